Background: an optimization exercise with open tools, aiming at small area and a short achievable clock period. Do not read the settings as production practice. Where RTL was checked, it was by simulation tests only, not by an equivalence proof against the original. Order is by start time. A run may have started before the one above it ended, and the first run may already hold edits. The series may have gaps, and a smaller design here may also do less where the tests do not look. Function not checked in runs 2 to 10, 12, 15 to 18, 27 to 31, 34, 36, 40, 42, 49, 50, 52, 54, 61 and 69: the RTL went through the layout flow alone. In runs 62 to 71 the design's own scripts or RTL, not TritonCTS, make the clock network. The flow treats the clock pin as an ideal source. Dropping or thinning the clock tree relies on that and would not hold on a real chip. No activity file was given, so power comes from the tool's default toggle rates.

### design/flow/design.v
`timescale 1ns / 1ps
module black_cell(
    input  wire g_left, p_left,
    input  wire g_right, p_right,
    output wire g_out, p_out
);
    assign g_out = g_left | (p_left & g_right);
    assign p_out = p_left & p_right;
endmodule
module gray_cell(
    input  wire g_left, p_left,
    input  wire g_right,
    output wire g_out
);
    assign g_out = g_left | (p_left & g_right);
endmodule
module han_carlson_32(
    input  wire [31:0] a,
    input  wire [31:0] b,
    output wire [31:0] s,
    output wire        ca
);
    wire [31:0] g0, p0;
    assign g0 = a & b;
    assign p0 = a ^ b;
    wire [31:0] gg1, pp1;
    wire [31:0] gg2, pp2;
    wire [31:0] gg3, pp3;
    wire [31:0] gg4, pp4;
    wire [31:0] gg5, pp5;
    genvar i;
    generate
        for (i = 0; i < 32; i = i + 1) begin : STAGE1
            if (i >= 1) begin
                assign gg1[i] = g0[i] | (p0[i] & g0[i-1]);
                assign pp1[i] = p0[i] & p0[i-1];
            end else begin
                assign gg1[i] = g0[i];
                assign pp1[i] = p0[i];
            end
        end
    endgenerate
    generate
        for (i = 0; i < 32; i = i + 1) begin : STAGE2
            if (i >= 2) begin
                assign gg2[i] = gg1[i] | (pp1[i] & gg1[i-2]);
                assign pp2[i] = pp1[i] & pp1[i-2];
            end else begin
                assign gg2[i] = gg1[i];
                assign pp2[i] = pp1[i];
            end
        end
    endgenerate
    generate
        for (i = 0; i < 32; i = i + 1) begin : STAGE3
            if (i >= 4) begin
                assign gg3[i] = gg2[i] | (pp2[i] & gg2[i-4]);
                assign pp3[i] = pp2[i] & pp2[i-4];
            end else begin
                assign gg3[i] = gg2[i];
                assign pp3[i] = pp2[i];
            end
        end
    endgenerate
    generate
        for (i = 0; i < 32; i = i + 1) begin : STAGE4
            if (i >= 8) begin
                assign gg4[i] = gg3[i] | (pp3[i] & gg3[i-8]);
                assign pp4[i] = pp3[i] & pp3[i-8];
            end else begin
                assign gg4[i] = gg3[i];
                assign pp4[i] = pp3[i];
            end
        end
    endgenerate
    generate
        for (i = 0; i < 32; i = i + 1) begin : STAGE5
            if (i >= 16) begin
                assign gg5[i] = gg4[i] | (pp4[i] & gg4[i-16]);
                assign pp5[i] = pp4[i] & pp4[i-16];
            end else begin
                assign gg5[i] = gg4[i];
                assign pp5[i] = pp4[i];
            end
        end
    endgenerate
    wire [31:0] c;
    assign c[0] = 1'b0;
    generate
        for (i = 1; i < 32; i = i + 1) begin : CARRY_ASSIGN
            assign c[i] = gg5[i-1];
        end
    endgenerate
    assign ca = gg5[31];
    assign s = p0 ^ c;
endmodule
module full_adder(
    input a, b, c,
    output s, ca
);
    assign s  = a ^ b ^ c;
    assign ca = (a & b) | (b & c) | (c & a);
endmodule
module compressor_7to3(
    input  [31:0] a1, a2, a3, a4, a5, a6, a7,
    output [31:0] s,
    output [31:0] c1,   
    output [31:0] c2    
);
    genvar j;
    generate
        for (j = 0; j < 32; j = j + 1) begin
            wire s1, s2, s3, s4, d1, d2, d3, d4;
            full_adder f1 (.a(a1[j]), .b(a2[j]), .c(a3[j]), .s(s1), .ca(d1));
            full_adder f2 (.a(a4[j]), .b(a5[j]), .c(a6[j]), .s(s2), .ca(d2));
            full_adder f3 (.a(s1),   .b(s2),   .c(a7[j]),  .s(s3), .ca(d3));
            full_adder f4 (.a(d1),   .b(d2),   .c(d3),    .s(s4), .ca(d4));
            assign s[j]  = s3;
            assign c1[j] = s4;  
            assign c2[j] = d4;  
        end
    endgenerate
endmodule
module csa(
    input  [31:0] a, b, c,
    output [31:0] s,
    output [31:0] ca 
);
    assign s  = a ^ b ^ c;
    assign ca = ((a & b) | (b & c) | (c & a)) << 1;
endmodule
module Optimized_Wallace(
    input clk, rst,
    input [15:0] A, B,
    output reg [31:0] PRODUCT
);
    genvar i, j;
    wire [31:0] pp [0:15];
    generate
        for (i = 0; i < 16; i = i + 1) begin
            for (j = 0; j < 32; j = j + 1) begin
                if ((j >= i) && (j < i + 16))
                    assign pp[i][j] = A[j - i] & B[i];
                else
                    assign pp[i][j] = 1'b0;
            end
        end
    endgenerate
    wire [31:0] s0, s1_1, c0, c1, c0_2, c1_2, b0, b1, b0_2, b1_2;
     compressor_7to3 u1 (.a1(pp[0]), .a2(pp[1]), .a3(pp[2]), .a4(pp[3]), .a5(pp[4]), .a6(pp[5]), .a7(pp[6]), .s(s0), .c1(b0), .c2(b0_2));
     compressor_7to3 u2 (.a1(pp[7]), .a2(pp[8]), .a3(pp[9]), .a4(pp[10]), .a5(pp[11]), .a6(pp[12]), .a7(pp[13]), .s(s1_1), .c1(b1), .c2(b1_2));
   assign c0   = b0<<1;      
   assign c1   = b1<<1;      
   assign c0_2 = b0_2<<2;    
   assign c1_2 = b1_2<<2;   
    reg [31:0] r_s0, r_s1, r_c0, r_c1, r_c02, r_c12, r_pp14, r_pp15;
    always @(posedge clk or posedge rst) begin
        if (rst) begin
            r_s0 <= 0; r_s1 <= 0;
            r_c0 <= 0; r_c1 <= 0;
            r_c02 <= 0; r_c12 <= 0;
            r_pp14 <= 0; r_pp15 <= 0;
        end 
        else begin
            r_s0 <= s0; r_s1 <= s1_1;
            r_c0 <= c0; r_c1 <= c1;
            r_c02 <= c0_2; r_c12 <= c1_2;
            r_pp14 <= pp[14]; r_pp15 <= pp[15];
        end
    end
    wire [31:0] sum2, c1_s2, c2_s2, ca1, ca2;
    compressor_7to3 p1 (.a1(r_s0), .a2(r_s1), .a3(r_c0), .a4(r_c1), .a5(r_c02), .a6(r_c12), .a7(r_pp14), .s(sum2), .c1(c1_s2), .c2(c2_s2));
    assign ca1 = c1_s2<<1;     
    assign ca2 = c2_s2<<2;     
    reg [31:0] rsum2, rca1, rca2, rlt;
    always @(posedge clk or posedge rst) begin
        if (rst) begin
            rsum2 <= 0;
            rca1 <= 0;
            rca2 <= 0;
            rlt <= 0;
        end
        else begin
            rsum2 <= sum2;
            rca1 <= ca1;
            rca2 <= ca2;
            rlt <= r_pp15;
        end
    end
    wire [31:0] ps1, pca1, s, ca;
    csa q1 (.a(rsum2), .b(rca1), .c(rca2), .s(ps1), .ca(pca1));
    csa q2 (.a(rlt), .b(ps1), .c(pca1), .s(s), .ca(ca));
    reg [31:0] rsum, rcarry;
    always @(posedge clk or posedge rst) begin
        if (rst) begin
            rsum <= 0;
            rcarry <= 0;
        end 
        else begin
            rsum <= s;
            rcarry <= ca;
        end
    end
    wire [31:0] sum;
    wire carry;
    han_carlson_32 p2 (.a(rsum), .b(rcarry), .s(sum), .ca(carry));
    always @(posedge clk or posedge rst) begin
        if (rst)
            PRODUCT <= 0;
        else
            PRODUCT <= sum;
    end
endmodule
### design/flow/config.mk
export PLATFORM = sky130hd
export DESIGN_NAME = Optimized_Wallace
export DESIGN_NICKNAME = Optimized_Wallace
export VERILOG_FILES = /design/flow/design.v
export SDC_FILE = /design/flow/constraint.sdc
export NUM_CORES = 4
export LEC_CHECK = 0
export CAP_MARGIN = 20
export CORE_MARGIN = 2
export CORE_UTILIZATION = 40
export SLEW_MARGIN = 20
### design/flow/constraint.sdc
create_clock -name core_clock -period 3.0 [get_ports {clk}]
set_input_delay 0.6000 -clock core_clock [delete_from_list [all_inputs] [get_ports {clk}]]
set_output_delay 0.6000 -clock core_clock [all_outputs]
set_load 0.01 [all_outputs]
### design/flow/run.sh
#!/bin/bash
# synth_recipe.tcl (not shown) runs the flow's synth.tcl, then flattens the netlist and writes it again
# the make line also repeats each setting of config.mk as NAME=value (left out here)
make -C /OpenROAD-flow-scripts/flow DESIGN_CONFIG=/design/flow/config.mk WORK_HOME=/design/flow/orfs CLKGATE_MAP_FILE= SYNTH_SCRIPT=/design/flow/synth_recipe.tcl finish
==> results of run 1 <==
## sequential cells by signal, indices dropped and copies added (netlist names)
name     cells
p1.a4       20
rsum        31
p1.a2       22
q1.c        24
r_s0        22
p1.a3       20
PRODUCT     32
p1.a5       17
q1.b        27
rcarry      27
rsum2       30
p1.a6       17
r_pp15      16
q2.a        16
p1.a7       16
## worst register-to-register path, cell delays in order, from the launching register on
cell and delay [ns]:
dfrtp_1 0.34, ha_1 0.18, inv_1 0.06, fa_1 0.45
nand2b_1 0.18, a21oi_1 0.21, a211oi_1 0.08, buf_4 0.16
o31ai_2 0.45, a2111oi_0 0.25, o21bai_1 0.21, xor2_1 0.15
## cell type report
| class | instances | area [sq um] |
|---|---|---|
| well taps | 539 | 674 |
| inverters | 205 | 773 |
| clock inverters | 15 | 191 |
| repair buffers | 118 | 1390 |
| flip-flops and latches | 337 | 8430 |
| clock buffers | 50 | 1050 |
| multi-input cells | 722 | 7850 |
| fillers | 3703 | 21900 |
## routing by layer
layer	track usage	up-vias
li1	-	4168
met1	0.238	4712
met2	0.249	182
met3	0.0242	53
met4	0.0505	0
met5	0	-
## how the worst max path moves through the flow
stage,endpoint,slack [ns],start,cells past startpoint
floorplan,PRODUCT[0]$_DFF_PP0_,-2.10,rst,1
global placement,p1.a3[7]$_DFF_PP0_,-0.03,A[2],7
finish,PRODUCT[31]$_DFF_PP0_,0.21,rcarry[5]$_DFF_PP0_,11
detailed placement,p1.a3[7]$_DFF_PP0_,-0.06,A[2],7
CTS,PRODUCT[31]$_DFF_PP0_,0.25,rcarry[5]$_DFF_PP0_,11
global route,PRODUCT[31]$_DFF_PP0_,0.08,rcarry[5]$_DFF_PP0_,11
## cell families after synthesis
logic type,share of synthesized area
adders and majority gates,0.312
and+or+nand+nor,0.103
AOI/OAI and AO/OA,0.0290
xor gates and xnor gates,0.0107
muxes,0.00124
buffers and inverters,0.0534
DFF,0.490
## cells in the mapped netlist (all sizes together), types with 3 or more instances
master,n,area [sq um]
dfrtp,337,8430
and2,210,1310
inv,205,769
fa,203,4060
ha,104,1300
nand2,68,255
clkbuf,34,131
a21oi,28,155
nor2,21,78.8
xnor2,14,123
a21o,10,76.3
o21ai,8,40.0
xor2,7,61.3
o211ai,6,45.0
nand3,5,25.0
o21a,5,38.8
a311oi,3,32.5
nand4,3,18.8
## per-stage QoR
step | setup TNS [ns] | worst slack, ns | area (sq um) | util | hold slack (ns)
floorplan | -709.24 | -2.10 | 17200 | - | 0.331
global placement | -0.0473 | -0.0349 | 19100 | 0.453 | 0.332
detailed placement | -0.391 | -0.0625 | 19100 | 0.453 | 0.335
CTS | 0 | 0.249 | 20400 | 0.482 | 0.344
global route | 0 | 0.0831 | 20400 | 0.482 | 0.353
finish | 0 | 0.210 | 20400 | 0.482 | 0.343
## where the power goes
group | internal [mW] | switching, mW | total, mW | leakage (nW)
Combinational | 2.53 | 3.03 | 5.56 | 5.43
Clock | 2.82 | 1.79 | 4.61 | 0.613
Sequential | 5.82 | 0.497 | 6.31 | 4.23
==> impl_metrics.yaml, run 1 <==
clock_tree:
  path_clk_slew_ns: 0.06
  cts.sinks: 337
  cts-root-buf: "clkbuf_16"
  postCtsResizedCells: 0
  cts_tree: "done"
  cts_max_path_buffers: 3
  cts_max_level: 2
  cts-hold-fix-buffers: 0
  post_cts_buffers: 0
  numCtsBuffers: 37
  worstSkewPairLatency_ns: 0.53
finish:
  final_layout_size_suffix_gt1_frac: 0.0857
  instances_no_fill: 1986
  syn_to_final_growth_pct: 18.4
  most-common-layout-cells: "dfrtp_1, and2_1, inv_1"
  antenna_cells: 0
  layout.nets: 1762
  final_common_cell: "dfrtp_1"
setup_path:
  cp_top_family: "compound AO/OA/AOI/OAI gates"
  critPathMaxFanout: 3
  r2r_cells: 11
  cp.arrival_ns: 3.24
  max_stage_delay_ns: 0.45
  r2r-end: "PRODUCT[31]$_DFF_PP0_"
  worst_setup_path_end_kind: "register"
  rr_startpoint: "rcarry[5]$_DFF_PP0_"
  r2r_setup_slack_ns: 0.21
  worst-path-buf-inv: 2
  worstSetupPathType: "reg -> reg"
  critPathLaunchType: "register"
  cp.required_ns: 3.45
  path_cells: "ha_1, inv_1, fa_1, nand2b_1, a21oi_1, a211oi_1, buf_4, o31ai_2, a2111oi_0, o21bai_1, xor2_1"
  cp_slowest_cell: "fa_1"
route:
  top_layer_used: "met4"
  m1WireLength_um: 16300
  route.met2.wl_um: 14900
  dr.pass1.iters: 5
  viasPerCell: 4.59
  drc: 0
  drtAntennaViolNets: 0
  dr.first_iter.drc_count: 442
  routed_wl_um: 33500
  route.met3.wl_um: 1460
  vias: 9115
  wl_per_cell_um: 16.8
power_and_ir_drop:
  p_leak_nw: 10.3
  ir_drop_mv: 0.385
  p_per_area_nw_per_um2: 809
  total_power_mw: 16.5
timing:
  fmax_mhz: 358
  rsz0062_at_grt: "no"
  drv_slew: 0
  period_needed_ns: 2.79
  fin_worst_skew_ns: 0.0144
  finalSetupViolCount: 0
  worst_slew_pin_slew_ns: 0.712
  maxSlewHeadroom: 0.524
  hold_viol: 0
  min_period_over_period: 0.930
hold_path:
  hp-class: "reg -> reg"
  timing.hold.worst_endpoint: "q2.a[18]$_DFF_PP0_"
  hold_path_depth: 0
  min_from: "r_pp15[18]$_DFF_PP0_"
grt:
  grt-ovfl-total: 0
  grt_pass1_wl_um: 55600
  grt_antenna_before_repair: 0
  grt_pass1_vias: 10100
  grt_max_degree: 79
  grt_use_total: 0.162
die:
  rows: 75
  core_sq_um: 42200
  die-area_sq_um: 44700
  start_util: 0.407
  fp.dieW_um: 211
  die_h_um: 211
  io_pins: 66
synth:
  yosysSeqAreaShare: 0.490
  syn_area_sq_um: 17200
  async_flop_share: 1.00
  yosys_warnings: 1
  syn_inst: 1300
  ys_ff_latch: 337
  postSynthAreaPerCell_sq_um: 13.2
  syn-num-nets: 1641
  ys_dominant_reg_cell: "dfrtp_1"
  ys_types: 49
  synth_edf_count: 0
status:
  outcome: "finished clean"
placed_design:
  io_buffers: 65
  globalplace.congestion: 0.839
  place_inst: 1921
  post-dp-hpwl_um: 24600
job:
  drv_cap: 0
==> run 2: too many edits to list; what changed since run 1 <==
design/flow/design.v: 213 -> 950 lines; modules unchanged: 0
  Optimized_Wallace: edited, 82 -> 949 lines, shown in part
  removed: black_cell, gray_cell, han_carlson_32, full_adder, compressor_7to3, csa
==> module Optimized_Wallace, changes in run 2, first 18 of 1018 lines <==
@@ -4,79 +4,946 @@
     output reg [31:0] PRODUCT
 );
-    genvar i, j;
-    wire [31:0] pp [0:15];
-    generate
-        for (i = 0; i < 16; i = i + 1) begin
-            for (j = 0; j < 32; j = j + 1) begin
-                if ((j >= i) && (j < i + 16))
-                    assign pp[i][j] = A[j - i] & B[i];
-                else
-                    assign pp[i][j] = 1'b0;
-            end
-        end
-    endgenerate
-    wire [31:0] s0, s1_1, c0, c1, c0_2, c1_2, b0, b1, b0_2, b1_2;
-     compressor_7to3 u1 (.a1(pp[0]), .a2(pp[1]), .a3(pp[2]), .a4(pp[3]), .a5(pp[4]), .a6(pp[5]), .a7(pp[6]), .s(s0), .c1(b0), .c2(b0_2));
-     compressor_7to3 u2 (.a1(pp[7]), .a2(pp[8]), .a3(pp[9]), .a4(pp[10]), .a5(pp[11]), .a6(pp[12]), .a7(pp[13]), .s(s1_1), .c1(b1), .c2(b1_2));
==> impl_metrics.yaml, run 2 <==
route:
  dr.pass1.iters: 5
  m1WireLength_um: 12900
  route.met2.wl_um: 12300
  top_layer_used: "met4"
  vias: 8033
  viasPerCell: 4.71
  drc: 0
  routed_wl_um: 27800
clock_tree:
  postCtsResizedCells: 20
  cts-hold-fix-buffers: 0
  cts_tree: "done"
  cts-root-buf: "clkbuf_16"
  cts_max_path_buffers: 3
  worstSkewPairLatency_ns: 0.55
synth:
  syn-num-nets: 1358
  syn_area_sq_um: 13100
  ys_dominant_reg_cell: "dfxtp_1"
  yosysTopAreaCell: "dfxtp_1"
  synth_edf_count: 0
  ys_ff_latch: 280
  synth_common_cells: "dfxtp_1, inv_1, xnor2_1, fa_1, a22oi_1"
  async_flop_share: 0.125
  postSynthAreaPerCell_sq_um: 11.2
power_and_ir_drop:
  p_leak_nw: 6.74
  switching_power_mw: 7.62
  pg_clk_mw: 3.92
  swShare: 0.365
  pg_comb_mw: 11.4
  power_leader: "combinational cells"
  total_power_mw: 20.9
  p_seq_frac: 0.268
grt:
  top_usage_layer: "met2"
  grt_pass1_vias: 8483
  grt_use_total: 0.169
  grt_max_degree: 36
  grt_antenna_before_repair: 0
  globalRouteMet3Util: 0.0338
die:
  core_sq_um: 32400
  fp.dieW_um: 185
  start_util: 0.404
  die-area_sq_um: 34200
setup_path:
  worst-path-buf-inv: 5
  critPathMaxFanout: 4
  r2r_setup_slack_ns: -2.28
  cp_slowest_cell: "fa_1"
  worst_setup_path_end_kind: "register"
  cp_top_family: "adder cells"
  r2r_cells: 21
  max_stage_delay_ns: 0.41
  worstSetupPathType: "reg -> reg"
  rr_startpoint: "r3[7]$_DFF_P_"
  cp.arrival_ns: 5.72
finish:
  antenna_cells: 0
  largest_reg_flops: 128
  largestRegisters: "r2: 128 flops, r3: 76 flops, PRODUCT: 32 flops"
  regMostFlops: "r2"
timing:
  rsz0062_at_grt: "yes"
  finalSetupViolCount: 21
  fin_worst_skew_ns: 0.0115
  tns_ns: -40.67
  maxSlewHeadroom: 0.388
  final.setup.worst_slack_ns: -2.28
  hold_viol: 0
  fmax_mhz: 189
hold_path:
  min_from: "r2[123]$_DFF_P_"
  timing.hold.worst_endpoint: "r3[72]$_DFF_P_"
  hp-class: "reg -> reg"
status:
  outcome: "failed layout checks"
  so.violations: "negative setup slack"
placed_design:
  placed_cell_area_sq_um: 14400
  pre_cts_slack_ns: -2.37
-- run 2: cells by family (layout without fill, tap and decap cells) --
group	Yosys count	count (layout)	synth area share
muxes	6	6	0.00468
and+or+nand+nor	143	143	0.0642
xor gates and xnor gates	151	151	0.101
AOI/OAI and AO/OA	162	162	0.0918
buffers and inverters	279	369	0.0808
other	1	1	0.000287
adders and majority gates	151	151	0.215
DFF	280	280	0.442
-- run 2: worst max path at each step --
stage	endpoint	depth (start not counted)	slack (ns)
2_1_floorplan	PRODUCT[24]$_DFF_PP0_	20	-2.11
3_3_place_gp	PRODUCT[26]$_DFF_PP0_	21	-2.32
3_5_place_dp	PRODUCT[26]$_DFF_PP0_	21	-2.37
4_1_cts	PRODUCT[26]$_DFF_PP0_	21	-2.31
5_1_grt	PRODUCT[26]$_DFF_PP0_	21	-2.46
6_report	PRODUCT[26]$_DFF_PP0_	21	-2.28
-- run 2: final cells by class --
cell class,instances,area [sq um],share of cell area
sequential,280,5780,0.371
multi-input combinational,614,6350,0.407
clock inverter,15,194,0.0124
tap,442,553,0.0355
timing repair buffer,119,1090,0.0699
inverter,195,732,0.0469
clock buffer,40,891,0.0571
-- run 2: worst reg2reg max path, delay by kind of cell (launching register included) --
kind	cells	cell delay, ns
buffers and inverters	5	0.35
adder cells (fa/ha/maj)	11	3.62
AO/OA/AOI/OAI	2	0.29
XOR/XNOR	1	0.14
AND/OR/NAND/NOR	2	0.45
flip-flops	1	0.34
--- run 3: outline of the changes from run 2 ---
design/flow/design.v: 950 -> 1394 lines; modules unchanged: 0
  Optimized_Wallace: edited, 949 -> 1393 lines, shown in part
==> module Optimized_Wallace, changes in run 3, first 50 of 1696 lines <==
@@ -5,31 +5,7 @@
 );
     reg [15:0] ra;
-    reg rb15;
-    reg one0;
-    reg two0;
-    reg neg0;
-    reg one1;
-    reg two1;
-    reg neg1;
-    reg one2;
-    reg two2;
-    reg neg2;
-    reg one3;
-    reg two3;
-    reg neg3;
-    reg one4;
-    reg two4;
-    reg neg4;
-    reg one5;
-    reg two5;
-    reg neg5;
-    reg one6;
-    reg two6;
-    reg neg6;
-    reg one7;
-    reg two7;
-    reg neg7;
-    reg [127:0] r2;
-    reg [75:0] r3;
+    reg [15:0] rb;
+    reg [180:0] r2;
+    reg [98:0] r3;
     reg v1, v2, v3;
     wire pp1;
@@ -50,5 +26,5 @@
     wire pp16;
     wire pp17;
-    wire ns18;
+    wire pp18;
     wire pp19;
     wire pp20;
@@ -68,5 +44,5 @@
     wire pp34;
     wire pp35;
-    wire ns36;
+    wire pp36;
     wire pp37;
     wire pp38;
@@ -86,5 +62,5 @@
==> impl_metrics.yaml, run 3 <==
status:
  outcome: "failed layout checks"
  so.violations: "negative setup slack"
die:
  core_sq_um: 37600
  die-area_sq_um: 39600
  start_util: 0.405
  rows: 71
  die_h_um: 199
  io_pins: 66
timing:
  rsz0062_at_grt: "yes"
  maxSlewHeadroom: 0.263
  period_needed_ns: 5.26
  drv_slew: 0
  worst_slew_pin_slew_ns: 1.10
  holdWs_ns: 0.324
  finalSetupViolCount: 21
  min_period_over_period: 1.75
  final.setup.worst_slack_ns: -2.26
clock_tree:
  cts-hold-fix-buffers: 0
  cts.sinks: 347
  cts_max_path_buffers: 3
  cts_tree: "done"
  numCtsBuffers: 38
  cts-root-buf: "clkbuf_16"
route:
  drc: 0
  dr.pass1.iters: 6
  top_layer_used: "met4"
  drtAntennaViolNets: 0
  wl_per_cell_um: 15.6
  route.met2.wl_um: 15000
synth:
  yosysSeqAreaShare: 0.468
  yosys_warnings: 1
  synth_top_family_by_area: "adder cells"
  synth_edf_count: 0
  yosysTopAreaCell: "dfxtp_1"
  ys_types: 46
  synth.most_common_cell: "inv_1"
  muxShareOfSynthArea: 0.00197
  syn-num-nets: 1678
  postSynthAreaPerCell_sq_um: 10.8
  synthXorXnorAreaFrac: 0.0104
  yosys.area_share.simple: 0.101
grt:
  grt_pass1_vias: 9793
  use_met2: 0.289
  globalRouteMet3Util: 0.0326
  grt_max_degree: 37
  top_usage_layer: "met2"
  grt_pass1_wl_um: 52600
finish:
  design_area_sq_um: 18300
  most-common-layout-cells: "inv_1, dfxtp_1, nand2_1"
  final_common_cell: "inv_1"
  antenna_cells: 0
  layout.nets: 1792
  largest_reg_flops: 181
  regMostFlops: "r2"
power_and_ir_drop:
  p_clk_frac: 0.218
  pg_clk_mw: 4.98
  ir_drop_mv: 1.10
  combPwrFrac: 0.520
  p_per_area_nw_per_um2: 1250
  pg_comb_mw: 11.9
  p_int_mw: 14.7
setup_path:
  r2r_setup_slack_ns: -2.26
  r2r-end: "PRODUCT[26]$_DFF_PP0_"
  cp.arrival_ns: 5.68
  setup.worst_path.end: "PRODUCT[26]$_DFF_PP0_"
  critPathMaxFanout: 3
  worst_setup_path_end_kind: "register"
  critPathLaunchType: "register"
placed_design:
  globalplace.congestion: 0.805
hold_path:
  timing.hold.worst_endpoint: "r3[0]$_DFF_P_"
  hp-class: "reg -> reg"
-- run 3: changes by cell type in the layout (fill, tap and decap cells not counted), moves of 23 or more --
cell     change
dfxtp_1     +67
inv_1      +191
a22oi_1    -120
fa_1        +86
and2_1      +23
nand2_1    +206
xnor2_1    -136
-- run 3: stage by stage --
stage                     total power [mW]  utilization  cells  setup slack [ns]  setup TNS [ns]
final                                 22.8        0.486   2069             -2.26          -38.38
after global routing                  24.7        0.486   2069             -2.51          -42.99
after CTS                             22.9        0.485   2068             -2.28          -39.23
after detailed placement              17.6        0.447   1996             -2.32          -38.91
after global placement                17.4        0.447   1996             -2.29          -38.24
after floorplan                       13.2            -   1415             -2.03          -33.23
-- run 3: final cells by class --
type / instances / area share
Inverter: 385 / 0.0791
Tap cell: 511 / 0.0350
Timing Repair Buffer: 120 / 0.0586
Clock buffer: 56 / 0.0625
Clock inverter: 13 / 0.0125
Sequential cell: 347 / 0.390
Multi-Input combinational cell: 637 / 0.362
-- run 3: critical path: stages (launching register included) --
cell	delay (ns)
dfxtp_2	0.32
fa_2	0.37
inv_2	0.06
fa_2	0.19
fa_1	0.16
inv_1	0.05
fa_2	0.33
inv_2	0.06
fa_2	0.19
fa_2	0.21
fa_1	0.18
inv_2	0.04
fa_2	0.33
fa_2	0.35
fa_2	0.35
fa_2	0.35
fa_2	0.37
ha_4	0.29
nand2_4	0.08
nor3_4	0.17
nand4_1	0.22
a21oi_2	0.21
o21ai_1	0.08
and3b_1	0.16
-- run 3: what timing repair did --
action,CTS,global route
pin swaps,16,9
endpoints found under the setup margin,21,22
setup buffers,3,1
gates resized for setup,7,10
==> run 4: too many edits to list; what changed since run 3 <==
design/flow/design.v: 1394 -> 732 lines; modules unchanged: 0
  fa: new, 4 lines
  ha: new, 4 lines
  Optimized_Wallace: edited, 1393 -> 723 lines, not shown
==> module fa as of run 4 <==
module fa(input a, b, c, output s, co);
    assign s = a ^ b ^ c;
    assign co = (a & b) | (a & c) | (b & c);
endmodule
==> module ha as of run 4 <==
module ha(input a, b, output s, co);
    assign s = a ^ b;
    assign co = a & b;
endmodule
--- a/design/flow/config.mk
+++ b/design/flow/config.mk
@@ -9,3 +9,6 @@
 export CORE_MARGIN = 2
 export CORE_UTILIZATION = 40
+export SETUP_SLACK_MARGIN = 1.4
 export SLEW_MARGIN = 20
+export SYNTH_HIERARCHICAL = 1
+export SYNTH_MINIMUM_KEEP_SIZE = 0
==> impl_metrics.yaml, run 4 <==
power_and_ir_drop:
  swShare: 0.361
  p_seq_mw: 5.71
  p_per_area_nw_per_um2: 1310
  p_clk_frac: 0.173
  pg_clk_mw: 3.38
  p_leak_nw: 5.94
  total_power_mw: 19.5
  p_seq_frac: 0.293
  switching_power_mw: 7.03
timing:
  tns_ns: -49.47
  maxSlewHeadroom: 0.575
  finalSetupViolCount: 22
  final.setup.worst_slack_ns: -2.81
  rsz0062_at_grt: "yes"
  holdWs_ns: 0.326
  fmax_mhz: 172
finish:
  final_layout_size_suffix_gt1_frac: 0.213
  design_area_sq_um: 14800
  layout.nets: 1238
  final_common_cell: "dfxtp_1"
  num-fill-cells: 2651
  largest_reg_flops: 128
  antenna_cells: 0
  multi_input_area_sq_um: 6300
synth:
  ys_types: 46
  yosysSeqAreaShare: 0.471
  syn_inst: 971
  synth.most_common_cell: "dfxtp_1"
  synth.top_cells.by_area: "dfxtp_1, fa_1, xnor2_1, a22oi_1, dfrtp_1"
  syn-num-nets: 1163
  ys_ff_latch: 280
  yosysTopAreaCell: "dfxtp_1"
  yosys_warnings: 7
  syn_area_sq_um: 12300
grt:
  grt_max_degree: 36
  grt_pass1_vias: 7488
  grt_pass1_wl_um: 42000
die:
  die_h_um: 179
  io_pins: 66
  fp.dieW_um: 179
route:
  viasPerCell: 4.91
  drtAntennaViolNets: 0
  vias: 7183
  drc: 0
  routed_wl_um: 26000
setup_path:
  cp_slowest_cell: "or4_4"
  worstSetupPathType: "reg -> reg"
  max_stage_delay_ns: 0.60
  worst_setup_path_end_kind: "register"
  cp.arrival_ns: 6.20
  r2r_cells: 16
  r2r_setup_slack_ns: -2.81
  cp_top_family: "adder cells"
  path_cells: "fa_2, fa_2, fa_2, fa_2, fa_2, fa_2, fa_2, fa_2, fa_2, fa_2, fa_2, nand4_4, or4_4, a2111oi_4, o211a_1, nor3_1"
  crit_start: "r3[6]$_DFF_P_"
  r2r-end: "PRODUCT[27]$_DFF_PP0_"
clock_tree:
  numCtsBuffers: 29
  cts-hold-fix-buffers: 0
  path_clk_slew_ns: 0.06
  cts_max_path_buffers: 3
  cts_tree: "done"
  cts-root-buf: "clkbuf_16"
  worstSkewPairLatency_ns: 0.54
  postCtsResizedCells: 213
placed_design:
  globalplace.congestion: 0.819
  io_buffers: 65
  post-dp-hpwl_um: 18300
job:
  drv_cap: 0
status:
  outcome: "failed layout checks"
  so.violations: "negative setup slack"
hold_path:
  timing.hold.worst_endpoint: "r3[1]$_DFF_P_"
## run 4: changes by cell type in the layout (fill, tap and decap cells not counted), moves of 9 or more
cell and delta:
inv_1 -354, nand2_1 -208, xnor2_1 +130, a22oi_1 +120, dfxtp_1 -98, fa_1 -85
and2_1 -37, clkdlybuf4s50_1 -32, dfxtp_4 +31, buf_6 +24, buf_2 +21, clkbuf_16 -11
a21oi_1 -9, ha_1 +9
## run 4: kinds of logic after synthesis
logic type               count (synthesis)  synth area share
flip-flops                             280             0.471
adder cells (fa/ha/maj)                158             0.238
XOR/XNOR                               148             0.106
AO/OA/AOI/OAI                          147            0.0931
AND/OR/NAND/NOR                        119            0.0522
buffers and inverters                  114            0.0357
multiplexers                             4           0.00327
other                                    1          0.000306
## run 4: worst max-delay path by stage
stage,end,slack [ns],cells after the start
after detailed placement,PRODUCT[27]$_DFF_PP0_,-2.94,17
after floorplan,PRODUCT[27]$_DFF_PP0_,-2.77,17
after CTS,PRODUCT[23]$_DFF_PP0_,-2.81,17
final,PRODUCT[27]$_DFF_PP0_,-2.81,16
after global placement,PRODUCT[27]$_DFF_PP0_,-2.92,17
after global routing,PRODUCT[25]$_DFF_PP0_,-3.00,16
## run 4: area by class of cell
cell class                 count  area share
multi-input combinational    577       0.425
tap                          396      0.0334
sequential                   280       0.398
clock inverter                12     0.00540
timing repair buffer         128      0.0743
clock buffer                  40      0.0565
inverter                      30     0.00776
## run 4: per-layer routing
layer,GRT usage,wire length [um]
met2,0.256,11400
met3,0.0354,2110
met4,0.0386,348
met5,0,0
met1,0.248,12100
==> inputs of run 5 (changes only) <==
--- a/design/flow/config.mk
+++ b/design/flow/config.mk
@@ -9,5 +9,4 @@
 export CORE_MARGIN = 2
 export CORE_UTILIZATION = 40
-export SETUP_SLACK_MARGIN = 1.4
 export SLEW_MARGIN = 20
 export SYNTH_HIERARCHICAL = 1
==> impl_metrics.yaml, run 5 <==
clock_tree:
  cts.sinks: 280
  cts_tree: "done"
  numCtsBuffers: 29
  worstSkewPairLatency_ns: 0.53
  cts_max_path_buffers: 3
setup_path:
  cp_common_cell: "fa_2"
  rr_startpoint: "r3[6]$_DFF_P_"
  critPathLaunchType: "register"
  cp_slowest_cell: "or4_4"
  critPathMaxFanout: 4
  cp.arrival_ns: 6.22
  worst_setup_path_end_kind: "register"
  cp.required_ns: 3.40
  cp_top_family: "adder cells"
  max_stage_delay_ns: 0.59
  crit_start: "r3[6]$_DFF_P_"
power_and_ir_drop:
  p_per_area_nw_per_um2: 1320
  pg_comb_mw: 10.1
  swShare: 0.353
  p_leak_nw: 5.85
  switching_power_mw: 6.85
  p_seq_mw: 5.70
  p_int_mw: 12.5
  combPwrFrac: 0.520
  pg_clk_mw: 3.61
grt:
  use_met1: 0.244
  grt_antenna_before_repair: 2
  grt_pass1_wl_um: 41700
  grt_max_degree: 36
  top_usage_layer: "met2"
  globalRouteMet3Util: 0.0327
  grt_use_total: 0.168
  use_met2: 0.260
synth:
  synthXorXnorAreaFrac: 0.106
  synth_compound_area_frac: 0.0931
  yosys_warnings: 7
  muxShareOfSynthArea: 0.00326
  syn_inst: 971
  async_flop_share: 0.125
  yosysSeqAreaShare: 0.471
  synth_edf_count: 0
  yosysTopAreaCell: "dfxtp_1"
  synth_common_cells: "dfxtp_1, xnor2_1, fa_1, a22oi_1, clkbuf_1"
  synth.most_common_cell: "dfxtp_1"
finish:
  final_layout_size_suffix_gt1_frac: 0.136
  antenna_cells: 0
  final_common_cell: "dfxtp_1"
  fin_util: 0.485
  regMostFlops: "r2"
  design_area_sq_um: 14700
route:
  dr.pass1.iters: 5
  vias: 7108
  dr.first_iter.drc_count: 440
  wl_per_cell_um: 17.8
status:
  outcome: "failed layout checks"
  so.violations: "negative setup slack"
timing:
  final.setup.worst_slack_ns: -2.82
  holdWs_ns: 0.327
  finalSetupViolCount: 22
  period_needed_ns: 5.82
  min_period_over_period: 1.94
  hold_viol: 0
  maxSlewHeadroom: 0.377
placed_design:
  post-dp-hpwl_um: 18000
  place_inst: 1400
  globalplace.congestion: 0.808
die:
  rows: 64
  core_sq_um: 30300
  io_pins: 66
hold_path:
  hp-class: "reg -> reg"
  timing.hold.worst_endpoint: "r3[1]$_DFF_P_"
run 5: cell count changes in the layout (fill, tap and decap cells not counted), moves of 3 or more:
cell,delta
clkinv_2,-3
dfxtp_1,+33
clkdlybuf4s50_1,+32
buf_6,-13
buf_4,-3
and2_1,+3
buf_2,-21
ha_1,+3
dfxtp_4,-31
and2_4,-3
bufinv_16,+3
ha_4,-3
run 5: timing repair:
action | 4_1_cts | 5_1_grt
hold buffers | 0 | 0
endpoints found under the setup margin | 22 | 22
endpoints found under the hold margin | 0 | 0
pin swaps | 9 | 4
buffers inserted | 3 | 3
gates resized for setup | 27 | 3
run 5: layout make-up:
class | instances | share of cell area
Sequential cell | 280 | 0.393
Clock inverter | 13 | 0.0116
Clock buffer | 40 | 0.0555
Tap cell | 396 | 0.0337
Multi-Input combinational cell | 577 | 0.422
Timing Repair Buffer | 122 | 0.0766
Inverter | 30 | 0.00782
run 5: Yosys stat by module, one instance, submodules excluded:
module,cell area [sq um],cells
fa,20.0,1
ha,12.5,1
Optimized_Wallace,9690,841
run 5: layer usage:
| layer | part of all wire | vias up |
|---|---|---|
| met4 | 0.016 | 0 |
| met5 | 0 | - |
| met2 | 0.44 | 237 |
| met1 | 0.48 | 3498 |
| met3 | 0.070 | 36 |
| li1 | - | 3337 |
run 5: cells by family after synthesis:
group	count (synthesis)
flops	280
fa+ha+maj	158
simple gates	119
other cells	1
xor+xnor	148
mux	4
compound gates	147
buf+inv	114
==> run 6: too many edits to list; what changed since run 5 <==
design/flow/design.v: 732 -> 769 lines; modules unchanged: 2
  fx: new, 5 lines
  Optimized_Wallace: edited, 723 -> 755 lines, shown in part
==> module fx as of run 6 <==
module fx(input a, b, c, output s, co);
    wire t = a ^ b;
    assign s = t ^ c;
    assign co = t ? c : a;
endmodule
==> module Optimized_Wallace, changes in run 6, first 19 of 912 lines <==
@@ -30,6 +30,6 @@
     reg two7;
     reg neg7;
-    reg [127:0] r2;
-    reg [75:0] r3;
+    reg [126:0] r2;
+    reg [72:0] r3;
     reg v1, v2, v3;
     wire pp1 = ((one0 & ra[0])) ^ neg0;
@@ -194,492 +194,524 @@
     wire pp160 = rb15 & ra[15];
     wire s161, c162;
-    ha u_s161 (.a(neg0), .b(pp1), .s(s161), .co(c162));
+    fa u_s161 (.a(pp3), .b(pp19), .c(neg1), .s(s161), .co(c162));
     wire s163, c164;
-    ha u_s163 (.a(pp2), .b(c162), .s(s163), .co(c164));
+    fa u_s163 (.a(pp5), .b(pp21), .c(pp37), .s(s163), .co(c164));
     wire s165, c166;
-    fa u_s165 (.a(neg1), .b(pp3), .c(pp19), .s(s165), .co(c166));
==> impl_metrics.yaml, run 6 <==
setup_path:
  worst-path-buf-inv: 0
  max_stage_delay_ns: 0.42
  cp.required_ns: 3.41
  path_cells: "fa_1, ha_1, nand2_1, o31a_1, o21ai_1, a41o_1, a21o_1, a21o_1, fa_1, xnor2_1, nor2_1"
  cp.arrival_ns: 3.28
  r2r_cells: 11
  setup.worst_path.end: "PRODUCT[17]$_DFF_PP0_"
  critPathLaunchType: "register"
  worst_setup_path_end_kind: "register"
power_and_ir_drop:
  swShare: 0.354
  ir_drop_mv: 0.429
  pg_comb_mw: 7.21
  switching_power_mw: 5.84
  p_per_area_nw_per_um2: 1130
  power_leader: "combinational cells"
  p_clk_frac: 0.223
  p_seq_mw: 5.60
  pg_clk_mw: 3.67
finish:
  regArea_sq_um: 5700
  inv_count: 28
  area_dominant_class: "multi-input gates"
  largest_reg_flops: 127
  nFlopsAndLatches: 276
  most-common-layout-cells: "dfxtp_1, xnor2_1, a22oi_1"
  clockBufferCount: 38
  area_share_clock_buf_inv: 0.0678
  nMultiInputCombCells: 647
  final_layout_size_suffix_gt1_frac: 0.0690
  n_all_buffers: 84
  multi_input_area_share: 0.444
  antenna_cells: 0
  num-fill-cells: 2752
  final_common_cell: "dfxtp_1"
grt:
  grt_antenna_before_repair: 0
  grt_max_degree: 36
clock_tree:
  numCtsBuffers: 28
  cts.sinks: 276
  cts_max_level: 1
  postCtsResizedCells: 0
  cts_tree: "done"
  post_cts_buffers: 0
  worstSkewPairLatency_ns: 0.54
timing:
  finalSetupViolCount: 0
  rsz0062_at_grt: "no"
  drv_slew: 0
  hold_viol: 0
  fmax_mhz: 348
  holdWs_ns: 0.325
  maxSlewHeadroom: 0.388
  period_needed_ns: 2.87
die:
  die_h_um: 181
  start_util: 0.409
  io_pins: 66
  die-area_sq_um: 32900
  core_sq_um: 30800
  fp.dieW_um: 181
  rows: 64
synth:
  postSynthAreaPerCell_sq_um: 12.1
  yosysSeqAreaShare: 0.453
  syn-num-nets: 1242
  synth_common_cells: "dfxtp_1, xnor2_1, a22oi_1, fa_1, clkbuf_1"
  syn_inst: 1039
  syn_area_sq_um: 12600
hold_path:
  timing.hold.worst_endpoint: "r3[8]$_DFF_P_"
  min_from: "r2[10]$_DFF_P_"
placed_design:
  post-dp-hpwl_um: 18500
  io_buffers: 65
  place_inst: 1431
status:
  outcome: "finished clean"
route:
  wl_per_cell_um: 17.6
job:
  drv_cap: 0
[run 6: stage by stage]
step / setup WS (ns) / utilization / instance area, sq um / total power [mW]
floorplan: 0.113 / - / 12600 / 10.7
global placement: 0.153 / 0.439 / 13500 / 12.8
detailed placement: 0.147 / 0.439 / 13500 / 12.9
CTS: 0.114 / 0.471 / 14500 / 16.6
global route: 0.00559 / 0.471 / 14500 / 17.8
finish: 0.129 / 0.471 / 14500 / 16.5
[run 6: logic make-up (layout without fill, tap and decap cells)]
kind of cell / after synthesis / in the layout / synth area share
adder cells (fa/ha/maj): 169 / 169 / 0.235
AND/OR/NAND/NOR: 136 / 136 / 0.0583
other: 1 / 1 / 0.000298
XOR/XNOR: 148 / 148 / 0.103
buffers and inverters: 116 / 164 / 0.0358
AO/OA/AOI/OAI: 185 / 185 / 0.108
multiplexers: 8 / 8 / 0.00675
flip-flops: 276 / 276 / 0.453
[run 6: metal layers]
| metal | global-route usage | wire (um) | up-vias |
|---|---|---|---|
| met5 | 0 | 0 | - |
| met4 | 0.0348 | 298 | 0 |
| met3 | 0.0275 | 1640 | 27 |
| met2 | 0.245 | 11100 | 233 |
| met1 | 0.241 | 13200 | 3633 |
| li1 | - | - | 3539 |
[run 6: worst register-to-register path: stages, from the launching register on]
cell and delay [ns]:
dfxtp_1 0.32, fa_1 0.42, ha_1 0.35, nand2_1 0.09, o31a_1 0.19, o21ai_1 0.12, a41o_1 0.27, a21o_1 0.20
a21o_1 0.20, fa_1 0.38, xnor2_1 0.16, nor2_1 0.06
==> inputs of run 7 (changes only) <==
--- a/design/flow/design.v
+++ b/design/flow/design.v
@@ -45,5 +45,5 @@
     reg neg7;
     reg [126:0] r2;
-    reg [72:0] r3;
+    reg [57:0] r3;
     reg v1, v2, v3;
     wire pp1 = ((one0 & ra[0])) ^ neg0;
@@ -422,53 +422,53 @@
     fa u_s373 (.a(c332), .b(r2[120]), .c(r2[121]), .s(s373), .co(c374));
     wire s375, c376;
-    fa u_s375 (.a(r3[6]), .b(r3[7]), .c(r3[8]), .s(s375), .co(c376));
+    fa u_s375 (.a(c336), .b(r2[9]), .c(r2[10]), .s(s375), .co(c376));
     wire s377, c378;
-    ha u_s377 (.a(r3[9]), .b(r3[10]), .s(s377), .co(c378));
+    ha u_s377 (.a(s265), .b(r2[14]), .s(s377), .co(c378));
     wire s379, c380;
-    ha u_s379 (.a(r3[11]), .b(r3[12]), .s(s379), .co(c380));
+    ha u_s379 (.a(c266), .b(s267), .s(s379), .co(c380));
     wire s381, c382;
-    ha u_s381 (.a(r3[13]), .b(r3[14]), .s(s381), .co(c382));
+    ha u_s381 (.a(c268), .b(s269), .s(s381), .co(c382));
     wire s383, c384;
-    ha u_s383 (.a(r3[15]), .b(r3[16]), .s(s383), .co(c384));
+    ha u_s383 (.a(s337), .b(r2[25]), .s(s383), .co(c384));
     wire s385, c386;
-    ha u_s385 (.a(r3[17]), .b(r3[18]), .s(s385), .co(c386));
+    ha u_s385 (.a(c338), .b(s339), .s(s385), .co(c386));
     wire s387, c388;
-    ha u_s387 (.a(r3[19]), .b(r3[20]), .s(s387), .co(c388));
+    ha u_s387 (.a(c340), .b(s341), .s(s387), .co(c388));
     wire s389, c390;
-    ha u_s389 (.a(r3[21]), .b(r3[22]), .s(s389), .co(c390));
+    ha u_s389 (.a(c342), .b(s343), .s(s389), .co(c390));
     wire s391, c392;
-    fa u_s391 (.a(r3[23]), .b(r3[24]), .c(r3[25]), .s(s391), .co(c392));
+    fa u_s391 (.a(c344), .b(s345), .c(s283), .s(s391), .co(c392));
     wire s393, c394;
-    fa u_s393 (.a(r3[26]), .b(r3[27]), .c(r3[28]), .s(s393), .co(c394));
+    fa u_s393 (.a(c346), .b(s347), .c(s287), .s(s393), .co(c394));
     wire s395, c396;
-    fa u_s395 (.a(r3[29]), .b(r3[30]), .c(r3[31]), .s(s395), .co(c396));
+    fa u_s395 (.a(c348), .b(s349), .c(s291), .s(s395), .co(c396));
     wire s397, c398;
-    fa u_s397 (.a(r3[32]), .b(r3[33]), .c(r3[34]), .s(s397), .co(c398));
+    fa u_s397 (.a(c350), .b(s351), .c(s295), .s(s397), .co(c398));
     wire s399, c400;
-    fa u_s399 (.a(r3[35]), .b(r3[36]), .c(r3[37]), .s(s399), .co(c400));
+    fa u_s399 (.a(c352), .b(s353), .c(s299), .s(s399), .co(c400));
     wire s401, c402;
-    fa u_s401 (.a(r3[38]), .b(r3[39]), .c(r3[40]), .s(s401), .co(c402));
+    fa u_s401 (.a(c354), .b(s355), .c(s303), .s(s401), .co(c402));
     wire s403, c404;
-    fa u_s403 (.a(r3[41]), .b(r3[42]), .c(r3[43]), .s(s403), .co(c404));
+    fa u_s403 (.a(c356), .b(s357), .c(s307), .s(s403), .co(c404));
     wire s405, c406;
-    fa u_s405 (.a(r3[44]), .b(r3[45]), .c(r3[46]), .s(s405), .co(c406));
+    fa u_s405 (.a(c358), .b(s359), .c(s311), .s(s405), .co(c406));
     wire s407, c408;
-    fa u_s407 (.a(r3[47]), .b(r3[48]), .c(r3[49]), .s(s407), .co(c408));
+    fa u_s407 (.a(c360), .b(s361), .c(s315), .s(s407), .co(c408));
     wire s409, c410;
-    fa u_s409 (.a(r3[50]), .b(r3[51]), .c(r3[52]), .s(s409), .co(c410));
+    fa u_s409 (.a(c362), .b(s363), .c(s319), .s(s409), .co(c410));
     wire s411, c412;
-    fa u_s411 (.a(r3[53]), .b(r3[54]), .c(r3[55]), .s(s411), .co(c412));
+    fa u_s411 (.a(c364), .b(s365), .c(r2[100]), .s(s411), .co(c412));
     wire s413, c414;
-    ha u_s413 (.a(r3[56]), .b(r3[57]), .s(s413), .co(c414));
+    ha u_s413 (.a(c366), .b(s367), .s(s413), .co(c414));
     wire s415, c416;
-    fa u_s415 (.a(r3[58]), .b(r3[59]), .c(r3[60]), .s(s415), .co(c416));
+    fa u_s415 (.a(c368), .b(s369), .c(r2[109]), .s(s415), .co(c416));
     wire s417, c418;
-    ha u_s417 (.a(r3[61]), .b(r3[62]), .s(s417), .co(c418));
+    ha u_s417 (.a(c370), .b(s371), .s(s417), .co(c418));
     wire s419, c420;
-    fa u_s419 (.a(r3[63]), .b(r3[64]), .c(r3[65]), .s(s419), .co(c420));
+    fa u_s419 (.a(c372), .b(c328), .c(s329), .s(s419), .co(c420));
     wire s421, c422;
-    ha u_s421 (.a(r3[66]), .b(r3[67]), .s(s421), .co(c422));
+    ha u_s421 (.a(c330), .b(s331), .s(s421), .co(c422));
     wire s423, c424;
-    fa u_s423 (.a(r3[69]), .b(r3[70]), .c(r3[71]), .s(s423), .co(c424));
+    fa u_s423 (.a(c374), .b(r2[122]), .c(r2[123]), .s(s423), .co(c424));
     wire g425 = r3[0] & r3[1];
     wire p426 = r3[0] ^ r3[1];
@@ -481,58 +481,58 @@
     wire g433 = r3[5] & 1'b0;
     wire p434 = r3[5] ^ 1'b0;
-    wire g435 = s375 & 1'b0;
-    wire p436 = s375 ^ 1'b0;
-    wire g437 = c376 & s377;
-    wire p438 = c376 ^ s377;
-    wire g439 = c378 & s379;
-    wire p440 = c378 ^ s379;
-    wire g441 = c380 & s381;
-    wire p442 = c380 ^ s381;
-    wire g443 = c382 & s383;
-    wire p444 = c382 ^ s383;
-    wire g445 = c384 & s385;
-    wire p446 = c384 ^ s385;
-    wire g447 = c386 & s387;
-    wire p448 = c386 ^ s387;
-    wire g449 = c388 & s389;
-    wire p450 = c388 ^ s389;
-    wire g451 = c390 & s391;
-    wire p452 = c390 ^ s391;
-    wire g453 = c392 & s393;
-    wire p454 = c392 ^ s393;
-    wire g455 = c394 & s395;
-    wire p456 = c394 ^ s395;
-    wire g457 = c396 & s397;
-    wire p458 = c396 ^ s397;
-    wire g459 = c398 & s399;
-    wire p460 = c398 ^ s399;
-    wire g461 = c400 & s401;
-    wire p462 = c400 ^ s401;
-    wire g463 = c402 & s403;
-    wire p464 = c402 ^ s403;
-    wire g465 = c404 & s405;
-    wire p466 = c404 ^ s405;
-    wire g467 = c406 & s407;
-    wire p468 = c406 ^ s407;
-    wire g469 = c408 & s409;
-    wire p470 = c408 ^ s409;
-    wire g471 = c410 & s411;
-    wire p472 = c410 ^ s411;
-    wire g473 = c412 & s413;
-    wire p474 = c412 ^ s413;
-    wire g475 = c414 & s415;
-    wire p476 = c414 ^ s415;
-    wire g477 = c416 & s417;
-    wire p478 = c416 ^ s417;
-    wire g479 = c418 & s419;
-    wire p480 = c418 ^ s419;
-    wire g481 = c420 & s421;
-    wire p482 = c420 ^ s421;
-    wire g483 = c422 & r3[68];
-    wire p484 = c422 ^ r3[68];
-    wire g485 = s423 & 1'b0;
-    wire p486 = s423 ^ 1'b0;
-    wire g487 = c424 & r3[72];
-    wire p488 = c424 ^ r3[72];
+    wire g435 = r3[6] & 1'b0;
+    wire p436 = r3[6] ^ 1'b0;
+    wire g437 = r3[7] & r3[8];
+    wire p438 = r3[7] ^ r3[8];
+    wire g439 = r3[9] & r3[10];
+    wire p440 = r3[9] ^ r3[10];
+    wire g441 = r3[11] & r3[12];
+    wire p442 = r3[11] ^ r3[12];
+    wire g443 = r3[13] & r3[14];
+    wire p444 = r3[13] ^ r3[14];
+    wire g445 = r3[15] & r3[16];
+    wire p446 = r3[15] ^ r3[16];
+    wire g447 = r3[17] & r3[18];
+    wire p448 = r3[17] ^ r3[18];
+    wire g449 = r3[19] & r3[20];
+    wire p450 = r3[19] ^ r3[20];
+    wire g451 = r3[21] & r3[22];
+    wire p452 = r3[21] ^ r3[22];
+    wire g453 = r3[23] & r3[24];
+    wire p454 = r3[23] ^ r3[24];
+    wire g455 = r3[25] & r3[26];
+    wire p456 = r3[25] ^ r3[26];
+    wire g457 = r3[27] & r3[28];
+    wire p458 = r3[27] ^ r3[28];
+    wire g459 = r3[29] & r3[30];
+    wire p460 = r3[29] ^ r3[30];
+    wire g461 = r3[31] & r3[32];
+    wire p462 = r3[31] ^ r3[32];
+    wire g463 = r3[33] & r3[34];
+    wire p464 = r3[33] ^ r3[34];
+    wire g465 = r3[35] & r3[36];
+    wire p466 = r3[35] ^ r3[36];
+    wire g467 = r3[37] & r3[38];
+    wire p468 = r3[37] ^ r3[38];
+    wire g469 = r3[39] & r3[40];
+    wire p470 = r3[39] ^ r3[40];
+    wire g471 = r3[41] & r3[42];
+    wire p472 = r3[41] ^ r3[42];
+    wire g473 = r3[43] & r3[44];
+    wire p474 = r3[43] ^ r3[44];
+    wire g475 = r3[45] & r3[46];
+    wire p476 = r3[45] ^ r3[46];
+    wire g477 = r3[47] & r3[48];
+    wire p478 = r3[47] ^ r3[48];
+    wire g479 = r3[49] & r3[50];
+    wire p480 = r3[49] ^ r3[50];
+    wire g481 = r3[51] & r3[52];
+    wire p482 = r3[51] ^ r3[52];
+    wire g483 = r3[53] & r3[54];
+    wire p484 = r3[53] ^ r3[54];
+    wire g485 = r3[55] & 1'b0;
+    wire p486 = r3[55] ^ 1'b0;
+    wire g487 = r3[56] & r3[57];
+    wire p488 = r3[56] ^ r3[57];
     wire G489 = g427 | (p428 & g425);
     wire P490 = p428 & p426;
@@ -765,5 +765,5 @@
         neg7 <= B[15] & ~(B[14] & B[13]);
         r2 <= {pp160, ns144, c262, s261, c260, s259, c258, pp157, s257, c256, pp156, s255, c254, pp155, pp139, s253, c252, pp154, pp138, s251, c250, c248, s249, s247, c246, c244, s245, s243, c242, c240, pp151, s241, s239, c238, c236, pp150, s237, s235, c234, c232, c230, s233, s231, s229, c228, c226, c224, s227, s225, s223, c222, c220, c218, s221, s219, s217, c216, c214, c212, s215, s213, s211, c210, c208, c206, s209, s207, s205, c204, c202, c200, s203, s201, s199, c198, c196, c194, s197, s195, s193, c192, c190, pp110, s191, s189, c188, c186, neg6, pp109, s187, s185, c184, c182, s183, s181, c180, c178, neg5, s179, s177, c176, pp74, pp58, s175, c174, c172, s173, s171, c170, pp56, s169, c168, neg3, pp55, s167, c166, s165, c164, neg2, s163, pp20, pp4, c162, s161, pp2, neg0, pp1};
-        r3 <= {s333, r2[123], r2[122], c374, s373, s331, c330, s329, c328, c372, s371, c370, r2[109], s369, c368, s367, c366, r2[100], s365, c364, s319, s363, c362, s315, s361, c360, s311, s359, c358, s307, s357, c356, s303, s355, c354, s299, s353, c352, s295, s351, c350, s291, s349, c348, s287, s347, c346, s283, s345, c344, s343, c342, s341, c340, s339, c338, r2[25], s337, s269, c268, s267, c266, r2[14], s265, r2[10], r2[9], c336, s335, s263, r2[3], r2[2], r2[1], r2[0]};
+        r3 <= {s333, c424, s423, s373, c422, s421, c420, s419, c418, s417, c416, s415, c414, s413, c412, s411, c410, s409, c408, s407, c406, s405, c404, s403, c402, s401, c400, s399, c398, s397, c396, s395, c394, s393, c392, s391, c390, s389, c388, s387, c386, s385, c384, s383, c382, s381, c380, s379, c378, s377, c376, s375, s335, s263, r2[3], r2[2], r2[1], r2[0]};
     end
 endmodule
==> impl_metrics.yaml, run 7 <==
setup_path:
  r2r_setup_slack_ns: 0.33
  r2r-end: "PRODUCT[17]$_DFF_PP0_"
  worst-path-buf-inv: 0
  rr_startpoint: "r3[0]$_DFF_P_"
  r2r_cells: 11
  path_cells: "ha_1, ha_1, and3_1, a221oi_2, o21ai_1, a41o_1, a21o_1, a21o_1, fa_1, xnor2_1, nor2_1"
  worst_setup_path_end_kind: "register"
  critPathLaunchType: "register"
  critPathMaxFanout: 3
clock_tree:
  numCtsBuffers: 28
  path_clk_slew_ns: 0.06
  cts.sinks: 261
  cts_tree: "done"
  cts_max_path_buffers: 3
  cts-root-buf: "clkbuf_16"
  post_cts_buffers: 0
placed_design:
  placed_cell_area_sq_um: 13300
  pre_cts_slack_ns: 0.317
  io_buffers: 65
  globalplace.congestion: 0.817
  place_inst: 1414
timing:
  hold_viol: 0
  worst_slew_pin_slew_ns: 1.01
  finalSetupViolCount: 0
  drv_slew: 0
  maxSlewHeadroom: 0.329
  min_period_over_period: 0.889
  period_needed_ns: 2.67
  fmax_mhz: 375
  holdWs_ns: 0.326
finish:
  instances_no_fill: 1466
  n_all_buffers: 82
  multi_input_area_sq_um: 6490
  nFlopsAndLatches: 261
  regMostFlops: "r2"
  buf_share: 0.0542
  final_layout_size_suffix_gt1_frac: 0.0748
  num-fill-cells: 2722
  inv_count: 27
  final_common_cell: "dfxtp_1"
  clockBufferCount: 35
synth:
  synth_common_cells: "dfxtp_1, xnor2_1, a22oi_1, fa_1, clkbuf_1"
  ys_dominant_reg_cell: "dfxtp_1"
  syn_area_sq_um: 12300
  synth.top_cells.by_area: "dfxtp_1, fa_1, xnor2_1, a22oi_1, dfrtp_1"
  synth_edf_count: 0
  yosysTopAreaCellShare: 0.367
  synth.most_common_cell: "dfxtp_1"
  syn_inst: 1024
  ys_ff_latch: 261
  ys_types: 57
die:
  fp.dieW_um: 180
  tap_cells: 396
power_and_ir_drop:
  p_seq_frac: 0.354
  p_per_area_nw_per_um2: 1040
  total_power_mw: 14.9
  switching_power_mw: 4.94
  ir_drop_mv: 0.453
grt:
  grt-ovfl-total: 0
  grt_max_degree: 36
  grt_pass1_vias: 7829
  use_met2: 0.244
  top_usage_layer: "met2"
route:
  m1WireLength_um: 12400
  top_layer_used: "met4"
  drc: 0
  route.met3.wl_um: 1700
  dr.first_iter.drc_count: 420
  wl_per_cell_um: 17.6
  routed_wl_um: 25900
status:
  outcome: "finished clean"
run 7: cell count changes in the layout (fill, tap and decap cells not counted), sizes merged, moves of 3 or more:
cell,delta
dfxtp,-15
clkbuf,-3
inv,-3
clkinv,+4
bufinv,+3
run 7: cell families (layout without fill, tap and decap cells):
family | after synthesis | count (layout) | share of synthesized area
mux | 9 | 9 | 0.00771
simple gates | 137 | 137 | 0.0606
buf+inv | 115 | 161 | 0.0356
fa+ha+maj | 169 | 169 | 0.240
flops | 261 | 261 | 0.438
compound gates | 184 | 184 | 0.113
other cells | 1 | 1 | 0.000304
xor+xnor | 148 | 148 | 0.105
run 7: power groups by stage:
stage / Sequential (mW) / Clock (mW) / Combinational, mW
floorplan: 5.14 / 0 / 4.05
global placement: 5.34 / 0 / 5.60
detailed placement: 5.37 / 0 / 5.69
CTS: 5.30 / 4.05 / 5.74
global route: 5.41 / 4.21 / 6.57
finish: 5.29 / 3.95 / 5.68
run 7: worst max-delay path by stage:
stage                  startpoint               endpoint  slack (ns)  cells after the start
floorplan           r3[0]$_DFF_P_  PRODUCT[17]$_DFF_PP0_        0.34                     11
global placement    r3[0]$_DFF_P_  PRODUCT[17]$_DFF_PP0_        0.29                     11
detailed placement  r3[0]$_DFF_P_  PRODUCT[17]$_DFF_PP0_        0.32                     11
CTS                 r3[0]$_DFF_P_  PRODUCT[17]$_DFF_PP0_        0.31                     11
global route        r3[0]$_DFF_P_  PRODUCT[17]$_DFF_PP0_        0.16                     11
finish              r3[0]$_DFF_P_  PRODUCT[17]$_DFF_PP0_        0.33                     11
==> inputs of run 8 (changes only) <==
==> design/flow/design.v: back to that of run 6 <==
--- a/design/flow/config.mk
+++ b/design/flow/config.mk
@@ -9,4 +9,5 @@
 export CORE_MARGIN = 2
 export CORE_UTILIZATION = 40
+export SETUP_SLACK_MARGIN = 1.4
 export SLEW_MARGIN = 20
 export SYNTH_HIERARCHICAL = 1
==> impl_metrics.yaml, run 8 <==
power_and_ir_drop:
  p_clk_frac: 0.191
  p_seq_mw: 5.62
  p_per_area_nw_per_um2: 1230
  pg_comb_mw: 9.52
  ir_drop_mv: 0.554
  p_leak_nw: 6.12
  pg_clk_mw: 3.59
  switching_power_mw: 6.77
  total_power_mw: 18.7
  power_leader: "combinational cells"
placed_design:
  globalplace.congestion: 0.809
  place_inst: 1432
  post-dp-hpwl_um: 18700
timing:
  holdWs_ns: 0.322
  finalSetupViolCount: 0
  fin_worst_skew_ns: 0.0227
  fmax_mhz: 364
  rsz0062_at_grt: "yes"
synth:
  yosys_warnings: 7
  synth_common_cells: "dfxtp_1, xnor2_1, a22oi_1, fa_1, clkbuf_1"
  syn_area_sq_um: 12600
  syn-num-nets: 1242
  ys_dominant_reg_cell: "dfxtp_1"
  synth_edf_count: 0
  syn_inst: 1039
grt:
  grt_use_total: 0.168
  grt-ovfl-total: 0
  use_met2: 0.260
  grt_pass1_vias: 8092
  globalRouteMet3Util: 0.0333
  use_met1: 0.240
finish:
  num-fill-cells: 2721
  multi_input_area_sq_um: 6790
  regArea_sq_um: 5840
  layout.nets: 1302
  design_area_sq_um: 15200
  largest_reg_flops: 127
  antenna_cells: 0
  final_common_cell: "dfxtp_1"
  instances_no_fill: 1518
  largestRegisters: "r2: 127 flops, r3: 73 flops, PRODUCT: 32 flops"
route:
  route.met2.wl_um: 12200
  m1WireLength_um: 12800
  top_layer_used: "met4"
  drtAntennaViolNets: 0
  routed_wl_um: 27400
  vias: 7710
  drc: 0
  dr.first_iter.drc_count: 568
hold_path:
  hp-class: "reg -> reg"
setup_path:
  worstSetupPathType: "reg -> reg"
  cp.arrival_ns: 3.18
  worst-path-buf-inv: 0
  cp_top_family: "compound AO/OA/AOI/OAI gates"
  critPathMaxFanout: 3
  max_stage_delay_ns: 0.57
  cp_slowest_cell: "fa_1"
  critPathLaunchType: "register"
clock_tree:
  cts.sinks: 276
  postCtsResizedCells: 223
  cts_tree: "done"
  numCtsBuffers: 29
  worstSkewPairLatency_ns: 0.55
  cts-root-buf: "clkbuf_16"
  post_cts_buffers: 19
  cts_max_level: 1
  cts-hold-fix-buffers: 0
die:
  start_util: 0.409
  fp.dieW_um: 181
job:
  drv_cap: 0
status:
  outcome: "finished clean"
-- run 8: worst paths after layout --
path	to	start	cells past startpoint	slack, ns
min in group asynchronous	PRODUCT[26]$_DFF_PP0_	rst	3	0.44
max in group asynchronous	PRODUCT[8]$_DFF_PP0_	rst	3	2.22
setup / recovery	PRODUCT[31]$_DFF_PP0_	r3[41]$_DFF_P_	8	0.25
hold reg to reg	r3[8]$_DFF_P_	r2[10]$_DFF_P_	0	0.32
hold / removal	r3[8]$_DFF_P_	r2[10]$_DFF_P_	0	0.32
setup reg to reg	PRODUCT[31]$_DFF_PP0_	r3[41]$_DFF_P_	8	0.25
-- run 8: logic make-up (layout without fill, tap and decap cells) --
kind of cell / after synthesis / after routing / share of synthesized area
AO/OA/AOI/OAI: 185 / 185 / 0.108
XOR/XNOR: 148 / 148 / 0.103
adder cells (fa/ha/maj): 169 / 169 / 0.235
buffers and inverters: 116 / 199 / 0.0358
flip-flops: 276 / 276 / 0.453
multiplexers: 8 / 8 / 0.00675
other: 1 / 1 / 0.000298
AND/OR/NAND/NOR: 136 / 136 / 0.0583
-- run 8: final cells by class --
| class | count | area share |
|---|---|---|
| tap | 396 | 0.0326 |
| sequential | 276 | 0.384 |
| multi-input combinational | 647 | 0.446 |
| inverter | 28 | 0.00691 |
| clock buffer | 40 | 0.0545 |
| clock inverter | 14 | 0.00930 |
| timing repair buffer | 117 | 0.0665 |
-- run 8: through the flow --
step                      worst slack [ns]  utilization
final                                0.251        0.493
after global routing                 0.151        0.493
after CTS                            0.243        0.483
after detailed placement            0.0864        0.442
after global placement               0.142        0.442
after floorplan                      0.189            -
==> inputs of run 9 (changes only) <==
==> design/flow/design.v: back to that of run 7 <==
==> impl_metrics.yaml, run 9 <==
route:
  drtAntennaViolNets: 0
  dr.first_iter.drc_count: 511
  routed_wl_um: 26200
  viasPerCell: 5.00
placed_design:
  place_inst: 1413
  post-dp-hpwl_um: 18100
  placed_cell_area_sq_um: 13400
  globalplace.congestion: 0.807
  io_buffers: 65
synth:
  async_flop_share: 0.134
  postSynthAreaPerCell_sq_um: 12.0
  yosysSeqAreaShare: 0.438
  synth_edf_count: 0
  yosys_warnings: 7
  synth_common_cells: "dfxtp_1, xnor2_1, a22oi_1, fa_1, clkbuf_1"
  ys_dominant_reg_cell: "dfxtp_1"
  syn_area_sq_um: 12300
  yosysTopAreaCell: "dfxtp_1"
  ys_ff_latch: 261
power_and_ir_drop:
  p_per_area_nw_per_um2: 1040
  combPwrFrac: 0.432
  p_int_mw: 10.2
  ir_drop_mv: 0.527
  p_seq_frac: 0.346
  total_power_mw: 15.6
  swShare: 0.344
  p_clk_frac: 0.222
clock_tree:
  cts-root-buf: "clkbuf_16"
  cts.sinks: 261
  worstSkewPairLatency_ns: 0.53
  cts_max_path_buffers: 3
  cts_tree: "done"
timing:
  hold_viol: 0
  worst_slew_pin_slew_ns: 0.535
  drv_slew: 0
  fin_worst_skew_ns: 0.0122
  rsz0062_at_grt: "yes"
  maxSlewHeadroom: 0.643
  fmax_mhz: 412
  finalSetupViolCount: 0
  min_period_over_period: 0.808
die:
  die-area_sq_um: 32300
  die_h_um: 180
  io_pins: 66
  rows: 64
  fp.dieW_um: 180
  start_util: 0.404
  core_sq_um: 30500
grt:
  grt_pass1_wl_um: 42800
  grt-ovfl-total: 0
  grt_use_total: 0.162
  grt_pass1_vias: 7714
  grt_max_degree: 36
  grt_antenna_before_repair: 0
setup_path:
  rr_startpoint: "r3[0]$_DFF_P_"
  worst_setup_path_end_kind: "register"
  cp.required_ns: 3.47
  crit_start: "r3[0]$_DFF_P_"
  max_stage_delay_ns: 0.51
finish:
  antenna_cells: 0
  final_common_cell: "dfxtp_1"
  syn_to_final_growth_pct: 21.0
  final_layout_size_suffix_gt1_frac: 0.258
  instances_no_fill: 1485
  fin_util: 0.489
  design_area_sq_um: 14900
  most-common-layout-cells: "dfxtp_1, xnor2_1, a22oi_1"
hold_path:
  timing.hold.worst_endpoint: "r3[0]$_DFF_P_"
  min_from: "r2[0]$_DFF_P_"
  hold_path_depth: 0
status:
  outcome: "finished clean"
run 9: cell count changes in the layout (fill, tap and decap cells not counted), sizes merged, moves of 2 or more:
cell / delta
dfxtp: -15
buf: -14
inv: -4
a21oi: -2
and3: -2
nand3: +2
run 9: critical path: cells and delay by family (launching register included):
family,cells,cell delay (ns)
compound gates,5,0.95
flops,1,0.30
fa+ha+maj,3,0.86
simple gates,2,0.27
run 9: repair_timing:
action | CTS | global route
setup buffers | 9 | 12
pin swaps | 37 | 21
cloned | 0 | 0
endpoints found under the setup margin | 195 | 123
resized for setup | 251 | 58
hold buffers | 0 | 0
run 9: per-layer routing:
metal  routed length [um]  global-route usage  up-vias
li1                     -                   -     3525
met2                11600               0.249      240
met5                   45              0.0104        -
met3                 1430              0.0280       38
met1                12700               0.237     3625
met4                  460              0.0390        2
run 9: cell families (layout without fill, tap and decap cells):
logic type | count (synthesis) | in the layout | share of synthesized area
other cells | 1 | 1 | 0.000304
buf+inv | 115 | 180 | 0.0356
fa+ha+maj | 169 | 169 | 0.240
flops | 261 | 261 | 0.438
simple gates | 137 | 137 | 0.0606
compound gates | 184 | 184 | 0.113
mux | 9 | 9 | 0.00771
xor+xnor | 148 | 148 | 0.105
run 9: layout make-up:
| cell class | instances | area (sq um) |
|---|---|---|
| Sequential cell | 261 | 5570 |
| Clock buffer | 40 | 828 |
| Clock inverter | 11 | 119 |
| Tap cell | 396 | 495 |
| Inverter | 27 | 101 |
| Timing Repair Buffer | 102 | 856 |
| Fill cell | 2713 | 15600 |
| Multi-Input combinational cell | 648 | 6950 |
--- run 10: outline of the changes from run 9 ---
design/flow/design.v: 769 -> 855 lines; modules unchanged: 3
  Optimized_Wallace: edited, 755 -> 841 lines, shown in part
==> module Optimized_Wallace, changes in run 10, first 20 of 856 lines <==
@@ -30,5 +30,5 @@
     reg two7;
     reg neg7;
-    reg [126:0] r2;
+    reg [92:0] r2;
     reg [57:0] r3;
     reg v1, v2, v3;
@@ -296,125 +296,125 @@
     wire c262 = pp143 | pp159;
     wire s263, c264;
-    fa u_s263 (.a(r2[4]), .b(r2[5]), .c(r2[6]), .s(s263), .co(c264));
+    fa u_s263 (.a(c162), .b(pp4), .c(pp20), .s(s263), .co(c264));
     wire s265, c266;
-    fa u_s265 (.a(r2[11]), .b(r2[12]), .c(r2[13]), .s(s265), .co(c266));
+    fa u_s265 (.a(c166), .b(s167), .c(pp55), .s(s265), .co(c266));
     wire s267, c268;
-    fa u_s267 (.a(r2[15]), .b(r2[16]), .c(r2[17]), .s(s267), .co(c268));
+    fa u_s267 (.a(c168), .b(s169), .c(pp56), .s(s267), .co(c268));
     wire s269, c270;
-    fa u_s269 (.a(r2[18]), .b(r2[19]), .c(r2[20]), .s(s269), .co(c270));
==> impl_metrics.yaml, run 10 <==
timing:
  finalSetupViolCount: 0
  holdWs_ns: 0.326
  period_needed_ns: 2.01
  rsz0062_at_grt: "yes"
  fin_worst_skew_ns: 0.0101
  fmax_mhz: 497
  final.setup.worst_slack_ns: 0.988
setup_path:
  worstSetupPathType: "reg -> reg"
  rr_startpoint: "one1$_DFF_P_"
  worst_setup_path_end_kind: "register"
  cp.required_ns: 3.39
  critPathMaxFanout: 8
  r2r_setup_slack_ns: 0.99
  critPathLaunchType: "register"
  r2r_cells: 5
synth:
  ys_ff_latch: 226
  synth_edf_count: 0
  yosysSeqAreaShare: 0.396
  synthXorXnorAreaFrac: 0.113
  yosys.area_share.simple: 0.0728
  ys_dominant_reg_cell: "dfxtp_1"
  yosysTopAreaCellShare: 0.322
  yosysTopAreaCell: "dfxtp_1"
  synth_compound_area_frac: 0.131
  yosys_warnings: 7
  synth_top_family_by_area: "adder cells"
  async_flop_share: 0.155
  synth.most_common_cell: "dfxtp_1"
  synth-adder-area-share: 0.245
  synth.top_cells.by_area: "dfxtp_1, fa_1, xnor2_1, a22oi_1, dfrtp_1"
die:
  die-area_sq_um: 31100
  io_pins: 66
  die_h_um: 176
  rows: 63
  core_sq_um: 29400
  fp.dieW_um: 176
finish:
  regMostFlops: "r2"
  final_layout_size_suffix_gt1_frac: 0.507
  design_area_sq_um: 16800
  syn_to_final_growth_pct: 41.9
  most-common-layout-cells: "dfxtp_1, a22oi_2, xnor2_1, fa_2, buf_4"
  final_common_cell: "dfxtp_1"
  antenna_cells: 0
  num-fill-cells: 2322
power_and_ir_drop:
  swShare: 0.363
  p_clk_frac: 0.206
  p_int_mw: 9.58
  p_seq_frac: 0.349
  p_leak_nw: 6.60
  combPwrFrac: 0.445
hold_path:
  min_from: "r2[3]$_DFF_P_"
  timing.hold.worst_endpoint: "r3[3]$_DFF_P_"
clock_tree:
  cts_tree: "done"
  cts-root-buf: "clkbuf_16"
  numCtsBuffers: 25
  path_clk_slew_ns: 0.06
  cts.sinks: 226
  cts-hold-fix-buffers: 0
grt:
  grt_max_degree: 36
  grt_use_total: 0.188
placed_design:
  post-dp-hpwl_um: 19400
  globalplace.congestion: 0.835
  placed_cell_area_sq_um: 13400
  io_buffers: 65
route:
  wl_per_cell_um: 18.2
  drc: 0
  dr.pass1.iters: 5
  vias: 8151
  drtAntennaViolNets: 0
  dr.first_iter.drc_count: 477
status:
  outcome: "finished clean"
-- run 10: modules after synthesis, one instance, submodules excluded --
| module | flops+latches | cells inside |
|---|---|---|
| fa | 0 | 1 |
| Optimized_Wallace | 226 | 901 |
| ha | 0 | 1 |
-- run 10: power groups by stage --
stage	Combinational, mW	Clock (mW)	Sequential [mW]
finish	6.69	3.10	5.25
global route	7.64	3.33	5.40
CTS	5.97	3.21	5.14
detailed placement	5.24	0	5.10
global placement	5.15	0	5.09
floorplan	3.76	0	4.87
-- run 10: cell type report --
class                   count  area [sq um]  share of cell area
clock inverters            12           129             0.00765
multi-input cells         712          8450               0.502
flip-flops and latches    226          4880               0.290
well taps                 390           488              0.0290
repair buffers            196          2070               0.123
inverters                  26           101             0.00602
clock buffers              32           723              0.0429
-- run 10: worst max-delay path, stage by stage, from the launching register on --
cell     delay, ns
dfxtp_4       0.37
buf_12        0.15
a22oi_2       0.20
xnor2_2       0.11
fa_2          0.62
fa_2          0.44
-- run 10: logic make-up after synthesis --
kind of cell | after synthesis
other | 1
adder cells (fa/ha/maj) | 166
AO/OA/AOI/OAI | 222
XOR/XNOR | 153
buffers and inverters | 115
AND/OR/NAND/NOR | 165
multiplexers | 5
flip-flops | 226
-- run 10: metal layers --
metal  vias to the layer above  track usage  routed length, um
met5                         -            0                  0
met4                         0       0.0561                780
met3                        62       0.0308               1610
met2                       224        0.301              13300
met1                      4019        0.262              13300
li1                       3846            -                  -
--- run 11: outline of the changes from run 10 ---
design/flow/design.v: 855 -> 855 lines; modules unchanged: 3
  Optimized_Wallace: edited, 841 -> 841 lines, shown in part
==> module Optimized_Wallace, changes in run 11, first 20 of 263 lines <==
@@ -30,5 +30,5 @@
     reg two7;
     reg neg7;
-    reg [92:0] r2;
+    reg [126:0] r2;
     reg [57:0] r3;
     reg v1, v2, v3;
@@ -296,125 +296,125 @@
     wire c262 = pp143 | pp159;
     wire s263, c264;
-    fa u_s263 (.a(c162), .b(pp4), .c(pp20), .s(s263), .co(c264));
+    fa u_s263 (.a(r2[4]), .b(r2[5]), .c(r2[6]), .s(s263), .co(c264));
     wire s265, c266;
-    fa u_s265 (.a(c166), .b(s167), .c(pp55), .s(s265), .co(c266));
+    fa u_s265 (.a(r2[11]), .b(r2[12]), .c(r2[13]), .s(s265), .co(c266));
     wire s267, c268;
-    fa u_s267 (.a(c168), .b(s169), .c(pp56), .s(s267), .co(c268));
+    fa u_s267 (.a(r2[15]), .b(r2[16]), .c(r2[17]), .s(s267), .co(c268));
     wire s269, c270;
-    fa u_s269 (.a(c170), .b(s171), .c(s173), .s(s269), .co(c270));
==> impl_metrics.yaml, run 11 <==
finish:
  clockBufferCount: 37
  most-common-layout-cells: "xnor2_1, dfxtp_1, a22oi_1"
  buf_share: 0.0588
  inv_count: 26
  regMostFlops: "r2"
  n_all_buffers: 107
  largest_reg_flops: 127
  final_common_cell: "xnor2_1"
  final_layout_size_suffix_gt1_frac: 0.276
  nFlopsAndLatches: 260
  largestRegisters: "r2: 127 flops, r3: 57 flops, PRODUCT: 32 flops"
  multi_input_area_sq_um: 7320
  syn_to_final_growth_pct: 21.6
timing:
  drv_slew: 0
  final.setup.worst_slack_ns: 0.812
  maxSlewHeadroom: 0.579
  tns_ns: 0
  fin_worst_skew_ns: 0.0103
  hold_viol: 0
  finalSetupViolCount: 0
power_and_ir_drop:
  combPwrFrac: 0.438
  p_per_area_nw_per_um2: 1040
  pg_comb_mw: 6.97
  ir_drop_mv: 0.503
  switching_power_mw: 5.86
  swShare: 0.368
synth:
  yosysTopAreaCellShare: 0.359
  synth.most_common_cell: "dfxtp_1"
  async_flop_share: 0.135
  ys_ff_latch: 260
  ys_types: 57
  yosys_warnings: 7
  synth_top_family_by_area: "adder cells"
  postSynthAreaPerCell_sq_um: 11.5
  syn-num-nets: 1287
  muxShareOfSynthArea: 0.00399
  synth_common_cells: "dfxtp_1, xnor2_1, a22oi_1, fa_1, clkbuf_1"
  ys_dominant_reg_cell: "dfxtp_1"
  syn_inst: 1087
  synth-adder-area-share: 0.232
hold_path:
  hold_path_depth: 0
setup_path:
  critPathLaunchType: "register"
  worstSetupPathType: "reg -> reg"
  r2r_cells: 4
  cp_common_cell: "fa_1"
  worst-path-buf-inv: 0
  cp_top_family: "adder cells"
  cp_num_cells: 4
placed_design:
  pre_cts_slack_ns: 0.810
  io_buffers: 65
  globalplace.congestion: 0.832
route:
  dr.first_iter.drc_count: 483
  dr.pass1.iters: 5
  viasPerCell: 5.18
clock_tree:
  postCtsResizedCells: 286
  cts-root-buf: "clkbuf_16"
  numCtsBuffers: 28
  cts_tree: "done"
  cts_max_path_buffers: 3
  path_clk_slew_ns: 0.06
  post_cts_buffers: 12
die:
  io_pins: 66
  start_util: 0.408
  core_sq_um: 30700
  fp.dieW_um: 181
  tap_cells: 396
grt:
  grt-ovfl-total: 0
  grt_pass1_vias: 8465
  grt_max_degree: 36
  grt_pass1_wl_um: 47200
status:
  outcome: "finished clean"
==> run 11: cell types whose count changed in the layout (fill, tap and decap cells not counted), moves of 7 or more <==
cell / change
a22oi_1: +97
fa_2: -46
xnor2_1: +68
fa_1: +46
dfxtp_2: +13
a22oi_2: -97
buf_6: -19
ha_4: +8
buf_4: -41
dfxtp_1: +17
buf_12: -19
xnor2_2: -68
buf_8: -9
ha_1: -7
==> run 11: worst paths after layout <==
kind,startpoint,to,slack [ns]
max,r2[92]$_DFF_P_,r3[39]$_DFF_P_,0.81
min,r2[2]$_DFF_P_,r3[2]$_DFF_P_,0.33
max reg2reg,r2[92]$_DFF_P_,r3[39]$_DFF_P_,0.81
min reg2reg,r2[2]$_DFF_P_,r3[2]$_DFF_P_,0.33
max in group asynchronous,rst,PRODUCT[22]$_DFF_PP0_,2.25
min in group asynchronous,rst,PRODUCT[0]$_DFF_PP0_,0.43
==> run 11: routing by layer <==
metal	global-route usage	vias to the layer above	routed length [um]
met2	0.283	251	12900
met5	0	-	0
met1	0.249	3961	13400
met3	0.0399	52	1910
met4	0.0517	0	680
li1	-	3772	-
==> run 11: metrics by stage <==
| stage | util | area, sq um | hold WS, ns | instances | total power, mW |
|---|---|---|---|---|---|
| floorplan | - | 12600 | 0.310 | 1087 | 9.32 |
| global placement | 0.439 | 13500 | 0.315 | 1471 | 11.2 |
| detailed placement | 0.439 | 13500 | 0.314 | 1471 | 11.4 |
| CTS | 0.480 | 14800 | 0.327 | 1534 | 15.4 |
| global route | 0.496 | 15300 | 0.338 | 1552 | 17.4 |
| finish | 0.496 | 15300 | 0.325 | 1552 | 15.9 |
==> run 12: too many edits to list; what changed since run 11 <==
design/flow/design.v: 855 -> 771 lines; modules unchanged: 2
  Optimized_Wallace: edited, 841 -> 762 lines, shown in part
  removed: fx
==> module Optimized_Wallace, changes in run 12, first 39 of 1163 lines <==
@@ -4,193 +4,192 @@
     output reg [31:0] PRODUCT
 );
-    reg [15:0] ra;
-    reg rb15;
-    reg one0;
-    reg two0;
-    reg neg0;
-    reg one1;
-    reg two1;
-    reg neg1;
-    reg one2;
-    reg two2;
-    reg neg2;
-    reg one3;
-    reg two3;
-    reg neg3;
-    reg one4;
-    reg two4;
-    reg neg4;
-    reg one5;
-    reg two5;
-    reg neg5;
-    reg one6;
-    reg two6;
-    reg neg6;
-    reg one7;
-    reg two7;
-    reg neg7;
-    reg [126:0] r2;
-    reg [57:0] r3;
+    reg [126:0] r1;
+    reg [72:0] r2;
+    reg [52:0] r3;
     reg v1, v2, v3;
-    wire pp1 = ((one0 & ra[0])) ^ neg0;
-    wire pp2 = ((one0 & ra[1]) | (two0 & ra[0])) ^ neg0;
-    wire pp3 = ((one0 & ra[2]) | (two0 & ra[1])) ^ neg0;
-    wire pp4 = ((one0 & ra[3]) | (two0 & ra[2])) ^ neg0;
==> impl_metrics.yaml, run 12 <==
status:
  outcome: "finished clean"
placed_design:
  io_buffers: 65
  globalplace.congestion: 0.834
  pre_cts_slack_ns: 0.0301
  post-dp-hpwl_um: 21000
timing:
  fin_worst_skew_ns: 0.0337
  hold_viol: 0
  maxSlewHeadroom: 0.604
  final.setup.worst_slack_ns: 0.974
  fmax_mhz: 494
power_and_ir_drop:
  ir_drop_mv: 0.478
  combPwrFrac: 0.368
  switching_power_mw: 5.33
  p_clk_frac: 0.233
  power_leader: "registers"
  swShare: 0.340
  total_power_mw: 15.7
  pg_clk_mw: 3.66
  p_seq_mw: 6.24
  p_int_mw: 10.3
  p_per_area_nw_per_um2: 861
finish:
  syn_to_final_growth_pct: 39.5
  design_area_sq_um: 18200
  largestRegisters: "r1: 127 flops, r2: 73 flops, r3: 51 flops"
  most-common-layout-cells: "dfxtp_1, fa_1, a22oi_2"
  final_common_cell: "dfxtp_1"
  regArea_sq_um: 5900
  final_layout_size_suffix_gt1_frac: 0.381
  layout.nets: 1444
  largest_reg_flops: 127
synth:
  synth_common_cells: "dfxtp_1, xnor2_1, fa_1, a22oi_1, ha_1"
  yosysTopAreaCell: "dfxtp_1"
  yosysTopAreaCellShare: 0.385
  syn_area_sq_um: 13000
  syn_inst: 1091
  yosys_warnings: 7
  synth_edf_count: 0
  yosysSeqAreaShare: 0.453
  ys_types: 58
  postSynthAreaPerCell_sq_um: 11.9
clock_tree:
  cts_tree: "done"
  path_clk_slew_ns: 0.06
  cts-hold-fix-buffers: 0
  cts_max_path_buffers: 3
  cts-root-buf: "clkbuf_16"
  cts.sinks: 286
setup_path:
  max_stage_delay_ns: 0.33
  worst-path-buf-inv: 0
  cp.required_ns: 3.48
  cp_top_family: "compound AO/OA/AOI/OAI gates"
  cp_slowest_cell: "dfxtp_2"
  path_cells: "ha_4, or2_4, ha_4, o211a_4, o211a_4, o31a_1, o21a_1, nor3_2"
route:
  dr.first_iter.drc_count: 572
  drc: 0
  viasPerCell: 5.16
  top_layer_used: "met4"
  route.met3.wl_um: 2300
  m1WireLength_um: 15800
  drtAntennaViolNets: 0
grt:
  use_met2: 0.339
  grt_use_total: 0.210
  grt_pass1_wl_um: 54400
  grt-ovfl-total: 0
  globalRouteMet3Util: 0.0371
  grt_antenna_before_repair: 1
  grt_pass1_vias: 9246
  use_met1: 0.286
hold_path:
  hp-class: "reg -> reg"
die:
  fp.dieW_um: 185
  die_h_um: 185
  die-area_sq_um: 34100
[run 12: cell types whose count changed after synthesis, moves of 13 or more]
cell and change:
and2_1 +13, buf_2 +14, dfxtp_1 +26, clkbuf_1 -29
a22oi_1 -18, nor2_1 -18, a21oi_1 -16, xnor2_1 -23
a22o_1 +14
[run 12: worst paths after layout]
kind / start / end / slack (ns) / cells past startpoint
min: r1[10]$_DFF_P_ / r2[8]$_DFF_P_ / 0.32 / 0
max: r3[12]$_DFF_P_ / PRODUCT[22]$_DFF_PP0_ / 0.97 / 8
min reg2reg: r1[10]$_DFF_P_ / r2[8]$_DFF_P_ / 0.32 / 0
max reg2reg: r3[12]$_DFF_P_ / PRODUCT[22]$_DFF_PP0_ / 0.97 / 8
min in group asynchronous: rst / PRODUCT[16]$_DFF_PP0_ / 0.46 / 3
max in group asynchronous: rst / v3$_DFF_PP0_ / 2.18 / 3
[run 12: cell families (layout without fill, tap and decap cells)]
kind of cell	after synthesis	after routing	share of synthesized area
adders and majority gates	168	168	0.225
other	1	1	0.000288
xor gates and xnor gates	134	134	0.0900
muxes	17	17	0.0131
and+or+nand+nor	159	160	0.0652
AOI/OAI and AO/OA	213	213	0.119
buffers and inverters	113	284	0.0348
DFF	286	286	0.453
[run 12: cell type report]
class                      instances  area share
inverter                          29     0.00922
clock inverter                    13     0.00764
tap                              442      0.0304
timing repair buffer             202       0.137
sequential                       286       0.325
clock buffer                      39      0.0465
timing repair inverter             1    0.000344
multi-input combinational        693       0.444
==> inputs of run 13 (changes only) <==
==> design/flow/design.v: back to that of run 11 <==
--- a/design/flow/config.mk
+++ b/design/flow/config.mk
@@ -13,2 +13,3 @@
 export SYNTH_HIERARCHICAL = 1
 export SYNTH_MINIMUM_KEEP_SIZE = 0
+export TNS_END_PERCENT = 0
==> impl_metrics.yaml, run 13 <==
synth:
  synth.most_common_cell: "dfxtp_1"
  synth_edf_count: 0
  syn_inst: 1087
  syn-num-nets: 1287
  synthXorXnorAreaFrac: 0.107
  ys_ff_latch: 260
  yosys_warnings: 7
  yosys.area_share.simple: 0.0689
  ys_types: 57
  synth_top_family_by_area: "adder cells"
  async_flop_share: 0.135
power_and_ir_drop:
  swShare: 0.351
  p_per_area_nw_per_um2: 1030
  p_leak_nw: 5.72
  power_leader: "combinational cells"
  total_power_mw: 15.0
  pg_comb_mw: 5.63
  pg_clk_mw: 3.77
  combPwrFrac: 0.376
grt:
  grt_max_degree: 36
  grt_use_total: 0.175
  grt_antenna_before_repair: 0
  use_met2: 0.273
  grt_pass1_wl_um: 46200
  use_met1: 0.252
setup_path:
  worstSetupPathType: "reg -> reg"
  path_cells: "fa_1, fa_1, fa_1, ha_1"
  worst_setup_path_end_kind: "register"
  max_stage_delay_ns: 0.58
  worst-path-buf-inv: 0
  critPathLaunchType: "register"
  crit_start: "r2[88]$_DFF_P_"
finish:
  final_layout_size_suffix_gt1_frac: 0.0750
  regArea_sq_um: 5380
  area_share_clock_buf_inv: 0.0734
  nMultiInputCombCells: 712
  inv_count: 26
  most-common-layout-cells: "dfxtp_1, xnor2_1, a22oi_1"
  instances_no_fill: 1529
  largestRegisters: "r2: 127 flops, r3: 57 flops, PRODUCT: 32 flops"
  largest_reg_flops: 127
  multi_input_area_share: 0.463
  clockBufferCount: 44
  antenna_cells: 0
hold_path:
  min_from: "r2[3]$_DFF_P_"
clock_tree:
  cts-hold-fix-buffers: 0
  cts.sinks: 260
  path_clk_slew_ns: 0.06
  numCtsBuffers: 30
  cts-root-buf: "clkbuf_16"
timing:
  maxSlewHeadroom: 0.422
  period_needed_ns: 2.17
  finalSetupViolCount: 0
  tns_ns: 0
die:
  start_util: 0.408
  core_sq_um: 30700
  io_pins: 66
  tap_cells: 396
  rows: 64
route:
  m1WireLength_um: 13500
  dr.pass1.iters: 5
  route.met3.wl_um: 1820
  top_layer_used: "met4"
  dr.first_iter.drc_count: 593
  vias: 7899
  viasPerCell: 5.17
  drtAntennaViolNets: 0
placed_design:
  placed_cell_area_sq_um: 13500
  io_buffers: 65
  post-dp-hpwl_um: 20000
status:
  outcome: "finished clean"
[run 13: changes by cell type after synthesis, moves of 16 or more]
cell      before  now
a21oi_1       21   37
a22oi_1      105  123
clkbuf_1      49   78
dfxtp_1      251  225
nor2_1        15   33
xnor2_1      120  143
[run 13: per-module statistics from Yosys (local to each module, per instance)]
module,flops+latches,times used,cells,cell area [sq um]
ha,0,41,1,12.5
Optimized_Wallace,260,1,935,9810
fa,0,111,1,20.0
[run 13: worst paths after layout]
path	endpoint	slack, ns	depth (start not counted)
worst max register to register	r3[37]$_DFF_P_	0.83	4
min in group asynchronous	PRODUCT[0]$_DFF_PP0_	0.45	3
worst min register to register	r3[3]$_DFF_P_	0.34	0
max in group asynchronous	PRODUCT[29]$_DFF_PP0_	2.24	3
worst max-delay path	r3[37]$_DFF_P_	0.83	4
worst min-delay path	r3[3]$_DFF_P_	0.34	0
[run 13: timing repair]
action / 4_1_cts / 5_1_grt
pin swaps: 2 / 3
hold endpoints to repair: 0 / 0
endpoints found under the setup margin: 190 / 199
buffers inserted: 0 / 0
resized for setup: 1 / 1
[run 13: per-stage QoR]
step           hold slack, ns  utilization  worst slack, ns
2_1_floorplan           0.310            -            0.899
3_3_place_gp            0.315        0.438            0.853
3_5_place_dp            0.327        0.438            0.820
4_1_cts                 0.338        0.472            0.823
5_1_grt                 0.354        0.472            0.769
6_report                0.336        0.472            0.827
[run 13: worst reg2reg max path, cell delays in order (launching register included)]
cell and delay, ns:
dfxtp_2 0.33, fa_1 0.58, fa_1 0.44, fa_1 0.44, ha_1 0.27
==> inputs of run 14 (changes only) <==
--- a/design/flow/config.mk
+++ b/design/flow/config.mk
@@ -8,5 +8,5 @@
 export CAP_MARGIN = 20
 export CORE_MARGIN = 2
-export CORE_UTILIZATION = 40
+export CORE_UTILIZATION = 65
 export SETUP_SLACK_MARGIN = 1.4
 export SLEW_MARGIN = 20
==> impl_metrics.yaml, run 14 <==
synth:
  yosys.area_share.simple: 0.0689
  muxShareOfSynthArea: 0.00399
  syn-num-nets: 1287
  synth_compound_area_frac: 0.124
  synth.most_common_cell: "dfxtp_1"
  synth-adder-area-share: 0.232
  synth_edf_count: 0
  synth_common_cells: "dfxtp_1, xnor2_1, a22oi_1, fa_1, clkbuf_1"
  yosysTopAreaCellShare: 0.359
  ys_types: 57
  syn_inst: 1087
  synth.top_cells.by_area: "dfxtp_1, fa_1, xnor2_1, a22oi_1, dfrtp_1"
  synthXorXnorAreaFrac: 0.107
  synth_top_family_by_area: "adder cells"
die:
  start_util: 0.666
  io_pins: 66
  fp.dieW_um: 143
  die_h_um: 143
finish:
  largest_reg_flops: 127
  antenna_cells: 0
  fin_util: 0.755
  final_common_cell: "dfxtp_1"
  instances_no_fill: 1388
  most-common-layout-cells: "dfxtp_1, xnor2_1, a22oi_1"
  num-fill-cells: 1299
  regMostFlops: "r2"
setup_path:
  path_cells: "fa_1, fa_1, fa_1, ha_1"
  worst_setup_path_end_kind: "register"
  cp_slowest_cell: "fa_1"
  cp.required_ns: 3.42
  critPathLaunchType: "register"
grt:
  grt-ovfl-total: 0
  grt_antenna_before_repair: 0
  grt_pass1_vias: 8378
  grt_use_total: 0.280
  globalRouteMet3Util: 0.0567
  grt_max_degree: 36
  use_met2: 0.438
placed_design:
  place_inst: 1336
  globalplace.congestion: 0.850
  placed_cell_area_sq_um: 13300
  io_buffers: 65
  pre_cts_slack_ns: 0.808
route:
  top_layer_used: "met4"
  drc: 0
  dr.first_iter.drc_count: 689
  vias: 8149
  route.met3.wl_um: 2260
  m1WireLength_um: 11900
  routed_wl_um: 27100
clock_tree:
  cts_max_path_buffers: 3
  cts-root-buf: "clkbuf_16"
  post_cts_buffers: 0
  postCtsResizedCells: 1
  cts-hold-fix-buffers: 0
  cts_max_level: 1
  worstSkewPairLatency_ns: 0.54
  numCtsBuffers: 28
timing:
  min_period_over_period: 0.731
  maxSlewHeadroom: 0.384
  finalSetupViolCount: 0
  rsz0062_at_grt: "yes"
  hold_viol: 0
  worst_slew_pin_slew_ns: 0.922
  drv_slew: 0
  tns_ns: 0
power_and_ir_drop:
  ir_drop_mv: 0.557
  p_leak_nw: 5.66
job:
  drv_cap: 0
hold_path:
  hp-class: "reg -> reg"
status:
  outcome: "finished clean"
run 14: cell counts after synthesis:
Identical to the previous run, type by type.
run 14: path summary, 6_finish.rpt:
check	start	endpoint	slack [ns]	cells past startpoint
min in group asynchronous	rst	PRODUCT[29]$_DFF_PP0_	0.47	3
max reg2reg	r2[50]$_DFF_P_	r3[25]$_DFF_P_	0.81	4
min reg2reg	r2[2]$_DFF_P_	r3[2]$_DFF_P_	0.33	0
min	r2[2]$_DFF_P_	r3[2]$_DFF_P_	0.33	0
max in group asynchronous	rst	PRODUCT[25]$_DFF_PP0_	2.24	3
max	r2[50]$_DFF_P_	r3[25]$_DFF_P_	0.81	4
run 14: logic make-up (layout without fill, tap and decap cells):
group / count (synthesis) / in the layout
flip-flops: 260 / 260
AO/OA/AOI/OAI: 222 / 222
other: 1 / 1
XOR/XNOR: 153 / 153
multiplexers: 5 / 5
buffers and inverters: 115 / 156
adder cells (fa/ha/maj): 166 / 166
AND/OR/NAND/NOR: 165 / 165
run 14: cell type report:
class                           instances  area (sq um)  area share
Multi-Input combinational cell        712          6730       0.473
Clock buffer                           39           835      0.0587
Clock inverter                         13           109     0.00765
Timing Repair Buffer                   78           748      0.0526
Tap cell                              260           325      0.0229
Sequential cell                       260          5380       0.378
Inverter                               26          97.6     0.00686
run 14: power by group:
part	switching, mW	total (mW)	internal [mW]
Combinational	2.93	5.75	2.82
Sequential	0.958	5.59	4.63
Clock	1.38	3.42	2.04
run 14: worst max-delay path: cells and delay by family (launching register included):
kind / cells / cell delay (ns)
adders and majority gates: 4 / 1.78
DFF: 1 / 0.31
--- run 15: outline of the changes from run 14 ---
design/flow/design.v: 855 -> 798 lines; modules unchanged: 2
  Optimized_Wallace: edited, 841 -> 789 lines, shown in part
  removed: fx
==> module Optimized_Wallace, changes in run 15, first 35 of 1190 lines <==
@@ -4,193 +4,192 @@
     output reg [31:0] PRODUCT
 );
-    reg [15:0] ra;
-    reg rb15;
-    reg one0;
-    reg two0;
-    reg neg0;
-    reg one1;
-    reg two1;
-    reg neg1;
-    reg one2;
-    reg two2;
-    reg neg2;
-    reg one3;
-    reg two3;
-    reg neg3;
-    reg one4;
-    reg two4;
-    reg neg4;
-    reg one5;
-    reg two5;
-    reg neg5;
-    reg one6;
-    reg two6;
-    reg neg6;
-    reg one7;
-    reg two7;
-    reg neg7;
-    reg [126:0] r2;
-    reg [57:0] r3;
+    reg [126:0] r1;
+    reg [72:0] r2;
+    reg [52:0] r3;
     reg v1, v2, v3;
--- a/design/flow/config.mk
+++ b/design/flow/config.mk
@@ -8,5 +8,5 @@
 export CAP_MARGIN = 20
 export CORE_MARGIN = 2
-export CORE_UTILIZATION = 65
+export CORE_UTILIZATION = 40
 export SETUP_SLACK_MARGIN = 1.4
 export SLEW_MARGIN = 20
==> impl_metrics.yaml, run 15 <==
status:
  outcome: "finished clean"
setup_path:
  cp.arrival_ns: 2.31
  critPathMaxFanout: 8
  rr_startpoint: "r2[8]$_DFF_P_"
  crit_start: "B[11]"
  critPathLaunchType: "input port"
  cp_num_cells: 7
  worst_setup_path_end_kind: "register"
  r2r_cells: 7
  path_cells: "dlygate4sd2_1, buf_4, ha_4, buf_12, a22oi_1, xnor2_1, fa_1"
grt:
  grt_pass1_vias: 8098
  grt_max_degree: 36
  grt_antenna_before_repair: 0
timing:
  drv_slew: 0
  min_period_over_period: 0.638
  holdWs_ns: 0.323
  finalSetupViolCount: 0
  fmax_mhz: 522
  maxSlewHeadroom: 0.550
die:
  io_pins: 66
  tap_cells: 402
  die_h_um: 182
  core_sq_um: 31400
  fp.dieW_um: 182
power_and_ir_drop:
  ir_drop_mv: 0.464
  total_power_mw: 14.7
finish:
  regMostFlops: "r1"
  largest_reg_flops: 127
  inv_count: 25
  n_all_buffers: 141
  regArea_sq_um: 5900
  instances_no_fill: 1563
  nMultiInputCombCells: 657
  multi_input_area_sq_um: 7080
  area_share_clock_buf_inv: 0.0628
  final_common_cell: "dfxtp_1"
  nFlopsAndLatches: 286
  largestRegisters: "r1: 127 flops, r2: 73 flops, r3: 51 flops"
  num-fill-cells: 2760
  fin_util: 0.513
  area_dominant_class: "multi-input gates"
  antenna_cells: 0
  most-common-layout-cells: "dfxtp_1, xnor2_1, fa_1"
synth:
  async_flop_share: 0.122
  yosys_warnings: 7
  synth_compound_area_frac: 0.106
  syn-num-nets: 1243
  yosysSeqAreaShare: 0.465
  yosysTopAreaCell: "dfxtp_1"
  postSynthAreaPerCell_sq_um: 12.2
  ys_dominant_reg_cell: "dfxtp_1"
  muxShareOfSynthArea: 0.0134
  synth_top_family_by_area: "adder cells"
  synth-adder-area-share: 0.230
  synth.most_common_cell: "dfxtp_1"
  synth_edf_count: 0
  ys_types: 48
  ys_ff_latch: 286
hold_path:
  hold_path_depth: 0
  hp-class: "reg -> reg"
clock_tree:
  cts-root-buf: "clkbuf_16"
  numCtsBuffers: 29
  cts.sinks: 286
  worstSkewPairLatency_ns: 0.53
  path_clk_slew_ns: 0.06
route:
  drc: 0
  wl_per_cell_um: 18.7
  viasPerCell: 4.97
  routed_wl_um: 29300
  drtAntennaViolNets: 0
placed_design:
  post-dp-hpwl_um: 19900
run 15: changes by cell type after synthesis, sizes merged, moves of 7 or more:
cell	delta
dfxtp	+26
clkbuf	-22
a21oi	-21
xnor2	-20
a22oi	-18
a22o	+14
mux2i	+12
o21ai	-12
and2	+11
nand2	-11
buf	+9
nand4	-9
nor2b	-7
run 15: what timing repair did:
| item | 4_1_cts | 5_1_grt |
|---|---|---|
| hold buffers | 0 | 0 |
| cloned | 4 | 0 |
| pin swaps | 26 | 9 |
| setup buffers | 31 | 3 |
| setup endpoints to repair | 160 | 154 |
| gates resized for setup | 101 | 15 |
| endpoints found under the hold margin | 0 | 0 |
run 15: worst min-delay path by stage:
stage                           endpoint  slack [ns]       startpoint
after floorplan            r2[0]$_DFF_P_        0.31    r1[0]$_DFF_P_
after global placement    r2[10]$_DFF_P_        0.31   r1[14]$_DFF_P_
after detailed placement  r2[16]$_DFF_P_        0.31   r1[25]$_DFF_P_
after CTS                 r2[71]$_DFF_P_        0.32  r1[123]$_DFF_P_
after global routing       r2[0]$_DFF_P_        0.33    r1[0]$_DFF_P_
final                      r2[0]$_DFF_P_        0.32    r1[0]$_DFF_P_
run 15: metal layers:
layer  part of all wire  routed length, um  vias up  GRT usage
met3              0.045               1310       48     0.0220
li1                   -                  -     3708          -
met2               0.44              12900      210      0.279
met1               0.49              14500     3799      0.268
met4              0.020                588        0     0.0471
met5                  0                  0        -          0
run 15: power breakdown:
part	internal [mW]	leakage, nW	switching, mW
clock	2.28	0.499	1.45
combinational	2.41	3.56	2.45
sequential	5.30	2.56	0.825
total	10.0	6.62	4.72
--- run 16: outline of the changes from run 15 ---
design/flow/design.v: 798 -> 790 lines; modules unchanged: 2
  Optimized_Wallace: edited, 789 -> 781 lines, shown in part
==> module Optimized_Wallace, changes in run 16, first 26 of 527 lines <==
@@ -6,5 +6,5 @@
     reg [126:0] r1;
     reg [72:0] r2;
-    reg [52:0] r3;
+    reg [48:0] r3;
     reg v1, v2, v3;
     wire one0 = B[0] ^ 1'b0;
@@ -515,262 +515,254 @@
     wire t482 = p436 | g435;
     wire t483 = p438 | g437;
-    wire G484 = 1'b0 | (r2[2] & g425);
-    wire P485 = r2[2] & t477;
-    wire G486 = 1'b0 | (r2[3] & 1'b0);
-    wire P487 = r2[3] & r2[2];
-    wire G488 = 1'b0 | (r2[4] & 1'b0);
-    wire P489 = r2[4] & r2[3];
-    wire G490 = 1'b0 | (r2[5] & 1'b0);
-    wire P491 = r2[5] & r2[4];
-    wire G492 = 1'b0 | (s375 & 1'b0);
-    wire P493 = s375 & r2[5];
-    wire G494 = g427 | (t478 & 1'b0);
-    wire P495 = t478 & s375;
-    wire G496 = g429 | (t479 & g427);
-    wire P497 = t479 & t478;
-    wire G498 = g431 | (t480 & g429);
-    wire P499 = t480 & t479;
==> impl_metrics.yaml, run 16 <==
status:
  outcome: "finished clean"
power_and_ir_drop:
  p_seq_frac: 0.386
  pg_clk_mw: 3.70
  p_leak_nw: 6.51
  switching_power_mw: 5.22
  combPwrFrac: 0.377
  ir_drop_mv: 0.483
  total_power_mw: 15.6
clock_tree:
  cts_tree: "done"
  path_clk_slew_ns: 0.07
  numCtsBuffers: 29
  cts-hold-fix-buffers: 0
  post_cts_buffers: 19
  cts.sinks: 282
  cts-root-buf: "clkbuf_16"
grt:
  grt_pass1_wl_um: 47200
  grt_max_degree: 36
  top_usage_layer: "met2"
  use_met1: 0.263
  grt_antenna_before_repair: 0
  grt_use_total: 0.181
synth:
  yosysSeqAreaShare: 0.456
  yosysTopAreaCellShare: 0.387
  ys_dominant_reg_cell: "dfxtp_1"
  ys_ff_latch: 282
  synth_common_cells: "dfxtp_1, xnor2_1, fa_1, a22oi_1, ha_1"
  synth.most_common_cell: "dfxtp_1"
  syn-num-nets: 1251
route:
  top_layer_used: "met4"
  vias: 8008
  route.met2.wl_um: 12700
  drtAntennaViolNets: 0
  viasPerCell: 5.11
  wl_per_cell_um: 18.9
  dr.first_iter.drc_count: 399
  routed_wl_um: 29600
placed_design:
  globalplace.congestion: 0.803
  post-dp-hpwl_um: 20100
  io_buffers: 65
  place_inst: 1483
setup_path:
  path_cells: "clkdlybuf4s50_1, buf_4, nand3b_1, o21ai_4, buf_12, a22oi_2, xnor2_2, fa_1"
  cp.required_ns: 3.42
  max_stage_delay_ns: 0.43
  setup.worst_path.end: "r1[54]$_DFF_P_"
  r2r-end: "r3[12]$_DFF_P_"
  critPathLaunchType: "input port"
  r2r_setup_slack_ns: 1.02
  cp.arrival_ns: 2.44
  cp_slowest_cell: "fa_1"
die:
  core_sq_um: 31500
  die-area_sq_um: 33400
  start_util: 0.406
  tap_cells: 402
timing:
  rsz0062_at_grt: "yes"
  fin_worst_skew_ns: 0.0215
  min_period_over_period: 0.673
finish:
  area_dominant_class: "multi-input gates"
  num-fill-cells: 2696
  layout.nets: 1346
  area_share_clock_buf_inv: 0.0626
  regArea_sq_um: 5820
  seq_area_frac: 0.364
  largestRegisters: "r1: 127 flops, r2: 73 flops, r3: 47 flops"
  multi_input_area_share: 0.445
  n_all_buffers: 138
  design_area_sq_um: 16000
  inv_count: 28
  most-common-layout-cells: "dfxtp_1, xnor2_1, fa_1"
hold_path:
  hp-class: "reg -> reg"
  timing.hold.worst_endpoint: "r2[60]$_DFF_P_"
job:
  drv_cap: 0
run 16: changes by cell type after synthesis, moves of 4 or more:
| cell | before | now |
|---|---|---|
| a21o_1 | 4 | 8 |
| buf_2 | 8 | 16 |
| clkbuf_1 | 56 | 50 |
| dfxtp_1 | 251 | 247 |
| inv_1 | 16 | 20 |
| nor2_1 | 29 | 18 |
| nor3b_1 | 0 | 4 |
| o21ai_0 | 5 | 10 |
| o22ai_1 | 7 | 3 |
| xor2_1 | 15 | 11 |
run 16: kinds of logic (layout without fill, tap and decap cells):
logic type / after synthesis / count (layout) / share of synthesized area
muxes: 16 / 16 / 0.0125
adders and majority gates: 167 / 167 / 0.229
and+or+nand+nor: 144 / 144 / 0.0603
DFF: 282 / 282 / 0.456
other: 1 / 1 / 0.000294
AOI/OAI and AO/OA: 200 / 201 / 0.116
xor gates and xnor gates: 137 / 137 / 0.0940
buffers and inverters: 103 / 217 / 0.0319
run 16: worst max-delay path, delay by kind of cell:
kind                     cells  cell delay (ns)
AO/OA/AOI/OAI                2             0.35
buffers and inverters        3             0.72
adder cells (fa/ha/maj)      1             0.43
AND/OR/NAND/NOR              1             0.20
XOR/XNOR                     1             0.14
run 16: modules after synthesis, one instance, submodules excluded:
module,cells,flops+latches
fa,1,0
Optimized_Wallace,898,282
ha,1,0
run 16: metrics by stage:
stage	worst slack (ns)	utilization	hold slack, ns
floorplan	1.01	-	0.310
global placement	0.135	0.458	0.313
detailed placement	0.0987	0.458	0.312
CTS	0.939	0.500	0.326
global route	0.927	0.507	0.342
finish	0.981	0.507	0.326
==> inputs of run 17 (changes only) <==
==> design/flow/design.v: back to that of run 15 <==
--- a/design/flow/config.mk
+++ b/design/flow/config.mk
@@ -9,4 +9,5 @@
 export CORE_MARGIN = 2
 export CORE_UTILIZATION = 40
+export CTS_BUF_LIST = sky130_fd_sc_hd__clkbuf_4 sky130_fd_sc_hd__clkbuf_8
 export SETUP_SLACK_MARGIN = 1.4
 export SLEW_MARGIN = 20
==> impl_metrics.yaml, run 17 <==
status:
  outcome: "finished clean"
clock_tree:
  worstSkewPairLatency_ns: 0.57
  cts_max_path_buffers: 3
  numCtsBuffers: 47
  path_clk_slew_ns: 0.06
  cts-root-buf: "clkbuf_8"
die:
  rows: 65
  die_h_um: 182
  tap_cells: 402
  io_pins: 66
finish:
  clockBufferCount: 75
  syn_to_final_growth_pct: 26.8
  regArea_sq_um: 5910
  largestRegisters: "r1: 127 flops, r2: 73 flops, r3: 51 flops"
  antenna_cells: 0
  seq_area_frac: 0.367
  area_share_clock_buf_inv: 0.0660
  largest_reg_flops: 127
  nFlopsAndLatches: 286
  layout.nets: 1356
  buf_share: 0.0886
setup_path:
  max_stage_delay_ns: 0.48
  critPathMaxFanout: 12
  worst_setup_path_end_kind: "register"
  cp_top_family: "adder cells"
  r2r_cells: 7
  worstSetupPathType: "in -> reg"
  path_cells: "clkdlybuf4s15_1, ha_4, buf_4, a22oi_2, xnor2_1, fa_1"
  cp_num_cells: 6
  critPathLaunchType: "input port"
  worst-path-buf-inv: 2
synth:
  synth_edf_count: 0
  synth.most_common_cell: "dfxtp_1"
  yosys.area_share.simple: 0.0586
  synth.top_cells.by_area: "dfxtp_1, fa_1, xnor2_1, dfrtp_1, a22oi_1"
  syn-num-nets: 1243
  synth-adder-area-share: 0.230
  ys_types: 48
  synth_top_family_by_area: "adder cells"
  ys_ff_latch: 286
  syn_inst: 1042
  yosysTopAreaCell: "dfxtp_1"
  yosysTopAreaCellShare: 0.396
  yosys_warnings: 7
  synthXorXnorAreaFrac: 0.0953
  muxShareOfSynthArea: 0.0134
power_and_ir_drop:
  p_seq_mw: 6.12
  p_seq_frac: 0.419
  swShare: 0.325
  power_leader: "registers"
  pg_comb_mw: 4.81
route:
  vias: 7828
  drc: 0
  dr.first_iter.drc_count: 353
  route.met3.wl_um: 1470
  top_layer_used: "met4"
  m1WireLength_um: 13900
  drtAntennaViolNets: 0
  dr.pass1.iters: 5
  route.met2.wl_um: 12700
  viasPerCell: 4.91
placed_design:
  post-dp-hpwl_um: 19900
  placed_cell_area_sq_um: 14400
  globalplace.congestion: 0.802
timing:
  fin_worst_skew_ns: 0.0308
  maxSlewHeadroom: 0.564
  drv_slew: 0
  rsz0062_at_grt: "yes"
  worst_slew_pin_slew_ns: 0.654
job:
  drv_cap: 0
grt:
  grt_pass1_vias: 8275
[run 17: changes by cell type after synthesis, moves of 4 or more]
cell      change
xor2_1        +4
clkbuf_1      +6
buf_2         -8
nor2_1       +11
dfxtp_1       +4
o22ai_1       +4
inv_1         -4
o21ai_0       -5
a21o_1        -4
nor3b_1       -4
[run 17: stage by stage]
stage	instances	util
floorplan	1042	-
global placement	1473	0.458
detailed placement	1473	0.458
CTS	1594	0.512
global route	1595	0.512
finish	1595	0.512
[run 17: final timing paths]
path,to,slack (ns),start
min in group asynchronous,PRODUCT[17]$_DFF_PP0_,0.46,rst
setup reg to reg,r3[11]$_DFF_P_,1.11,r2[6]$_DFF_P_
hold reg to reg,r2[71]$_DFF_P_,0.30,r1[123]$_DFF_P_
setup / recovery,r1[32]$_DFF_P_,1.09,B[3]
max in group asynchronous,v1$_DFF_PP0_,2.22,rst
hold / removal,r2[71]$_DFF_P_,0.30,r1[123]$_DFF_P_
[run 17: cell families after synthesis]
logic type | count (synthesis)
other cells | 1
flops | 286
xor+xnor | 138
mux | 17
fa+ha+maj | 167
simple gates | 147
compound gates | 187
buf+inv | 99
[run 17: routing by layer]
layer | GRT usage | up-vias
met2 | 0.277 | 244
met1 | 0.261 | 3798
met5 | 0 | -
li1 | - | 3740
met4 | 0.0494 | 0
met3 | 0.0273 | 46
[run 17: timing repair]
| item | CTS | global route |
|---|---|---|
| gates cloned | 2 | 0 |
| hold endpoints to repair | 0 | 0 |
| pin swaps | 27 | 9 |
| gates resized for setup | 92 | 12 |
| setup buffers | 32 | 1 |
| hold buffers | 0 | 0 |
| endpoints found under the setup margin | 157 | 154 |
==> inputs of run 18 (changes only) <==
--- a/design/flow/config.mk
+++ b/design/flow/config.mk
@@ -9,5 +9,6 @@
 export CORE_MARGIN = 2
 export CORE_UTILIZATION = 40
-export CTS_BUF_LIST = sky130_fd_sc_hd__clkbuf_4 sky130_fd_sc_hd__clkbuf_8
+export CTS_BUF_LIST = sky130_fd_sc_hd__clkbuf_8
+export CTS_CLUSTER_SIZE = 20
 export SETUP_SLACK_MARGIN = 1.4
 export SLEW_MARGIN = 20
==> impl_metrics.yaml, run 18 <==
route:
  drc: 0
  dr.first_iter.drc_count: 445
  vias: 7886
  viasPerCell: 4.93
power_and_ir_drop:
  p_int_mw: 9.75
  p_clk_frac: 0.246
  p_seq_frac: 0.422
  pg_clk_mw: 3.57
  power_leader: "registers"
  switching_power_mw: 4.75
  ir_drop_mv: 0.388
  swShare: 0.328
  p_per_area_nw_per_um2: 902
setup_path:
  r2r_setup_slack_ns: 1.10
  rr_startpoint: "r2[6]$_DFF_P_"
  r2r-end: "r3[11]$_DFF_P_"
  critPathMaxFanout: 11
  crit_start: "B[3]"
  r2r_cells: 7
  setup.worst_path.end: "r1[47]$_DFF_P_"
  cp.required_ns: 3.44
synth:
  postSynthAreaPerCell_sq_um: 12.2
  yosysTopAreaCell: "dfxtp_1"
  ys_dominant_reg_cell: "dfxtp_1"
  synth_edf_count: 0
  yosysTopAreaCellShare: 0.396
  ys_types: 48
  syn-num-nets: 1243
  yosysSeqAreaShare: 0.465
  synth.most_common_cell: "dfxtp_1"
  ys_ff_latch: 286
  yosys_warnings: 7
  async_flop_share: 0.122
job:
  drv_cap: 0
clock_tree:
  cts_max_level: 2
  cts-hold-fix-buffers: 0
  cts.sinks: 286
  worstSkewPairLatency_ns: 0.57
  cts_tree: "done"
finish:
  final_layout_size_suffix_gt1_frac: 0.220
  inv_count: 24
  seq_area_frac: 0.367
  num-fill-cells: 2754
  n_all_buffers: 144
  largestRegisters: "r1: 127 flops, r2: 73 flops, r3: 51 flops"
  layout.nets: 1361
  regArea_sq_um: 5910
  nFlopsAndLatches: 286
  area_share_clock_buf_inv: 0.0637
  multi_input_area_sq_um: 7060
  nMultiInputCombCells: 657
die:
  rows: 65
  core_sq_um: 31400
  io_pins: 66
  fp.dieW_um: 182
  tap_cells: 402
hold_path:
  timing.hold.worst_endpoint: "r2[71]$_DFF_P_"
  min_from: "r1[123]$_DFF_P_"
  hp-class: "reg -> reg"
timing:
  finalSetupViolCount: 0
  drv_slew: 0
  tns_ns: 0
  rsz0062_at_grt: "yes"
  min_period_over_period: 0.643
  fmax_mhz: 518
  final.setup.worst_slack_ns: 1.07
placed_design:
  globalplace.congestion: 0.802
  post-dp-hpwl_um: 19900
status:
  outcome: "finished clean"
grt:
  grt_pass1_wl_um: 46500
  grt-ovfl-total: 0
==> run 18: cell counts after synthesis <==
No cell type changed its count.
==> run 18: cells by family after synthesis <==
kind of cell / Yosys count / synth area share
xor+xnor: 138 / 0.0953
simple gates: 147 / 0.0586
buf+inv: 99 / 0.0307
fa+ha+maj: 167 / 0.230
flops: 286 / 0.465
other cells: 1 / 0.000296
mux: 17 / 0.0134
compound gates: 187 / 0.106
==> run 18: worst max-delay path, cell delays in order <==
cell,delay [ns]
clkdlybuf4s15_1,0.37
ha_4,0.40
buf_4,0.16
a22oi_1,0.23
xnor2_1,0.16
fa_1,0.44
==> run 18: per-stage QoR <==
stage               hold WS, ns  instances  power (mW)  utilization
floorplan                 0.310       1042        9.17            -
global placement          0.312       1473        10.7        0.458
detailed placement        0.312       1473        10.8        0.458
CTS                       0.287       1597        14.6        0.511
global route              0.311       1600        15.7        0.512
finish                    0.303       1600        14.5        0.512
==> run 18: timing repair <==
| action | in CTS | in global routing |
|---|---|---|
| setup endpoints to repair | 157 | 150 |
| pin swaps | 27 | 8 |
| resized for setup | 97 | 8 |
| hold endpoints to repair | 0 | 0 |
| buffers inserted | 35 | 3 |
| cloned | 2 | 0 |
==> run 18: layer usage <==
| layer | routed length, um | up-vias | GRT usage |
|---|---|---|---|
| li1 | - | 3753 | - |
| met3 | 1580 | 42 | 0.0273 |
| met5 | 0 | - | 0 |
| met1 | 14000 | 3842 | 0.263 |
| met4 | 482 | 0 | 0.0471 |
| met2 | 12900 | 249 | 0.279 |
==> run 18: per-module statistics from Yosys (local to each module, per instance) <==
module	cells	flops+latches
ha	1	0
Optimized_Wallace	890	286
fa	1	0
## Run 19: large edit since run 18, in outline
design/flow/design.v: 798 -> 828 lines; modules unchanged: 2
  Optimized_Wallace: edited, 789 -> 819 lines, shown in part
==> module Optimized_Wallace, changes in run 19, first 33 of 1195 lines <==
@@ -4,192 +4,193 @@
     output reg [31:0] PRODUCT
 );
-    reg [126:0] r1;
-    reg [72:0] r2;
-    reg [52:0] r3;
+    reg [15:0] ra;
+    reg rb15;
+    reg one0;
+    reg two0;
+    reg neg0;
+    reg one1;
+    reg two1;
+    reg neg1;
+    reg one2;
+    reg two2;
+    reg neg2;
+    reg one3;
+    reg two3;
+    reg neg3;
+    reg one4;
+    reg two4;
+    reg neg4;
+    reg one5;
+    reg two5;
+    reg neg5;
+    reg one6;
+    reg two6;
+    reg neg6;
+    reg one7;
+    reg two7;
+    reg neg7;
+    reg [92:0] r2;
--- a/design/flow/config.mk
+++ b/design/flow/config.mk
@@ -9,6 +9,4 @@
 export CORE_MARGIN = 2
 export CORE_UTILIZATION = 40
-export CTS_BUF_LIST = sky130_fd_sc_hd__clkbuf_8
-export CTS_CLUSTER_SIZE = 20
 export SETUP_SLACK_MARGIN = 1.4
 export SLEW_MARGIN = 20
==> impl_metrics.yaml, run 19 <==
synth:
  async_flop_share: 0.158
  synth_common_cells: "dfxtp_1, xnor2_1, a22oi_1, fa_1, clkbuf_1"
  syn-num-nets: 1190
  ys_types: 45
  syn_inst: 989
  yosys_warnings: 7
  synth.top_cells.by_area: "dfxtp_1, fa_1, xnor2_1, a22oi_1, dfrtp_1"
  synth_edf_count: 0
  yosysTopAreaCellShare: 0.327
  postSynthAreaPerCell_sq_um: 11.6
  yosysSeqAreaShare: 0.403
  yosysTopAreaCell: "dfxtp_1"
clock_tree:
  cts_max_path_buffers: 3
  cts_max_level: 1
  cts-root-buf: "clkbuf_16"
  cts_tree: "done"
  path_clk_slew_ns: 0.06
  worstSkewPairLatency_ns: 0.52
  numCtsBuffers: 25
grt:
  use_met2: 0.270
  grt-ovfl-total: 0
  grt_pass1_wl_um: 42400
  grt_max_degree: 36
finish:
  design_area_sq_um: 14000
  largest_reg_flops: 93
  area_share_clock_buf_inv: 0.0630
  area_dominant_class: "multi-input gates"
  multi_input_area_share: 0.486
  regArea_sq_um: 4640
  nFlopsAndLatches: 222
  most-common-layout-cells: "dfxtp_1, xnor2_1, fa_1"
  nMultiInputCombCells: 659
  largestRegisters: "r2: 93 flops, r3: 53 flops, PRODUCT: 32 flops"
  n_all_buffers: 112
  inv_count: 23
timing:
  finalSetupViolCount: 0
  maxSlewHeadroom: 0.662
  tns_ns: 0
  drv_slew: 0
  fmax_mhz: 489
  rsz0062_at_grt: "yes"
setup_path:
  cp.arrival_ns: 2.43
  worstSetupPathType: "reg -> reg"
  worst_setup_path_end_kind: "register"
  cp_top_family: "adder cells"
  path_cells: "buf_6, a22oi_2, xnor2_1, fa_1, fa_1"
  max_stage_delay_ns: 0.49
  cp_slowest_cell: "fa_1"
  critPathLaunchType: "register"
route:
  route.met3.wl_um: 1620
  drc: 0
  m1WireLength_um: 12500
  drtAntennaViolNets: 0
  dr.first_iter.drc_count: 447
  routed_wl_um: 25600
  top_layer_used: "met4"
placed_design:
  globalplace.congestion: 0.828
  post-dp-hpwl_um: 17800
  place_inst: 1391
  placed_cell_area_sq_um: 12900
die:
  start_util: 0.409
  core_sq_um: 28000
power_and_ir_drop:
  p_per_area_nw_per_um2: 949
  p_clk_frac: 0.246
  switching_power_mw: 4.48
  p_leak_nw: 5.53
  swShare: 0.337
  pg_comb_mw: 5.22
  pg_clk_mw: 3.27
hold_path:
  hp-class: "reg -> reg"
status:
  outcome: "finished clean"
run 19: cell types whose count changed after synthesis, moves of 9 or more:
cell      previous run  this run
a22o_1              14         0
a22oi_1            105       120
clkbuf_1            56        82
dfxtp_1            251       187
mux2i_1             17         8
o21ai_0              5        17
o21ai_1             10         0
xnor2_1            123       147
xor2_1              15         5
run 19: final timing paths:
path / start / slack, ns / to / cells after the start
max reg2reg: two5$_DFF_P_ / 0.95 / r2[28]$_DFF_P_ / 5
min: v1$_DFF_PP0_ / 0.36 / v2$_DFF_PP0_ / 0
max: two5$_DFF_P_ / 0.95 / r2[28]$_DFF_P_ / 5
min reg2reg: v1$_DFF_PP0_ / 0.36 / v2$_DFF_PP0_ / 0
min in group asynchronous: rst / 0.48 / PRODUCT[1]$_DFF_PP0_ / 3
max in group asynchronous: rst / 2.20 / PRODUCT[25]$_DFF_PP0_ / 3
run 19: worst register-to-register path, stage by stage (launching register included):
cell	delay [ns]
dfxtp_2	0.44
buf_6	0.20
a22oi_2	0.07
xnor2_1	0.26
fa_1	0.49
fa_1	0.45
run 19: logic make-up (layout without fill, tap and decap cells):
group                      after synthesis  in the layout  synth area share
and+or+nand+nor                        141            141            0.0642
adders and majority gates              167            167             0.255
AOI/OAI and AO/OA                      190            190             0.118
buffers and inverters                  108            179            0.0354
DFF                                    222            222             0.403
muxes                                    8              8           0.00699
other                                    1              1          0.000327
xor gates and xnor gates               152            152             0.116
run 19: what timing repair did:
action / in CTS / in global routing
gates resized for setup: 23 / 29
endpoints found under the hold margin: 0 / 0
pin swaps: 9 / 7
hold buffers: 0 / 0
setup endpoints to repair: 156 / 163
setup buffers: 1 / 2
==> inputs of run 20 (changes only) <==
--- a/design/flow/config.mk
+++ b/design/flow/config.mk
@@ -9,4 +9,7 @@
 export CORE_MARGIN = 2
 export CORE_UTILIZATION = 40
+export CTS_BUF_LIST = sky130_fd_sc_hd__clkbuf_16
+export CTS_CLUSTER_DIAMETER = 80
+export CTS_CLUSTER_SIZE = 30
 export SETUP_SLACK_MARGIN = 1.4
 export SLEW_MARGIN = 20
==> impl_metrics.yaml, run 20 <==
status:
  outcome: "finished clean"
grt:
  use_met2: 0.265
  grt_max_degree: 36
  use_met1: 0.252
synth:
  synth_top_family_by_area: "adder cells"
  yosysSeqAreaShare: 0.403
  async_flop_share: 0.158
  synth.top_cells.by_area: "dfxtp_1, fa_1, xnor2_1, a22oi_1, dfrtp_1"
  muxShareOfSynthArea: 0.00699
  yosysTopAreaCell: "dfxtp_1"
  ys_dominant_reg_cell: "dfxtp_1"
  synth_common_cells: "dfxtp_1, xnor2_1, a22oi_1, fa_1, clkbuf_1"
  yosysTopAreaCellShare: 0.327
  yosys_warnings: 7
  syn_area_sq_um: 11500
  synth_compound_area_frac: 0.118
  ys_ff_latch: 222
  synth-adder-area-share: 0.255
  yosys.area_share.simple: 0.0642
route:
  route.met3.wl_um: 1720
  drc: 0
  dr.pass1.iters: 5
  dr.first_iter.drc_count: 526
  top_layer_used: "met4"
  viasPerCell: 5.01
  vias: 7096
  m1WireLength_um: 12200
clock_tree:
  cts_max_path_buffers: 3
  cts-root-buf: "clkbuf_16"
  cts_tree: "done"
  numCtsBuffers: 14
  cts_max_level: 1
  path_clk_slew_ns: 0.11
hold_path:
  hp-class: "reg -> reg"
finish:
  layout.nets: 1232
  final_common_cell: "dfxtp_1"
  syn_to_final_growth_pct: 18.8
  antenna_cells: 0
  design_area_sq_um: 13600
  instances_no_fill: 1417
  largest_reg_flops: 93
power_and_ir_drop:
  p_clk_frac: 0.178
  swShare: 0.364
  power_leader: "combinational cells"
  ir_drop_mv: 0.347
  combPwrFrac: 0.428
  pg_comb_mw: 5.21
  switching_power_mw: 4.43
placed_design:
  io_buffers: 65
  globalplace.congestion: 0.828
  placed_cell_area_sq_um: 12900
  place_inst: 1391
timing:
  final.setup.worst_slack_ns: 0.942
  fin_worst_skew_ns: 0.0225
  rsz0062_at_grt: "yes"
  maxSlewHeadroom: 0.671
  tns_ns: 0
setup_path:
  worst-path-buf-inv: 1
  critPathMaxFanout: 9
  cp_top_family: "adder cells"
  cp.required_ns: 3.38
  worstSetupPathType: "reg -> reg"
  path_cells: "buf_6, a22oi_2, xnor2_1, fa_1, fa_1"
  worst_setup_path_end_kind: "register"
  cp.arrival_ns: 2.43
  cp_slowest_cell: "fa_1"
job:
  drv_cap: 0
die:
  rows: 61
  die_h_um: 173
  core_sq_um: 28000
  io_pins: 66
==> run 20: changes by cell type in the layout (fill, tap and decap cells not counted), sizes merged <==
cell / change
bufinv: -6
clkbuf: -12
clkinv: -4
buf: -1
inv: +2
==> run 20: path summary, 6_finish.rpt <==
check	start	end	slack (ns)
setup reg to reg	two5$_DFF_P_	r2[28]$_DFF_P_	0.94
max in group asynchronous	rst	PRODUCT[31]$_DFF_PP0_	2.20
min in group asynchronous	rst	PRODUCT[1]$_DFF_PP0_	0.49
hold reg to reg	v1$_DFF_PP0_	v2$_DFF_PP0_	0.37
setup / recovery	two5$_DFF_P_	r2[28]$_DFF_P_	0.94
hold / removal	v1$_DFF_PP0_	v2$_DFF_PP0_	0.37
==> run 20: per-stage QoR <==
step,util,hold slack (ns)
5_1_grt,0.486,0.390
6_report,0.486,0.367
2_1_floorplan,-,0.330
4_1_cts,0.481,0.371
3_5_place_dp,0.461,0.336
3_3_place_gp,0.461,0.336
==> run 20: modules after synthesis, one instance, submodules excluded <==
| module | cells | area [sq um] | flops+latches |
|---|---|---|---|
| fa | 1 | 20.0 | 0 |
| ha | 1 | 12.5 | 0 |
| Optimized_Wallace | 837 | 8720 | 222 |
==> run 20: repair_timing <==
item | CTS | global route
setup buffers | 1 | 1
pin swaps | 9 | 7
setup endpoints to repair | 157 | 162
gates resized for setup | 18 | 27
==> run 20: area by class of cell <==
type / instances / area (sq um)
Timing Repair Buffer: 111 / 1080
Clock buffer: 15 / 375
Multi-Input combinational cell: 659 / 6810
Fill cell: 2538 / 14400
Tap cell: 378 / 473
Inverter: 23 / 86.3
Clock inverter: 9 / 141
Sequential cell: 222 / 4640
==> inputs of run 21 (changes only) <==
--- a/design/flow/config.mk
+++ b/design/flow/config.mk
@@ -10,6 +10,6 @@
 export CORE_UTILIZATION = 40
 export CTS_BUF_LIST = sky130_fd_sc_hd__clkbuf_16
-export CTS_CLUSTER_DIAMETER = 80
-export CTS_CLUSTER_SIZE = 30
+export CTS_CLUSTER_DIAMETER = 100
+export CTS_CLUSTER_SIZE = 25
 export SETUP_SLACK_MARGIN = 1.4
 export SLEW_MARGIN = 20
==> impl_metrics.yaml, run 21 <==
timing:
  maxSlewHeadroom: 0.664
  period_needed_ns: 2.04
  hold_viol: 0
  holdWs_ns: 0.365
  final.setup.worst_slack_ns: 0.961
  fmax_mhz: 490
  min_period_over_period: 0.680
  finalSetupViolCount: 0
  tns_ns: 0
job:
  drv_cap: 0
clock_tree:
  cts-hold-fix-buffers: 0
  path_clk_slew_ns: 0.11
  cts.sinks: 222
  worstSkewPairLatency_ns: 0.51
  cts_max_path_buffers: 3
  cts-root-buf: "clkbuf_16"
  numCtsBuffers: 13
  cts_tree: "done"
finish:
  most-common-layout-cells: "dfxtp_1, xnor2_1, fa_1"
  antenna_cells: 0
  regArea_sq_um: 4650
  multi_input_area_sq_um: 6830
  largestRegisters: "r2: 93 flops, r3: 53 flops, PRODUCT: 32 flops"
  final_common_cell: "dfxtp_1"
  layout.nets: 1233
  largest_reg_flops: 93
  design_area_sq_um: 13600
  regMostFlops: "r2"
route:
  viasPerCell: 5.03
  dr.pass1.iters: 5
  drtAntennaViolNets: 0
  vias: 7113
  routed_wl_um: 25200
hold_path:
  hp-class: "reg -> reg"
  min_from: "v1$_DFF_PP0_"
grt:
  grt_use_total: 0.172
  grt_pass1_vias: 7464
  grt_pass1_wl_um: 41800
  grt-ovfl-total: 0
  grt_max_degree: 36
synth:
  synth_edf_count: 0
  synth_common_cells: "dfxtp_1, xnor2_1, a22oi_1, fa_1, clkbuf_1"
  yosysSeqAreaShare: 0.403
  yosys_warnings: 7
  syn_area_sq_um: 11500
  yosysTopAreaCell: "dfxtp_1"
  synth.top_cells.by_area: "dfxtp_1, fa_1, xnor2_1, a22oi_1, dfrtp_1"
  yosysTopAreaCellShare: 0.327
  synth.most_common_cell: "dfxtp_1"
  syn-num-nets: 1190
  ys_dominant_reg_cell: "dfxtp_1"
  postSynthAreaPerCell_sq_um: 11.6
placed_design:
  post-dp-hpwl_um: 17800
  place_inst: 1391
  placed_cell_area_sq_um: 12900
  io_buffers: 65
setup_path:
  path_cells: "buf_8, a22oi_1, xnor2_1, fa_1, fa_1"
  cp.required_ns: 3.36
  cp_slowest_cell: "fa_1"
  worst-path-buf-inv: 1
  cp_common_cell: "fa_1"
  cp.arrival_ns: 2.40
  rr_startpoint: "ra[10]$_DFF_P_"
  critPathLaunchType: "register"
die:
  core_sq_um: 28000
  die-area_sq_um: 30000
  fp.dieW_um: 173
  die_h_um: 173
status:
  outcome: "finished clean"
power_and_ir_drop:
  p_leak_nw: 5.30
  ir_drop_mv: 0.350
-- run 21: logic make-up (layout without fill, tap and decap cells) --
kind of cell	after synthesis	after routing	share of synthesized area
DFF	222	222	0.403
AOI/OAI and AO/OA	190	190	0.118
adders and majority gates	167	167	0.255
xor gates and xnor gates	152	152	0.116
and+or+nand+nor	141	141	0.0642
buffers and inverters	108	156	0.0354
muxes	8	8	0.00699
other	1	1	0.000327
-- run 21: final cells by class --
class,count,share of cell area
Clock buffer,13,0.0240
Sequential cell,222,0.343
Multi-Input combinational cell,659,0.504
Timing Repair Buffer,113,0.0833
Clock inverter,7,0.00443
Inverter,23,0.00637
Tap cell,378,0.0349
-- run 21: repair_timing --
item | CTS | global route
pin swaps | 10 | 11
setup buffers | 1 | 3
resized for setup | 29 | 35
setup endpoints to repair | 161 | 165
-- run 21: routing by layer --
metal	track usage	vias to the layer above	part of all wire
met3	0.0330	22	0.062
met4	0.0353	0	0.014
met5	0	-	0
met2	0.267	213	0.44
li1	-	3400	-
met1	0.252	3478	0.49
-- run 21: where the power goes --
group          internal [mW]  switching, mW
logic                   2.66           2.61
registers               4.12          0.683
clock network          0.826           1.03
total                   7.60           4.32
-- run 21: path summary, 6_finish.rpt --
check                      cells after the start                    end  slack (ns)
min                                            0           v2$_DFF_PP0_        0.37
min reg2reg                                    0           v2$_DFF_PP0_        0.37
max                                            5         r2[60]$_DFF_P_        0.96
max in group asynchronous                      3  PRODUCT[31]$_DFF_PP0_        2.17
min in group asynchronous                      3   PRODUCT[1]$_DFF_PP0_        0.48
max reg2reg                                    5         r2[60]$_DFF_P_        0.96
==> inputs of run 22 (changes only) <==
--- a/design/flow/config.mk
+++ b/design/flow/config.mk
@@ -12,5 +12,5 @@
 export CTS_CLUSTER_DIAMETER = 100
 export CTS_CLUSTER_SIZE = 25
-export SETUP_SLACK_MARGIN = 1.4
+export SETUP_SLACK_MARGIN = 1.1
 export SLEW_MARGIN = 20
 export SYNTH_HIERARCHICAL = 1
==> impl_metrics.yaml, run 22 <==
status:
  outcome: "finished clean"
finish:
  most-common-layout-cells: "dfxtp_1, xnor2_1, fa_1"
  final_common_cell: "dfxtp_1"
  design_area_sq_um: 13600
  regArea_sq_um: 4650
  layout.nets: 1233
  syn_to_final_growth_pct: 18.3
  largest_reg_flops: 93
  regMostFlops: "r2"
  fin_util: 0.484
  largestRegisters: "r2: 93 flops, r3: 53 flops, PRODUCT: 32 flops"
synth:
  ys_dominant_reg_cell: "dfxtp_1"
  synth_compound_area_frac: 0.118
  yosysSeqAreaShare: 0.403
  muxShareOfSynthArea: 0.00699
  ys_ff_latch: 222
  synth-adder-area-share: 0.255
  synth.top_cells.by_area: "dfxtp_1, fa_1, xnor2_1, a22oi_1, dfrtp_1"
  syn-num-nets: 1190
  async_flop_share: 0.158
  synthXorXnorAreaFrac: 0.116
  synth_top_family_by_area: "adder cells"
setup_path:
  crit_start: "ra[10]$_DFF_P_"
  cp_slowest_cell: "fa_1"
  critPathLaunchType: "register"
  worstSetupPathType: "reg -> reg"
  max_stage_delay_ns: 0.48
  worst_setup_path_end_kind: "register"
  setup.worst_path.end: "r2[60]$_DFF_P_"
  cp.arrival_ns: 2.40
  cp_num_cells: 5
  cp.required_ns: 3.36
  cp_top_family: "adder cells"
  cp_common_cell: "fa_1"
  r2r_setup_slack_ns: 0.96
  rr_startpoint: "ra[10]$_DFF_P_"
placed_design:
  placed_cell_area_sq_um: 12900
  io_buffers: 65
  post-dp-hpwl_um: 17800
route:
  viasPerCell: 5.03
  routed_wl_um: 25200
  drtAntennaViolNets: 0
  dr.pass1.iters: 5
  vias: 7113
  wl_per_cell_um: 17.8
timing:
  rsz0062_at_grt: "yes"
  drv_slew: 0
  hold_viol: 0
  holdWs_ns: 0.365
  tns_ns: 0
  worst_slew_pin_slew_ns: 0.492
die:
  start_util: 0.409
  core_sq_um: 28000
  die_h_um: 173
  fp.dieW_um: 173
power_and_ir_drop:
  swShare: 0.362
  p_int_mw: 7.60
  ir_drop_mv: 0.350
  combPwrFrac: 0.442
  switching_power_mw: 4.32
  p_seq_frac: 0.402
  p_leak_nw: 5.30
clock_tree:
  path_clk_slew_ns: 0.11
  worstSkewPairLatency_ns: 0.51
  cts_max_path_buffers: 3
hold_path:
  min_from: "v1$_DFF_PP0_"
  hp-class: "reg -> reg"
grt:
  grt_use_total: 0.172
  grt_antenna_before_repair: 0
  grt_max_degree: 36
job:
  drv_cap: 0
## run 22: routing by layer
layer / global-route usage / part of all wire / wire, um / up-vias
met3: 0.0330 / 0.062 / 1560 / 22
met5: 0 / 0 / 0 / -
met1: 0.252 / 0.49 / 12300 / 3478
met4: 0.0353 / 0.014 / 344 / 0
met2: 0.267 / 0.44 / 11000 / 213
li1: - / - / - / 3400
## run 22: power groups by stage
stage	Sequential, mW	Combinational [mW]	Clock [mW]
after global placement	4.84	5.03	0
after CTS	4.78	5.26	1.94
after global routing	4.93	6.16	2.03
after floorplan	4.73	3.65	0
after detailed placement	4.85	5.16	0
final	4.80	5.27	1.86
## run 22: final cells by class
cell class              instances  area share
clock buffers                  13      0.0240
clock inverters                 7     0.00443
inverters                      23     0.00637
multi-input cells             659       0.504
flip-flops and latches        222       0.343
well taps                     378      0.0349
repair buffers                113      0.0833
## run 22: cell families (layout without fill, tap and decap cells)
logic type	Yosys count	in the layout
flops	222	222
mux	8	8
xor+xnor	152	152
simple gates	141	141
other cells	1	1
buf+inv	108	156
fa+ha+maj	167	167
compound gates	190	190
## run 22: worst reg2reg max path: cells and delay by family, from the launching register on
| family | cells | cell delay, ns |
|---|---|---|
| AO/OA/AOI/OAI | 1 | 0.14 |
| XOR/XNOR | 1 | 0.23 |
| adder cells (fa/ha/maj) | 2 | 0.96 |
| buffers and inverters | 1 | 0.20 |
| flip-flops | 1 | 0.37 |
## run 22: what timing repair did
item                       in CTS  in global routing
resized for setup              29                 35
hold endpoints to repair        0                  0
buffers inserted                1                  3
hold buffers                    0                  0
gates cloned                    0                  0
pin swaps                      10                 11
setup endpoints to repair     116                114
==> inputs of run 23 (changes only) <==
==> design/flow/flow/run.sh (new file) <==
#!/bin/bash
# The standard layout (standard.sh: ORFS synthesis through finish),
# with the port buffers made of sky130_fd_sc_hd__buf_1 instead of the
# resizer's default pick.  Every tool's output goes to a log in this folder
# (make's own output to flow_make.log, ORFS's per-step logs under orfs/logs).
set -euo pipefail
export BUFFER_PORTS_ARGS="-buffer_cell sky130_fd_sc_hd__buf_1"
bash standard.sh finish > flow_make.log 2>&1
==> design/flow/standard.sh (new file) <==
#!/bin/bash
# synth_recipe.tcl (not shown) runs the flow's synth.tcl, then flattens the netlist and writes it again
# the make line also repeats each setting of config.mk as NAME=value (left out here)
make -C /OpenROAD-flow-scripts/flow DESIGN_CONFIG=/design/flow/config.mk WORK_HOME=/design/flow/orfs CLKGATE_MAP_FILE= SYNTH_SCRIPT=/design/flow/synth_recipe.tcl "${@:-finish}"
--- a/design/flow/config.mk
+++ b/design/flow/config.mk
@@ -12,5 +12,5 @@
 export CTS_CLUSTER_DIAMETER = 100
 export CTS_CLUSTER_SIZE = 25
-export SETUP_SLACK_MARGIN = 1.1
+export SETUP_SLACK_MARGIN = 1.4
 export SLEW_MARGIN = 20
 export SYNTH_HIERARCHICAL = 1
removed: design/flow/run.sh
==> impl_metrics.yaml, run 23 <==
job:
  drv_cap: 0
finish:
  largestRegisters: "r2: 93 flops, r3: 53 flops, PRODUCT: 32 flops"
  final_layout_size_suffix_gt1_frac: 0.160
  design_area_sq_um: 13200
  multi_input_area_sq_um: 6850
  antenna_cells: 0
  regMostFlops: "r2"
  regArea_sq_um: 4650
  final_common_cell: "dfxtp_1"
  layout.nets: 1237
placed_design:
  pre_cts_slack_ns: 0.724
  post-dp-hpwl_um: 17800
  placed_cell_area_sq_um: 12500
synth:
  yosysSeqAreaShare: 0.403
  synth.most_common_cell: "dfxtp_1"
  yosys_warnings: 7
  synth_common_cells: "dfxtp_1, xnor2_1, a22oi_1, fa_1, clkbuf_1"
  ys_types: 45
  synth.top_cells.by_area: "dfxtp_1, fa_1, xnor2_1, a22oi_1, dfrtp_1"
  postSynthAreaPerCell_sq_um: 11.6
  async_flop_share: 0.158
  yosysTopAreaCellShare: 0.327
  ys_ff_latch: 222
  synth_edf_count: 0
  syn-num-nets: 1190
power_and_ir_drop:
  p_per_area_nw_per_um2: 882
  p_clk_frac: 0.154
  switching_power_mw: 4.27
  p_seq_frac: 0.414
  p_int_mw: 7.36
  combPwrFrac: 0.432
timing:
  maxSlewHeadroom: 0.629
  fin_worst_skew_ns: 0.0163
  rsz0062_at_grt: "yes"
  final.setup.worst_slack_ns: 0.940
  finalSetupViolCount: 0
  hold_viol: 0
  worst_slew_pin_slew_ns: 0.556
  drv_slew: 0
  min_period_over_period: 0.687
route:
  vias: 7028
  wl_per_cell_um: 17.7
  m1WireLength_um: 12300
  top_layer_used: "met4"
  dr.pass1.iters: 4
  route.met2.wl_um: 10800
  dr.first_iter.drc_count: 404
  routed_wl_um: 25100
  drc: 0
setup_path:
  cp.arrival_ns: 2.39
  cp_slowest_cell: "fa_1"
  cp_num_cells: 5
  crit_start: "ra[6]$_DFF_P_"
  cp.required_ns: 3.33
  critPathMaxFanout: 17
  path_cells: "buf_6, a22oi_1, xnor2_1, fa_1, fa_1"
clock_tree:
  cts-hold-fix-buffers: 0
  cts-root-buf: "clkbuf_16"
  worstSkewPairLatency_ns: 0.47
  path_clk_slew_ns: 0.10
  cts_max_path_buffers: 3
die:
  die-area_sq_um: 30000
  fp.dieW_um: 173
  io_pins: 66
grt:
  grt_pass1_vias: 7336
  top_usage_layer: "met2"
  use_met1: 0.247
  grt_max_degree: 36
  grt_use_total: 0.171
hold_path:
  hp-class: "in -> async"
status:
  outcome: "finished clean"
## run 23: cell type report
| class | count | share of cell area |
|---|---|---|
| tap | 378 | 0.0359 |
| multi-input combinational | 659 | 0.519 |
| sequential | 222 | 0.353 |
| timing repair buffer | 117 | 0.0575 |
| clock buffer | 13 | 0.0247 |
| inverter | 23 | 0.00654 |
| clock inverter | 6 | 0.00360 |
## run 23: metrics by stage
stage                     hold slack (ns)  std cells   util
after global placement              0.335       1393  0.447
final                               0.173       1418  0.471
after CTS                           0.183       1417  0.466
after floorplan                     0.330        989      -
after global routing                0.188       1418  0.471
after detailed placement            0.341       1393  0.447
## run 23: logic make-up (layout without fill, tap and decap cells)
family / Yosys count / count (layout) / synth area share
flip-flops: 222 / 222 / 0.403
AO/OA/AOI/OAI: 190 / 190 / 0.118
adder cells (fa/ha/maj): 167 / 167 / 0.255
XOR/XNOR: 152 / 152 / 0.116
AND/OR/NAND/NOR: 141 / 141 / 0.0642
buffers and inverters: 108 / 159 / 0.0354
multiplexers: 8 / 8 / 0.00699
other: 1 / 1 / 0.000327
## run 23: power by group through the flow
stage	registers, mW	clock network, mW	logic [mW]
after detailed placement	4.86	0	4.95
after global routing	4.95	1.99	5.92
after floorplan	4.73	0	3.65
final	4.81	1.79	5.03
after global placement	4.84	0	4.81
after CTS	4.79	1.88	5.07
## run 23: modules after synthesis, one instance, submodules excluded
module,cells,times used,flops+latches
fa,1,111,0
ha,1,41,0
Optimized_Wallace,837,1,222
## run 23: repair_timing
action | CTS | global route
resized for setup | 45 | 25
pin swaps | 15 | 8
gates cloned | 0 | 0
endpoints found under the setup margin | 135 | 157
setup buffers | 5 | 1
==> inputs of run 24 (changes only) <==
==> design/flow/run.sh (new file) <==
#!/bin/bash
# synth_recipe.tcl (not shown) runs the flow's synth.tcl, then flattens the netlist and writes it again
# the make line also repeats each setting of config.mk as NAME=value (left out here)
make -C /OpenROAD-flow-scripts/flow DESIGN_CONFIG=/design/flow/config.mk WORK_HOME=/design/flow/orfs CLKGATE_MAP_FILE= SYNTH_SCRIPT=/design/flow/synth_recipe.tcl finish
--- a/design/flow/config.mk
+++ b/design/flow/config.mk
@@ -12,5 +12,4 @@
 export CTS_CLUSTER_DIAMETER = 100
 export CTS_CLUSTER_SIZE = 25
-export SETUP_SLACK_MARGIN = 1.4
 export SLEW_MARGIN = 20
 export SYNTH_HIERARCHICAL = 1
removed: design/flow/flow/run.sh
removed: design/flow/standard.sh
==> impl_metrics.yaml, run 24 <==
placed_design:
  io_buffers: 65
  post-dp-hpwl_um: 17200
timing:
  fmax_mhz: 409
  min_period_over_period: 0.814
  maxSlewHeadroom: 0.461
  worst_slew_pin_slew_ns: 0.808
  fin_worst_skew_ns: 0.0200
  drv_slew: 0
  rsz0062_at_grt: "no"
  hold_viol: 0
  tns_ns: 0
route:
  routed_wl_um: 23900
  dr.first_iter.drc_count: 563
  vias: 6958
  top_layer_used: "met4"
  wl_per_cell_um: 17.1
  viasPerCell: 4.99
  drc: 0
clock_tree:
  cts-hold-fix-buffers: 0
  postCtsResizedCells: 0
  worstSkewPairLatency_ns: 0.47
  cts_max_path_buffers: 3
  post_cts_buffers: 0
  path_clk_slew_ns: 0.10
  numCtsBuffers: 13
  cts_max_level: 1
die:
  die-area_sq_um: 30000
  rows: 61
  die_h_um: 173
  fp.dieW_um: 173
synth:
  async_flop_share: 0.158
  synth_compound_area_frac: 0.118
  yosysTopAreaCellShare: 0.327
  synthXorXnorAreaFrac: 0.116
  ys_dominant_reg_cell: "dfxtp_1"
  ys_types: 45
  synth_top_family_by_area: "adder cells"
  synth.top_cells.by_area: "dfxtp_1, fa_1, xnor2_1, a22oi_1, dfrtp_1"
  syn_inst: 989
  yosysTopAreaCell: "dfxtp_1"
  yosys.area_share.simple: 0.0642
  syn_area_sq_um: 11500
  syn-num-nets: 1190
setup_path:
  critPathMaxFanout: 16
  critPathLaunchType: "register"
  r2r_setup_slack_ns: 0.56
  rr_startpoint: "one4$_DFF_P_"
  cp.arrival_ns: 2.79
  cp_common_cell: "fa_1"
  cp_top_family: "adder cells"
hold_path:
  hp-class: "reg -> reg"
  min_from: "v2$_DFF_PP0_"
grt:
  grt_use_total: 0.162
  grt_max_degree: 36
  grt_pass1_vias: 7103
  top_usage_layer: "met1"
  grt-ovfl-total: 0
  globalRouteMet3Util: 0.0200
  grt_pass1_wl_um: 39900
job:
  drv_cap: 0
finish:
  layout.nets: 1212
  antenna_cells: 0
  largest_reg_flops: 93
  final_common_cell: "dfxtp_1"
  regMostFlops: "r2"
  regArea_sq_um: 4620
  multi_input_area_sq_um: 6430
  most-common-layout-cells: "dfxtp_1, xnor2_1, a22oi_1"
power_and_ir_drop:
  p_per_area_nw_per_um2: 905
  p_leak_nw: 5.11
status:
  outcome: "finished clean"
## run 24: cell type report
cell class | count | area share
Clock buffer | 13 | 0.0253
Clock inverter | 7 | 0.00574
Inverter | 23 | 0.00671
Multi-Input combinational cell | 659 | 0.500
Sequential cell | 222 | 0.359
Tap cell | 378 | 0.0368
Timing Repair Buffer | 92 | 0.0664
## run 24: modules after synthesis, one instance, submodules excluded
module,cells inside,copies in the design,flops+latches,cell area (sq um)
Optimized_Wallace,837,1,222,8720
fa,1,111,0,20.0
ha,1,41,0,12.5
## run 24: path summary, 6_finish.rpt
check,endpoint,cells past startpoint
min reg2reg,v3$_DFF_PP0_,0
min in group asynchronous,PRODUCT[1]$_DFF_PP0_,3
max,r2[56]$_DFF_P_,4
min,v3$_DFF_PP0_,0
max reg2reg,r2[56]$_DFF_P_,4
max in group asynchronous,PRODUCT[28]$_DFF_PP0_,3
## run 24: through the flow
| stage | total power [mW] | cells | hold WS, ns | setup WS, ns | area [sq um] |
|---|---|---|---|---|---|
| after CTS | 11.8 | 1394 | 0.360 | 0.592 | 12900 |
| after floorplan | 8.18 | 989 | 0.329 | 0.462 | 11500 |
| after detailed placement | 9.89 | 1374 | 0.336 | 0.603 | 12500 |
| after global routing | 12.9 | 1394 | 0.362 | 0.458 | 12900 |
| after global placement | 9.76 | 1374 | 0.335 | 0.611 | 12500 |
| final | 11.6 | 1394 | 0.353 | 0.557 | 12900 |
## run 24: report_power, final
group	total [mW]	internal, mW	switching, mW
clock	1.87	0.900	0.969
sequential	4.86	4.11	0.750
combinational	4.91	2.49	2.42
==> inputs of run 25 (changes only) <==
==> design/flow/flow/run.sh (new file) <==
#!/bin/bash
# The standard layout (standard.sh: ORFS synthesis through finish),
# with the port buffers made of sky130_fd_sc_hd__buf_1 instead of the
# resizer's default pick.  Every tool's output goes to a log in this folder
# (make's own output to flow_make.log, ORFS's per-step logs under orfs/logs).
set -euo pipefail
export BUFFER_PORTS_ARGS="-buffer_cell sky130_fd_sc_hd__buf_1"
bash standard.sh finish > flow_make.log 2>&1
==> design/flow/standard.sh (new file) <==
#!/bin/bash
# synth_recipe.tcl (not shown) runs the flow's synth.tcl, then flattens the netlist and writes it again
# the make line also repeats each setting of config.mk as NAME=value (left out here)
make -C /OpenROAD-flow-scripts/flow DESIGN_CONFIG=/design/flow/config.mk WORK_HOME=/design/flow/orfs CLKGATE_MAP_FILE= SYNTH_SCRIPT=/design/flow/synth_recipe.tcl "${@:-finish}"
--- a/design/flow/config.mk
+++ b/design/flow/config.mk
@@ -8,8 +8,9 @@
 export CAP_MARGIN = 20
 export CORE_MARGIN = 2
-export CORE_UTILIZATION = 40
+export CORE_UTILIZATION = 60
 export CTS_BUF_LIST = sky130_fd_sc_hd__clkbuf_16
 export CTS_CLUSTER_DIAMETER = 100
 export CTS_CLUSTER_SIZE = 25
+export SETUP_SLACK_MARGIN = 1.4
 export SLEW_MARGIN = 20
 export SYNTH_HIERARCHICAL = 1
removed: design/flow/run.sh
==> impl_metrics.yaml, run 25 <==
status:
  outcome: "finished clean"
finish:
  antenna_cells: 0
  most-common-layout-cells: "dfxtp_1, xnor2_1, fa_1"
  regMostFlops: "r2"
  largest_reg_flops: 93
  final_layout_size_suffix_gt1_frac: 0.141
  num-fill-cells: 1401
  final_common_cell: "dfxtp_1"
  syn_to_final_growth_pct: 11.5
  design_area_sq_um: 12800
  fin_util: 0.682
  largestRegisters: "r2: 93 flops, r3: 53 flops, PRODUCT: 32 flops"
clock_tree:
  cts_tree: "done"
  worstSkewPairLatency_ns: 0.47
  numCtsBuffers: 12
  cts.sinks: 222
  cts-root-buf: "clkbuf_16"
  path_clk_slew_ns: 0.10
setup_path:
  worst-path-buf-inv: 1
  rr_startpoint: "two2$_DFF_P_"
  critPathMaxFanout: 16
  worstSetupPathType: "reg -> reg"
  r2r_setup_slack_ns: 0.91
  cp_slowest_cell: "fa_1"
  cp.arrival_ns: 2.43
  max_stage_delay_ns: 0.50
  cp_common_cell: "fa_1"
  r2r-end: "r2[40]$_DFF_P_"
  critPathLaunchType: "register"
route:
  drtAntennaViolNets: 0
  drc: 0
  viasPerCell: 5.81
synth:
  yosys_warnings: 7
  synth.top_cells.by_area: "dfxtp_1, fa_1, xnor2_1, a22oi_1, dfrtp_1"
  syn_inst: 989
  syn_area_sq_um: 11500
  yosysSeqAreaShare: 0.403
  synth_edf_count: 0
  synth_common_cells: "dfxtp_1, xnor2_1, a22oi_1, fa_1, clkbuf_1"
  ys_dominant_reg_cell: "dfxtp_1"
die:
  die_h_um: 142
  rows: 50
  start_util: 0.612
timing:
  fin_worst_skew_ns: 0.0149
  rsz0062_at_grt: "yes"
  tns_ns: 0
  finalSetupViolCount: 0
  period_needed_ns: 2.09
  final.setup.worst_slack_ns: 0.914
  worst_slew_pin_slew_ns: 0.686
  drv_slew: 0
  maxSlewHeadroom: 0.542
power_and_ir_drop:
  combPwrFrac: 0.434
  p_clk_frac: 0.145
  p_leak_nw: 5.04
  p_per_area_nw_per_um2: 904
  p_seq_frac: 0.421
  swShare: 0.367
  total_power_mw: 11.5
  switching_power_mw: 4.24
  p_int_mw: 7.31
job:
  drv_cap: 0
placed_design:
  globalplace.congestion: 0.912
  io_buffers: 65
  pre_cts_slack_ns: 0.526
  place_inst: 1241
grt:
  grt_antenna_before_repair: 0
  grt_pass1_wl_um: 39500
  grt_use_total: 0.249
  grt_max_degree: 36
hold_path:
  hp-class: "in -> async"
==> run 25: cell counts after synthesis <==
Identical to the previous run, type by type.
==> run 25: power groups by stage <==
stage | combinational [mW] | sequential [mW] | clock (mW)
CTS | 5.06 | 4.85 | 1.72
finish | 5.01 | 4.86 | 1.67
floorplan | 3.65 | 4.73 | 0
global route | 5.82 | 4.98 | 1.82
detailed placement | 4.96 | 4.92 | 0
global placement | 4.75 | 4.88 | 0
==> run 25: area by class of cell <==
class                           count  area [sq um]  share of cell area
Inverter                           23          86.3             0.00676
Clock inverter                      6          22.5             0.00176
Sequential cell                   222          4680               0.367
Timing Repair Buffer              103           567              0.0444
Clock buffer                       13           325              0.0255
Multi-Input combinational cell    659          6790               0.532
Tap cell                          234           293              0.0229
==> run 25: what timing repair did <==
action	in CTS	in global routing
gates resized for setup	51	4
gates cloned	0	0
pin swaps	2	2
endpoints found under the setup margin	125	133
hold buffers	0	0
hold endpoints to repair	0	0
==> run 25: layer usage <==
layer  global-route usage  part of all wire  routed length [um]
met5                    0                 0                   0
met4               0.0695             0.019                 467
met3               0.0424             0.077                1880
met2                0.402              0.46               11200
met1                0.349              0.45               11000
==> run 25: kinds of logic (layout without fill, tap and decap cells) <==
logic type                 Yosys count  in the layout  synth area share
adders and majority gates          167            167             0.255
xor gates and xnor gates           152            152             0.116
buffers and inverters              108            145            0.0354
and+or+nand+nor                    141            141            0.0642
other                                1              1          0.000327
AOI/OAI and AO/OA                  190            190             0.118
DFF                                222            222             0.403
muxes                                8              8           0.00699
==> inputs of run 26 (changes only) <==
--- a/design/flow/config.mk
+++ b/design/flow/config.mk
@@ -8,8 +8,9 @@
 export CAP_MARGIN = 20
 export CORE_MARGIN = 2
-export CORE_UTILIZATION = 60
+export CORE_UTILIZATION = 40
 export CTS_BUF_LIST = sky130_fd_sc_hd__clkbuf_16
 export CTS_CLUSTER_DIAMETER = 100
 export CTS_CLUSTER_SIZE = 25
+export PLACE_DENSITY = 0.75
 export SETUP_SLACK_MARGIN = 1.4
 export SLEW_MARGIN = 20
==> impl_metrics.yaml, run 26 <==
status:
  outcome: "finished clean"
synth:
  postSynthAreaPerCell_sq_um: 11.6
  syn-num-nets: 1190
  yosys_warnings: 7
  yosysTopAreaCell: "dfxtp_1"
  synth.top_cells.by_area: "dfxtp_1, fa_1, xnor2_1, a22oi_1, dfrtp_1"
  ys_types: 45
  synth_edf_count: 0
  syn_area_sq_um: 11500
  ys_ff_latch: 222
finish:
  nMultiInputCombCells: 659
  syn_to_final_growth_pct: 15.1
  largestRegisters: "r2: 93 flops, r3: 53 flops, PRODUCT: 32 flops"
  nFlopsAndLatches: 222
  layout.nets: 1234
  final_common_cell: "dfxtp_1"
  multi_input_area_sq_um: 6860
  antenna_cells: 0
  regArea_sq_um: 4660
  area_share_clock_buf_inv: 0.0262
power_and_ir_drop:
  p_leak_nw: 5.15
  p_seq_mw: 4.82
  total_power_mw: 11.6
  p_seq_frac: 0.415
  switching_power_mw: 4.25
  p_clk_frac: 0.146
  p_per_area_nw_per_um2: 882
  p_int_mw: 7.37
  combPwrFrac: 0.439
route:
  wl_per_cell_um: 17.6
  drtAntennaViolNets: 0
  m1WireLength_um: 10800
  top_layer_used: "met4"
  routed_wl_um: 24900
  vias: 7376
  dr.pass1.iters: 5
  drc: 0
  viasPerCell: 5.21
setup_path:
  path_cells: "buf_4, xnor2_1, fa_1, fa_1"
  worstSetupPathType: "reg -> reg"
  cp_common_cell: "fa_1"
  worst-path-buf-inv: 1
  r2r_cells: 4
  max_stage_delay_ns: 0.57
  cp.required_ns: 3.34
  worst_setup_path_end_kind: "register"
  cp_slowest_cell: "dfxtp_2"
  cp.arrival_ns: 2.39
  critPathLaunchType: "register"
grt:
  grt_use_total: 0.167
  grt_max_degree: 31
  use_met1: 0.219
  grt_pass1_vias: 7891
  grt_antenna_before_repair: 0
  top_usage_layer: "met2"
clock_tree:
  cts-hold-fix-buffers: 0
  cts_max_path_buffers: 3
  cts_max_level: 1
  worstSkewPairLatency_ns: 0.48
  numCtsBuffers: 12
  path_clk_slew_ns: 0.09
  post_cts_buffers: 1
  cts_tree: "done"
  postCtsResizedCells: 47
die:
  rows: 61
  die_h_um: 173
  start_util: 0.409
timing:
  period_needed_ns: 2.05
  hold_viol: 0
  rsz0062_at_grt: "yes"
  min_period_over_period: 0.684
-- run 26: per-module statistics from Yosys, one instance, submodules excluded --
module	cell area (sq um)	cells inside	flops+latches	copies in the design
fa	20.0	1	0	111
ha	12.5	1	0	41
Optimized_Wallace	8720	837	222	1
-- run 26: cells by family (layout without fill, tap and decap cells) --
kind of cell	Yosys count	after routing	synth area share
xor+xnor	152	152	0.116
simple gates	141	141	0.0642
compound gates	190	190	0.118
flops	222	222	0.403
mux	8	8	0.00699
buf+inv	108	156	0.0354
other cells	1	1	0.000327
fa+ha+maj	167	167	0.255
-- run 26: final timing paths --
path                         startpoint              endpoint  slack (ns)
max                        neg6$_DFF_P_        r2[64]$_DFF_P_        0.95
min                                 rst          v3$_DFF_PP0_       0.005
max reg2reg                neg6$_DFF_P_        r2[64]$_DFF_P_        0.95
min reg2reg                v1$_DFF_PP0_          v2$_DFF_PP0_        0.35
max in group asynchronous           rst  PRODUCT[7]$_DFF_PP0_        2.61
min in group core_clock            A[1]         ra[1]$_DFF_P_        0.20
-- run 26: metrics by stage --
| step | utilization | cells | setup slack (ns) | area (sq um) |
|---|---|---|---|---|
| 2_1_floorplan | - | 989 | 1.04 | 12300 |
| 3_3_place_gp | 0.446 | 1393 | 0.675 | 12500 |
| 3_5_place_dp | 0.446 | 1393 | 0.642 | 12500 |
| 4_1_cts | 0.464 | 1412 | 0.946 | 13000 |
| 5_1_grt | 0.470 | 1415 | 0.902 | 13200 |
| 6_report | 0.470 | 1415 | 0.949 | 13200 |
--- run 27: outline of the changes from run 26 ---
design/flow/design.v: 828 -> 740 lines; modules unchanged: 2
  Optimized_Wallace: edited, 819 -> 731 lines, not shown
--- a/design/flow/config.mk
+++ b/design/flow/config.mk
@@ -8,9 +8,8 @@
 export CAP_MARGIN = 20
 export CORE_MARGIN = 2
-export CORE_UTILIZATION = 40
+export CORE_UTILIZATION = 60
 export CTS_BUF_LIST = sky130_fd_sc_hd__clkbuf_16
 export CTS_CLUSTER_DIAMETER = 100
 export CTS_CLUSTER_SIZE = 25
-export PLACE_DENSITY = 0.75
 export SETUP_SLACK_MARGIN = 1.4
 export SLEW_MARGIN = 20
==> impl_metrics.yaml, run 27 <==
synth:
  ys_ff_latch: 222
  syn_area_sq_um: 11400
  syn-num-nets: 1168
  async_flop_share: 0.158
  yosys_warnings: 7
  synth_edf_count: 0
  synth.most_common_cell: "dfxtp_1"
  yosysSeqAreaShare: 0.405
  synth_common_cells: "dfxtp_1, xnor2_1, a22oi_1, fa_1, clkbuf_1"
  ys_types: 49
  ys_dominant_reg_cell: "dfxtp_1"
finish:
  final_layout_size_suffix_gt1_frac: 0.127
  seq_area_frac: 0.376
  layout.nets: 1196
  inv_count: 26
  nFlopsAndLatches: 222
  largest_reg_flops: 93
  instances_no_fill: 1233
  buf_share: 0.0403
  multi_input_area_share: 0.523
  area_dominant_class: "multi-input gates"
  syn_to_final_growth_pct: 10.4
  design_area_sq_um: 12600
  nMultiInputCombCells: 632
  num-fill-cells: 1420
  clockBufferCount: 13
  n_all_buffers: 98
  multi_input_area_sq_um: 6570
  final_common_cell: "dfxtp_1"
  most-common-layout-cells: "dfxtp_1, xnor2_1, fa_1"
  area_share_clock_buf_inv: 0.0301
  regArea_sq_um: 4730
  fin_util: 0.675
setup_path:
  worst_setup_path_end_kind: "register"
  crit_start: "two7$_DFF_P_"
  r2r_cells: 4
  path_cells: "a22oi_1, xnor2_1, fa_1, fa_1"
  r2r_setup_slack_ns: 0.89
  cp_common_cell: "fa_1"
  cp_slowest_cell: "dfxtp_2"
  cp.required_ns: 3.33
  setup.worst_path.end: "r2[58]$_DFF_P_"
  r2r-end: "r2[58]$_DFF_P_"
route:
  m1WireLength_um: 10900
  drc: 0
  drtAntennaViolNets: 0
  viasPerCell: 5.80
  dr.first_iter.drc_count: 568
  dr.pass1.iters: 5
  top_layer_used: "met5"
  route.met2.wl_um: 11200
  wl_per_cell_um: 20.1
  route.met3.wl_um: 2160
  routed_wl_um: 24800
clock_tree:
  cts_tree: "done"
  cts-root-buf: "clkbuf_16"
  worstSkewPairLatency_ns: 0.47
  numCtsBuffers: 13
  cts_max_path_buffers: 3
  cts-hold-fix-buffers: 0
  cts_max_level: 1
  cts.sinks: 222
power_and_ir_drop:
  total_power_mw: 11.7
  pg_clk_mw: 1.78
  p_int_mw: 7.39
  combPwrFrac: 0.428
  switching_power_mw: 4.30
  p_per_area_nw_per_um2: 930
  p_seq_frac: 0.419
  p_clk_frac: 0.153
  swShare: 0.368
  p_leak_nw: 5.00
timing:
  rsz0062_at_grt: "yes"
  fmax_mhz: 473
  min_period_over_period: 0.704
  final.setup.worst_slack_ns: 0.888
  period_needed_ns: 2.11
  worst_slew_pin_slew_ns: 0.814
  tns_ns: 0
  drv_slew: 0
  finalSetupViolCount: 0
  fin_worst_skew_ns: 0.0102
  hold_viol: 0
grt:
  grt_pass1_vias: 7451
  grt_use_total: 0.257
  grt_antenna_before_repair: 1
  grt_pass1_wl_um: 40400
  grt-ovfl-total: 0
  use_met2: 0.396
  top_usage_layer: "met2"
  globalRouteMet3Util: 0.0499
die:
  die-area_sq_um: 20100
  io_pins: 66
  die_h_um: 142
placed_design:
  post-dp-hpwl_um: 17200
  place_inst: 1206
  io_buffers: 65
  globalplace.congestion: 0.884
  placed_cell_area_sq_um: 12000
  pre_cts_slack_ns: 0.512
job:
  drv_cap: 0
status:
  outcome: "finished clean"
-- run 27: cell count changes after synthesis, sizes merged, moves of 3 or more --
cell	delta
a21oi	-9
o21ai	-6
o21a	+4
xnor2	-4
inv	+3
or3	+3
nand3	-4
a21o	-3
nand2	-5
nor2	-7
o211ai	-3
-- run 27: critical path, delay by kind of cell, from the launching register on --
kind | cells | cell delay [ns]
adders and majority gates | 2 | 0.96
AOI/OAI and AO/OA | 1 | 0.14
DFF | 1 | 0.58
xor gates and xnor gates | 1 | 0.29
-- run 27: worst min path at each step --
stage / startpoint / endpoint / slack (ns) / cells after the start
after floorplan: neg3$_DFF_P_ / r2[11]$_DFF_P_ / 0.33 / 0
after global placement: v1$_DFF_PP0_ / v2$_DFF_PP0_ / 0.34 / 0
after detailed placement: v2$_DFF_PP0_ / v3$_DFF_PP0_ / 0.34 / 0
after CTS: rst / PRODUCT[11]$_DFF_PP0_ / 0.18 / 3
after global routing: rst / PRODUCT[9]$_DFF_PP0_ / 0.20 / 3
final: rst / PRODUCT[0]$_DFF_PP0_ / 0.17 / 3
-- run 27: timing repair --
action                     CTS  global route
resized for setup           44            30
gates cloned                 0             0
buffers inserted             0             6
pin swaps                    3             6
setup endpoints to repair  124           150
-- run 27: kinds of logic after synthesis --
| group | share of synthesized area |
|---|---|
| simple gates | 0.0615 |
| flops | 0.405 |
| other cells | 0.000329 |
| xor+xnor | 0.115 |
| compound gates | 0.116 |
| fa+ha+maj | 0.259 |
| buf+inv | 0.0366 |
| mux | 0.00703 |
==> inputs of run 28 (changes only) <==
--- a/design/flow/design.v
+++ b/design/flow/design.v
@@ -533,170 +533,150 @@
     wire G490 = g433 | (t481 & g431);
     wire P491 = t481 & t480;
-    wire G492 = 1'b0 | (r2[3] & G482);
-    wire P493 = r2[3] & P483;
-    wire G494 = G484 | (P485 & G482);
-    wire P495 = P485 & P483;
-    wire G496 = g427 | (t478 & G486);
-    wire P497 = t478 & P487;
-    wire G498 = G488 | (P489 & G486);
-    wire P499 = P489 & P487;
-    wire G500 = 1'b0 | (s335 & G494);
-    wire P501 = s335 & P495;
-    wire G502 = G486 | (P487 & G494);
-    wire P503 = P487 & P495;
-    wire G504 = G496 | (P497 & G494);
-    wire P505 = P497 & P495;
-    wire G506 = G498 | (P499 & G494);
-    wire P507 = P499 & P495;
-    wire G508 = g431 | (t480 & G506);
-    wire P509 = t480 & P507;
-    wire G510 = G490 | (P491 & G506);
-    wire P511 = P491 & P507;
-    wire sum512 = p426;
-    wire sum513 = r2[2] ^ g425;
-    wire sum514 = r2[3] ^ G482;
-    wire sum515 = r2[4] ^ G492;
-    wire sum516 = s335 ^ G494;
-    wire sum517 = s375 ^ G500;
-    wire sum518 = p428 ^ G502;
-    wire sum519 = p430 ^ G504;
-    wire sum520 = p432 ^ G506;
-    wire sum521 = p434 ^ G508;
-    wire t522 = r3[11] | r3[12];
-    wire t523 = r3[13] | r3[14];
-    wire t524 = r3[15] | r3[16];
-    wire t525 = r3[17] | r3[18];
-    wire t526 = r3[19] | r3[20];
-    wire t527 = r3[21] | r3[22];
-    wire t528 = r3[23] | r3[24];
-    wire t529 = r3[25] | r3[26];
-    wire t530 = r3[27] | r3[28];
-    wire t531 = r3[29] | r3[30];
-    wire t532 = r3[31] | r3[32];
-    wire t533 = r3[33] | r3[34];
-    wire t534 = r3[35] | r3[36];
-    wire t535 = r3[37] | r3[38];
-    wire t536 = r3[39] | r3[40];
-    wire t537 = r3[41] | r3[42];
-    wire t538 = r3[43] | r3[44];
-    wire t539 = r3[45] | r3[46];
-    wire t540 = r3[47] | r3[48];
-    wire t541 = r3[49] | r3[50];
-    wire t542 = r3[51] | r3[52];
-    wire t543 = r3[53] | r3[54];
-    wire g544 = r3[12] | (r3[11] & r3[10]);
-    wire G545 = r3[14] | (t523 & g544);
+    wire G492 = G484 | (P485 & G482);
+    wire P493 = P485 & P483;
+    wire G494 = G488 | (P489 & G486);
+    wire P495 = P489 & P487;
+    wire G496 = G494 | (P495 & G492);
+    wire P497 = P495 & P493;
+    wire G498 = G486 | (P487 & G492);
+    wire P499 = P487 & P493;
+    wire G500 = G490 | (P491 & G496);
+    wire P501 = P491 & P497;
+    wire G502 = 1'b0 | (r2[3] & G482);
+    wire P503 = r2[3] & P483;
+    wire G504 = 1'b0 | (s335 & G492);
+    wire P505 = s335 & P493;
+    wire G506 = g427 | (t478 & G498);
+    wire P507 = t478 & P499;
+    wire G508 = g431 | (t480 & G496);
+    wire P509 = t480 & P497;
+    wire sum510 = p426;
+    wire sum511 = r2[2] ^ g425;
+    wire sum512 = r2[3] ^ G482;
+    wire sum513 = r2[4] ^ G502;
+    wire sum514 = s335 ^ G492;
+    wire sum515 = s375 ^ G504;
+    wire sum516 = p428 ^ G498;
+    wire sum517 = p430 ^ G506;
+    wire sum518 = p432 ^ G496;
+    wire sum519 = p434 ^ G508;
+    wire t520 = r3[11] | r3[12];
+    wire t521 = r3[13] | r3[14];
+    wire t522 = r3[15] | r3[16];
+    wire t523 = r3[17] | r3[18];
+    wire t524 = r3[19] | r3[20];
+    wire t525 = r3[21] | r3[22];
+    wire t526 = r3[23] | r3[24];
+    wire t527 = r3[25] | r3[26];
+    wire t528 = r3[27] | r3[28];
+    wire t529 = r3[29] | r3[30];
+    wire t530 = r3[31] | r3[32];
+    wire t531 = r3[33] | r3[34];
+    wire t532 = r3[35] | r3[36];
+    wire t533 = r3[37] | r3[38];
+    wire t534 = r3[39] | r3[40];
+    wire t535 = r3[41] | r3[42];
+    wire t536 = r3[43] | r3[44];
+    wire t537 = r3[45] | r3[46];
+    wire t538 = r3[47] | r3[48];
+    wire t539 = r3[49] | r3[50];
+    wire t540 = r3[51] | r3[52];
+    wire t541 = r3[53] | r3[54];
+    wire g542 = r3[12] | (r3[11] & r3[10]);
+    wire G543 = r3[14] | (t521 & g542);
+    wire P544 = t521 & t520;
+    wire G545 = r3[18] | (t523 & r3[16]);
     wire P546 = t523 & t522;
-    wire G547 = r3[18] | (t525 & r3[16]);
+    wire G547 = r3[22] | (t525 & r3[20]);
     wire P548 = t525 & t524;
-    wire G549 = r3[22] | (t527 & r3[20]);
+    wire G549 = r3[26] | (t527 & r3[24]);
     wire P550 = t527 & t526;
-    wire G551 = r3[26] | (t529 & r3[24]);
+    wire G551 = r3[30] | (t529 & r3[28]);
     wire P552 = t529 & t528;
-    wire G553 = r3[30] | (t531 & r3[28]);
+    wire G553 = r3[34] | (t531 & r3[32]);
     wire P554 = t531 & t530;
-    wire G555 = r3[34] | (t533 & r3[32]);
+    wire G555 = r3[38] | (t533 & r3[36]);
     wire P556 = t533 & t532;
-    wire G557 = r3[38] | (t535 & r3[36]);
+    wire G557 = r3[42] | (t535 & r3[40]);
     wire P558 = t535 & t534;
-    wire G559 = r3[42] | (t537 & r3[40]);
+    wire G559 = r3[46] | (t537 & r3[44]);
     wire P560 = t537 & t536;
-    wire G561 = r3[46] | (t539 & r3[44]);
+    wire G561 = r3[50] | (t539 & r3[48]);
     wire P562 = t539 & t538;
-    wire G563 = r3[50] | (t541 & r3[48]);
+    wire G563 = r3[54] | (t541 & r3[52]);
     wire P564 = t541 & t540;
-    wire G565 = r3[54] | (t543 & r3[52]);
-    wire P566 = t543 & t542;
-    wire G567 = r3[16] | (t524 & G545);
-    wire P568 = t524 & P546;
-    wire G569 = G547 | (P548 & G545);
-    wire P570 = P548 & P546;
-    wire G571 = r3[24] | (t528 & G549);
-    wire P572 = t528 & P550;
-    wire G573 = G551 | (P552 & G549);
-    wire P574 = P552 & P550;
-    wire G575 = r3[32] | (t532 & G553);
-    wire P576 = t532 & P554;
-    wire G577 = G555 | (P556 & G553);
-    wire P578 = P556 & P554;
-    wire G579 = r3[40] | (t536 & G557);
-    wire P580 = t536 & P558;
-    wire G581 = G559 | (P560 & G557);
-    wire P582 = P560 & P558;
-    wire G583 = r3[48] | (t540 & G561);
-    wire P584 = t540 & P562;
-    wire G585 = G563 | (P564 & G561);
-    wire P586 = P564 & P562;
-    wire G587 = r3[20] | (t526 & G569);
-    wire P588 = t526 & P570;
-    wire G589 = G549 | (P550 & G569);
-    wire P590 = P550 & P570;
-    wire G591 = G571 | (P572 & G569);
-    wire P592 = P572 & P570;
-    wire G593 = G573 | (P574 & G569);
-    wire P594 = P574 & P570;
-    wire G595 = r3[36] | (t534 & G577);
-    wire P596 = t534 & P578;
-    wire G597 = G557 | (P558 & G577);
-    wire P598 = P558 & P578;
-    wire G599 = G579 | (P580 & G577);
-    wire P600 = P580 & P578;
-    wire G601 = G581 | (P582 & G577);
-    wire P602 = P582 & P578;
-    wire G603 = r3[52] | (t542 & G585);
-    wire P604 = t542 & P586;
-    wire G605 = G565 | (P566 & G585);
-    wire P606 = P566 & P586;
-    wire G607 = r3[28] | (t530 & G593);
-    wire P608 = t530 & P594;
-    wire G609 = G553 | (P554 & G593);
-    wire P610 = P554 & P594;
-    wire G611 = G575 | (P576 & G593);
-    wire P612 = P576 & P594;
-    wire G613 = G577 | (P578 & G593);
-    wire P614 = P578 & P594;
-    wire G615 = G595 | (P596 & G593);
-    wire P616 = P596 & P594;
-    wire G617 = G597 | (P598 & G593);
-    wire P618 = P598 & P594;
-    wire G619 = G599 | (P600 & G593);
-    wire P620 = P600 & P594;
-    wire G621 = G601 | (P602 & G593);
-    wire P622 = P602 & P594;
-    wire G623 = r3[44] | (t538 & G621);
-    wire P624 = t538 & P622;
-    wire G625 = G561 | (P562 & G621);
-    wire P626 = P562 & P622;
-    wire G627 = G583 | (P584 & G621);
-    wire P628 = P584 & P622;
-    wire G629 = G585 | (P586 & G621);
-    wire P630 = P586 & P622;
-    wire G631 = G603 | (P604 & G621);
-    wire P632 = P604 & P622;
-    wire G633 = G605 | (P606 & G621);
-    wire P634 = P606 & P622;
-    wire sum635 = r3[11] ^ r3[10];
-    wire sum636 = r3[13] ^ g544;
-    wire sum637 = r3[15] ^ G545;
-    wire sum638 = r3[17] ^ G567;
-    wire sum639 = r3[19] ^ G569;
-    wire sum640 = r3[21] ^ G587;
-    wire sum641 = r3[23] ^ G589;
-    wire sum642 = r3[25] ^ G591;
-    wire sum643 = r3[27] ^ G593;
-    wire sum644 = r3[29] ^ G607;
-    wire sum645 = r3[31] ^ G609;
-    wire sum646 = r3[33] ^ G611;
-    wire sum647 = r3[35] ^ G613;
-    wire sum648 = r3[37] ^ G615;
-    wire sum649 = r3[39] ^ G617;
-    wire sum650 = r3[41] ^ G619;
-    wire sum651 = r3[43] ^ G621;
-    wire sum652 = r3[45] ^ G623;
-    wire sum653 = r3[47] ^ G625;
-    wire sum654 = r3[49] ^ G627;
-    wire sum655 = r3[51] ^ G629;
-    wire sum656 = r3[53] ^ G631;
-    wire [31:0] sum = {sum656, sum655, sum654, sum653, sum652, sum651, sum650, sum649, sum648, sum647, sum646, sum645, sum644, sum643, sum642, sum641, sum640, sum639, sum638, sum637, sum636, sum635, r3[9], r3[8], r3[7], r3[6], r3[5], r3[4], r3[3], r3[2], r3[1], r3[0]};
+    wire G565 = G545 | (P546 & G543);
+    wire P566 = P546 & P544;
+    wire G567 = G549 | (P550 & G547);
+    wire P568 = P550 & P548;
+    wire G569 = G553 | (P554 & G551);
+    wire P570 = P554 & P552;
+    wire G571 = G557 | (P558 & G555);
+    wire P572 = P558 & P556;
+    wire G573 = G561 | (P562 & G559);
+    wire P574 = P562 & P560;
+    wire G575 = G567 | (P568 & G565);
+    wire P576 = P568 & P566;
+    wire G577 = G571 | (P572 & G569);
+    wire P578 = P572 & P570;
+    wire G579 = G577 | (P578 & G575);
+    wire P580 = P578 & P576;
+    wire G581 = G569 | (P570 & G575);
+    wire P582 = P570 & P576;
+    wire G583 = G573 | (P574 & G579);
+    wire P584 = P574 & P580;
+    wire G585 = G547 | (P548 & G565);
+    wire P586 = P548 & P566;
+    wire G587 = G551 | (P552 & G575);
+    wire P588 = P552 & P576;
+    wire G589 = G555 | (P556 & G581);
+    wire P590 = P556 & P582;
+    wire G591 = G559 | (P560 & G579);
+    wire P592 = P560 & P580;
+    wire G593 = G563 | (P564 & G583);
+    wire P594 = P564 & P584;
+    wire G595 = r3[16] | (t522 & G543);
+    wire P596 = t522 & P544;
+    wire G597 = r3[20] | (t524 & G565);
+    wire P598 = t524 & P566;
+    wire G599 = r3[24] | (t526 & G585);
+    wire P600 = t526 & P586;
+    wire G601 = r3[28] | (t528 & G575);
+    wire P602 = t528 & P576;
+    wire G603 = r3[32] | (t530 & G587);
+    wire P604 = t530 & P588;
+    wire G605 = r3[36] | (t532 & G581);
+    wire P606 = t532 & P582;
+    wire G607 = r3[40] | (t534 & G589);
+    wire P608 = t534 & P590;
+    wire G609 = r3[44] | (t536 & G579);
+    wire P610 = t536 & P580;
+    wire G611 = r3[48] | (t538 & G591);
+    wire P612 = t538 & P592;
+    wire G613 = r3[52] | (t540 & G583);
+    wire P614 = t540 & P584;
+    wire sum615 = r3[11] ^ r3[10];
+    wire sum616 = r3[13] ^ g542;
+    wire sum617 = r3[15] ^ G543;
+    wire sum618 = r3[17] ^ G595;
+    wire sum619 = r3[19] ^ G565;
+    wire sum620 = r3[21] ^ G597;
+    wire sum621 = r3[23] ^ G585;
+    wire sum622 = r3[25] ^ G599;
+    wire sum623 = r3[27] ^ G575;
+    wire sum624 = r3[29] ^ G601;
+    wire sum625 = r3[31] ^ G587;
+    wire sum626 = r3[33] ^ G603;
+    wire sum627 = r3[35] ^ G581;
+    wire sum628 = r3[37] ^ G605;
+    wire sum629 = r3[39] ^ G589;
+    wire sum630 = r3[41] ^ G607;
+    wire sum631 = r3[43] ^ G579;
+    wire sum632 = r3[45] ^ G609;
+    wire sum633 = r3[47] ^ G591;
+    wire sum634 = r3[49] ^ G611;
+    wire sum635 = r3[51] ^ G583;
+    wire sum636 = r3[53] ^ G613;
+    wire [31:0] sum = {sum636, sum635, sum634, sum633, sum632, sum631, sum630, sum629, sum628, sum627, sum626, sum625, sum624, sum623, sum622, sum621, sum620, sum619, sum618, sum617, sum616, sum615, r3[9], r3[8], r3[7], r3[6], r3[5], r3[4], r3[3], r3[2], r3[1], r3[0]};
     always @(posedge clk or posedge rst) begin
         if (rst) begin
@@ -736,5 +716,5 @@
         neg7 <= B[15] & ~(B[14] & B[13]);
         r2 <= {s333, s261, c260, s259, c258, c332, s331, c330, s329, c328, pp155, s327, c326, pp154, pp138, s325, c324, s249, s323, c322, s245, s321, c320, c318, s319, s317, c316, c314, s315, s313, c312, c310, s311, s309, c308, c306, s307, s305, c304, c302, s303, s301, c300, c298, s299, s297, c296, c294, s295, s293, c292, c290, s291, s289, c288, c286, s287, s285, c284, c282, s283, s281, c280, c278, s279, s277, c276, s183, s275, c274, neg5, s273, c272, pp74, pp58, s271, c270, s269, c268, s267, c266, neg3, s265, s165, c164, neg2, s163, c264, s263, s161, pp2, neg0, pp1};
-        r3 <= {g475, p476, 1'b0, s423, g473, p474, g471, p472, g469, p470, g467, p468, g465, p466, g463, p464, g461, p462, g459, p460, g457, p458, g455, p456, g453, p454, g451, p452, g449, p450, g447, p448, g445, p446, g443, p444, g441, p442, g439, p440, g437, p438, g435, p436, G510, sum521, sum520, sum519, sum518, sum517, sum516, sum515, sum514, sum513, sum512};
+        r3 <= {g475, p476, 1'b0, s423, g473, p474, g471, p472, g469, p470, g467, p468, g465, p466, g463, p464, g461, p462, g459, p460, g457, p458, g455, p456, g453, p454, g451, p452, g449, p450, g447, p448, g445, p446, g443, p444, g441, p442, g439, p440, g437, p438, g435, p436, G500, sum519, sum518, sum517, sum516, sum515, sum514, sum513, sum512, sum511, sum510};
     end
 endmodule
==> impl_metrics.yaml, run 28 <==
power_and_ir_drop:
  switching_power_mw: 4.08
  pg_comb_mw: 4.79
  p_seq_frac: 0.428
  p_seq_mw: 4.86
  combPwrFrac: 0.422
  p_per_area_nw_per_um2: 937
  p_clk_frac: 0.149
  swShare: 0.360
  total_power_mw: 11.3
  p_leak_nw: 4.81
  power_leader: "registers"
timing:
  worst_slew_pin_slew_ns: 0.704
  holdWs_ns: 0.175
  fmax_mhz: 465
  min_period_over_period: 0.716
  hold_viol: 0
  period_needed_ns: 2.15
  maxSlewHeadroom: 0.531
  rsz0062_at_grt: "yes"
route:
  route.met3.wl_um: 1610
  drtAntennaViolNets: 0
  dr.first_iter.drc_count: 513
  viasPerCell: 5.77
  m1WireLength_um: 10900
  dr.pass1.iters: 5
  drc: 0
  routed_wl_um: 23100
  route.met2.wl_um: 10100
setup_path:
  crit_start: "ra[4]$_DFF_P_"
  critPathLaunchType: "register"
  r2r_cells: 4
  worst_setup_path_end_kind: "register"
  rr_startpoint: "ra[4]$_DFF_P_"
  critPathMaxFanout: 17
  worstSetupPathType: "reg -> reg"
placed_design:
  io_buffers: 65
  place_inst: 1176
  globalplace.congestion: 0.877
  post-dp-hpwl_um: 16800
finish:
  syn_to_final_growth_pct: 7.53
  most-common-layout-cells: "dfxtp_1, xnor2_1, a22oi_1"
  instances_no_fill: 1200
  fin_util: 0.651
  largestRegisters: "r2: 93 flops, r3: 53 flops, PRODUCT: 32 flops"
  multi_input_area_sq_um: 6290
  antenna_cells: 0
synth:
  synth_edf_count: 0
  postSynthAreaPerCell_sq_um: 11.9
  yosys_warnings: 7
  ys_types: 46
  yosysTopAreaCell: "dfxtp_1"
  yosysSeqAreaShare: 0.410
  async_flop_share: 0.158
  ys_dominant_reg_cell: "dfxtp_1"
  synth.top_cells.by_area: "dfxtp_1, fa_1, xnor2_1, a22oi_1, dfrtp_1"
  syn_inst: 948
  ys_ff_latch: 222
die:
  die_h_um: 141
  io_pins: 66
status:
  outcome: "finished clean"
clock_tree:
  cts_max_path_buffers: 3
  path_clk_slew_ns: 0.10
  cts.sinks: 222
  cts-root-buf: "clkbuf_16"
  numCtsBuffers: 12
  postCtsResizedCells: 46
job:
  drv_cap: 0
grt:
  grt_max_degree: 36
  grt_antenna_before_repair: 0
  grt-ovfl-total: 0
  grt_use_total: 0.241
run 28: cell count changes after synthesis, moves of 3 or more:
cell      previous run  this run
o21bai_1             0         4
mux2i_1              8         4
o22ai_1              5         1
xnor2_1            143       148
nor4_1               3         0
nor2_1              17        13
o21ai_0             11        20
a21o_1               5         2
nand2b_1            15        12
run 28: layout make-up:
cell class	count	share of cell area
clock buffers	13	0.0269
clock inverters	5	0.00165
inverters	28	0.00869
multi-input cells	614	0.520
flip-flops and latches	222	0.387
well taps	234	0.0242
repair buffers	84	0.0320
run 28: worst max-delay path by stage:
stage / to / slack (ns)
5_1_grt: r3[9]$_DFF_P_ / 0.76
6_report: r2[10]$_DFF_P_ / 0.85
2_1_floorplan: PRODUCT[30]$_DFF_PP0_ / 1.0
3_3_place_gp: r2[15]$_DFF_P_ / 0.51
3_5_place_dp: r2[10]$_DFF_P_ / 0.50
4_1_cts: r3[10]$_DFF_P_ / 0.89
run 28: kinds of logic after synthesis:
kind of cell	synth area share
AO/OA/AOI/OAI	0.114
XOR/XNOR	0.118
adder cells (fa/ha/maj)	0.263
buffers and inverters	0.0374
flip-flops	0.410
multiplexers	0.00356
other	0.000333
AND/OR/NAND/NOR	0.0534
run 28: through the flow:
step / area, sq um / setup WS [ns]
5_1_grt: 12100 / 0.763
4_1_cts: 12100 / 0.892
6_report: 12100 / 0.851
3_5_place_dp: 11600 / 0.501
3_3_place_gp: 11600 / 0.512
2_1_floorplan: 11500 / 0.996
run 28: critical path, stage by stage, from the launching register on:
cell,delay [ns]
dfxtp_2,0.60
a22oi_1,0.18
xnor2_1,0.28
fa_1,0.49
fa_1,0.47
## Run 29: large edit since run 28, in outline
design/flow/design.v: 720 -> 726 lines; modules unchanged: 2
  Optimized_Wallace: edited, 711 -> 717 lines, shown in part
==> module Optimized_Wallace, changes in run 29, first 26 of 337 lines <==
@@ -31,5 +31,5 @@
     reg neg7;
     reg [92:0] r2;
-    reg [54:0] r3;
+    reg [52:0] r3;
     reg v1, v2, v3;
     wire pp1 = ((one0 & ra[0])) ^ neg0;
@@ -514,160 +514,166 @@
     wire t480 = p432 | g431;
     wire t481 = p434 | g433;
-    wire G482 = 1'b0 | (r2[2] & g425);
-    wire P483 = r2[2] & t477;
-    wire G484 = 1'b0 | (r2[4] & 1'b0);
-    wire P485 = r2[4] & r2[3];
-    wire G486 = 1'b0 | (s375 & 1'b0);
-    wire P487 = s375 & s335;
-    wire G488 = g429 | (t479 & g427);
-    wire P489 = t479 & t478;
-    wire G490 = g433 | (t481 & g431);
-    wire P491 = t481 & t480;
-    wire G492 = G484 | (P485 & G482);
-    wire P493 = P485 & P483;
-    wire G494 = G488 | (P489 & G486);
-    wire P495 = P489 & P487;
-    wire G496 = G494 | (P495 & G492);
-    wire P497 = P495 & P493;
==> impl_metrics.yaml, run 29 <==
synth:
  yosysTopAreaCellShare: 0.331
  ys_ff_latch: 220
  synth.most_common_cell: "dfxtp_1"
  synthXorXnorAreaFrac: 0.120
  postSynthAreaPerCell_sq_um: 11.9
  synth_edf_count: 0
  synth.top_cells.by_area: "dfxtp_1, fa_1, xnor2_1, a22oi_1, dfrtp_1"
  yosys_warnings: 7
  synth_compound_area_frac: 0.116
  yosysTopAreaCell: "dfxtp_1"
  async_flop_share: 0.159
  syn-num-nets: 1141
hold_path:
  hp-class: "in -> async"
status:
  outcome: "finished clean"
finish:
  multi_input_area_sq_um: 6260
  final_common_cell: "dfxtp_1"
  final_layout_size_suffix_gt1_frac: 0.0677
  fin_util: 0.657
  design_area_sq_um: 11900
  syn_to_final_growth_pct: 6.51
  antenna_cells: 0
  most-common-layout-cells: "dfxtp_1, xnor2_1, a22oi_1"
  largestRegisters: "r2: 93 flops, r3: 51 flops, PRODUCT: 32 flops"
  regArea_sq_um: 4610
  regMostFlops: "r2"
  largest_reg_flops: 93
route:
  route.met3.wl_um: 1740
  drtAntennaViolNets: 0
  viasPerCell: 5.78
  drc: 0
  top_layer_used: "met4"
  wl_per_cell_um: 19.1
placed_design:
  placed_cell_area_sq_um: 11500
  pre_cts_slack_ns: 0.613
  io_buffers: 65
job:
  drv_cap: 0
clock_tree:
  cts-hold-fix-buffers: 0
  cts_tree: "done"
  numCtsBuffers: 12
  cts_max_level: 1
  postCtsResizedCells: 13
  post_cts_buffers: 0
timing:
  hold_viol: 0
  maxSlewHeadroom: 0.422
  fin_worst_skew_ns: 0.0148
  final.setup.worst_slack_ns: 0.627
  period_needed_ns: 2.37
  rsz0062_at_grt: "yes"
  fmax_mhz: 421
grt:
  grt_max_degree: 36
  grt_use_total: 0.233
  grt_pass1_wl_um: 36800
  grt_pass1_vias: 6901
power_and_ir_drop:
  p_clk_frac: 0.147
  pg_clk_mw: 1.67
  power_leader: "combinational cells"
  total_power_mw: 11.4
  combPwrFrac: 0.429
  pg_comb_mw: 4.87
  p_int_mw: 7.25
  p_seq_frac: 0.423
  ir_drop_mv: 0.478
setup_path:
  worstSetupPathType: "reg -> reg"
  critPathMaxFanout: 16
  cp_slowest_cell: "dfxtp_1"
die:
  io_pins: 66
  die-area_sq_um: 19800
  rows: 49
  start_util: 0.617
  fp.dieW_um: 141
  die_h_um: 141
[run 29: cell count changes after synthesis, moves of 3 or more]
| cell | previous run | this run |
|---|---|---|
| nor2_1 | 13 | 16 |
| o21ai_0 | 20 | 11 |
| nand2_1 | 26 | 22 |
| a21o_1 | 2 | 8 |
| clkbuf_1 | 81 | 78 |
| o21a_1 | 4 | 1 |
| xor2_1 | 4 | 7 |
| buf_1 | 3 | 6 |
[run 29: metal layers]
layer,track usage,vias up
met4,0.0558,0
met5,0,-
met2,0.361,336
met1,0.352,3296
li1,-,3119
met3,0.0340,46
[run 29: area by class of cell]
type / count / area share
sequential: 220 / 0.387
inverter: 27 / 0.00850
multi-input combinational: 606 / 0.525
tap: 229 / 0.0240
clock buffer: 13 / 0.0273
timing repair buffer: 75 / 0.0268
clock inverter: 5 / 0.00189
[run 29: per-module statistics from Yosys, one instance, submodules excluded]
| module | area [sq um] | times used |
|---|---|---|
| Optimized_Wallace | 8460 | 1 |
| fa | 20.0 | 111 |
| ha | 12.5 | 41 |
[run 29: final timing paths]
check	startpoint	endpoint	slack, ns	depth (start not counted)
max reg2reg	two0$_DFF_P_	r2[27]$_DFF_P_	0.63	4
min in group core_clock	A[2]	ra[2]$_DFF_P_	0.21	1
max	two0$_DFF_P_	r2[27]$_DFF_P_	0.63	4
min	rst	PRODUCT[10]$_DFF_PP0_	0.18	3
min reg2reg	v1$_DFF_PP0_	v2$_DFF_PP0_	0.36	0
max in group asynchronous	rst	PRODUCT[31]$_DFF_PP0_	2.52	3
[run 29: tightest hold or removal path, stage by stage]
cell and delay, ns:
buf_1 0.07, inv_1 0.04, buf_4 0.37
## Run 30: large edit since run 29, in outline
design/flow/design.v: 726 -> 726 lines; modules unchanged: 2
  Optimized_Wallace: edited, 717 -> 717 lines, shown in part
==> module Optimized_Wallace, changes in run 30, first 26 of 347 lines <==
@@ -31,5 +31,5 @@
     reg neg7;
     reg [92:0] r2;
-    reg [52:0] r3;
+    reg [56:0] r3;
     reg v1, v2, v3;
     wire pp1 = ((one0 & ra[0])) ^ neg0;
@@ -512,168 +512,168 @@
     wire t478 = p428 | g427;
     wire t479 = p430 | g429;
-    wire t480 = p432 | g431;
-    wire t481 = p434 | g433;
-    wire t482 = p436 | g435;
-    wire t483 = p438 | g437;
-    wire G484 = 1'b0 | (r2[2] & g425);
-    wire P485 = r2[2] & t477;
-    wire G486 = 1'b0 | (r2[4] & 1'b0);
-    wire P487 = r2[4] & r2[3];
-    wire G488 = 1'b0 | (s375 & 1'b0);
-    wire P489 = s375 & s335;
-    wire G490 = g429 | (t479 & g427);
-    wire P491 = t479 & t478;
-    wire G492 = g433 | (t481 & g431);
-    wire P493 = t481 & t480;
-    wire G494 = g437 | (t483 & g435);
-    wire P495 = t483 & t482;
==> impl_metrics.yaml, run 30 <==
setup_path:
  cp.arrival_ns: 2.66
  worst-path-buf-inv: 0
  critPathMaxFanout: 16
  path_cells: "a22oi_1, xnor2_1, fa_1, fa_1"
  worstSetupPathType: "reg -> reg"
  critPathLaunchType: "register"
  max_stage_delay_ns: 0.74
  cp_common_cell: "fa_1"
  worst_setup_path_end_kind: "register"
  cp.required_ns: 3.37
  cp_slowest_cell: "dfxtp_1"
placed_design:
  globalplace.congestion: 0.884
  post-dp-hpwl_um: 16800
  pre_cts_slack_ns: 0.560
  placed_cell_area_sq_um: 11700
  place_inst: 1187
  io_buffers: 65
power_and_ir_drop:
  swShare: 0.361
  p_per_area_nw_per_um2: 933
  total_power_mw: 11.4
  p_int_mw: 7.27
  p_clk_frac: 0.147
  p_leak_nw: 4.86
  switching_power_mw: 4.10
finish:
  regArea_sq_um: 4700
  num-fill-cells: 1450
  multi_input_area_sq_um: 6370
  fin_util: 0.651
  nMultiInputCombCells: 623
  antenna_cells: 0
  nFlopsAndLatches: 224
  n_all_buffers: 83
  syn_to_final_growth_pct: 6.73
  final_layout_size_suffix_gt1_frac: 0.0790
  area_dominant_class: "multi-input gates"
  layout.nets: 1176
  design_area_sq_um: 12200
  seq_area_frac: 0.386
  multi_input_area_share: 0.522
  most-common-layout-cells: "dfxtp_1, xnor2_1, a22oi_1"
  final_common_cell: "dfxtp_1"
timing:
  min_period_over_period: 0.765
  fin_worst_skew_ns: 0.0276
  holdWs_ns: 0.178
  hold_viol: 0
  rsz0062_at_grt: "yes"
  fmax_mhz: 436
  worst_slew_pin_slew_ns: 0.677
  period_needed_ns: 2.29
  maxSlewHeadroom: 0.548
  final.setup.worst_slack_ns: 0.706
  finalSetupViolCount: 0
synth:
  syn_inst: 960
  ys_ff_latch: 224
  yosysSeqAreaShare: 0.408
  syn-num-nets: 1164
  synth.top_cells.by_area: "dfxtp_1, fa_1, xnor2_1, a22oi_1, dfrtp_1"
  synth.most_common_cell: "dfxtp_1"
  postSynthAreaPerCell_sq_um: 11.9
  synth_edf_count: 0
  syn_area_sq_um: 11400
  async_flop_share: 0.156
  yosysTopAreaCellShare: 0.331
  synth_common_cells: "dfxtp_1, xnor2_1, a22oi_1, fa_1, clkbuf_1"
  ys_types: 51
route:
  drtAntennaViolNets: 0
  dr.pass1.iters: 5
  top_layer_used: "met4"
  wl_per_cell_um: 19.2
  route.met3.wl_um: 1540
  drc: 0
  viasPerCell: 5.77
  routed_wl_um: 23200
  vias: 6977
  route.met2.wl_um: 10400
clock_tree:
  postCtsResizedCells: 34
  numCtsBuffers: 12
  cts-root-buf: "clkbuf_16"
  cts_max_path_buffers: 3
  worstSkewPairLatency_ns: 0.48
  cts_tree: "done"
  cts_max_level: 1
  post_cts_buffers: 3
  cts.sinks: 224
grt:
  grt_use_total: 0.240
  use_met2: 0.382
  top_usage_layer: "met2"
  globalRouteMet3Util: 0.0410
  grt_pass1_wl_um: 38100
  grt_max_degree: 36
  grt_pass1_vias: 7398
  grt_antenna_before_repair: 0
die:
  start_util: 0.610
  fp.dieW_um: 142
  tap_cells: 234
  io_pins: 66
  core_sq_um: 18700
  die-area_sq_um: 20100
  rows: 50
  die_h_um: 142
status:
  outcome: "finished clean"
hold_path:
  hp-class: "in -> async"
## run 30: logic make-up (layout without fill, tap and decap cells)
kind of cell             count (synthesis)  count (layout)  share of synthesized area
other                                    1               1                   0.000328
AO/OA/AOI/OAI                          182             182                      0.119
adder cells (fa/ha/maj)                170             170                      0.259
XOR/XNOR                               149             149                      0.114
buffers and inverters                  113             128                     0.0372
AND/OR/NAND/NOR                        114             114                     0.0552
multiplexers                             7               7                    0.00614
flip-flops                             224             224                      0.408
## run 30: per-module statistics from Yosys, one instance, submodules excluded
module	cell area, sq um	flip-flops and latches
Optimized_Wallace	8680	224
fa	20.0	0
ha	12.5	0
## run 30: final timing paths
path | start | endpoint | slack (ns) | cells past startpoint
max | two0$_DFF_P_ | r2[40]$_DFF_P_ | 0.71 | 4
min | rst | v2$_DFF_PP0_ | 0.18 | 3
max reg2reg | two0$_DFF_P_ | r2[40]$_DFF_P_ | 0.71 | 4
min reg2reg | v2$_DFF_PP0_ | v3$_DFF_PP0_ | 0.36 | 0
max in group asynchronous | rst | PRODUCT[6]$_DFF_PP0_ | 2.54 | 3
min in group core_clock | A[12] | ra[12]$_DFF_P_ | 0.20 | 1
## run 30: power by group through the flow
stage | clock (mW) | combinational (mW) | sequential, mW
3_3_place_gp | 0 | 4.48 | 4.94
6_report | 1.68 | 4.77 | 4.93
4_1_cts | 1.73 | 4.83 | 4.91
3_5_place_dp | 0 | 4.68 | 4.98
2_1_floorplan | 0 | 3.32 | 4.74
5_1_grt | 1.83 | 5.55 | 5.05
==> run 31: too many edits to list; what changed since run 30 <==
design/flow/design.v: 726 -> 720 lines; modules unchanged: 2
  Optimized_Wallace: edited, 717 -> 711 lines, shown in part
==> module Optimized_Wallace, changes in run 31, first 26 of 341 lines <==
@@ -31,5 +31,5 @@
     reg neg7;
     reg [92:0] r2;
-    reg [56:0] r3;
+    reg [55:0] r3;
     reg v1, v2, v3;
     wire pp1 = ((one0 & ra[0])) ^ neg0;
@@ -512,168 +512,162 @@
     wire t478 = p428 | g427;
     wire t479 = p430 | g429;
-    wire G480 = 1'b0 | (r2[2] & g425);
-    wire P481 = r2[2] & t477;
-    wire G482 = 1'b0 | (r2[4] & 1'b0);
-    wire P483 = r2[4] & r2[3];
-    wire G484 = 1'b0 | (s375 & 1'b0);
-    wire P485 = s375 & s335;
-    wire G486 = g429 | (t479 & g427);
-    wire P487 = t479 & t478;
-    wire G488 = 1'b0 | (r2[3] & G480);
-    wire P489 = r2[3] & P481;
-    wire G490 = G482 | (P483 & G480);
-    wire P491 = P483 & P481;
-    wire G492 = g427 | (t478 & G484);
-    wire P493 = t478 & P485;
-    wire G494 = G486 | (P487 & G484);
-    wire P495 = P487 & P485;
==> impl_metrics.yaml, run 31 <==
placed_design:
  post-dp-hpwl_um: 17600
  placed_cell_area_sq_um: 12200
  globalplace.congestion: 0.925
hold_path:
  hp-class: "in -> async"
timing:
  tns_ns: 0
  drv_slew: 0
  fin_worst_skew_ns: 0.0177
  finalSetupViolCount: 0
  worst_slew_pin_slew_ns: 0.521
  fmax_mhz: 477
  rsz0062_at_grt: "yes"
  min_period_over_period: 0.699
  period_needed_ns: 2.10
  hold_viol: 0
finish:
  clockBufferCount: 13
  syn_to_final_growth_pct: 13.1
  num-fill-cells: 1352
  buf_share: 0.0554
  most-common-layout-cells: "dfxtp_1, xnor2_1, fa_1"
  nMultiInputCombCells: 623
  final_common_cell: "dfxtp_1"
  multi_input_area_share: 0.518
  instances_no_fill: 1243
  largest_reg_flops: 93
  layout.nets: 1206
  regMostFlops: "r2"
  n_all_buffers: 115
  final_layout_size_suffix_gt1_frac: 0.159
  multi_input_area_sq_um: 6630
  design_area_sq_um: 12800
  regArea_sq_um: 4680
  inv_count: 27
route:
  m1WireLength_um: 11100
  drtAntennaViolNets: 0
  wl_per_cell_um: 19.7
  top_layer_used: "met4"
  drc: 0
  vias: 7153
  viasPerCell: 5.75
  routed_wl_um: 24500
  dr.pass1.iters: 5
setup_path:
  worstSetupPathType: "reg -> reg"
  cp_slowest_cell: "dfxtp_2"
  path_cells: "a22oi_2, xnor2_1, fa_1, fa_1"
  cp_top_family: "adder cells"
  worst-path-buf-inv: 0
  worst_setup_path_end_kind: "register"
  critPathLaunchType: "register"
  critPathMaxFanout: 15
  cp.required_ns: 3.34
  cp_common_cell: "fa_1"
power_and_ir_drop:
  ir_drop_mv: 0.527
  swShare: 0.367
  p_leak_nw: 5.06
  p_int_mw: 7.30
  switching_power_mw: 4.23
  p_per_area_nw_per_um2: 901
  combPwrFrac: 0.426
  p_seq_frac: 0.418
grt:
  use_met1: 0.359
  grt_pass1_wl_um: 39600
  top_usage_layer: "met2"
  grt_pass1_vias: 7425
  grt-ovfl-total: 0
  grt_use_total: 0.252
  use_met2: 0.396
  grt_max_degree: 36
  grt_antenna_before_repair: 0
  globalRouteMet3Util: 0.0530
clock_tree:
  cts_tree: "done"
  numCtsBuffers: 13
  cts.sinks: 223
  cts-hold-fix-buffers: 0
  post_cts_buffers: 7
  path_clk_slew_ns: 0.09
  cts_max_path_buffers: 3
synth:
  syn_area_sq_um: 11300
  synth_edf_count: 0
  ys_ff_latch: 223
  synth_top_family_by_area: "adder cells"
  async_flop_share: 0.157
  synth-adder-area-share: 0.260
  syn-num-nets: 1160
  synth_compound_area_frac: 0.113
  yosys.area_share.simple: 0.0584
  yosys_warnings: 7
  muxShareOfSynthArea: 0.00177
  yosysSeqAreaShare: 0.410
  synth_common_cells: "dfxtp_1, xnor2_1, a22oi_1, fa_1, clkbuf_1"
  yosysTopAreaCell: "dfxtp_1"
  ys_dominant_reg_cell: "dfxtp_1"
  ys_types: 49
  postSynthAreaPerCell_sq_um: 11.8
die:
  rows: 50
  start_util: 0.609
  core_sq_um: 18600
  tap_cells: 234
  die_h_um: 141
  die-area_sq_um: 20000
  fp.dieW_um: 141
job:
  drv_cap: 0
status:
  outcome: "finished clean"
## run 31: cell count changes in the layout (fill, tap and decap cells not counted), sizes merged, moves of 3 or more
cell   change
buf       +32
nand2      +3
nand3      +5
a21oi      -5
o21a       -4
nor2      +13
xor2       +4
mux2i      -5
## run 31: worst paths after layout
kind | from | to | slack (ns) | depth (start not counted)
worst max register to register | two4$_DFF_P_ | r2[44]$_DFF_P_ | 0.90 | 4
min in group core_clock | A[12] | ra[12]$_DFF_P_ | 0.21 | 1
worst min-delay path | rst | PRODUCT[6]$_DFF_PP0_ | 0.17 | 3
max in group asynchronous | rst | PRODUCT[29]$_DFF_PP0_ | 2.54 | 3
worst max-delay path | two4$_DFF_P_ | r2[44]$_DFF_P_ | 0.90 | 4
worst min register to register | v2$_DFF_PP0_ | v3$_DFF_PP0_ | 0.37 | 0
## run 31: power by group through the flow
stage                     registers [mW]  clock network (mW)  logic [mW]
after detailed placement            4.88                   0        4.84
after global routing                4.94                1.95        5.69
after CTS                           4.82                1.84        4.98
after global placement              4.85                   0        4.61
final                               4.82                1.79        4.92
after floorplan                     4.72                   0        3.47
## run 31: worst min-delay path, delay by kind of cell
family	cells	cell delay [ns]
buffers and inverters	3	0.46
## run 31: Yosys stat by module, one instance, submodules excluded
module             cell area, sq um  flops+latches  copies in the design
ha                             12.5              0                    41
Optimized_Wallace              8580            223                     1
fa                             20.0              0                   111
## run 31: metrics by stage
step / setup slack [ns] / power [mW]
after floorplan: 1.04 / 8.19
after global placement: 0.654 / 9.46
after detailed placement: 0.601 / 9.72
after CTS: 0.942 / 11.6
after global routing: 0.846 / 12.6
final: 0.902 / 11.5
--- run 32: outline of the changes from run 31 ---
design/flow/design.v: 720 -> 722 lines; modules unchanged: 2
  Optimized_Wallace: edited, 711 -> 713 lines, shown in part
==> module Optimized_Wallace, changes in run 32, first 20 of 335 lines <==
@@ -31,5 +31,5 @@
     reg neg7;
     reg [92:0] r2;
-    reg [55:0] r3;
+    reg [54:0] r3;
     reg v1, v2, v3;
     wire pp1 = ((one0 & ra[0])) ^ neg0;
@@ -513,161 +513,163 @@
     wire t479 = p430 | g429;
     wire t480 = p432 | g431;
-    wire G481 = 1'b0 | (r2[2] & g425);
-    wire P482 = r2[2] & t477;
-    wire G483 = 1'b0 | (r2[4] & 1'b0);
-    wire P484 = r2[4] & r2[3];
-    wire G485 = 1'b0 | (s375 & 1'b0);
-    wire P486 = s375 & s335;
-    wire G487 = g429 | (t479 & g427);
-    wire P488 = t479 & t478;
-    wire G489 = 1'b0 | (r2[3] & G481);
-    wire P490 = r2[3] & P482;
--- a/design/flow/config.mk
+++ b/design/flow/config.mk
@@ -16,3 +16,3 @@
 export SYNTH_HIERARCHICAL = 1
 export SYNTH_MINIMUM_KEEP_SIZE = 0
-export TNS_END_PERCENT = 0
+export TNS_END_PERCENT = 10
==> impl_metrics.yaml, run 32 <==
route:
  wl_per_cell_um: 21.3
  routed_wl_um: 27600
  dr.first_iter.drc_count: 802
  m1WireLength_um: 11100
  top_layer_used: "met4"
  drc: 0
  route.met2.wl_um: 12700
  route.met3.wl_um: 2750
grt:
  grt_pass1_vias: 7825
  grt_pass1_wl_um: 42200
  grt-ovfl-total: 0
  use_met2: 0.428
  grt_max_degree: 27
  grt_use_total: 0.274
  grt_antenna_before_repair: 0
  use_met1: 0.374
status:
  outcome: "finished clean"
timing:
  min_period_over_period: 0.709
  maxSlewHeadroom: 0.427
  rsz0062_at_grt: "yes"
  finalSetupViolCount: 0
  hold_viol: 0
  holdWs_ns: 0.192
  period_needed_ns: 2.13
  drv_slew: 0
  final.setup.worst_slack_ns: 0.874
synth:
  synth-adder-area-share: 0.263
  ys_types: 46
  synth_top_family_by_area: "adder cells"
  synth.most_common_cell: "dfxtp_1"
  yosysTopAreaCellShare: 0.333
  ys_ff_latch: 222
  yosys_warnings: 7
  synth_common_cells: "dfxtp_1, xnor2_1, a22oi_1, fa_1, clkbuf_1"
  synthXorXnorAreaFrac: 0.118
  yosysSeqAreaShare: 0.410
  syn-num-nets: 1152
  async_flop_share: 0.158
  synth.top_cells.by_area: "dfxtp_1, fa_1, xnor2_1, a22oi_1, dfrtp_1"
  yosysTopAreaCell: "dfxtp_1"
  synth_compound_area_frac: 0.114
  syn_area_sq_um: 11300
  ys_dominant_reg_cell: "dfxtp_1"
finish:
  antenna_cells: 0
  instances_no_fill: 1293
  most-common-layout-cells: "dfxtp_1, xnor2_1, fa_1"
  largest_reg_flops: 93
  syn_to_final_growth_pct: 21.6
  regMostFlops: "r2"
  final_layout_size_suffix_gt1_frac: 0.266
placed_design:
  placed_cell_area_sq_um: 11800
  io_buffers: 65
  place_inst: 1182
  post-dp-hpwl_um: 16600
  pre_cts_slack_ns: 0.507
setup_path:
  worstSetupPathType: "reg -> reg"
  cp_common_cell: "fa_2"
  critPathMaxFanout: 8
  cp_slowest_cell: "fa_2"
clock_tree:
  cts-hold-fix-buffers: 0
  worstSkewPairLatency_ns: 0.49
  numCtsBuffers: 12
  cts-root-buf: "clkbuf_16"
power_and_ir_drop:
  total_power_mw: 12.0
  p_leak_nw: 5.49
  ir_drop_mv: 0.671
die:
  fp.dieW_um: 141
  io_pins: 66
  start_util: 0.606
  die-area_sq_um: 19900
job:
  drv_cap: 0
## run 32: cell types whose count changed in the layout (fill, tap and decap cells not counted), moves of 6 or more
cell,previous run,this run
xnor2_1,138,129
xor2_1,10,4
buf_12,3,18
fa_2,0,21
dfxtp_4,8,33
buf_4,33,71
xnor2_2,6,19
dfxtp_1,171,143
nor2_1,24,11
fa_1,111,90
## run 32: power breakdown
part	internal (mW)	total (mW)	switching, mW
logic	2.76	5.50	2.74
registers	4.12	4.82	0.704
clock network	0.786	1.70	0.911
## run 32: final timing paths
path	from	end	slack [ns]	depth (start not counted)
worst max-delay path	ra[9]$_DFF_P_	r2[56]$_DFF_P_	0.87	5
worst min-delay path	A[10]	ra[10]$_DFF_P_	0.19	1
worst max register to register	ra[9]$_DFF_P_	r2[56]$_DFF_P_	0.87	5
worst min register to register	v1$_DFF_PP0_	v2$_DFF_PP0_	0.36	0
max in group asynchronous	rst	PRODUCT[27]$_DFF_PP0_	2.06	3
min in group asynchronous	rst	PRODUCT[15]$_DFF_PP0_	0.26	2
## run 32: repair_timing
item | in CTS | in global routing
pin swaps | 64 | 44
setup buffers | 63 | 30
gates resized for setup | 121 | 62
setup endpoints to repair | 125 | 143
## run 32: cell type report
| class | count | area (sq um) | area share |
|---|---|---|---|
| clock inverter | 5 | 20.0 | 0.00146 |
| clock buffer | 13 | 325 | 0.0238 |
| inverter | 28 | 105 | 0.00768 |
| multi-input combinational | 614 | 6780 | 0.495 |
| tap | 234 | 293 | 0.0214 |
| timing repair buffer | 177 | 1410 | 0.103 |
| sequential | 222 | 4760 | 0.348 |
==> inputs of run 33 (changes only) <==
--- a/design/flow/config.mk
+++ b/design/flow/config.mk
@@ -12,7 +12,7 @@
 export CTS_CLUSTER_DIAMETER = 100
 export CTS_CLUSTER_SIZE = 25
-export SETUP_SLACK_MARGIN = 1.4
+export SETUP_SLACK_MARGIN = 1.8
 export SLEW_MARGIN = 20
 export SYNTH_HIERARCHICAL = 1
 export SYNTH_MINIMUM_KEEP_SIZE = 0
-export TNS_END_PERCENT = 10
+export TNS_END_PERCENT = 0
==> impl_metrics.yaml, run 33 <==
setup_path:
  crit_start: "two0$_DFF_P_"
  r2r_cells: 4
  cp.required_ns: 3.35
  worstSetupPathType: "reg -> reg"
  critPathLaunchType: "register"
  cp.arrival_ns: 2.47
  setup.worst_path.end: "r2[40]$_DFF_P_"
  rr_startpoint: "two0$_DFF_P_"
  worst_setup_path_end_kind: "register"
timing:
  drv_slew: 0
  fin_worst_skew_ns: 0.0136
  worst_slew_pin_slew_ns: 0.681
  hold_viol: 0
  period_needed_ns: 2.12
  tns_ns: 0
  min_period_over_period: 0.708
die:
  die-area_sq_um: 19900
  io_pins: 66
  core_sq_um: 18600
  die_h_um: 141
grt:
  grt_use_total: 0.248
  grt-ovfl-total: 0
  grt_pass1_wl_um: 38500
  grt_pass1_vias: 7218
  grt_max_degree: 36
finish:
  layout.nets: 1163
  final_common_cell: "dfxtp_1"
  syn_to_final_growth_pct: 7.67
  buf_share: 0.0304
  largestRegisters: "r2: 93 flops, r3: 53 flops, PRODUCT: 32 flops"
  regArea_sq_um: 4720
  antenna_cells: 0
  multi_input_area_share: 0.519
  fin_util: 0.652
  area_share_clock_buf_inv: 0.0285
  nFlopsAndLatches: 222
  multi_input_area_sq_um: 6280
  final_layout_size_suffix_gt1_frac: 0.0841
synth:
  synth_edf_count: 0
  synth-adder-area-share: 0.263
  ys_dominant_reg_cell: "dfxtp_1"
  synthXorXnorAreaFrac: 0.118
  yosysTopAreaCellShare: 0.333
  syn_area_sq_um: 11300
  synth.top_cells.by_area: "dfxtp_1, fa_1, xnor2_1, a22oi_1, dfrtp_1"
  syn_inst: 948
  yosysSeqAreaShare: 0.410
  yosys_warnings: 7
  synth_compound_area_frac: 0.114
  yosys.area_share.simple: 0.0534
  synth_common_cells: "dfxtp_1, xnor2_1, a22oi_1, fa_1, clkbuf_1"
  ys_types: 46
route:
  routed_wl_um: 23700
  wl_per_cell_um: 19.8
  dr.pass1.iters: 6
  vias: 6928
  drtAntennaViolNets: 0
clock_tree:
  numCtsBuffers: 12
  cts_tree: "done"
  cts.sinks: 222
  cts-root-buf: "clkbuf_16"
  cts_max_level: 1
  worstSkewPairLatency_ns: 0.48
placed_design:
  io_buffers: 65
  globalplace.congestion: 0.927
power_and_ir_drop:
  p_per_area_nw_per_um2: 936
  swShare: 0.361
  ir_drop_mv: 0.441
  switching_power_mw: 4.10
status:
  outcome: "finished clean"
job:
  drv_cap: 0
==> run 33: cell counts after synthesis <==
No cell type changed its count.
==> run 33: metrics by stage <==
stage          hold slack [ns]  instance area (sq um)  power [mW]  setup WS [ns]  cells
6_report                 0.171                  12100        11.3          0.877   1197
5_1_grt                  0.187                  12100        12.4          0.791   1197
4_1_cts                  0.175                  12100        11.5          0.901   1197
3_5_place_dp             0.346                  11600        9.63          0.511   1176
3_3_place_gp             0.339                  11600        9.39          0.528   1176
2_1_floorplan            0.330                  11500        8.09          0.996    948
==> run 33: worst max-delay path, cell delays in order, from the launching register on <==
cell     delay [ns]
dfxtp_2        0.59
a22oi_1        0.14
xnor2_1        0.18
fa_1           0.57
fa_1           0.51
==> run 33: power groups by stage <==
| stage | combinational, mW | sequential (mW) | clock, mW |
|---|---|---|---|
| floorplan | 3.42 | 4.68 | 0 |
| global route | 5.63 | 4.97 | 1.85 |
| finish | 4.80 | 4.85 | 1.69 |
| CTS | 4.86 | 4.85 | 1.75 |
| global placement | 4.53 | 4.86 | 0 |
| detailed placement | 4.72 | 4.91 | 0 |
==> run 33: layer usage <==
layer  GRT usage  routed length, um  vias up
met1       0.360              10700     3394
met5           0                  0        -
met2       0.377              10600      318
met4      0.0784                427        0
li1            -                  -     3171
met3      0.0499               1980       45
==> run 33: timing repair <==
action / CTS / global route
setup buffers: 3 / 0
hold endpoints to repair: 0 / 0
hold buffers: 0 / 0
pin swaps: 5 / 0
gates resized for setup: 53 / 9
setup endpoints to repair: 188 / 183
## Run 34: large edit since run 33, in outline
design/flow/design.v: 722 -> 722 lines; modules unchanged: 2
  Optimized_Wallace: edited, 713 -> 713 lines, shown in part
==> module Optimized_Wallace, changes in run 34, first 11 of 316 lines <==
@@ -194,23 +194,23 @@
     wire pp160 = rb15 & ra[15];
     wire s161, c162;
-    fa u_s161 (.a(pp3), .b(pp19), .c(neg1), .s(s161), .co(c162));
+    fa u_s161 (.a(neg1), .b(pp3), .c(pp19), .s(s161), .co(c162));
     wire s163, c164;
-    fa u_s163 (.a(pp5), .b(pp21), .c(pp37), .s(s163), .co(c164));
+    fa u_s163 (.a(neg2), .b(pp5), .c(pp21), .s(s163), .co(c164));
     wire s165, c166;
     fa u_s165 (.a(pp6), .b(pp22), .c(pp38), .s(s165), .co(c166));
     wire s167, c168;
--- a/design/flow/config.mk
+++ b/design/flow/config.mk
@@ -12,5 +12,5 @@
 export CTS_CLUSTER_DIAMETER = 100
 export CTS_CLUSTER_SIZE = 25
-export SETUP_SLACK_MARGIN = 1.8
+export SETUP_SLACK_MARGIN = 1.4
 export SLEW_MARGIN = 20
 export SYNTH_HIERARCHICAL = 1
==> impl_metrics.yaml, run 34 <==
timing:
  fmax_mhz: 473
  worst_slew_pin_slew_ns: 0.646
  hold_viol: 0
  finalSetupViolCount: 0
  fin_worst_skew_ns: 0.0294
  rsz0062_at_grt: "yes"
  maxSlewHeadroom: 0.569
  min_period_over_period: 0.705
route:
  dr.first_iter.drc_count: 561
  m1WireLength_um: 11300
  route.met3.wl_um: 1980
  drc: 0
  wl_per_cell_um: 20.0
  top_layer_used: "met4"
  dr.pass1.iters: 6
  drtAntennaViolNets: 0
setup_path:
  worst_setup_path_end_kind: "register"
  path_cells: "a22oi_1, xnor2_1, fa_1, fa_1"
  cp_common_cell: "fa_1"
  worstSetupPathType: "reg -> reg"
  critPathMaxFanout: 15
  r2r-end: "r2[21]$_DFF_P_"
  r2r_cells: 4
  critPathLaunchType: "register"
  cp_slowest_cell: "dfxtp_2"
clock_tree:
  worstSkewPairLatency_ns: 0.49
  postCtsResizedCells: 40
  cts_max_level: 1
  path_clk_slew_ns: 0.11
  cts.sinks: 222
  numCtsBuffers: 12
grt:
  use_met1: 0.375
  grt_pass1_vias: 7252
  top_usage_layer: "met2"
  use_met2: 0.399
synth:
  ys_dominant_reg_cell: "dfxtp_1"
  ys_types: 46
  postSynthAreaPerCell_sq_um: 11.9
  synthXorXnorAreaFrac: 0.118
  synth-adder-area-share: 0.263
  synth_top_family_by_area: "adder cells"
  yosys.area_share.simple: 0.0523
  yosysTopAreaCellShare: 0.333
  yosysSeqAreaShare: 0.411
  synth.most_common_cell: "dfxtp_1"
placed_design:
  post-dp-hpwl_um: 17100
  pre_cts_slack_ns: 0.619
  globalplace.congestion: 0.888
power_and_ir_drop:
  pg_comb_mw: 4.74
  p_seq_frac: 0.430
  combPwrFrac: 0.418
  p_clk_frac: 0.152
  p_per_area_nw_per_um2: 930
  p_int_mw: 7.23
  switching_power_mw: 4.11
  power_leader: "registers"
  p_seq_mw: 4.88
  swShare: 0.363
  pg_clk_mw: 1.72
die:
  io_pins: 66
  fp.dieW_um: 141
finish:
  final_common_cell: "dfxtp_1"
  num-fill-cells: 1424
  layout.nets: 1182
  syn_to_final_growth_pct: 8.46
  largestRegisters: "r2: 93 flops, r3: 53 flops, PRODUCT: 32 flops"
  regMostFlops: "r2"
  regArea_sq_um: 4670
  instances_no_fill: 1217
job:
  drv_cap: 0
status:
  outcome: "finished clean"
[run 34: cell types whose count changed in the layout (fill, tap and decap cells not counted), sizes merged]
cell,delta
and2,-5
buf,+19
diode,+1
nand2,+5
[run 34: critical path, delay by kind of cell (launching register included)]
family / cells / cell delay (ns)
compound gates: 1 / 0.17
xor+xnor: 1 / 0.25
fa+ha+maj: 2 / 0.98
flops: 1 / 0.57
[run 34: layout make-up]
class                           instances  share of cell area
Multi-Input combinational cell        614               0.514
Timing Repair Buffer                  100              0.0416
Tap cell                              234              0.0240
Inverter                               28             0.00862
Clock buffer                           13              0.0267
Sequential cell                       222               0.383
Clock inverter                          5             0.00164
Antenna cell                            1            0.000205
[run 34: worst min path at each step]
stage	start	endpoint
5_1_grt	A[9]	ra[9]$_DFF_P_
6_report	rst	PRODUCT[30]$_DFF_PP0_
3_3_place_gp	v1$_DFF_PP0_	v2$_DFF_PP0_
3_5_place_dp	v2$_DFF_PP0_	v3$_DFF_PP0_
4_1_cts	rst	PRODUCT[10]$_DFF_PP0_
2_1_floorplan	v1$_DFF_PP0_	v2$_DFF_PP0_
[run 34: kinds of logic after synthesis]
family,count (synthesis)
AOI/OAI and AO/OA,177
xor gates and xnor gates,152
adders and majority gates,170
buffers and inverters,112
DFF,222
muxes,4
other,1
and+or+nand+nor,110
[run 34: through the flow]
stage                     utilization  power (mW)  hold WS, ns  cell area [sq um]
after floorplan                     -        8.04        0.331              11400
after global routing            0.658        12.3        0.170              12200
after CTS                       0.658        11.4        0.176              12200
after detailed placement        0.635        9.56        0.342              11800
final                           0.658        11.3        0.177              12200
after global placement          0.635        9.31        0.339              11800
==> inputs of run 35 (changes only) <==
==> design/flow/design.v: back to that of run 32 <==
==> impl_metrics.yaml, run 35 <==
setup_path:
  rr_startpoint: "two0$_DFF_P_"
  cp_top_family: "adder cells"
  worst-path-buf-inv: 0
  worst_setup_path_end_kind: "register"
  r2r_cells: 4
  cp_common_cell: "fa_1"
  cp_slowest_cell: "dfxtp_2"
  path_cells: "a22oi_1, xnor2_1, fa_1, fa_1"
  r2r_setup_slack_ns: 0.88
clock_tree:
  cts-hold-fix-buffers: 0
  postCtsResizedCells: 53
  post_cts_buffers: 3
  cts_tree: "done"
  path_clk_slew_ns: 0.10
  cts-root-buf: "clkbuf_16"
  numCtsBuffers: 12
  worstSkewPairLatency_ns: 0.48
finish:
  most-common-layout-cells: "dfxtp_1, xnor2_1, a22oi_1"
  fin_util: 0.652
  syn_to_final_growth_pct: 7.67
  final_common_cell: "dfxtp_1"
  largestRegisters: "r2: 93 flops, r3: 53 flops, PRODUCT: 32 flops"
  layout.nets: 1163
  regMostFlops: "r2"
synth:
  synth.top_cells.by_area: "dfxtp_1, fa_1, xnor2_1, a22oi_1, dfrtp_1"
  ys_types: 46
  synth-adder-area-share: 0.263
  synth_compound_area_frac: 0.114
  yosysTopAreaCellShare: 0.333
  ys_dominant_reg_cell: "dfxtp_1"
  synth_top_family_by_area: "adder cells"
  ys_ff_latch: 222
  syn_area_sq_um: 11300
  synthXorXnorAreaFrac: 0.118
  synth.most_common_cell: "dfxtp_1"
  syn_inst: 948
  yosysSeqAreaShare: 0.410
  synth_common_cells: "dfxtp_1, xnor2_1, a22oi_1, fa_1, clkbuf_1"
job:
  drv_cap: 0
die:
  start_util: 0.606
  core_sq_um: 18600
  fp.dieW_um: 141
  io_pins: 66
status:
  outcome: "finished clean"
grt:
  grt_use_total: 0.248
  top_usage_layer: "met2"
  use_met2: 0.377
  grt_antenna_before_repair: 0
  grt-ovfl-total: 0
  use_met1: 0.360
timing:
  period_needed_ns: 2.12
  maxSlewHeadroom: 0.546
  holdWs_ns: 0.171
  fin_worst_skew_ns: 0.0136
  finalSetupViolCount: 0
route:
  vias: 6928
  routed_wl_um: 23700
  viasPerCell: 5.79
power_and_ir_drop:
  power_leader: "registers"
  p_int_mw: 7.25
  p_leak_nw: 4.80
  p_clk_frac: 0.149
  p_seq_mw: 4.85
  switching_power_mw: 4.10
  swShare: 0.361
  p_per_area_nw_per_um2: 936
  ir_drop_mv: 0.441
placed_design:
  globalplace.congestion: 0.927
  pre_cts_slack_ns: 0.511
  post-dp-hpwl_um: 16700
  place_inst: 1176
-- run 35: worst max path at each step --
| stage | cells after the start | to | startpoint |
|---|---|---|---|
| after floorplan | 8 | PRODUCT[30]$_DFF_PP0_ | r3[37]$_DFF_P_ |
| after global placement | 4 | r2[10]$_DFF_P_ | ra[6]$_DFF_P_ |
| after detailed placement | 4 | r2[10]$_DFF_P_ | ra[4]$_DFF_P_ |
| after CTS | 9 | PRODUCT[31]$_DFF_PP0_ | r3[37]$_DFF_P_ |
| after global routing | 9 | PRODUCT[31]$_DFF_PP0_ | r3[41]$_DFF_P_ |
| final | 4 | r2[40]$_DFF_P_ | two0$_DFF_P_ |
-- run 35: per-module statistics from Yosys, one instance, submodules excluded --
module             flops+latches  times used  cell area, sq um  cells
Optimized_Wallace            222           1              8520    796
fa                             0         111              20.0      1
ha                             0          41              12.5      1
-- run 35: area by class of cell --
type / instances / area [sq um] / share of cell area
clock buffers: 13 / 325 / 0.0268
clock inverters: 5 / 20.0 / 0.00165
inverters: 28 / 105 / 0.00867
multi-input cells: 614 / 6280 / 0.519
flip-flops and latches: 222 / 4720 / 0.390
well taps: 234 / 293 / 0.0242
repair buffers: 81 / 368 / 0.0304
-- run 35: cells by family after synthesis --
logic type / count (synthesis)
compound gates: 177
xor+xnor: 152
fa+ha+maj: 170
buf+inv: 112
flops: 222
mux: 4
other cells: 1
simple gates: 110
-- run 35: metal layers --
| layer | part of all wire | wire length (um) |
|---|---|---|
| met1 | 0.45 | 10700 |
| met2 | 0.45 | 10600 |
| met3 | 0.084 | 1980 |
| met4 | 0.018 | 427 |
| met5 | 0 | 0 |
==> inputs of run 36 (changes only) <==
--- a/design/flow/design.v
+++ b/design/flow/design.v
@@ -588,97 +588,183 @@
     wire G545 = r3[14] | (t523 & g544);
     wire P546 = t523 & t522;
-    wire G547 = r3[18] | (t525 & r3[16]);
-    wire P548 = t525 & t524;
-    wire G549 = r3[22] | (t527 & r3[20]);
-    wire P550 = t527 & t526;
-    wire G551 = r3[26] | (t529 & r3[24]);
-    wire P552 = t529 & t528;
-    wire G553 = r3[30] | (t531 & r3[28]);
-    wire P554 = t531 & t530;
-    wire G555 = r3[34] | (t533 & r3[32]);
-    wire P556 = t533 & t532;
-    wire G557 = r3[38] | (t535 & r3[36]);
-    wire P558 = t535 & t534;
-    wire G559 = r3[42] | (t537 & r3[40]);
-    wire P560 = t537 & t536;
-    wire G561 = r3[46] | (t539 & r3[44]);
-    wire P562 = t539 & t538;
-    wire G563 = r3[50] | (t541 & r3[48]);
-    wire P564 = t541 & t540;
-    wire G565 = r3[54] | (t543 & r3[52]);
-    wire P566 = t543 & t542;
-    wire G567 = G547 | (P548 & G545);
-    wire P568 = P548 & P546;
-    wire G569 = G551 | (P552 & G549);
-    wire P570 = P552 & P550;
-    wire G571 = G555 | (P556 & G553);
-    wire P572 = P556 & P554;
-    wire G573 = G559 | (P560 & G557);
-    wire P574 = P560 & P558;
-    wire G575 = G563 | (P564 & G561);
-    wire P576 = P564 & P562;
-    wire G577 = G569 | (P570 & G567);
-    wire P578 = P570 & P568;
-    wire G579 = G573 | (P574 & G571);
-    wire P580 = P574 & P572;
-    wire G581 = G579 | (P580 & G577);
-    wire P582 = P580 & P578;
-    wire G583 = G571 | (P572 & G577);
-    wire P584 = P572 & P578;
-    wire G585 = G575 | (P576 & G581);
-    wire P586 = P576 & P582;
-    wire G587 = G549 | (P550 & G567);
-    wire P588 = P550 & P568;
-    wire G589 = G553 | (P554 & G577);
-    wire P590 = P554 & P578;
-    wire G591 = G557 | (P558 & G583);
-    wire P592 = P558 & P584;
-    wire G593 = G561 | (P562 & G581);
-    wire P594 = P562 & P582;
-    wire G595 = G565 | (P566 & G585);
-    wire P596 = P566 & P586;
-    wire G597 = r3[16] | (t524 & G545);
-    wire P598 = t524 & P546;
-    wire G599 = r3[20] | (t526 & G567);
-    wire P600 = t526 & P568;
-    wire G601 = r3[24] | (t528 & G587);
-    wire P602 = t528 & P588;
-    wire G603 = r3[28] | (t530 & G577);
-    wire P604 = t530 & P578;
-    wire G605 = r3[32] | (t532 & G589);
-    wire P606 = t532 & P590;
-    wire G607 = r3[36] | (t534 & G583);
-    wire P608 = t534 & P584;
-    wire G609 = r3[40] | (t536 & G591);
-    wire P610 = t536 & P592;
-    wire G611 = r3[44] | (t538 & G581);
-    wire P612 = t538 & P582;
-    wire G613 = r3[48] | (t540 & G593);
-    wire P614 = t540 & P594;
-    wire G615 = r3[52] | (t542 & G585);
-    wire P616 = t542 & P586;
-    wire sum617 = r3[11] ^ r3[10];
-    wire sum618 = r3[13] ^ g544;
-    wire sum619 = r3[15] ^ G545;
-    wire sum620 = r3[17] ^ G597;
-    wire sum621 = r3[19] ^ G567;
-    wire sum622 = r3[21] ^ G599;
-    wire sum623 = r3[23] ^ G587;
-    wire sum624 = r3[25] ^ G601;
-    wire sum625 = r3[27] ^ G577;
-    wire sum626 = r3[29] ^ G603;
-    wire sum627 = r3[31] ^ G589;
-    wire sum628 = r3[33] ^ G605;
-    wire sum629 = r3[35] ^ G583;
-    wire sum630 = r3[37] ^ G607;
-    wire sum631 = r3[39] ^ G591;
-    wire sum632 = r3[41] ^ G609;
-    wire sum633 = r3[43] ^ G581;
-    wire sum634 = r3[45] ^ G611;
-    wire sum635 = r3[47] ^ G593;
-    wire sum636 = r3[49] ^ G613;
-    wire sum637 = r3[51] ^ G585;
-    wire sum638 = r3[53] ^ G615;
-    wire [31:0] sum = {sum638, sum637, sum636, sum635, sum634, sum633, sum632, sum631, sum630, sum629, sum628, sum627, sum626, sum625, sum624, sum623, sum622, sum621, sum620, sum619, sum618, sum617, r3[9], r3[8], r3[7], r3[6], r3[5], r3[4], r3[3], r3[2], r3[1], r3[0]};
+    wire G547 = r3[16] | (t524 & r3[14]);
+    wire P548 = t524 & t523;
+    wire G549 = r3[18] | (t525 & r3[16]);
+    wire P550 = t525 & t524;
+    wire G551 = r3[20] | (t526 & r3[18]);
+    wire P552 = t526 & t525;
+    wire G553 = r3[22] | (t527 & r3[20]);
+    wire P554 = t527 & t526;
+    wire G555 = r3[24] | (t528 & r3[22]);
+    wire P556 = t528 & t527;
+    wire G557 = r3[26] | (t529 & r3[24]);
+    wire P558 = t529 & t528;
+    wire G559 = r3[28] | (t530 & r3[26]);
+    wire P560 = t530 & t529;
+    wire G561 = r3[30] | (t531 & r3[28]);
+    wire P562 = t531 & t530;
+    wire G563 = r3[32] | (t532 & r3[30]);
+    wire P564 = t532 & t531;
+    wire G565 = r3[34] | (t533 & r3[32]);
+    wire P566 = t533 & t532;
+    wire G567 = r3[36] | (t534 & r3[34]);
+    wire P568 = t534 & t533;
+    wire G569 = r3[38] | (t535 & r3[36]);
+    wire P570 = t535 & t534;
+    wire G571 = r3[40] | (t536 & r3[38]);
+    wire P572 = t536 & t535;
+    wire G573 = r3[42] | (t537 & r3[40]);
+    wire P574 = t537 & t536;
+    wire G575 = r3[44] | (t538 & r3[42]);
+    wire P576 = t538 & t537;
+    wire G577 = r3[46] | (t539 & r3[44]);
+    wire P578 = t539 & t538;
+    wire G579 = r3[48] | (t540 & r3[46]);
+    wire P580 = t540 & t539;
+    wire G581 = r3[50] | (t541 & r3[48]);
+    wire P582 = t541 & t540;
+    wire G583 = r3[52] | (t542 & r3[50]);
+    wire P584 = t542 & t541;
+    wire G585 = r3[54] | (t543 & r3[52]);
+    wire P586 = t543 & t542;
+    wire G587 = G547 | (P548 & g544);
+    wire P588 = P548 & t522;
+    wire G589 = G549 | (P550 & G545);
+    wire P590 = P550 & P546;
+    wire G591 = G551 | (P552 & G547);
+    wire P592 = P552 & P548;
+    wire G593 = G553 | (P554 & G549);
+    wire P594 = P554 & P550;
+    wire G595 = G555 | (P556 & G551);
+    wire P596 = P556 & P552;
+    wire G597 = G557 | (P558 & G553);
+    wire P598 = P558 & P554;
+    wire G599 = G559 | (P560 & G555);
+    wire P600 = P560 & P556;
+    wire G601 = G561 | (P562 & G557);
+    wire P602 = P562 & P558;
+    wire G603 = G563 | (P564 & G559);
+    wire P604 = P564 & P560;
+    wire G605 = G565 | (P566 & G561);
+    wire P606 = P566 & P562;
+    wire G607 = G567 | (P568 & G563);
+    wire P608 = P568 & P564;
+    wire G609 = G569 | (P570 & G565);
+    wire P610 = P570 & P566;
+    wire G611 = G571 | (P572 & G567);
+    wire P612 = P572 & P568;
+    wire G613 = G573 | (P574 & G569);
+    wire P614 = P574 & P570;
+    wire G615 = G575 | (P576 & G571);
+    wire P616 = P576 & P572;
+    wire G617 = G577 | (P578 & G573);
+    wire P618 = P578 & P574;
+    wire G619 = G579 | (P580 & G575);
+    wire P620 = P580 & P576;
+    wire G621 = G581 | (P582 & G577);
+    wire P622 = P582 & P578;
+    wire G623 = G583 | (P584 & G579);
+    wire P624 = P584 & P580;
+    wire G625 = G585 | (P586 & G581);
+    wire P626 = P586 & P582;
+    wire G627 = G591 | (P592 & g544);
+    wire P628 = P592 & t522;
+    wire G629 = G593 | (P594 & G545);
+    wire P630 = P594 & P546;
+    wire G631 = G595 | (P596 & G587);
+    wire P632 = P596 & P588;
+    wire G633 = G597 | (P598 & G589);
+    wire P634 = P598 & P590;
+    wire G635 = G599 | (P600 & G591);
+    wire P636 = P600 & P592;
+    wire G637 = G601 | (P602 & G593);
+    wire P638 = P602 & P594;
+    wire G639 = G603 | (P604 & G595);
+    wire P640 = P604 & P596;
+    wire G641 = G605 | (P606 & G597);
+    wire P642 = P606 & P598;
+    wire G643 = G607 | (P608 & G599);
+    wire P644 = P608 & P600;
+    wire G645 = G609 | (P610 & G601);
+    wire P646 = P610 & P602;
+    wire G647 = G611 | (P612 & G603);
+    wire P648 = P612 & P604;
+    wire G649 = G613 | (P614 & G605);
+    wire P650 = P614 & P606;
+    wire G651 = G615 | (P616 & G607);
+    wire P652 = P616 & P608;
+    wire G653 = G617 | (P618 & G609);
+    wire P654 = P618 & P610;
+    wire G655 = G619 | (P620 & G611);
+    wire P656 = P620 & P612;
+    wire G657 = G621 | (P622 & G613);
+    wire P658 = P622 & P614;
+    wire G659 = G623 | (P624 & G615);
+    wire P660 = P624 & P616;
+    wire G661 = G625 | (P626 & G617);
+    wire P662 = P626 & P618;
+    wire G663 = G635 | (P636 & g544);
+    wire P664 = P636 & t522;
+    wire G665 = G637 | (P638 & G545);
+    wire P666 = P638 & P546;
+    wire G667 = G639 | (P640 & G587);
+    wire P668 = P640 & P588;
+    wire G669 = G641 | (P642 & G589);
+    wire P670 = P642 & P590;
+    wire G671 = G643 | (P644 & G627);
+    wire P672 = P644 & P628;
+    wire G673 = G645 | (P646 & G629);
+    wire P674 = P646 & P630;
+    wire G675 = G647 | (P648 & G631);
+    wire P676 = P648 & P632;
+    wire G677 = G649 | (P650 & G633);
+    wire P678 = P650 & P634;
+    wire G679 = G651 | (P652 & G635);
+    wire P680 = P652 & P636;
+    wire G681 = G653 | (P654 & G637);
+    wire P682 = P654 & P638;
+    wire G683 = G655 | (P656 & G639);
+    wire P684 = P656 & P640;
+    wire G685 = G657 | (P658 & G641);
+    wire P686 = P658 & P642;
+    wire G687 = G659 | (P660 & G643);
+    wire P688 = P660 & P644;
+    wire G689 = G661 | (P662 & G645);
+    wire P690 = P662 & P646;
+    wire G691 = G679 | (P680 & g544);
+    wire P692 = P680 & t522;
+    wire G693 = G681 | (P682 & G545);
+    wire P694 = P682 & P546;
+    wire G695 = G683 | (P684 & G587);
+    wire P696 = P684 & P588;
+    wire G697 = G685 | (P686 & G589);
+    wire P698 = P686 & P590;
+    wire G699 = G687 | (P688 & G627);
+    wire P700 = P688 & P628;
+    wire G701 = G689 | (P690 & G629);
+    wire P702 = P690 & P630;
+    wire sum703 = r3[11] ^ r3[10];
+    wire sum704 = r3[13] ^ g544;
+    wire sum705 = r3[15] ^ G545;
+    wire sum706 = r3[17] ^ G587;
+    wire sum707 = r3[19] ^ G589;
+    wire sum708 = r3[21] ^ G627;
+    wire sum709 = r3[23] ^ G629;
+    wire sum710 = r3[25] ^ G631;
+    wire sum711 = r3[27] ^ G633;
+    wire sum712 = r3[29] ^ G663;
+    wire sum713 = r3[31] ^ G665;
+    wire sum714 = r3[33] ^ G667;
+    wire sum715 = r3[35] ^ G669;
+    wire sum716 = r3[37] ^ G671;
+    wire sum717 = r3[39] ^ G673;
+    wire sum718 = r3[41] ^ G675;
+    wire sum719 = r3[43] ^ G677;
+    wire sum720 = r3[45] ^ G691;
+    wire sum721 = r3[47] ^ G693;
+    wire sum722 = r3[49] ^ G695;
+    wire sum723 = r3[51] ^ G697;
+    wire sum724 = r3[53] ^ G699;
+    wire [31:0] sum = {sum724, sum723, sum722, sum721, sum720, sum719, sum718, sum717, sum716, sum715, sum714, sum713, sum712, sum711, sum710, sum709, sum708, sum707, sum706, sum705, sum704, sum703, r3[9], r3[8], r3[7], r3[6], r3[5], r3[4], r3[3], r3[2], r3[1], r3[0]};
     always @(posedge clk or posedge rst) begin
         if (rst) begin
==> impl_metrics.yaml, run 36 <==
status:
  outcome: "finished clean"
timing:
  fin_worst_skew_ns: 0.0260
  rsz0062_at_grt: "yes"
  maxSlewHeadroom: 0.592
  fmax_mhz: 479
  period_needed_ns: 2.09
  finalSetupViolCount: 0
  hold_viol: 0
  worst_slew_pin_slew_ns: 0.611
  drv_slew: 0
clock_tree:
  cts_max_path_buffers: 3
  cts-root-buf: "clkbuf_16"
  path_clk_slew_ns: 0.11
  worstSkewPairLatency_ns: 0.48
  cts_tree: "done"
  cts.sinks: 222
route:
  dr.pass1.iters: 5
  drc: 0
  wl_per_cell_um: 19.8
  dr.first_iter.drc_count: 528
  routed_wl_um: 24700
  viasPerCell: 5.78
finish:
  fin_util: 0.670
  final_layout_size_suffix_gt1_frac: 0.110
  final_common_cell: "dfxtp_1"
  design_area_sq_um: 12500
  largestRegisters: "r2: 93 flops, r3: 53 flops, PRODUCT: 32 flops"
  syn_to_final_growth_pct: 9.58
  largest_reg_flops: 93
synth:
  yosysSeqAreaShare: 0.404
  syn-num-nets: 1186
  yosysTopAreaCellShare: 0.327
  synthXorXnorAreaFrac: 0.115
  synth_common_cells: "dfxtp_1, xnor2_1, a22oi_1, fa_1, clkbuf_1"
  syn_area_sq_um: 11400
  synth.most_common_cell: "dfxtp_1"
  syn_inst: 983
  ys_types: 45
  ys_dominant_reg_cell: "dfxtp_1"
  yosys.area_share.simple: 0.0636
  muxShareOfSynthArea: 0.00700
  yosys_warnings: 7
power_and_ir_drop:
  total_power_mw: 11.4
  switching_power_mw: 4.15
  p_leak_nw: 4.98
  ir_drop_mv: 0.386
  p_int_mw: 7.23
  p_seq_mw: 4.90
  power_leader: "registers"
  combPwrFrac: 0.421
  p_seq_frac: 0.431
setup_path:
  rr_startpoint: "neg4$_DFF_P_"
  r2r_cells: 4
  worst_setup_path_end_kind: "register"
  cp.required_ns: 3.42
  worstSetupPathType: "reg -> reg"
  critPathLaunchType: "register"
  critPathMaxFanout: 11
hold_path:
  hp-class: "in -> async"
die:
  io_pins: 66
  die-area_sq_um: 20200
  rows: 50
grt:
  use_met2: 0.406
  grt_pass1_wl_um: 40000
  use_met1: 0.356
  grt_antenna_before_repair: 0
  grt_use_total: 0.252
  grt-ovfl-total: 0
placed_design:
  placed_cell_area_sq_um: 12000
  place_inst: 1225
  post-dp-hpwl_um: 17100
-- run 36: changes by cell type in the layout (fill, tap and decap cells not counted), sizes merged, moves of 4 or more --
| cell | previous run | this run |
|---|---|---|
| a21o | 2 | 7 |
| o21ai | 20 | 16 |
| o22ai | 1 | 7 |
| nand2 | 26 | 31 |
| buf | 81 | 95 |
| inv | 32 | 27 |
| nand2b | 12 | 18 |
| mux2i | 4 | 8 |
| nor2 | 13 | 26 |
-- run 36: metal layers --
| layer | share of wire | wire length (um) |
|---|---|---|
| met4 | 0.018 | 438 |
| met1 | 0.46 | 11400 |
| met5 | 0 | 0 |
| met2 | 0.45 | 11200 |
| met3 | 0.066 | 1630 |
-- run 36: final cells by class --
| cell class | count | area [sq um] |
|---|---|---|
| Inverter | 23 | 86.3 |
| Clock buffer | 13 | 325 |
| Multi-Input combinational cell | 653 | 6600 |
| Sequential cell | 222 | 4700 |
| Timing Repair Buffer | 95 | 503 |
| Fill cell | 1413 | 6180 |
| Clock inverter | 5 | 20.0 |
| Tap cell | 234 | 293 |
-- run 36: repair_timing --
item                       CTS  global route
gates resized for setup     50            14
pin swaps                    2             0
setup endpoints to repair  130           136
gates cloned                 0             0
hold buffers                 0             0
buffers inserted             0             2
-- run 36: Yosys stat by module, one instance, submodules excluded --
| module | copies in the design | flops+latches |
|---|---|---|
| ha | 41 | 0 |
| Optimized_Wallace | 1 | 222 |
| fa | 111 | 0 |
-- run 36: critical path: stages (launching register included) --
cell	delay, ns
dfxtp_2	0.48
buf_4	0.31
xnor2_1	0.17
fa_1	0.51
fa_1	0.55
==> inputs of run 37 (changes only) <==
==> design/flow/design.v: back to that of run 32 <==
--- a/design/flow/config.mk
+++ b/design/flow/config.mk
@@ -11,5 +11,5 @@
 export CTS_BUF_LIST = sky130_fd_sc_hd__clkbuf_16
 export CTS_CLUSTER_DIAMETER = 100
-export CTS_CLUSTER_SIZE = 25
+export CTS_CLUSTER_SIZE = 30
 export SETUP_SLACK_MARGIN = 1.4
 export SLEW_MARGIN = 20
==> impl_metrics.yaml, run 37 <==
finish:
  n_all_buffers: 80
  instances_no_fill: 1194
  largestRegisters: "r2: 93 flops, r3: 53 flops, PRODUCT: 32 flops"
  num-fill-cells: 1459
  regMostFlops: "r2"
  multi_input_area_share: 0.521
  nFlopsAndLatches: 222
  area_share_clock_buf_inv: 0.0254
  multi_input_area_sq_um: 6280
  most-common-layout-cells: "dfxtp_1, xnor2_1, a22oi_1"
  buf_share: 0.0299
  area_dominant_class: "multi-input gates"
synth:
  yosysTopAreaCell: "dfxtp_1"
  syn-num-nets: 1152
  syn_area_sq_um: 11300
  postSynthAreaPerCell_sq_um: 11.9
  yosysSeqAreaShare: 0.410
  synth.most_common_cell: "dfxtp_1"
  synth_compound_area_frac: 0.114
  muxShareOfSynthArea: 0.00356
  yosys.area_share.simple: 0.0534
  yosys_warnings: 7
  syn_inst: 948
  synthXorXnorAreaFrac: 0.118
  synth_top_family_by_area: "adder cells"
  synth.top_cells.by_area: "dfxtp_1, fa_1, xnor2_1, a22oi_1, dfrtp_1"
placed_design:
  place_inst: 1176
  globalplace.congestion: 0.927
  post-dp-hpwl_um: 16700
setup_path:
  r2r_cells: 4
  path_cells: "a22oi_1, xnor2_1, fa_1, fa_1"
  cp_top_family: "adder cells"
  worst-path-buf-inv: 0
  r2r-end: "r2[10]$_DFF_P_"
  worst_setup_path_end_kind: "register"
  max_stage_delay_ns: 0.60
  cp_slowest_cell: "dfxtp_2"
  cp.required_ns: 3.35
  critPathMaxFanout: 16
die:
  die_h_um: 141
  die-area_sq_um: 19900
  rows: 50
  fp.dieW_um: 141
  io_pins: 66
power_and_ir_drop:
  switching_power_mw: 4.10
  swShare: 0.365
  p_seq_mw: 4.85
  pg_comb_mw: 4.78
  p_per_area_nw_per_um2: 930
  p_leak_nw: 4.77
  pg_clk_mw: 1.60
  p_clk_frac: 0.142
  p_seq_frac: 0.432
grt:
  use_met1: 0.363
  grt_use_total: 0.247
  grt_max_degree: 36
  grt_pass1_vias: 7174
  globalRouteMet3Util: 0.0493
  top_usage_layer: "met2"
route:
  top_layer_used: "met4"
  routed_wl_um: 23800
  dr.pass1.iters: 7
timing:
  fin_worst_skew_ns: 0.0290
  worst_slew_pin_slew_ns: 0.690
  tns_ns: 0
clock_tree:
  cts_max_level: 1
  cts-root-buf: "clkbuf_16"
  path_clk_slew_ns: 0.11
status:
  outcome: "finished clean"
hold_path:
  hp-class: "in -> async"
job:
  drv_cap: 0
run 37: through the flow:
stage          hold slack (ns)  cell area, sq um  setup WS, ns  total power, mW
2_1_floorplan            0.330             11500         0.996             8.09
3_3_place_gp             0.339             11600         0.528             9.39
3_5_place_dp             0.346             11600         0.511             9.63
4_1_cts                  0.177             12000         0.886             11.3
5_1_grt                  0.182             12100         0.772             12.3
6_report                 0.177             12100         0.868             11.2
run 37: worst max path at each step:
stage	startpoint	to	slack, ns	cells after the start
2_1_floorplan	r3[37]$_DFF_P_	PRODUCT[30]$_DFF_PP0_	1.0	8
3_5_place_dp	ra[4]$_DFF_P_	r2[10]$_DFF_P_	0.51	4
5_1_grt	r3[37]$_DFF_P_	PRODUCT[31]$_DFF_PP0_	0.77	9
3_3_place_gp	ra[6]$_DFF_P_	r2[10]$_DFF_P_	0.53	4
4_1_cts	r3[37]$_DFF_P_	PRODUCT[31]$_DFF_PP0_	0.89	9
6_report	one2$_DFF_P_	r2[10]$_DFF_P_	0.87	4
run 37: per-module statistics from Yosys, one instance, submodules excluded:
| module | flops+latches | cells inside | cell area, sq um | copies in the design |
|---|---|---|---|---|
| ha | 0 | 1 | 12.5 | 41 |
| Optimized_Wallace | 222 | 796 | 8520 | 1 |
| fa | 0 | 1 | 20.0 | 111 |
run 37: what timing repair did:
action,CTS,global route
setup buffers,2,0
gates resized for setup,49,11
pin swaps,4,0
setup endpoints to repair,127,140
run 37: worst register-to-register path, cell delays in order (launching register included):
cell,delay (ns)
dfxtp_2,0.60
a22oi_1,0.15
xnor2_1,0.25
fa_1,0.50
fa_1,0.50
==> inputs of run 38 (changes only) <==
--- a/design/flow/config.mk
+++ b/design/flow/config.mk
@@ -8,8 +8,9 @@
 export CAP_MARGIN = 20
 export CORE_MARGIN = 2
-export CORE_UTILIZATION = 60
+export CORE_UTILIZATION = 70
 export CTS_BUF_LIST = sky130_fd_sc_hd__clkbuf_16
 export CTS_CLUSTER_DIAMETER = 100
-export CTS_CLUSTER_SIZE = 30
+export CTS_CLUSTER_SIZE = 25
+export PLACE_DENSITY = 0.75
 export SETUP_SLACK_MARGIN = 1.4
 export SLEW_MARGIN = 20
==> impl_metrics.yaml, run 38 <==
clock_tree:
  worstSkewPairLatency_ns: 0.49
  post_cts_buffers: 6
  cts.sinks: 222
  cts_max_path_buffers: 3
  cts-root-buf: "clkbuf_16"
  cts-hold-fix-buffers: 0
  cts_tree: "done"
  postCtsResizedCells: 37
  numCtsBuffers: 12
synth:
  syn_area_sq_um: 11300
  ys_dominant_reg_cell: "dfxtp_1"
  yosysTopAreaCellShare: 0.333
  synth-adder-area-share: 0.263
  ys_types: 46
  synth_compound_area_frac: 0.114
  syn_inst: 948
  yosysSeqAreaShare: 0.410
  synth.top_cells.by_area: "dfxtp_1, fa_1, xnor2_1, a22oi_1, dfrtp_1"
  synth_top_family_by_area: "adder cells"
  yosysTopAreaCell: "dfxtp_1"
  yosys_warnings: 7
  synth_common_cells: "dfxtp_1, xnor2_1, a22oi_1, fa_1, clkbuf_1"
  ys_ff_latch: 222
  async_flop_share: 0.158
  muxShareOfSynthArea: 0.00356
  postSynthAreaPerCell_sq_um: 11.9
finish:
  layout.nets: 1178
  regMostFlops: "r2"
  nMultiInputCombCells: 614
  num-fill-cells: 998
  n_all_buffers: 96
  fin_util: 0.771
  clockBufferCount: 13
  inv_count: 28
  instances_no_fill: 1194
  seq_area_frac: 0.384
  multi_input_area_sq_um: 6290
  multi_input_area_share: 0.518
  final_common_cell: "dfxtp_1"
  most-common-layout-cells: "dfxtp_1, xnor2_1, a22oi_1"
  antenna_cells: 0
  regArea_sq_um: 4660
  syn_to_final_growth_pct: 7.99
setup_path:
  max_stage_delay_ns: 0.35
  worstSetupPathType: "reg -> reg"
  cp.required_ns: 3.38
  r2r_setup_slack_ns: 0.83
  critPathLaunchType: "register"
  worst-path-buf-inv: 0
  worst_setup_path_end_kind: "register"
  rr_startpoint: "r3[37]$_DFF_P_"
  critPathMaxFanout: 4
  cp_top_family: "compound AO/OA/AOI/OAI gates"
  path_cells: "a21o_1, a31o_1, o31a_1, and3_4, a221oi_4, o21bai_1, ha_2, and2_1"
grt:
  globalRouteMet3Util: 0.0647
  grt_max_degree: 36
  use_met2: 0.500
  use_met1: 0.417
  grt-ovfl-total: 0
  grt_antenna_before_repair: 0
  grt_pass1_wl_um: 39700
  grt_pass1_vias: 7492
route:
  viasPerCell: 6.00
  drtAntennaViolNets: 0
  routed_wl_um: 24900
  vias: 7165
  wl_per_cell_um: 20.8
  route.met3.wl_um: 2250
  top_layer_used: "met4"
  dr.first_iter.drc_count: 625
  route.met2.wl_um: 11800
  m1WireLength_um: 10300
placed_design:
  globalplace.congestion: 0.879
  place_inst: 1168
  io_buffers: 65
timing:
  fin_worst_skew_ns: 0.0362
  worst_slew_pin_slew_ns: 0.688
  maxSlewHeadroom: 0.541
  drv_slew: 0
  tns_ns: 0
  fmax_mhz: 461
  period_needed_ns: 2.17
  rsz0062_at_grt: "yes"
die:
  tap_cells: 216
  die_h_um: 131
  die-area_sq_um: 17100
  start_util: 0.714
  rows: 46
job:
  drv_cap: 0
power_and_ir_drop:
  p_int_mw: 7.40
  total_power_mw: 11.8
  pg_clk_mw: 1.70
  power_leader: "combinational cells"
  p_seq_frac: 0.414
  combPwrFrac: 0.441
  pg_comb_mw: 5.19
  swShare: 0.371
  ir_drop_mv: 0.572
  p_per_area_nw_per_um2: 968
  p_seq_mw: 4.88
hold_path:
  hp-class: "in -> async"
status:
  outcome: "finished clean"
-- run 38: logic make-up (layout without fill, tap and decap cells) --
group                    after synthesis  in the layout
buffers and inverters                112            142
flip-flops                           222            222
AND/OR/NAND/NOR                      110            110
multiplexers                           4              4
adder cells (fa/ha/maj)              170            170
AO/OA/AOI/OAI                        177            177
other                                  1              1
XOR/XNOR                             152            152
-- run 38: Yosys stat by module, one instance, submodules excluded --
module             cells  area (sq um)  flops+latches
Optimized_Wallace    796          8520            222
fa                     1          20.0              0
ha                     1          12.5              0
-- run 38: through the flow --
step	setup slack, ns	hold WS [ns]	area, sq um
5_1_grt	0.728	0.187	12200
3_3_place_gp	0.622	0.344	11700
4_1_cts	0.857	0.182	12100
3_5_place_dp	0.620	0.354	11700
6_report	0.829	0.161	12200
2_1_floorplan	0.996	0.330	11500
-- run 38: worst max-delay path by stage --
stage / cells after the start / slack, ns / startpoint / end
final: 8 / 0.83 / r3[37]$_DFF_P_ / PRODUCT[30]$_DFF_PP0_
after CTS: 9 / 0.86 / r3[41]$_DFF_P_ / PRODUCT[31]$_DFF_PP0_
after global placement: 4 / 0.62 / ra[9]$_DFF_P_ / r2[40]$_DFF_P_
after global routing: 9 / 0.73 / r3[37]$_DFF_P_ / PRODUCT[31]$_DFF_PP0_
after floorplan: 8 / 1.0 / r3[37]$_DFF_P_ / PRODUCT[30]$_DFF_PP0_
after detailed placement: 4 / 0.62 / ra[7]$_DFF_P_ / r2[13]$_DFF_P_
==> inputs of run 39 (changes only) <==
==> design/flow/run.sh (new file) <==
#!/bin/bash
# synth_recipe.tcl (not shown) runs the flow's synth.tcl, then flattens the netlist and writes it again
# the make line also repeats each setting of config.mk as NAME=value (left out here)
make -C /OpenROAD-flow-scripts/flow DESIGN_CONFIG=/design/flow/config.mk WORK_HOME=/design/flow/orfs CLKGATE_MAP_FILE= SYNTH_SCRIPT=/design/flow/synth_recipe.tcl finish
--- a/design/flow/config.mk
+++ b/design/flow/config.mk
@@ -8,9 +8,8 @@
 export CAP_MARGIN = 20
 export CORE_MARGIN = 2
-export CORE_UTILIZATION = 70
+export CORE_UTILIZATION = 60
 export CTS_BUF_LIST = sky130_fd_sc_hd__clkbuf_16
 export CTS_CLUSTER_DIAMETER = 100
 export CTS_CLUSTER_SIZE = 25
-export PLACE_DENSITY = 0.75
 export SETUP_SLACK_MARGIN = 1.4
 export SLEW_MARGIN = 20
removed: design/flow/flow/run.sh
removed: design/flow/standard.sh
==> impl_metrics.yaml, run 39 <==
setup_path:
  r2r_cells: 4
  path_cells: "a22oi_1, xnor2_1, fa_1, fa_1"
  worstSetupPathType: "reg -> reg"
  cp.arrival_ns: 2.50
  cp_common_cell: "fa_1"
  r2r-end: "r2[56]$_DFF_P_"
  critPathMaxFanout: 16
  max_stage_delay_ns: 0.60
  setup.worst_path.end: "r2[56]$_DFF_P_"
route:
  m1WireLength_um: 11000
  wl_per_cell_um: 20.2
  route.met3.wl_um: 1880
  dr.pass1.iters: 5
  vias: 7048
  drc: 0
  top_layer_used: "met4"
  viasPerCell: 5.84
placed_design:
  placed_cell_area_sq_um: 12000
  post-dp-hpwl_um: 17500
  pre_cts_slack_ns: 0.503
  place_inst: 1176
  io_buffers: 65
  globalplace.congestion: 0.910
grt:
  top_usage_layer: "met2"
  grt_pass1_vias: 7221
  grt_use_total: 0.253
  use_met1: 0.373
  grt_antenna_before_repair: 0
  use_met2: 0.401
  grt-ovfl-total: 0
  globalRouteMet3Util: 0.0397
power_and_ir_drop:
  total_power_mw: 11.8
  ir_drop_mv: 0.438
synth:
  synth_edf_count: 0
  syn_area_sq_um: 11300
  synth.most_common_cell: "dfxtp_1"
  ys_types: 46
  yosysSeqAreaShare: 0.410
  yosysTopAreaCell: "dfxtp_1"
  postSynthAreaPerCell_sq_um: 11.9
  synth_common_cells: "dfxtp_1, xnor2_1, a22oi_1, fa_1, clkbuf_1"
  async_flop_share: 0.158
finish:
  largestRegisters: "r2: 93 flops, r3: 53 flops, PRODUCT: 32 flops"
  design_area_sq_um: 12600
  final_common_cell: "dfxtp_1"
  regMostFlops: "r2"
  most-common-layout-cells: "dfxtp_1, xnor2_1, a22oi_1"
  instances_no_fill: 1206
  final_layout_size_suffix_gt1_frac: 0.0936
  layout.nets: 1170
timing:
  finalSetupViolCount: 0
  final.setup.worst_slack_ns: 0.847
  maxSlewHeadroom: 0.541
  tns_ns: 0
  hold_viol: 0
  min_period_over_period: 0.718
  rsz0062_at_grt: "yes"
hold_path:
  hp-class: "reg -> reg"
  min_from: "v2$_DFF_PP0_"
  timing.hold.worst_endpoint: "v3$_DFF_PP0_"
die:
  die_h_um: 141
  start_util: 0.606
  core_sq_um: 18600
  io_pins: 66
  rows: 50
job:
  drv_cap: 0
clock_tree:
  worstSkewPairLatency_ns: 0.47
  cts-hold-fix-buffers: 0
  cts_tree: "done"
  numCtsBuffers: 13
status:
  outcome: "finished clean"
run 39: cell counts after synthesis:
No cell type changed its count.
run 39: worst max-delay path: cells and delay by family, from the launching register on:
family / cells / cell delay (ns)
XOR/XNOR: 1 / 0.28
adder cells (fa/ha/maj): 2 / 0.97
AO/OA/AOI/OAI: 1 / 0.17
flip-flops: 1 / 0.60
run 39: cells by family after synthesis:
kind of cell / after synthesis / share of synthesized area
AO/OA/AOI/OAI: 177 / 0.114
buffers and inverters: 112 / 0.0374
AND/OR/NAND/NOR: 110 / 0.0534
XOR/XNOR: 152 / 0.118
flip-flops: 222 / 0.410
other: 1 / 0.000333
adder cells (fa/ha/maj): 170 / 0.263
multiplexers: 4 / 0.00356
run 39: where the power goes:
part,internal [mW],switching (mW),leakage [nW]
registers,4.12,0.754,2.02
clock network,0.814,0.968,0.199
logic,2.65,2.53,2.79
run 39: repair_timing:
action | CTS | global route
pin swaps | 8 | 7
setup buffers | 6 | 3
gates resized for setup | 40 | 11
endpoints found under the setup margin | 156 | 164
run 39: layout make-up:
class | count | area (sq um)
inverters | 28 | 105
fillers | 1357 | 6000
flip-flops and latches | 222 | 4680
clock inverters | 8 | 50.0
clock buffers | 13 | 325
multi-input cells | 614 | 6300
repair buffers | 87 | 816
well taps | 234 | 293
run 39: Yosys stat by module (local to each module, per instance):
module             times used  flip-flops and latches  cells  cell area [sq um]
fa                        111                       0      1               20.0
Optimized_Wallace           1                     222    796               8520
ha                         41                       0      1               12.5
==> run 40: too many edits to list; what changed since run 39 <==
design/flow/design.v: 722 -> 796 lines; modules unchanged: 2
  Optimized_Wallace: edited, 713 -> 787 lines, not shown
removed: design/flow/run.sh
==> design/flow/flow/run.sh (new file) <==
#!/bin/bash
# The standard layout (standard.sh: ORFS synthesis through finish),
# with the port buffers made of sky130_fd_sc_hd__buf_1 instead of the
# resizer's default pick.  Every tool's output goes to a log in this folder
# (make's own output to flow_make.log, ORFS's per-step logs under orfs/logs).
set -euo pipefail
export BUFFER_PORTS_ARGS="-buffer_cell sky130_fd_sc_hd__buf_1"
bash standard.sh finish > flow_make.log 2>&1
==> design/flow/standard.sh (new file) <==
#!/bin/bash
# synth_recipe.tcl (not shown) runs the flow's synth.tcl, then flattens the netlist and writes it again
# the make line also repeats each setting of config.mk as NAME=value (left out here)
make -C /OpenROAD-flow-scripts/flow DESIGN_CONFIG=/design/flow/config.mk WORK_HOME=/design/flow/orfs CLKGATE_MAP_FILE= SYNTH_SCRIPT=/design/flow/synth_recipe.tcl "${@:-finish}"
==> impl_metrics.yaml, run 40 <==
clock_tree:
  cts-root-buf: "clkbuf_16"
  cts-hold-fix-buffers: 0
  cts_max_path_buffers: 3
  worstSkewPairLatency_ns: 0.50
  cts_tree: "done"
  numCtsBuffers: 15
status:
  outcome: "finished clean"
power_and_ir_drop:
  p_seq_frac: 0.485
  total_power_mw: 12.8
  p_leak_nw: 5.82
  pg_clk_mw: 2.11
  p_int_mw: 8.46
  p_per_area_nw_per_um2: 896
  switching_power_mw: 4.38
  swShare: 0.341
  p_seq_mw: 6.23
timing:
  min_period_over_period: 0.697
  finalSetupViolCount: 0
  rsz0062_at_grt: "yes"
  fmax_mhz: 478
  tns_ns: 0
  maxSlewHeadroom: 0.469
  worst_slew_pin_slew_ns: 0.797
setup_path:
  worst_setup_path_end_kind: "register"
  cp.arrival_ns: 2.47
  worstSetupPathType: "reg -> reg"
  critPathLaunchType: "register"
  critPathMaxFanout: 5
  cp.required_ns: 3.37
synth:
  muxShareOfSynthArea: 0.0141
  ys_dominant_reg_cell: "dfxtp_1"
  ys_types: 52
  postSynthAreaPerCell_sq_um: 12.4
  yosysSeqAreaShare: 0.467
  syn_inst: 1037
  yosys.area_share.simple: 0.0560
  ys_ff_latch: 290
  yosys_warnings: 7
  synth.most_common_cell: "dfxtp_1"
  async_flop_share: 0.121
  syn_area_sq_um: 12800
  yosysTopAreaCellShare: 0.398
  synth_edf_count: 0
  synth_common_cells: "dfxtp_1, xnor2_1, fa_1, a22oi_1, clkbuf_1"
route:
  wl_per_cell_um: 19.2
  dr.first_iter.drc_count: 339
  routed_wl_um: 26000
  dr.pass1.iters: 5
  viasPerCell: 5.53
finish:
  largest_reg_flops: 127
  fin_util: 0.681
  regArea_sq_um: 5990
  final_common_cell: "dfxtp_1"
  layout.nets: 1277
  regMostFlops: "r1"
  design_area_sq_um: 14300
  final_layout_size_suffix_gt1_frac: 0.139
  most-common-layout-cells: "dfxtp_1, xnor2_1, fa_1"
grt:
  grt_pass1_wl_um: 41400
  grt_antenna_before_repair: 0
  grt_max_degree: 27
die:
  core_sq_um: 21000
  start_util: 0.610
  io_pins: 66
  die-area_sq_um: 22500
placed_design:
  io_buffers: 65
  pre_cts_slack_ns: 0.439
  post-dp-hpwl_um: 18600
  globalplace.congestion: 0.858
  place_inst: 1329
  placed_cell_area_sq_um: 13800
==> run 40: worst paths after layout <==
check	start	to	slack (ns)
setup reg to reg	r3[9]$_DFF_P_	PRODUCT[25]$_DFF_PP0_	0.91
hold / removal	rst	PRODUCT[26]$_DFF_PP0_	0.08
min in group core_clock	r1[10]$_DFF_P_	r2[8]$_DFF_P_	0.33
setup / recovery	r3[9]$_DFF_P_	PRODUCT[25]$_DFF_PP0_	0.91
hold reg to reg	r1[10]$_DFF_P_	r2[8]$_DFF_P_	0.33
max in group asynchronous	rst	v3$_DFF_PP0_	2.27
==> run 40: layer usage <==
metal	vias to the layer above	global-route usage	part of all wire
li1	3545	-	-
met1	3646	0.365	0.48
met2	253	0.361	0.43
met3	41	0.0364	0.067
met4	0	0.0693	0.024
met5	-	0	0
==> run 40: area by class of cell <==
type	count	share of cell area
multi-input cells	642	0.487
flip-flops and latches	290	0.418
repair buffers	97	0.0338
clock buffers	15	0.0262
well taps	275	0.0240
inverters	28	0.00856
clock inverters	6	0.00245
==> run 40: repair_timing <==
| action | in CTS | in global routing |
|---|---|---|
| pin swaps | 0 | 7 |
| buffers inserted | 0 | 3 |
| endpoints found under the setup margin | 135 | 155 |
| gates resized for setup | 3 | 20 |
==> run 40: modules after synthesis (local to each module, per instance) <==
module             area [sq um]  flip-flops and latches
Optimized_Wallace         10100                     290
fa                         20.0                       0
ha                         12.5                       0
==> run 40: critical path: stages, from the launching register on <==
cell and delay, ns:
dfxtp_2 0.35, ha_4 0.13, o21a_4 0.14, o22ai_4 0.08, or3_4 0.44, a31oi_4 0.29
a211oi_2 0.11, o31a_1 0.31, mux2i_1 0.13
==> inputs of run 41 (changes only) <==
==> design/flow/design.v: back to that of run 32 <==
--- a/design/flow/config.mk
+++ b/design/flow/config.mk
@@ -6,4 +6,5 @@
 export NUM_CORES = 4
 export LEC_CHECK = 0
+export ABC_AREA = 1
 export CAP_MARGIN = 20
 export CORE_MARGIN = 2
==> impl_metrics.yaml, run 41 <==
clock_tree:
  post_cts_buffers: 57
  cts_tree: "done"
  cts-hold-fix-buffers: 0
  numCtsBuffers: 12
  cts_max_level: 1
  cts_max_path_buffers: 3
route:
  drtAntennaViolNets: 0
  top_layer_used: "met4"
  viasPerCell: 5.46
  dr.first_iter.drc_count: 584
  route.met3.wl_um: 1830
  m1WireLength_um: 11100
  wl_per_cell_um: 18.0
  routed_wl_um: 24700
synth:
  syn_area_sq_um: 11200
  syn-num-nets: 1239
  ys_dominant_reg_cell: "dfxtp_1"
  syn_inst: 1035
  yosysTopAreaCell: "dfxtp_1"
  synth.most_common_cell: "dfxtp_1"
  synth_common_cells: "dfxtp_1, xor2_1, inv_1, o22ai_1, fa_1"
  yosysSeqAreaShare: 0.413
  postSynthAreaPerCell_sq_um: 10.8
power_and_ir_drop:
  p_clk_frac: 0.154
  p_int_mw: 7.09
  power_leader: "combinational cells"
  pg_comb_mw: 4.77
  pg_clk_mw: 1.72
  total_power_mw: 11.2
  p_seq_mw: 4.68
  swShare: 0.366
  p_seq_frac: 0.419
  switching_power_mw: 4.09
  combPwrFrac: 0.427
  p_per_area_nw_per_um2: 853
placed_design:
  placed_cell_area_sq_um: 11700
  place_inst: 1288
  pre_cts_slack_ns: 0.666
  io_buffers: 65
timing:
  holdWs_ns: 0.0776
  tns_ns: 0
  drv_slew: 0
  min_period_over_period: 0.731
  maxSlewHeadroom: 0.584
  final.setup.worst_slack_ns: 0.806
  period_needed_ns: 2.19
die:
  fp.dieW_um: 141
  io_pins: 66
  rows: 49
  core_sq_um: 18100
  die_h_um: 141
setup_path:
  cp.arrival_ns: 2.56
  worst_setup_path_end_kind: "register"
  r2r-end: "r2[56]$_DFF_P_"
  critPathMaxFanout: 16
  worstSetupPathType: "reg -> reg"
  path_cells: "clkinvlp_4, buf_12, o22ai_1, xor2_1, fa_1, fa_1"
status:
  outcome: "finished clean"
hold_path:
  hp-class: "in -> async"
finish:
  final_common_cell: "dfxtp_1"
  layout.nets: 1341
  most-common-layout-cells: "dfxtp_1, xor2_1, fa_1"
  instances_no_fill: 1371
  design_area_sq_um: 13100
  syn_to_final_growth_pct: 17.0
  antenna_cells: 0
grt:
  grt_use_total: 0.255
  grt_pass1_wl_um: 39500
  use_met1: 0.380
  grt_antenna_before_repair: 0
job:
  drv_cap: 0
run 41: cell count changes after synthesis, sizes merged, moves of 28 or more:
cell | before | now
dfxtp | 255 | 187
a22oi | 105 | 0
o22ai | 5 | 122
nand2 | 29 | 96
inv | 28 | 127
and2 | 37 | 0
nor2 | 11 | 39
xor2 | 15 | 141
clkbuf | 62 | 29
xnor2 | 123 | 3
run 41: cell families after synthesis:
| family | Yosys count | synth area share |
|---|---|---|
| adder cells (fa/ha/maj) | 170 | 0.265 |
| other | 1 | 0.000335 |
| buffers and inverters | 179 | 0.0610 |
| AND/OR/NAND/NOR | 160 | 0.0612 |
| XOR/XNOR | 144 | 0.113 |
| flip-flops | 222 | 0.413 |
| AO/OA/AOI/OAI | 159 | 0.0875 |
run 41: layout make-up:
class	instances	area, sq um
Fill cell	1333	5050
Multi-Input combinational cell	634	6140
Clock buffer	13	325
Sequential cell	222	4660
Tap cell	229	287
Timing Repair inverter	2	15.0
Timing Repair Buffer	138	1060
Clock inverter	6	23.8
Inverter	127	586
run 41: how the worst max path moves through the flow:
stage                                 to  slack [ns]  cells after the start
after global placement    r2[64]$_DFF_P_        0.67                      5
after CTS                 r2[28]$_DFF_P_        0.88                      6
final                     r2[56]$_DFF_P_        0.81                      6
after floorplan            r3[9]$_DFF_P_        1.03                      8
after detailed placement  r2[52]$_DFF_P_        0.67                      5
after global routing      r2[56]$_DFF_P_        0.73                      6
run 41: modules after synthesis, one instance, submodules excluded:
| module | flops+latches | cells | times used |
|---|---|---|---|
| fa | 0 | 1 | 111 |
| Optimized_Wallace | 222 | 883 | 1 |
| ha | 0 | 1 | 41 |
==> inputs of run 42 (changes only) <==
==> design/flow/design.v: back to that of run 36 <==
==> impl_metrics.yaml, run 42 <==
finish:
  largestRegisters: "r2: 93 flops, r3: 53 flops, PRODUCT: 32 flops"
  syn_to_final_growth_pct: 12.0
  buf_share: 0.0466
  fin_util: 0.686
  clockBufferCount: 13
  n_all_buffers: 102
  multi_input_area_share: 0.503
  area_dominant_class: "multi-input gates"
  seq_area_frac: 0.347
  regArea_sq_um: 4640
setup_path:
  cp.required_ns: 3.36
  worstSetupPathType: "reg -> reg"
  cp.arrival_ns: 2.56
  critPathLaunchType: "register"
  worst_setup_path_end_kind: "register"
  r2r_setup_slack_ns: 0.80
  critPathMaxFanout: 7
  r2r_cells: 6
die:
  die_h_um: 145
  fp.dieW_um: 145
  rows: 51
  core_sq_um: 19500
  io_pins: 66
  die-area_sq_um: 21100
timing:
  hold_viol: 0
  fmax_mhz: 455
  min_period_over_period: 0.733
  finalSetupViolCount: 0
  holdWs_ns: 0.174
  maxSlewHeadroom: 0.605
  rsz0062_at_grt: "yes"
power_and_ir_drop:
  p_clk_frac: 0.146
  p_leak_nw: 6.32
  total_power_mw: 12.2
  switching_power_mw: 4.92
  pg_clk_mw: 1.79
  p_seq_mw: 4.76
  pg_comb_mw: 5.66
  p_int_mw: 7.28
  power_leader: "combinational cells"
  p_seq_frac: 0.390
route:
  drc: 0
  drtAntennaViolNets: 0
  route.met3.wl_um: 2060
  routed_wl_um: 27000
  m1WireLength_um: 11800
  dr.first_iter.drc_count: 549
  top_layer_used: "met4"
synth:
  synth-adder-area-share: 0.246
  synth_top_family_by_area: "adder cells"
  postSynthAreaPerCell_sq_um: 9.80
  syn_area_sq_um: 12000
  synth.most_common_cell: "dfxtp_1"
  muxShareOfSynthArea: 0
  synth_common_cells: "dfxtp_1, nand2_1, inv_1, xor2_1, o22ai_1"
  yosys.area_share.simple: 0.105
  synth_edf_count: 0
  yosysTopAreaCellShare: 0.313
grt:
  use_met1: 0.354
  globalRouteMet3Util: 0.0472
  use_met2: 0.433
  grt_pass1_vias: 8357
  grt_use_total: 0.260
clock_tree:
  path_clk_slew_ns: 0.09
  cts.sinks: 222
  numCtsBuffers: 13
hold_path:
  hp-class: "in -> async"
placed_design:
  post-dp-hpwl_um: 20000
  globalplace.congestion: 0.925
  io_buffers: 65
status:
  outcome: "finished clean"
==> run 42: cell count changes in the layout (fill, tap and decap cells not counted), sizes merged, moves of 3 or more <==
cell	change
clkinvlp	-21
xnor2	-3
nor2	+45
nand2	+82
nor3	-12
nand4	+5
a21oi	+21
buf	-36
nand3	+18
inv	+55
==> run 42: how the worst max path moves through the flow <==
stage | end | slack (ns) | cells past startpoint
final | r2[48]$_DFF_P_ | 0.80 | 6
after global routing | r2[84]$_DFF_P_ | 0.79 | 6
after CTS | r2[24]$_DFF_P_ | 0.89 | 6
after detailed placement | r2[48]$_DFF_P_ | 0.62 | 5
after global placement | r2[48]$_DFF_P_ | 0.59 | 5
after floorplan | r3[9]$_DFF_P_ | 1.07 | 9
==> run 42: kinds of logic (layout without fill, tap and decap cells) <==
kind of cell | after synthesis | in the layout
buffers and inverters | 214 | 282
xor gates and xnor gates | 141 | 141
adders and majority gates | 169 | 169
DFF | 222 | 222
and+or+nand+nor | 297 | 297
other | 1 | 1
AOI/OAI and AO/OA | 177 | 177
==> run 42: per-module statistics from Yosys, one instance, submodules excluded <==
| module | cells inside | times used |
|---|---|---|
| Optimized_Wallace | 1069 | 1 |
| ha | 1 | 41 |
| fa | 1 | 111 |
==> run 42: critical path: cells and delay by family (launching register included) <==
kind            cells  cell delay (ns)
fa+ha+maj           2             0.89
flops               1             0.41
buf+inv             2             0.34
xor+xnor            1             0.25
compound gates      1             0.19
==> run 42: what timing repair did <==
action,4_1_cts,5_1_grt
resized for setup,33,25
pin swaps,12,16
buffers inserted,17,7
endpoints found under the setup margin,112,137
endpoints found under the hold margin,0,0
==> inputs of run 43 (changes only) <==
==> design/flow/design.v: back to that of run 32 <==
--- a/design/flow/config.mk
+++ b/design/flow/config.mk
@@ -6,5 +6,5 @@
 export NUM_CORES = 4
 export LEC_CHECK = 0
-export ABC_AREA = 1
+export ABC_CLOCK_PERIOD_IN_PS = 1500
 export CAP_MARGIN = 20
 export CORE_MARGIN = 2
==> impl_metrics.yaml, run 43 <==
placed_design:
  post-dp-hpwl_um: 16700
  placed_cell_area_sq_um: 11600
  place_inst: 1176
  globalplace.congestion: 0.927
  pre_cts_slack_ns: 0.511
power_and_ir_drop:
  total_power_mw: 11.3
  ir_drop_mv: 0.441
  p_leak_nw: 4.80
hold_path:
  hp-class: "in -> async"
setup_path:
  cp_common_cell: "fa_1"
  worst_setup_path_end_kind: "register"
  setup.worst_path.end: "r2[40]$_DFF_P_"
  path_cells: "a22oi_1, xnor2_1, fa_1, fa_1"
  rr_startpoint: "two0$_DFF_P_"
  cp.required_ns: 3.35
  critPathLaunchType: "register"
  cp_slowest_cell: "dfxtp_2"
  r2r_cells: 4
  cp.arrival_ns: 2.47
  critPathMaxFanout: 16
timing:
  drv_slew: 0
  tns_ns: 0
  worst_slew_pin_slew_ns: 0.681
  hold_viol: 0
  holdWs_ns: 0.171
  min_period_over_period: 0.708
  final.setup.worst_slack_ns: 0.877
  finalSetupViolCount: 0
  maxSlewHeadroom: 0.546
  rsz0062_at_grt: "yes"
finish:
  final_common_cell: "dfxtp_1"
  largestRegisters: "r2: 93 flops, r3: 53 flops, PRODUCT: 32 flops"
  syn_to_final_growth_pct: 7.67
  final_layout_size_suffix_gt1_frac: 0.0841
  most-common-layout-cells: "dfxtp_1, xnor2_1, a22oi_1"
  antenna_cells: 0
  regMostFlops: "r2"
  instances_no_fill: 1197
  design_area_sq_um: 12100
grt:
  grt_pass1_wl_um: 38500
  grt-ovfl-total: 0
  grt_max_degree: 36
  grt_antenna_before_repair: 0
  grt_pass1_vias: 7218
die:
  die-area_sq_um: 19900
  start_util: 0.606
  io_pins: 66
  fp.dieW_um: 141
  core_sq_um: 18600
  die_h_um: 141
route:
  drc: 0
  wl_per_cell_um: 19.8
  routed_wl_um: 23700
  dr.first_iter.drc_count: 726
  drtAntennaViolNets: 0
  vias: 6928
clock_tree:
  cts.sinks: 222
  path_clk_slew_ns: 0.10
  worstSkewPairLatency_ns: 0.48
  cts_max_level: 1
  cts-root-buf: "clkbuf_16"
  cts_tree: "done"
synth:
  yosysTopAreaCellShare: 0.333
  yosysTopAreaCell: "dfxtp_1"
  synth_edf_count: 0
  postSynthAreaPerCell_sq_um: 11.9
  synth_common_cells: "dfxtp_1, xnor2_1, a22oi_1, fa_1, clkbuf_1"
  ys_types: 46
  yosysSeqAreaShare: 0.410
status:
  outcome: "finished clean"
job:
  drv_cap: 0
[run 43: area by class of cell]
class | instances | area [sq um]
flip-flops and latches | 222 | 4720
clock buffers | 13 | 325
fillers | 1457 | 6460
inverters | 28 | 105
multi-input cells | 614 | 6280
well taps | 234 | 293
repair buffers | 81 | 368
clock inverters | 5 | 20.0
[run 43: critical path: cells and delay by family (launching register included)]
| kind | cells | cell delay [ns] |
|---|---|---|
| xor gates and xnor gates | 1 | 0.18 |
| AOI/OAI and AO/OA | 1 | 0.14 |
| adders and majority gates | 2 | 1.08 |
| DFF | 1 | 0.59 |
[run 43: kinds of logic (layout without fill, tap and decap cells)]
logic type	after synthesis	in the layout	synth area share
fa+ha+maj	170	170	0.263
other cells	1	1	0.000333
compound gates	177	177	0.114
mux	4	4	0.00356
flops	222	222	0.410
simple gates	110	110	0.0534
xor+xnor	152	152	0.118
buf+inv	112	127	0.0374
[run 43: per-layer routing]
metal	GRT usage	share of wire	vias up
li1	-	-	3171
met1	0.360	0.45	3394
met2	0.377	0.45	318
met3	0.0499	0.084	45
met4	0.0784	0.018	0
met5	0	0	-
[run 43: repair_timing]
action                                  in CTS  in global routing
endpoints found under the setup margin     124                144
endpoints found under the hold margin        0                  0
setup buffers                                3                  0
resized for setup                           53                  9
pin swaps                                    5                  0
hold buffers                                 0                  0
[run 43: per-module statistics from Yosys (local to each module, per instance)]
module / flip-flops and latches / copies in the design
Optimized_Wallace: 222 / 1
fa: 0 / 111
ha: 0 / 41
[run 43: power breakdown]
group | switching [mW] | internal [mW]
registers | 0.739 | 4.11
clock network | 0.907 | 0.786
logic | 2.45 | 2.35
==> inputs of run 44 (changes only) <==
--- a/design/flow/config.mk
+++ b/design/flow/config.mk
@@ -6,5 +6,5 @@
 export NUM_CORES = 4
 export LEC_CHECK = 0
-export ABC_CLOCK_PERIOD_IN_PS = 1500
+export ABC_CLOCK_PERIOD_IN_PS = 800
 export CAP_MARGIN = 20
 export CORE_MARGIN = 2
==> impl_metrics.yaml, run 44 <==
status:
  outcome: "finished clean"
timing:
  fmax_mhz: 471
  worst_slew_pin_slew_ns: 0.681
  min_period_over_period: 0.708
  maxSlewHeadroom: 0.546
  drv_slew: 0
  rsz0062_at_grt: "yes"
  period_needed_ns: 2.12
  holdWs_ns: 0.171
setup_path:
  cp_slowest_cell: "dfxtp_2"
  cp.required_ns: 3.35
  cp_common_cell: "fa_1"
  worst_setup_path_end_kind: "register"
  critPathMaxFanout: 16
  cp_top_family: "adder cells"
  critPathLaunchType: "register"
  worst-path-buf-inv: 0
grt:
  grt_max_degree: 36
  grt_antenna_before_repair: 0
  top_usage_layer: "met2"
  globalRouteMet3Util: 0.0499
  use_met1: 0.360
finish:
  regArea_sq_um: 4720
  instances_no_fill: 1197
  final_layout_size_suffix_gt1_frac: 0.0841
  fin_util: 0.652
  num-fill-cells: 1457
  antenna_cells: 0
  multi_input_area_sq_um: 6280
  final_common_cell: "dfxtp_1"
  syn_to_final_growth_pct: 7.67
  largest_reg_flops: 93
die:
  core_sq_um: 18600
  rows: 50
  io_pins: 66
  die-area_sq_um: 19900
  fp.dieW_um: 141
  die_h_um: 141
synth:
  yosysSeqAreaShare: 0.410
  syn_inst: 948
  synth_compound_area_frac: 0.114
  synth.most_common_cell: "dfxtp_1"
  synth_top_family_by_area: "adder cells"
  yosysTopAreaCell: "dfxtp_1"
  syn-num-nets: 1152
  ys_dominant_reg_cell: "dfxtp_1"
  synth_edf_count: 0
  syn_area_sq_um: 11300
  muxShareOfSynthArea: 0.00356
  ys_ff_latch: 222
  postSynthAreaPerCell_sq_um: 11.9
  synth-adder-area-share: 0.263
  ys_types: 46
route:
  top_layer_used: "met4"
  drtAntennaViolNets: 0
  drc: 0
  routed_wl_um: 23700
  route.met3.wl_um: 1980
power_and_ir_drop:
  p_seq_frac: 0.427
  p_clk_frac: 0.149
  combPwrFrac: 0.423
  ir_drop_mv: 0.441
  switching_power_mw: 4.10
  p_int_mw: 7.25
clock_tree:
  worstSkewPairLatency_ns: 0.48
  path_clk_slew_ns: 0.10
  numCtsBuffers: 12
  post_cts_buffers: 3
placed_design:
  globalplace.congestion: 0.927
  place_inst: 1176
hold_path:
  hp-class: "in -> async"
[run 44: cell counts after synthesis]
No cell type changed its count.
[run 44: path summary, 6_finish.rpt]
kind | start | endpoint | slack, ns | cells after the start
worst min-delay path | rst | PRODUCT[24]$_DFF_PP0_ | 0.17 | 3
worst min register to register | v1$_DFF_PP0_ | v2$_DFF_PP0_ | 0.36 | 0
min in group core_clock | A[7] | ra[7]$_DFF_P_ | 0.20 | 1
max in group asynchronous | rst | PRODUCT[17]$_DFF_PP0_ | 2.54 | 3
worst max-delay path | two0$_DFF_P_ | r2[40]$_DFF_P_ | 0.88 | 4
worst max register to register | two0$_DFF_P_ | r2[40]$_DFF_P_ | 0.88 | 4
[run 44: power by group through the flow]
stage	registers (mW)	logic (mW)	clock network, mW
floorplan	4.68	3.42	0
global placement	4.86	4.53	0
detailed placement	4.91	4.72	0
CTS	4.85	4.86	1.75
global route	4.97	5.63	1.85
finish	4.85	4.80	1.69
[run 44: final cells by class]
| cell class | instances | share of cell area |
|---|---|---|
| Multi-Input combinational cell | 614 | 0.519 |
| Sequential cell | 222 | 0.390 |
| Timing Repair Buffer | 81 | 0.0304 |
| Clock buffer | 13 | 0.0268 |
| Tap cell | 234 | 0.0242 |
| Inverter | 28 | 0.00867 |
| Clock inverter | 5 | 0.00165 |
[run 44: tightest hold or removal path, delay by kind of cell]
family | cells | cell delay [ns]
buffers and inverters | 3 | 0.47
[run 44: stage by stage]
stage / area, sq um / worst slack [ns]
floorplan: 11500 / 0.996
global placement: 11600 / 0.528
detailed placement: 11600 / 0.511
CTS: 12100 / 0.901
global route: 12100 / 0.791
finish: 12100 / 0.877
==> inputs of run 45 (changes only) <==
==> design/flow/flow/run.sh (replaced) <==
#!/bin/bash
set -euo pipefail
export BUFFER_PORTS_ARGS="-buffer_cell sky130_fd_sc_hd__buf_1"
bash standard.sh cts > flow_cts.log 2>&1
export RES=$PWD/orfs/results/sky130hd/Optimized_Wallace/base
export PLATFORM_DIR=$FLOW_HOME/platforms/sky130hd
export SKEW_PLAN=$PWD/flow/plan.tcl
openroad -no_splash -exit flow/skew.tcl > skew_eco.log 2>&1
bash standard.sh finish > flow_make.log 2>&1
==> design/flow/flow/plan.tcl (new file) <==
branch r1 {ra* rb15* one* two* neg*} {clkbuf_16} 2
branch r3 {r3*} {clkbuf_4 clkbuf_4 clkbuf_16} 2
branch prod {PRODUCT*} {clkbuf_4 clkbuf_4 clkbuf_4 clkbuf_16} 1
==> design/flow/flow/skew.tcl (new file) <==
set res $::env(RES)
read_lef $::env(PLATFORM_DIR)/lef/sky130_fd_sc_hd.tlef
read_lef $::env(PLATFORM_DIR)/lef/sky130_fd_sc_hd_merged.lef
read_liberty $::env(PLATFORM_DIR)/lib/sky130_fd_sc_hd__tt_025C_1v80.lib
read_db $res/4_cts.odb
read_sdc $res/4_cts.sdc
source $::env(PLATFORM_DIR)/setRC.tcl
set db [ord::get_db]
set block [ord::get_db_block]
set root [$block findNet clknet_0_clk]

proc master {n} { return [[ord::get_db] findMaster sky130_fd_sc_hd__$n] }
set uid 0
proc newbuf {type innet x y} {
  global block uid
  incr uid
  set inst [odb::dbInst_create $block [master $type] "cksk_buf_$uid"]
  set net [odb::dbNet_create $block "cksk_net_$uid"]
  $net setSigType CLOCK
  [$inst findITerm A] connect $innet
  [$inst findITerm X] connect $net
  $inst setLocation [expr int($x)] [expr int($y)]
  $inst setPlacementStatus PLACED
  return $net
}
proc flops {pats} {
  global block
  set out {}
  foreach inst [$block getInsts] {
    set n [$inst getName]
    foreach p $pats { if {[string match $p $n]} { lappend out $inst; break } }
  }
  return $out
}
proc centroid {insts} {
  set sx 0; set sy 0
  foreach i $insts { set b [$i getBBox]; set sx [expr $sx + [$b xMin]]; set sy [expr $sy + [$b yMin]] }
  set n [llength $insts]
  return [list [expr $sx / $n] [expr $sy / $n]]
}
# chain: list of buffer types from the root; the last one is repeated per leaf cluster
proc branch {name pats chain nleaf} {
  global root
  set fl [flops $pats]
  set fl [lsort -command {apply {{a b} {expr {[[$a getBBox] xMin] - [[$b getBBox] xMin]}}}} $fl]
  set c [centroid $fl]
  set net $root
  foreach t [lrange $chain 0 end-1] { set net [newbuf $t $net [lindex $c 0] [lindex $c 1]] }
  set per [expr {([llength $fl] + $nleaf - 1) / $nleaf}]
  for {set k 0} {$k < $nleaf} {incr k} {
    set grp [lrange $fl [expr $k*$per] [expr ($k+1)*$per - 1]]
    if {![llength $grp]} continue
    set cc [centroid $grp]
    set leaf [newbuf [lindex $chain end] $net [lindex $cc 0] [lindex $cc 1]]
    foreach f $grp {
      set it [$f findITerm CLK]
      $it disconnect
      $it connect $leaf
    }
  }
  puts "branch $name: [llength $fl] flops, chain $chain x $nleaf"
}
source $::env(SKEW_PLAN)
# remove clock buffers left without sinks
set changed 1
while {$changed} {
  set changed 0
  foreach inst [$block getInsts] {
    set m [[$inst getMaster] getName]
    if {![string match "*clkbuf*" $m] && ![string match "*clkinv*" $m]} continue
    set x [$inst findITerm X]
    if {$x eq "NULL"} { set x [$inst findITerm Y] }
    if {$x eq "NULL"} continue
    set n [$x getNet]
    if {$n eq "NULL"} continue
    if {[llength [$n getITerms]] <= 1 && [llength [$n getBTerms]] == 0} {
      puts "removing [$inst getName]"
      odb::dbInst_destroy $inst
      odb::dbNet_destroy $n
      set changed 1
    }
  }
}
detailed_placement
check_placement
estimate_parasitics -placement
set_propagated_clock [all_clocks]
catch { report_checks -path_delay max -group_path_count 3 -format end }
catch { report_clock_skew }
foreach p {ra[0]* one0* r2[0]* r3[0]* PRODUCT[0]* v1*} {
  catch { foreach pin [get_pins -quiet $p/CLK] { puts "latency [get_full_name $pin] [get_property $pin arrival_max_rise]" } }
}
write_db $res/4_cts.odb
--- a/design/flow/config.mk
+++ b/design/flow/config.mk
@@ -6,5 +6,4 @@
 export NUM_CORES = 4
 export LEC_CHECK = 0
-export ABC_CLOCK_PERIOD_IN_PS = 800
 export CAP_MARGIN = 20
 export CORE_MARGIN = 2
==> impl_metrics.yaml, run 45 <==
clock_tree:
  path_clk_slew_ns: 0.11
  cts_tree: "done"
  worstSkewPairLatency_ns: 0.69
  numCtsBuffers: 12
grt:
  grt-ovfl-total: 0
  use_met1: 0.357
  globalRouteMet3Util: 0.0676
  use_met2: 0.390
  grt_max_degree: 36
synth:
  ys_dominant_reg_cell: "dfxtp_1"
  yosysSeqAreaShare: 0.410
  synth_edf_count: 0
  yosysTopAreaCellShare: 0.333
  yosys_warnings: 7
  ys_ff_latch: 222
  synth_top_family_by_area: "adder cells"
  yosysTopAreaCell: "dfxtp_1"
  synth.most_common_cell: "dfxtp_1"
  ys_types: 46
  synthXorXnorAreaFrac: 0.118
  synth.top_cells.by_area: "dfxtp_1, fa_1, xnor2_1, a22oi_1, dfrtp_1"
  muxShareOfSynthArea: 0.00356
  syn_area_sq_um: 11300
power_and_ir_drop:
  p_per_area_nw_per_um2: 965
  pg_comb_mw: 4.82
  swShare: 0.357
  p_int_mw: 7.61
  p_seq_frac: 0.410
  combPwrFrac: 0.407
  p_leak_nw: 4.89
  ir_drop_mv: 0.546
  p_seq_mw: 4.85
route:
  route.met2.wl_um: 10900
  vias: 6974
  route.met3.wl_um: 2090
  wl_per_cell_um: 20.0
  viasPerCell: 5.77
  top_layer_used: "met4"
  dr.pass1.iters: 5
  m1WireLength_um: 10700
  drtAntennaViolNets: 0
  dr.first_iter.drc_count: 687
die:
  die-area_sq_um: 19900
  fp.dieW_um: 141
  rows: 50
  io_pins: 66
hold_path:
  hp-class: "reg -> reg"
setup_path:
  cp.arrival_ns: 2.61
  cp_top_family: "compound AO/OA/AOI/OAI gates"
  worst_setup_path_end_kind: "register"
  worst-path-buf-inv: 0
  critPathLaunchType: "register"
  worstSetupPathType: "reg -> reg"
  cp.required_ns: 3.57
  max_stage_delay_ns: 0.34
  critPathMaxFanout: 4
finish:
  regMostFlops: "r2"
  final_common_cell: "dfxtp_1"
  largestRegisters: "r2: 93 flops, r3: 53 flops, PRODUCT: 32 flops"
  instances_no_fill: 1208
  design_area_sq_um: 12300
job:
  drv_cap: 0
timing:
  fmax_mhz: 491
  drv_slew: 0
  hold_viol: 0
  tns_ns: 0
  rsz0062_at_grt: "yes"
  fin_worst_skew_ns: 0.224
placed_design:
  place_inst: 1176
  pre_cts_slack_ns: 0.511
status:
  outcome: "finished clean"
run 45: what timing repair did:
item | in CTS | in global routing
hold buffers | 0 | 1
gates cloned | 0 | 0
gates resized for setup | 53 | 1
endpoints found under the hold margin | 0 | 32
buffers inserted | 3 | 0
endpoints found under the setup margin | 124 | 132
pin swaps | 5 | 0
run 45: per-module statistics from Yosys (local to each module, per instance):
module             cells  flip-flops and latches  times used
ha                     1                       0          41
Optimized_Wallace    796                     222           1
fa                     1                       0         111
run 45: kinds of logic after synthesis:
logic type | count (synthesis)
AOI/OAI and AO/OA | 177
buffers and inverters | 112
other | 1
muxes | 4
adders and majority gates | 170
and+or+nand+nor | 110
xor gates and xnor gates | 152
DFF | 222
run 45: final timing paths:
check                                             end  cells past startpoint           start  slack [ns]
worst min-delay path                     v2$_DFF_PP0_                      0    v1$_DFF_PP0_        0.35
worst max register to register  PRODUCT[31]$_DFF_PP0_                      9  r3[37]$_DFF_P_        0.96
worst max-delay path            PRODUCT[31]$_DFF_PP0_                      9  r3[37]$_DFF_P_        0.96
max in group asynchronous                v2$_DFF_PP0_                      4             rst        1.97
min in group asynchronous       PRODUCT[24]$_DFF_PP0_                      4             rst        0.50
worst min register to register           v2$_DFF_PP0_                      0    v1$_DFF_PP0_        0.35
run 45: final cells by class:
type / count / area [sq um]
fill: 1441 / 6310
timing repair buffer: 82 / 374
buffer: 10 / 163
inverter: 28 / 105
sequential: 222 / 4700
tap: 234 / 293
clock buffer: 13 / 325
clock inverter: 5 / 20.0
multi-input combinational: 614 / 6280
==> inputs of run 46 (changes only) <==
==> design/flow/flow/plan.tcl (replaced) <==
branch r1 {ra* rb15* one* two* neg*} {clkbuf_16} 2
branch r2 {r2*} {clkbuf_4 clkbuf_4 clkbuf_16} 4
branch r3 {r3*} {clkbuf_4 clkbuf_4 clkbuf_4 clkbuf_4 clkbuf_16} 2
branch prod {PRODUCT*} {clkbuf_4 clkbuf_4 clkbuf_4 clkbuf_4 clkbuf_4 clkbuf_4 clkbuf_16} 1
--- a/design/flow/flow/skew.tcl
+++ b/design/flow/flow/skew.tcl
@@ -46,4 +46,9 @@
   set c [centroid $fl]
   set net $root
+  if {![llength $chain]} {
+    foreach f $fl { set it [$f findITerm CLK]; $it disconnect; $it connect $root }
+    puts "branch $name: [llength $fl] flops on the root net"
+    return
+  }
   foreach t [lrange $chain 0 end-1] { set net [newbuf $t $net [lindex $c 0] [lindex $c 1]] }
   set per [expr {([llength $fl] + $nleaf - 1) / $nleaf}]
==> impl_metrics.yaml, run 46 <==
status:
  outcome: "finished clean"
grt:
  grt_use_total: 0.258
  grt_pass1_vias: 7372
  use_met2: 0.399
  top_usage_layer: "met2"
  grt_pass1_wl_um: 39400
  grt_antenna_before_repair: 1
  grt-ovfl-total: 0
  use_met1: 0.360
  grt_max_degree: 36
  globalRouteMet3Util: 0.0608
setup_path:
  cp.required_ns: 2.40
  worstSetupPathType: "reg -> out"
  worst-path-buf-inv: 1
  cp_slowest_cell: "dfrtp_1"
  critPathMaxFanout: 1
  worst_setup_path_end_kind: "primary output"
  cp.arrival_ns: 1.54
  critPathLaunchType: "register"
finish:
  largestRegisters: "r2: 93 flops, r3: 53 flops, PRODUCT: 32 flops"
  most-common-layout-cells: "dfxtp_1, xnor2_1, a22oi_1"
  syn_to_final_growth_pct: 9.47
  instances_no_fill: 1216
  inv_count: 28
  regArea_sq_um: 4700
  num-fill-cells: 1432
  multi_input_area_sq_um: 6280
  largest_reg_flops: 93
  antenna_cells: 1
  seq_area_frac: 0.382
  layout.nets: 1181
  multi_input_area_share: 0.510
  buf_share: 0.0561
  area_share_clock_buf_inv: 0.0199
  final_layout_size_suffix_gt1_frac: 0.0999
  n_all_buffers: 103
  final_common_cell: "dfxtp_1"
clock_tree:
  worstSkewPairLatency_ns: 1.03
  cts.sinks: 222
  cts_max_level: 1
  numCtsBuffers: 12
  postCtsResizedCells: 53
  cts_tree: "done"
  cts_max_path_buffers: 3
  path_clk_slew_ns: 0.11
  cts-hold-fix-buffers: 0
  post_cts_buffers: 3
placed_design:
  post-dp-hpwl_um: 16700
  place_inst: 1176
  globalplace.congestion: 0.927
  io_buffers: 65
synth:
  yosysSeqAreaShare: 0.410
  muxShareOfSynthArea: 0.00356
  async_flop_share: 0.158
  synth.top_cells.by_area: "dfxtp_1, fa_1, xnor2_1, a22oi_1, dfrtp_1"
  synth.most_common_cell: "dfxtp_1"
  syn-num-nets: 1152
  synth_compound_area_frac: 0.114
  ys_ff_latch: 222
  synth_top_family_by_area: "adder cells"
  synth_edf_count: 0
  yosys_warnings: 7
  ys_dominant_reg_cell: "dfxtp_1"
  yosysTopAreaCellShare: 0.333
  synthXorXnorAreaFrac: 0.118
  postSynthAreaPerCell_sq_um: 11.9
  syn_inst: 948
  yosysTopAreaCell: "dfxtp_1"
die:
  fp.dieW_um: 141
  tap_cells: 234
  start_util: 0.606
  die-area_sq_um: 19900
  rows: 50
  core_sq_um: 18600
route:
  vias: 7023
  dr.first_iter.drc_count: 689
  wl_per_cell_um: 20.1
  routed_wl_um: 24500
  viasPerCell: 5.78
  drc: 0
power_and_ir_drop:
  switching_power_mw: 4.29
  p_clk_frac: 0.192
  power_leader: "registers"
  pg_comb_mw: 4.83
  p_seq_frac: 0.405
  pg_clk_mw: 2.31
  p_seq_mw: 4.86
  p_int_mw: 7.71
  p_leak_nw: 4.92
  total_power_mw: 12.0
  swShare: 0.357
timing:
  drv_slew: 0
  finalSetupViolCount: 0
  rsz0062_at_grt: "yes"
  fmax_mhz: 467
  maxSlewHeadroom: 0.541
  hold_viol: 0
  worst_slew_pin_slew_ns: 0.689
  period_needed_ns: 2.14
  min_period_over_period: 0.714
job:
  drv_cap: 0
hold_path:
  hp-class: "in -> async"
-- run 46: cell counts after synthesis --
Identical to the previous run, type by type.
-- run 46: per-stage QoR --
step           utilization  setup WS, ns  cell area, sq um  hold WS [ns]
6_report             0.663         0.859             12300         0.158
2_1_floorplan            -         0.996             11500         0.330
3_3_place_gp         0.625         0.528             11600         0.339
3_5_place_dp         0.625         0.511             11600         0.346
4_1_cts              0.651         0.901             12100         0.175
5_1_grt              0.663         0.777             12300         0.181
-- run 46: worst paths after layout --
kind	from	endpoint	slack, ns	cells after the start
worst max register to register	r3[37]$_DFF_P_	PRODUCT[31]$_DFF_PP0_	1.07	9
max in group asynchronous	rst	v2$_DFF_PP0_	1.97	4
worst max-delay path	PRODUCT[29]$_DFF_PP0_	PRODUCT[29]	0.86	1
worst min register to register	neg3$_DFF_P_	r2[11]$_DFF_P_	0.26	1
min in group core_clock	neg3$_DFF_P_	r2[11]$_DFF_P_	0.26	1
worst min-delay path	rst	PRODUCT[24]$_DFF_PP0_	0.16	4
-- run 46: kinds of logic after synthesis --
kind of cell | Yosys count
flops | 222
compound gates | 177
fa+ha+maj | 170
xor+xnor | 152
buf+inv | 112
simple gates | 110
mux | 4
other cells | 1
-- run 46: modules after synthesis (local to each module, per instance) --
module             cells  area [sq um]
ha                     1          12.5
Optimized_Wallace    796          8520
fa                     1          20.0
-- run 46: layer usage --
layer	up-vias	share of wire
li1	3207	-
met1	3412	0.44
met2	342	0.45
met3	62	0.081
met4	0	0.023
met5	-	0
==> inputs of run 47 (changes only) <==
==> design/flow/flow/plan.tcl (replaced) <==
branch r1 {ra* rb15* one* two* neg*} {clkbuf_16} 2
tune r2 {r2*} 0.55 4
tune r3 {r3*} 0.695 3
tune prod {PRODUCT*} 0.875 2
--- a/design/flow/flow/skew.tcl
+++ b/design/flow/flow/skew.tcl
@@ -66,4 +66,66 @@
   puts "branch $name: [llength $fl] flops, chain $chain x $nleaf"
 }
+
+# Build a branch, measure the mean clock latency of its flops, and undo it.
+set created {}
+proc newbuf2 {type innet x y} {
+  global created
+  set net [newbuf $type $innet $x $y]
+  lappend created $net
+  return $net
+}
+proc build {fl chain nleaf} {
+  global root created
+  set created {}
+  set c [centroid $fl]
+  set net $root
+  foreach t [lrange $chain 0 end-1] { set net [newbuf2 $t $net [lindex $c 0] [lindex $c 1]] }
+  set per [expr {([llength $fl] + $nleaf - 1) / $nleaf}]
+  for {set k 0} {$k < $nleaf} {incr k} {
+    set grp [lrange $fl [expr $k*$per] [expr ($k+1)*$per - 1]]
+    if {![llength $grp]} continue
+    set cc [centroid $grp]
+    set leaf [newbuf2 [lindex $chain end] $net [lindex $cc 0] [lindex $cc 1]]
+    foreach f $grp { set it [$f findITerm CLK]; $it disconnect; $it connect $leaf }
+  }
+}
+proc undo {fl orig} {
+  global created
+  foreach f $fl o $orig { set it [$f findITerm CLK]; $it disconnect; $it connect $o }
+  foreach net [lreverse $created] {
+    foreach it [$net getITerms] { if {[$it isOutputSignal]} { set inst [$it getInst] } }
+    odb::dbInst_destroy $inst
+    odb::dbNet_destroy $net
+  }
+  set created {}
+}
+proc meanlat {fl} {
+  estimate_parasitics -placement
+  set s 0.0
+  foreach f $fl { set s [expr {$s + [get_property [get_pins "[$f getName]/CLK"] arrival_max_rise]}] }
+  return [expr {$s / [llength $fl]}]
+}
+proc tune {name pats target nleaf} {
+  set fl [flops $pats]
+  set fl [lsort -command {apply {{a b} {expr {[[$a getBBox] xMin] - [[$b getBBox] xMin]}}}} $fl]
+  set orig {}
+  foreach f $fl { lappend orig [[$f findITerm CLK] getNet] }
+  set best {}
+  set besterr 1e9
+  foreach first {{} clkbuf_1 clkbuf_2 clkbuf_8} {
+    for {set n 0} {$n <= 6} {incr n} {
+      set chain [concat $first [lrepeat $n clkbuf_4] clkbuf_16]
+      build $fl $chain $nleaf
+      set lat [meanlat $fl]
+      undo $fl $orig
+      set err [expr {abs($lat - $target)}]
+      puts "tune $name: $chain x $nleaf -> [format %.3f $lat] (target $target)"
+      if {$err < $besterr} { set besterr $err; set best $chain }
+    }
+  }
+  build $fl $best $nleaf
+  puts "tune $name: chose $best x $nleaf, latency [format %.3f [meanlat $fl]]"
+}
+
 source $::env(SKEW_PLAN)
 # remove clock buffers left without sinks
==> impl_metrics.yaml, run 47 <==
synth:
  postSynthAreaPerCell_sq_um: 11.9
  ys_dominant_reg_cell: "dfxtp_1"
  synth.top_cells.by_area: "dfxtp_1, fa_1, xnor2_1, a22oi_1, dfrtp_1"
  synth_common_cells: "dfxtp_1, xnor2_1, a22oi_1, fa_1, clkbuf_1"
  ys_types: 46
  synth_edf_count: 0
  synth.most_common_cell: "dfxtp_1"
  syn_area_sq_um: 11300
  async_flop_share: 0.158
  yosysTopAreaCellShare: 0.333
  yosysTopAreaCell: "dfxtp_1"
grt:
  grt-ovfl-total: 0
  grt_pass1_vias: 7477
  grt_use_total: 0.260
status:
  outcome: "finished clean"
die:
  core_sq_um: 18600
  rows: 50
  die_h_um: 141
  start_util: 0.606
  fp.dieW_um: 141
power_and_ir_drop:
  p_per_area_nw_per_um2: 979
  total_power_mw: 12.1
timing:
  drv_slew: 0
  fmax_mhz: 496
  min_period_over_period: 0.672
  worst_slew_pin_slew_ns: 0.689
  period_needed_ns: 2.02
  holdWs_ns: 0.240
  final.setup.worst_slack_ns: 0.983
  hold_viol: 0
  fin_worst_skew_ns: 0.462
finish:
  syn_to_final_growth_pct: 9.68
  nMultiInputCombCells: 614
  fin_util: 0.664
  largestRegisters: "r2: 93 flops, r3: 53 flops, PRODUCT: 32 flops"
  area_dominant_class: "multi-input gates"
  instances_no_fill: 1214
  final_common_cell: "dfxtp_1"
  design_area_sq_um: 12300
  antenna_cells: 0
  layout.nets: 1180
  regArea_sq_um: 4700
  num-fill-cells: 1432
  most-common-layout-cells: "dfxtp_1, xnor2_1, a22oi_1"
  multi_input_area_share: 0.509
  seq_area_frac: 0.381
  area_share_clock_buf_inv: 0.0199
  buf_share: 0.0581
clock_tree:
  postCtsResizedCells: 53
  worstSkewPairLatency_ns: 0.92
  path_clk_slew_ns: 0.08
  post_cts_buffers: 3
  numCtsBuffers: 12
  cts.sinks: 222
  cts_tree: "done"
route:
  viasPerCell: 5.83
  dr.pass1.iters: 6
  routed_wl_um: 24700
  wl_per_cell_um: 20.3
  vias: 7079
  drc: 0
placed_design:
  placed_cell_area_sq_um: 11600
  io_buffers: 65
setup_path:
  worst_setup_path_end_kind: "primary output"
  cp.arrival_ns: 1.42
  cp_top_family: "flip-flops"
  worst-path-buf-inv: 1
  max_stage_delay_ns: 0.37
  path_cells: "clkbuf_2"
job:
  drv_cap: 0
hold_path:
  hp-class: "reg -> reg"
-- run 47: cell counts after synthesis --
Identical to the previous run, type by type.
-- run 47: final timing paths --
check,from,end,slack [ns],depth (start not counted)
min reg2reg,r3[1]$_DFF_P_,PRODUCT[1]$_DFF_PP0_,0.24,1
min in group asynchronous,rst,PRODUCT[24]$_DFF_PP0_,0.28,4
max in group asynchronous,rst,v2$_DFF_PP0_,1.97,4
min,r3[1]$_DFF_P_,PRODUCT[1]$_DFF_PP0_,0.24,1
max reg2reg,ra[12]$_DFF_P_,r2[40]$_DFF_P_,1.06,4
max,PRODUCT[29]$_DFF_PP0_,PRODUCT[29],0.98,1
-- run 47: power by group --
| part | switching [mW] | internal (mW) | total [mW] |
|---|---|---|---|
| Clock | 1.10 | 1.31 | 2.41 |
| Sequential | 0.748 | 4.12 | 4.86 |
| Combinational | 2.46 | 2.35 | 4.81 |
| Total | 4.31 | 7.77 | 12.1 |
-- run 47: layer usage --
layer  wire length (um)  up-vias  track usage
li1                   -     3207            -
met1              10700     3476        0.353
met2              11300      338        0.407
met3               2130       58       0.0652
met4                599        0       0.0953
met5                  0        -            0
-- run 47: kinds of logic after synthesis --
kind of cell             Yosys count  synth area share
other                              1          0.000333
adder cells (fa/ha/maj)          170             0.263
AO/OA/AOI/OAI                    177             0.114
buffers and inverters            112            0.0374
XOR/XNOR                         152             0.118
AND/OR/NAND/NOR                  110            0.0534
multiplexers                       4           0.00356
flip-flops                       222             0.410
-- run 47: worst reg2reg max path, cell delays in order, from the launching register on --
cell	delay [ns]
dfxtp_2	0.59
a22oi_1	0.16
xnor2_1	0.22
fa_1	0.52
fa_1	0.51
==> inputs of run 48 (changes only) <==
==> design/flow/flow/plan.tcl (replaced) <==
branch r1 {ra* rb15* one* two* neg*} {clkbuf_16} 2
branch r2 {r2*} {clkbuf_4 clkbuf_16} 4
branch r3 {r3*} {clkbuf_4 clkbuf_4 clkbuf_4 clkbuf_16} 2
branch prod {PRODUCT*} {clkbuf_4 clkbuf_4 clkbuf_4 clkbuf_4 clkbuf_4 clkbuf_16} 1
--- a/design/flow/flow/skew.tcl
+++ b/design/flow/flow/skew.tcl
@@ -66,66 +66,4 @@
   puts "branch $name: [llength $fl] flops, chain $chain x $nleaf"
 }
-
-# Build a branch, measure the mean clock latency of its flops, and undo it.
-set created {}
-proc newbuf2 {type innet x y} {
-  global created
-  set net [newbuf $type $innet $x $y]
-  lappend created $net
-  return $net
-}
-proc build {fl chain nleaf} {
-  global root created
-  set created {}
-  set c [centroid $fl]
-  set net $root
-  foreach t [lrange $chain 0 end-1] { set net [newbuf2 $t $net [lindex $c 0] [lindex $c 1]] }
-  set per [expr {([llength $fl] + $nleaf - 1) / $nleaf}]
-  for {set k 0} {$k < $nleaf} {incr k} {
-    set grp [lrange $fl [expr $k*$per] [expr ($k+1)*$per - 1]]
-    if {![llength $grp]} continue
-    set cc [centroid $grp]
-    set leaf [newbuf2 [lindex $chain end] $net [lindex $cc 0] [lindex $cc 1]]
-    foreach f $grp { set it [$f findITerm CLK]; $it disconnect; $it connect $leaf }
-  }
-}
-proc undo {fl orig} {
-  global created
-  foreach f $fl o $orig { set it [$f findITerm CLK]; $it disconnect; $it connect $o }
-  foreach net [lreverse $created] {
-    foreach it [$net getITerms] { if {[$it isOutputSignal]} { set inst [$it getInst] } }
-    odb::dbInst_destroy $inst
-    odb::dbNet_destroy $net
-  }
-  set created {}
-}
-proc meanlat {fl} {
-  estimate_parasitics -placement
-  set s 0.0
-  foreach f $fl { set s [expr {$s + [get_property [get_pins "[$f getName]/CLK"] arrival_max_rise]}] }
-  return [expr {$s / [llength $fl]}]
-}
-proc tune {name pats target nleaf} {
-  set fl [flops $pats]
-  set fl [lsort -command {apply {{a b} {expr {[[$a getBBox] xMin] - [[$b getBBox] xMin]}}}} $fl]
-  set orig {}
-  foreach f $fl { lappend orig [[$f findITerm CLK] getNet] }
-  set best {}
-  set besterr 1e9
-  foreach first {{} clkbuf_1 clkbuf_2 clkbuf_8} {
-    for {set n 0} {$n <= 6} {incr n} {
-      set chain [concat $first [lrepeat $n clkbuf_4] clkbuf_16]
-      build $fl $chain $nleaf
-      set lat [meanlat $fl]
-      undo $fl $orig
-      set err [expr {abs($lat - $target)}]
-      puts "tune $name: $chain x $nleaf -> [format %.3f $lat] (target $target)"
-      if {$err < $besterr} { set besterr $err; set best $chain }
-    }
-  }
-  build $fl $best $nleaf
-  puts "tune $name: chose $best x $nleaf, latency [format %.3f [meanlat $fl]]"
-}
-
 source $::env(SKEW_PLAN)
 # remove clock buffers left without sinks
==> impl_metrics.yaml, run 48 <==
status:
  outcome: "finished clean"
synth:
  yosysTopAreaCell: "dfxtp_1"
  syn_inst: 948
  ys_types: 46
  yosysTopAreaCellShare: 0.333
  synth.top_cells.by_area: "dfxtp_1, fa_1, xnor2_1, a22oi_1, dfrtp_1"
  async_flop_share: 0.158
  yosysSeqAreaShare: 0.410
  synth_common_cells: "dfxtp_1, xnor2_1, a22oi_1, fa_1, clkbuf_1"
  postSynthAreaPerCell_sq_um: 11.9
  yosys_warnings: 7
route:
  wl_per_cell_um: 20.1
  route.met3.wl_um: 2100
  drc: 0
  drtAntennaViolNets: 0
  routed_wl_um: 24300
  dr.first_iter.drc_count: 594
  route.met2.wl_um: 11000
timing:
  maxSlewHeadroom: 0.543
  worst_slew_pin_slew_ns: 0.686
  hold_viol: 0
  fmax_mhz: 494
  drv_slew: 0
  holdWs_ns: 0.260
  rsz0062_at_grt: "yes"
  period_needed_ns: 2.02
  fin_worst_skew_ns: 0.457
die:
  die-area_sq_um: 19900
  rows: 50
  start_util: 0.606
  fp.dieW_um: 141
placed_design:
  place_inst: 1176
  pre_cts_slack_ns: 0.511
  post-dp-hpwl_um: 16700
power_and_ir_drop:
  ir_drop_mv: 0.550
  switching_power_mw: 4.25
  pg_comb_mw: 4.82
  swShare: 0.357
  total_power_mw: 11.9
  pg_clk_mw: 2.24
finish:
  final_common_cell: "dfxtp_1"
  layout.nets: 1178
  num-fill-cells: 1435
  most-common-layout-cells: "dfxtp_1, xnor2_1, a22oi_1"
  antenna_cells: 0
  design_area_sq_um: 12300
  fin_util: 0.662
  regMostFlops: "r2"
  final_layout_size_suffix_gt1_frac: 0.0971
  instances_no_fill: 1212
clock_tree:
  postCtsResizedCells: 53
  worstSkewPairLatency_ns: 0.92
  post_cts_buffers: 3
  cts.sinks: 222
  cts_tree: "done"
  path_clk_slew_ns: 0.11
  cts-hold-fix-buffers: 0
  cts-root-buf: "clkbuf_16"
  numCtsBuffers: 12
setup_path:
  rr_startpoint: "r2[5]$_DFF_P_"
  crit_start: "PRODUCT[29]$_DFF_PP0_"
  cp.arrival_ns: 1.42
  cp.required_ns: 2.40
  cp_top_family: "flip-flops"
grt:
  use_met1: 0.354
  use_met2: 0.398
  grt_antenna_before_repair: 0
  grt_pass1_wl_um: 39300
  grt_max_degree: 36
job:
  drv_cap: 0
hold_path:
  min_from: "r3[0]$_DFF_P_"
## run 48: changes by cell type in the layout (fill, tap and decap cells not counted)
cell / previous run / this run
clkbuf_8: 1 / 0
clkbuf_4: 6 / 9
clkbuf_16: 20 / 18
clkbuf_1: 2 / 0
## run 48: layout make-up
cell class / count / area (sq um) / share of cell area
repair buffers: 82 / 375 / 0.0305
well taps: 234 / 293 / 0.0238
clock buffers: 9 / 225 / 0.0183
flip-flops and latches: 222 / 4700 / 0.383
plain buffers: 18 / 293 / 0.0238
inverters: 28 / 105 / 0.00855
clock inverters: 5 / 20.0 / 0.00163
multi-input cells: 614 / 6280 / 0.511
## run 48: logic make-up after synthesis
kind of cell               share of synthesized area
AOI/OAI and AO/OA                              0.114
and+or+nand+nor                               0.0534
buffers and inverters                         0.0374
xor gates and xnor gates                       0.118
adders and majority gates                      0.263
other                                       0.000333
DFF                                            0.410
muxes                                        0.00356
## run 48: Yosys stat by module (local to each module, per instance)
module	times used	flops+latches	cells	cell area, sq um
Optimized_Wallace	1	222	796	8520
ha	41	0	1	12.5
fa	111	0	1	20.0
## run 48: path summary, 6_finish.rpt
kind / endpoint / slack [ns] / depth (start not counted)
worst min register to register: PRODUCT[0]$_DFF_PP0_ / 0.26 / 1
worst max register to register: r3[10]$_DFF_P_ / 1.07 / 8
worst min-delay path: PRODUCT[0]$_DFF_PP0_ / 0.26 / 1
max in group asynchronous: v2$_DFF_PP0_ / 1.96 / 4
worst max-delay path: PRODUCT[29] / 0.98 / 1
min in group asynchronous: PRODUCT[24]$_DFF_PP0_ / 0.28 / 4
==> inputs of run 49 (changes only) <==
--- a/design/flow/design.v
+++ b/design/flow/design.v
@@ -39,5 +39,5 @@
     reg two7;
     reg neg7;
-    reg [92:0] r2;
+    reg [72:0] r2;
     reg [54:0] r3;
     reg v1, v2, v3;
@@ -377,93 +377,93 @@
     fa u_s333 (.a(c262), .b(ns144), .c(pp160), .s(s333), .co(c334));
     wire s335, c336;
-    fa u_s335 (.a(r2[5]), .b(r2[6]), .c(r2[7]), .s(s335), .co(c336));
+    fa u_s335 (.a(c264), .b(s163), .c(neg2), .s(s335), .co(c336));
     wire s337, c338;
-    fa u_s337 (.a(r2[16]), .b(r2[17]), .c(r2[18]), .s(s337), .co(c338));
+    fa u_s337 (.a(c270), .b(s271), .c(pp58), .s(s337), .co(c338));
     wire s339, c340;
-    fa u_s339 (.a(r2[20]), .b(r2[21]), .c(r2[22]), .s(s339), .co(c340));
+    fa u_s339 (.a(c272), .b(s273), .c(neg5), .s(s339), .co(c340));
     wire s341, c342;
-    fa u_s341 (.a(r2[23]), .b(r2[24]), .c(r2[25]), .s(s341), .co(c342));
+    fa u_s341 (.a(c274), .b(s275), .c(s183), .s(s341), .co(c342));
     wire s343, c344;
-    fa u_s343 (.a(r2[26]), .b(r2[27]), .c(r2[28]), .s(s343), .co(c344));
+    fa u_s343 (.a(c276), .b(s277), .c(s279), .s(s343), .co(c344));
     wire s345, c346;
-    fa u_s345 (.a(r2[29]), .b(r2[30]), .c(r2[31]), .s(s345), .co(c346));
+    fa u_s345 (.a(c278), .b(c280), .c(s281), .s(s345), .co(c346));
     wire s347, c348;
-    fa u_s347 (.a(r2[33]), .b(r2[34]), .c(r2[35]), .s(s347), .co(c348));
+    fa u_s347 (.a(c282), .b(c284), .c(s285), .s(s347), .co(c348));
     wire s349, c350;
-    fa u_s349 (.a(r2[37]), .b(r2[38]), .c(r2[39]), .s(s349), .co(c350));
+    fa u_s349 (.a(c286), .b(c288), .c(s289), .s(s349), .co(c350));
     wire s351, c352;
-    fa u_s351 (.a(r2[41]), .b(r2[42]), .c(r2[43]), .s(s351), .co(c352));
+    fa u_s351 (.a(c290), .b(c292), .c(s293), .s(s351), .co(c352));
     wire s353, c354;
-    fa u_s353 (.a(r2[45]), .b(r2[46]), .c(r2[47]), .s(s353), .co(c354));
+    fa u_s353 (.a(c294), .b(c296), .c(s297), .s(s353), .co(c354));
     wire s355, c356;
-    fa u_s355 (.a(r2[49]), .b(r2[50]), .c(r2[51]), .s(s355), .co(c356));
+    fa u_s355 (.a(c298), .b(c300), .c(s301), .s(s355), .co(c356));
     wire s357, c358;
-    fa u_s357 (.a(r2[53]), .b(r2[54]), .c(r2[55]), .s(s357), .co(c358));
+    fa u_s357 (.a(c302), .b(c304), .c(s305), .s(s357), .co(c358));
     wire s359, c360;
-    fa u_s359 (.a(r2[57]), .b(r2[58]), .c(r2[59]), .s(s359), .co(c360));
+    fa u_s359 (.a(c306), .b(c308), .c(s309), .s(s359), .co(c360));
     wire s361, c362;
-    fa u_s361 (.a(r2[61]), .b(r2[62]), .c(r2[63]), .s(s361), .co(c362));
+    fa u_s361 (.a(c310), .b(c312), .c(s313), .s(s361), .co(c362));
     wire s363, c364;
-    fa u_s363 (.a(r2[65]), .b(r2[66]), .c(r2[67]), .s(s363), .co(c364));
+    fa u_s363 (.a(c314), .b(c316), .c(s317), .s(s363), .co(c364));
     wire s365, c366;
-    fa u_s365 (.a(r2[69]), .b(r2[70]), .c(r2[71]), .s(s365), .co(c366));
+    fa u_s365 (.a(c318), .b(c320), .c(s321), .s(s365), .co(c366));
     wire s367, c368;
-    fa u_s367 (.a(r2[73]), .b(r2[74]), .c(r2[75]), .s(s367), .co(c368));
+    fa u_s367 (.a(c322), .b(s323), .c(s249), .s(s367), .co(c368));
     wire s369, c370;
-    fa u_s369 (.a(r2[76]), .b(r2[77]), .c(r2[78]), .s(s369), .co(c370));
+    fa u_s369 (.a(c324), .b(s325), .c(pp138), .s(s369), .co(c370));
     wire s371, c372;
-    fa u_s371 (.a(r2[80]), .b(r2[81]), .c(r2[82]), .s(s371), .co(c372));
+    fa u_s371 (.a(c326), .b(s327), .c(pp155), .s(s371), .co(c372));
     wire s373, c374;
-    fa u_s373 (.a(r2[87]), .b(r2[88]), .c(r2[89]), .s(s373), .co(c374));
+    fa u_s373 (.a(c332), .b(c258), .c(s259), .s(s373), .co(c374));
     wire s375, c376;
-    fa u_s375 (.a(c336), .b(r2[8]), .c(r2[9]), .s(s375), .co(c376));
+    fa u_s375 (.a(r2[6]), .b(r2[7]), .c(r2[8]), .s(s375), .co(c376));
     wire s377, c378;
-    ha u_s377 (.a(r2[10]), .b(r2[11]), .s(s377), .co(c378));
+    ha u_s377 (.a(r2[9]), .b(r2[10]), .s(s377), .co(c378));
     wire s379, c380;
-    ha u_s379 (.a(r2[12]), .b(r2[13]), .s(s379), .co(c380));
+    ha u_s379 (.a(r2[11]), .b(r2[12]), .s(s379), .co(c380));
     wire s381, c382;
-    ha u_s381 (.a(r2[14]), .b(r2[15]), .s(s381), .co(c382));
+    ha u_s381 (.a(r2[13]), .b(r2[14]), .s(s381), .co(c382));
     wire s383, c384;
-    ha u_s383 (.a(s337), .b(r2[19]), .s(s383), .co(c384));
+    ha u_s383 (.a(r2[15]), .b(r2[16]), .s(s383), .co(c384));
     wire s385, c386;
-    ha u_s385 (.a(c338), .b(s339), .s(s385), .co(c386));
+    ha u_s385 (.a(r2[17]), .b(r2[18]), .s(s385), .co(c386));
     wire s387, c388;
-    ha u_s387 (.a(c340), .b(s341), .s(s387), .co(c388));
+    ha u_s387 (.a(r2[19]), .b(r2[20]), .s(s387), .co(c388));
     wire s389, c390;
-    ha u_s389 (.a(c342), .b(s343), .s(s389), .co(c390));
+    ha u_s389 (.a(r2[21]), .b(r2[22]), .s(s389), .co(c390));
     wire s391, c392;
-    fa u_s391 (.a(c344), .b(s345), .c(r2[32]), .s(s391), .co(c392));
+    fa u_s391 (.a(r2[23]), .b(r2[24]), .c(r2[25]), .s(s391), .co(c392));
     wire s393, c394;
-    fa u_s393 (.a(c346), .b(s347), .c(r2[36]), .s(s393), .co(c394));
+    fa u_s393 (.a(r2[26]), .b(r2[27]), .c(r2[28]), .s(s393), .co(c394));
     wire s395, c396;
-    fa u_s395 (.a(c348), .b(s349), .c(r2[40]), .s(s395), .co(c396));
+    fa u_s395 (.a(r2[29]), .b(r2[30]), .c(r2[31]), .s(s395), .co(c396));
     wire s397, c398;
-    fa u_s397 (.a(c350), .b(s351), .c(r2[44]), .s(s397), .co(c398));
+    fa u_s397 (.a(r2[32]), .b(r2[33]), .c(r2[34]), .s(s397), .co(c398));
     wire s399, c400;
-    fa u_s399 (.a(c352), .b(s353), .c(r2[48]), .s(s399), .co(c400));
+    fa u_s399 (.a(r2[35]), .b(r2[36]), .c(r2[37]), .s(s399), .co(c400));
     wire s401, c402;
-    fa u_s401 (.a(c354), .b(s355), .c(r2[52]), .s(s401), .co(c402));
+    fa u_s401 (.a(r2[38]), .b(r2[39]), .c(r2[40]), .s(s401), .co(c402));
     wire s403, c404;
-    fa u_s403 (.a(c356), .b(s357), .c(r2[56]), .s(s403), .co(c404));
+    fa u_s403 (.a(r2[41]), .b(r2[42]), .c(r2[43]), .s(s403), .co(c404));
     wire s405, c406;
-    fa u_s405 (.a(c358), .b(s359), .c(r2[60]), .s(s405), .co(c406));
+    fa u_s405 (.a(r2[44]), .b(r2[45]), .c(r2[46]), .s(s405), .co(c406));
     wire s407, c408;
-    fa u_s407 (.a(c360), .b(s361), .c(r2[64]), .s(s407), .co(c408));
+    fa u_s407 (.a(r2[47]), .b(r2[48]), .c(r2[49]), .s(s407), .co(c408));
     wire s409, c410;
-    fa u_s409 (.a(c362), .b(s363), .c(r2[68]), .s(s409), .co(c410));
+    fa u_s409 (.a(r2[50]), .b(r2[51]), .c(r2[52]), .s(s409), .co(c410));
     wire s411, c412;
-    fa u_s411 (.a(c364), .b(s365), .c(r2[72]), .s(s411), .co(c412));
+    fa u_s411 (.a(r2[53]), .b(r2[54]), .c(r2[55]), .s(s411), .co(c412));
     wire s413, c414;
-    ha u_s413 (.a(c366), .b(s367), .s(s413), .co(c414));
+    ha u_s413 (.a(r2[56]), .b(r2[57]), .s(s413), .co(c414));
     wire s415, c416;
-    fa u_s415 (.a(c368), .b(s369), .c(r2[79]), .s(s415), .co(c416));
+    fa u_s415 (.a(r2[58]), .b(r2[59]), .c(r2[60]), .s(s415), .co(c416));
     wire s417, c418;
-    ha u_s417 (.a(c370), .b(s371), .s(s417), .co(c418));
+    ha u_s417 (.a(r2[61]), .b(r2[62]), .s(s417), .co(c418));
     wire s419, c420;
-    fa u_s419 (.a(c372), .b(r2[83]), .c(r2[84]), .s(s419), .co(c420));
+    fa u_s419 (.a(r2[63]), .b(r2[64]), .c(r2[65]), .s(s419), .co(c420));
     wire s421, c422;
-    ha u_s421 (.a(r2[85]), .b(r2[86]), .s(s421), .co(c422));
+    ha u_s421 (.a(r2[66]), .b(r2[67]), .s(s421), .co(c422));
     wire s423, c424;
-    fa u_s423 (.a(c374), .b(r2[90]), .c(r2[91]), .s(s423), .co(c424));
+    fa u_s423 (.a(r2[69]), .b(r2[70]), .c(r2[71]), .s(s423), .co(c424));
     wire g425, p426;
     ha u_p426 (.a(r2[0]), .b(r2[1]), .s(p426), .co(g425));
@@ -515,7 +515,7 @@
     ha u_p472 (.a(c420), .b(s421), .s(p472), .co(g471));
     wire g473, p474;
-    ha u_p474 (.a(c422), .b(s373), .s(p474), .co(g473));
+    ha u_p474 (.a(c422), .b(r2[68]), .s(p474), .co(g473));
     wire g475, p476;
-    ha u_p476 (.a(c424), .b(r2[92]), .s(p476), .co(g475));
+    ha u_p476 (.a(c424), .b(r2[72]), .s(p476), .co(g475));
     wire t477 = p426 | g425;
     wire t478 = p428 | g427;
@@ -528,5 +528,5 @@
     wire P485 = r2[4] & r2[3];
     wire G486 = 1'b0 | (s375 & 1'b0);
-    wire P487 = s375 & s335;
+    wire P487 = s375 & r2[5];
     wire G488 = g429 | (t479 & g427);
     wire P489 = t479 & t478;
@@ -541,6 +541,6 @@
     wire G498 = G488 | (P489 & G486);
     wire P499 = P489 & P487;
-    wire G500 = 1'b0 | (s335 & G494);
-    wire P501 = s335 & P495;
+    wire G500 = 1'b0 | (r2[5] & G494);
+    wire P501 = r2[5] & P495;
     wire G502 = G486 | (P487 & G494);
     wire P503 = P487 & P495;
@@ -557,5 +557,5 @@
     wire sum514 = r2[3] ^ G482;
     wire sum515 = r2[4] ^ G492;
-    wire sum516 = s335 ^ G494;
+    wire sum516 = r2[5] ^ G494;
     wire sum517 = s375 ^ G500;
     wire sum518 = p428 ^ G502;
@@ -717,5 +717,5 @@
         two7 <= (B[15] & ~B[14] & ~B[13]) | (~B[15] & B[14] & B[13]);
         neg7 <= B[15] & ~(B[14] & B[13]);
-        r2 <= {s333, s261, c260, s259, c258, c332, s331, c330, s329, c328, pp155, s327, c326, pp154, pp138, s325, c324, s249, s323, c322, s245, s321, c320, c318, s319, s317, c316, c314, s315, s313, c312, c310, s311, s309, c308, c306, s307, s305, c304, c302, s303, s301, c300, c298, s299, s297, c296, c294, s295, s293, c292, c290, s291, s289, c288, c286, s287, s285, c284, c282, s283, s281, c280, c278, s279, s277, c276, s183, s275, c274, neg5, s273, c272, pp74, pp58, s271, c270, s269, c268, s267, c266, neg3, s265, s165, c164, neg2, s163, c264, s263, s161, pp2, neg0, pp1};
+        r2 <= {s333, s261, c260, c374, s373, s331, c330, s329, c328, c372, s371, c370, pp154, s369, c368, s367, c366, s245, s365, c364, s319, s363, c362, s315, s361, c360, s311, s359, c358, s307, s357, c356, s303, s355, c354, s299, s353, c352, s295, s351, c350, s291, s349, c348, s287, s347, c346, s283, s345, c344, s343, c342, s341, c340, s339, c338, pp74, s337, s269, c268, s267, c266, neg3, s265, s165, c164, c336, s335, s263, s161, pp2, neg0, pp1};
         r3 <= {g475, p476, 1'b0, s423, g473, p474, g471, p472, g469, p470, g467, p468, g465, p466, g463, p464, g461, p462, g459, p460, g457, p458, g455, p456, g453, p454, g451, p452, g449, p450, g447, p448, g445, p446, g443, p444, g441, p442, g439, p440, g437, p438, g435, p436, G510, sum521, sum520, sum519, sum518, sum517, sum516, sum515, sum514, sum513, sum512};
     end
==> design/flow/flow/run.sh (replaced) <==
#!/bin/bash
# The standard layout (standard.sh: ORFS synthesis through finish),
# with the port buffers made of sky130_fd_sc_hd__buf_1 instead of the
# resizer's default pick.  Every tool's output goes to a log in this folder
# (make's own output to flow_make.log, ORFS's per-step logs under orfs/logs).
set -euo pipefail
export BUFFER_PORTS_ARGS="-buffer_cell sky130_fd_sc_hd__buf_1"
bash standard.sh finish > flow_make.log 2>&1
removed: design/flow/flow/plan.tcl
removed: design/flow/flow/skew.tcl
==> impl_metrics.yaml, run 49 <==
setup_path:
  crit_start: "one1$_DFF_P_"
  worst-path-buf-inv: 1
  worstSetupPathType: "reg -> reg"
  rr_startpoint: "one1$_DFF_P_"
  cp_common_cell: "fa_1"
  max_stage_delay_ns: 0.54
  worst_setup_path_end_kind: "register"
  path_cells: "buf_8, a22oi_2, xnor2_2, fa_1, fa_1, fa_1"
  r2r_cells: 6
  r2r_setup_slack_ns: 0.48
  cp_num_cells: 6
  critPathMaxFanout: 8
  cp.required_ns: 3.33
  cp_top_family: "adder cells"
  setup.worst_path.end: "r2[18]$_DFF_P_"
  critPathLaunchType: "register"
finish:
  layout.nets: 1179
  seq_area_frac: 0.344
  area_dominant_class: "multi-input gates"
  regMostFlops: "r2"
  num-fill-cells: 1314
  syn_to_final_growth_pct: 14.1
  antenna_cells: 0
  regArea_sq_um: 4260
  final_layout_size_suffix_gt1_frac: 0.145
  area_share_clock_buf_inv: 0.0302
  multi_input_area_share: 0.524
  n_all_buffers: 117
  nFlopsAndLatches: 202
  largestRegisters: "r2: 73 flops, r3: 53 flops, PRODUCT: 32 flops"
  clockBufferCount: 13
  most-common-layout-cells: "dfxtp_1, xnor2_1, fa_1"
  fin_util: 0.694
  multi_input_area_sq_um: 6480
  inv_count: 28
power_and_ir_drop:
  pg_clk_mw: 1.66
  combPwrFrac: 0.436
  total_power_mw: 10.6
  swShare: 0.360
  ir_drop_mv: 0.647
  p_seq_mw: 4.33
  pg_comb_mw: 4.63
  switching_power_mw: 3.82
  power_leader: "combinational cells"
synth:
  yosysTopAreaCellShare: 0.308
  ys_dominant_reg_cell: "dfxtp_1"
  postSynthAreaPerCell_sq_um: 11.7
  syn_inst: 928
  syn_area_sq_um: 10900
  yosys_warnings: 7
  syn-num-nets: 1132
  synth_common_cells: "dfxtp_1, xnor2_1, a22oi_1, fa_1, clkbuf_1"
  synth.top_cells.by_area: "dfxtp_1, fa_1, xnor2_1, a22oi_1, dfrtp_1"
  ys_types: 46
  yosysTopAreaCell: "dfxtp_1"
  yosysSeqAreaShare: 0.389
timing:
  fin_worst_skew_ns: 0.0197
  period_needed_ns: 2.52
  fmax_mhz: 397
  min_period_over_period: 0.839
  tns_ns: 0
  maxSlewHeadroom: 0.620
  drv_slew: 0
  holdWs_ns: 0.00753
  worst_slew_pin_slew_ns: 0.569
  final.setup.worst_slack_ns: 0.484
  finalSetupViolCount: 0
grt:
  grt_antenna_before_repair: 0
  grt_use_total: 0.247
  grt-ovfl-total: 0
  grt_pass1_wl_um: 38400
  grt_max_degree: 30
  globalRouteMet3Util: 0.0412
  use_met2: 0.382
  use_met1: 0.363
route:
  dr.first_iter.drc_count: 668
  drc: 0
  wl_per_cell_um: 19.5
  routed_wl_um: 23600
  m1WireLength_um: 10600
  route.met3.wl_um: 1920
  vias: 6989
  route.met2.wl_um: 10500
  dr.pass1.iters: 6
  top_layer_used: "met4"
placed_design:
  pre_cts_slack_ns: 0.0809
  globalplace.congestion: 0.939
  placed_cell_area_sq_um: 11500
  place_inst: 1180
clock_tree:
  cts.sinks: 202
  cts-hold-fix-buffers: 0
  worstSkewPairLatency_ns: 0.47
  cts-root-buf: "clkbuf_16"
  cts_tree: "done"
die:
  fp.dieW_um: 138
  rows: 49
  die_h_um: 138
  tap_cells: 229
  core_sq_um: 17800
  die-area_sq_um: 19200
status:
  outcome: "finished clean"
job:
  drv_cap: 0
==> run 49: cell types whose count changed in the layout (fill, tap and decap cells not counted), moves of 8 or more <==
cell / before / now
a22oi_1: 119 / 87
a22oi_2: 2 / 34
buf_12: 0 / 10
buf_6: 0 / 10
clkbuf_4: 9 / 1
dfxtp_2: 19 / 8
xnor2_1: 147 / 137
xnor2_2: 1 / 11
==> run 49: repair_timing <==
action / CTS / global route
cloned: 0 / 1
buffers inserted: 2 / 7
gates resized for setup: 44 / 63
endpoints found under the setup margin: 86 / 91
pin swaps: 9 / 25
==> run 49: kinds of logic after synthesis <==
kind of cell,Yosys count,share of synthesized area
buffers and inverters,112,0.0387
AND/OR/NAND/NOR,110,0.0553
AO/OA/AOI/OAI,177,0.118
flip-flops,202,0.389
XOR/XNOR,152,0.123
other,1,0.000346
adder cells (fa/ha/maj),170,0.273
multiplexers,4,0.00369
==> run 49: modules after synthesis, one instance, submodules excluded <==
module / flops+latches / times used / cells
ha: 0 / 41 / 1
Optimized_Wallace: 202 / 1 / 776
fa: 0 / 111 / 1
==> run 49: how the worst min path moves through the flow <==
stage          slack [ns]                    end
2_1_floorplan        0.33         r2[10]$_DFF_P_
3_3_place_gp         0.34           v2$_DFF_PP0_
3_5_place_dp         0.34           v2$_DFF_PP0_
4_1_cts             0.006           v3$_DFF_PP0_
5_1_grt              0.03  PRODUCT[28]$_DFF_PP0_
6_report            0.008           v2$_DFF_PP0_
==> run 50: too many edits to list; what changed since run 49 <==
design/flow/design.v: 722 -> 736 lines; modules unchanged: 2
  Optimized_Wallace: edited, 713 -> 727 lines, shown in part
==> module Optimized_Wallace, changes in run 50, first 26 of 349 lines <==
@@ -31,5 +31,5 @@
     reg neg7;
     reg [72:0] r2;
-    reg [54:0] r3;
+    reg [48:0] r3;
     reg v1, v2, v3;
     wire pp1 = ((one0 & ra[0])) ^ neg0;
@@ -514,162 +514,176 @@
     wire t480 = p432 | g431;
     wire t481 = p434 | g433;
-    wire G482 = 1'b0 | (r2[2] & g425);
-    wire P483 = r2[2] & t477;
-    wire G484 = 1'b0 | (r2[4] & 1'b0);
-    wire P485 = r2[4] & r2[3];
-    wire G486 = 1'b0 | (s375 & 1'b0);
-    wire P487 = s375 & r2[5];
-    wire G488 = g429 | (t479 & g427);
-    wire P489 = t479 & t478;
-    wire G490 = g433 | (t481 & g431);
-    wire P491 = t481 & t480;
-    wire G492 = 1'b0 | (r2[3] & G482);
-    wire P493 = r2[3] & P483;
-    wire G494 = G484 | (P485 & G482);
-    wire P495 = P485 & P483;
-    wire G496 = g427 | (t478 & G486);
-    wire P497 = t478 & P487;
==> impl_metrics.yaml, run 50 <==
power_and_ir_drop:
  p_leak_nw: 5.05
  ir_drop_mv: 0.499
  p_per_area_nw_per_um2: 930
  total_power_mw: 11.7
synth:
  syn-num-nets: 1129
  ys_ff_latch: 196
  yosys_warnings: 7
  yosysSeqAreaShare: 0.379
  muxShareOfSynthArea: 0.00474
  yosysTopAreaCell: "dfxtp_1"
  syn_area_sq_um: 10800
  syn_inst: 925
  async_flop_share: 0.179
  synth-adder-area-share: 0.274
  ys_dominant_reg_cell: "dfxtp_1"
  synth.top_cells.by_area: "dfxtp_1, fa_1, xnor2_1, a22oi_1, dfrtp_1"
  synth_edf_count: 0
  synth_common_cells: "dfxtp_1, xnor2_1, a22oi_1, fa_1, clkbuf_1"
  yosys.area_share.simple: 0.0618
  synth_compound_area_frac: 0.117
  postSynthAreaPerCell_sq_um: 11.7
  synth_top_family_by_area: "adder cells"
  ys_types: 45
  synth.most_common_cell: "dfxtp_1"
setup_path:
  rr_startpoint: "ra[6]$_DFF_P_"
  worst-path-buf-inv: 1
  r2r-end: "r2[15]$_DFF_P_"
  crit_start: "ra[6]$_DFF_P_"
  critPathLaunchType: "register"
  cp.required_ns: 3.31
  cp_num_cells: 6
  cp_top_family: "adder cells"
  critPathMaxFanout: 11
  cp_slowest_cell: "fa_1"
  setup.worst_path.end: "r2[15]$_DFF_P_"
  r2r_cells: 6
  cp_common_cell: "fa_1"
  r2r_setup_slack_ns: 0.50
  worst_setup_path_end_kind: "register"
  max_stage_delay_ns: 0.48
timing:
  drv_slew: 0
  tns_ns: 0
  maxSlewHeadroom: 0.404
  fmax_mhz: 400
  fin_worst_skew_ns: 0.0145
  hold_viol: 0
  period_needed_ns: 2.50
  rsz0062_at_grt: "yes"
  min_period_over_period: 0.832
  worst_slew_pin_slew_ns: 0.895
  holdWs_ns: 0.210
  finalSetupViolCount: 0
route:
  drtAntennaViolNets: 0
  dr.pass1.iters: 6
  dr.first_iter.drc_count: 663
  wl_per_cell_um: 20.1
  drc: 0
  routed_wl_um: 24500
  viasPerCell: 5.74
  vias: 6999
grt:
  grt_pass1_wl_um: 40100
  grt_antenna_before_repair: 0
  grt-ovfl-total: 0
  use_met2: 0.423
  grt_max_degree: 40
  top_usage_layer: "met2"
  grt_pass1_vias: 7532
  grt_use_total: 0.266
  globalRouteMet3Util: 0.0464
  use_met1: 0.373
finish:
  fin_util: 0.705
  syn_to_final_growth_pct: 16.2
  most-common-layout-cells: "dfxtp_1, xnor2_1, fa_1"
  regMostFlops: "r2"
  final_layout_size_suffix_gt1_frac: 0.158
  design_area_sq_um: 12600
  instances_no_fill: 1219
  layout.nets: 1181
  antenna_cells: 0
  largest_reg_flops: 73
  final_common_cell: "dfxtp_1"
clock_tree:
  cts_max_level: 4
  cts-hold-fix-buffers: 0
  numCtsBuffers: 17
  cts_tree: "done"
  cts-root-buf: "clkbuf_16"
placed_design:
  place_inst: 1177
  globalplace.congestion: 0.882
  placed_cell_area_sq_um: 11500
  io_buffers: 65
  pre_cts_slack_ns: 0.0803
  post-dp-hpwl_um: 16900
status:
  outcome: "finished clean"
die:
  io_pins: 66
  rows: 49
  die_h_um: 138
  fp.dieW_um: 138
  die-area_sq_um: 19100
  start_util: 0.606
  core_sq_um: 17800
job:
  drv_cap: 0
hold_path:
  hp-class: "in -> async"
[run 50: cell types whose count changed after synthesis, moves of 6 or more]
cell | before | now
nor2_1 | 13 | 7
buf_2 | 0 | 8
dfxtp_1 | 167 | 161
o21ai_0 | 20 | 12
and2_1 | 28 | 41
xor2_1 | 4 | 11
[run 50: logic make-up after synthesis]
logic type                 Yosys count
adders and majority gates          170
muxes                                5
DFF                                196
buffers and inverters              110
other                                1
xor gates and xnor gates           154
and+or+nand+nor                    119
AOI/OAI and AO/OA                  170
[run 50: routing by layer]
| metal | vias up | part of all wire |
|---|---|---|
| met2 | 355 | 0.46 |
| met3 | 42 | 0.081 |
| li1 | 3190 | - |
| met5 | - | 0 |
| met4 | 0 | 0.020 |
| met1 | 3412 | 0.44 |
[run 50: where the power goes]
group	internal (mW)	switching, mW
combinational	2.48	2.77
clock	1.14	1.16
sequential	3.66	0.492
total	7.28	4.42
[run 50: area by class of cell]
class | instances | area, sq um
multi-input combinational | 619 | 6560
tap | 229 | 287
fill | 1274 | 5270
sequential | 196 | 4130
clock inverter | 15 | 186
inverter | 25 | 93.8
clock buffer | 17 | 425
timing repair buffer | 118 | 885
[run 50: worst reg2reg max path, stage by stage (launching register included)]
cell and delay (ns):
dfxtp_4 0.42, buf_6 0.20, a22oi_1 0.12, xnor2_1 0.23, fa_1 0.48, fa_1 0.43, fa_1 0.48
[run 50: timing repair]
item	CTS	global route
pin swaps	18	10
setup endpoints to repair	82	82
buffers inserted	8	1
cloned	0	1
resized for setup	59	39
==> inputs of run 51 (changes only) <==
==> design/flow/design.v: back to that of run 32 <==
==> design/flow/flow/run.sh (replaced) <==
#!/bin/bash
set -euo pipefail
export BUFFER_PORTS_ARGS="-buffer_cell sky130_fd_sc_hd__buf_1"
bash standard.sh cts > flow_cts.log 2>&1
export RES=$PWD/orfs/results/sky130hd/Optimized_Wallace/base
export PLATFORM_DIR=$FLOW_HOME/platforms/sky130hd
export R1_LEAVES=2 R2_LEAVES=4 R3_LEAVES=3 P_LEAVES=2
openroad -no_splash -exit flow/skew.tcl > skew_eco.log 2>&1
bash standard.sh finish > flow_make.log 2>&1
==> design/flow/flow/skew.tcl (new file) <==
set res $::env(RES)
read_lef $::env(PLATFORM_DIR)/lef/sky130_fd_sc_hd.tlef
read_lef $::env(PLATFORM_DIR)/lef/sky130_fd_sc_hd_merged.lef
read_liberty $::env(PLATFORM_DIR)/lib/sky130_fd_sc_hd__tt_025C_1v80.lib
read_db $res/4_cts.odb
read_sdc $res/4_cts.sdc
source $::env(PLATFORM_DIR)/setRC.tcl
set db [ord::get_db]
set block [ord::get_db_block]
set root [$block findNet clknet_0_clk]

proc master {n} { return [[ord::get_db] findMaster sky130_fd_sc_hd__$n] }
set uid 0
proc newbuf {type innet x y} {
  global block uid
  incr uid
  set inst [odb::dbInst_create $block [master $type] "cksk_buf_$uid"]
  set net [odb::dbNet_create $block "cksk_net_$uid"]
  $net setSigType CLOCK
  [$inst findITerm A] connect $innet
  [$inst findITerm X] connect $net
  $inst setLocation [expr int($x)] [expr int($y)]
  $inst setPlacementStatus PLACED
  return $net
}
proc flops {pats} {
  global block
  set out {}
  foreach inst [$block getInsts] {
    set n [$inst getName]
    foreach p $pats { if {[string match $p $n]} { lappend out $inst; break } }
  }
  return $out
}
proc centroid {insts} {
  set sx 0; set sy 0
  foreach i $insts { set b [$i getBBox]; set sx [expr $sx + [$b xMin]]; set sy [expr $sy + [$b yMin]] }
  set n [llength $insts]
  return [list [expr $sx / $n] [expr $sy / $n]]
}
# chain: list of buffer types from the root; the last one is repeated per leaf cluster
proc branch {name pats chain nleaf} {
  global root
  set fl [flops $pats]
  set fl [lsort -command {apply {{a b} {expr {[[$a getBBox] xMin] - [[$b getBBox] xMin]}}}} $fl]
  set c [centroid $fl]
  set net $root
  if {![llength $chain]} {
    foreach f $fl { set it [$f findITerm CLK]; $it disconnect; $it connect $root }
    puts "branch $name: [llength $fl] flops on the root net"
    return
  }
  foreach t [lrange $chain 0 end-1] { set net [newbuf $t $net [lindex $c 0] [lindex $c 1]] }
  set per [expr {([llength $fl] + $nleaf - 1) / $nleaf}]
  for {set k 0} {$k < $nleaf} {incr k} {
    set grp [lrange $fl [expr $k*$per] [expr ($k+1)*$per - 1]]
    if {![llength $grp]} continue
    set cc [centroid $grp]
    set leaf [newbuf [lindex $chain end] $net [lindex $cc 0] [lindex $cc 1]]
    foreach f $grp {
      set it [$f findITerm CLK]
      $it disconnect
      $it connect $leaf
    }
  }
  puts "branch $name: [llength $fl] flops, chain $chain x $nleaf"
}

# Build a branch, measure the mean clock latency of its flops, and undo it.
set created {}
proc newbuf2 {type innet x y} {
  global created
  set net [newbuf $type $innet $x $y]
  lappend created $net
  return $net
}
proc build {fl chain nleaf} {
  global root created
  set created {}
  set c [centroid $fl]
  set net $root
  foreach t [lrange $chain 0 end-1] { set net [newbuf2 $t $net [lindex $c 0] [lindex $c 1]] }
  set per [expr {([llength $fl] + $nleaf - 1) / $nleaf}]
  for {set k 0} {$k < $nleaf} {incr k} {
    set grp [lrange $fl [expr $k*$per] [expr ($k+1)*$per - 1]]
    if {![llength $grp]} continue
    set cc [centroid $grp]
    set leaf [newbuf2 [lindex $chain end] $net [lindex $cc 0] [lindex $cc 1]]
    foreach f $grp { set it [$f findITerm CLK]; $it disconnect; $it connect $leaf }
  }
}
proc undo {fl orig} {
  global created
  foreach f $fl o $orig { set it [$f findITerm CLK]; $it disconnect; $it connect $o }
  foreach net [lreverse $created] {
    foreach it [$net getITerms] { if {[$it isOutputSignal]} { set inst [$it getInst] } }
    odb::dbInst_destroy $inst
    odb::dbNet_destroy $net
  }
  set created {}
}
proc meanlat {fl} {
  estimate_parasitics -placement
  set s 0.0
  foreach f $fl { set s [expr {$s + [get_property [get_pins "[$f getName]/CLK"] arrival_max_rise]}] }
  return [expr {$s / [llength $fl]}]
}
proc tune {name pats target nleaf} {
  set fl [flops $pats]
  set fl [lsort -command {apply {{a b} {expr {[[$a getBBox] xMin] - [[$b getBBox] xMin]}}}} $fl]
  set orig {}
  foreach f $fl { lappend orig [[$f findITerm CLK] getNet] }
  set best {}
  set besterr 1e9
  foreach first {{} clkbuf_1 clkbuf_2 clkbuf_8} {
    for {set n 0} {$n <= 14} {incr n} {
      set chain [concat $first [lrepeat $n clkbuf_4] clkbuf_16]
      build $fl $chain $nleaf
      set lat [meanlat $fl]
      undo $fl $orig
      set err [expr {abs($lat - $target)}]
      puts "tune $name: $chain x $nleaf -> [format %.3f $lat] (target $target)"
      if {$err < $besterr} { set besterr $err; set best $chain }
    }
  }
  build $fl $best $nleaf
  puts "tune $name: chose $best x $nleaf, latency [format %.3f [meanlat $fl]]"
}


proc worst_req {pins} {
  set w 100.0
  foreach p $pins { set s [get_property $p slack_max]; if {$s < $w} { set w $s } }
  return [expr {3.0 - $w}]
}
proc mean_lat_pats {pats} {
  set fl [flops $pats]
  set s 0.0
  foreach f $fl { set s [expr {$s + [get_property [get_pins "[$f getName]/CLK"] arrival_max_rise]}] }
  return [expr {$s / [llength $fl]}]
}
estimate_parasitics -placement
set_propagated_clock [all_clocks]
set R1 {ra* rb15* one* two* neg* r1*}
set lat0 [list [mean_lat_pats $R1] [mean_lat_pats {r2*}] [mean_lat_pats {r3*}] [mean_lat_pats {PRODUCT*}]]
set S1 [worst_req [get_pins -hierarchical r2*/D]]
set S2 [worst_req [get_pins -hierarchical r3*/D]]
set S3 [worst_req [get_pins -hierarchical PRODUCT*/D]]
set So [expr {3.0 - [get_property [lindex [find_timing_paths -to [all_outputs]] 0] slack]}]
set D1 [expr {$S1 - [lindex $lat0 0] + [lindex $lat0 1]}]
set D2 [expr {$S2 - [lindex $lat0 1] + [lindex $lat0 2]}]
set D3 [expr {$S3 - [lindex $lat0 2] + [lindex $lat0 3]}]
set Do [expr {$So - [lindex $lat0 3]}]
puts "stages: D1 $D1 D2 $D2 D3 $D3 Do $Do latencies $lat0"
branch r1 $R1 {clkbuf_16} $::env(R1_LEAVES)
set x1 [mean_lat_pats $R1]
set P [expr {($D1 + $D2 + $D3 + $Do + $x1) / 4.0}]
set x2 [expr {$x1 + $D1 - $P}]
set x3 [expr {$x2 + $D2 - $P}]
set x4 [expr {$x3 + $D3 - $P}]
puts "plan: P $P x1 $x1 x2 $x2 x3 $x3 x4 $x4"
tune r2 {r2*} $x2 $::env(R2_LEAVES)
tune r3 {r3*} $x3 $::env(R3_LEAVES)
tune prod {PRODUCT*} $x4 $::env(P_LEAVES)

# remove clock buffers left without sinks
set changed 1
while {$changed} {
  set changed 0
  foreach inst [$block getInsts] {
    set m [[$inst getMaster] getName]
    if {![string match "*clkbuf*" $m] && ![string match "*clkinv*" $m]} continue
    set x [$inst findITerm X]
    if {$x eq "NULL"} { set x [$inst findITerm Y] }
    if {$x eq "NULL"} continue
    set n [$x getNet]
    if {$n eq "NULL"} continue
    if {[llength [$n getITerms]] <= 1 && [llength [$n getBTerms]] == 0} {
      puts "removing [$inst getName]"
      odb::dbInst_destroy $inst
      odb::dbNet_destroy $n
      set changed 1
    }
  }
}
detailed_placement
check_placement
estimate_parasitics -placement
set_propagated_clock [all_clocks]
catch { report_checks -path_delay max -group_path_count 3 -format end }
catch { report_clock_skew }
foreach p {ra[0]* one0* r2[0]* r3[0]* PRODUCT[0]* v1*} {
  catch { foreach pin [get_pins -quiet $p/CLK] { puts "latency [get_full_name $pin] [get_property $pin arrival_max_rise]" } }
}
write_db $res/4_cts.odb
==> impl_metrics.yaml, run 51 <==
finish:
  multi_input_area_share: 0.492
  seq_area_frac: 0.361
  largest_reg_flops: 93
  final_layout_size_suffix_gt1_frac: 0.176
  final_common_cell: "dfxtp_1"
  regMostFlops: "r2"
  area_dominant_class: "multi-input gates"
  nFlopsAndLatches: 222
  n_all_buffers: 154
  area_share_clock_buf_inv: 0.0187
  syn_to_final_growth_pct: 16.6
  largestRegisters: "r2: 93 flops, r3: 53 flops, PRODUCT: 32 flops"
synth:
  synthXorXnorAreaFrac: 0.118
  syn_area_sq_um: 11300
  ys_ff_latch: 222
  yosysTopAreaCell: "dfxtp_1"
  yosysSeqAreaShare: 0.410
  yosys_warnings: 7
  synth-adder-area-share: 0.263
  syn-num-nets: 1152
  synth_top_family_by_area: "adder cells"
  synth_common_cells: "dfxtp_1, xnor2_1, a22oi_1, fa_1, clkbuf_1"
  yosysTopAreaCellShare: 0.333
  synth.top_cells.by_area: "dfxtp_1, fa_1, xnor2_1, a22oi_1, dfrtp_1"
  postSynthAreaPerCell_sq_um: 11.9
  synth_edf_count: 0
  synth.most_common_cell: "dfxtp_1"
timing:
  rsz0062_at_grt: "yes"
  min_period_over_period: 0.689
  final.setup.worst_slack_ns: 0.934
  fmax_mhz: 484
  maxSlewHeadroom: 0.534
  worst_slew_pin_slew_ns: 0.699
  hold_viol: 0
clock_tree:
  cts_max_level: 1
  post_cts_buffers: 3
  cts.sinks: 222
placed_design:
  globalplace.congestion: 0.927
  io_buffers: 65
  pre_cts_slack_ns: 0.511
die:
  io_pins: 66
  die-area_sq_um: 19900
  die_h_um: 141
  rows: 50
  fp.dieW_um: 141
status:
  outcome: "finished clean"
setup_path:
  worstSetupPathType: "reg -> reg"
  cp.required_ns: 3.27
  path_cells: "buf_4, a22oi_1, xnor2_1, fa_1, fa_1"
  worst_setup_path_end_kind: "register"
  cp.arrival_ns: 2.34
  cp_top_family: "adder cells"
  cp_common_cell: "fa_1"
route:
  drtAntennaViolNets: 0
  vias: 7381
  viasPerCell: 5.83
  drc: 0
power_and_ir_drop:
  p_int_mw: 7.83
  p_seq_mw: 4.83
  combPwrFrac: 0.413
  pg_comb_mw: 5.04
  swShare: 0.358
  switching_power_mw: 4.37
  p_clk_frac: 0.190
  p_seq_frac: 0.396
  pg_clk_mw: 2.32
grt:
  grt-ovfl-total: 0
  grt_pass1_wl_um: 39700
  grt_antenna_before_repair: 0
  grt_max_degree: 36
hold_path:
  hp-class: "reg -> reg"
[run 51: final timing paths]
kind / startpoint / slack [ns] / cells past startpoint / to
max: one7$_DFF_P_ / 0.93 / 5 / r2[77]$_DFF_P_
min: r3[1]$_DFF_P_ / 0.17 / 1 / PRODUCT[1]$_DFF_PP0_
max reg2reg: one7$_DFF_P_ / 0.93 / 5 / r2[77]$_DFF_P_
min reg2reg: r3[1]$_DFF_P_ / 0.17 / 1 / PRODUCT[1]$_DFF_PP0_
max in group asynchronous: rst / 2.01 / 4 / v2$_DFF_PP0_
min in group asynchronous: rst / 0.36 / 4 / PRODUCT[24]$_DFF_PP0_
[run 51: kinds of logic after synthesis]
family | count (synthesis)
XOR/XNOR | 152
AO/OA/AOI/OAI | 177
buffers and inverters | 112
flip-flops | 222
AND/OR/NAND/NOR | 110
multiplexers | 4
other | 1
adder cells (fa/ha/maj) | 170
[run 51: metrics by stage]
step | instances | cell area, sq um | power (mW) | hold slack, ns
5_1_grt | 1266 | 13100 | 13.3 | 0.178
6_report | 1266 | 13100 | 12.2 | 0.173
2_1_floorplan | 948 | 11500 | 8.09 | 0.330
3_3_place_gp | 1176 | 11600 | 9.39 | 0.339
3_5_place_dp | 1176 | 11600 | 9.63 | 0.346
4_1_cts | 1197 | 12100 | 11.5 | 0.175
[run 51: layer usage]
metal,vias up,routed length (um),track usage
li1,3315,-,-
met1,3629,11300,0.352
met2,375,12200,0.407
met3,62,2320,0.0710
met4,0,658,0.0921
met5,-,0,0
==> inputs of run 52 (changes only) <==
==> design/flow/design.v: back to that of run 49 <==
==> impl_metrics.yaml, run 52 <==
finish:
  layout.nets: 1190
  regMostFlops: "r2"
  syn_to_final_growth_pct: 13.7
  largestRegisters: "r2: 73 flops, r3: 53 flops, PRODUCT: 32 flops"
  antenna_cells: 0
  instances_no_fill: 1220
  final_layout_size_suffix_gt1_frac: 0.124
  final_common_cell: "dfxtp_1"
timing:
  holdWs_ns: 0.0699
  final.setup.worst_slack_ns: 0.897
  rsz0062_at_grt: "yes"
  maxSlewHeadroom: 0.597
  fin_worst_skew_ns: 0.520
  drv_slew: 0
  min_period_over_period: 0.701
  period_needed_ns: 2.10
synth:
  synth_edf_count: 0
  syn_inst: 928
  yosysSeqAreaShare: 0.389
  synth.top_cells.by_area: "dfxtp_1, fa_1, xnor2_1, a22oi_1, dfrtp_1"
  yosys.area_share.simple: 0.0553
  synth_top_family_by_area: "adder cells"
  synth.most_common_cell: "dfxtp_1"
  synth-adder-area-share: 0.273
  synth_common_cells: "dfxtp_1, xnor2_1, a22oi_1, fa_1, clkbuf_1"
  ys_types: 46
  muxShareOfSynthArea: 0.00369
  ys_dominant_reg_cell: "dfxtp_1"
  postSynthAreaPerCell_sq_um: 11.7
  syn_area_sq_um: 10900
setup_path:
  worst_setup_path_end_kind: "register"
  rr_startpoint: "ra[11]$_DFF_P_"
  cp.arrival_ns: 2.75
  crit_start: "ra[11]$_DFF_P_"
  setup.worst_path.end: "r2[22]$_DFF_P_"
  r2r-end: "r2[22]$_DFF_P_"
grt:
  grt_max_degree: 30
  grt_pass1_vias: 7578
  grt-ovfl-total: 0
  grt_pass1_wl_um: 39900
power_and_ir_drop:
  switching_power_mw: 4.08
  p_seq_frac: 0.380
  p_seq_mw: 4.34
  p_clk_frac: 0.218
  combPwrFrac: 0.403
  swShare: 0.357
  power_leader: "combinational cells"
  p_int_mw: 7.35
  p_per_area_nw_per_um2: 926
  pg_comb_mw: 4.60
die:
  rows: 49
  io_pins: 66
  core_sq_um: 17800
  die_h_um: 138
  fp.dieW_um: 138
placed_design:
  io_buffers: 65
  pre_cts_slack_ns: 0.0809
  post-dp-hpwl_um: 16400
route:
  viasPerCell: 5.80
  wl_per_cell_um: 20.0
  vias: 7077
  drtAntennaViolNets: 0
  dr.first_iter.drc_count: 752
  drc: 0
  dr.pass1.iters: 8
status:
  outcome: "finished clean"
clock_tree:
  cts-root-buf: "clkbuf_16"
  path_clk_slew_ns: 0.08
  worstSkewPairLatency_ns: 0.97
  numCtsBuffers: 12
  cts_max_level: 1
==> run 52: changes by cell type after synthesis <==
cell     previous run  this run
dfxtp_1           187       167
==> run 52: per-stage QoR <==
stage	cell area, sq um	utilization
after floorplan	11300	-
after global placement	11500	0.644
after detailed placement	11500	0.644
after CTS	12000	0.674
after global routing	12300	0.692
final	12300	0.692
==> run 52: per-layer routing <==
metal | GRT usage | vias up | part of all wire
li1 | - | 3204 | -
met1 | 0.350 | 3459 | 0.42
met2 | 0.414 | 347 | 0.47
met3 | 0.0720 | 67 | 0.095
met4 | 0.0956 | 0 | 0.024
met5 | 0 | - | 0
==> run 52: area by class of cell <==
| type | count | area (sq um) |
|---|---|---|
| fill | 1337 | 5500 |
| timing repair buffer | 110 | 683 |
| clock buffer | 10 | 250 |
| multi-input combinational | 614 | 6370 |
| inverter | 28 | 105 |
| tap | 229 | 287 |
| clock inverter | 6 | 48.8 |
| buffer | 21 | 344 |
| sequential | 202 | 4250 |
==> run 52: cells by family (layout without fill, tap and decap cells) <==
logic type,Yosys count,count (layout)
buf+inv,112,175
xor+xnor,152,152
fa+ha+maj,170,170
flops,202,202
simple gates,110,110
other cells,1,1
mux,4,4
compound gates,177,177
==> run 52: timing repair <==
action                                  CTS  global route
endpoints found under the setup margin   86            99
endpoints found under the hold margin     0            32
cloned                                    0             0
setup buffers                             2             0
gates resized for setup                  44             8
hold buffers                              0             1
pin swaps                                 9             1
==> run 52: critical path: stages (launching register included) <==
cell     delay, ns
dfxtp_1       0.31
buf_4         0.26
a22oi_2       0.13
xnor2_1       0.16
fa_1          0.54
fa_1          0.59
fa_1          0.42
==> inputs of run 53 (changes only) <==
==> design/flow/design.v: back to that of run 32 <==
==> design/flow/flow/run.sh (replaced) <==
#!/bin/bash
set -euo pipefail
export BUFFER_PORTS_ARGS="-buffer_cell sky130_fd_sc_hd__buf_1"
bash standard.sh cts > flow_cts.log 2>&1
export RES=$PWD/orfs/results/sky130hd/Optimized_Wallace/base
export PLATFORM_DIR=$FLOW_HOME/platforms/sky130hd
export SKEW_PLAN=$PWD/flow/plan.tcl
openroad -no_splash -exit flow/skew.tcl > skew_eco.log 2>&1
bash standard.sh finish > flow_make.log 2>&1
==> design/flow/flow/plan.tcl (new file) <==
branch r1 {ra* rb15* one* two* neg*} {clkbuf_16} 3
tune r2 {r2*} 0.545 4
tune r3 {r3*} 0.686 3
tune prod {PRODUCT*} 0.83 2
--- a/design/flow/flow/skew.tcl
+++ b/design/flow/flow/skew.tcl
@@ -114,5 +114,5 @@
   set besterr 1e9
   foreach first {{} clkbuf_1 clkbuf_2 clkbuf_8} {
-    for {set n 0} {$n <= 14} {incr n} {
+    for {set n 0} {$n <= 6} {incr n} {
       set chain [concat $first [lrepeat $n clkbuf_4] clkbuf_16]
       build $fl $chain $nleaf
@@ -128,40 +128,5 @@
 }
 
-
-proc worst_req {pins} {
-  set w 100.0
-  foreach p $pins { set s [get_property $p slack_max]; if {$s < $w} { set w $s } }
-  return [expr {3.0 - $w}]
-}
-proc mean_lat_pats {pats} {
-  set fl [flops $pats]
-  set s 0.0
-  foreach f $fl { set s [expr {$s + [get_property [get_pins "[$f getName]/CLK"] arrival_max_rise]}] }
-  return [expr {$s / [llength $fl]}]
-}
-estimate_parasitics -placement
-set_propagated_clock [all_clocks]
-set R1 {ra* rb15* one* two* neg* r1*}
-set lat0 [list [mean_lat_pats $R1] [mean_lat_pats {r2*}] [mean_lat_pats {r3*}] [mean_lat_pats {PRODUCT*}]]
-set S1 [worst_req [get_pins -hierarchical r2*/D]]
-set S2 [worst_req [get_pins -hierarchical r3*/D]]
-set S3 [worst_req [get_pins -hierarchical PRODUCT*/D]]
-set So [expr {3.0 - [get_property [lindex [find_timing_paths -to [all_outputs]] 0] slack]}]
-set D1 [expr {$S1 - [lindex $lat0 0] + [lindex $lat0 1]}]
-set D2 [expr {$S2 - [lindex $lat0 1] + [lindex $lat0 2]}]
-set D3 [expr {$S3 - [lindex $lat0 2] + [lindex $lat0 3]}]
-set Do [expr {$So - [lindex $lat0 3]}]
-puts "stages: D1 $D1 D2 $D2 D3 $D3 Do $Do latencies $lat0"
-branch r1 $R1 {clkbuf_16} $::env(R1_LEAVES)
-set x1 [mean_lat_pats $R1]
-set P [expr {($D1 + $D2 + $D3 + $Do + $x1) / 4.0}]
-set x2 [expr {$x1 + $D1 - $P}]
-set x3 [expr {$x2 + $D2 - $P}]
-set x4 [expr {$x3 + $D3 - $P}]
-puts "plan: P $P x1 $x1 x2 $x2 x3 $x3 x4 $x4"
-tune r2 {r2*} $x2 $::env(R2_LEAVES)
-tune r3 {r3*} $x3 $::env(R3_LEAVES)
-tune prod {PRODUCT*} $x4 $::env(P_LEAVES)
-
+source $::env(SKEW_PLAN)
 # remove clock buffers left without sinks
 set changed 1
==> impl_metrics.yaml, run 53 <==
synth:
  synth_compound_area_frac: 0.114
  yosys_warnings: 7
  ys_ff_latch: 222
  postSynthAreaPerCell_sq_um: 11.9
  ys_dominant_reg_cell: "dfxtp_1"
  synth.most_common_cell: "dfxtp_1"
  yosysTopAreaCell: "dfxtp_1"
  yosysTopAreaCellShare: 0.333
  synth_common_cells: "dfxtp_1, xnor2_1, a22oi_1, fa_1, clkbuf_1"
  syn-num-nets: 1152
  synth_top_family_by_area: "adder cells"
  synth.top_cells.by_area: "dfxtp_1, fa_1, xnor2_1, a22oi_1, dfrtp_1"
  muxShareOfSynthArea: 0.00356
  synthXorXnorAreaFrac: 0.118
  yosys.area_share.simple: 0.0534
  synth_edf_count: 0
grt:
  use_met1: 0.358
  grt_max_degree: 36
  grt_antenna_before_repair: 0
  top_usage_layer: "met2"
  use_met2: 0.409
  globalRouteMet3Util: 0.0611
  grt_pass1_vias: 7464
  grt_use_total: 0.261
die:
  die_h_um: 141
  rows: 50
  die-area_sq_um: 19900
setup_path:
  critPathLaunchType: "register"
  cp.arrival_ns: 2.64
  cp_top_family: "compound AO/OA/AOI/OAI gates"
  cp.required_ns: 3.70
  cp_slowest_cell: "dfxtp_2"
status:
  outcome: "finished clean"
route:
  route.met2.wl_um: 11300
  viasPerCell: 5.82
  top_layer_used: "met4"
  route.met3.wl_um: 2010
  drtAntennaViolNets: 0
  dr.pass1.iters: 6
  wl_per_cell_um: 20.4
  vias: 7060
  drc: 0
  routed_wl_um: 24800
  dr.first_iter.drc_count: 706
clock_tree:
  numCtsBuffers: 12
  cts_max_level: 1
  path_clk_slew_ns: 0.08
  cts-root-buf: "clkbuf_16"
  postCtsResizedCells: 53
hold_path:
  hp-class: "reg -> reg"
timing:
  maxSlewHeadroom: 0.550
  tns_ns: 0
  period_needed_ns: 1.94
  fmax_mhz: 515
  drv_slew: 0
  hold_viol: 0
  worst_slew_pin_slew_ns: 0.676
placed_design:
  globalplace.congestion: 0.927
  placed_cell_area_sq_um: 11600
  post-dp-hpwl_um: 16700
  pre_cts_slack_ns: 0.511
finish:
  design_area_sq_um: 12400
  regMostFlops: "r2"
  syn_to_final_growth_pct: 9.97
  final_layout_size_suffix_gt1_frac: 0.0981
  largestRegisters: "r2: 93 flops, r3: 53 flops, PRODUCT: 32 flops"
  layout.nets: 1179
  antenna_cells: 0
  fin_util: 0.666
job:
  drv_cap: 0
power_and_ir_drop:
  p_leak_nw: 4.94
## run 53: final cells by class
type / instances / area (sq um)
inverter: 28 / 105
clock inverter: 5 / 20.0
tap: 234 / 293
timing repair buffer: 82 / 374
multi-input combinational: 614 / 6280
buffer: 19 / 365
sequential: 222 / 4710
clock buffer: 9 / 225
fill: 1430 / 6200
## run 53: worst register-to-register path, cell delays in order, from the launching register on
cell      delay [ns]
dfxtp_2         0.35
a21o_1          0.18
a31o_1          0.21
o31a_1          0.31
and3_4          0.18
a221oi_4        0.25
o21bai_1        0.10
ha_2            0.19
xnor2_2         0.14
nor2_1          0.06
## run 53: path summary, 6_finish.rpt
check | startpoint | slack (ns) | cells past startpoint | to
worst max register to register | r3[41]$_DFF_P_ | 1.06 | 9 | PRODUCT[31]$_DFF_PP0_
min in group asynchronous | rst | 0.37 | 4 | PRODUCT[24]$_DFF_PP0_
worst max-delay path | r3[41]$_DFF_P_ | 1.06 | 9 | PRODUCT[31]$_DFF_PP0_
max in group asynchronous | rst | 1.98 | 4 | v2$_DFF_PP0_
worst min register to register | r3[1]$_DFF_P_ | 0.26 | 1 | PRODUCT[1]$_DFF_PP0_
worst min-delay path | r3[1]$_DFF_P_ | 0.26 | 1 | PRODUCT[1]$_DFF_PP0_
## run 53: power by group
| group | internal [mW] | total [mW] | switching [mW] |
|---|---|---|---|
| Clock | 1.37 | 2.49 | 1.12 |
| Sequential | 4.11 | 4.86 | 0.749 |
| Combinational | 2.35 | 4.81 | 2.46 |
| Total | 7.83 | 12.2 | 4.34 |
==> run 54: too many edits to list; what changed since run 53 <==
design/flow/design.v: 722 -> 732 lines; modules unchanged: 2
  Optimized_Wallace: edited, 713 -> 723 lines, not shown
changed, not shown: design/flow/flow/skew.tcl
removed: design/flow/flow/plan.tcl
--- a/design/flow/flow/run.sh
+++ b/design/flow/flow/run.sh
@@ -5,5 +5,5 @@
 export RES=$PWD/orfs/results/sky130hd/Optimized_Wallace/base
 export PLATFORM_DIR=$FLOW_HOME/platforms/sky130hd
-export SKEW_PLAN=$PWD/flow/plan.tcl
+export R1_LEAVES=2 R2_LEAVES=4 R3_LEAVES=3 P_LEAVES=2
 openroad -no_splash -exit flow/skew.tcl > skew_eco.log 2>&1
 bash standard.sh finish > flow_make.log 2>&1
==> impl_metrics.yaml, run 54 <==
status:
  outcome: "failed layout checks"
  so.violations: "negative hold slack"
setup_path:
  cp_common_cell: "fa_1"
  cp.required_ns: 3.23
  r2r-end: "r2[48]$_DFF_P_"
  critPathMaxFanout: 17
  cp_top_family: "adder cells"
  setup.worst_path.end: "r2[48]$_DFF_P_"
  cp.arrival_ns: 2.71
  crit_start: "ra[5]$_DFF_P_"
  rr_startpoint: "ra[5]$_DFF_P_"
synth:
  syn-num-nets: 1132
  yosysSeqAreaShare: 0.404
  ys_types: 42
  ys_dominant_reg_cell: "dfxtp_1"
  syn_inst: 928
  synth_compound_area_frac: 0.107
  muxShareOfSynthArea: 0.00181
  syn_area_sq_um: 11100
  async_flop_share: 0.164
  synth_edf_count: 0
  yosys_warnings: 7
grt:
  grt-ovfl-total: 0
  grt_pass1_vias: 7245
placed_design:
  io_buffers: 65
  place_inst: 1152
  post-dp-hpwl_um: 16300
  globalplace.congestion: 0.899
  pre_cts_slack_ns: 0.167
timing:
  holdWs_ns: -0.0137
  min_period_over_period: 0.827
  hold_viol: 1
  maxSlewHeadroom: 0.447
  final.setup.worst_slack_ns: 0.520
  finalSetupViolCount: 0
  fmax_mhz: 403
  worst_slew_pin_slew_ns: 0.830
  rsz0062_at_grt: "yes"
finish:
  final_layout_size_suffix_gt1_frac: 0.0743
  antenna_cells: 0
  largest_reg_flops: 93
  instances_no_fill: 1211
  largestRegisters: "r2: 93 flops, r3: 45 flops, PRODUCT: 32 flops"
  most-common-layout-cells: "dfxtp_1, xnor2_1, a22oi_1"
  final_common_cell: "dfxtp_1"
  regMostFlops: "r2"
clock_tree:
  cts_max_level: 1
  worstSkewPairLatency_ns: 1.29
  path_clk_slew_ns: 0.09
  cts-root-buf: "clkbuf_16"
  cts.sinks: 214
route:
  dr.first_iter.drc_count: 624
  dr.pass1.iters: 7
  vias: 6997
  viasPerCell: 5.78
  wl_per_cell_um: 19.6
power_and_ir_drop:
  total_power_mw: 13.8
  p_clk_frac: 0.178
  switching_power_mw: 5.11
  p_int_mw: 8.66
  p_leak_nw: 4.98
  combPwrFrac: 0.489
  p_per_area_nw_per_um2: 1120
die:
  start_util: 0.613
  io_pins: 66
  rows: 49
  die-area_sq_um: 19500
hold_path:
  hp-class: "reg -> reg"
  hold_path_depth: 1
  timing.hold.worst_endpoint: "PRODUCT[16]$_DFF_PP0_"
  min_from: "r3[16]$_DFF_P_"
==> run 54: metal layers <==
layer  global-route usage  vias up  routed length, um
li1                     -     3162                  -
met1                0.350     3475              10400
met2                0.401      322              11000
met3               0.0513       38               1930
met4               0.0679        0                429
met5                    0        -                  0
==> run 54: cells by family (layout without fill, tap and decap cells) <==
group,count (synthesis),after routing
AO/OA/AOI/OAI,163,163
XOR/XNOR,156,156
adder cells (fa/ha/maj),170,170
buffers and inverters,107,161
flip-flops,214,214
multiplexers,2,2
other,1,1
AND/OR/NAND/NOR,115,115
==> run 54: power by group through the flow <==
stage	registers, mW	logic [mW]	clock network [mW]
finish	4.59	6.73	2.45
global route	4.70	7.62	2.64
CTS	4.58	6.55	1.72
detailed placement	4.65	6.36	0
global placement	4.60	6.06	0
floorplan	4.46	4.68	0
==> run 54: worst reg2reg max path, delay by kind of cell (launching register included) <==
kind / cells / cell delay (ns)
compound gates: 1 / 0.25
xor+xnor: 1 / 0.21
fa+ha+maj: 2 / 1.03
flops: 1 / 0.84
==> run 54: final cells by class <==
class,instances,area [sq um],share of cell area
Buffer,20,337,0.0274
Clock buffer,10,250,0.0204
Clock inverter,6,30.0,0.00245
Inverter,23,86.3,0.00704
Multi-Input combinational cell,607,6210,0.506
Sequential cell,214,4480,0.365
Tap cell,229,287,0.0234
Timing Repair Buffer,102,594,0.0484
==> run 54: repair_timing <==
item	4_1_cts	5_1_grt
setup buffers	4	0
endpoints found under the setup margin	123	128
hold buffers	0	19
pin swaps	4	0
gates resized for setup	0	18
hold endpoints to repair	0	48
==> inputs of run 55 (changes only) <==
==> design/flow/design.v: back to that of run 32 <==
==> design/flow/flow/run.sh (replaced) <==
#!/bin/bash
set -euo pipefail
export BUFFER_PORTS_ARGS="-buffer_cell sky130_fd_sc_hd__buf_1"
bash standard.sh cts > flow_cts.log 2>&1
export RES=$PWD/orfs/results/sky130hd/Optimized_Wallace/base
export PLATFORM_DIR=$FLOW_HOME/platforms/sky130hd
export SKEW_PLAN=$PWD/flow/plan.tcl
openroad -no_splash -exit flow/skew.tcl > skew_eco.log 2>&1
bash standard.sh finish > flow_make.log 2>&1
==> design/flow/flow/plan.tcl (new file) <==
branch r1 {ra* rb15* one* two* neg*} {clkbuf_16} 4
tune r2 {r2*} 0.545 4
tune r3 {r3*} 0.686 3
tune prod {PRODUCT*} 0.83 2
==> design/flow/flow/skew.tcl: back to that of run 47 <==
==> impl_metrics.yaml, run 55 <==
die:
  die-area_sq_um: 19900
  start_util: 0.606
  die_h_um: 141
  core_sq_um: 18600
  io_pins: 66
synth:
  yosys_warnings: 7
  postSynthAreaPerCell_sq_um: 11.9
  ys_ff_latch: 222
  synth_compound_area_frac: 0.114
  yosysSeqAreaShare: 0.410
  syn_inst: 948
  ys_types: 46
  yosysTopAreaCellShare: 0.333
  synthXorXnorAreaFrac: 0.118
  synth_common_cells: "dfxtp_1, xnor2_1, a22oi_1, fa_1, clkbuf_1"
  synth-adder-area-share: 0.263
  async_flop_share: 0.158
  synth_top_family_by_area: "adder cells"
  synth.top_cells.by_area: "dfxtp_1, fa_1, xnor2_1, a22oi_1, dfrtp_1"
  synth_edf_count: 0
  syn-num-nets: 1152
finish:
  regArea_sq_um: 4700
  antenna_cells: 0
  largest_reg_flops: 93
  most-common-layout-cells: "dfxtp_1, xnor2_1, a22oi_1"
  largestRegisters: "r2: 93 flops, r3: 53 flops, PRODUCT: 32 flops"
  final_layout_size_suffix_gt1_frac: 0.0990
  syn_to_final_growth_pct: 10.1
  num-fill-cells: 1431
  multi_input_area_sq_um: 6280
  layout.nets: 1180
  final_common_cell: "dfxtp_1"
power_and_ir_drop:
  p_per_area_nw_per_um2: 987
  swShare: 0.356
  p_seq_frac: 0.398
  p_int_mw: 7.87
  ir_drop_mv: 0.537
  power_leader: "registers"
timing:
  worst_slew_pin_slew_ns: 0.663
  fin_worst_skew_ns: 0.333
  min_period_over_period: 0.656
  finalSetupViolCount: 0
  maxSlewHeadroom: 0.558
  rsz0062_at_grt: "yes"
placed_design:
  globalplace.congestion: 0.927
  placed_cell_area_sq_um: 11600
  pre_cts_slack_ns: 0.511
  place_inst: 1176
setup_path:
  r2r-end: "PRODUCT[31]$_DFF_PP0_"
  cp_num_cells: 9
  max_stage_delay_ns: 0.35
  crit_start: "r3[41]$_DFF_P_"
  cp_top_family: "compound AO/OA/AOI/OAI gates"
  r2r_setup_slack_ns: 1.03
  rr_startpoint: "r3[41]$_DFF_P_"
  setup.worst_path.end: "PRODUCT[31]$_DFF_PP0_"
grt:
  grt_pass1_vias: 7478
  grt_use_total: 0.261
  grt-ovfl-total: 0
route:
  wl_per_cell_um: 20.4
  viasPerCell: 5.76
hold_path:
  hold_path_depth: 1
  timing.hold.worst_endpoint: "PRODUCT[1]$_DFF_PP0_"
  hp-class: "reg -> reg"
clock_tree:
  numCtsBuffers: 12
  cts.sinks: 222
  cts_max_level: 1
  worstSkewPairLatency_ns: 0.82
  cts-root-buf: "clkbuf_16"
  cts_max_path_buffers: 3
status:
  outcome: "finished clean"
[run 55: changes by cell type after synthesis, sizes merged, moves of 3 or more]
| cell | previous run | this run |
|---|---|---|
| and2 | 44 | 28 |
| dfxtp | 179 | 187 |
| inv | 23 | 28 |
| nand2 | 23 | 26 |
| nor2 | 9 | 13 |
| nor3 | 1 | 6 |
| o21ai | 14 | 20 |
| o21bai | 1 | 4 |
| xnor2 | 144 | 148 |
| xor2 | 12 | 4 |
[run 55: repair_timing]
action                                  in CTS  in global routing
cloned                                       0                  0
hold buffers                                 0                  1
pin swaps                                    5                  0
gates resized for setup                     53                  1
endpoints found under the hold margin        0                 32
setup buffers                                3                  0
endpoints found under the setup margin     124                137
[run 55: routing by layer]
metal  part of all wire  GRT usage  wire (um)
met2               0.47      0.413      11500
met5                  0          0          0
met1               0.44      0.355      10800
met4              0.021     0.0984        512
met3              0.078     0.0591       1930
[run 55: final cells by class]
| cell class | count | share of cell area |
|---|---|---|
| clock buffer | 9 | 0.0182 |
| inverter | 28 | 0.00848 |
| tap | 234 | 0.0236 |
| buffer | 20 | 0.0308 |
| multi-input combinational | 614 | 0.507 |
| sequential | 222 | 0.380 |
| clock inverter | 5 | 0.00162 |
| timing repair buffer | 82 | 0.0302 |
[run 55: worst register-to-register path: cells and delay by family (launching register included)]
kind,cells,cell delay (ns)
flops,1,0.35
fa+ha+maj,1,0.19
simple gates,2,0.24
xor+xnor,1,0.14
compound gates,5,1.05
==> inputs of run 56 (changes only) <==
==> design/flow/flow/plan.tcl (replaced) <==
branch r1 {ra* rb15* one* two* neg*} {clkbuf_16} 3
tune r2 {r2*} 0.545 4
tune r3 {r3*} 0.686 3
tune prod {PRODUCT*} 0.83 2
--- a/design/flow/config.mk
+++ b/design/flow/config.mk
@@ -16,3 +16,3 @@
 export SYNTH_HIERARCHICAL = 1
 export SYNTH_MINIMUM_KEEP_SIZE = 0
-export TNS_END_PERCENT = 0
+export TNS_END_PERCENT = 100
==> impl_metrics.yaml, run 56 <==
status:
  outcome: "finished clean"
die:
  start_util: 0.606
  core_sq_um: 18600
  fp.dieW_um: 141
  rows: 50
timing:
  hold_viol: 0
  drv_slew: 0
  maxSlewHeadroom: 0.527
  final.setup.worst_slack_ns: 1.05
  fin_worst_skew_ns: 0.396
  period_needed_ns: 1.95
  tns_ns: 0
power_and_ir_drop:
  p_leak_nw: 6.37
  switching_power_mw: 5.13
  p_seq_frac: 0.347
  swShare: 0.363
  p_per_area_nw_per_um2: 899
  combPwrFrac: 0.476
  p_clk_frac: 0.177
synth:
  yosys_warnings: 7
  yosys.area_share.simple: 0.0534
  syn_inst: 948
  yosysSeqAreaShare: 0.410
  synth_edf_count: 0
  ys_dominant_reg_cell: "dfxtp_1"
  synth_compound_area_frac: 0.114
  syn-num-nets: 1152
  yosysTopAreaCell: "dfxtp_1"
  async_flop_share: 0.158
  synth_common_cells: "dfxtp_1, xnor2_1, a22oi_1, fa_1, clkbuf_1"
  postSynthAreaPerCell_sq_um: 11.9
  yosysTopAreaCellShare: 0.333
route:
  dr.pass1.iters: 6
  dr.first_iter.drc_count: 594
  m1WireLength_um: 12500
  drtAntennaViolNets: 0
  routed_wl_um: 32100
  drc: 0
  viasPerCell: 5.96
  route.met2.wl_um: 15800
finish:
  largest_reg_flops: 93
  final_layout_size_suffix_gt1_frac: 0.501
  design_area_sq_um: 15700
  largestRegisters: "r2: 93 flops, r3: 53 flops, PRODUCT: 32 flops"
  antenna_cells: 0
  instances_no_fill: 1350
clock_tree:
  cts-root-buf: "clkbuf_16"
  cts.sinks: 222
  numCtsBuffers: 12
  worstSkewPairLatency_ns: 0.85
  cts_max_level: 1
setup_path:
  cp.arrival_ns: 2.69
  cp.required_ns: 3.74
  worst_setup_path_end_kind: "register"
  cp_slowest_cell: "dfxtp_2"
  r2r-end: "PRODUCT[30]$_DFF_PP0_"
  max_stage_delay_ns: 0.32
  setup.worst_path.end: "PRODUCT[30]$_DFF_PP0_"
job:
  drv_cap: 0
placed_design:
  placed_cell_area_sq_um: 12400
  post-dp-hpwl_um: 17500
  pre_cts_slack_ns: 0.674
  place_inst: 1208
  io_buffers: 65
grt:
  globalRouteMet3Util: 0.0751
  use_met1: 0.401
  use_met2: 0.534
  grt_pass1_wl_um: 47600
  grt_antenna_before_repair: 0
hold_path:
  hp-class: "reg -> reg"
  timing.hold.worst_endpoint: "r3[2]$_DFF_P_"
==> run 56: cell counts after synthesis <==
Identical to the previous run, type by type.
==> run 56: power groups by stage <==
| stage | combinational, mW | clock [mW] | sequential [mW] |
|---|---|---|---|
| 6_report | 6.74 | 2.50 | 4.91 |
| 5_1_grt | 7.49 | 2.64 | 5.01 |
| 4_1_cts | 6.17 | 1.75 | 4.85 |
| 3_5_place_dp | 4.97 | 0 | 4.83 |
| 3_3_place_gp | 4.77 | 0 | 4.78 |
| 2_1_floorplan | 3.64 | 0 | 4.70 |
==> run 56: kinds of logic (layout without fill, tap and decap cells) <==
logic type	Yosys count	after routing
AOI/OAI and AO/OA	177	177
xor gates and xnor gates	152	152
adders and majority gates	170	170
buffers and inverters	112	280
DFF	222	222
muxes	4	4
other	1	1
and+or+nand+nor	110	110
==> run 56: critical path: cells and delay by family, from the launching register on <==
kind	cells	cell delay, ns
adders and majority gates	1	0.25
AOI/OAI and AO/OA	5	1.02
and+or+nand+nor	2	0.33
DFF	1	0.32
==> run 56: cell type report <==
cell class / instances / area, sq um
flip-flops and latches: 222 / 4730
clock inverters: 5 / 18.8
inverters: 28 / 105
plain buffers: 20 / 363
repair buffers: 218 / 2280
multi-input cells: 614 / 7730
well taps: 234 / 293
fillers: 887 / 2840
clock buffers: 9 / 225
==> run 56: what timing repair did <==
action	CTS	global route
setup endpoints to repair	126	117
hold buffers	0	1
pin swaps	164	104
endpoints found under the hold margin	0	32
cloned	10	1
resized for setup	317	86
buffers inserted	69	27
==> inputs of run 57 (changes only) <==
==> design/flow/flow/plan.tcl (replaced) <==
set rootnet $root
branch r1 {ra* rb15* one* two* neg*} {clkbuf_16} 2 [$block findNet clk]
set root $rootnet
tune r2 {r2*} 0.545 4
tune r3 {r3*} 0.686 3
tune prod {PRODUCT*} 0.83 2
--- a/design/flow/flow/skew.tcl
+++ b/design/flow/flow/skew.tcl
@@ -40,6 +40,7 @@
 }
 # chain: list of buffer types from the root; the last one is repeated per leaf cluster
-proc branch {name pats chain nleaf} {
+proc branch {name pats chain nleaf {src {}}} {
   global root
+  if {$src ne {}} { set root $src }
   set fl [flops $pats]
   set fl [lsort -command {apply {{a b} {expr {[[$a getBBox] xMin] - [[$b getBBox] xMin]}}}} $fl]
--- a/design/flow/config.mk
+++ b/design/flow/config.mk
@@ -16,3 +16,3 @@
 export SYNTH_HIERARCHICAL = 1
 export SYNTH_MINIMUM_KEEP_SIZE = 0
-export TNS_END_PERCENT = 100
+export TNS_END_PERCENT = 0
==> impl_metrics.yaml, run 57 <==
route:
  drc: 0
  route.met2.wl_um: 11300
  top_layer_used: "met4"
timing:
  fin_worst_skew_ns: 0.465
  finalSetupViolCount: 0
  worst_slew_pin_slew_ns: 0.701
  min_period_over_period: 0.663
  final.setup.worst_slack_ns: 1.01
  drv_slew: 0
  maxSlewHeadroom: 0.533
  hold_viol: 0
grt:
  use_met1: 0.354
  globalRouteMet3Util: 0.0588
  grt_max_degree: 36
  grt_antenna_before_repair: 0
setup_path:
  worst_setup_path_end_kind: "primary output"
  critPathMaxFanout: 1
  cp_num_cells: 1
  max_stage_delay_ns: 0.37
  setup.worst_path.end: "PRODUCT[29]"
  rr_startpoint: "r2[5]$_DFF_P_"
  cp_top_family: "flip-flops"
  cp.required_ns: 2.40
  path_cells: "clkbuf_2"
  worst-path-buf-inv: 1
  r2r_cells: 8
  cp.arrival_ns: 1.39
synth:
  yosys_warnings: 7
  synth_common_cells: "dfxtp_1, xnor2_1, a22oi_1, fa_1, clkbuf_1"
  yosysTopAreaCellShare: 0.333
  ys_types: 46
  synth_edf_count: 0
  ys_ff_latch: 222
  syn_area_sq_um: 11300
  ys_dominant_reg_cell: "dfxtp_1"
  postSynthAreaPerCell_sq_um: 11.9
  yosysSeqAreaShare: 0.410
  syn-num-nets: 1152
  yosysTopAreaCell: "dfxtp_1"
power_and_ir_drop:
  p_per_area_nw_per_um2: 975
  ir_drop_mv: 0.554
placed_design:
  io_buffers: 65
  place_inst: 1176
  post-dp-hpwl_um: 16700
  globalplace.congestion: 0.927
finish:
  final_layout_size_suffix_gt1_frac: 0.0969
  antenna_cells: 0
  regMostFlops: "r2"
  regArea_sq_um: 4700
  multi_input_area_sq_um: 6280
  largest_reg_flops: 93
  final_common_cell: "dfxtp_1"
  layout.nets: 1180
  syn_to_final_growth_pct: 9.63
  instances_no_fill: 1214
  num-fill-cells: 1434
  largestRegisters: "r2: 93 flops, r3: 53 flops, PRODUCT: 32 flops"
die:
  die-area_sq_um: 19900
  fp.dieW_um: 141
  start_util: 0.606
hold_path:
  hp-class: "reg -> reg"
  min_from: "neg3$_DFF_P_"
clock_tree:
  cts-root-buf: "clkbuf_16"
  worstSkewPairLatency_ns: 0.90
  postCtsResizedCells: 53
  cts_max_level: 1
  cts_tree: "done"
  numCtsBuffers: 12
  cts_max_path_buffers: 3
job:
  drv_cap: 0
status:
  outcome: "finished clean"
## run 57: cell counts after synthesis
Identical to the previous run, type by type.
## run 57: power by group
| group | internal (mW) | switching, mW |
|---|---|---|
| combinational | 2.35 | 2.46 |
| sequential | 4.12 | 0.746 |
| clock | 1.29 | 1.07 |
## run 57: per-stage QoR
stage / instance area [sq um] / total power [mW] / util
detailed placement: 11600 / 9.63 / 0.625
finish: 12300 / 12.0 / 0.664
global route: 12300 / 13.1 / 0.664
CTS: 12100 / 11.5 / 0.651
global placement: 11600 / 9.39 / 0.625
floorplan: 11500 / 8.09 / -
## run 57: layout make-up
cell class                      instances  share of cell area
Inverter                               28             0.00852
Sequential cell                       222               0.381
Buffer                                 20              0.0272
Clock inverter                          5             0.00162
Clock buffer                            9              0.0183
Timing Repair Buffer                   82              0.0304
Tap cell                              234              0.0237
Multi-Input combinational cell        614               0.509
## run 57: cells by family after synthesis
| logic type | Yosys count | synth area share |
|---|---|---|
| DFF | 222 | 0.410 |
| buffers and inverters | 112 | 0.0374 |
| adders and majority gates | 170 | 0.263 |
| and+or+nand+nor | 110 | 0.0534 |
| AOI/OAI and AO/OA | 177 | 0.114 |
| other | 1 | 0.000333 |
| muxes | 4 | 0.00356 |
| xor gates and xnor gates | 152 | 0.118 |
## run 57: Yosys stat by module, one instance, submodules excluded
| module | times used | flops+latches | cell area [sq um] |
|---|---|---|---|
| ha | 41 | 0 | 12.5 |
| fa | 111 | 0 | 20.0 |
| Optimized_Wallace | 1 | 222 | 8520 |
==> inputs of run 58 (changes only) <==
==> design/flow/flow/plan.tcl (replaced) <==
set rootnet $root
branch r1 {ra* rb15* one* two* neg*} {clkbuf_16} 2 [$block findNet clk]
set root $rootnet
tune r2 {r2*} 0.39 4
tune r3 {r3*} 0.575 3
tune prod {PRODUCT*} 0.77 2
==> impl_metrics.yaml, run 58 <==
die:
  fp.dieW_um: 141
  tap_cells: 234
  rows: 50
  die-area_sq_um: 19900
  start_util: 0.606
synth:
  postSynthAreaPerCell_sq_um: 11.9
  yosysSeqAreaShare: 0.410
  yosysTopAreaCellShare: 0.333
  ys_dominant_reg_cell: "dfxtp_1"
  synth_common_cells: "dfxtp_1, xnor2_1, a22oi_1, fa_1, clkbuf_1"
  synth.most_common_cell: "dfxtp_1"
  ys_ff_latch: 222
  syn_inst: 948
  ys_types: 46
  synth.top_cells.by_area: "dfxtp_1, fa_1, xnor2_1, a22oi_1, dfrtp_1"
  async_flop_share: 0.158
setup_path:
  cp_top_family: "adder cells"
  critPathLaunchType: "register"
  worst_setup_path_end_kind: "register"
  path_cells: "a22oi_1, xnor2_1, fa_1, fa_1"
  worstSetupPathType: "reg -> reg"
  r2r_setup_slack_ns: 1.08
  cp.arrival_ns: 2.13
power_and_ir_drop:
  combPwrFrac: 0.402
  p_seq_frac: 0.407
  p_int_mw: 7.71
  ir_drop_mv: 0.558
  p_clk_frac: 0.191
  p_per_area_nw_per_um2: 969
  swShare: 0.355
route:
  vias: 6986
  viasPerCell: 5.77
  m1WireLength_um: 10800
  drtAntennaViolNets: 0
  drc: 0
  wl_per_cell_um: 20.3
  route.met2.wl_um: 11300
clock_tree:
  worstSkewPairLatency_ns: 0.81
  cts_max_level: 1
  cts-hold-fix-buffers: 0
  postCtsResizedCells: 53
  cts-root-buf: "clkbuf_16"
finish:
  multi_input_area_share: 0.509
  nMultiInputCombCells: 614
  most-common-layout-cells: "dfxtp_1, xnor2_1, a22oi_1"
  antenna_cells: 0
  nFlopsAndLatches: 222
  multi_input_area_sq_um: 6280
  n_all_buffers: 98
  buf_share: 0.0561
  clockBufferCount: 9
  regMostFlops: "r2"
  largest_reg_flops: 93
  layout.nets: 1176
  seq_area_frac: 0.383
grt:
  top_usage_layer: "met2"
  grt_max_degree: 36
  grt_use_total: 0.259
  globalRouteMet3Util: 0.0645
  use_met1: 0.353
  grt_pass1_wl_um: 39600
  grt_pass1_vias: 7425
timing:
  hold_viol: 0
  period_needed_ns: 1.92
  rsz0062_at_grt: "yes"
  drv_slew: 0
  tns_ns: 0
  fin_worst_skew_ns: 0.339
status:
  outcome: "finished clean"
placed_design:
  globalplace.congestion: 0.927
  post-dp-hpwl_um: 16700
## run 58: cell counts after synthesis
No cell type changed its count.
## run 58: cell families after synthesis
group / count (synthesis) / share of synthesized area
muxes: 4 / 0.00356
AOI/OAI and AO/OA: 177 / 0.114
DFF: 222 / 0.410
xor gates and xnor gates: 152 / 0.118
buffers and inverters: 112 / 0.0374
other: 1 / 0.000333
adders and majority gates: 170 / 0.263
and+or+nand+nor: 110 / 0.0534
## run 58: worst paths after layout
check / from / endpoint / depth (start not counted)
worst max-delay path: two0$_DFF_P_ / r2[40]$_DFF_P_ / 4
worst min-delay path: r3[1]$_DFF_P_ / PRODUCT[1]$_DFF_PP0_ / 1
worst max register to register: two0$_DFF_P_ / r2[40]$_DFF_P_ / 4
worst min register to register: r3[1]$_DFF_P_ / PRODUCT[1]$_DFF_PP0_ / 1
max in group asynchronous: rst / v2$_DFF_PP0_ / 4
min in group asynchronous: rst / PRODUCT[24]$_DFF_PP0_ / 4
## run 58: power by group through the flow
stage	Clock, mW	Sequential (mW)	Combinational (mW)
2_1_floorplan	0	4.68	3.42
3_3_place_gp	0	4.86	4.53
3_5_place_dp	0	4.91	4.72
4_1_cts	1.75	4.85	4.86
5_1_grt	2.46	4.97	5.62
6_report	2.28	4.86	4.81
## run 58: per-stage QoR
step           instances  power [mW]  utilization  cell area, sq um  worst slack (ns)
6_report            1210        12.0        0.664             12300              1.08
5_1_grt             1210        13.1        0.664             12300              1.02
4_1_cts             1197        11.5        0.651             12100             0.901
3_5_place_dp        1176        9.63        0.625             11600             0.511
3_3_place_gp        1176        9.39        0.625             11600             0.528
2_1_floorplan        948        8.09            -             11500             0.996
==> inputs of run 59 (changes only) <==
--- a/design/flow/flow/skew.tcl
+++ b/design/flow/flow/skew.tcl
@@ -102,10 +102,18 @@
 }
 proc meanlat {fl} {
+  global maxslew
   estimate_parasitics -placement
   set s 0.0
-  foreach f $fl { set s [expr {$s + [get_property [get_pins "[$f getName]/CLK"] arrival_max_rise]}] }
+  set maxslew 0.0
+  foreach f $fl {
+    set pin [get_pins "[$f getName]/CLK"]
+    set s [expr {$s + [get_property $pin arrival_max_rise]}]
+    set sl [get_property $pin slew_max]
+    if {$sl > $maxslew} { set maxslew $sl }
+  }
   return [expr {$s / [llength $fl]}]
 }
 proc tune {name pats target nleaf} {
+  global maxslew
   set fl [flops $pats]
   set fl [lsort -command {apply {{a b} {expr {[[$a getBBox] xMin] - [[$b getBBox] xMin]}}}} $fl]
@@ -114,17 +122,24 @@
   set best {}
   set besterr 1e9
-  foreach first {{} clkbuf_1 clkbuf_2 clkbuf_8} {
-    for {set n 0} {$n <= 6} {incr n} {
-      set chain [concat $first [lrepeat $n clkbuf_4] clkbuf_16]
-      build $fl $chain $nleaf
-      set lat [meanlat $fl]
-      undo $fl $orig
-      set err [expr {abs($lat - $target)}]
-      puts "tune $name: $chain x $nleaf -> [format %.3f $lat] (target $target)"
-      if {$err < $besterr} { set besterr $err; set best $chain }
+  set bestn $nleaf
+  foreach leaf {clkbuf_16 clkbuf_8} {
+    foreach nl [list [expr {$nleaf - 1}] $nleaf [expr {$nleaf + 1}] [expr {$nleaf + 2}]] {
+      if {$nl < 1} continue
+      foreach first {{} clkbuf_1 clkbuf_2 clkbuf_8 clkbuf_16} {
+        for {set n 0} {$n <= 14} {incr n} {
+          set chain [concat $first [lrepeat $n clkbuf_4] $leaf]
+          build $fl $chain $nl
+          set lat [meanlat $fl]
+          undo $fl $orig
+          set err [expr {abs($lat - $target)}]
+          puts "tune $name: $chain x $nl -> [format %.3f $lat] slew [format %.3f $maxslew] (target [format %.3f $target])"
+          if {$maxslew < 0.100 && $err < $besterr} { set besterr $err; set best $chain; set bestn $nl }
+          if {$lat > $target + 0.2} break
+        }
+      }
     }
   }
-  build $fl $best $nleaf
-  puts "tune $name: chose $best x $nleaf, latency [format %.3f [meanlat $fl]]"
+  build $fl $best $bestn
+  puts "tune $name: chose $best x $bestn, latency [format %.3f [meanlat $fl]] slew [format %.3f $maxslew]"
 }
 
==> impl_metrics.yaml, run 59 <==
placed_design:
  placed_cell_area_sq_um: 11600
  io_buffers: 65
  post-dp-hpwl_um: 16700
route:
  dr.pass1.iters: 6
  routed_wl_um: 24800
  m1WireLength_um: 10800
  vias: 7042
  drtAntennaViolNets: 0
  dr.first_iter.drc_count: 688
  wl_per_cell_um: 20.4
  drc: 0
  top_layer_used: "met4"
setup_path:
  r2r-end: "r2[40]$_DFF_P_"
  path_cells: "a22oi_1, xnor2_1, fa_1, fa_1"
  critPathLaunchType: "register"
  cp.arrival_ns: 2.14
  rr_startpoint: "two0$_DFF_P_"
  crit_start: "two0$_DFF_P_"
  cp.required_ns: 3.22
  worst_setup_path_end_kind: "register"
  cp_slowest_cell: "dfxtp_2"
  worst-path-buf-inv: 0
  max_stage_delay_ns: 0.58
finish:
  largest_reg_flops: 93
  design_area_sq_um: 12400
  most-common-layout-cells: "dfxtp_1, xnor2_1, a22oi_1"
  fin_util: 0.669
  final_layout_size_suffix_gt1_frac: 0.0981
  layout.nets: 1179
grt:
  use_met1: 0.350
  grt_use_total: 0.261
  grt-ovfl-total: 0
  globalRouteMet3Util: 0.0703
  use_met2: 0.410
  grt_max_degree: 36
  grt_pass1_vias: 7498
  top_usage_layer: "met2"
timing:
  fmax_mhz: 519
  rsz0062_at_grt: "yes"
  period_needed_ns: 1.93
  finalSetupViolCount: 0
  maxSlewHeadroom: 0.548
  final.setup.worst_slack_ns: 1.07
  min_period_over_period: 0.642
  hold_viol: 0
  tns_ns: 0
clock_tree:
  path_clk_slew_ns: 0.09
  cts_tree: "done"
  numCtsBuffers: 12
  cts_max_level: 1
  cts_max_path_buffers: 3
  cts-root-buf: "clkbuf_16"
power_and_ir_drop:
  p_per_area_nw_per_um2: 987
  p_leak_nw: 4.96
synth:
  synth.top_cells.by_area: "dfxtp_1, fa_1, xnor2_1, a22oi_1, dfrtp_1"
  ys_dominant_reg_cell: "dfxtp_1"
  yosysSeqAreaShare: 0.410
  postSynthAreaPerCell_sq_um: 11.9
  ys_types: 46
  synth_edf_count: 0
  syn-num-nets: 1152
  yosysTopAreaCellShare: 0.333
  yosys_warnings: 7
job:
  drv_cap: 0
die:
  die_h_um: 141
  start_util: 0.606
  io_pins: 66
hold_path:
  hp-class: "reg -> reg"
  timing.hold.worst_endpoint: "PRODUCT[1]$_DFF_PP0_"
  hold_path_depth: 1
status:
  outcome: "finished clean"
run 59: cell counts after synthesis:
No cell type changed its count.
run 59: stage by stage:
stage / power (mW) / hold slack (ns) / cells
final: 12.3 / 0.229 / 1213
after global routing: 13.4 / 0.235 / 1213
after CTS: 11.5 / 0.175 / 1197
after detailed placement: 9.63 / 0.346 / 1176
after global placement: 9.39 / 0.339 / 1176
after floorplan: 8.09 / 0.330 / 948
run 59: cells by family (layout without fill, tap and decap cells):
family	Yosys count	count (layout)	share of synthesized area
multiplexers	4	4	0.00356
flip-flops	222	222	0.410
AND/OR/NAND/NOR	110	110	0.0534
buffers and inverters	112	143	0.0374
adder cells (fa/ha/maj)	170	170	0.263
XOR/XNOR	152	152	0.118
other	1	1	0.000333
AO/OA/AOI/OAI	177	177	0.114
run 59: final cells by class:
type | count | share of cell area
buffer | 19 | 0.0324
clock buffer | 9 | 0.0181
tap | 234 | 0.0236
timing repair buffer | 82 | 0.0304
inverter | 28 | 0.00845
multi-input combinational | 614 | 0.506
clock inverter | 5 | 0.00161
sequential | 222 | 0.380
run 59: Yosys stat by module, one instance, submodules excluded:
module | flip-flops and latches | cell area (sq um)
ha | 0 | 12.5
Optimized_Wallace | 222 | 8520
fa | 0 | 20.0
run 59: where the power goes:
part           switching, mW  internal [mW]
Sequential             0.745           4.12
Clock                   1.13           1.46
Combinational           2.46           2.35
Total                   4.34           7.93
run 59: timing repair:
item / CTS / global route
setup endpoints to repair: 124 / 120
setup buffers: 3 / 0
gates resized for setup: 53 / 10
hold buffers: 0 / 1
hold endpoints to repair: 0 / 32
pin swaps: 5 / 0
==> inputs of run 60 (changes only) <==
==> design/flow/flow/plan.tcl (replaced) <==
set rootnet $root
branch r1 {ra* rb15* one* two* neg*} {clkbuf_16} 2 [$block findNet clk]
set root [$block findNet clk]
tune r2 {r2*} 0.46 5 {clkbuf_1 clkbuf_2 clkbuf_4 clkbuf_8 clkbuf_16}
set root $rootnet
tune r3 {r3*} 0.62 3
tune prod {PRODUCT*} 0.82 3
--- a/design/flow/flow/skew.tcl
+++ b/design/flow/flow/skew.tcl
@@ -114,5 +114,5 @@
   return [expr {$s / [llength $fl]}]
 }
-proc tune {name pats target nleaf} {
+proc tune {name pats target nleaf {firsts {{} clkbuf_1 clkbuf_2 clkbuf_8 clkbuf_16}}} {
   global maxslew
   set fl [flops $pats]
@@ -126,5 +126,5 @@
     foreach nl [list [expr {$nleaf - 1}] $nleaf [expr {$nleaf + 1}] [expr {$nleaf + 2}]] {
       if {$nl < 1} continue
-      foreach first {{} clkbuf_1 clkbuf_2 clkbuf_8 clkbuf_16} {
+      foreach first $firsts {
         for {set n 0} {$n <= 14} {incr n} {
           set chain [concat $first [lrepeat $n clkbuf_4] $leaf]
==> impl_metrics.yaml, run 60 <==
synth:
  yosys_warnings: 7
  yosysSeqAreaShare: 0.410
  synth_edf_count: 0
  yosysTopAreaCell: "dfxtp_1"
  synth_common_cells: "dfxtp_1, xnor2_1, a22oi_1, fa_1, clkbuf_1"
  synth.most_common_cell: "dfxtp_1"
  synth_compound_area_frac: 0.114
  ys_ff_latch: 222
  muxShareOfSynthArea: 0.00356
  synth_top_family_by_area: "adder cells"
  synth.top_cells.by_area: "dfxtp_1, fa_1, xnor2_1, a22oi_1, dfrtp_1"
  synthXorXnorAreaFrac: 0.118
  syn-num-nets: 1152
  synth-adder-area-share: 0.263
  yosysTopAreaCellShare: 0.333
  postSynthAreaPerCell_sq_um: 11.9
finish:
  multi_input_area_sq_um: 6280
  most-common-layout-cells: "dfxtp_1, xnor2_1, a22oi_1"
  fin_util: 0.669
  syn_to_final_growth_pct: 10.5
  regMostFlops: "r2"
  final_common_cell: "dfxtp_1"
  num-fill-cells: 1428
  layout.nets: 1184
  design_area_sq_um: 12400
  largest_reg_flops: 93
timing:
  drv_slew: 0
  hold_viol: 0
  rsz0062_at_grt: "yes"
  min_period_over_period: 0.644
  final.setup.worst_slack_ns: 1.07
  worst_slew_pin_slew_ns: 0.685
  finalSetupViolCount: 0
  fmax_mhz: 518
power_and_ir_drop:
  p_leak_nw: 4.98
  combPwrFrac: 0.390
  ir_drop_mv: 0.554
  p_clk_frac: 0.217
  p_per_area_nw_per_um2: 994
  p_int_mw: 7.98
die:
  die-area_sq_um: 19900
  die_h_um: 141
  io_pins: 66
  start_util: 0.606
  core_sq_um: 18600
setup_path:
  worst-path-buf-inv: 1
  cp.required_ns: 2.40
  cp_top_family: "flip-flops"
  worst_setup_path_end_kind: "primary output"
grt:
  grt_antenna_before_repair: 0
  grt_use_total: 0.264
  grt_max_degree: 36
  grt_pass1_wl_um: 40400
  grt_pass1_vias: 7500
  grt-ovfl-total: 0
clock_tree:
  numCtsBuffers: 12
  cts_tree: "done"
  post_cts_buffers: 3
  worstSkewPairLatency_ns: 0.84
  cts_max_level: 1
route:
  wl_per_cell_um: 20.5
  dr.first_iter.drc_count: 607
  drtAntennaViolNets: 0
  dr.pass1.iters: 6
placed_design:
  post-dp-hpwl_um: 16700
  globalplace.congestion: 0.927
  place_inst: 1176
  placed_cell_area_sq_um: 11600
job:
  drv_cap: 0
hold_path:
  hp-class: "reg -> reg"
status:
  outcome: "finished clean"
-- run 60: layer usage --
metal | global-route usage | part of all wire | vias to the layer above | routed length, um
met2 | 0.421 | 0.46 | 357 | 11600
met3 | 0.0605 | 0.083 | 52 | 2070
met4 | 0.101 | 0.028 | 0 | 690
met1 | 0.356 | 0.43 | 3452 | 10700
li1 | - | - | 3215 | -
met5 | 0 | 0 | - | 0
-- run 60: power by group through the flow --
stage	Sequential, mW	Combinational [mW]	Clock [mW]
2_1_floorplan	4.68	3.42	0
3_3_place_gp	4.86	4.53	0
3_5_place_dp	4.91	4.72	0
4_1_cts	4.85	4.86	1.75
5_1_grt	4.98	5.64	2.86
6_report	4.86	4.82	2.69
-- run 60: layout make-up --
cell class / count / area share
inverters: 28 / 0.00845
clock inverters: 5 / 0.00161
repair buffers: 82 / 0.0301
plain buffers: 24 / 0.0349
multi-input cells: 614 / 0.505
well taps: 234 / 0.0235
clock buffers: 9 / 0.0181
flip-flops and latches: 222 / 0.378
-- run 60: worst paths after layout --
path	slack, ns	to	start	cells past startpoint
worst min-delay path	0.20	PRODUCT[0]$_DFF_PP0_	r3[0]$_DFF_P_	1
worst max register to register	1.10	r3[10]$_DFF_P_	r2[5]$_DFF_P_	8
worst max-delay path	1.07	PRODUCT[7]	PRODUCT[7]$_DFF_PP0_	1
min in group asynchronous	0.36	PRODUCT[24]$_DFF_PP0_	rst	4
worst min register to register	0.20	PRODUCT[0]$_DFF_PP0_	r3[0]$_DFF_P_	1
max in group asynchronous	1.94	v2$_DFF_PP0_	rst	4
==> inputs of run 61 (changes only) <==
==> design/flow/design.v: back to that of run 49 <==
==> design/flow/flow/plan.tcl (replaced) <==
set rootnet $root
branch r1 {ra* rb15* one* two* neg*} {clkbuf_16} 2 [$block findNet clk]
set root $rootnet
tune r2 {r2*} 0.77 4
tune r3 {r3*} 0.65 3
tune prod {PRODUCT*} 0.85 3
==> impl_metrics.yaml, run 61 <==
clock_tree:
  cts_max_level: 1
  cts.sinks: 202
  path_clk_slew_ns: 0.08
  cts_max_path_buffers: 3
finish:
  regMostFlops: "r2"
  layout.nets: 1194
  most-common-layout-cells: "dfxtp_1, xnor2_1, fa_1"
  final_common_cell: "dfxtp_1"
  syn_to_final_growth_pct: 14.8
  antenna_cells: 0
  fin_util: 0.699
route:
  m1WireLength_um: 10400
  viasPerCell: 5.86
  dr.first_iter.drc_count: 782
  top_layer_used: "met4"
  drc: 0
setup_path:
  cp_common_cell: "fa_1"
  cp.arrival_ns: 2.66
  r2r_cells: 6
  critPathLaunchType: "register"
  worstSetupPathType: "reg -> reg"
  worst_setup_path_end_kind: "register"
  cp_slowest_cell: "fa_1"
  path_cells: "buf_4, a22oi_1, xnor2_1, fa_1, fa_1, fa_1"
  critPathMaxFanout: 17
  cp_top_family: "adder cells"
  worst-path-buf-inv: 1
synth:
  synth_compound_area_frac: 0.118
  syn_area_sq_um: 10900
  synth-adder-area-share: 0.273
  yosys.area_share.simple: 0.0553
  synth_top_family_by_area: "adder cells"
  yosysTopAreaCell: "dfxtp_1"
  synth_edf_count: 0
  yosysTopAreaCellShare: 0.308
  ys_ff_latch: 202
  syn_inst: 928
  yosysSeqAreaShare: 0.389
  synth.top_cells.by_area: "dfxtp_1, fa_1, xnor2_1, a22oi_1, dfrtp_1"
die:
  die-area_sq_um: 19200
  rows: 49
  fp.dieW_um: 138
  io_pins: 66
  start_util: 0.608
grt:
  globalRouteMet3Util: 0.0530
  grt_pass1_wl_um: 40700
  grt-ovfl-total: 0
  grt_use_total: 0.266
  grt_pass1_vias: 7522
  use_met2: 0.440
  grt_antenna_before_repair: 0
  grt_max_degree: 30
  use_met1: 0.360
timing:
  holdWs_ns: 0.0231
  fin_worst_skew_ns: 0.650
  period_needed_ns: 2.00
  final.setup.worst_slack_ns: 0.998
  drv_slew: 0
  finalSetupViolCount: 0
  maxSlewHeadroom: 0.618
  min_period_over_period: 0.667
  rsz0062_at_grt: "yes"
  tns_ns: 0
power_and_ir_drop:
  total_power_mw: 11.8
  p_leak_nw: 5.03
status:
  outcome: "finished clean"
job:
  drv_cap: 0
hold_path:
  hold_path_depth: 3
placed_design:
  place_inst: 1180
  pre_cts_slack_ns: 0.0809
  post-dp-hpwl_um: 16400
==> run 61: cell type report <==
cell class	instances	share of cell area
flip-flops and latches	202	0.341
clock inverters	6	0.00392
plain buffers	24	0.0357
clock buffers	10	0.0201
well taps	229	0.0230
repair buffers	111	0.0550
multi-input cells	614	0.513
inverters	28	0.00843
==> run 61: final timing paths <==
check / start / end / slack, ns
worst min register to register: one0$_DFF_P_ / r2[0]$_DFF_P_ / 0.02
worst min-delay path: one0$_DFF_P_ / r2[0]$_DFF_P_ / 0.02
min in group asynchronous: rst / PRODUCT[29]$_DFF_PP0_ / 0.14
worst max-delay path: ra[11]$_DFF_P_ / r2[36]$_DFF_P_ / 1.0
max in group asynchronous: rst / v1$_DFF_PP0_ / 2.18
worst max register to register: ra[11]$_DFF_P_ / r2[36]$_DFF_P_ / 1.0
==> run 61: what timing repair did <==
action / in CTS / in global routing
buffers inserted: 2 / 0
hold buffers: 0 / 2
endpoints found under the hold margin: 0 / 4
pin swaps: 9 / 2
endpoints found under the setup margin: 86 / 92
gates resized for setup: 44 / 10
cloned: 0 / 0
==> run 61: where the power goes <==
part	switching, mW	internal [mW]	total (mW)
combinational	2.50	2.24	4.74
clock	1.14	1.62	2.76
sequential	0.572	3.78	4.35
==> run 61: modules after synthesis (local to each module, per instance) <==
module / copies in the design / flops+latches / cells inside
Optimized_Wallace: 1 / 202 / 776
fa: 111 / 0 / 1
ha: 41 / 0 / 1
==> run 61: worst min-delay path, delay by kind of cell (launching register included) <==
family	cells	cell delay, ns
buf+inv	1	0.16
xor+xnor	1	0.05
simple gates	1	0.09
flops	1	0.31
==> inputs of run 62 (changes only) <==
==> design/flow/design.v: back to that of run 32 <==
==> design/flow/flow/plan.tcl (replaced) <==
set rootnet $root
branch r1 {ra* rb15* one* two* neg*} {clkbuf_16} 2 [$block findNet clk]
set root [$block findNet clk]
tune r2 {r2*} 0.46 5 {clkbuf_1 clkbuf_2 clkbuf_4 clkbuf_8 clkbuf_16}
set root $rootnet
tune r3 {r3* v1* v2* v3*} 0.645 3
tune prod {PRODUCT*} 0.86 3
--- a/design/flow/flow/skew.tcl
+++ b/design/flow/flow/skew.tcl
@@ -29,4 +29,5 @@
   foreach inst [$block getInsts] {
     set n [$inst getName]
+    if {[$inst findITerm CLK] eq "NULL"} continue
     foreach p $pats { if {[string match $p $n]} { lappend out $inst; break } }
   }
@@ -114,4 +115,10 @@
   return [expr {$s / [llength $fl]}]
 }
+proc branch_area {chain nl} {
+  set a 0.0
+  foreach t [lrange $chain 0 end-1] { set a [expr {$a + [[master $t] getWidth] * [[master $t] getHeight] / 1e6}] }
+  set t [lindex $chain end]
+  return [expr {$a + $nl * [[master $t] getWidth] * [[master $t] getHeight] / 1e6}]
+}
 proc tune {name pats target nleaf {firsts {{} clkbuf_1 clkbuf_2 clkbuf_8 clkbuf_16}}} {
   global maxslew
@@ -122,5 +129,7 @@
   set best {}
   set besterr 1e9
+  set bestcost 1e9
   set bestn $nleaf
+  set cands {}
   foreach leaf {clkbuf_16 clkbuf_8} {
     foreach nl [list [expr {$nleaf - 1}] $nleaf [expr {$nleaf + 1}] [expr {$nleaf + 2}]] {
@@ -134,5 +143,6 @@
           set err [expr {abs($lat - $target)}]
           puts "tune $name: $chain x $nl -> [format %.3f $lat] slew [format %.3f $maxslew] (target [format %.3f $target])"
-          if {$maxslew < 0.100 && $err < $besterr} { set besterr $err; set best $chain; set bestn $nl }
+          if {$maxslew < 0.100} { lappend cands [list $err [branch_area $chain $nl] $chain $nl] }
+          if {$maxslew < 0.100 && $err < $besterr} { set besterr $err }
           if {$lat > $target + 0.2} break
         }
@@ -140,4 +150,9 @@
     }
   }
+  foreach c $cands {
+    if {[lindex $c 0] <= $besterr + 0.015 && [lindex $c 1] < $bestcost} {
+      set bestcost [lindex $c 1]; set best [lindex $c 2]; set bestn [lindex $c 3]
+    }
+  }
   build $fl $best $bestn
   puts "tune $name: chose $best x $bestn, latency [format %.3f [meanlat $fl]] slew [format %.3f $maxslew]"
@@ -145,16 +160,28 @@
 
 source $::env(SKEW_PLAN)
-# remove clock buffers left without sinks
+# remove clock buffers left without sinks, and CTS's dummy clock loads
+# (clock cells whose output is unconnected)
+proc is_clkcell {inst} {
+  set m [[$inst getMaster] getName]
+  return [expr {[string match "*clkbuf*" $m] || [string match "*clkinv*" $m] || [string match "*__inv_*" $m] || [string match "*__buf_*" $m]}]
+}
+proc outnet {inst} {
+  foreach it [$inst getITerms] { if {[$it isOutputSignal]} { return [$it getNet] } }
+  return "NULL"
+}
 set changed 1
 while {$changed} {
   set changed 0
   foreach inst [$block getInsts] {
-    set m [[$inst getMaster] getName]
-    if {![string match "*clkbuf*" $m] && ![string match "*clkinv*" $m]} continue
-    set x [$inst findITerm X]
-    if {$x eq "NULL"} { set x [$inst findITerm Y] }
-    if {$x eq "NULL"} continue
-    set n [$x getNet]
-    if {$n eq "NULL"} continue
+    if {![is_clkcell $inst]} continue
+    set n [outnet $inst]
+    if {$n eq "NULL"} {
+      # dummy load: only if its input is on a clock net
+      set clkin 0
+      foreach it [$inst getITerms] { if {[$it isInputSignal] && [$it getNet] ne "NULL" && [[$it getNet] getSigType] eq "CLOCK"} { set clkin 1 } }
+      if {$clkin} { puts "removing dummy [$inst getName]"; odb::dbInst_destroy $inst; set changed 1 }
+      continue
+    }
+    if {[$n getSigType] ne "CLOCK"} continue
     if {[llength [$n getITerms]] <= 1 && [llength [$n getBTerms]] == 0} {
       puts "removing [$inst getName]"
==> impl_metrics.yaml, run 62 <==
grt:
  grt-ovfl-total: 0
  top_usage_layer: "met2"
  grt_max_degree: 36
  use_met2: 0.419
  use_met1: 0.350
  grt_pass1_wl_um: 39700
  globalRouteMet3Util: 0.0547
  grt_pass1_vias: 7425
placed_design:
  pre_cts_slack_ns: 0.511
  place_inst: 1176
  globalplace.congestion: 0.927
  io_buffers: 65
  post-dp-hpwl_um: 16700
  placed_cell_area_sq_um: 11600
synth:
  synth_compound_area_frac: 0.114
  synth.top_cells.by_area: "dfxtp_1, fa_1, xnor2_1, a22oi_1, dfrtp_1"
  synth-adder-area-share: 0.263
  postSynthAreaPerCell_sq_um: 11.9
  ys_dominant_reg_cell: "dfxtp_1"
  synth.most_common_cell: "dfxtp_1"
  yosysSeqAreaShare: 0.410
  yosysTopAreaCell: "dfxtp_1"
  yosysTopAreaCellShare: 0.333
  syn-num-nets: 1152
  synth_edf_count: 0
  async_flop_share: 0.158
  synth_top_family_by_area: "adder cells"
  yosys_warnings: 7
  yosys.area_share.simple: 0.0534
  synthXorXnorAreaFrac: 0.118
  muxShareOfSynthArea: 0.00356
  ys_ff_latch: 222
  syn_inst: 948
  syn_area_sq_um: 11300
timing:
  fin_worst_skew_ns: 0.299
  maxSlewHeadroom: 0.555
  min_period_over_period: 0.654
  final.setup.worst_slack_ns: 1.04
  finalSetupViolCount: 0
  fmax_mhz: 510
  holdWs_ns: 0.171
  tns_ns: 0
  drv_slew: 0
  rsz0062_at_grt: "yes"
  worst_slew_pin_slew_ns: 0.667
  period_needed_ns: 1.96
setup_path:
  worst-path-buf-inv: 1
  cp_top_family: "flip-flops"
  path_cells: "clkbuf_2"
  max_stage_delay_ns: 0.38
  worstSetupPathType: "reg -> out"
  cp_slowest_cell: "dfrtp_1"
  worst_setup_path_end_kind: "primary output"
  cp.required_ns: 2.40
  critPathMaxFanout: 1
  critPathLaunchType: "register"
power_and_ir_drop:
  p_seq_frac: 0.422
  pg_clk_mw: 1.86
  switching_power_mw: 4.18
  swShare: 0.363
  p_int_mw: 7.34
  pg_comb_mw: 4.80
  ir_drop_mv: 0.553
  p_leak_nw: 4.82
  total_power_mw: 11.5
  p_seq_mw: 4.86
  combPwrFrac: 0.417
  p_per_area_nw_per_um2: 948
  p_clk_frac: 0.161
die:
  start_util: 0.606
  io_pins: 66
  die_h_um: 141
  fp.dieW_um: 141
  die-area_sq_um: 19900
  core_sq_um: 18600
route:
  route.met3.wl_um: 1820
  route.met2.wl_um: 11600
  dr.pass1.iters: 8
  top_layer_used: "met4"
  viasPerCell: 5.81
  dr.first_iter.drc_count: 629
  vias: 7002
  wl_per_cell_um: 20.4
  m1WireLength_um: 10700
  drtAntennaViolNets: 0
  routed_wl_um: 24600
  drc: 0
hold_path:
  hp-class: "reg -> reg"
finish:
  layout.nets: 1177
  syn_to_final_growth_pct: 7.95
  num-fill-cells: 1458
  final_layout_size_suffix_gt1_frac: 0.0937
  design_area_sq_um: 12100
  fin_util: 0.654
  final_common_cell: "dfxtp_1"
  most-common-layout-cells: "dfxtp_1, xnor2_1, a22oi_1"
  instances_no_fill: 1205
  largest_reg_flops: 93
status:
  outcome: "finished clean"
job:
  drv_cap: 0
clock_tree:
  worstSkewPairLatency_ns: 0.44
  cts.sinks: 222
run 62: cell count changes after synthesis:
cell / change
dfxtp_1: +20
run 62: final timing paths:
check / start / endpoint / slack (ns) / cells past startpoint
worst max-delay path: PRODUCT[29]$_DFF_PP0_ / PRODUCT[29] / 1.04 / 1
worst max register to register: r2[5]$_DFF_P_ / r3[10]$_DFF_P_ / 1.08 / 8
min in group asynchronous: rst / PRODUCT[23]$_DFF_PP0_ / 0.34 / 4
max in group asynchronous: rst / v2$_DFF_PP0_ / 2.10 / 4
worst min-delay path: r3[0]$_DFF_P_ / PRODUCT[0]$_DFF_PP0_ / 0.17 / 1
worst min register to register: r3[0]$_DFF_P_ / PRODUCT[0]$_DFF_PP0_ / 0.17 / 1
run 62: what timing repair did:
| item | in CTS | in global routing |
|---|---|---|
| endpoints found under the hold margin | 0 | 32 |
| setup endpoints to repair | 124 | 119 |
| resized for setup | 53 | 1 |
| hold buffers | 0 | 1 |
| cloned | 0 | 0 |
| pin swaps | 5 | 0 |
| setup buffers | 3 | 0 |
run 62: area by class of cell:
class / instances / area, sq um / area share
repair buffers: 82 / 375 / 0.0309
well taps: 234 / 293 / 0.0241
clock buffers: 1 / 25.0 / 0.00206
plain buffers: 24 / 367 / 0.0302
flip-flops and latches: 222 / 4700 / 0.387
inverters: 28 / 105 / 0.00865
multi-input cells: 614 / 6280 / 0.517
run 62: Yosys stat by module (local to each module, per instance):
module             area [sq um]  cells  flops+latches  times used
ha                         12.5      1              0          41
fa                         20.0      1              0         111
Optimized_Wallace          8520    796            222           1
==> inputs of run 63 (changes only) <==
==> design/flow/flow/plan.tcl (replaced) <==
set rootnet $root
branch r1 {ra* rb15* one* two* neg*} {clkbuf_16} 2 [$block findNet clk]
set root [$block findNet clk]
tune r2 {r2*} 0.40 5 {clkbuf_1 clkbuf_2 clkbuf_4 clkbuf_8 clkbuf_16}
set root $rootnet
tune r3 {r3* v1* v2* v3*} 0.628 3
tune prod {PRODUCT*} 0.838 3
==> impl_metrics.yaml, run 63 <==
status:
  outcome: "finished clean"
die:
  core_sq_um: 18600
  start_util: 0.606
  die_h_um: 141
timing:
  worst_slew_pin_slew_ns: 0.666
  drv_slew: 0
  period_needed_ns: 1.96
  rsz0062_at_grt: "yes"
  fin_worst_skew_ns: 0.292
  tns_ns: 0
  maxSlewHeadroom: 0.556
  min_period_over_period: 0.654
  hold_viol: 0
  finalSetupViolCount: 0
finish:
  most-common-layout-cells: "dfxtp_1, xnor2_1, a22oi_1"
  final_layout_size_suffix_gt1_frac: 0.0928
  instances_no_fill: 1204
  antenna_cells: 0
  largest_reg_flops: 93
  regMostFlops: "r2"
  design_area_sq_um: 12100
  layout.nets: 1176
  largestRegisters: "r2: 93 flops, r3: 53 flops, PRODUCT: 32 flops"
grt:
  grt_max_degree: 36
  grt_use_total: 0.255
  grt_pass1_vias: 7449
  grt-ovfl-total: 0
synth:
  postSynthAreaPerCell_sq_um: 11.9
  synth_edf_count: 0
  syn_inst: 948
  synth.top_cells.by_area: "dfxtp_1, fa_1, xnor2_1, a22oi_1, dfrtp_1"
  yosysTopAreaCell: "dfxtp_1"
  syn-num-nets: 1152
  synth.most_common_cell: "dfxtp_1"
  synth_top_family_by_area: "adder cells"
  yosys_warnings: 7
  async_flop_share: 0.158
  syn_area_sq_um: 11300
  ys_dominant_reg_cell: "dfxtp_1"
  yosys.area_share.simple: 0.0534
placed_design:
  globalplace.congestion: 0.927
  place_inst: 1176
  post-dp-hpwl_um: 16700
power_and_ir_drop:
  p_seq_frac: 0.424
  p_seq_mw: 4.86
  switching_power_mw: 4.17
  p_int_mw: 7.29
  swShare: 0.364
  p_clk_frac: 0.156
  p_per_area_nw_per_um2: 945
  pg_clk_mw: 1.78
  pg_comb_mw: 4.82
  power_leader: "registers"
  combPwrFrac: 0.421
route:
  wl_per_cell_um: 20.3
  dr.first_iter.drc_count: 697
  routed_wl_um: 24500
  drc: 0
  vias: 7025
clock_tree:
  post_cts_buffers: 3
  postCtsResizedCells: 53
  cts-hold-fix-buffers: 0
job:
  drv_cap: 0
setup_path:
  path_cells: "clkbuf_2"
  cp_top_family: "flip-flops"
  cp.required_ns: 2.40
  critPathMaxFanout: 1
  cp_num_cells: 1
  worst-path-buf-inv: 1
  cp_slowest_cell: "dfrtp_1"
  max_stage_delay_ns: 0.38
==> run 63: cell count changes in the layout (fill, tap and decap cells not counted), sizes merged <==
cell | before | now
clkbuf | 26 | 25
==> run 63: modules after synthesis, one instance, submodules excluded <==
module	area (sq um)	cells	flip-flops and latches	times used
Optimized_Wallace	8520	796	222	1
ha	12.5	1	0	41
fa	20.0	1	0	111
==> run 63: path summary, 6_finish.rpt <==
path	from	end	slack (ns)
worst max register to register	r2[5]$_DFF_P_	r3[10]$_DFF_P_	1.09
worst max-delay path	PRODUCT[29]$_DFF_PP0_	PRODUCT[29]	1.04
worst min register to register	r3[0]$_DFF_P_	PRODUCT[0]$_DFF_PP0_	0.17
max in group asynchronous	rst	v2$_DFF_PP0_	2.10
worst min-delay path	r3[0]$_DFF_P_	PRODUCT[0]$_DFF_PP0_	0.17
min in group asynchronous	rst	PRODUCT[23]$_DFF_PP0_	0.33
==> run 63: stage by stage <==
stage / power (mW) / setup slack [ns]
finish: 11.5 / 1.04
global route: 12.6 / 0.947
CTS: 11.5 / 0.901
detailed placement: 9.63 / 0.511
global placement: 9.39 / 0.528
floorplan: 8.09 / 0.996
==> run 63: layer usage <==
layer / global-route usage / vias up / wire length (um)
li1: - / 3191 / -
met2: 0.412 / 341 / 11500
met1: 0.351 / 3449 / 10500
met3: 0.0540 / 44 / 2020
met5: 0 / - / 0
met4: 0.0774 / 0 / 454
==> run 63: final cells by class <==
class / count / area, sq um
multi-input combinational: 614 / 6280
clock buffer: 1 / 25.0
buffer: 23 / 342
sequential: 222 / 4700
inverter: 28 / 105
fill: 1461 / 6460
tap: 234 / 293
timing repair buffer: 82 / 375
==> inputs of run 64 (changes only) <==
==> design/flow/flow/plan.tcl (replaced) <==
set rootnet $root
branch r1 {ra* rb15* one* two* neg*} {clkbuf_16} 2 [$block findNet clk]
set root [$block findNet clk]
tune r2 {r2*} 0.434 5 {clkbuf_1 clkbuf_2 clkbuf_4 clkbuf_8 clkbuf_16}
set root $rootnet
tune r3 {r3* v1* v2* v3*} 0.635 3
tune prod {PRODUCT*} 0.80 3
==> impl_metrics.yaml, run 64 <==
die:
  die_h_um: 141
  rows: 50
  die-area_sq_um: 19900
  core_sq_um: 18600
  fp.dieW_um: 141
  start_util: 0.606
  io_pins: 66
synth:
  yosysTopAreaCell: "dfxtp_1"
  postSynthAreaPerCell_sq_um: 11.9
  synth_edf_count: 0
  async_flop_share: 0.158
  synth_common_cells: "dfxtp_1, xnor2_1, a22oi_1, fa_1, clkbuf_1"
  syn-num-nets: 1152
  yosysSeqAreaShare: 0.410
  ys_ff_latch: 222
  ys_dominant_reg_cell: "dfxtp_1"
  yosysTopAreaCellShare: 0.333
  ys_types: 46
  synth.most_common_cell: "dfxtp_1"
  yosys_warnings: 7
power_and_ir_drop:
  p_leak_nw: 4.81
  total_power_mw: 11.5
  ir_drop_mv: 0.557
grt:
  grt_max_degree: 36
  globalRouteMet3Util: 0.0550
  grt_antenna_before_repair: 0
  use_met1: 0.351
  top_usage_layer: "met2"
  grt_use_total: 0.256
route:
  m1WireLength_um: 10600
  dr.pass1.iters: 5
  dr.first_iter.drc_count: 578
  viasPerCell: 5.85
  route.met3.wl_um: 1980
  vias: 7048
  route.met2.wl_um: 11200
  drc: 0
  drtAntennaViolNets: 0
  top_layer_used: "met4"
timing:
  finalSetupViolCount: 0
  fin_worst_skew_ns: 0.287
  rsz0062_at_grt: "yes"
  hold_viol: 0
  drv_slew: 0
  min_period_over_period: 0.645
  holdWs_ns: 0.252
  worst_slew_pin_slew_ns: 0.679
finish:
  largest_reg_flops: 93
  fin_util: 0.653
  layout.nets: 1176
  largestRegisters: "r2: 93 flops, r3: 53 flops, PRODUCT: 32 flops"
  final_common_cell: "dfxtp_1"
placed_design:
  io_buffers: 65
  placed_cell_area_sq_um: 11600
clock_tree:
  postCtsResizedCells: 53
  post_cts_buffers: 3
  worstSkewPairLatency_ns: 0.43
  cts.sinks: 222
job:
  drv_cap: 0
setup_path:
  cp_slowest_cell: "dfxtp_2"
  r2r_setup_slack_ns: 1.06
  worst-path-buf-inv: 0
  rr_startpoint: "r3[37]$_DFF_P_"
  cp_top_family: "compound AO/OA/AOI/OAI gates"
  cp.required_ns: 3.64
  crit_start: "r3[37]$_DFF_P_"
  worst_setup_path_end_kind: "register"
  r2r_cells: 9
hold_path:
  hp-class: "reg -> reg"
  min_from: "r3[0]$_DFF_P_"
status:
  outcome: "finished clean"
## run 64: through the flow
step	cells	worst slack, ns
global placement	1176	0.528
finish	1204	1.06
global route	1204	0.938
detailed placement	1176	0.511
CTS	1197	0.901
floorplan	948	0.996
## run 64: per-module statistics from Yosys (local to each module, per instance)
module,copies in the design,cells,area (sq um)
Optimized_Wallace,1,796,8520
fa,111,1,20.0
ha,41,1,12.5
## run 64: cell families (layout without fill, tap and decap cells)
family | Yosys count | count (layout) | share of synthesized area
buf+inv | 112 | 134 | 0.0374
flops | 222 | 222 | 0.410
compound gates | 177 | 177 | 0.114
other cells | 1 | 1 | 0.000333
fa+ha+maj | 170 | 170 | 0.263
mux | 4 | 4 | 0.00356
xor+xnor | 152 | 152 | 0.118
simple gates | 110 | 110 | 0.0534
## run 64: power breakdown
group | leakage, nW | switching (mW) | internal (mW)
clock network | 0.195 | 0.981 | 0.847
logic | 2.59 | 2.47 | 2.35
registers | 2.03 | 0.739 | 4.12
## run 64: worst min-delay path by stage
stage	end	slack [ns]	depth (start not counted)
6_report	PRODUCT[0]$_DFF_PP0_	0.25	1
3_5_place_dp	v2$_DFF_PP0_	0.35	0
2_1_floorplan	r2[11]$_DFF_P_	0.33	0
4_1_cts	PRODUCT[24]$_DFF_PP0_	0.17	3
3_3_place_gp	v2$_DFF_PP0_	0.34	0
5_1_grt	PRODUCT[0]$_DFF_PP0_	0.28	1
## run 64: cell type report
cell class,instances,area (sq um)
plain buffers,23,352
clock buffers,1,25.0
fillers,1463,6440
inverters,28,105
multi-input cells,614,6280
flip-flops and latches,222,4700
well taps,234,293
repair buffers,82,374
==> inputs of run 65 (changes only) <==
==> design/flow/flow/plan.tcl (replaced) <==
set rootnet $root
branch r1 {ra* rb15* one* two* neg*} {clkbuf_16} 2 [$block findNet clk]
foreach pass {1 2} {
  set root [$block findNet clk]
  tune r2 {r2*} 0.40 5 {clkbuf_1 clkbuf_2 clkbuf_4 clkbuf_8 clkbuf_16}
  set root $rootnet
  tune r3 {r3* v1* v2* v3*} 0.60 3
  tune prod {PRODUCT*} 0.78 3
  cleanup
}
--- a/design/flow/flow/skew.tcl
+++ b/design/flow/flow/skew.tcl
@@ -133,9 +133,10 @@
   set cands {}
   foreach leaf {clkbuf_16 clkbuf_8} {
-    foreach nl [list [expr {$nleaf - 1}] $nleaf [expr {$nleaf + 1}] [expr {$nleaf + 2}]] {
+    foreach nl [list $nleaf [expr {$nleaf + 1}]] {
       if {$nl < 1} continue
       foreach first $firsts {
+       foreach mid {{} clkbuf_2 clkbuf_8 clkbuf_16} {
         for {set n 0} {$n <= 14} {incr n} {
-          set chain [concat $first [lrepeat $n clkbuf_4] $leaf]
+          set chain [concat $first [lrepeat $n clkbuf_4] $mid $leaf]
           build $fl $chain $nl
           set lat [meanlat $fl]
@@ -145,6 +146,7 @@
           if {$maxslew < 0.100} { lappend cands [list $err [branch_area $chain $nl] $chain $nl] }
           if {$maxslew < 0.100 && $err < $besterr} { set besterr $err }
-          if {$lat > $target + 0.2} break
+          if {$lat > $target + 0.15} break
         }
+       }
       }
     }
@@ -159,5 +161,4 @@
 }
 
-source $::env(SKEW_PLAN)
 # remove clock buffers left without sinks, and CTS's dummy clock loads
 # (clock cells whose output is unconnected)
@@ -170,6 +171,8 @@
   return "NULL"
 }
-set changed 1
-while {$changed} {
+proc cleanup {} {
+  global block
+  set changed 1
+  while {$changed} {
   set changed 0
   foreach inst [$block getInsts] {
@@ -192,4 +195,8 @@
   }
 }
+}
+
+source $::env(SKEW_PLAN)
+cleanup
 detailed_placement
 check_placement
==> impl_metrics.yaml, run 65 <==
status:
  outcome: "finished clean"
synth:
  synth_common_cells: "dfxtp_1, xnor2_1, a22oi_1, fa_1, clkbuf_1"
  yosys.area_share.simple: 0.0534
  synth_compound_area_frac: 0.114
  yosysTopAreaCell: "dfxtp_1"
  yosys_warnings: 7
  synth.top_cells.by_area: "dfxtp_1, fa_1, xnor2_1, a22oi_1, dfrtp_1"
  synth_top_family_by_area: "adder cells"
  synthXorXnorAreaFrac: 0.118
  synth.most_common_cell: "dfxtp_1"
  ys_ff_latch: 222
  syn-num-nets: 1152
  postSynthAreaPerCell_sq_um: 11.9
setup_path:
  critPathMaxFanout: 5
  setup.worst_path.end: "PRODUCT[31]$_DFF_PP0_"
  r2r_setup_slack_ns: 1.08
  max_stage_delay_ns: 0.35
  cp_num_cells: 9
  critPathLaunchType: "register"
  worst_setup_path_end_kind: "register"
  path_cells: "a21o_1, a31o_1, o31a_1, and3_4, a221oi_4, o21bai_1, ha_2, xnor2_2, nor2_1"
  r2r_cells: 9
  r2r-end: "PRODUCT[31]$_DFF_PP0_"
  cp_slowest_cell: "dfxtp_2"
  worst-path-buf-inv: 0
hold_path:
  hp-class: "reg -> reg"
  timing.hold.worst_endpoint: "PRODUCT[1]$_DFF_PP0_"
  min_from: "r3[1]$_DFF_P_"
clock_tree:
  worstSkewPairLatency_ns: 0.44
  path_clk_slew_ns: 0.08
  cts.sinks: 222
placed_design:
  globalplace.congestion: 0.927
  io_buffers: 65
  place_inst: 1176
  placed_cell_area_sq_um: 11600
timing:
  fmax_mhz: 520
  maxSlewHeadroom: 0.543
  period_needed_ns: 1.92
  hold_viol: 0
  min_period_over_period: 0.641
  finalSetupViolCount: 0
  drv_slew: 0
  tns_ns: 0
  worst_slew_pin_slew_ns: 0.685
  rsz0062_at_grt: "yes"
finish:
  buf_share: 0.0593
  seq_area_frac: 0.388
  final_layout_size_suffix_gt1_frac: 0.0899
  multi_input_area_share: 0.518
  layout.nets: 1174
  instances_no_fill: 1202
  syn_to_final_growth_pct: 7.79
  inv_count: 28
  num-fill-cells: 1454
  area_share_clock_buf_inv: 0.00206
  largest_reg_flops: 93
  clockBufferCount: 1
  regMostFlops: "r2"
  final_common_cell: "dfxtp_1"
  area_dominant_class: "multi-input gates"
  nMultiInputCombCells: 614
grt:
  grt_pass1_wl_um: 39300
  grt-ovfl-total: 0
die:
  core_sq_um: 18600
  io_pins: 66
  fp.dieW_um: 141
  die-area_sq_um: 19900
power_and_ir_drop:
  p_per_area_nw_per_um2: 948
  p_leak_nw: 4.81
route:
  drc: 0
  dr.pass1.iters: 6
-- run 65: cell count changes in the layout (fill, tap and decap cells not counted) --
cell       change
clkbuf_4       -4
clkbuf_2       +2
clkbuf_8       -5
clkbuf_16      +3
clkbuf_1       +2
-- run 65: timing repair --
action / 4_1_cts / 5_1_grt
pin swaps: 5 / 0
hold buffers: 0 / 1
gates resized for setup: 53 / 1
setup endpoints to repair: 124 / 121
endpoints found under the hold margin: 0 / 32
setup buffers: 3 / 0
-- run 65: Yosys stat by module (local to each module, per instance) --
| module | area, sq um | flops+latches |
|---|---|---|
| Optimized_Wallace | 8520 | 222 |
| fa | 20.0 | 0 |
| ha | 12.5 | 0 |
-- run 65: routing by layer --
layer	GRT usage	part of all wire	up-vias
met5	0	0	-
met4	0.0821	0.022	0
met3	0.0537	0.078	48
met2	0.406	0.46	319
met1	0.352	0.44	3474
li1	-	-	3187
-- run 65: where the power goes --
group	internal [mW]	leakage [nW]	total [mW]	switching, mW
clock network	0.842	0.189	1.80	0.959
registers	4.12	2.03	4.86	0.748
logic	2.36	2.59	4.83	2.48
total	7.31	4.81	11.5	4.18
-- run 65: stage by stage --
stage	worst slack, ns	utilization	hold slack, ns	power [mW]
2_1_floorplan	0.996	-	0.330	8.09
3_3_place_gp	0.528	0.625	0.339	9.39
3_5_place_dp	0.511	0.625	0.346	9.63
4_1_cts	0.901	0.651	0.175	11.5
5_1_grt	0.978	0.653	0.259	12.6
6_report	1.08	0.653	0.236	11.5
==> inputs of run 66 (changes only) <==
--- a/design/flow/flow/plan.tcl
+++ b/design/flow/flow/plan.tcl
@@ -6,5 +6,5 @@
   set root $rootnet
   tune r3 {r3* v1* v2* v3*} 0.60 3
-  tune prod {PRODUCT*} 0.78 3
+  tune prod {PRODUCT*} 0.80 3
   cleanup
 }
==> impl_metrics.yaml, run 66 <==
placed_design:
  io_buffers: 65
  globalplace.congestion: 0.927
  post-dp-hpwl_um: 16700
  pre_cts_slack_ns: 0.511
synth:
  yosysTopAreaCellShare: 0.333
  synth.top_cells.by_area: "dfxtp_1, fa_1, xnor2_1, a22oi_1, dfrtp_1"
  synth.most_common_cell: "dfxtp_1"
  yosys_warnings: 7
  yosysTopAreaCell: "dfxtp_1"
  synth-adder-area-share: 0.263
  ys_types: 46
  syn-num-nets: 1152
  ys_ff_latch: 222
  async_flop_share: 0.158
  syn_area_sq_um: 11300
setup_path:
  rr_startpoint: "r2[5]$_DFF_P_"
  crit_start: "PRODUCT[29]$_DFF_PP0_"
  r2r_setup_slack_ns: 1.08
  r2r-end: "r3[10]$_DFF_P_"
  cp_slowest_cell: "dfrtp_1"
  worstSetupPathType: "reg -> out"
  cp.arrival_ns: 1.35
  path_cells: "clkbuf_2"
  cp.required_ns: 2.40
  worst-path-buf-inv: 1
  worst_setup_path_end_kind: "primary output"
  critPathLaunchType: "register"
grt:
  grt_pass1_vias: 7429
  grt_max_degree: 36
  grt-ovfl-total: 0
  grt_use_total: 0.254
power_and_ir_drop:
  p_clk_frac: 0.156
  power_leader: "registers"
  p_seq_frac: 0.424
  pg_clk_mw: 1.79
  p_leak_nw: 4.81
  swShare: 0.362
  combPwrFrac: 0.420
  switching_power_mw: 4.15
  ir_drop_mv: 0.557
  p_int_mw: 7.32
finish:
  final_layout_size_suffix_gt1_frac: 0.0899
  regMostFlops: "r2"
  regArea_sq_um: 4700
  largest_reg_flops: 93
  most-common-layout-cells: "dfxtp_1, xnor2_1, a22oi_1"
  area_share_clock_buf_inv: 0.00206
  largestRegisters: "r2: 93 flops, r3: 53 flops, PRODUCT: 32 flops"
  antenna_cells: 0
  buf_share: 0.0596
  n_all_buffers: 103
  multi_input_area_share: 0.518
clock_tree:
  cts.sinks: 222
  path_clk_slew_ns: 0.09
  worstSkewPairLatency_ns: 0.85
timing:
  drv_slew: 0
  rsz0062_at_grt: "yes"
  tns_ns: 0
  maxSlewHeadroom: 0.541
  holdWs_ns: 0.159
  worst_slew_pin_slew_ns: 0.688
  fmax_mhz: 512
  finalSetupViolCount: 0
die:
  fp.dieW_um: 141
  start_util: 0.606
  die-area_sq_um: 19900
route:
  viasPerCell: 5.82
  dr.first_iter.drc_count: 621
  drtAntennaViolNets: 0
hold_path:
  hp-class: "reg -> reg"
status:
  outcome: "finished clean"
==> run 66: cell count changes in the layout (fill, tap and decap cells not counted) <==
cell | before | now
nor3_1 | 5 | 6
buf_1 | 65 | 64
nor3_2 | 1 | 0
clkbuf_4 | 3 | 4
==> run 66: what timing repair did <==
item,4_1_cts,5_1_grt
setup endpoints to repair,124,119
gates resized for setup,53,1
cloned,0,0
pin swaps,5,0
setup buffers,3,0
hold buffers,0,1
endpoints found under the hold margin,0,32
==> run 66: metrics by stage <==
stage	area, sq um	instances
2_1_floorplan	11500	948
3_3_place_gp	11600	1176
3_5_place_dp	11600	1176
4_1_cts	12100	1197
5_1_grt	12100	1202
6_report	12100	1202
==> run 66: worst min-delay path by stage <==
stage	startpoint	end	slack, ns	cells after the start
floorplan	neg3$_DFF_P_	r2[11]$_DFF_P_	0.33	0
global placement	v1$_DFF_PP0_	v2$_DFF_PP0_	0.34	0
detailed placement	v1$_DFF_PP0_	v2$_DFF_PP0_	0.35	0
CTS	rst	PRODUCT[24]$_DFF_PP0_	0.17	3
global route	r3[7]$_DFF_P_	PRODUCT[7]$_DFF_PP0_	0.20	1
finish	r3[7]$_DFF_P_	PRODUCT[7]$_DFF_PP0_	0.16	1
==> run 66: routing by layer <==
layer	wire [um]	up-vias	track usage
met3	2150	47	0.0533
li1	-	3186	-
met4	418	0	0.0721
met1	10500	3409	0.353
met5	0	-	0
met2	11400	359	0.410
==> run 66: Yosys stat by module (local to each module, per instance) <==
module             times used  flops+latches  cells inside  area (sq um)
Optimized_Wallace           1            222           796          8520
fa                        111              0             1          20.0
ha                         41              0             1          12.5
==> inputs of run 67 (changes only) <==
==> design/flow/flow/plan.tcl (replaced) <==
set rootnet $root
branch r1 {ra* rb15* one* two* neg*} {clkbuf_16} 2 [$block findNet clk]
set root [$block findNet clk]
tune r2 {r2*} 0.434 5 {clkbuf_1 clkbuf_2 clkbuf_4 clkbuf_8 clkbuf_16}
set root $rootnet
tune r3 {r3* v1* v2* v3*} 0.635 3
tune prod {PRODUCT*} 0.80 3
--- a/design/flow/flow/skew.tcl
+++ b/design/flow/flow/skew.tcl
@@ -133,10 +133,9 @@
   set cands {}
   foreach leaf {clkbuf_16 clkbuf_8} {
-    foreach nl [list $nleaf [expr {$nleaf + 1}]] {
+    foreach nl [list [expr {$nleaf - 1}] $nleaf [expr {$nleaf + 1}] [expr {$nleaf + 2}]] {
       if {$nl < 1} continue
       foreach first $firsts {
-       foreach mid {{} clkbuf_2 clkbuf_8 clkbuf_16} {
         for {set n 0} {$n <= 14} {incr n} {
-          set chain [concat $first [lrepeat $n clkbuf_4] $mid $leaf]
+          set chain [concat $first [lrepeat $n clkbuf_4] $leaf]
           build $fl $chain $nl
           set lat [meanlat $fl]
@@ -146,7 +145,6 @@
           if {$maxslew < 0.100} { lappend cands [list $err [branch_area $chain $nl] $chain $nl] }
           if {$maxslew < 0.100 && $err < $besterr} { set besterr $err }
-          if {$lat > $target + 0.15} break
+          if {$lat > $target + 0.2} break
         }
-       }
       }
     }
@@ -161,4 +159,5 @@
 }
 
+source $::env(SKEW_PLAN)
 # remove clock buffers left without sinks, and CTS's dummy clock loads
 # (clock cells whose output is unconnected)
@@ -171,8 +170,6 @@
   return "NULL"
 }
-proc cleanup {} {
-  global block
-  set changed 1
-  while {$changed} {
+set changed 1
+while {$changed} {
   set changed 0
   foreach inst [$block getInsts] {
@@ -195,8 +192,4 @@
   }
 }
-}
-
-source $::env(SKEW_PLAN)
-cleanup
 detailed_placement
 check_placement
--- a/design/flow/config.mk
+++ b/design/flow/config.mk
@@ -12,5 +12,5 @@
 export CTS_CLUSTER_DIAMETER = 100
 export CTS_CLUSTER_SIZE = 25
-export SETUP_SLACK_MARGIN = 1.4
+export SETUP_SLACK_MARGIN = 1.15
 export SLEW_MARGIN = 20
 export SYNTH_HIERARCHICAL = 1
==> impl_metrics.yaml, run 67 <==
synth:
  muxShareOfSynthArea: 0.00356
  async_flop_share: 0.158
  syn_area_sq_um: 11300
  synth_compound_area_frac: 0.114
  synth.top_cells.by_area: "dfxtp_1, fa_1, xnor2_1, a22oi_1, dfrtp_1"
  synth_common_cells: "dfxtp_1, xnor2_1, a22oi_1, fa_1, clkbuf_1"
  yosys.area_share.simple: 0.0534
  ys_ff_latch: 222
  syn_inst: 948
  yosys_warnings: 7
  yosysTopAreaCellShare: 0.333
  syn-num-nets: 1152
  synth.most_common_cell: "dfxtp_1"
  postSynthAreaPerCell_sq_um: 11.9
  yosysSeqAreaShare: 0.410
  ys_dominant_reg_cell: "dfxtp_1"
  ys_types: 46
finish:
  buf_share: 0.0598
  inv_count: 28
  design_area_sq_um: 12100
  antenna_cells: 0
  nFlopsAndLatches: 222
  final_common_cell: "dfxtp_1"
  instances_no_fill: 1204
  num-fill-cells: 1463
  area_share_clock_buf_inv: 0.00206
  clockBufferCount: 1
  multi_input_area_sq_um: 6280
  layout.nets: 1176
  syn_to_final_growth_pct: 7.85
  fin_util: 0.653
  final_layout_size_suffix_gt1_frac: 0.0938
clock_tree:
  postCtsResizedCells: 53
  worstSkewPairLatency_ns: 0.43
  post_cts_buffers: 3
  cts-hold-fix-buffers: 0
  path_clk_slew_ns: 0.08
timing:
  tns_ns: 0
  maxSlewHeadroom: 0.547
  finalSetupViolCount: 0
  fmax_mhz: 517
  final.setup.worst_slack_ns: 1.06
status:
  outcome: "finished clean"
die:
  die-area_sq_um: 19900
  fp.dieW_um: 141
  start_util: 0.606
  io_pins: 66
  rows: 50
  core_sq_um: 18600
setup_path:
  critPathMaxFanout: 4
  r2r_cells: 9
  worstSetupPathType: "reg -> reg"
placed_design:
  io_buffers: 65
  post-dp-hpwl_um: 16700
  globalplace.congestion: 0.927
  placed_cell_area_sq_um: 11600
route:
  dr.pass1.iters: 5
  viasPerCell: 5.85
  drtAntennaViolNets: 0
  drc: 0
  vias: 7048
  wl_per_cell_um: 20.4
hold_path:
  hold_path_depth: 1
  hp-class: "reg -> reg"
grt:
  grt_pass1_wl_um: 39500
  grt_antenna_before_repair: 0
  grt-ovfl-total: 0
power_and_ir_drop:
  p_leak_nw: 4.81
  total_power_mw: 11.5
  ir_drop_mv: 0.557
job:
  drv_cap: 0
## run 67: cell count changes in the layout (fill, tap and decap cells not counted), moves of 2 or more
cell,change
clkbuf_1,-2
clkbuf_2,-2
clkbuf_16,-3
clkbuf_8,+5
clkbuf_4,+3
## run 67: power by group
group / total (mW) / internal (mW) / switching [mW]
combinational: 4.82 / 2.35 / 2.47
clock: 1.83 / 0.847 / 0.981
sequential: 4.85 / 4.12 / 0.739
## run 67: metal layers
metal | share of wire | up-vias | GRT usage | wire (um)
li1 | - | 3194 | - | -
met1 | 0.43 | 3444 | 0.351 | 10600
met2 | 0.46 | 345 | 0.411 | 11200
met3 | 0.081 | 65 | 0.0550 | 1980
met4 | 0.030 | 0 | 0.0816 | 738
met5 | 0 | - | 0 | 0
## run 67: worst max-delay path: stages, from the launching register on
cell	delay [ns]
dfxtp_2	0.34
a21o_1	0.20
a31o_1	0.22
o31a_1	0.31
and3_4	0.18
a221oi_4	0.25
o21bai_1	0.10
ha_2	0.19
xnor2_2	0.14
nor2_1	0.06
## run 67: path summary, 6_finish.rpt
check	endpoint	slack, ns	start
worst max-delay path	PRODUCT[31]$_DFF_PP0_	1.06	r3[37]$_DFF_P_
worst min-delay path	PRODUCT[0]$_DFF_PP0_	0.25	r3[0]$_DFF_P_
worst max register to register	PRODUCT[31]$_DFF_PP0_	1.06	r3[37]$_DFF_P_
worst min register to register	PRODUCT[0]$_DFF_PP0_	0.25	r3[0]$_DFF_P_
max in group asynchronous	v2$_DFF_PP0_	2.09	rst
min in group asynchronous	PRODUCT[31]$_DFF_PP0_	0.43	rst
==> inputs of run 68 (changes only) <==
--- a/design/flow/config.mk
+++ b/design/flow/config.mk
@@ -12,7 +12,7 @@
 export CTS_CLUSTER_DIAMETER = 100
 export CTS_CLUSTER_SIZE = 25
-export SETUP_SLACK_MARGIN = 1.15
+export SETUP_SLACK_MARGIN = 1.4
 export SLEW_MARGIN = 20
 export SYNTH_HIERARCHICAL = 1
 export SYNTH_MINIMUM_KEEP_SIZE = 0
-export TNS_END_PERCENT = 0
+export TNS_END_PERCENT = 5
==> impl_metrics.yaml, run 68 <==
status:
  outcome: "finished clean"
setup_path:
  cp.arrival_ns: 2.42
  worstSetupPathType: "reg -> reg"
  critPathMaxFanout: 2
  cp.required_ns: 3.49
  worst_setup_path_end_kind: "register"
  critPathLaunchType: "register"
power_and_ir_drop:
  power_leader: "combinational cells"
  p_clk_frac: 0.157
  p_leak_nw: 5.12
  pg_comb_mw: 4.95
  combPwrFrac: 0.424
  ir_drop_mv: 0.610
  p_per_area_nw_per_um2: 910
  swShare: 0.363
  p_seq_mw: 4.88
  p_seq_frac: 0.419
  pg_clk_mw: 1.83
  total_power_mw: 11.7
  p_int_mw: 7.42
  switching_power_mw: 4.24
finish:
  final_layout_size_suffix_gt1_frac: 0.172
  largestRegisters: "r2: 93 flops, r3: 53 flops, PRODUCT: 32 flops"
  final_common_cell: "dfxtp_1"
  antenna_cells: 0
  design_area_sq_um: 12800
  fin_util: 0.690
  most-common-layout-cells: "dfxtp_1, xnor2_1, fa_1"
  syn_to_final_growth_pct: 13.9
  instances_no_fill: 1251
  layout.nets: 1223
  largest_reg_flops: 93
  regMostFlops: "r2"
timing:
  fin_worst_skew_ns: 0.300
  holdWs_ns: 0.218
  finalSetupViolCount: 0
  min_period_over_period: 0.644
  period_needed_ns: 1.93
  rsz0062_at_grt: "yes"
  drv_slew: 0
  tns_ns: 0
  fmax_mhz: 518
  final.setup.worst_slack_ns: 1.07
  hold_viol: 0
route:
  drc: 0
  drtAntennaViolNets: 0
  wl_per_cell_um: 21.0
  dr.pass1.iters: 6
  vias: 7354
  dr.first_iter.drc_count: 602
  viasPerCell: 5.88
  routed_wl_um: 26200
clock_tree:
  path_clk_slew_ns: 0.09
  cts.sinks: 222
  worstSkewPairLatency_ns: 0.44
  cts-hold-fix-buffers: 1
  post_cts_buffers: 40
  postCtsResizedCells: 103
die:
  io_pins: 66
  fp.dieW_um: 141
  die_h_um: 141
  rows: 50
  die-area_sq_um: 19900
  start_util: 0.606
  core_sq_um: 18600
grt:
  grt_pass1_vias: 7829
  grt_use_total: 0.274
  grt-ovfl-total: 0
  grt_max_degree: 35
  grt_antenna_before_repair: 0
  grt_pass1_wl_um: 42000
job:
  drv_cap: 0
synth:
  async_flop_share: 0.158
  yosys_warnings: 7
  syn-num-nets: 1152
  yosys.area_share.simple: 0.0534
  ys_types: 46
  synthXorXnorAreaFrac: 0.118
  yosysSeqAreaShare: 0.410
  ys_ff_latch: 222
  synth_common_cells: "dfxtp_1, xnor2_1, a22oi_1, fa_1, clkbuf_1"
  postSynthAreaPerCell_sq_um: 11.9
  synth.most_common_cell: "dfxtp_1"
  syn_area_sq_um: 11300
  muxShareOfSynthArea: 0.00356
  ys_dominant_reg_cell: "dfxtp_1"
  synth_top_family_by_area: "adder cells"
  synth.top_cells.by_area: "dfxtp_1, fa_1, xnor2_1, a22oi_1, dfrtp_1"
  yosysTopAreaCell: "dfxtp_1"
  synth-adder-area-share: 0.263
  syn_inst: 948
  yosysTopAreaCellShare: 0.333
  synth_edf_count: 0
  synth_compound_area_frac: 0.114
placed_design:
  pre_cts_slack_ns: 0.525
  place_inst: 1180
  io_buffers: 65
  post-dp-hpwl_um: 16800
  placed_cell_area_sq_um: 11700
  globalplace.congestion: 0.907
hold_path:
  hp-class: "reg -> reg"
==> run 68: cell counts after synthesis <==
Identical to the previous run, type by type.
==> run 68: metal layers <==
metal  share of wire  track usage  vias up
met3           0.088       0.0581       78
met1            0.41        0.362     3589
li1                -            -     3292
met5               0            0        -
met2            0.46        0.440      395
met4           0.041        0.120        0
==> run 68: final timing paths <==
check | start | slack (ns) | depth (start not counted) | endpoint
min in group asynchronous | rst | 0.37 | 3 | v3$_DFF_PP0_
worst min-delay path | r3[9]$_DFF_P_ | 0.22 | 1 | PRODUCT[9]$_DFF_PP0_
worst max-delay path | r2[5]$_DFF_P_ | 1.07 | 8 | r3[10]$_DFF_P_
max in group asynchronous | rst | 2.08 | 4 | v1$_DFF_PP0_
worst min register to register | r3[9]$_DFF_P_ | 0.22 | 1 | PRODUCT[9]$_DFF_PP0_
worst max register to register | r2[5]$_DFF_P_ | 1.07 | 8 | r3[10]$_DFF_P_
==> run 68: worst max-delay path, cell delays in order (launching register included) <==
cell and delay, ns:
dfxtp_2 0.33, fa_2 0.38, fa_2 0.38, ha_4 0.25, a41oi_4 0.18, nor2b_2 0.07
o21a_1 0.19, o21ai_1 0.13, nand2b_1 0.07
==> run 68: final cells by class <==
| cell class | instances | area, sq um |
|---|---|---|
| Inverter | 28 | 105 |
| Sequential cell | 222 | 4750 |
| Multi-Input combinational cell | 614 | 6450 |
| Buffer | 23 | 352 |
| Timing Repair Buffer | 129 | 836 |
| Clock buffer | 1 | 25.0 |
| Fill cell | 1364 | 5770 |
| Tap cell | 234 | 293 |
--- run 69: outline of the changes from run 68 ---
design/flow/design.v: 722 -> 736 lines; modules unchanged: 2
  Optimized_Wallace: edited, 713 -> 727 lines, not shown
changed, not shown: design/flow/flow/skew.tcl
==> design/flow/flow/plan.tcl (replaced) <==
set rootnet $root
branch r1 {ra* rb15* one* two* neg*} {clkbuf_16} 2 [$block findNet clk]
foreach pass {1 2} {
  set root [$block findNet clk]
  tune r2 {r2*} 0.40 5 {clkbuf_1 clkbuf_2 clkbuf_4 clkbuf_8 clkbuf_16}
  set root $rootnet
  tune r3 {r3* v1* v2* v3*} 0.85 3
  tune prod {PRODUCT*} 0.83 3
  cleanup
}
--- a/design/flow/config.mk
+++ b/design/flow/config.mk
@@ -12,7 +12,8 @@
 export CTS_CLUSTER_DIAMETER = 100
 export CTS_CLUSTER_SIZE = 25
+export HOLD_SLACK_MARGIN = 0.05
 export SETUP_SLACK_MARGIN = 1.4
 export SLEW_MARGIN = 20
 export SYNTH_HIERARCHICAL = 1
 export SYNTH_MINIMUM_KEEP_SIZE = 0
-export TNS_END_PERCENT = 5
+export TNS_END_PERCENT = 0
==> impl_metrics.yaml, run 69 <==
finish:
  largest_reg_flops: 93
  instances_no_fill: 1200
  final_layout_size_suffix_gt1_frac: 0.0669
  final_common_cell: "dfxtp_1"
  largestRegisters: "r2: 93 flops, r3: 43 flops, PRODUCT: 32 flops"
  layout.nets: 1177
  design_area_sq_um: 11900
grt:
  grt_pass1_wl_um: 37700
  grt-ovfl-total: 0
  globalRouteMet3Util: 0.0509
  grt_use_total: 0.243
  top_usage_layer: "met2"
  grt_max_degree: 36
die:
  die-area_sq_um: 19500
  core_sq_um: 18000
  rows: 49
  start_util: 0.614
  io_pins: 66
route:
  dr.pass1.iters: 5
  routed_wl_um: 23000
  wl_per_cell_um: 19.2
  route.met3.wl_um: 1680
  viasPerCell: 5.74
  dr.first_iter.drc_count: 541
  m1WireLength_um: 10400
  vias: 6892
power_and_ir_drop:
  p_leak_nw: 4.79
  total_power_mw: 13.7
  p_per_area_nw_per_um2: 1150
  p_int_mw: 8.35
  switching_power_mw: 5.37
timing:
  finalSetupViolCount: 0
  min_period_over_period: 0.781
  period_needed_ns: 2.34
  fmax_mhz: 427
  hold_viol: 0
  worst_slew_pin_slew_ns: 0.828
  tns_ns: 0
synth:
  yosysTopAreaCell: "dfxtp_1"
  synth-adder-area-share: 0.268
  synthXorXnorAreaFrac: 0.120
  yosys.area_share.simple: 0.0595
  syn_inst: 936
  yosysTopAreaCellShare: 0.320
  synth.top_cells.by_area: "dfxtp_1, fa_1, xnor2_1, a22oi_1, dfrtp_1"
  yosysSeqAreaShare: 0.400
  synth_common_cells: "dfxtp_1, xnor2_1, a22oi_1, fa_1, clkbuf_1"
  syn-num-nets: 1140
  muxShareOfSynthArea: 0.000905
  synth_compound_area_frac: 0.113
  async_flop_share: 0.165
  ys_types: 46
  synth_edf_count: 0
  synth_top_family_by_area: "adder cells"
setup_path:
  path_cells: "fa_1, fa_1, ha_4, a21o_1, a21o_2, a21oi_2, a21boi_2, o41ai_2, xnor2_1"
  cp_top_family: "adder cells"
  worstSetupPathType: "reg -> reg"
  cp.required_ns: 3.75
  cp_slowest_cell: "fa_1"
  critPathMaxFanout: 4
placed_design:
  place_inst: 1172
  placed_cell_area_sq_um: 11500
  pre_cts_slack_ns: 0.275
  io_buffers: 65
job:
  drv_cap: 0
clock_tree:
  postCtsResizedCells: 0
  cts.sinks: 212
  post_cts_buffers: 0
  cts-hold-fix-buffers: 0
hold_path:
  hp-class: "reg -> reg"
status:
  outcome: "finished clean"
## run 69: changes by cell type after synthesis, sizes merged, moves of 4 or more
| cell | previous run | this run |
|---|---|---|
| clkbuf | 81 | 74 |
| o21ai | 20 | 13 |
| buf | 3 | 9 |
| o21bai | 4 | 0 |
| dfxtp | 187 | 177 |
| and2 | 28 | 37 |
## run 69: power by group through the flow
stage / combinational, mW / sequential (mW) / clock, mW
floorplan: 5.54 / 4.43 / 0
global placement: 7.07 / 4.56 / 0
detailed placement: 7.34 / 4.60 / 0
CTS: 7.41 / 4.54 / 1.72
global route: 8.48 / 4.64 / 1.88
finish: 7.48 / 4.53 / 1.71
## run 69: final cells by class
class / instances / area (sq um)
Buffer: 24 / 334
Clock buffer: 1 / 25.0
Fill cell: 1387 / 6130
Inverter: 28 / 105
Multi-Input combinational cell: 613 / 6260
Sequential cell: 212 / 4420
Tap cell: 229 / 287
Timing Repair Buffer: 93 / 462
## run 69: worst paths after layout
| kind | start | to | slack [ns] | depth (start not counted) |
|---|---|---|---|---|
| worst min-delay path | r2[2]$_DFF_P_ | r3[1]$_DFF_P_ | 0.07 | 1 |
| worst max-delay path | r2[31]$_DFF_P_ | r3[18]$_DFF_P_ | 0.66 | 9 |
| max in group asynchronous | rst | v1$_DFF_PP0_ | 2.34 | 4 |
| min in group asynchronous | rst | PRODUCT[26]$_DFF_PP0_ | 0.32 | 4 |
| worst min register to register | r2[2]$_DFF_P_ | r3[1]$_DFF_P_ | 0.07 | 1 |
| worst max register to register | r2[31]$_DFF_P_ | r3[18]$_DFF_P_ | 0.66 | 9 |
==> inputs of run 70 (changes only) <==
==> design/flow/design.v: back to that of run 32 <==
==> design/flow/flow/plan.tcl (replaced) <==
set rootnet $root
branch r1 {ra* rb15* one* two* neg*} {clkbuf_16} 2 [$block findNet clk]
foreach pass {1 2} {
  set root [$block findNet clk]
  tune r2 {r2*} 0.40 5 {clkbuf_1 clkbuf_2 clkbuf_4 clkbuf_8 clkbuf_16}
  set root $rootnet
  tune r3 {r3* v1* v2* v3*} 0.59 3
  tune prod {PRODUCT*} 0.795 3
  cleanup
}
--- a/design/flow/config.mk
+++ b/design/flow/config.mk
@@ -12,5 +12,4 @@
 export CTS_CLUSTER_DIAMETER = 100
 export CTS_CLUSTER_SIZE = 25
-export HOLD_SLACK_MARGIN = 0.05
 export SETUP_SLACK_MARGIN = 1.4
 export SLEW_MARGIN = 20
==> impl_metrics.yaml, run 70 <==
synth:
  ys_ff_latch: 222
  synthXorXnorAreaFrac: 0.118
  yosysTopAreaCellShare: 0.333
  synth_common_cells: "dfxtp_1, xnor2_1, a22oi_1, fa_1, clkbuf_1"
  synth.top_cells.by_area: "dfxtp_1, fa_1, xnor2_1, a22oi_1, dfrtp_1"
  postSynthAreaPerCell_sq_um: 11.9
  yosys_warnings: 7
  yosysTopAreaCell: "dfxtp_1"
  yosys.area_share.simple: 0.0534
  syn_area_sq_um: 11300
  synth.most_common_cell: "dfxtp_1"
  synth_compound_area_frac: 0.114
  async_flop_share: 0.158
  yosysSeqAreaShare: 0.410
placed_design:
  place_inst: 1176
  globalplace.congestion: 0.927
finish:
  syn_to_final_growth_pct: 7.84
  num-fill-cells: 1454
  final_common_cell: "dfxtp_1"
  largestRegisters: "r2: 93 flops, r3: 53 flops, PRODUCT: 32 flops"
  instances_no_fill: 1202
  regArea_sq_um: 4700
  largest_reg_flops: 93
  multi_input_area_sq_um: 6280
die:
  core_sq_um: 18600
  die-area_sq_um: 19900
  io_pins: 66
  die_h_um: 141
power_and_ir_drop:
  power_leader: "registers"
  p_seq_mw: 4.86
  pg_comb_mw: 4.82
  swShare: 0.362
  p_clk_frac: 0.157
  p_per_area_nw_per_um2: 947
  ir_drop_mv: 0.558
  p_seq_frac: 0.423
  total_power_mw: 11.5
  combPwrFrac: 0.419
grt:
  grt_use_total: 0.254
  grt_pass1_vias: 7425
  grt-ovfl-total: 0
setup_path:
  cp_slowest_cell: "dfrtp_1"
  cp_num_cells: 1
  worst_setup_path_end_kind: "primary output"
  critPathMaxFanout: 1
  r2r-end: "r3[10]$_DFF_P_"
  cp.arrival_ns: 1.35
  worst-path-buf-inv: 1
  path_cells: "clkbuf_2"
  r2r_cells: 8
  cp.required_ns: 2.40
  worstSetupPathType: "reg -> out"
  rr_startpoint: "r2[5]$_DFF_P_"
  setup.worst_path.end: "PRODUCT[29]"
  critPathLaunchType: "register"
timing:
  drv_slew: 0
  tns_ns: 0
  holdWs_ns: 0.157
  fmax_mhz: 513
  period_needed_ns: 1.95
  fin_worst_skew_ns: 0.292
  hold_viol: 0
  worst_slew_pin_slew_ns: 0.683
clock_tree:
  worstSkewPairLatency_ns: 0.85
  cts.sinks: 222
  path_clk_slew_ns: 0.09
route:
  drtAntennaViolNets: 0
  drc: 0
hold_path:
  min_from: "r3[7]$_DFF_P_"
  hp-class: "reg -> reg"
status:
  outcome: "finished clean"
run 70: changes by cell type after synthesis, moves of 4 or more:
| cell | change |
|---|---|
| dfxtp_1 | +10 |
| buf_2 | -8 |
| and2_1 | -9 |
| clkbuf_1 | +7 |
| o21ai_0 | +8 |
| o21bai_1 | +4 |
run 70: cell type report:
type                    instances  share of cell area
repair buffers                 82              0.0309
clock buffers                   1             0.00206
inverters                      28             0.00866
multi-input cells             614               0.517
well taps                     234              0.0241
flip-flops and latches        222               0.388
plain buffers                  21              0.0292
run 70: layer usage:
layer	GRT usage	up-vias	part of all wire
li1	-	3189	-
met2	0.410	355	0.47
met1	0.353	3445	0.43
met3	0.0533	41	0.083
met5	0	-	0
met4	0.0695	0	0.016
run 70: how the worst min path moves through the flow:
stage,to,slack [ns],cells past startpoint
6_report,PRODUCT[7]$_DFF_PP0_,0.16,1
5_1_grt,PRODUCT[7]$_DFF_PP0_,0.17,1
4_1_cts,PRODUCT[24]$_DFF_PP0_,0.17,3
3_5_place_dp,v2$_DFF_PP0_,0.35,0
3_3_place_gp,v2$_DFF_PP0_,0.34,0
2_1_floorplan,r2[11]$_DFF_P_,0.33,0
run 70: what timing repair did:
| item | 4_1_cts | 5_1_grt |
|---|---|---|
| endpoints found under the hold margin | 0 | 32 |
| cloned | 0 | 0 |
| pin swaps | 5 | 0 |
| hold buffers | 0 | 1 |
| buffers inserted | 3 | 0 |
| gates resized for setup | 53 | 1 |
| endpoints found under the setup margin | 124 | 120 |
==> inputs of run 71 (changes only) <==
==> design/flow/flow/plan.tcl (replaced) <==
set rootnet $root
branch r1 {ra* rb15* one* two* neg*} {clkbuf_16} 2 [$block findNet clk]
foreach pass {1 2} {
  set root [$block findNet clk]
  tune r2 {r2*} 0.385 5 {clkbuf_1 clkbuf_2 clkbuf_4 clkbuf_8 clkbuf_16}
  set root $rootnet
  tune r3 {r3* v1* v2* v3*} 0.60 3
  tune prod {PRODUCT*} 0.79 3
  cleanup
}
==> impl_metrics.yaml, run 71 <==
setup_path:
  critPathMaxFanout: 1
  path_cells: "clkbuf_2"
  worstSetupPathType: "reg -> out"
  rr_startpoint: "r2[5]$_DFF_P_"
  r2r-end: "r3[10]$_DFF_P_"
  cp.arrival_ns: 1.35
  r2r_setup_slack_ns: 1.08
  worst_setup_path_end_kind: "primary output"
  cp_top_family: "flip-flops"
timing:
  finalSetupViolCount: 0
  fmax_mhz: 512
  worst_slew_pin_slew_ns: 0.688
  maxSlewHeadroom: 0.541
  hold_viol: 0
  tns_ns: 0
  drv_slew: 0
  period_needed_ns: 1.95
  final.setup.worst_slack_ns: 1.05
placed_design:
  pre_cts_slack_ns: 0.511
  placed_cell_area_sq_um: 11600
  place_inst: 1176
  globalplace.congestion: 0.927
grt:
  grt_use_total: 0.254
  grt_pass1_vias: 7429
  grt_max_degree: 36
  grt_antenna_before_repair: 0
route:
  viasPerCell: 5.82
  dr.first_iter.drc_count: 621
  drc: 0
  vias: 7001
finish:
  num-fill-cells: 1455
  syn_to_final_growth_pct: 7.78
  regArea_sq_um: 4700
  clockBufferCount: 1
  fin_util: 0.653
  inv_count: 28
  most-common-layout-cells: "dfxtp_1, xnor2_1, a22oi_1"
  regMostFlops: "r2"
  design_area_sq_um: 12100
  instances_no_fill: 1202
  largest_reg_flops: 93
  area_share_clock_buf_inv: 0.00206
  area_dominant_class: "multi-input gates"
  seq_area_frac: 0.388
  antenna_cells: 0
  layout.nets: 1174
  final_common_cell: "dfxtp_1"
  multi_input_area_sq_um: 6280
power_and_ir_drop:
  p_per_area_nw_per_um2: 945
  ir_drop_mv: 0.557
job:
  drv_cap: 0
hold_path:
  timing.hold.worst_endpoint: "PRODUCT[7]$_DFF_PP0_"
  hold_path_depth: 1
  min_from: "r3[7]$_DFF_P_"
synth:
  syn_area_sq_um: 11300
  yosysTopAreaCell: "dfxtp_1"
  synth-adder-area-share: 0.263
  ys_types: 46
  synth_compound_area_frac: 0.114
  synth.most_common_cell: "dfxtp_1"
  synthXorXnorAreaFrac: 0.118
  ys_dominant_reg_cell: "dfxtp_1"
  yosys_warnings: 7
  synth_common_cells: "dfxtp_1, xnor2_1, a22oi_1, fa_1, clkbuf_1"
  async_flop_share: 0.158
die:
  tap_cells: 234
  rows: 50
  die_h_um: 141
  die-area_sq_um: 19900
  fp.dieW_um: 141
status:
  outcome: "finished clean"
run 71: cell counts after synthesis:
No cell type changed its count.
run 71: routing by layer:
metal  up-vias  wire, um  track usage
met5         -         0            0
met4         0       418       0.0721
met3        47      2150       0.0533
met2       359     11400        0.410
met1      3409     10500        0.353
li1       3186         -            -
run 71: worst max-delay path by stage:
stage	startpoint	end
4_1_cts	r3[37]$_DFF_P_	PRODUCT[31]$_DFF_PP0_
3_3_place_gp	ra[6]$_DFF_P_	r2[10]$_DFF_P_
2_1_floorplan	r3[37]$_DFF_P_	PRODUCT[30]$_DFF_PP0_
6_report	PRODUCT[29]$_DFF_PP0_	PRODUCT[29]
3_5_place_dp	ra[4]$_DFF_P_	r2[10]$_DFF_P_
5_1_grt	PRODUCT[29]$_DFF_PP0_	PRODUCT[29]
run 71: power breakdown:
group          total, mW  switching, mW  internal, mW
Combinational       4.82           2.47          2.35
Clock               1.79          0.936         0.850
Sequential          4.86          0.747          4.11
Total               11.5           4.15          7.32
run 71: timing repair:
action                                  CTS  global route
cloned                                    0             0
buffers inserted                          3             0
pin swaps                                 5             0
hold buffers                              0             1
gates resized for setup                  53             1
endpoints found under the setup margin  124           119
endpoints found under the hold margin     0            32
run 71: kinds of logic after synthesis:
logic type               after synthesis
adder cells (fa/ha/maj)              170
buffers and inverters                112
other                                  1
flip-flops                           222
multiplexers                           4
AO/OA/AOI/OAI                        177
XOR/XNOR                             152
AND/OR/NAND/NOR                      110
run 71: modules after synthesis, one instance, submodules excluded:
module,area (sq um),cells,times used
ha,12.5,1,41
fa,20.0,1,111
Optimized_Wallace,8520,796,1

## port drivers added, routing unchanged
How much do the figures lean on ideal ports? The routed layouts below were timed once more, with nothing changed but the port constraints. Step 1 sets driving cells, clkbuf_16 on the clock port and buf_2 on the other inputs (assumed; they add their load-dependent delay and slew). Step 2, shift: input delay + t, output delay - t, t = (earliest + latest rising clock arrival at the registers) / 2. This alone moves slack from input paths to output paths. Three values: ideal, step 1, step 2; two values: the first two.
run | t, ns | setup WS [ns] | hold slack, ns | clock arrival spread, ns | slew at the worst register clock pin (ns) | worst slew at a driven data input, ns | cell pins on the clock port's net
run 1 | 0.567 | 0.210 / 0.210 / -0.098 | 0.343 / 0.343 / 0.343 | 0.017 / 0.018 | 0.06 / 0.06 | 0.04 | 1
run 2 | 0.591 | -2.282 / -2.282 / -2.282 | 0.326 / 0.326 / 0.326 | 0.013 / 0.012 | 0.06 / 0.06 | 0.03 | 1
run 3 | 0.590 | -2.255 / -2.255 / -2.255 | 0.324 / 0.324 / 0.324 | 0.014 / 0.014 | 0.06 / 0.06 | 0.04 | 1
run 4 | 0.577 | -2.813 / -2.813 / -2.813 | 0.326 / 0.326 / 0.326 | 0.022 / 0.023 | 0.07 / 0.07 | 0.04 | 1
run 5 | 0.575 | -2.822 / -2.822 / -2.822 | 0.327 / 0.327 / 0.327 | 0.011 / 0.011 | 0.07 / 0.07 | 0.04 | 1
run 6 | 0.581 | 0.129 / 0.129 / 0.129 | 0.325 / 0.325 / 0.325 | 0.025 / 0.025 | 0.07 / 0.07 | 0.03 | 1
run 7 | 0.571 | 0.334 / 0.334 / 0.334 | 0.326 / 0.326 / 0.326 | 0.016 / 0.015 | 0.06 / 0.06 | 0.04 | 1
run 8 | 0.587 | 0.251 / 0.251 / 0.251 | 0.322 / 0.322 / 0.322 | 0.023 / 0.023 | 0.07 / 0.07 | 0.04 | 1
run 9 | 0.571 | 0.576 / 0.576 / 0.576 | 0.322 / 0.322 / 0.322 | 0.013 / 0.013 | 0.06 / 0.06 | 0.04 | 1
run 10 | 0.559 | 0.988 / 0.988 / 0.988 | 0.326 / 0.326 / 0.326 | 0.010 / 0.011 | 0.07 / 0.07 | 0.03 | 1
run 11 | 0.594 | 0.812 / 0.812 / 0.812 | 0.325 / 0.325 / 0.325 | 0.011 / 0.012 | 0.06 / 0.06 | 0.03 | 1
run 12 | 0.595 | 0.974 / 0.974 / 0.622 | 0.323 / 0.323 / 0.323 | 0.036 / 0.036 | 0.07 / 0.07 | 0.06 | 1
run 13 | 0.593 | 0.827 / 0.827 / 0.827 | 0.336 / 0.336 / 0.336 | 0.017 / 0.018 | 0.06 / 0.06 | 0.03 | 1
run 14 | 0.575 | 0.806 / 0.806 / 0.806 | 0.328 / 0.328 / 0.328 | 0.013 / 0.013 | 0.07 / 0.07 | 0.04 | 1
run 15 | 0.575 | 1.086 / 1.109 / 0.539 | 0.323 / 0.323 / 0.323 | 0.010 / 0.009 | 0.07 / 0.07 | 0.03 | 1
run 16 | 0.576 | 0.981 / 0.962 / 0.429 | 0.326 / 0.326 / 0.326 | 0.028 / 0.027 | 0.07 / 0.07 | 0.04 | 1
run 17 | 0.595 | 1.087 / 1.105 / 0.516 | 0.298 / 0.298 / 0.298 | 0.035 / 0.035 | 0.07 / 0.07 | 0.03 | 1
run 18 | 0.590 | 1.070 / 1.089 / 0.499 | 0.303 / 0.303 / 0.303 | 0.034 / 0.034 | 0.07 / 0.07 | 0.03 | 1
run 19 | 0.561 | 0.954 / 0.954 / 0.954 | 0.356 / 0.356 / 0.356 | 0.011 / 0.011 | 0.06 / 0.06 | 0.03 | 1
run 20 | 0.530 | 0.942 / 0.942 / 0.942 | 0.367 / 0.367 / 0.367 | 0.023 / 0.022 | 0.11 / 0.11 | 0.03 | 1
run 21 | 0.536 | 0.961 / 0.961 / 0.961 | 0.365 / 0.365 / 0.365 | 0.041 / 0.042 | 0.11 / 0.11 | 0.03 | 1
run 22 | 0.536 | 0.961 / 0.961 / 0.961 | 0.365 / 0.365 / 0.365 | 0.041 / 0.042 | 0.11 / 0.11 | 0.03 | 1
run 23 | 0.518 | 0.940 / 0.940 / 0.940 | 0.173 / 0.141 / 0.359 | 0.017 / 0.017 | 0.10 / 0.10 | 0.04 | 1
run 24 | 0.511 | 0.557 / 0.557 / 0.557 | 0.353 / 0.353 / 0.353 | 0.022 / 0.022 | 0.10 / 0.10 | 0.03 | 1
run 25 | 0.512 | 0.914 / 0.914 / 0.914 | 0.175 / 0.150 / 0.366 | 0.017 / 0.016 | 0.10 / 0.10 | 0.03 | 1
run 26 | 0.517 | 0.949 / 0.949 / 0.949 | 0.005 / -0.024 / 0.355 | 0.026 / 0.026 | 0.10 / 0.10 | 0.04 | 1
run 27 | 0.506 | 0.888 / 0.888 / 0.888 | 0.172 / 0.153 / 0.359 | 0.010 / 0.010 | 0.10 / 0.10 | 0.04 | 1
run 28 | 0.517 | 0.851 / 0.851 / 0.851 | 0.175 / 0.153 / 0.364 | 0.021 / 0.022 | 0.10 / 0.10 | 0.03 | 1
run 29 | 0.510 | 0.627 / 0.627 / 0.627 | 0.180 / 0.158 / 0.361 | 0.015 / 0.015 | 0.10 / 0.10 | 0.03 | 1
run 30 | 0.512 | 0.706 / 0.706 / 0.706 | 0.178 / 0.154 / 0.364 | 0.028 / 0.029 | 0.10 / 0.10 | 0.03 | 1
run 31 | 0.515 | 0.902 / 0.902 / 0.902 | 0.171 / 0.145 / 0.365 | 0.018 / 0.018 | 0.10 / 0.10 | 0.03 | 1
run 32 | 0.519 | 0.874 / 0.874 / 0.874 | 0.192 / 0.170 / 0.358 | 0.034 / 0.034 | 0.11 / 0.11 | 0.03 | 1
run 33 | 0.513 | 0.877 / 0.877 / 0.877 | 0.171 / 0.148 / 0.362 | 0.014 / 0.014 | 0.10 / 0.10 | 0.03 | 1
run 34 | 0.522 | 0.885 / 0.885 / 0.885 | 0.177 / 0.150 / 0.365 | 0.029 / 0.029 | 0.11 / 0.11 | 0.04 | 1
run 35 | 0.513 | 0.877 / 0.877 / 0.877 | 0.171 / 0.148 / 0.362 | 0.014 / 0.014 | 0.10 / 0.10 | 0.03 | 1
run 36 | 0.513 | 0.914 / 0.914 / 0.914 | 0.177 / 0.152 / 0.361 | 0.026 / 0.026 | 0.11 / 0.11 | 0.03 | 1
run 37 | 0.514 | 0.868 / 0.868 / 0.868 | 0.177 / 0.154 / 0.364 | 0.029 / 0.030 | 0.11 / 0.11 | 0.03 | 1
run 38 | 0.512 | 0.829 / 0.829 / 0.829 | 0.161 / 0.138 / 0.374 | 0.036 / 0.036 | 0.10 / 0.10 | 0.03 | 1
run 39 | 0.506 | 0.847 / 0.847 / 0.847 | 0.368 / 0.368 / 0.368 | 0.026 / 0.025 | 0.09 / 0.09 | 0.04 | 1
run 40 | 0.541 | 0.908 / 0.908 / 0.452 | 0.077 / 0.048 / 0.333 | 0.028 / 0.028 | 0.10 / 0.10 | 0.03 | 1
run 41 | 0.518 | 0.806 / 0.806 / 0.806 | 0.078 / 0.052 / 0.356 | 0.018 / 0.018 | 0.10 / 0.10 | 0.03 | 1
run 42 | 0.522 | 0.800 / 0.800 / 0.800 | 0.174 / 0.146 / 0.367 | 0.026 / 0.026 | 0.11 / 0.11 | 0.03 | 1
run 43 | 0.513 | 0.877 / 0.877 / 0.877 | 0.171 / 0.148 / 0.362 | 0.014 / 0.014 | 0.10 / 0.10 | 0.03 | 1
run 44 | 0.513 | 0.877 / 0.877 / 0.877 | 0.171 / 0.148 / 0.362 | 0.014 / 0.014 | 0.10 / 0.10 | 0.03 | 1
run 45 | 0.551 | 0.962 / 0.962 / 0.962 | 0.348 / 0.331 / 0.348 | 0.364 / 0.365 | 0.11 / 0.11 | 0.03 | 1
run 46 | 0.730 | 0.859 / 0.814 / 1.068 | 0.158 / 0.131 / 0.258 | 0.700 / 0.701 | 0.11 / 0.11 | 0.03 | 1
run 47 | 0.671 | 0.983 / 0.938 / 1.062 | 0.240 / 0.240 / 0.240 | 0.594 / 0.594 | 0.11 / 0.11 | 0.03 | 1
run 48 | 0.668 | 0.975 / 0.930 / 1.069 | 0.260 / 0.250 / 0.260 | 0.587 / 0.588 | 0.11 / 0.11 | 0.03 | 1
run 49 | 0.504 | 0.484 / 0.484 / 0.484 | 0.008 / -0.020 / 0.363 | 0.022 / 0.021 | 0.09 / 0.09 | 0.03 | 1
run 50 | 0.478 | 0.503 / 0.503 / 0.503 | 0.210 / 0.187 / 0.359 | 0.014 / 0.015 | 0.09 / 0.09 | 0.04 | 1
run 51 | 0.649 | 0.934 / 0.934 / 0.934 | 0.173 / 0.173 / 0.173 | 0.469 / 0.469 | 0.12 / 0.12 | 0.03 | 1
run 52 | 0.696 | 0.897 / 0.885 / 0.897 | 0.070 / 0.049 / 0.094 | 0.640 / 0.640 | 0.09 / 0.09 | 0.03 | 1
run 53 | 0.628 | 1.059 / 1.027 / 1.059 | 0.264 / 0.264 / 0.264 | 0.503 / 0.502 | 0.11 / 0.11 | 0.03 | 1
run 54 | 0.874 | 0.520 / 0.520 / 0.520 | -0.014 / -0.014 / -0.014 | 0.929 / 0.928 | 0.10 / 0.10 | 0.03 | 1
run 55 | 0.623 | 1.032 / 1.032 / 1.032 | 0.289 / 0.289 / 0.289 | 0.494 / 0.493 | 0.11 / 0.11 | 0.03 | 1
run 56 | 0.635 | 1.051 / 1.009 / 1.051 | 0.252 / 0.252 / 0.252 | 0.524 / 0.524 | 0.11 / 0.11 | 0.04 | 1
run 57 | 0.593 | 1.010 / 0.937 / 1.060 | 0.218 / 0.218 / 0.218 | 0.752 / 0.753 | 0.11 / 0.11 | 0.03 | 3
run 58 | 0.547 | 1.082 / 1.026 / 1.082 | 0.169 / 0.169 / 0.169 | 0.664 / 0.663 | 0.11 / 0.11 | 0.03 | 3
run 59 | 0.526 | 1.074 / 1.071 / 1.074 | 0.229 / 0.229 / 0.229 | 0.627 / 0.626 | 0.09 / 0.09 | 0.03 | 3
run 60 | 0.562 | 1.069 / 0.999 / 1.095 | 0.204 / 0.204 / 0.204 | 0.701 / 0.700 | 0.09 / 0.09 | 0.03 | 4
run 61 | 0.585 | 0.998 / 0.938 / 0.998 | 0.023 / 0.023 / 0.023 | 0.757 / 0.757 | 0.09 / 0.09 | 0.03 | 3
run 62 | 0.574 | 1.039 / 0.967 / 1.076 | 0.171 / 0.171 / 0.171 | 0.718 / 0.717 | 0.09 / 0.09 | 0.03 | 4
run 63 | 0.575 | 1.037 / 0.964 / 1.094 | 0.168 / 0.168 / 0.168 | 0.719 / 0.720 | 0.09 / 0.09 | 0.03 | 4
run 64 | 0.528 | 1.064 / 1.063 / 1.064 | 0.252 / 0.252 / 0.252 | 0.626 / 0.625 | 0.09 / 0.09 | 0.03 | 4
run 65 | 0.532 | 1.077 / 1.049 / 1.077 | 0.236 / 0.236 / 0.236 | 0.639 / 0.639 | 0.09 / 0.09 | 0.03 | 4
run 66 | 0.571 | 1.047 / 0.974 / 1.076 | 0.159 / 0.159 / 0.159 | 0.711 / 0.710 | 0.09 / 0.09 | 0.03 | 4
run 67 | 0.528 | 1.064 / 1.063 / 1.064 | 0.252 / 0.252 / 0.252 | 0.626 / 0.625 | 0.09 / 0.09 | 0.03 | 4
run 68 | 0.549 | 1.068 / 1.022 / 1.068 | 0.218 / 0.218 / 0.218 | 0.672 / 0.671 | 0.10 / 0.10 | 0.03 | 4
run 69 | 0.582 | 0.658 / 0.658 / 0.658 | 0.067 / 0.068 / 0.068 | 0.736 / 0.736 | 0.09 / 0.09 | 0.03 | 4
run 70 | 0.566 | 1.052 / 0.981 / 1.069 | 0.157 / 0.157 / 0.157 | 0.705 / 0.705 | 0.09 / 0.09 | 0.03 | 4
run 71 | 0.571 | 1.047 / 0.974 / 1.076 | 0.159 / 0.159 / 0.159 | 0.711 / 0.710 | 0.09 / 0.09 | 0.03 | 4
Clock arrivals are far apart in 25 of these runs, so t is only a midpoint there and step 2 fits no single register. With both steps, setup timing fails in run 1, where it was met with ideal ports.
